Background: an optimization exercise with open tools, aiming at small area and a short achievable clock period. Do not read the settings as production practice.
Where RTL was checked, it was by simulation tests only, not by an equivalence proof against the original.
Order is by start time. A run may have started before the one above it ended, and the first run may already hold edits.
Not every run is shown, and edits may drop behaviour that the tests do not exercise.
Function not checked in runs 5 to 7, 14 to 19 and 24 to 29: the RTL went through the layout flow alone.
Power and IR drop assume default switching activity.

$ cat flow/design.v
module fa(input x,y,z,output sum2,cy2);
assign sum2=x^y^z;
assign cy2=(x&y) | (y&z) | (z&x);
endmodule
module ha(input a,b,output sum1,cy1);
assign sum1=a^b;
assign cy1=a&b;
endmodule
module bk_adder(inp_a,inp_b,out,inp_carry);
parameter nLayer=5;
parameter N=2**(nLayer-1);
input [N-1:0] inp_a,inp_b;
input inp_carry;
output [N:0] out;
wire [N-1:0] P [N-1:0]; 
wire [N-1:0] G [N-1:0];
wire [N-1:0] carry_intermediate;
assign carry_intermediate[0] = inp_carry;
assign P[0] = inp_a ^ inp_b;
assign G[0] = inp_a & inp_b;
genvar i,j;
generate
	for(i=1;i<nLayer;i=i+1) begin : outer
		for(j=0;j<(N/(2**i));j=j+1) begin : inner
			assign P[i][j]=P[i-1][2*j] & P[i-1][(2*j)+1];
			assign G[i][j]=G[i-1][(2*j)+1] | (P[i-1][(2*j)+1] & G[i-1][2*j]);
		end
	end
endgenerate
assign out[N]= G[nLayer-1][0] | (P[nLayer-1][0] & inp_carry);	
genvar l;
generate
	for(l=1;l<N;l=l+2) begin : odd_carry
		assign carry_intermediate[l] = G[0][l-1] | (P[0][l-1] & carry_intermediate[l-1]);
	end
endgenerate
generate
	for(l=2;l<N;l=l+2) begin : even_carry
		assign carry_intermediate[l] = G[1][(l/2)-1] | (P[1][(l/2)-1] & carry_intermediate[l-2]);
	end
endgenerate
assign out[N-1:0] = P[0] ^ carry_intermediate;
endmodule
module dadda_16_16(mpd_in,mpr_in,op_out,clk);
input clk; 
input [15:0] mpd_in,mpr_in;
output reg [32:0] op_out;
reg [15:0] mpd,mpr;
wire [32:0] op;
wire [31:0] partial_prod [15:0];
wire [29:0]cout;
wire [31:0] l1 [12:0];
wire [31:0] l2 [8:0];
wire [31:0] l3 [5:0];
wire [31:0] l4 [3:0];
wire [31:0] l5 [2:0];
wire [31:0] l6 [1:0];
genvar i,j,k,l,m,n,p,p1,p2,p3,p4,p5,p6,a1,b1,a12,b12,a13,a14,a15,a16,a17,a18,c1,d1,e1,f1,g1;
always @(posedge clk) begin
mpd<=mpd_in;
mpr<=mpr_in;
op_out<=op;
end
generate
 for(i=0;i<=15;i=i+1)
	begin:Loop1
		for(j=0;j<=15;j=j+1)
		begin:loop1a
			assign partial_prod[i][j+i]=mpd[i] & mpr[j];
		end
	end
 endgenerate
 generate
	for(i=1;i<=15;i=i+1)
		begin: loop50
			for(j=0;j<i;j=j+1)
				begin:loop51
					assign partial_prod[i][j]=1'b0;
				end
			end
		endgenerate	
generate 
 for(k=0;k<=15;k=k+1)
 begin:loop52
	for(l=16+k;l<=30;l=l+1)
	 begin:loop2a
	  assign partial_prod[k][l]=1'b0;
	  end
 end 
  endgenerate
generate 
 for(k=0;k<=12;k=k+1)
 begin:loop2
	for(l=0;l<=12;l=l+1)
	 begin:loop2a
	  assign l1[k][l]=partial_prod[k][l];
	  end
 end 
  endgenerate
generate 
 for(m=2;m<=12;m=m+1)
  begin:loop3
    for(n=20;n<=30;n=n+1)
	  begin:loop3a
	   assign l1[m][n]=partial_prod[m+3][n];
		end
  end 
 endgenerate
 ha ha1(partial_prod[0][13],partial_prod[1][13],l1[0][13],l1[1][14]);
 fa fa1(partial_prod[0][14],partial_prod[1][14],partial_prod[2][14],l1[0][14],l1[1][15]);
 ha ha2(partial_prod[3][14],partial_prod[4][14],l1[2][14],l1[3][15]);
 fa fa2(partial_prod[0][15],partial_prod[1][15],partial_prod[2][15],l1[0][15],l1[1][16]);
 fa fa3(partial_prod[3][15],partial_prod[4][15],partial_prod[5][15],l1[2][15],l1[3][16]);
 ha ha3(partial_prod[6][15],partial_prod[7][15],l1[4][15],l1[5][16]);
 fa fa4(partial_prod[1][16],partial_prod[2][16],partial_prod[3][16],l1[0][16],l1[1][17]);
 fa fa5(partial_prod[4][16],partial_prod[5][16],partial_prod[6][16],l1[2][16],l1[3][17]);
 ha ha4(partial_prod[7][16],partial_prod[8][16],l1[4][16],l1[5][17]);
 fa fa6(partial_prod[2][17],partial_prod[3][17],partial_prod[4][17],l1[0][17],l1[1][18]);
 fa fa7(partial_prod[5][17],partial_prod[6][17],partial_prod[7][17],l1[2][17],l1[3][18]);
 fa fa8(partial_prod[3][18],partial_prod[4][18],partial_prod[5][18],l1[0][18],l1[1][19]);
 generate 
 for(p=1;p<=12;p=p+1)begin:loop4
	assign l1[p][13]=partial_prod[p+1][13];end
endgenerate
 generate 
 for(p1=3;p1<=12;p1=p1+1)begin:loop5
	assign l1[p1][14]=partial_prod[p1+2][14];end
endgenerate
 generate 
 for(p2=5;p2<=12;p2=p2+1)begin:loop6
	assign l1[p2][15]=partial_prod[p2+3][15];end
endgenerate 
 generate 
 for(p3=6;p3<=12;p3=p3+1)begin:loop7
	assign l1[p3][16]=partial_prod[p3+3][16];end
endgenerate
 generate 
 for(p4=6;p4<=12;p4=p4+1)begin:loop8
	assign l1[p4][17]=partial_prod[p4+3][17];end
endgenerate
 assign l1[4][17]=partial_prod[8][17];
  generate 
 for(p5=4;p5<=12;p5=p5+1)begin:loop9
	assign l1[p5][18]=partial_prod[p5+3][18];end
endgenerate
assign l1[2][18]=partial_prod[6][18];
 generate 
 for(p6=2;p6<=12;p6=p6+1)begin:loop10
	assign l1[p6][19]=partial_prod[p6+3][19];end
endgenerate
assign l1[0][19]=partial_prod[4][19];
generate 
 for(a1=0;a1<=8;a1=a1+1)
 begin:loop11
	for(b1=0;b1<=8;b1=b1+1)begin:loop11a
	  assign l2[a1][b1]=l1[a1][b1];end
 end 
endgenerate
generate 
 for(a12=2;a12<=8;a12=a12+1)
 begin:loop12
	for(b12=24;b12<=30;b12=b12+1)begin:loop12a
	  assign l2[a12][b12]=l1[a12+4][b12];end
 end 
endgenerate
ha ha5(l1[0][9],l1[1][9],l2[0][9],l2[1][10]);
fa fa9(l1[0][10],l1[1][10],l1[2][10],l2[0][10],l2[1][11]);
ha ha6(l1[3][10],l1[4][10],l2[2][10],l2[3][11]);
fa fa10(l1[0][11],l1[1][11],l1[2][11],l2[0][11],l2[1][12]);
fa fa11(l1[3][11],l1[4][11],l1[5][11],l2[2][11],l2[3][12]);
ha ha7(l1[6][11],l1[7][11],l2[4][11],l2[5][12]);
fa fa12(l1[0][12],l1[1][12],l1[2][12],l2[0][12],l2[1][13]);
fa fa13(l1[3][12],l1[4][12],l1[5][12],l2[2][12],l2[3][13]);
fa fa14(l1[6][12],l1[7][12],l1[8][12],l2[4][12],l2[5][13]);
ha ha8(l1[9][12],l1[10][12],l2[6][12],l2[7][13]);
fa fa15(l1[0][13],l1[1][13],l1[2][13],l2[0][13],l2[1][14]);
fa fa16(l1[3][13],l1[4][13],l1[5][13],l2[2][13],l2[3][14]);
fa fa17(l1[6][13],l1[7][13],l1[8][13],l2[4][13],l2[5][14]);
fa fa18(l1[9][13],l1[10][13],l1[11][13],l2[6][13],l2[7][14]);
fa fa19(l1[0][14],l1[1][14],l1[2][14],l2[0][14],l2[1][15]);
fa fa20(l1[3][14],l1[4][14],l1[5][14],l2[2][14],l2[3][15]);
fa fa21(l1[6][14],l1[7][14],l1[8][14],l2[4][14],l2[5][15]);
fa fa22(l1[9][14],l1[10][14],l1[11][14],l2[6][14],l2[7][15]);
fa fa23(l1[0][15],l1[1][15],l1[2][15],l2[0][15],l2[1][16]);
fa fa24(l1[3][15],l1[4][15],l1[5][15],l2[2][15],l2[3][16]);
fa fa25(l1[6][15],l1[7][15],l1[8][15],l2[4][15],l2[5][16]);
fa fa26(l1[9][15],l1[10][15],l1[11][15],l2[6][15],l2[7][16]);
fa fa27(l1[0][16],l1[1][16],l1[2][16],l2[0][16],l2[1][17]);
fa fa28(l1[3][16],l1[4][16],l1[5][16],l2[2][16],l2[3][17]);
fa fa29(l1[6][16],l1[7][16],l1[8][16],l2[4][16],l2[5][17]);
fa fa30(l1[9][16],l1[10][16],l1[11][16],l2[6][16],l2[7][17]);
fa fa31(l1[0][17],l1[1][17],l1[2][17],l2[0][17],l2[1][18]);
fa fa32(l1[3][17],l1[4][17],l1[5][17],l2[2][17],l2[3][18]);
fa fa33(l1[6][17],l1[7][17],l1[8][17],l2[4][17],l2[5][18]);
fa fa34(l1[9][17],l1[10][17],l1[11][17],l2[6][17],l2[7][18]);
fa fa35(l1[0][18],l1[1][18],l1[2][18],l2[0][18],l2[1][19]);
fa fa36(l1[3][18],l1[4][18],l1[5][18],l2[2][18],l2[3][19]);
fa fa37(l1[6][18],l1[7][18],l1[8][18],l2[4][18],l2[5][19]);
fa fa38(l1[9][18],l1[10][18],l1[11][18],l2[6][18],l2[7][19]);
fa fa39(l1[0][19],l1[1][19],l1[2][19],l2[0][19],l2[1][20]);
fa fa40(l1[3][19],l1[4][19],l1[5][19],l2[2][19],l2[3][20]);
fa fa41(l1[6][19],l1[7][19],l1[8][19],l2[4][19],l2[5][20]);
fa fa42(l1[9][19],l1[10][19],l1[11][19],l2[6][19],l2[7][20]);
fa fa43(l1[2][20],l1[3][20],l1[4][20],l2[0][20],l2[1][21]);
fa fa44(l1[5][20],l1[6][20],l1[7][20],l2[2][20],l2[3][21]);
fa fa45(l1[8][20],l1[9][20],l1[10][20],l2[4][20],l2[5][21]);
fa fa46(l1[3][21],l1[4][21],l1[5][21],l2[0][21],l2[1][22]);
fa fa47(l1[6][21],l1[7][21],l1[8][21],l2[2][21],l2[3][22]);
fa fa48(l1[4][22],l1[5][22],l1[6][22],l2[0][22],l2[1][23]);
generate 
 for(a13=1;a13<=8;a13=a13+1)begin:loop13
	  assign l2[a13][9]=l1[a13+1][9];end 
endgenerate
generate 
 for(a14=3;a14<=8;a14=a14+1)begin:loop14
	  assign l2[a14][10]=l1[a14+2][10];end 
endgenerate
generate 
 for(a15=5;a15<=8;a15=a15+1)begin:loop15
	  assign l2[a15][11]=l1[a15+3][11];end 
endgenerate
assign l2[7][12]=l1[11][12];
generate 
 for(a16=12;a16<=20;a16=a16+1)begin:loop16
	  assign l2[8][a16]=l1[12][a16]; end
endgenerate
assign l2[6][20]=l1[11][20];
generate 
 for(a17=2;a17<=8;a17=a17+1)begin:loop17
	  assign l2[a17][23]=l1[a17+4][23]; end
endgenerate
assign l2[0][23]=l1[5][23];
generate 
 for(a18=4;a18<=8;a18=a18+1)begin:loop18
	  assign l2[a18][22]=l1[a18+4][22];end 
endgenerate
assign l2[2][22]=l1[7][22];
assign l2[4][21]=l1[9][21];
assign l2[6][21]=l1[10][21];
assign l2[7][21]=l1[11][21];
assign l2[8][21]=l1[12][21];
generate 
 for(c1=0;c1<=5;c1=c1+1)
 begin:loop19
	for(d1=0;d1<=5;d1=d1+1)begin:loop19a
	  assign l3[c1][d1]=l2[c1][d1];end
 end 
endgenerate
assign l3[1][6]=l2[2][6];
assign l3[2][6]=l2[3][6];
assign l3[3][6]=l2[4][6];
assign l3[4][6]=l2[5][6];
assign l3[5][6]=l2[6][6];
assign l3[3][7]=l2[5][7];
assign l3[4][7]=l2[6][7];
assign l3[5][7]=l2[7][7];
assign l3[5][8]=l2[8][8];
ha ha9(l2[0][6],l2[1][6],l3[0][6],l3[1][7]);
fa fa49(l2[0][7],l2[1][7],l2[2][7],l3[0][7],l3[1][8]);
ha ha10(l2[3][7],l2[4][7],l3[2][7],l3[3][8]);
fa fa50(l2[0][8],l2[1][8],l2[2][8],l3[0][8],l3[1][9]); 
fa fa51(l2[3][8],l2[4][8],l2[5][8],l3[2][8],l3[3][9]);
ha ha11(l2[6][8],l2[7][8],l3[4][8],l3[5][9]);
fa fa52(l2[0][9],l2[1][9],l2[2][9],l3[0][9],l3[1][10]);
fa fa53(l2[3][9],l2[4][9],l2[5][9],l3[2][9],l3[3][10]);
fa fa54(l2[6][9],l2[7][9],l2[8][9],l3[4][9],l3[5][10]);
fa fa55(l2[0][10],l2[1][10],l2[2][10],l3[0][10],l3[1][11]);
fa fa56(l2[3][10],l2[4][10],l2[5][10],l3[2][10],l3[3][11]);
fa fa57(l2[6][10],l2[7][10],l2[8][10],l3[4][10],l3[5][11]);
fa fa58(l2[0][11],l2[1][11],l2[2][11],l3[0][11],l3[1][12]);
fa fa59(l2[3][11],l2[4][11],l2[5][11],l3[2][11],l3[3][12]);
fa fa60(l2[6][11],l2[7][11],l2[8][11],l3[4][11],l3[5][12]);
fa fa61(l2[0][12],l2[1][12],l2[2][12],l3[0][12],l3[1][13]);
fa fa62(l2[3][12],l2[4][12],l2[5][12],l3[2][12],l3[3][13]);
fa fa63(l2[6][12],l2[7][12],l2[8][12],l3[4][12],l3[5][13]);
fa fa64(l2[0][13],l2[1][13],l2[2][13],l3[0][13],l3[1][14]);
fa fa65(l2[3][13],l2[4][13],l2[5][13],l3[2][13],l3[3][14]);
fa fa66(l2[6][13],l2[7][13],l2[8][13],l3[4][13],l3[5][14]);
fa fa67(l2[0][14],l2[1][14],l2[2][14],l3[0][14],l3[1][15]);
fa fa68(l2[3][14],l2[4][14],l2[5][14],l3[2][14],l3[3][15]);
fa fa69(l2[6][14],l2[7][14],l2[8][14],l3[4][14],l3[5][15]); 
fa fa70(l2[0][15],l2[1][15],l2[2][15],l3[0][15],l3[1][16]);
fa fa71(l2[3][15],l2[4][15],l2[5][15],l3[2][15],l3[3][16]);
fa fa72(l2[6][15],l2[7][15],l2[8][15],l3[4][15],l3[5][16]); 
fa fa73(l2[0][16],l2[1][16],l2[2][16],l3[0][16],l3[1][17]);
fa fa74(l2[3][16],l2[4][16],l2[5][16],l3[2][16],l3[3][17]);
fa fa75(l2[6][16],l2[7][16],l2[8][16],l3[4][16],l3[5][17]);
fa fa76(l2[0][17],l2[1][17],l2[2][17],l3[0][17],l3[1][18]);
fa fa77(l2[3][17],l2[4][17],l2[5][17],l3[2][17],l3[3][18]);
fa fa78(l2[6][17],l2[7][17],l2[8][17],l3[4][17],l3[5][18]);
fa fa79(l2[0][18],l2[1][18],l2[2][18],l3[0][18],l3[1][19]);
fa fa80(l2[3][18],l2[4][18],l2[5][18],l3[2][18],l3[3][19]);
fa fa81(l2[6][18],l2[7][18],l2[8][18],l3[4][18],l3[5][19]);
fa fa82(l2[0][19],l2[1][19],l2[2][19],l3[0][19],l3[1][20]);
fa fa83(l2[3][19],l2[4][19],l2[5][19],l3[2][19],l3[3][20]);
fa fa84(l2[6][19],l2[7][19],l2[8][19],l3[4][19],l3[5][20]);
fa fa85(l2[0][20],l2[1][20],l2[2][20],l3[0][20],l3[1][21]);
fa fa86(l2[3][20],l2[4][20],l2[5][20],l3[2][20],l3[3][21]);
fa fa87(l2[6][20],l2[7][20],l2[8][20],l3[4][20],l3[5][21]);
fa fa88(l2[0][21],l2[1][21],l2[2][21],l3[0][21],l3[1][22]);
fa fa89(l2[3][21],l2[4][21],l2[5][21],l3[2][21],l3[3][22]);
fa fa90(l2[6][21],l2[7][21],l2[8][21],l3[4][21],l3[5][22]);
fa fa91(l2[0][22],l2[1][22],l2[2][22],l3[0][22],l3[1][23]);
fa fa92(l2[3][22],l2[4][22],l2[5][22],l3[2][22],l3[3][23]);
fa fa93(l2[6][22],l2[7][22],l2[8][22],l3[4][22],l3[5][23]);
fa fa94(l2[0][23],l2[1][23],l2[2][23],l3[0][23],l3[1][24]);
fa fa95(l2[3][23],l2[4][23],l2[5][23],l3[2][23],l3[3][24]);
fa fa96(l2[6][23],l2[7][23],l2[8][23],l3[4][23],l3[5][24]);
fa fa97(l2[3][24],l2[4][24],l2[5][24],l3[2][24],l3[3][25]);
fa fa98(l2[6][24],l2[7][24],l2[8][24],l3[4][24],l3[5][25]);
assign l3[0][24]=l2[2][24];
fa fa99(l2[3][25],l2[4][25],l2[5][25],l3[0][25],l3[1][26]); 
assign l3[1][25]=l2[6][25];
assign l3[2][25]=l2[7][25];
assign l3[4][25]=l2[8][25];
assign l3[0][26]=l2[4][26]; 
assign l3[2][26]=l2[5][26];
assign l3[3][26]=l2[6][26];
assign l3[4][26]=l2[7][26]; 
assign l3[5][26]=l2[8][26];
assign l3[2][27]=l2[5][27];
assign l3[3][27]=l2[6][27];
assign l3[4][27]=l2[7][27];
assign l3[5][27]=l2[8][27];
assign l3[3][28]=l2[6][28];
assign l3[4][28]=l2[7][28];
assign l3[5][28]=l2[8][28];
assign l3[4][29]=l2[7][29];
assign l3[5][29]=l2[8][29];
assign l3[5][30]=l2[8][30];
generate 
 for(e1=0;e1<=3;e1=e1+1)
 begin:loop20
	for(f1=0;f1<=3;f1=f1+1)begin:loop20a
	  assign l4[e1][f1]=l3[e1][f1];end
 end 
endgenerate
ha ha12(l3[0][4],l3[1][4],l4[0][4],l4[1][5]);
assign l4[1][4]=l3[2][4];
assign l4[2][4]=l3[3][4];
assign l4[3][4]=l3[4][4];
fa fa100(l3[0][5],l3[1][5],l3[2][5],l4[0][5],l4[1][6]);
ha ha13(l3[3][5],l3[4][5],l4[2][5],l4[3][6]);
assign l4[3][5]=l3[5][5];
fa fa102(l3[0][6],l3[1][6],l3[2][6],l4[0][6],l4[1][7]);
fa fa103(l3[3][6],l3[4][6],l3[5][6],l4[2][6],l4[3][7]);
fa fa104(l3[0][7],l3[1][7],l3[2][7],l4[0][7],l4[1][8]);
fa fa105(l3[3][7],l3[4][7],l3[5][7],l4[2][7],l4[3][8]);
fa fa106(l3[0][8],l3[1][8],l3[2][8],l4[0][8],l4[1][9]);
fa fa107(l3[3][8],l3[4][8],l3[5][8],l4[2][8],l4[3][9]);
fa fa108(l3[0][9],l3[1][9],l3[2][9],l4[0][9],l4[1][10]);
fa fa109(l3[3][9],l3[4][9],l3[5][9],l4[2][9],l4[3][10]);
fa fa110(l3[0][10],l3[1][10],l3[2][10],l4[0][10],l4[1][11]);
fa fa111(l3[3][10],l3[4][10],l3[5][10],l4[2][10],l4[3][11]);
fa fa112(l3[0][11],l3[1][11],l3[2][11],l4[0][11],l4[1][12]);
fa fa113(l3[3][11],l3[4][11],l3[5][11],l4[2][11],l4[3][12]);
fa fa114(l3[0][12],l3[1][12],l3[2][12],l4[0][12],l4[1][13]);
fa fa115(l3[3][12],l3[4][12],l3[5][12],l4[2][12],l4[3][13]);
fa fa116(l3[0][13],l3[1][13],l3[2][13],l4[0][13],l4[1][14]);
fa fa117(l3[3][13],l3[4][13],l3[5][13],l4[2][13],l4[3][14]);
fa fa118(l3[0][14],l3[1][14],l3[2][14],l4[0][14],l4[1][15]);
fa fa119(l3[3][14],l3[4][14],l3[5][14],l4[2][14],l4[3][15]);
fa fa120(l3[0][15],l3[1][15],l3[2][15],l4[0][15],l4[1][16]);
fa fa121(l3[3][15],l3[4][15],l3[5][15],l4[2][15],l4[3][16]);
fa fa122(l3[0][16],l3[1][16],l3[2][16],l4[0][16],l4[1][17]);
fa fa123(l3[3][16],l3[4][16],l3[5][16],l4[2][16],l4[3][17]);
fa fa124(l3[0][17],l3[1][17],l3[2][17],l4[0][17],l4[1][18]);
fa fa125(l3[3][17],l3[4][17],l3[5][17],l4[2][17],l4[3][18]);
fa fa126(l3[0][18],l3[1][18],l3[2][18],l4[0][18],l4[1][19]);
fa fa127(l3[3][18],l3[4][18],l3[5][18],l4[2][18],l4[3][19]);
fa fa128(l3[0][19],l3[1][19],l3[2][19],l4[0][19],l4[1][20]);
fa fa129(l3[3][19],l3[4][19],l3[5][19],l4[2][19],l4[3][20]);
fa fa130(l3[0][20],l3[1][20],l3[2][20],l4[0][20],l4[1][21]);
fa fa131(l3[3][20],l3[4][20],l3[5][20],l4[2][20],l4[3][21]);
fa fa132(l3[0][21],l3[1][21],l3[2][21],l4[0][21],l4[1][22]);
fa fa133(l3[3][21],l3[4][21],l3[5][21],l4[2][21],l4[3][22]);
fa fa134(l3[0][22],l3[1][22],l3[2][22],l4[0][22],l4[1][23]);
fa fa135(l3[3][22],l3[4][22],l3[5][22],l4[2][22],l4[3][23]);
fa fa136(l3[0][23],l3[1][23],l3[2][23],l4[0][23],l4[1][24]);
fa fa137(l3[3][23],l3[4][23],l3[5][23],l4[2][23],l4[3][24]);
fa fa138(l3[0][24],l3[1][24],l3[2][24],l4[0][24],l4[1][25]);
fa fa139(l3[3][24],l3[4][24],l3[5][24],l4[2][24],l4[3][25]);
fa fa140(l3[0][25],l3[1][25],l3[2][25],l4[0][25],l4[1][26]);
fa fa141(l3[3][25],l3[4][25],l3[5][25],l4[2][25],l4[3][26]);
fa fa142(l3[0][26],l3[1][26],l3[2][26],l4[0][26],l4[1][27]);
fa fa143(l3[3][26],l3[4][26],l3[5][26],l4[2][26],l4[3][27]);
fa fa144(l3[2][27],l3[3][27],l3[4][27],l4[0][27],l4[1][28]);
assign l4[2][27]=l3[5][27];
assign l4[0][28]=l3[3][28];
assign l4[2][28]=l3[4][28];
assign l4[3][28]=l3[5][28];
assign l4[2][29]=l3[4][29];
assign l4[3][29]=l3[5][29];
assign l4[3][30]=l3[5][30];
assign l5[0][0]=l4[0][0];
assign l5[0][1]=l4[0][1];
assign l5[1][1]=l4[1][1];
assign l5[0][2]=l4[0][2];
assign l5[1][2]=l4[1][2];
assign l5[2][2]=l4[2][2];
ha ha14(l4[0][3],l4[1][3],l5[0][3],l5[1][4]);
assign l5[1][3]=l4[2][3];
assign l5[2][3]=l4[3][3];
fa fa145(l4[0][4],l4[1][4],l4[2][4],l5[0][4],l5[1][5]);
fa fa146(l4[0][5],l4[1][5],l4[2][5],l5[0][5],l5[1][6]);
fa fa147(l4[0][6],l4[1][6],l4[2][6],l5[0][6],l5[1][7]);
fa fa148(l4[0][7],l4[1][7],l4[2][7],l5[0][7],l5[1][8]);
fa fa149(l4[0][8],l4[1][8],l4[2][8],l5[0][8],l5[1][9]);
fa fa150(l4[0][9],l4[1][9],l4[2][9],l5[0][9],l5[1][10]);
fa fa151(l4[0][10],l4[1][10],l4[2][10],l5[0][10],l5[1][11]);
fa fa152(l4[0][11],l4[1][11],l4[2][11],l5[0][11],l5[1][12]);
fa fa153(l4[0][12],l4[1][12],l4[2][12],l5[0][12],l5[1][13]);
fa fa154(l4[0][13],l4[1][13],l4[2][13],l5[0][13],l5[1][14]);
fa fa155(l4[0][14],l4[1][14],l4[2][14],l5[0][14],l5[1][15]);
fa fa156(l4[0][15],l4[1][15],l4[2][15],l5[0][15],l5[1][16]);
fa fa157(l4[0][16],l4[1][16],l4[2][16],l5[0][16],l5[1][17]);
fa fa158(l4[0][17],l4[1][17],l4[2][17],l5[0][17],l5[1][18]);
fa fa159(l4[0][18],l4[1][18],l4[2][18],l5[0][18],l5[1][19]);
fa fa160(l4[0][19],l4[1][19],l4[2][19],l5[0][19],l5[1][20]);
fa fa161(l4[0][20],l4[1][20],l4[2][20],l5[0][20],l5[1][21]);
fa fa162(l4[0][21],l4[1][21],l4[2][21],l5[0][21],l5[1][22]);
fa fa163(l4[0][22],l4[1][22],l4[2][22],l5[0][22],l5[1][23]);
fa fa164(l4[0][23],l4[1][23],l4[2][23],l5[0][23],l5[1][24]);
fa fa165(l4[0][24],l4[1][24],l4[2][24],l5[0][24],l5[1][25]);
fa fa166(l4[0][25],l4[1][25],l4[2][25],l5[0][25],l5[1][26]);
fa fa167(l4[0][26],l4[1][26],l4[2][26],l5[0][26],l5[1][27]);
fa fa168(l4[0][27],l4[1][27],l4[2][27],l5[0][27],l5[1][28]);
fa fa169(l4[0][28],l4[1][28],l4[2][28],l5[0][28],l5[1][29]);
assign l5[0][29]=l4[2][29];
generate
for(g1=4;g1<=30;g1=g1+1)begin:loop21
	assign l5[2][g1]=l4[3][g1];end
endgenerate
assign l6[1][0]=1'b0;
assign l6[0][0]=l5[0][0];
assign l6[0][1]=l5[0][1];
assign l6[1][1]=l5[1][1];
ha ha15(l5[0][2],l5[1][2],l6[0][2],l6[1][3]);
assign l6[1][2]=l5[2][2];
fa fa170(l5[0][3],l5[1][3],l5[2][3],l6[0][3],l6[1][4]);
fa fa171(l5[0][4],l5[1][4],l5[2][4],l6[0][4],l6[1][5]);
fa fa172(l5[0][5],l5[1][5],l5[2][5],l6[0][5],l6[1][6]);
fa fa173(l5[0][6],l5[1][6],l5[2][6],l6[0][6],l6[1][7]);
fa fa174(l5[0][7],l5[1][7],l5[2][7],l6[0][7],l6[1][8]);
fa fa175(l5[0][8],l5[1][8],l5[2][8],l6[0][8],l6[1][9]);
fa fa176(l5[0][9],l5[1][9],l5[2][9],l6[0][9],l6[1][10]);
fa fa177(l5[0][10],l5[1][10],l5[2][10],l6[0][10],l6[1][11]);
fa fa178(l5[0][11],l5[1][11],l5[2][11],l6[0][11],l6[1][12]);
fa fa179(l5[0][12],l5[1][12],l5[2][12],l6[0][12],l6[1][13]);
fa fa180(l5[0][13],l5[1][13],l5[2][13],l6[0][13],l6[1][14]);
fa fa181(l5[0][14],l5[1][14],l5[2][14],l6[0][14],l6[1][15]);
fa fa182(l5[0][15],l5[1][15],l5[2][15],l6[0][15],l6[1][16]);
fa fa183(l5[0][16],l5[1][16],l5[2][16],l6[0][16],l6[1][17]);
fa fa184(l5[0][17],l5[1][17],l5[2][17],l6[0][17],l6[1][18]);
fa fa185(l5[0][18],l5[1][18],l5[2][18],l6[0][18],l6[1][19]);
fa fa186(l5[0][19],l5[1][19],l5[2][19],l6[0][19],l6[1][20]);
fa fa187(l5[0][20],l5[1][20],l5[2][20],l6[0][20],l6[1][21]);
fa fa188(l5[0][21],l5[1][21],l5[2][21],l6[0][21],l6[1][22]);
fa fa189(l5[0][22],l5[1][22],l5[2][22],l6[0][22],l6[1][23]);
fa fa190(l5[0][23],l5[1][23],l5[2][23],l6[0][23],l6[1][24]);
fa fa191(l5[0][24],l5[1][24],l5[2][24],l6[0][24],l6[1][25]);
fa fa192(l5[0][25],l5[1][25],l5[2][25],l6[0][25],l6[1][26]);
fa fa193(l5[0][26],l5[1][26],l5[2][26],l6[0][26],l6[1][27]);
fa fa194(l5[0][27],l5[1][27],l5[2][27],l6[0][27],l6[1][28]);
fa fa195(l5[0][28],l5[1][28],l5[2][28],l6[0][28],l6[1][29]);
fa fa196(l5[0][29],l5[1][29],l5[2][29],l6[0][29],l6[1][30]);
assign l6[0][30]=l5[2][30];
assign l6[0][31]=1'b0;
assign l6[1][31]=1'b0;
bk_adder #(.nLayer(6)) bk(l6[0],l6[1],op,1'b0);
endmodule
$ cat flow/run.sh
#!/bin/bash
# synth_recipe.tcl (not shown) runs the flow's synth.tcl, then flattens the netlist and writes it again
# the make line also repeats each setting of config.mk as NAME=value (left out here)
make -C /OpenROAD-flow-scripts/flow DESIGN_CONFIG=/design/flow/config.mk WORK_HOME=/design/flow/orfs CLKGATE_MAP_FILE= SYNTH_SCRIPT=/design/flow/synth_recipe.tcl finish
$ cat flow/config.mk
export PLATFORM = sky130hd
export DESIGN_NAME = dadda_16_16
export DESIGN_NICKNAME = dadda_16_16
export VERILOG_FILES = /design/flow/design.v
export SDC_FILE = /design/flow/constraint.sdc
export NUM_CORES = 4
export LEC_CHECK = 0
export CAP_MARGIN = 20
export CORE_MARGIN = 2
export CORE_UTILIZATION = 40
export SLEW_MARGIN = 20
$ cat flow/constraint.sdc
create_clock -name core_clock -period 7.0 [get_ports {clk}]
set_input_delay 1.4000 -clock core_clock [delete_from_list [all_inputs] [get_ports {clk}]]
set_output_delay 1.4000 -clock core_clock [all_outputs]
set_load 0.01 [all_outputs]
==> flow_metrics.tcl, run 1 <==
set metrics [dict create \
    internal_power_mw 2.56 \
    die_w_microns 154 \
    post_cts_buffers 0 \
    fmax_mhz 151 \
    slew-limit-headroom_pct 53.6 \
    cpPeakStageDelay_ps 700 \
    synthTopCellsByArea "fa_1 (47%), dfxtp_1 (14%), and2_1 (13%), inv_1 (9.9%), ha_1 (6.1%)" \
    clockPowerShare_pct 10.5 \
    cts_buffer_depth 2 \
    maxSlewViolCount 0 \
    synth_top_area_share_pct 46.7 \
    antenna_found_initial 0 \
    cts.sinks 64 \
    skew_ps 11.1 \
    power_density_nw_per_um2 470 \
    crit_path_start_kind "register" \
    synth_compound_gate_area_share_pct 3.25 \
    synth_top_cell_by_area "fa_1" \
    worst_pin_slew_ps 695 \
    mostFrequentLayoutCells "inv_1 (237), fa_1 (210), and2_1 (183), nand2_1 (83), clkdlybuf4s50_1 (64)" \
    maxCapViolations 0 \
    grt_setup_unrepaired "false" \
    grt_pass1_wl_microns 33400 \
    crit_path_max_fanout 16 \
    synthDistinctLibCells 33 \
    die_area_sq_um 23700 \
    cts_tree "yes" \
    cts_buffers 9 \
    cp_cell_sequence "nand2_1, fa_1, fa_1, fa_1, fa_1, fa_1, inv_1, fa_1, ha_1, o21ai_0, o21ai_1, a221o_1, a311o_1, a2111oi_2, nor3_1, a21o_1, fa_1, xor2_1" \
    root_buffer "clkbuf_16" \
    initial_core_util_pct 41.0 \
    status "finished clean" \
    boundaryPins 66 \
    ys_ff_latch 64 \
    grt-ovfl-total 0 \
    total_leakage_power_nw 5.02 \
    clkLatencyLatePin_ps 350 \
    seq_power_share_pct 12.1 \
    sw_frac_of_total_pct 47.5 \
    vias 5911 \
    fp.dieH_microns 154 \
    num_antenna_cells 0 \
    portBuffers 64 \
    post-place-ws_ps 234 \
    layout_min_cycle_time_ps 6640 \
    wl_per_cell_microns 15.3 \
    final_nets 1275 \
    holdBufCountCts 0 \
    totalWireLength_microns 19500 \
    clk_pin_slew_worst_paths_ps 60 \
    startpoint "mpd[7]" \
    ant_nets 0 \
    cts_repair_resize_count 0 \
    syn_avg_cell_area_sq_um 9.72 \
    p_comb_share_pct 77.4 \
    std_cell_rows 54 \
    synthSimpleGateAreaFrac_pct 17.0 \
    synth_top_family_by_area "adder cells" \
    htree_levels 3 \
    netSwitchingPower_mw 2.31 \
    power_mw 4.87 \
    synth-xor-area-share_pct 1.36 \
    detail_route.drc_violations 0 \
    grt_pass1_vias 6566 \
    viasPerCell 4.64 \
    layout-drive-gt1-share_pct 4.23 \
    synth_mux_area_share_pct 0 \
    setup_tns_ps 0 \
    slowest_stage "dfxtp_1" \
    netlist_instances 926 \
    syn2layout_area_growth_pct 15.0 \
    min_from "mpd[0]" \
    hpwl_microns 16300 \
    hold_viol 0 \
    peakVddDrop_mv 0.417 \
    rr_startpoint "mpd[7]" \
    worstSetupEndpointType "register" \
    gp_congestion 0.837 \
    final_common_cell "inv_1" \
    cp.arrival_ps 6870 \
    track_usage_pct 18.1 \
    crit_required_ps 7230 \
    yosysWarningCount 2 \
    r2r_slack_ps 360 \
    setup_viol 0 \
    post-route-period-util_pct 94.8 \
    worstSetupPathType "register to register" \
    setup_slack_ps 363 \
    min_path_type "register to register" \
    drt-pass1-iter-count 4 \
    syn_area_sq_um 9000 \
    grt_max_degree 17 \
    crit_top_cell "fa_1" \
    drt_iter0_drc 197 \
    synthAdderAreaFrac_pct 52.8 \
    core_sq_um 22000 \
    synth-seq-area-share_pct 14.2 \
]
-- worst max-delay path: cells and delay by family, from the launching register on --
family	cells	cell delay (ps)
buf+inv	1	50
fa+ha+maj	8	3870
simple gates	2	280
compound gates	6	1450
xor+xnor	1	160
flops	1	700
-- power by group through the flow --
stage          clock (mW)  combinational, mW  sequential (mW)
2_1_floorplan           0               2.74            0.618
3_3_place_gp            0               3.84            0.598
3_5_place_dp            0               3.83            0.600
4_1_cts             0.528               3.88            0.593
5_1_grt             0.540               4.36            0.601
6_report            0.510               3.77            0.590
-- cells in the mapped netlist --
| library cell | n |
|---|---|
| o21a_1 | 5 |
| o21bai_1 | 1 |
| a211oi_1 | 2 |
| o211ai_1 | 3 |
| nand2_1 | 83 |
| xnor2_1 | 10 |
| inv_1 | 237 |
| buf_4 | 1 |
| o21ai_0 | 6 |
| o211a_1 | 1 |
| and3_1 | 1 |
| a211o_1 | 1 |
| nor2b_1 | 1 |
| a21oi_1 | 10 |
| o21ai_1 | 1 |
| ha_1 | 44 |
| a311o_1 | 1 |
| a221o_1 | 1 |
| dfxtp_1 | 64 |
| a31oi_1 | 1 |
| nand3_1 | 2 |
| nor2_1 | 5 |
| xor2_1 | 4 |
| a21o_1 | 6 |
| nand2b_1 | 2 |
| conb_1 | 1 |
| a2111oi_2 | 1 |
| a211oi_2 | 1 |
| nor3_1 | 4 |
| and2_1 | 183 |
| fa_1 | 210 |
| clkbuf_1 | 32 |
| a21boi_0 | 1 |
-- cell type report --
| cell class | instances | area, sq um |
|---|---|---|
| inverters | 237 | 890 |
| fillers | 2093 | 11600 |
| repair buffers | 84 | 791 |
| multi-input cells | 592 | 6700 |
| clock buffers | 9 | 225 |
| clock inverters | 7 | 104 |
| flip-flops and latches | 64 | 1290 |
| well taps | 280 | 350 |
-- final timing paths --
path,endpoint,cells after the start
max,op_out[29],18
min,op_out[0],2
max reg2reg,op_out[29],18
min reg2reg,op_out[0],2
-- per-layer routing --
| metal | up-vias | track usage, % | part of all wire, % |
|---|---|---|---|
| li1 | 2749 | - | - |
| met1 | 3048 | 22.5 | 42 |
| met2 | 91 | 32.6 | 53 |
| met3 | 23 | 3.13 | 3.3 |
| met4 | 0 | 4.67 | 2.2 |
| met5 | - | 0 | 0 |
-- sequential cells by signal (all words and copies together) (netlist names) --
name and count:
mpd 16, mpr 16, op_out 32
-- per-stage QoR --
step	cell area, sq um	hold slack (ps)	utilization, %	std cells
2_1_floorplan	9000	495	-	926
5_1_grt	10300	754	47.1	1273
6_report	10300	709	47.1	1273
4_1_cts	10300	721	47.1	1273
3_5_place_dp	10000	720	45.6	1257
3_3_place_gp	10000	724	45.6	1257
-- cells by family after synthesis --
logic type | count (synthesis)
buffers and inverters | 270
other | 1
and+or+nand+nor | 281
xor gates and xnor gates | 14
adders and majority gates | 254
AOI/OAI and AO/OA | 42
DFF | 64
==> inputs of run 2 (changes only) <==
==> flow/design.v (replaced) <==
module fa(input x, y, z, output s, c);
  assign s = x ^ y ^ z;
  assign c = (x & y) | (z & (x | y));
endmodule
module hac(input xn, yn, output sn, cn);
  assign sn = ~(xn ^ yn);
  assign cn = xn | yn;
endmodule
module dadda_16_16(mpd_in, mpr_in, op_out, clk);
  input clk;
  input [15:0] mpd_in, mpr_in;
  output [32:0] op_out;
  wire [17:0] ye = {2'b00, mpr_in};
  wire [7:0] e_one, e_two;
  genvar gi, gj;
  generate for (gi = 0; gi < 8; gi = gi + 1) begin : g_enc
    wire ym1 = (gi == 0) ? 1'b0 : ye[2*gi-1];
    assign e_one[gi] = ye[2*gi] ^ ym1;
    assign e_two[gi] = (ye[2*gi+1] & ~ye[2*gi] & ~ym1) | (~ye[2*gi+1] & ye[2*gi] & ym1);
  end endgenerate
  reg [15:0] x;
  reg [7:0] one, two, neg;
  reg [31:0] q0, q1;
  wire [31:0] r0n, r1n;
  always @(posedge clk) begin
    x <= mpd_in;
    one <= e_one;
    two <= e_two;
    neg <= {mpr_in[15], mpr_in[13], mpr_in[11], mpr_in[9], mpr_in[7], mpr_in[5], mpr_in[3], mpr_in[1]};
    q0 <= r0n;
    q1 <= r1n;
  end
  wire [7:0] negn = ~neg;
  wire [16:0] ppn [0:7];
  wire [17:0] xe = {1'b0, x, 1'b0};
  generate for (gi = 0; gi < 8; gi = gi + 1) begin : g_pp
    for (gj = 0; gj < 17; gj = gj + 1) begin : g_ppj
      assign ppn[gi][gj] = ~(((xe[gj+1] & one[gi]) | (xe[gj] & two[gi])) ^ neg[gi]);
    end
  end endgenerate
  wire [15:0] r8n = ~(x & {16{neg[7]}});
  wire ci1;
  wire ci2;
  wire ci3;
  wire ci4;
  wire ci5;
  wire ci6;
  wire w7;
  wire w8;
  wire w9;
  wire w10;
  wire w11;
  wire w12;
  wire w13;
  wire w14;
  wire w15;
  wire w16;
  wire w17;
  wire w18;
  wire w19;
  wire w20;
  wire w21;
  wire w22;
  wire w23;
  wire w24;
  wire w25;
  wire w26;
  wire w27;
  wire w28;
  wire w29;
  wire w30;
  wire w31;
  wire w32;
  wire w33;
  wire w34;
  wire w35;
  wire w36;
  wire w37;
  wire w38;
  wire w39;
  wire w40;
  wire w41;
  wire w42;
  wire w43;
  wire w44;
  wire w45;
  wire w46;
  wire w47;
  wire w48;
  wire w49;
  wire w50;
  wire w51;
  wire w52;
  wire w53;
  wire w54;
  wire w55;
  wire w56;
  wire w57;
  wire w58;
  wire w59;
  wire w60;
  wire w61;
  wire w62;
  wire w63;
  wire w64;
  wire w65;
  wire w66;
  wire w67;
  wire w68;
  wire w69;
  wire w70;
  wire w71;
  wire w72;
  wire w73;
  wire w74;
  wire w75;
  wire w76;
  wire w77;
  wire w78;
  wire w79;
  wire w80;
  wire w81;
  wire w82;
  wire w83;
  wire w84;
  wire w85;
  wire w86;
  wire w87;
  wire w88;
  wire w89;
  wire w90;
  wire w91;
  wire w92;
  wire w93;
  wire w94;
  wire w95;
  wire w96;
  wire w97;
  wire w98;
  wire w99;
  wire w100;
  wire w101;
  wire w102;
  wire w103;
  wire w104;
  wire w105;
  wire w106;
  wire w107;
  wire w108;
  wire w109;
  wire w110;
  wire w111;
  wire w112;
  wire w113;
  wire w114;
  wire w115;
  wire w116;
  wire w117;
  wire w118;
  wire w119;
  wire w120;
  wire w121;
  wire w122;
  wire w123;
  wire w124;
  wire w125;
  wire w126;
  wire w127;
  wire w128;
  wire w129;
  wire w130;
  wire w131;
  wire w132;
  wire w133;
  wire w134;
  wire w135;
  wire w136;
  wire w137;
  wire w138;
  wire w139;
  wire w140;
  wire w141;
  wire w142;
  wire w143;
  wire w144;
  wire w145;
  wire w146;
  wire w147;
  wire w148;
  wire w149;
  wire w150;
  wire w151;
  wire w152;
  wire w153;
  wire w154;
  wire w155;
  wire w156;
  wire w157;
  wire w158;
  wire w159;
  wire w160;
  wire w161;
  wire w162;
  wire w163;
  wire w164;
  wire w165;
  wire w166;
  wire w167;
  wire w168;
  wire w169;
  wire w170;
  wire w171;
  wire w172;
  wire w173;
  wire w174;
  wire w175;
  wire w176;
  wire w177;
  wire w178;
  wire w179;
  wire w180;
  wire w181;
  wire w182;
  wire w183;
  wire w184;
  wire w185;
  wire w186;
  wire w187;
  wire w188;
  wire w189;
  wire w190;
  wire w191;
  wire w192;
  wire w193;
  wire w194;
  wire w195;
  wire w196;
  wire w197;
  wire w198;
  wire w199;
  wire w200;
  wire w201;
  wire w202;
  wire w203;
  wire w204;
  wire w205;
  wire w206;
  wire w207;
  wire w208;
  wire w209;
  wire w210;
  wire w211;
  wire w212;
  wire w213;
  wire w214;
  wire w215;
  wire w216;
  wire w217;
  wire w218;
  wire w219;
  wire w220;
  wire w221;
  wire w222;
  wire w223;
  wire w224;
  wire w225;
  wire w226;
  wire w227;
  wire w228;
  wire w229;
  wire w230;
  wire w231;
  wire w232;
  wire w233;
  wire w234;
  wire w235;
  wire w236;
  wire w237;
  wire w238;
  wire w239;
  wire w240;
  wire w241;
  wire w242;
  wire w243;
  wire w244;
  wire w245;
  wire w246;
  wire w247;
  wire w248;
  wire w249;
  wire w250;
  wire w251;
  wire w252;
  wire w253;
  wire w254;
  wire w255;
  wire w256;
  wire w257;
  wire w258;
  assign ci1 = ~r8n[4];
  assign ci2 = ~r8n[6];
  assign ci3 = ~r8n[8];
  assign ci4 = ~r8n[10];
  assign ci5 = ~r8n[12];
  assign ci6 = ~r8n[14];
  hac u_w7 (.xn(negn[5]), .yn(ppn[0][10]), .sn(w7), .cn(w8));
  hac u_w9 (.xn(ppn[0][11]), .yn(ppn[1][9]), .sn(w9), .cn(w10));
  fa u_w11 (.x(negn[6]), .y(ppn[0][12]), .z(ppn[1][10]), .s(w11), .c(w12));
  hac u_w13 (.xn(ppn[2][8]), .yn(ppn[3][6]), .sn(w13), .cn(w14));
  fa u_w15 (.x(ppn[0][13]), .y(ppn[1][11]), .z(ppn[2][9]), .s(w15), .c(w16));
  hac u_w17 (.xn(ppn[3][7]), .yn(ppn[4][5]), .sn(w17), .cn(w18));
  fa u_w19 (.x(negn[7]), .y(ppn[0][14]), .z(ppn[1][12]), .s(w19), .c(w20));
  fa u_w21 (.x(ppn[2][10]), .y(ppn[3][8]), .z(ppn[4][6]), .s(w21), .c(w22));
  hac u_w23 (.xn(ppn[5][4]), .yn(ppn[6][2]), .sn(w23), .cn(w24));
  fa u_w25 (.x(ppn[0][15]), .y(ppn[1][13]), .z(ppn[2][11]), .s(w25), .c(w26));
  fa u_w27 (.x(ppn[3][9]), .y(ppn[4][7]), .z(ppn[5][5]), .s(w27), .c(w28));
  hac u_w29 (.xn(ppn[6][3]), .yn(ppn[7][1]), .sn(w29), .cn(w30));
  fa u_w31 (.x(r8n[0]), .y(ppn[0][16]), .z(ppn[1][14]), .s(w31), .c(w32));
  fa u_w33 (.x(ppn[2][12]), .y(ppn[3][10]), .z(ppn[4][8]), .s(w33), .c(w34));
  fa u_w35 (.x(ppn[5][6]), .y(ppn[6][4]), .z(ppn[7][2]), .s(w35), .c(w36));
  fa u_w37 (.x(r8n[1]), .y(negn[0]), .z(ppn[1][15]), .s(w37), .c(w38));
  fa u_w39 (.x(ppn[2][13]), .y(ppn[3][11]), .z(ppn[4][9]), .s(w39), .c(w40));
  fa u_w41 (.x(ppn[5][7]), .y(ppn[6][5]), .z(ppn[7][3]), .s(w41), .c(w42));
  fa u_w43 (.x(r8n[2]), .y(negn[0]), .z(ppn[1][16]), .s(w43), .c(w44));
  fa u_w45 (.x(ppn[2][14]), .y(ppn[3][12]), .z(ppn[4][10]), .s(w45), .c(w46));
  fa u_w47 (.x(ppn[5][8]), .y(ppn[6][6]), .z(ppn[7][4]), .s(w47), .c(w48));
  fa u_w49 (.x(r8n[3]), .y(neg[0]), .z(neg[1]), .s(w49), .c(w50));
  fa u_w51 (.x(ppn[2][15]), .y(ppn[3][13]), .z(ppn[4][11]), .s(w51), .c(w52));
  fa u_w53 (.x(ppn[5][9]), .y(ppn[6][7]), .z(ppn[7][5]), .s(w53), .c(w54));
  fa u_w55 (.x(ci1), .y(ppn[2][16]), .z(ppn[3][14]), .s(w55), .c(w56));
  fa u_w57 (.x(ppn[4][12]), .y(ppn[5][10]), .z(ppn[6][8]), .s(w57), .c(w58));
  fa u_w59 (.x(r8n[5]), .y(r8n[4]), .z(neg[2]), .s(w59), .c(w60));
  fa u_w61 (.x(ppn[3][15]), .y(ppn[4][13]), .z(ppn[5][11]), .s(w61), .c(w62));
  fa u_w63 (.x(ci2), .y(ppn[3][16]), .z(ppn[4][14]), .s(w63), .c(w64));
  fa u_w65 (.x(r8n[7]), .y(r8n[6]), .z(neg[3]), .s(w65), .c(w66));
  hac u_w67 (.xn(negn[3]), .yn(ppn[0][6]), .sn(w67), .cn(w68));
  hac u_w69 (.xn(ppn[0][7]), .yn(ppn[1][5]), .sn(w69), .cn(w70));
  fa u_w71 (.x(negn[4]), .y(ppn[0][8]), .z(ppn[1][6]), .s(w71), .c(w72));
  hac u_w73 (.xn(ppn[2][4]), .yn(ppn[3][2]), .sn(w73), .cn(w74));
  fa u_w75 (.x(ppn[0][9]), .y(ppn[1][7]), .z(ppn[2][5]), .s(w75), .c(w76));
  hac u_w77 (.xn(ppn[3][3]), .yn(ppn[4][1]), .sn(w77), .cn(w78));
  fa u_w79 (.x(ppn[1][8]), .y(ppn[2][6]), .z(ppn[3][4]), .s(w79), .c(w80));
  fa u_w81 (.x(ppn[4][2]), .y(ppn[5][0]), .z(w7), .s(w81), .c(w82));
  fa u_w83 (.x(ppn[2][7]), .y(ppn[3][5]), .z(ppn[4][3]), .s(w83), .c(w84));
  fa u_w85 (.x(ppn[5][1]), .y(w8), .z(w9), .s(w85), .c(w86));
  fa u_w87 (.x(ppn[4][4]), .y(ppn[5][2]), .z(ppn[6][0]), .s(w87), .c(w88));
  fa u_w89 (.x(w10), .y(w13), .z(w11), .s(w89), .c(w90));
  fa u_w91 (.x(ppn[5][3]), .y(ppn[6][1]), .z(w14), .s(w91), .c(w92));
  fa u_w93 (.x(w17), .y(w12), .z(w15), .s(w93), .c(w94));
  fa u_w95 (.x(ppn[7][0]), .y(w18), .z(w23), .s(w95), .c(w96));
  fa u_w97 (.x(w16), .y(w19), .z(w21), .s(w97), .c(w98));
  fa u_w99 (.x(w24), .y(w29), .z(w20), .s(w99), .c(w100));
  fa u_w101 (.x(w22), .y(w25), .z(w27), .s(w101), .c(w102));
  fa u_w103 (.x(w30), .y(w26), .z(w28), .s(w103), .c(w104));
  fa u_w105 (.x(w31), .y(w33), .z(w35), .s(w105), .c(w106));
  fa u_w107 (.x(w32), .y(w34), .z(w36), .s(w107), .c(w108));
  fa u_w109 (.x(w37), .y(w39), .z(w41), .s(w109), .c(w110));
  fa u_w111 (.x(w38), .y(w40), .z(w42), .s(w111), .c(w112));
  fa u_w113 (.x(w43), .y(w45), .z(w47), .s(w113), .c(w114));
  fa u_w115 (.x(w44), .y(w46), .z(w48), .s(w115), .c(w116));
  fa u_w117 (.x(w49), .y(w51), .z(w53), .s(w117), .c(w118));
  fa u_w119 (.x(ppn[7][6]), .y(w50), .z(w52), .s(w119), .c(w120));
  fa u_w121 (.x(w54), .y(w55), .z(w57), .s(w121), .c(w122));
  fa u_w123 (.x(ppn[6][9]), .y(ppn[7][7]), .z(w56), .s(w123), .c(w124));
  fa u_w125 (.x(w58), .y(w59), .z(w61), .s(w125), .c(w126));
  fa u_w127 (.x(ppn[5][12]), .y(ppn[6][10]), .z(ppn[7][8]), .s(w127), .c(w128));
  fa u_w129 (.x(w60), .y(w62), .z(w63), .s(w129), .c(w130));
  fa u_w131 (.x(ppn[4][15]), .y(ppn[5][13]), .z(ppn[6][11]), .s(w131), .c(w132));
  fa u_w133 (.x(ppn[7][9]), .y(w64), .z(w65), .s(w133), .c(w134));
  fa u_w135 (.x(ci3), .y(ppn[4][16]), .z(ppn[5][14]), .s(w135), .c(w136));
  fa u_w137 (.x(ppn[6][12]), .y(ppn[7][10]), .z(w66), .s(w137), .c(w138));
  fa u_w139 (.x(r8n[9]), .y(r8n[8]), .z(neg[4]), .s(w139), .c(w140));
  fa u_w141 (.x(ppn[5][15]), .y(ppn[6][13]), .z(ppn[7][11]), .s(w141), .c(w142));
  fa u_w143 (.x(ci4), .y(ppn[5][16]), .z(ppn[6][14]), .s(w143), .c(w144));
  fa u_w145 (.x(r8n[11]), .y(r8n[10]), .z(neg[5]), .s(w145), .c(w146));
  hac u_w147 (.xn(negn[2]), .yn(ppn[0][4]), .sn(w147), .cn(w148));
  hac u_w149 (.xn(ppn[0][5]), .yn(ppn[1][3]), .sn(w149), .cn(w150));
  fa u_w151 (.x(ppn[1][4]), .y(ppn[2][2]), .z(ppn[3][0]), .s(w151), .c(w152));
  fa u_w153 (.x(ppn[2][3]), .y(ppn[3][1]), .z(w68), .s(w153), .c(w154));
  fa u_w155 (.x(ppn[4][0]), .y(w70), .z(w73), .s(w155), .c(w156));
  fa u_w157 (.x(w74), .y(w77), .z(w72), .s(w157), .c(w158));
  fa u_w159 (.x(w78), .y(w76), .z(w79), .s(w159), .c(w160));
  fa u_w161 (.x(w80), .y(w83), .z(w82), .s(w161), .c(w162));
  fa u_w163 (.x(w84), .y(w87), .z(w86), .s(w163), .c(w164));
  fa u_w165 (.x(w88), .y(w91), .z(w90), .s(w165), .c(w166));
  fa u_w167 (.x(w92), .y(w95), .z(w94), .s(w167), .c(w168));
  fa u_w169 (.x(w96), .y(w98), .z(w99), .s(w169), .c(w170));
  fa u_w171 (.x(w100), .y(w102), .z(w103), .s(w171), .c(w172));
  fa u_w173 (.x(w104), .y(w106), .z(w107), .s(w173), .c(w174));
  fa u_w175 (.x(w108), .y(w110), .z(w111), .s(w175), .c(w176));
  fa u_w177 (.x(w112), .y(w114), .z(w115), .s(w177), .c(w178));
  fa u_w179 (.x(w116), .y(w118), .z(w119), .s(w179), .c(w180));
  fa u_w181 (.x(w120), .y(w122), .z(w123), .s(w181), .c(w182));
  fa u_w183 (.x(w127), .y(w124), .z(w126), .s(w183), .c(w184));
  fa u_w185 (.x(w128), .y(w131), .z(w130), .s(w185), .c(w186));
  fa u_w187 (.x(w132), .y(w135), .z(w137), .s(w187), .c(w188));
  fa u_w189 (.x(w136), .y(w139), .z(w141), .s(w189), .c(w190));
  fa u_w191 (.x(ppn[7][12]), .y(w140), .z(w142), .s(w191), .c(w192));
  fa u_w193 (.x(ppn[6][15]), .y(ppn[7][13]), .z(w144), .s(w193), .c(w194));
  fa u_w195 (.x(ci5), .y(ppn[6][16]), .z(ppn[7][14]), .s(w195), .c(w196));
  fa u_w197 (.x(r8n[13]), .y(r8n[12]), .z(neg[6]), .s(w197), .c(w198));
  hac u_w199 (.xn(negn[1]), .yn(ppn[0][2]), .sn(w199), .cn(w200));
  hac u_w201 (.xn(ppn[0][3]), .yn(ppn[1][1]), .sn(w201), .cn(w202));
  fa u_w203 (.x(ppn[1][2]), .y(ppn[2][0]), .z(w147), .s(w203), .c(w204));
  fa u_w205 (.x(ppn[2][1]), .y(w148), .z(w149), .s(w205), .c(w206));
  fa u_w207 (.x(w150), .y(w67), .z(w151), .s(w207), .c(w208));
  fa u_w209 (.x(w69), .y(w152), .z(w153), .s(w209), .c(w210));
  fa u_w211 (.x(w71), .y(w154), .z(w155), .s(w211), .c(w212));
  fa u_w213 (.x(w75), .y(w156), .z(w157), .s(w213), .c(w214));
  fa u_w215 (.x(w81), .y(w158), .z(w159), .s(w215), .c(w216));
  fa u_w217 (.x(w85), .y(w160), .z(w161), .s(w217), .c(w218));
  fa u_w219 (.x(w89), .y(w162), .z(w163), .s(w219), .c(w220));
  fa u_w221 (.x(w93), .y(w164), .z(w165), .s(w221), .c(w222));
  fa u_w223 (.x(w97), .y(w166), .z(w167), .s(w223), .c(w224));
  fa u_w225 (.x(w101), .y(w168), .z(w169), .s(w225), .c(w226));
  fa u_w227 (.x(w105), .y(w170), .z(w171), .s(w227), .c(w228));
  fa u_w229 (.x(w109), .y(w172), .z(w173), .s(w229), .c(w230));
  fa u_w231 (.x(w113), .y(w174), .z(w175), .s(w231), .c(w232));
  fa u_w233 (.x(w117), .y(w176), .z(w177), .s(w233), .c(w234));
  fa u_w235 (.x(w121), .y(w178), .z(w179), .s(w235), .c(w236));
  fa u_w237 (.x(w125), .y(w180), .z(w181), .s(w237), .c(w238));
  fa u_w239 (.x(w129), .y(w182), .z(w183), .s(w239), .c(w240));
  fa u_w241 (.x(w133), .y(w184), .z(w185), .s(w241), .c(w242));
  fa u_w243 (.x(w134), .y(w186), .z(w187), .s(w243), .c(w244));
  fa u_w245 (.x(w138), .y(w189), .z(w188), .s(w245), .c(w246));
  fa u_w247 (.x(w143), .y(w190), .z(w191), .s(w247), .c(w248));
  fa u_w249 (.x(w145), .y(w192), .z(w193), .s(w249), .c(w250));
  fa u_w251 (.x(w146), .y(w195), .z(w194), .s(w251), .c(w252));
  fa u_w253 (.x(ppn[7][15]), .y(w196), .z(w197), .s(w253), .c(w254));
  fa u_w255 (.x(ci6), .y(ppn[7][16]), .z(w198), .s(w255), .c(w256));
  fa u_w257 (.x(r8n[15]), .y(r8n[14]), .z(neg[7]), .s(w257), .c(w258));
  assign r0n[0] = negn[0];
  assign r1n[0] = ppn[0][0];
  assign r0n[1] = ppn[0][1];
  assign r1n[1] = 1'b1;
  assign r0n[2] = w199;
  assign r1n[2] = ppn[1][0];
  assign r0n[3] = w200;
  assign r1n[3] = w201;
  assign r0n[4] = w202;
  assign r1n[4] = w203;
  assign r0n[5] = w204;
  assign r1n[5] = w205;
  assign r0n[6] = w206;
  assign r1n[6] = w207;
  assign r0n[7] = w208;
  assign r1n[7] = w209;
  assign r0n[8] = w210;
  assign r1n[8] = w211;
  assign r0n[9] = w212;
  assign r1n[9] = w213;
  assign r0n[10] = w214;
  assign r1n[10] = w215;
  assign r0n[11] = w216;
  assign r1n[11] = w217;
  assign r0n[12] = w218;
  assign r1n[12] = w219;
  assign r0n[13] = w220;
  assign r1n[13] = w221;
  assign r0n[14] = w222;
  assign r1n[14] = w223;
  assign r0n[15] = w224;
  assign r1n[15] = w225;
  assign r0n[16] = w226;
  assign r1n[16] = w227;
  assign r0n[17] = w228;
  assign r1n[17] = w229;
  assign r0n[18] = w230;
  assign r1n[18] = w231;
  assign r0n[19] = w232;
  assign r1n[19] = w233;
  assign r0n[20] = w234;
  assign r1n[20] = w235;
  assign r0n[21] = w236;
  assign r1n[21] = w237;
  assign r0n[22] = w238;
  assign r1n[22] = w239;
  assign r0n[23] = w240;
  assign r1n[23] = w241;
  assign r0n[24] = w242;
  assign r1n[24] = w243;
  assign r0n[25] = w244;
  assign r1n[25] = w245;
  assign r0n[26] = w246;
  assign r1n[26] = w247;
  assign r0n[27] = w248;
  assign r1n[27] = w249;
  assign r0n[28] = w250;
  assign r1n[28] = w251;
  assign r0n[29] = w252;
  assign r1n[29] = w253;
  assign r0n[30] = w254;
  assign r1n[30] = w255;
  assign r0n[31] = w256;
  assign r1n[31] = w257;
  wire [31:0] hi = ~q0 + ~q1;
  assign op_out = {1'b0, hi};
endmodule
--- a/flow/config.mk
+++ b/flow/config.mk
@@ -11 +11,2 @@
 export SLEW_MARGIN = 20
+export SYNTH_HIERARCHICAL = 1
==> run 2 against run 1 <==
Net effect:
- clock skew shrank 1.7 ps
- critical path depth shrank 9
- utilization down 1.7 points
- total power up 0.79%
- clock power increased by 0.8%
- sequential cell count up 39
- combinational power fell by 7.7%
- final cell count is 1.7% higher
- worst hold slack better by 79 ps
- via count grew 14%
- non-clock buffer count shrank 20
- critical path type is now register to output port
- critical endpoint is now op_out[22]
==> flow_metrics.tcl, run 2 <==
set metrics [dict create \
    mostFrequentLayoutCells "xnor2_1 (154), inv_1 (127), a22oi_1 (122), fa_1 (112), dfxtp_1 (103)" \
    synth_top_cell_by_area "fa_1" \
    totalWireLength_microns 22300 \
    post_cts_buffers 0 \
    seq_power_share_pct 18.6 \
    clk_pin_slew_worst_paths_ps 70 \
    setup_tns_ps 0 \
    final_common_cell "xnor2_1" \
    drt_iter0_drc 622 \
    syn_avg_cell_area_sq_um 9.47 \
    yosysWarningCount 7 \
    hpwl_microns 16700 \
    grt_setup_unrepaired "false" \
    syn2layout_area_growth_pct 10.7 \
    core_sq_um 22800 \
    layout-drive-gt1-share_pct 3.87 \
    yosysMostFrequentCell "xnor2_1" \
    syn_area_sq_um 9340 \
    p_comb_share_pct 71.0 \
    gp_congestion 0.863 \
    hold_viol 0 \
    cp.arrival_ps 3250 \
    netlist_instances 986 \
    drt-pass1-iter-count 7 \
    cp_cell_sequence "inv_1, ha_1, nand4_1, a2111oi_1, a211oi_2, nand3_2, a31oi_1, xnor2_1, clkdlybuf4s50_1" \
    antenna_found_initial 0 \
    min_path_type "register to register" \
    synthDistinctLibCells 53 \
    dpl.cell_count 1279 \
    sw_frac_of_total_pct 43.3 \
    die_area_sq_um 24600 \
    grt_pass1_vias 6691 \
    viasPerCell 5.20 \
    maxSlewViolCount 0 \
    cts_tree "yes" \
    maxCapViolations 0 \
    ys_ff_latch 103 \
    clockPowerShare_pct 10.5 \
    synthTopCellsByArea "fa_1 (24%), dfxtp_1 (22%), xnor2_1 (14%), a22oi_1 (9.8%), ha_1 (6.0%)" \
    instances_no_fill 1295 \
    crit_path_start_kind "register" \
    skew_ps 9.44 \
    fillers 2212 \
    cts_buffer_depth 2 \
    total_leakage_power_nw 4.24 \
    crit_path_max_fanout 7 \
    synth-edff-count 0 \
    initial_core_util_pct 41.0 \
    peakVddDrop_mv 0.232 \
    cts_buffers 9 \
    grt-ovfl-total 0 \
    setup_viol 0 \
    fp.dieH_microns 157 \
    final_nets 1167 \
    largest_register_ffs 32 \
    regMostFlops "q0" \
    synth-seq-area-share_pct 22.1 \
    track_usage_pct 18.9 \
    vias 6737 \
    power_mw 4.91 \
    cts_repair_resize_count 0 \
    holdBufCountCts 0 \
    internal_power_mw 2.78 \
    top_regs "q0: 32 flops, q1: 31 flops, x: 16 flops" \
    cts.sinks 103 \
    htree_levels 3 \
    grt_max_degree 21 \
    layout_min_cycle_time_ps 4650 \
    netSwitchingPower_mw 2.12 \
    fmax_mhz 215 \
    die_w_microns 157 \
    holdWs_ps 788 \
    cpPeakStageDelay_ps 650 \
    crit_required_ps 5600 \
    worstSetupPathType "register to output port" \
    synth_flop_cell "dfxtp_1" \
    slowest_stage "a2111oi_1" \
    root_buffer "clkbuf_16" \
    worstSetupEndpointType "output port" \
    power_density_nw_per_um2 475 \
    slew-limit-headroom_pct 43.4 \
    std_cell_rows 55 \
    detail_route.drc_violations 0 \
    num_antenna_cells 0 \
    grt_pass1_wl_microns 36300 \
    portBuffers 64 \
    synth_top_area_share_pct 24.0 \
    status "finished clean" \
    ant_nets 0 \
    wl_per_cell_microns 17.2 \
    worst_pin_slew_ps 847 \
    async_flop_share_pct 0 \
    synth_common_cells "xnor2_1 (154), inv_1 (127), a22oi_1 (122)" \
    post-route-period-util_pct 66.5 \
    boundaryPins 66 \
    clkLatencyLatePin_ps 370 \
]
-- run 2: changes by cell type after synthesis, moves of 13 or more --
cell      delta
a22oi_1    +122
dfxtp_1     +39
nand2_1     -29
inv_1      -110
fa_1        -98
xor2_1      +13
xnor2_1    +144
a21oi_1     +21
and2_1     -182
clkbuf_1    +36
-- run 2: per-module statistics from Yosys (local to each module, per instance) --
module	flops+latches	area, sq um	copies in the design
hac	0	27.5	14
dadda_16_16	103	6710	1
fa	0	20.0	112
-- run 2: cell families after synthesis --
group                      synth area share (%)
DFF                                        22.1
buffers and inverters                      9.01
adders and majority gates                  30.0
and+or+nand+nor                            5.84
AOI/OAI and AO/OA                          16.9
other                                    0.0402
xor gates and xnor gates                   16.0
-- run 2: critical path, delay by kind of cell, from the launching register on --
family          cells  cell delay (ps)
simple gates        2              420
compound gates      3              940
flops               1              320
xor+xnor            1              170
fa+ha+maj           1              410
buf+inv             2              600
-- run 2: final cells by class --
| cell class | instances | area (sq um) | share of cell area [%] |
|---|---|---|---|
| clock buffers | 9 | 225 | 2.18 |
| clock inverters | 7 | 80.1 | 0.774 |
| inverters | 135 | 507 | 4.90 |
| multi-input cells | 664 | 6430 | 62.2 |
| flip-flops and latches | 103 | 2060 | 19.9 |
| well taps | 313 | 392 | 3.79 |
| repair buffers | 64 | 641 | 6.20 |
-- run 2: final timing paths --
kind                             start    endpoint  slack [ps]  cells past startpoint
worst min register to register  neg[5]      q1[27]         790                      2
worst max-delay path             q0[9]  op_out[22]        2350                      9
worst max register to register  neg[7]      q1[20]        3370                      6
worst min-delay path            neg[5]      q1[27]         790                      2
-- run 2: per-stage QoR --
| stage | area, sq um | setup slack, ps | util, % |
|---|---|---|---|
| final | 10300 | 2350 | 45.4 |
| after global routing | 10300 | 2150 | 45.4 |
| after CTS | 10300 | 2390 | 45.4 |
| after detailed placement | 10000 | 2800 | 44.1 |
| after global placement | 10000 | 2820 | 44.1 |
| after floorplan | 9340 | 3610 | - |
-- run 2: routing by layer --
layer	part of all wire [%]	wire [microns]	vias up	global-route usage [%]
met3	7.6	1710	35	3.16
met2	42	9340	252	27.7
met4	2.0	446	0	7.03
li1	-	-	3200	-
met1	49	10800	3250	27.9
met5	0	0	-	0
-- run 2: power groups by stage --
stage | sequential (mW) | clock, mW | combinational, mW
after floorplan | 0.839 | 0 | 2.31
after global placement | 0.920 | 0 | 3.46
after detailed placement | 0.923 | 0 | 3.49
after CTS | 0.909 | 0.524 | 3.50
after global routing | 0.933 | 0.548 | 3.87
final | 0.911 | 0.514 | 3.48
==> inputs of run 3 (changes only) <==
--- a/flow/config.mk
+++ b/flow/config.mk
@@ -10,2 +10,3 @@
 export CORE_UTILIZATION = 40
+export SETUP_SLACK_MARGIN = 4.2
 export SLEW_MARGIN = 20
==> run 3 against run 2 <==
Net effect:
- still clean on timing, DRC and antenna
- sequential share of layout area fell by 2.7 points
- clock-buffer cell count rose by 1
- worst hold slack got worse by 150 ps
- die area did not move
- first-iteration DRC count fell by 20%
- maximum frequency rose by 18%
- via count rose by 11%
- combinational power rose by 24%
- clock skew fell by 3.3 ps
- design area rose by 24%
- largest cell class unchanged
==> flow_metrics.tcl, run 3 <==
set metrics [dict create \
    status "finished clean" \
    root_buffer "clkbuf_16" \
    crit_required_ps 5600 \
    synthDistinctLibCells 53 \
    cts.sinks 103 \
    totalWireLength_microns 26500 \
    fmax_mhz 254 \
    maxSlewViolCount 0 \
    synthAdderAreaFrac_pct 30.0 \
    cts_buffers 9 \
    async_flop_share_pct 0 \
    wl_per_cell_microns 18.5 \
    min_from "neg[0]" \
    synth_common_cells "xnor2_1 (154), inv_1 (127), a22oi_1 (122)" \
    grt_max_degree 21 \
    largest_register_ffs 32 \
    grt-ovfl-total 0 \
    crit_path_max_fanout 7 \
    layout-drive-gt1-share_pct 42.8 \
    netlist_instances 986 \
    clkLatencyLatePin_ps 360 \
    vias 7445 \
    drt-pass1-iter-count 5 \
    gp_congestion 0.837 \
    cpPeakStageDelay_ps 410 \
    finalInstanceArea_sq_um 12800 \
    syn_avg_cell_area_sq_um 9.47 \
    cp.arrival_ps 2540 \
    total_leakage_power_nw 5.21 \
    core_sq_um 22800 \
    slowest_stage "a2111oi_4" \
    viasPerCell 5.20 \
    final_util_pct 56.3 \
    layout_min_cycle_time_ps 3940 \
    synth_mux_area_share_pct 0 \
    yosysWarningCount 7 \
    die_w_microns 157 \
    top_regs "q0: 32 flops, q1: 31 flops, x: 16 flops" \
    setup_slack_ps 3060 \
    cp_cell_sequence "inv_2, ha_4, ha_4, a21o_1, nand4_1, a2111oi_4, a211oi_2, buf_4, nand3_4, a21boi_2, xnor2_1, buf_2" \
    setup_viol 0 \
    peakVddDrop_mv 0.218 \
    power_density_nw_per_um2 445 \
    final_nets 1304 \
    worstSetupEndpointType "output port" \
    std_cell_rows 55 \
    cts_tree "yes" \
    num_antenna_cells 0 \
    rr_endpoint "q1[21]" \
    synth-edff-count 0 \
    holdPathStages 1 \
    skew_ps 6.17 \
    setup_tns_ps 0 \
    synth_flop_cell "dfxtp_1" \
    maxCapViolations 0 \
    holdBufCountCts 0 \
    rr_startpoint "one[4]" \
    hpwl_microns 16900 \
    hold-path-endpoint "q0[0]" \
    drt_iter0_drc 496 \
    hold_viol 0 \
    synth-seq-area-share_pct 22.1 \
    r2r_slack_ps 4080 \
    rr_worst_depth 7 \
    htree_levels 3 \
    synth_top_family_by_area "adder cells" \
    crit_top_cell "ha_4" \
    syn2layout_area_growth_pct 37.3 \
    track_usage_pct 21.9 \
    syn_area_sq_um 9340 \
    boundaryPins 66 \
    clk_pin_slew_worst_paths_ps 70 \
    yosysMostFrequentCell "xnor2_1" \
    ant_nets 0 \
    portBuffers 64 \
    synthTopCellsByArea "fa_1 (24%), dfxtp_1 (22%), xnor2_1 (14%), a22oi_1 (9.8%), ha_1 (6.0%)" \
    die_area_sq_um 24600 \
    grt_setup_unrepaired "true" \
    synth-xor-area-share_pct 16.0 \
    postPlaceCellArea_sq_um 10500 \
    worstSetupPathType "register to output port" \
    detail_route.drc_violations 0 \
    synthSimpleGateAreaFrac_pct 5.84 \
    synth_compound_gate_area_share_pct 16.9 \
    post-route-period-util_pct 56.3 \
    crit_path_start_kind "register" \
    synth_top_cell_by_area "fa_1" \
    cts_buffer_depth 2 \
    initial_core_util_pct 41.0 \
    grt_pass1_vias 7546 \
    ys_ff_latch 103 \
    regMostFlops "q0" \
    min_path_type "register to register" \
    mostFrequentLayoutCells "xnor2_1 (125), buf_4 (112), inv_1 (108), fa_1 (68)" \
    antenna_found_initial 0 \
    fp.dieH_microns 157 \
    post-place-ws_ps 2820 \
    grt_pass1_wl_microns 41700 \
    final_common_cell "xnor2_1" \
    synth_top_area_share_pct 24.0 \
]
-- run 3: cell counts after synthesis --
Identical to the previous run, type by type.
-- run 3: cell type report --
type | instances | area (sq um)
fill | 1943 | 9960
timing repair buffer | 201 | 1700
clock buffer | 10 | 239
multi-input combinational | 664 | 7670
clock inverter | 6 | 51.3
tap | 313 | 392
sequential | 103 | 2210
inverter | 135 | 552
-- run 3: metal layers --
layer  up-vias  wire length [microns]  GRT usage, %
li1       3475                      -             -
met1      3589                  12000          30.9
met2       321                  11700          33.8
met3        60                   1990          3.93
met4         0                    768          7.69
met5         -                      0             0
-- run 3: repair_timing --
action | CTS | global route
pin swaps | 115 | 81
endpoints found under the setup margin | 73 | 56
setup buffers | 108 | 29
resized for setup | 325 | 76
-- run 3: per-module statistics from Yosys, one instance, submodules excluded --
module / times used / area (sq um) / cells inside / flops+latches
dadda_16_16: 1 / 6710 / 804 / 103
fa: 112 / 20.0 / 1 / 0
hac: 14 / 27.5 / 5 / 0
-- run 3: stage by stage --
| step | instances | power, mW | hold WS (ps) |
|---|---|---|---|
| floorplan | 986 | 3.41 | 509 |
| global placement | 1279 | 4.62 | 773 |
| detailed placement | 1279 | 4.65 | 773 |
| CTS | 1403 | 5.37 | 611 |
| global route | 1432 | 6.17 | 636 |
| finish | 1432 | 5.70 | 635 |
-- run 3: kinds of logic (layout without fill, tap and decap cells) --
family,count (synthesis),in the layout
AO/OA/AOI/OAI,220,220
XOR/XNOR,171,171
flip-flops,103,103
AND/OR/NAND/NOR,115,115
other,1,1
adder cells (fa/ha/maj),157,157
buffers and inverters,219,352
-- run 3: how the worst max path moves through the flow --
stage	slack, ps	cells after the start	endpoint	start
floorplan	3670	10	op_out[31]	q0[14]
global placement	2880	10	op_out[30]	q0[4]
detailed placement	2820	10	op_out[30]	q0[4]
CTS	3090	12	op_out[22]	q1[0]
global route	2940	12	op_out[24]	q1[0]
finish	3060	12	op_out[24]	q1[0]
-- run 3: critical path: cells and delay by family, from the launching register on --
family | cells | cell delay (ps)
XOR/XNOR | 1 | 160
AND/OR/NAND/NOR | 2 | 350
adder cells (fa/ha/maj) | 2 | 270
flip-flops | 1 | 320
AO/OA/AOI/OAI | 4 | 700
buffers and inverters | 3 | 390
-- run 3: power by group --
part / internal (mW) / total (mW) / switching [mW] / leakage (nW)
Clock: 0.256 / 0.487 / 0.231 / 0.145
Sequential: 0.799 / 0.901 / 0.102 / 0.881
Combinational: 2.07 / 4.31 / 2.24 / 4.19
==> inputs of run 4 (changes only) <==
--- a/flow/config.mk
+++ b/flow/config.mk
@@ -10,3 +10,3 @@
 export CORE_UTILIZATION = 40
-export SETUP_SLACK_MARGIN = 4.2
+export SETUP_SLACK_MARGIN = 3.5
 export SLEW_MARGIN = 20
==> run 4 against run 3 <==
Net effect:
- utilization shrank 7.6 points
- total power shrank 3.8%
- non-clock buffer count shrank 99
- first-iteration DRC count grew 18%
- maximum frequency shrank 5.0%
- highest routed layer unchanged
- area after synthesis is the same
- worst setup slack lost 210 ps
- sequential share of layout area grew 1.6 points
- synthesized cell count is the same
- via count shrank 5.8%
==> flow_metrics.tcl, run 4 <==
set metrics [dict create \
    status "finished clean" \
    htree_levels 3 \
    track_usage_pct 19.7 \
    syn_area_sq_um 9340 \
    top_regs "q0: 32 flops, q1: 31 flops, x: 16 flops" \
    yosysMostFrequentCell "xnor2_1" \
    drt-pass1-iter-count 6 \
    wl_per_cell_microns 17.8 \
    r2r_slack_ps 3600 \
    fp.dieH_microns 157 \
    worst_pin_slew_ps 826 \
    peakVddDrop_mv 0.178 \
    synth-seq-area-share_pct 22.1 \
    slowest_stage "a211oi_2" \
    viasPerCell 5.26 \
    syn2layout_area_growth_pct 18.9 \
    root_buffer "clkbuf_16" \
    maxSlewViolCount 0 \
    crit_top_cell "ha_4" \
    maxCapViolations 0 \
    yosysWarningCount 7 \
    final_common_cell "xnor2_1" \
    timing.critical_path.buf_inv 3 \
    synth-edff-count 0 \
    slew-limit-headroom_pct 44.9 \
    total_leakage_power_nw 4.51 \
    largest_register_ffs 32 \
    drt_iter0_drc 585 \
    setup_slack_ps 2850 \
    synthDistinctLibCells 53 \
    netSwitchingPower_mw 2.47 \
    mostFrequentLayoutCells "xnor2_1 (152), a22oi_1 (120), inv_1 (116), fa_1 (112), dfxtp_1 (78)" \
    clkLatencyLatePin_ps 360 \
    power_density_nw_per_um2 494 \
    grt-ovfl-total 0 \
    std_cell_rows 55 \
    crit_required_ps 5600 \
    worstSetupEndpointType "output port" \
    seqCellArea_sq_um 2090 \
    seq_power_share_pct 16.8 \
    min_from "one[1]" \
    cpPeakStageDelay_ps 410 \
    synth_common_cells "xnor2_1 (154), inv_1 (127), a22oi_1 (122)" \
    hpwl_microns 16700 \
    setup_viol 0 \
    die_area_sq_um 24600 \
    internal_power_mw 3.01 \
    regMostFlops "q0" \
    post-place-ws_ps 2800 \
    gp_congestion 0.863 \
    crit_path_start_kind "register" \
    synth_flop_cell "dfxtp_1" \
    synth_top_area_share_pct 24.0 \
    rr_worst_depth 6 \
    antenna_found_initial 0 \
    setup_tns_ps 0 \
    cts_tree "yes" \
    crit_path_max_fanout 5 \
    cp_cell_sequence "inv_2, ha_4, ha_4, a21o_1, nand4_1, a2111oi_4, a211oi_2, nand3_4, buf_6, a31oi_4, xnor2_1, buf_2" \
    num_antenna_cells 0 \
    p_comb_share_pct 73.9 \
    portBuffers 64 \
    vias 7014 \
    cts_buffers 9 \
    holdPathStages 2 \
    grt_setup_unrepaired "true" \
    grt_pass1_vias 6981 \
    totalWireLength_microns 23700 \
    initial_core_util_pct 41.0 \
    core_sq_um 22800 \
    clockPowerShare_pct 9.3 \
    post-route-period-util_pct 59.2 \
    cp.arrival_ps 2750 \
    rr_startpoint "one[5]" \
    synthTopCellsByArea "fa_1 (24%), dfxtp_1 (22%), xnor2_1 (14%), a22oi_1 (9.8%), ha_1 (6.0%)" \
    worstSetupPathType "register to output port" \
    synth_top_cell_by_area "fa_1" \
    netlist_instances 986 \
    sw_frac_of_total_pct 45.1 \
    ys_ff_latch 103 \
    hold_viol 0 \
    holdWs_ps 698 \
    detail_route.drc_violations 0 \
    startpoint "q0[0]" \
    rr_endpoint "q1[16]" \
    min_path_type "register to register" \
    async_flop_share_pct 0 \
    boundaryPins 66 \
    final_nets 1205 \
    clk_pin_slew_worst_paths_ps 70 \
    syn_avg_cell_area_sq_um 9.47 \
    layout_min_cycle_time_ps 4150 \
    cts.sinks 103 \
    skew_ps 7.17 \
    cts_buffer_depth 2 \
    grt_pass1_wl_microns 37900 \
    grt_max_degree 21 \
    ant_nets 0 \
    layout-drive-gt1-share_pct 18.9 \
    die_w_microns 157 \
    multi_input_area_sq_um 6970 \
    hold-path-endpoint "q1[2]" \
    fillers 2135 \
    fmax_mhz 241 \
    cp_top_family "compound AO/OA/AOI/OAI gates" \
]
==> run 4: cell counts after synthesis <==
Identical to the previous run, type by type.
==> run 4: area by class of cell <==
class | count | share of cell area [%]
clock buffer | 9 | 2.03
multi-input combinational | 664 | 62.8
timing repair buffer | 102 | 7.52
clock inverter | 7 | 0.722
tap | 313 | 3.53
inverter | 135 | 4.57
sequential | 103 | 18.9
==> run 4: per-module statistics from Yosys (local to each module, per instance) <==
module	flops+latches	times used	cells
dadda_16_16	103	1	804
hac	0	14	5
fa	0	112	1
==> run 4: how the worst max path moves through the flow <==
stage | endpoint | slack, ps | cells after the start
6_report | op_out[22] | 2850 | 12
5_1_grt | op_out[28] | 2770 | 11
4_1_cts | op_out[30] | 2870 | 12
3_5_place_dp | op_out[22] | 2800 | 11
3_3_place_gp | op_out[22] | 2820 | 9
2_1_floorplan | op_out[31] | 3610 | 10
==> run 4: layer usage <==
metal	share of wire, %	track usage (%)	vias to the layer above
li1	-	-	3271
met1	47	28.6	3390
met2	43	29.1	314
met3	7.8	3.38	39
met4	2.2	7.86	0
met5	0	0	-
==> run 4: metrics by stage <==
stage	std cells	util, %	total power, mW	area, sq um
finish	1333	48.7	5.48	11100
global route	1333	48.7	5.95	11100
CTS	1318	47.5	5.16	10800
detailed placement	1279	44.1	4.41	10000
global placement	1279	44.1	4.38	10000
floorplan	986	-	3.15	9340
==> run 4: cell families after synthesis <==
| kind of cell | share of synthesized area (%) |
|---|---|
| AND/OR/NAND/NOR | 5.84 |
| buffers and inverters | 9.01 |
| other | 0.0402 |
| XOR/XNOR | 16.0 |
| adder cells (fa/ha/maj) | 30.0 |
| AO/OA/AOI/OAI | 16.9 |
| flip-flops | 22.1 |
==> run 4: power by group through the flow <==
stage	Combinational (mW)	Clock, mW	Sequential [mW]
after floorplan	2.31	0	0.839
after global placement	3.46	0	0.920
after detailed placement	3.49	0	0.923
after CTS	3.72	0.524	0.916
after global routing	4.46	0.548	0.941
final	4.05	0.511	0.920
==> run 4: worst min-delay path: cells and delay by family, from the launching register on <==
kind / cells / cell delay [ps]
simple gates: 1 / 130
flops: 1 / 440
xor+xnor: 1 / 70
==> run 4: what timing repair did <==
action / in CTS / in global routing
pin swaps: 58 / 29
endpoints found under the setup margin: 39 / 38
hold buffers: 0 / 0
buffers inserted: 23 / 15
resized for setup: 186 / 53
==> inputs of run 5 (changes only) <==
--- a/flow/design.v
+++ b/flow/design.v
@@ -4,5 +4,35 @@
 endmodule
+module bsel(input a, b, one, two, neg, output pn);
+  assign pn = ~(((a & one) | (b & two)) ^ neg);
+endmodule
 module hac(input xn, yn, output sn, cn);
-  assign sn = ~(xn ^ yn);
-  assign cn = xn | yn;
+  xnor_m u_s (.a(xn), .b(yn), .y(sn));
+  or_m u_c (.a(xn), .b(yn), .y(cn));
+endmodule
+module xnor_m(input a, b, output y);
+  assign y = ~(a ^ b);
+endmodule
+module or_m(input a, b, output y);
+  assign y = a | b;
+endmodule
+module g_inv(input a, output y);
+  assign y = ~a;
+endmodule
+module g_nand2(input a, b, output y);
+  assign y = ~(a & b);
+endmodule
+module g_nor2(input a, b, output y);
+  assign y = ~(a | b);
+endmodule
+module g_xor2(input a, b, output y);
+  assign y = a ^ b;
+endmodule
+module g_xnor2(input a, b, output y);
+  assign y = ~(a ^ b);
+endmodule
+module g_aoi21(input a, b, c, output y);
+  assign y = ~(c | (a & b));
+endmodule
+module g_oai21(input a, b, c, output y);
+  assign y = ~(c & (a | b));
 endmodule
@@ -22,4 +52,8 @@
   reg [7:0] one, two, neg;
-  reg [31:0] q0, q1;
-  wire [31:0] r0n, r1n;
+  reg [25:0] q0, q1;
+  reg [5:0] ql;
+  reg qc;
+  wire carry_n = w270;
+  wire [25:0] r0n, r1n;
+  wire [5:0] sln;
   always @(posedge clk) begin
@@ -31,2 +65,4 @@
     q1 <= r1n;
+    ql <= sln;
+    qc <= carry_n;
   end
@@ -37,6 +73,9 @@
     for (gj = 0; gj < 17; gj = gj + 1) begin : g_ppj
-      assign ppn[gi][gj] = ~(((xe[gj+1] & one[gi]) | (xe[gj] & two[gi])) ^ neg[gi]);
+      bsel u_sel (.a(xe[gj+1]), .b(xe[gj]), .one(one[gi]), .two(two[gi]), .neg(neg[gi]), .pn(ppn[gi][gj]));
     end
   end endgenerate
-  wire [15:0] r8n = ~(x & {16{neg[7]}});
+  wire [15:0] r8n;
+  generate for (gj = 0; gj < 16; gj = gj + 1) begin : g_r8
+    g_nand2 u_r8 (.a(x[gj]), .b(neg[7]), .y(r8n[gj]));
+  end endgenerate
   wire ci1;
@@ -299,2 +338,14 @@
   wire w258;
+  wire w259;
+  wire w260;
+  wire w261;
+  wire w262;
+  wire w263;
+  wire w264;
+  wire w265;
+  wire w266;
+  wire w267;
+  wire w268;
+  wire w269;
+  wire w270;
   assign ci1 = ~r8n[4];
@@ -431,68 +482,446 @@
   fa u_w257 (.x(r8n[15]), .y(r8n[14]), .z(neg[7]), .s(w257), .c(w258));
-  assign r0n[0] = negn[0];
-  assign r1n[0] = ppn[0][0];
-  assign r0n[1] = ppn[0][1];
-  assign r1n[1] = 1'b1;
-  assign r0n[2] = w199;
-  assign r1n[2] = ppn[1][0];
-  assign r0n[3] = w200;
-  assign r1n[3] = w201;
-  assign r0n[4] = w202;
-  assign r1n[4] = w203;
-  assign r0n[5] = w204;
-  assign r1n[5] = w205;
-  assign r0n[6] = w206;
-  assign r1n[6] = w207;
-  assign r0n[7] = w208;
-  assign r1n[7] = w209;
-  assign r0n[8] = w210;
-  assign r1n[8] = w211;
-  assign r0n[9] = w212;
-  assign r1n[9] = w213;
-  assign r0n[10] = w214;
-  assign r1n[10] = w215;
-  assign r0n[11] = w216;
-  assign r1n[11] = w217;
-  assign r0n[12] = w218;
-  assign r1n[12] = w219;
-  assign r0n[13] = w220;
-  assign r1n[13] = w221;
-  assign r0n[14] = w222;
-  assign r1n[14] = w223;
-  assign r0n[15] = w224;
-  assign r1n[15] = w225;
-  assign r0n[16] = w226;
-  assign r1n[16] = w227;
-  assign r0n[17] = w228;
-  assign r1n[17] = w229;
-  assign r0n[18] = w230;
-  assign r1n[18] = w231;
-  assign r0n[19] = w232;
-  assign r1n[19] = w233;
-  assign r0n[20] = w234;
-  assign r1n[20] = w235;
-  assign r0n[21] = w236;
-  assign r1n[21] = w237;
-  assign r0n[22] = w238;
-  assign r1n[22] = w239;
-  assign r0n[23] = w240;
-  assign r1n[23] = w241;
-  assign r0n[24] = w242;
-  assign r1n[24] = w243;
-  assign r0n[25] = w244;
-  assign r1n[25] = w245;
-  assign r0n[26] = w246;
-  assign r1n[26] = w247;
-  assign r0n[27] = w248;
-  assign r1n[27] = w249;
-  assign r0n[28] = w250;
-  assign r1n[28] = w251;
-  assign r0n[29] = w252;
-  assign r1n[29] = w253;
-  assign r0n[30] = w254;
-  assign r1n[30] = w255;
-  assign r0n[31] = w256;
-  assign r1n[31] = w257;
-  wire [31:0] hi = ~q0 + ~q1;
-  assign op_out = {1'b0, hi};
+  hac u_w259 (.xn(negn[0]), .yn(ppn[0][0]), .sn(w259), .cn(w260));
+  hac u_w261 (.xn(ppn[0][1]), .yn(w260), .sn(w261), .cn(w262));
+  fa u_w263 (.x(w199), .y(ppn[1][0]), .z(w262), .s(w263), .c(w264));
+  fa u_w265 (.x(w200), .y(w201), .z(w264), .s(w265), .c(w266));
+  fa u_w267 (.x(w202), .y(w203), .z(w266), .s(w267), .c(w268));
+  fa u_w269 (.x(w204), .y(w205), .z(w268), .s(w269), .c(w270));
+  assign r0n[0] = w206;
+  assign r1n[0] = w207;
+  assign r0n[1] = w208;
+  assign r1n[1] = w209;
+  assign r0n[2] = w210;
+  assign r1n[2] = w211;
+  assign r0n[3] = w212;
+  assign r1n[3] = w213;
+  assign r0n[4] = w214;
+  assign r1n[4] = w215;
+  assign r0n[5] = w216;
+  assign r1n[5] = w217;
+  assign r0n[6] = w218;
+  assign r1n[6] = w219;
+  assign r0n[7] = w220;
+  assign r1n[7] = w221;
+  assign r0n[8] = w222;
+  assign r1n[8] = w223;
+  assign r0n[9] = w224;
+  assign r1n[9] = w225;
+  assign r0n[10] = w226;
+  assign r1n[10] = w227;
+  assign r0n[11] = w228;
+  assign r1n[11] = w229;
+  assign r0n[12] = w230;
+  assign r1n[12] = w231;
+  assign r0n[13] = w232;
+  assign r1n[13] = w233;
+  assign r0n[14] = w234;
+  assign r1n[14] = w235;
+  assign r0n[15] = w236;
+  assign r1n[15] = w237;
+  assign r0n[16] = w238;
+  assign r1n[16] = w239;
+  assign r0n[17] = w240;
+  assign r1n[17] = w241;
+  assign r0n[18] = w242;
+  assign r1n[18] = w243;
+  assign r0n[19] = w244;
+  assign r1n[19] = w245;
+  assign r0n[20] = w246;
+  assign r1n[20] = w247;
+  assign r0n[21] = w248;
+  assign r1n[21] = w249;
+  assign r0n[22] = w250;
+  assign r1n[22] = w251;
+  assign r0n[23] = w252;
+  assign r1n[23] = w253;
+  assign r0n[24] = w254;
+  assign r1n[24] = w255;
+  assign r0n[25] = w256;
+  assign r1n[25] = w257;
+  assign sln[0] = w259;
+  assign sln[1] = w261;
+  assign sln[2] = w263;
+  assign sln[3] = w265;
+  assign sln[4] = w267;
+  assign sln[5] = w269;
+  wire a1;
+  wire a2;
+  wire a3;
+  wire a4;
+  wire a5;
+  wire a6;
+  wire a7;
+  wire a8;
+  wire a9;
+  wire a10;
+  wire a11;
+  wire a12;
+  wire a13;
+  wire a14;
+  wire a15;
+  wire a16;
+  wire a17;
+  wire a18;
+  wire a19;
+  wire a20;
+  wire a21;
+  wire a22;
+  wire a23;
+  wire a24;
+  wire a25;
+  wire a26;
+  wire a27;
+  wire a28;
+  wire a29;
+  wire a30;
+  wire a31;
+  wire a32;
+  wire a33;
+  wire a34;
+  wire a35;
+  wire a36;
+  wire a37;
+  wire a38;
+  wire a39;
+  wire a40;
+  wire a41;
+  wire a42;
+  wire a43;
+  wire a44;
+  wire a45;
+  wire a46;
+  wire a47;
+  wire a48;
+  wire a49;
+  wire a50;
+  wire a51;
+  wire a52;
+  wire a53;
+  wire a54;
+  wire a55;
+  wire a56;
+  wire a57;
+  wire a58;
+  wire a59;
+  wire a60;
+  wire a61;
+  wire a62;
+  wire a63;
+  wire a64;
+  wire a65;
+  wire a66;
+  wire a67;
+  wire a68;
+  wire a69;
+  wire a70;
+  wire a71;
+  wire a72;
+  wire a73;
+  wire a74;
+  wire a75;
+  wire a76;
+  wire a77;
+  wire a78;
+  wire a79;
+  wire a80;
+  wire a81;
+  wire a82;
+  wire a83;
+  wire a84;
+  wire a85;
+  wire a86;
+  wire a87;
+  wire a88;
+  wire a89;
+  wire a90;
+  wire a91;
+  wire a92;
+  wire a93;
+  wire a94;
+  wire a95;
+  wire a96;
+  wire a97;
+  wire a98;
+  wire a99;
+  wire a100;
+  wire a101;
+  wire a102;
+  wire a103;
+  wire a104;
+  wire a105;
+  wire a106;
+  wire a107;
+  wire a108;
+  wire a109;
+  wire a110;
+  wire a111;
+  wire a112;
+  wire a113;
+  wire a114;
+  wire a115;
+  wire a116;
+  wire a117;
+  wire a118;
+  wire a119;
+  wire a120;
+  wire a121;
+  wire a122;
+  wire a123;
+  wire a124;
+  wire a125;
+  wire a126;
+  wire a127;
+  wire a128;
+  wire a129;
+  wire a130;
+  wire a131;
+  wire a132;
+  wire a133;
+  wire a134;
+  wire a135;
+  wire a136;
+  wire a137;
+  wire a138;
+  wire a139;
+  wire a140;
+  wire a141;
+  wire a142;
+  wire a143;
+  wire a144;
+  wire a145;
+  wire a146;
+  wire a147;
+  wire a148;
+  wire a149;
+  wire a150;
+  wire a151;
+  wire a152;
+  wire a153;
+  wire a154;
+  wire a155;
+  wire a156;
+  wire a157;
+  wire a158;
+  wire a159;
+  wire a160;
+  wire a161;
+  wire a162;
+  wire a163;
+  wire a164;
+  wire a165;
+  wire a166;
+  wire a167;
+  wire a168;
+  wire a169;
+  wire a170;
+  wire a171;
+  wire a172;
+  wire a173;
+  wire a174;
+  wire a175;
+  wire a176;
+  g_nor2 u_a1 (.a(q0[0]), .b(q1[0]), .y(a1));
+  g_xor2 u_a2 (.a(q0[0]), .b(q1[0]), .y(a2));
+  g_nand2 u_a3 (.a(q0[0]), .b(q1[0]), .y(a3));
+  g_nor2 u_a4 (.a(q0[1]), .b(q1[1]), .y(a4));
+  g_xor2 u_a5 (.a(q0[1]), .b(q1[1]), .y(a5));
+  g_nand2 u_a6 (.a(q0[1]), .b(q1[1]), .y(a6));
+  g_nor2 u_a7 (.a(q0[2]), .b(q1[2]), .y(a7));
+  g_xor2 u_a8 (.a(q0[2]), .b(q1[2]), .y(a8));
+  g_nand2 u_a9 (.a(q0[2]), .b(q1[2]), .y(a9));
+  g_nor2 u_a10 (.a(q0[3]), .b(q1[3]), .y(a10));
+  g_xor2 u_a11 (.a(q0[3]), .b(q1[3]), .y(a11));
+  g_nand2 u_a12 (.a(q0[3]), .b(q1[3]), .y(a12));
+  g_nor2 u_a13 (.a(q0[4]), .b(q1[4]), .y(a13));
+  g_xor2 u_a14 (.a(q0[4]), .b(q1[4]), .y(a14));
+  g_nand2 u_a15 (.a(q0[4]), .b(q1[4]), .y(a15));
+  g_nor2 u_a16 (.a(q0[5]), .b(q1[5]), .y(a16));
+  g_xor2 u_a17 (.a(q0[5]), .b(q1[5]), .y(a17));
+  g_nand2 u_a18 (.a(q0[5]), .b(q1[5]), .y(a18));
+  g_nor2 u_a19 (.a(q0[6]), .b(q1[6]), .y(a19));
+  g_xor2 u_a20 (.a(q0[6]), .b(q1[6]), .y(a20));
+  g_nand2 u_a21 (.a(q0[6]), .b(q1[6]), .y(a21));
+  g_nor2 u_a22 (.a(q0[7]), .b(q1[7]), .y(a22));
+  g_xor2 u_a23 (.a(q0[7]), .b(q1[7]), .y(a23));
+  g_nand2 u_a24 (.a(q0[7]), .b(q1[7]), .y(a24));
+  g_nor2 u_a25 (.a(q0[8]), .b(q1[8]), .y(a25));
+  g_xor2 u_a26 (.a(q0[8]), .b(q1[8]), .y(a26));
+  g_nand2 u_a27 (.a(q0[8]), .b(q1[8]), .y(a27));
+  g_nor2 u_a28 (.a(q0[9]), .b(q1[9]), .y(a28));
+  g_xor2 u_a29 (.a(q0[9]), .b(q1[9]), .y(a29));
+  g_nand2 u_a30 (.a(q0[9]), .b(q1[9]), .y(a30));
+  g_nor2 u_a31 (.a(q0[10]), .b(q1[10]), .y(a31));
+  g_xor2 u_a32 (.a(q0[10]), .b(q1[10]), .y(a32));
+  g_nand2 u_a33 (.a(q0[10]), .b(q1[10]), .y(a33));
+  g_nor2 u_a34 (.a(q0[11]), .b(q1[11]), .y(a34));
+  g_xor2 u_a35 (.a(q0[11]), .b(q1[11]), .y(a35));
+  g_nand2 u_a36 (.a(q0[11]), .b(q1[11]), .y(a36));
+  g_nor2 u_a37 (.a(q0[12]), .b(q1[12]), .y(a37));
+  g_xor2 u_a38 (.a(q0[12]), .b(q1[12]), .y(a38));
+  g_nand2 u_a39 (.a(q0[12]), .b(q1[12]), .y(a39));
+  g_nor2 u_a40 (.a(q0[13]), .b(q1[13]), .y(a40));
+  g_xor2 u_a41 (.a(q0[13]), .b(q1[13]), .y(a41));
+  g_nand2 u_a42 (.a(q0[13]), .b(q1[13]), .y(a42));
+  g_nor2 u_a43 (.a(q0[14]), .b(q1[14]), .y(a43));
+  g_xor2 u_a44 (.a(q0[14]), .b(q1[14]), .y(a44));
+  g_nand2 u_a45 (.a(q0[14]), .b(q1[14]), .y(a45));
+  g_nor2 u_a46 (.a(q0[15]), .b(q1[15]), .y(a46));
+  g_xor2 u_a47 (.a(q0[15]), .b(q1[15]), .y(a47));
+  g_nand2 u_a48 (.a(q0[15]), .b(q1[15]), .y(a48));
+  g_nor2 u_a49 (.a(q0[16]), .b(q1[16]), .y(a49));
+  g_xor2 u_a50 (.a(q0[16]), .b(q1[16]), .y(a50));
+  g_nand2 u_a51 (.a(q0[16]), .b(q1[16]), .y(a51));
+  g_nor2 u_a52 (.a(q0[17]), .b(q1[17]), .y(a52));
+  g_xor2 u_a53 (.a(q0[17]), .b(q1[17]), .y(a53));
+  g_nand2 u_a54 (.a(q0[17]), .b(q1[17]), .y(a54));
+  g_nor2 u_a55 (.a(q0[18]), .b(q1[18]), .y(a55));
+  g_xor2 u_a56 (.a(q0[18]), .b(q1[18]), .y(a56));
+  g_nand2 u_a57 (.a(q0[18]), .b(q1[18]), .y(a57));
+  g_nor2 u_a58 (.a(q0[19]), .b(q1[19]), .y(a58));
+  g_xor2 u_a59 (.a(q0[19]), .b(q1[19]), .y(a59));
+  g_nand2 u_a60 (.a(q0[19]), .b(q1[19]), .y(a60));
+  g_nor2 u_a61 (.a(q0[20]), .b(q1[20]), .y(a61));
+  g_xor2 u_a62 (.a(q0[20]), .b(q1[20]), .y(a62));
+  g_nand2 u_a63 (.a(q0[20]), .b(q1[20]), .y(a63));
+  g_nor2 u_a64 (.a(q0[21]), .b(q1[21]), .y(a64));
+  g_xor2 u_a65 (.a(q0[21]), .b(q1[21]), .y(a65));
+  g_nand2 u_a66 (.a(q0[21]), .b(q1[21]), .y(a66));
+  g_nor2 u_a67 (.a(q0[22]), .b(q1[22]), .y(a67));
+  g_xor2 u_a68 (.a(q0[22]), .b(q1[22]), .y(a68));
+  g_nand2 u_a69 (.a(q0[22]), .b(q1[22]), .y(a69));
+  g_nor2 u_a70 (.a(q0[23]), .b(q1[23]), .y(a70));
+  g_xor2 u_a71 (.a(q0[23]), .b(q1[23]), .y(a71));
+  g_nand2 u_a72 (.a(q0[23]), .b(q1[23]), .y(a72));
+  g_nor2 u_a73 (.a(q0[24]), .b(q1[24]), .y(a73));
+  g_xor2 u_a74 (.a(q0[24]), .b(q1[24]), .y(a74));
+  g_nand2 u_a75 (.a(q0[24]), .b(q1[24]), .y(a75));
+  g_nor2 u_a76 (.a(q0[25]), .b(q1[25]), .y(a76));
+  g_xor2 u_a77 (.a(q0[25]), .b(q1[25]), .y(a77));
+  g_nand2 u_a78 (.a(q0[25]), .b(q1[25]), .y(a78));
+  g_inv u_a79 (.a(qc), .y(a79));
+  g_aoi21 u_a80 (.a(a3), .b(a79), .c(a1), .y(a80));
+  g_aoi21 u_a81 (.a(a9), .b(a4), .c(a7), .y(a81));
+  g_nand2 u_a82 (.a(a9), .b(a6), .y(a82));
+  g_aoi21 u_a83 (.a(a15), .b(a10), .c(a13), .y(a83));
+  g_nand2 u_a84 (.a(a15), .b(a12), .y(a84));
+  g_aoi21 u_a85 (.a(a21), .b(a16), .c(a19), .y(a85));
+  g_nand2 u_a86 (.a(a21), .b(a18), .y(a86));
+  g_aoi21 u_a87 (.a(a27), .b(a22), .c(a25), .y(a87));
+  g_nand2 u_a88 (.a(a27), .b(a24), .y(a88));
+  g_aoi21 u_a89 (.a(a33), .b(a28), .c(a31), .y(a89));
+  g_nand2 u_a90 (.a(a33), .b(a30), .y(a90));
+  g_aoi21 u_a91 (.a(a39), .b(a34), .c(a37), .y(a91));
+  g_nand2 u_a92 (.a(a39), .b(a36), .y(a92));
+  g_aoi21 u_a93 (.a(a45), .b(a40), .c(a43), .y(a93));
+  g_nand2 u_a94 (.a(a45), .b(a42), .y(a94));
+  g_aoi21 u_a95 (.a(a51), .b(a46), .c(a49), .y(a95));
+  g_nand2 u_a96 (.a(a51), .b(a48), .y(a96));
+  g_aoi21 u_a97 (.a(a57), .b(a52), .c(a55), .y(a97));
+  g_nand2 u_a98 (.a(a57), .b(a54), .y(a98));
+  g_aoi21 u_a99 (.a(a63), .b(a58), .c(a61), .y(a99));
+  g_nand2 u_a100 (.a(a63), .b(a60), .y(a100));
+  g_aoi21 u_a101 (.a(a69), .b(a64), .c(a67), .y(a101));
+  g_nand2 u_a102 (.a(a69), .b(a66), .y(a102));
+  g_aoi21 u_a103 (.a(a75), .b(a70), .c(a73), .y(a103));
+  g_nand2 u_a104 (.a(a75), .b(a72), .y(a104));
+  g_oai21 u_a105 (.a(a82), .b(a80), .c(a81), .y(a105));
+  g_oai21 u_a106 (.a(a86), .b(a83), .c(a85), .y(a106));
+  g_nor2 u_a107 (.a(a86), .b(a84), .y(a107));
+  g_oai21 u_a108 (.a(a90), .b(a87), .c(a89), .y(a108));
+  g_nor2 u_a109 (.a(a90), .b(a88), .y(a109));
+  g_oai21 u_a110 (.a(a94), .b(a91), .c(a93), .y(a110));
+  g_nor2 u_a111 (.a(a94), .b(a92), .y(a111));
+  g_oai21 u_a112 (.a(a98), .b(a95), .c(a97), .y(a112));
+  g_nor2 u_a113 (.a(a98), .b(a96), .y(a113));
+  g_oai21 u_a114 (.a(a102), .b(a99), .c(a101), .y(a114));
+  g_nor2 u_a115 (.a(a102), .b(a100), .y(a115));
+  g_aoi21 u_a116 (.a(a107), .b(a105), .c(a106), .y(a116));
+  g_aoi21 u_a117 (.a(a111), .b(a108), .c(a110), .y(a117));
+  g_nand2 u_a118 (.a(a111), .b(a109), .y(a118));
+  g_aoi21 u_a119 (.a(a115), .b(a112), .c(a114), .y(a119));
+  g_nand2 u_a120 (.a(a115), .b(a113), .y(a120));
+  g_oai21 u_a121 (.a(a118), .b(a116), .c(a117), .y(a121));
+  g_inv u_a122 (.a(a121), .y(a122));
+  g_oai21 u_a123 (.a(a120), .b(a122), .c(a119), .y(a123));
+  g_inv u_a124 (.a(a116), .y(a124));
+  g_aoi21 u_a125 (.a(a109), .b(a124), .c(a108), .y(a125));
+  g_aoi21 u_a126 (.a(a113), .b(a121), .c(a112), .y(a126));
+  g_inv u_a127 (.a(a105), .y(a127));
+  g_oai21 u_a128 (.a(a84), .b(a127), .c(a83), .y(a128));
+  g_oai21 u_a129 (.a(a88), .b(a116), .c(a87), .y(a129));
+  g_oai21 u_a130 (.a(a92), .b(a125), .c(a91), .y(a130));
+  g_oai21 u_a131 (.a(a96), .b(a122), .c(a95), .y(a131));
+  g_oai21 u_a132 (.a(a100), .b(a126), .c(a99), .y(a132));
+  g_inv u_a133 (.a(a123), .y(a133));
+  g_oai21 u_a134 (.a(a104), .b(a133), .c(a103), .y(a134));
+  g_inv u_a135 (.a(a80), .y(a135));
+  g_aoi21 u_a136 (.a(a6), .b(a135), .c(a4), .y(a136));
+  g_aoi21 u_a137 (.a(a12), .b(a105), .c(a10), .y(a137));
+  g_aoi21 u_a138 (.a(a18), .b(a128), .c(a16), .y(a138));
+  g_aoi21 u_a139 (.a(a24), .b(a124), .c(a22), .y(a139));
+  g_aoi21 u_a140 (.a(a30), .b(a129), .c(a28), .y(a140));
+  g_inv u_a141 (.a(a125), .y(a141));
+  g_aoi21 u_a142 (.a(a36), .b(a141), .c(a34), .y(a142));
+  g_aoi21 u_a143 (.a(a42), .b(a130), .c(a40), .y(a143));
+  g_aoi21 u_a144 (.a(a48), .b(a121), .c(a46), .y(a144));
+  g_aoi21 u_a145 (.a(a54), .b(a131), .c(a52), .y(a145));
+  g_inv u_a146 (.a(a126), .y(a146));
+  g_aoi21 u_a147 (.a(a60), .b(a146), .c(a58), .y(a147));
+  g_aoi21 u_a148 (.a(a66), .b(a132), .c(a64), .y(a148));
+  g_aoi21 u_a149 (.a(a72), .b(a123), .c(a70), .y(a149));
+  g_aoi21 u_a150 (.a(a78), .b(a134), .c(a76), .y(a150));
+  g_xnor2 u_a151 (.a(a2), .b(qc), .y(a151));
+  g_xnor2 u_a152 (.a(a5), .b(a80), .y(a152));
+  g_xnor2 u_a153 (.a(a8), .b(a136), .y(a153));
+  g_xor2 u_a154 (.a(a11), .b(a105), .y(a154));
+  g_xnor2 u_a155 (.a(a14), .b(a137), .y(a155));
+  g_xor2 u_a156 (.a(a17), .b(a128), .y(a156));
+  g_xnor2 u_a157 (.a(a20), .b(a138), .y(a157));
+  g_xnor2 u_a158 (.a(a23), .b(a116), .y(a158));
+  g_xnor2 u_a159 (.a(a26), .b(a139), .y(a159));
+  g_xor2 u_a160 (.a(a29), .b(a129), .y(a160));
+  g_xnor2 u_a161 (.a(a32), .b(a140), .y(a161));
+  g_xnor2 u_a162 (.a(a35), .b(a125), .y(a162));
+  g_xnor2 u_a163 (.a(a38), .b(a142), .y(a163));
+  g_xor2 u_a164 (.a(a41), .b(a130), .y(a164));
+  g_xnor2 u_a165 (.a(a44), .b(a143), .y(a165));
+  g_xor2 u_a166 (.a(a47), .b(a121), .y(a166));
+  g_xnor2 u_a167 (.a(a50), .b(a144), .y(a167));
+  g_xor2 u_a168 (.a(a53), .b(a131), .y(a168));
+  g_xnor2 u_a169 (.a(a56), .b(a145), .y(a169));
+  g_xnor2 u_a170 (.a(a59), .b(a126), .y(a170));
+  g_xnor2 u_a171 (.a(a62), .b(a147), .y(a171));
+  g_xor2 u_a172 (.a(a65), .b(a132), .y(a172));
+  g_xnor2 u_a173 (.a(a68), .b(a148), .y(a173));
+  g_xor2 u_a174 (.a(a71), .b(a123), .y(a174));
+  g_xnor2 u_a175 (.a(a74), .b(a149), .y(a175));
+  g_xor2 u_a176 (.a(a77), .b(a134), .y(a176));
+  wire [25:0] hi;
+  assign hi[0] = a151;
+  assign hi[1] = a152;
+  assign hi[2] = a153;
+  assign hi[3] = a154;
+  assign hi[4] = a155;
+  assign hi[5] = a156;
+  assign hi[6] = a157;
+  assign hi[7] = a158;
+  assign hi[8] = a159;
+  assign hi[9] = a160;
+  assign hi[10] = a161;
+  assign hi[11] = a162;
+  assign hi[12] = a163;
+  assign hi[13] = a164;
+  assign hi[14] = a165;
+  assign hi[15] = a166;
+  assign hi[16] = a167;
+  assign hi[17] = a168;
+  assign hi[18] = a169;
+  assign hi[19] = a170;
+  assign hi[20] = a171;
+  assign hi[21] = a172;
+  assign hi[22] = a173;
+  assign hi[23] = a174;
+  assign hi[24] = a175;
+  assign hi[25] = a176;
+  assign op_out = {1'b0, hi, ~ql};
 endmodule
==> flow/flow/run.sh (new file) <==
#!/bin/bash
# Standard layout, with a step after synthesis (flow/post_synth.tcl) that
# downsizes logic cells and removes synthesis buffers before placement.
set -euo pipefail
here=$(pwd)
bash standard.sh POST_SYNTH_TCL=$here/flow/post_synth.tcl finish > $here/standard_flow.log 2>&1
==> flow/flow/post_synth.tcl (new file) <==
# After synthesis: take every logic cell down to the smallest drive strength
# of its own kind and drop the buffers synthesis inserted; timing repair in the
# later steps sizes up what the critical paths need.
set n_resized 0
foreach inst [get_cells *] {
  set master [get_property $inst ref_name]
  if {![regexp {^(sky130_fd_sc_hd__[a-z0-9]+)_([0-9]+)$} $master -> base size]} { continue }
  if {[regexp {__(df|dl|sdf|edf|conb|tap|fill|decap|clk)} $base]} { continue }
  set best ""
  set best_area 1e9
  foreach s {0 1 2 4} {
    set lc [get_lib_cells -quiet */${base}_$s]
    if {$lc eq ""} { continue }
    if {[get_property $lc dont_use]} { continue }
    set a [get_property $lc area]
    if {$a < $best_area} { set best_area $a; set best [get_name $lc] }
  }
  if {$best ne "" && $best ne $master} {
    replace_cell $inst $best
    incr n_resized
  }
}
puts "post_synth: resized $n_resized cells"
remove_buffers
==> flow/standard.sh (new file) <==
#!/bin/bash
# synth_recipe.tcl (not shown) runs the flow's synth.tcl, then flattens the netlist and writes it again
# the make line also repeats each setting of config.mk as NAME=value (left out here)
make -C /OpenROAD-flow-scripts/flow DESIGN_CONFIG=/design/flow/config.mk WORK_HOME=/design/flow/orfs CLKGATE_MAP_FILE= SYNTH_SCRIPT=/design/flow/synth_recipe.tcl "${@:-finish}"
--- a/flow/config.mk
+++ b/flow/config.mk
@@ -10,3 +10,3 @@
 export CORE_UTILIZATION = 40
-export SETUP_SLACK_MARGIN = 3.5
+export SETUP_SLACK_MARGIN = 4.0
 export SLEW_MARGIN = 20
removed: flow/run.sh
==> run 5 against run 4 <==
Net effect:
- worst setup slack improved by 540 ps
- utilization rose by 4.3 points
- combinational power shrank 28%
- critical path depth unchanged
- clock skew rose by 4.0 ps
- total power down 19%
- first-iteration DRC count shrank 25%
- critical endpoint is now op_out[16]
- largest cell class unchanged
- largest power group unchanged
==> flow_metrics.tcl, run 5 <==
set metrics [dict create \
    core_sq_um 19600 \
    cp_top_family "compound AO/OA/AOI/OAI gates" \
    netSwitchingPower_mw 1.96 \
    multi_input_area_sq_um 6470 \
    root_buffer "clkbuf_16" \
    fmax_mhz 277 \
    maxSlewViolCount 0 \
    crit_top_cell "buf_6" \
    portBuffers 64 \
    layout-drive-gt1-share_pct 26.1 \
    boundaryPins 66 \
    hpwl_microns 13900 \
    initial_core_util_pct 41.1 \
    clkLatencyLatePin_ps 360 \
    cts.sinks 99 \
    num_antenna_cells 0 \
    cp.arrival_ps 2210 \
    total_leakage_power_nw 3.99 \
    crit_required_ps 5600 \
    std_cell_rows 51 \
    grt_max_degree 22 \
    seq_power_share_pct 22.9 \
    min_path_type "register to register" \
    crit_path_start_kind "register" \
    status "finished clean" \
    met1_usage_pct 26.7 \
    setup_tns_ps 0 \
    use_met3_pct 5.24 \
    track_usage_pct 20.1 \
    worstSetupPathType "register to output port" \
    sw_frac_of_total_pct 44.3 \
    htree_levels 3 \
    syn2layout_area_growth_pct 28.9 \
    slowest_stage "dfxtp_4" \
    syn_area_sq_um 8060 \
    maxCapViolations 0 \
    postPlaceCellArea_sq_um 9160 \
    crit_path_max_fanout 3 \
    drt-pass1-iter-count 5 \
    peakVddDrop_mv 0.312 \
    seqCellArea_sq_um 2150 \
    power_density_nw_per_um2 427 \
    grt_use_met2_pct 31.9 \
    vias 6214 \
    post-route-period-util_pct 51.5 \
    cts_tree "yes" \
    instances_no_fill 1173 \
    grt-busiest-layer "met2" \
    wl_per_cell_microns 18.1 \
    finalInstanceArea_sq_um 10400 \
    clk_pin_slew_worst_paths_ps 80 \
    fillers 1756 \
    antenna_found_initial 0 \
    netlist_instances 758 \
    final_common_cell "xor2_1" \
    yosysWarningCount 7 \
    detail_route.drc_violations 0 \
    drt_iter0_drc 438 \
    grt_pass1_vias 6338 \
    totalWireLength_microns 21300 \
    clockPowerShare_pct 11.4 \
    fp.dieH_microns 146 \
    grt-ovfl-total 0 \
    cts_buffers 9 \
    die_area_sq_um 21300 \
    worstSetupEndpointType "output port" \
    holdWs_ps 708 \
    die_w_microns 146 \
    ant_nets 0 \
    cts_buffer_depth 2 \
    dpl.cell_count 1104 \
    skew_ps 11.2 \
    final_nets 1052 \
    hold_viol 0 \
    gp_congestion 0.812 \
    syn_avg_cell_area_sq_um 10.6 \
    internal_power_mw 2.47 \
    cpPeakStageDelay_ps 370 \
    p_comb_share_pct 65.7 \
    viasPerCell 5.30 \
    timing.critical_path.buf_inv 5 \
    layout_min_cycle_time_ps 3610 \
    cp_cell_sequence "nand2_2, a21oi_4, o21ai_4, a21oi_4, buf_4, buf_6, buf_6, buf_6, o21ai_2, a21oi_1, xnor2_1, buf_2" \
    setup_viol 0 \
    grt_pass1_wl_microns 33700 \
    grt_setup_unrepaired "true" \
    top_regs "q0: 26 flops, q1: 26 flops, x: 16 flops" \
    mostFrequentLayoutCells "xor2_1 (172), a22oi_1 (115), fa_1 (98), nand2_1 (50), dfxtp_1 (49)" \
    holdBufCountCts 0 \
]
## run 5: worst paths after layout
kind                end  slack [ps]    from  cells past startpoint
max          op_out[16]        3390   q1[0]                     12
min               ql[0]         710  neg[0]                      2
max reg2reg      q1[12]        4000    x[8]                      7
min reg2reg       ql[0]         710  neg[0]                      2
## run 5: timing repair
item | in CTS | in global routing
gates cloned | 0 | 1
setup buffers | 18 | 34
pin swaps | 23 | 44
resized for setup | 190 | 96
endpoints found under the hold margin | 0 | 0
endpoints found under the setup margin | 56 | 44
## run 5: power by group through the flow
stage	combinational, mW	clock, mW	sequential [mW]
floorplan	1.70	0	0.960
global placement	2.72	0	1.02
detailed placement	2.74	0	1.02
CTS	2.73	0.520	1.00
global route	3.29	0.546	1.04
finish	2.92	0.505	1.02
## run 5: layer usage
layer / vias up / part of all wire [%]
met4: 0 / 1.7
met1: 3122 / 43
met2: 207 / 49
li1: 2857 / -
met3: 28 / 6.3
met5: - / 0
## run 5: worst min-delay path, delay by kind of cell, from the launching register on
kind | cells | cell delay [ps]
flops | 1 | 370
xor+xnor | 1 | 160
buf+inv | 1 | 150
## run 5: per-stage QoR
stage / util (%) / power [mW] / worst slack [ps]
finish: 53.0 / 4.44 / 3390
global route: 53.0 / 4.88 / 3230
CTS: 49.9 / 4.25 / 3320
detailed placement: 46.7 / 3.77 / 3040
global placement: 46.7 / 3.74 / 3040
floorplan: - / 2.66 / 3930
## run 5: final cells by class
type	instances	share of cell area [%]
clock buffers	9	2.17
clock inverters	7	0.880
inverters	28	1.01
multi-input cells	647	62.3
flip-flops and latches	99	20.7
well taps	265	3.19
repair buffers	118	9.76
==> inputs of run 6 (changes only) <==
--- a/flow/config.mk
+++ b/flow/config.mk
@@ -10,3 +10,3 @@
 export CORE_UTILIZATION = 40
-export SETUP_SLACK_MARGIN = 4.0
+export SETUP_SLACK_MARGIN = 3.5
 export SLEW_MARGIN = 20
==> run 6 against run 5 <==
Net effect:
- utilization is 2.9 points lower
- sequential cell count stayed put
- still clean on timing, DRC and antenna
- non-clock buffer count decreased by 27
- area after synthesis did not move
- clock skew decreased by 3.5 ps
- worst hold slack better by 170 ps
- register-to-register slack got worse by 420 ps
- maximum frequency is 1.9% lower
- routed wire length decreased by 7.2%
- via count fell by 4.0%
- global-route usage is 0.78 points lower
==> flow_metrics.tcl, run 6 <==
set metrics [dict create \
    status "finished clean" \
    setup_viol 0 \
    holdPathStages 2 \
    min_path_type "register to register" \
    layout_min_cycle_time_ps 3680 \
    r2r_slack_ps 3580 \
    p_comb_share_pct 64.3 \
    skew_ps 7.65 \
    maxCapViolations 0 \
    grt-ovfl-total 0 \
    clockPowerShare_pct 12.7 \
    root_buffer "clkbuf_16" \
    setup_slack_ps 3320 \
    num_antenna_cells 0 \
    slew-limit-headroom_pct 44.5 \
    holdBufCountCts 0 \
    antenna_found_initial 0 \
    detail_route.drc_violations 0 \
    seq_power_share_pct 23.0 \
    crit_path_max_fanout 3 \
    worstSetupEndpointType "output port" \
    setup_tns_ps 0 \
    gp_congestion 0.816 \
    wl_per_cell_microns 17.2 \
    grt_pass1_wl_microns 32700 \
    syn_avg_cell_area_sq_um 10.6 \
    total_leakage_power_nw 3.83 \
    cp.arrival_ps 2280 \
    mostFrequentLayoutCells "xor2_1 (178), a22oi_1 (136), fa_1 (116), dfxtp_1 (70), nand2_1 (52)" \
    totalWireLength_microns 19700 \
    peakVddDrop_mv 0.309 \
    yosysWarningCount 7 \
    crit_path_start_kind "register" \
    power_density_nw_per_um2 448 \
    internal_power_mw 2.51 \
    sw_frac_of_total_pct 42.8 \
    track_usage_pct 19.3 \
    netSwitchingPower_mw 1.88 \
    post-place-ws_ps 2330 \
    drt_iter0_drc 406 \
    post-route-period-util_pct 52.6 \
    cts_buffers 9 \
    die_w_microns 146 \
    maxSlewViolCount 0 \
    top_regs "q0: 26 flops, q1: 26 flops, x: 16 flops" \
    hold-path-endpoint "q1[25]" \
    drt-pass1-iter-count 5 \
    final_nets 1025 \
    grt_pass1_vias 6254 \
    cts_tree "yes" \
    final_common_cell "xor2_1" \
    grt_max_degree 36 \
    ant_nets 0 \
    cts.sinks 99 \
    clk_pin_slew_worst_paths_ps 70 \
    std_cell_rows 51 \
    layout-drive-gt1-share_pct 14.1 \
    min_from "x[15]" \
    cts_buffer_depth 2 \
    portBuffers 64 \
    viasPerCell 5.21 \
    clkLatencyLatePin_ps 360 \
    grt_setup_unrepaired "true" \
    fmax_mhz 272 \
    hpwl_microns 13600 \
    vias 5966 \
    syn2layout_area_growth_pct 21.7 \
    fp.dieH_microns 146 \
    crit_required_ps 5600 \
    die_area_sq_um 21300 \
    worst_pin_slew_ps 832 \
    core_sq_um 19600 \
    netlist_instances 758 \
    worstSetupPathType "register to output port" \
    boundaryPins 66 \
    initial_core_util_pct 41.1 \
    syn_area_sq_um 8060 \
    rr_worst_depth 6 \
    rr_startpoint "x[8]" \
    hold_viol 0 \
    rr_endpoint "q1[9]" \
    htree_levels 3 \
]
## run 6: timing repair
action	CTS	global route
gates resized for setup	111	42
pin swaps	23	10
endpoints found under the setup margin	24	27
buffers inserted	13	5
## run 6: layout make-up
| class | instances | area, sq um |
|---|---|---|
| clock buffer | 9 | 225 |
| clock inverter | 7 | 116 |
| fill | 1836 | 9780 |
| inverter | 28 | 105 |
| multi-input combinational | 647 | 6230 |
| sequential | 99 | 2020 |
| tap | 265 | 332 |
| timing repair buffer | 91 | 783 |
## run 6: layer usage
layer	track usage, %	wire (microns)	up-vias
li1	-	-	2808
met1	26.4	8870	2943
met2	31.2	9390	195
met3	3.89	1190	20
met4	5.39	308	0
met5	0	0	-
## run 6: power groups by stage
stage / logic, mW / clock network, mW / registers (mW)
2_1_floorplan: 1.65 / 0 / 0.959
3_3_place_gp: 2.69 / 0 / 0.990
3_5_place_dp: 2.71 / 0 / 0.996
4_1_cts: 2.80 / 0.571 / 0.989
5_1_grt: 3.18 / 0.594 / 1.04
6_report: 2.82 / 0.557 / 1.01
## run 6: worst max path at each step
stage / from / endpoint / slack [ps] / cells after the start
2_1_floorplan: neg[0] / ql[5] / 3550 / 7
3_3_place_gp: q1[0] / op_out[31] / 2330 / 11
3_5_place_dp: q1[0] / op_out[31] / 2330 / 11
4_1_cts: q0[12] / op_out[31] / 3360 / 11
5_1_grt: q0[3] / op_out[28] / 3220 / 11
6_report: q0[3] / op_out[28] / 3320 / 11
## run 6: critical path, stage by stage, from the launching register on
cell,delay [ps]
dfxtp_1,410
nor2_4,60
a21oi_2,170
o21ai_2,100
a21oi_4,210
o21ai_4,130
buf_4,160
a21oi_4,160
o21ai_2,90
a21oi_2,160
xnor2_1,120
buf_2,140
## run 6: stage by stage
step	area [sq um]	std cells	power (mW)	hold slack, ps	util [%]
after floorplan	8120	774	2.61	708	-
after global placement	9160	1112	3.68	871	46.8
after CTS	9720	1141	4.36	903	49.6
after detailed placement	9160	1112	3.71	872	46.8
after global routing	9810	1146	4.81	935	50.1
final	9810	1146	4.39	883	50.1
==> inputs of run 7 (changes only) <==
--- a/flow/design.v
+++ b/flow/design.v
@@ -7,2 +7,5 @@
 endmodule
+module bsel1(input a, s, neg, output pn);
+  assign pn = ~((a & s) ^ neg);
+endmodule
 module hac(input xn, yn, output sn, cn);
@@ -70,6 +73,11 @@
   wire [16:0] ppn [0:7];
-  wire [17:0] xe = {1'b0, x, 1'b0};
   generate for (gi = 0; gi < 8; gi = gi + 1) begin : g_pp
     for (gj = 0; gj < 17; gj = gj + 1) begin : g_ppj
-      bsel u_sel (.a(xe[gj+1]), .b(xe[gj]), .one(one[gi]), .two(two[gi]), .neg(neg[gi]), .pn(ppn[gi][gj]));
+      if (gj == 0) begin : g_lo
+        bsel1 u_sel (.a(x[0]), .s(one[gi]), .neg(neg[gi]), .pn(ppn[gi][gj]));
+      end else if (gj == 16) begin : g_hi
+        bsel1 u_sel (.a(x[15]), .s(two[gi]), .neg(neg[gi]), .pn(ppn[gi][gj]));
+      end else begin : g_mid
+        bsel u_sel (.a(x[gj]), .b(x[gj-1]), .one(one[gi]), .two(two[gi]), .neg(neg[gi]), .pn(ppn[gi][gj]));
+      end
     end
@@ -722,2 +730,120 @@
   wire a176;
+  wire a177;
+  wire a178;
+  wire a179;
+  wire a180;
+  wire a181;
+  wire a182;
+  wire a183;
+  wire a184;
+  wire a185;
+  wire a186;
+  wire a187;
+  wire a188;
+  wire a189;
+  wire a190;
+  wire a191;
+  wire a192;
+  wire a193;
+  wire a194;
+  wire a195;
+  wire a196;
+  wire a197;
+  wire a198;
+  wire a199;
+  wire a200;
+  wire a201;
+  wire a202;
+  wire a203;
+  wire a204;
+  wire a205;
+  wire a206;
+  wire a207;
+  wire a208;
+  wire a209;
+  wire a210;
+  wire a211;
+  wire a212;
+  wire a213;
+  wire a214;
+  wire a215;
+  wire a216;
+  wire a217;
+  wire a218;
+  wire a219;
+  wire a220;
+  wire a221;
+  wire a222;
+  wire a223;
+  wire a224;
+  wire a225;
+  wire a226;
+  wire a227;
+  wire a228;
+  wire a229;
+  wire a230;
+  wire a231;
+  wire a232;
+  wire a233;
+  wire a234;
+  wire a235;
+  wire a236;
+  wire a237;
+  wire a238;
+  wire a239;
+  wire a240;
+  wire a241;
+  wire a242;
+  wire a243;
+  wire a244;
+  wire a245;
+  wire a246;
+  wire a247;
+  wire a248;
+  wire a249;
+  wire a250;
+  wire a251;
+  wire a252;
+  wire a253;
+  wire a254;
+  wire a255;
+  wire a256;
+  wire a257;
+  wire a258;
+  wire a259;
+  wire a260;
+  wire a261;
+  wire a262;
+  wire a263;
+  wire a264;
+  wire a265;
+  wire a266;
+  wire a267;
+  wire a268;
+  wire a269;
+  wire a270;
+  wire a271;
+  wire a272;
+  wire a273;
+  wire a274;
+  wire a275;
+  wire a276;
+  wire a277;
+  wire a278;
+  wire a279;
+  wire a280;
+  wire a281;
+  wire a282;
+  wire a283;
+  wire a284;
+  wire a285;
+  wire a286;
+  wire a287;
+  wire a288;
+  wire a289;
+  wire a290;
+  wire a291;
+  wire a292;
+  wire a293;
+  wire a294;
   g_nor2 u_a1 (.a(q0[0]), .b(q1[0]), .y(a1));
@@ -802,125 +928,243 @@
   g_aoi21 u_a80 (.a(a3), .b(a79), .c(a1), .y(a80));
-  g_aoi21 u_a81 (.a(a9), .b(a4), .c(a7), .y(a81));
-  g_nand2 u_a82 (.a(a9), .b(a6), .y(a82));
-  g_aoi21 u_a83 (.a(a15), .b(a10), .c(a13), .y(a83));
-  g_nand2 u_a84 (.a(a15), .b(a12), .y(a84));
-  g_aoi21 u_a85 (.a(a21), .b(a16), .c(a19), .y(a85));
-  g_nand2 u_a86 (.a(a21), .b(a18), .y(a86));
-  g_aoi21 u_a87 (.a(a27), .b(a22), .c(a25), .y(a87));
-  g_nand2 u_a88 (.a(a27), .b(a24), .y(a88));
-  g_aoi21 u_a89 (.a(a33), .b(a28), .c(a31), .y(a89));
-  g_nand2 u_a90 (.a(a33), .b(a30), .y(a90));
-  g_aoi21 u_a91 (.a(a39), .b(a34), .c(a37), .y(a91));
-  g_nand2 u_a92 (.a(a39), .b(a36), .y(a92));
-  g_aoi21 u_a93 (.a(a45), .b(a40), .c(a43), .y(a93));
-  g_nand2 u_a94 (.a(a45), .b(a42), .y(a94));
-  g_aoi21 u_a95 (.a(a51), .b(a46), .c(a49), .y(a95));
-  g_nand2 u_a96 (.a(a51), .b(a48), .y(a96));
-  g_aoi21 u_a97 (.a(a57), .b(a52), .c(a55), .y(a97));
-  g_nand2 u_a98 (.a(a57), .b(a54), .y(a98));
-  g_aoi21 u_a99 (.a(a63), .b(a58), .c(a61), .y(a99));
-  g_nand2 u_a100 (.a(a63), .b(a60), .y(a100));
-  g_aoi21 u_a101 (.a(a69), .b(a64), .c(a67), .y(a101));
-  g_nand2 u_a102 (.a(a69), .b(a66), .y(a102));
-  g_aoi21 u_a103 (.a(a75), .b(a70), .c(a73), .y(a103));
-  g_nand2 u_a104 (.a(a75), .b(a72), .y(a104));
-  g_oai21 u_a105 (.a(a82), .b(a80), .c(a81), .y(a105));
-  g_oai21 u_a106 (.a(a86), .b(a83), .c(a85), .y(a106));
-  g_nor2 u_a107 (.a(a86), .b(a84), .y(a107));
-  g_oai21 u_a108 (.a(a90), .b(a87), .c(a89), .y(a108));
-  g_nor2 u_a109 (.a(a90), .b(a88), .y(a109));
-  g_oai21 u_a110 (.a(a94), .b(a91), .c(a93), .y(a110));
-  g_nor2 u_a111 (.a(a94), .b(a92), .y(a111));
-  g_oai21 u_a112 (.a(a98), .b(a95), .c(a97), .y(a112));
-  g_nor2 u_a113 (.a(a98), .b(a96), .y(a113));
-  g_oai21 u_a114 (.a(a102), .b(a99), .c(a101), .y(a114));
-  g_nor2 u_a115 (.a(a102), .b(a100), .y(a115));
-  g_aoi21 u_a116 (.a(a107), .b(a105), .c(a106), .y(a116));
-  g_aoi21 u_a117 (.a(a111), .b(a108), .c(a110), .y(a117));
-  g_nand2 u_a118 (.a(a111), .b(a109), .y(a118));
-  g_aoi21 u_a119 (.a(a115), .b(a112), .c(a114), .y(a119));
-  g_nand2 u_a120 (.a(a115), .b(a113), .y(a120));
-  g_oai21 u_a121 (.a(a118), .b(a116), .c(a117), .y(a121));
-  g_inv u_a122 (.a(a121), .y(a122));
-  g_oai21 u_a123 (.a(a120), .b(a122), .c(a119), .y(a123));
-  g_inv u_a124 (.a(a116), .y(a124));
-  g_aoi21 u_a125 (.a(a109), .b(a124), .c(a108), .y(a125));
-  g_aoi21 u_a126 (.a(a113), .b(a121), .c(a112), .y(a126));
-  g_inv u_a127 (.a(a105), .y(a127));
-  g_oai21 u_a128 (.a(a84), .b(a127), .c(a83), .y(a128));
-  g_oai21 u_a129 (.a(a88), .b(a116), .c(a87), .y(a129));
-  g_oai21 u_a130 (.a(a92), .b(a125), .c(a91), .y(a130));
-  g_oai21 u_a131 (.a(a96), .b(a122), .c(a95), .y(a131));
-  g_oai21 u_a132 (.a(a100), .b(a126), .c(a99), .y(a132));
-  g_inv u_a133 (.a(a123), .y(a133));
-  g_oai21 u_a134 (.a(a104), .b(a133), .c(a103), .y(a134));
-  g_inv u_a135 (.a(a80), .y(a135));
-  g_aoi21 u_a136 (.a(a6), .b(a135), .c(a4), .y(a136));
-  g_aoi21 u_a137 (.a(a12), .b(a105), .c(a10), .y(a137));
-  g_aoi21 u_a138 (.a(a18), .b(a128), .c(a16), .y(a138));
-  g_aoi21 u_a139 (.a(a24), .b(a124), .c(a22), .y(a139));
-  g_aoi21 u_a140 (.a(a30), .b(a129), .c(a28), .y(a140));
-  g_inv u_a141 (.a(a125), .y(a141));
-  g_aoi21 u_a142 (.a(a36), .b(a141), .c(a34), .y(a142));
-  g_aoi21 u_a143 (.a(a42), .b(a130), .c(a40), .y(a143));
-  g_aoi21 u_a144 (.a(a48), .b(a121), .c(a46), .y(a144));
-  g_aoi21 u_a145 (.a(a54), .b(a131), .c(a52), .y(a145));
-  g_inv u_a146 (.a(a126), .y(a146));
-  g_aoi21 u_a147 (.a(a60), .b(a146), .c(a58), .y(a147));
-  g_aoi21 u_a148 (.a(a66), .b(a132), .c(a64), .y(a148));
-  g_aoi21 u_a149 (.a(a72), .b(a123), .c(a70), .y(a149));
-  g_aoi21 u_a150 (.a(a78), .b(a134), .c(a76), .y(a150));
-  g_xnor2 u_a151 (.a(a2), .b(qc), .y(a151));
-  g_xnor2 u_a152 (.a(a5), .b(a80), .y(a152));
-  g_xnor2 u_a153 (.a(a8), .b(a136), .y(a153));
-  g_xor2 u_a154 (.a(a11), .b(a105), .y(a154));
-  g_xnor2 u_a155 (.a(a14), .b(a137), .y(a155));
-  g_xor2 u_a156 (.a(a17), .b(a128), .y(a156));
-  g_xnor2 u_a157 (.a(a20), .b(a138), .y(a157));
-  g_xnor2 u_a158 (.a(a23), .b(a116), .y(a158));
-  g_xnor2 u_a159 (.a(a26), .b(a139), .y(a159));
-  g_xor2 u_a160 (.a(a29), .b(a129), .y(a160));
-  g_xnor2 u_a161 (.a(a32), .b(a140), .y(a161));
-  g_xnor2 u_a162 (.a(a35), .b(a125), .y(a162));
-  g_xnor2 u_a163 (.a(a38), .b(a142), .y(a163));
-  g_xor2 u_a164 (.a(a41), .b(a130), .y(a164));
-  g_xnor2 u_a165 (.a(a44), .b(a143), .y(a165));
-  g_xor2 u_a166 (.a(a47), .b(a121), .y(a166));
-  g_xnor2 u_a167 (.a(a50), .b(a144), .y(a167));
-  g_xor2 u_a168 (.a(a53), .b(a131), .y(a168));
-  g_xnor2 u_a169 (.a(a56), .b(a145), .y(a169));
-  g_xnor2 u_a170 (.a(a59), .b(a126), .y(a170));
-  g_xnor2 u_a171 (.a(a62), .b(a147), .y(a171));
-  g_xor2 u_a172 (.a(a65), .b(a132), .y(a172));
-  g_xnor2 u_a173 (.a(a68), .b(a148), .y(a173));
-  g_xor2 u_a174 (.a(a71), .b(a123), .y(a174));
-  g_xnor2 u_a175 (.a(a74), .b(a149), .y(a175));
-  g_xor2 u_a176 (.a(a77), .b(a134), .y(a176));
+  g_aoi21 u_a81 (.a(a6), .b(a1), .c(a4), .y(a81));
+  g_nand2 u_a82 (.a(a6), .b(a3), .y(a82));
+  g_aoi21 u_a83 (.a(a9), .b(a4), .c(a7), .y(a83));
+  g_nand2 u_a84 (.a(a9), .b(a6), .y(a84));
+  g_aoi21 u_a85 (.a(a12), .b(a7), .c(a10), .y(a85));
+  g_nand2 u_a86 (.a(a12), .b(a9), .y(a86));
+  g_aoi21 u_a87 (.a(a15), .b(a10), .c(a13), .y(a87));
+  g_nand2 u_a88 (.a(a15), .b(a12), .y(a88));
+  g_aoi21 u_a89 (.a(a18), .b(a13), .c(a16), .y(a89));
+  g_nand2 u_a90 (.a(a18), .b(a15), .y(a90));
+  g_aoi21 u_a91 (.a(a21), .b(a16), .c(a19), .y(a91));
+  g_nand2 u_a92 (.a(a21), .b(a18), .y(a92));
+  g_aoi21 u_a93 (.a(a24), .b(a19), .c(a22), .y(a93));
+  g_nand2 u_a94 (.a(a24), .b(a21), .y(a94));
+  g_aoi21 u_a95 (.a(a27), .b(a22), .c(a25), .y(a95));
+  g_nand2 u_a96 (.a(a27), .b(a24), .y(a96));
+  g_aoi21 u_a97 (.a(a30), .b(a25), .c(a28), .y(a97));
+  g_nand2 u_a98 (.a(a30), .b(a27), .y(a98));
+  g_aoi21 u_a99 (.a(a33), .b(a28), .c(a31), .y(a99));
+  g_nand2 u_a100 (.a(a33), .b(a30), .y(a100));
+  g_aoi21 u_a101 (.a(a36), .b(a31), .c(a34), .y(a101));
+  g_nand2 u_a102 (.a(a36), .b(a33), .y(a102));
+  g_aoi21 u_a103 (.a(a39), .b(a34), .c(a37), .y(a103));
+  g_nand2 u_a104 (.a(a39), .b(a36), .y(a104));
+  g_aoi21 u_a105 (.a(a42), .b(a37), .c(a40), .y(a105));
+  g_nand2 u_a106 (.a(a42), .b(a39), .y(a106));
+  g_aoi21 u_a107 (.a(a45), .b(a40), .c(a43), .y(a107));
+  g_nand2 u_a108 (.a(a45), .b(a42), .y(a108));
+  g_aoi21 u_a109 (.a(a48), .b(a43), .c(a46), .y(a109));
+  g_nand2 u_a110 (.a(a48), .b(a45), .y(a110));
+  g_aoi21 u_a111 (.a(a51), .b(a46), .c(a49), .y(a111));
+  g_nand2 u_a112 (.a(a51), .b(a48), .y(a112));
+  g_aoi21 u_a113 (.a(a54), .b(a49), .c(a52), .y(a113));
+  g_nand2 u_a114 (.a(a54), .b(a51), .y(a114));
+  g_aoi21 u_a115 (.a(a57), .b(a52), .c(a55), .y(a115));
+  g_nand2 u_a116 (.a(a57), .b(a54), .y(a116));
+  g_aoi21 u_a117 (.a(a60), .b(a55), .c(a58), .y(a117));
+  g_nand2 u_a118 (.a(a60), .b(a57), .y(a118));
+  g_aoi21 u_a119 (.a(a63), .b(a58), .c(a61), .y(a119));
+  g_nand2 u_a120 (.a(a63), .b(a60), .y(a120));
+  g_aoi21 u_a121 (.a(a66), .b(a61), .c(a64), .y(a121));
+  g_nand2 u_a122 (.a(a66), .b(a63), .y(a122));
+  g_aoi21 u_a123 (.a(a69), .b(a64), .c(a67), .y(a123));
+  g_nand2 u_a124 (.a(a69), .b(a66), .y(a124));
+  g_aoi21 u_a125 (.a(a72), .b(a67), .c(a70), .y(a125));
+  g_nand2 u_a126 (.a(a72), .b(a69), .y(a126));
+  g_aoi21 u_a127 (.a(a75), .b(a70), .c(a73), .y(a127));
+  g_nand2 u_a128 (.a(a75), .b(a72), .y(a128));
+  g_aoi21 u_a129 (.a(a78), .b(a73), .c(a76), .y(a129));
+  g_nand2 u_a130 (.a(a78), .b(a75), .y(a130));
+  g_oai21 u_a131 (.a(a82), .b(qc), .c(a81), .y(a131));
+  g_oai21 u_a132 (.a(a84), .b(a80), .c(a83), .y(a132));
+  g_oai21 u_a133 (.a(a86), .b(a81), .c(a85), .y(a133));
+  g_nor2 u_a134 (.a(a86), .b(a82), .y(a134));
+  g_oai21 u_a135 (.a(a88), .b(a83), .c(a87), .y(a135));
+  g_nor2 u_a136 (.a(a88), .b(a84), .y(a136));
+  g_oai21 u_a137 (.a(a90), .b(a85), .c(a89), .y(a137));
+  g_nor2 u_a138 (.a(a90), .b(a86), .y(a138));
+  g_oai21 u_a139 (.a(a92), .b(a87), .c(a91), .y(a139));
+  g_nor2 u_a140 (.a(a92), .b(a88), .y(a140));
+  g_oai21 u_a141 (.a(a94), .b(a89), .c(a93), .y(a141));
+  g_nor2 u_a142 (.a(a94), .b(a90), .y(a142));
+  g_oai21 u_a143 (.a(a96), .b(a91), .c(a95), .y(a143));
+  g_nor2 u_a144 (.a(a96), .b(a92), .y(a144));
+  g_oai21 u_a145 (.a(a98), .b(a93), .c(a97), .y(a145));
+  g_nor2 u_a146 (.a(a98), .b(a94), .y(a146));
+  g_oai21 u_a147 (.a(a100), .b(a95), .c(a99), .y(a147));
+  g_nor2 u_a148 (.a(a100), .b(a96), .y(a148));
+  g_oai21 u_a149 (.a(a102), .b(a97), .c(a101), .y(a149));
+  g_nor2 u_a150 (.a(a102), .b(a98), .y(a150));
+  g_oai21 u_a151 (.a(a104), .b(a99), .c(a103), .y(a151));
+  g_nor2 u_a152 (.a(a104), .b(a100), .y(a152));
+  g_oai21 u_a153 (.a(a106), .b(a101), .c(a105), .y(a153));
+  g_nor2 u_a154 (.a(a106), .b(a102), .y(a154));
+  g_oai21 u_a155 (.a(a108), .b(a103), .c(a107), .y(a155));
+  g_nor2 u_a156 (.a(a108), .b(a104), .y(a156));
+  g_oai21 u_a157 (.a(a110), .b(a105), .c(a109), .y(a157));
+  g_nor2 u_a158 (.a(a110), .b(a106), .y(a158));
+  g_oai21 u_a159 (.a(a112), .b(a107), .c(a111), .y(a159));
+  g_nor2 u_a160 (.a(a112), .b(a108), .y(a160));
+  g_oai21 u_a161 (.a(a114), .b(a109), .c(a113), .y(a161));
+  g_nor2 u_a162 (.a(a114), .b(a110), .y(a162));
+  g_oai21 u_a163 (.a(a116), .b(a111), .c(a115), .y(a163));
+  g_nor2 u_a164 (.a(a116), .b(a112), .y(a164));
+  g_oai21 u_a165 (.a(a118), .b(a113), .c(a117), .y(a165));
+  g_nor2 u_a166 (.a(a118), .b(a114), .y(a166));
+  g_oai21 u_a167 (.a(a120), .b(a115), .c(a119), .y(a167));
+  g_nor2 u_a168 (.a(a120), .b(a116), .y(a168));
+  g_oai21 u_a169 (.a(a122), .b(a117), .c(a121), .y(a169));
+  g_nor2 u_a170 (.a(a122), .b(a118), .y(a170));
+  g_oai21 u_a171 (.a(a124), .b(a119), .c(a123), .y(a171));
+  g_nor2 u_a172 (.a(a124), .b(a120), .y(a172));
+  g_oai21 u_a173 (.a(a126), .b(a121), .c(a125), .y(a173));
+  g_nor2 u_a174 (.a(a126), .b(a122), .y(a174));
+  g_oai21 u_a175 (.a(a128), .b(a123), .c(a127), .y(a175));
+  g_nor2 u_a176 (.a(a128), .b(a124), .y(a176));
+  g_oai21 u_a177 (.a(a130), .b(a125), .c(a129), .y(a177));
+  g_nor2 u_a178 (.a(a130), .b(a126), .y(a178));
+  g_aoi21 u_a179 (.a(a134), .b(a79), .c(a133), .y(a179));
+  g_inv u_a180 (.a(a80), .y(a180));
+  g_aoi21 u_a181 (.a(a136), .b(a180), .c(a135), .y(a181));
+  g_aoi21 u_a182 (.a(a138), .b(a131), .c(a137), .y(a182));
+  g_aoi21 u_a183 (.a(a140), .b(a132), .c(a139), .y(a183));
+  g_aoi21 u_a184 (.a(a142), .b(a133), .c(a141), .y(a184));
+  g_nand2 u_a185 (.a(a142), .b(a134), .y(a185));
+  g_aoi21 u_a186 (.a(a144), .b(a135), .c(a143), .y(a186));
+  g_nand2 u_a187 (.a(a144), .b(a136), .y(a187));
+  g_aoi21 u_a188 (.a(a146), .b(a137), .c(a145), .y(a188));
+  g_nand2 u_a189 (.a(a146), .b(a138), .y(a189));
+  g_aoi21 u_a190 (.a(a148), .b(a139), .c(a147), .y(a190));
+  g_nand2 u_a191 (.a(a148), .b(a140), .y(a191));
+  g_aoi21 u_a192 (.a(a150), .b(a141), .c(a149), .y(a192));
+  g_nand2 u_a193 (.a(a150), .b(a142), .y(a193));
+  g_aoi21 u_a194 (.a(a152), .b(a143), .c(a151), .y(a194));
+  g_nand2 u_a195 (.a(a152), .b(a144), .y(a195));
+  g_aoi21 u_a196 (.a(a154), .b(a145), .c(a153), .y(a196));
+  g_nand2 u_a197 (.a(a154), .b(a146), .y(a197));
+  g_aoi21 u_a198 (.a(a156), .b(a147), .c(a155), .y(a198));
+  g_nand2 u_a199 (.a(a156), .b(a148), .y(a199));
+  g_aoi21 u_a200 (.a(a158), .b(a149), .c(a157), .y(a200));
+  g_nand2 u_a201 (.a(a158), .b(a150), .y(a201));
+  g_aoi21 u_a202 (.a(a160), .b(a151), .c(a159), .y(a202));
+  g_nand2 u_a203 (.a(a160), .b(a152), .y(a203));
+  g_aoi21 u_a204 (.a(a162), .b(a153), .c(a161), .y(a204));
+  g_nand2 u_a205 (.a(a162), .b(a154), .y(a205));
+  g_aoi21 u_a206 (.a(a164), .b(a155), .c(a163), .y(a206));
+  g_nand2 u_a207 (.a(a164), .b(a156), .y(a207));
+  g_aoi21 u_a208 (.a(a166), .b(a157), .c(a165), .y(a208));
+  g_nand2 u_a209 (.a(a166), .b(a158), .y(a209));
+  g_aoi21 u_a210 (.a(a168), .b(a159), .c(a167), .y(a210));
+  g_nand2 u_a211 (.a(a168), .b(a160), .y(a211));
+  g_aoi21 u_a212 (.a(a170), .b(a161), .c(a169), .y(a212));
+  g_nand2 u_a213 (.a(a170), .b(a162), .y(a213));
+  g_aoi21 u_a214 (.a(a172), .b(a163), .c(a171), .y(a214));
+  g_nand2 u_a215 (.a(a172), .b(a164), .y(a215));
+  g_aoi21 u_a216 (.a(a174), .b(a165), .c(a173), .y(a216));
+  g_nand2 u_a217 (.a(a174), .b(a166), .y(a217));
+  g_aoi21 u_a218 (.a(a176), .b(a167), .c(a175), .y(a218));
+  g_nand2 u_a219 (.a(a176), .b(a168), .y(a219));
+  g_aoi21 u_a220 (.a(a178), .b(a169), .c(a177), .y(a220));
+  g_nand2 u_a221 (.a(a178), .b(a170), .y(a221));
+  g_oai21 u_a222 (.a(a185), .b(qc), .c(a184), .y(a222));
+  g_oai21 u_a223 (.a(a187), .b(a80), .c(a186), .y(a223));
+  g_inv u_a224 (.a(a131), .y(a224));
+  g_oai21 u_a225 (.a(a189), .b(a224), .c(a188), .y(a225));
+  g_inv u_a226 (.a(a132), .y(a226));
+  g_oai21 u_a227 (.a(a191), .b(a226), .c(a190), .y(a227));
+  g_oai21 u_a228 (.a(a193), .b(a179), .c(a192), .y(a228));
+  g_oai21 u_a229 (.a(a195), .b(a181), .c(a194), .y(a229));
+  g_oai21 u_a230 (.a(a197), .b(a182), .c(a196), .y(a230));
+  g_oai21 u_a231 (.a(a199), .b(a183), .c(a198), .y(a231));
+  g_oai21 u_a232 (.a(a201), .b(a184), .c(a200), .y(a232));
+  g_nor2 u_a233 (.a(a201), .b(a185), .y(a233));
+  g_oai21 u_a234 (.a(a203), .b(a186), .c(a202), .y(a234));
+  g_nor2 u_a235 (.a(a203), .b(a187), .y(a235));
+  g_oai21 u_a236 (.a(a205), .b(a188), .c(a204), .y(a236));
+  g_nor2 u_a237 (.a(a205), .b(a189), .y(a237));
+  g_oai21 u_a238 (.a(a207), .b(a190), .c(a206), .y(a238));
+  g_nor2 u_a239 (.a(a207), .b(a191), .y(a239));
+  g_oai21 u_a240 (.a(a209), .b(a192), .c(a208), .y(a240));
+  g_nor2 u_a241 (.a(a209), .b(a193), .y(a241));
+  g_oai21 u_a242 (.a(a211), .b(a194), .c(a210), .y(a242));
+  g_nor2 u_a243 (.a(a211), .b(a195), .y(a243));
+  g_oai21 u_a244 (.a(a213), .b(a196), .c(a212), .y(a244));
+  g_nor2 u_a245 (.a(a213), .b(a197), .y(a245));
+  g_oai21 u_a246 (.a(a215), .b(a198), .c(a214), .y(a246));
+  g_nor2 u_a247 (.a(a215), .b(a199), .y(a247));
+  g_oai21 u_a248 (.a(a217), .b(a200), .c(a216), .y(a248));
+  g_nor2 u_a249 (.a(a217), .b(a201), .y(a249));
+  g_oai21 u_a250 (.a(a219), .b(a202), .c(a218), .y(a250));
+  g_nor2 u_a251 (.a(a219), .b(a203), .y(a251));
+  g_oai21 u_a252 (.a(a221), .b(a204), .c(a220), .y(a252));
+  g_nor2 u_a253 (.a(a221), .b(a205), .y(a253));
+  g_aoi21 u_a254 (.a(a233), .b(a79), .c(a232), .y(a254));
+  g_aoi21 u_a255 (.a(a235), .b(a180), .c(a234), .y(a255));
+  g_aoi21 u_a256 (.a(a237), .b(a131), .c(a236), .y(a256));
+  g_aoi21 u_a257 (.a(a239), .b(a132), .c(a238), .y(a257));
+  g_inv u_a258 (.a(a179), .y(a258));
+  g_aoi21 u_a259 (.a(a241), .b(a258), .c(a240), .y(a259));
+  g_inv u_a260 (.a(a181), .y(a260));
+  g_aoi21 u_a261 (.a(a243), .b(a260), .c(a242), .y(a261));
+  g_inv u_a262 (.a(a182), .y(a262));
+  g_aoi21 u_a263 (.a(a245), .b(a262), .c(a244), .y(a263));
+  g_inv u_a264 (.a(a183), .y(a264));
+  g_aoi21 u_a265 (.a(a247), .b(a264), .c(a246), .y(a265));
+  g_aoi21 u_a266 (.a(a249), .b(a222), .c(a248), .y(a266));
+  g_aoi21 u_a267 (.a(a251), .b(a223), .c(a250), .y(a267));
+  g_aoi21 u_a268 (.a(a253), .b(a225), .c(a252), .y(a268));
+  g_xnor2 u_a269 (.a(a2), .b(qc), .y(a269));
+  g_xnor2 u_a270 (.a(a5), .b(a80), .y(a270));
+  g_xor2 u_a271 (.a(a8), .b(a131), .y(a271));
+  g_xor2 u_a272 (.a(a11), .b(a132), .y(a272));
+  g_xnor2 u_a273 (.a(a14), .b(a179), .y(a273));
+  g_xnor2 u_a274 (.a(a17), .b(a181), .y(a274));
+  g_xnor2 u_a275 (.a(a20), .b(a182), .y(a275));
+  g_xnor2 u_a276 (.a(a23), .b(a183), .y(a276));
+  g_xor2 u_a277 (.a(a26), .b(a222), .y(a277));
+  g_xor2 u_a278 (.a(a29), .b(a223), .y(a278));
+  g_xor2 u_a279 (.a(a32), .b(a225), .y(a279));
+  g_xor2 u_a280 (.a(a35), .b(a227), .y(a280));
+  g_xor2 u_a281 (.a(a38), .b(a228), .y(a281));
+  g_xor2 u_a282 (.a(a41), .b(a229), .y(a282));
+  g_xor2 u_a283 (.a(a44), .b(a230), .y(a283));
+  g_xor2 u_a284 (.a(a47), .b(a231), .y(a284));
+  g_xnor2 u_a285 (.a(a50), .b(a254), .y(a285));
+  g_xnor2 u_a286 (.a(a53), .b(a255), .y(a286));
+  g_xnor2 u_a287 (.a(a56), .b(a256), .y(a287));
+  g_xnor2 u_a288 (.a(a59), .b(a257), .y(a288));
+  g_xnor2 u_a289 (.a(a62), .b(a259), .y(a289));
+  g_xnor2 u_a290 (.a(a65), .b(a261), .y(a290));
+  g_xnor2 u_a291 (.a(a68), .b(a263), .y(a291));
+  g_xnor2 u_a292 (.a(a71), .b(a265), .y(a292));
+  g_xnor2 u_a293 (.a(a74), .b(a266), .y(a293));
+  g_xnor2 u_a294 (.a(a77), .b(a267), .y(a294));
   wire [25:0] hi;
-  assign hi[0] = a151;
-  assign hi[1] = a152;
-  assign hi[2] = a153;
-  assign hi[3] = a154;
-  assign hi[4] = a155;
-  assign hi[5] = a156;
-  assign hi[6] = a157;
-  assign hi[7] = a158;
-  assign hi[8] = a159;
-  assign hi[9] = a160;
-  assign hi[10] = a161;
-  assign hi[11] = a162;
-  assign hi[12] = a163;
-  assign hi[13] = a164;
-  assign hi[14] = a165;
-  assign hi[15] = a166;
-  assign hi[16] = a167;
-  assign hi[17] = a168;
-  assign hi[18] = a169;
-  assign hi[19] = a170;
-  assign hi[20] = a171;
-  assign hi[21] = a172;
-  assign hi[22] = a173;
-  assign hi[23] = a174;
-  assign hi[24] = a175;
-  assign hi[25] = a176;
+  assign hi[0] = a269;
+  assign hi[1] = a270;
+  assign hi[2] = a271;
+  assign hi[3] = a272;
+  assign hi[4] = a273;
+  assign hi[5] = a274;
+  assign hi[6] = a275;
+  assign hi[7] = a276;
+  assign hi[8] = a277;
+  assign hi[9] = a278;
+  assign hi[10] = a279;
+  assign hi[11] = a280;
+  assign hi[12] = a281;
+  assign hi[13] = a282;
+  assign hi[14] = a283;
+  assign hi[15] = a284;
+  assign hi[16] = a285;
+  assign hi[17] = a286;
+  assign hi[18] = a287;
+  assign hi[19] = a288;
+  assign hi[20] = a289;
+  assign hi[21] = a290;
+  assign hi[22] = a291;
+  assign hi[23] = a292;
+  assign hi[24] = a293;
+  assign hi[25] = a294;
   assign op_out = {1'b0, hi, ~ql};
==> flow/flow/run.sh (replaced) <==
#!/bin/bash
# Standard layout (standard.sh) with two changes:
#  - after synthesis, flow/post_synth.tcl takes logic cells down to their
#    smallest drive strength (timing repair later sizes up what it needs);
#  - the port buffers are buf_1 cells (sized up by repair where needed).
set -euo pipefail
here=$(pwd)
bash standard.sh POST_SYNTH_TCL=$here/flow/post_synth.tcl \
  "BUFFER_PORTS_ARGS=-buffer_cell sky130_fd_sc_hd__buf_1" finish > $here/standard_flow.log 2>&1
--- a/flow/config.mk
+++ b/flow/config.mk
@@ -9,4 +9,5 @@
 export CORE_MARGIN = 2
-export CORE_UTILIZATION = 40
-export SETUP_SLACK_MARGIN = 3.5
+export CORE_UTILIZATION = 55
+export CTS_BUF_LIST = sky130_fd_sc_hd__clkbuf_4 sky130_fd_sc_hd__clkbuf_8
+export SETUP_SLACK_MARGIN = 3.8
 export SLEW_MARGIN = 20
==> run 7 against run 6 <==
Net effect:
- clock power is 34% lower
- critical path depth down 3
- routed wire length increased by 31%
- sequential cell count stayed put
- utilization increased by 19 points
- global-route usage increased by 12 points
- design area grew 6.4%
- die area fell by 23%
- via count up 21%
==> flow_metrics.tcl, run 7 <==
set metrics [dict create \
    status "finished clean" \
    cts_buffer_depth 2 \
    syn2layout_area_growth_pct 23.0 \
    setup_tns_ps 0 \
    clockPowerShare_pct 6.8 \
    route.met3.wl_microns 2040 \
    detail_route.drc_violations 0 \
    worstSetupEndpointType "output port" \
    worst_pin_slew_ps 530 \
    crit_path_max_fanout 3 \
    worstSetupPathType "register to output port" \
    post-route-period-util_pct 48.7 \
    final_common_cell "xor2_1" \
    total_leakage_power_nw 3.92 \
    min_path_type "register to register" \
    drt-pass1-iter-count 6 \
    final_util_pct 68.9 \
    path_depth 8 \
    cp_cell_sequence "nand2_2, nand2_2, nor2_4, nand2_1, o21ai_4, a21oi_2, xnor2_1, buf_2" \
    r2r_slack_ps 3840 \
    mostFrequentLayoutCells "xor2_1 (179), a22oi_1 (119), fa_1 (116), nand2_1 (70), buf_1 (43)" \
    cp.arrival_ps 2010 \
    grt_max_degree 36 \
    seq_power_share_pct 20.7 \
    viasPerCell 6.15 \
    drt_iter0_drc 578 \
    grt-ovfl-total 0 \
    initial_core_util_pct 56.0 \
    wl_met2_microns 12100 \
    netlist_instances 868 \
    internal_power_mw 2.62 \
    wl_per_cell_microns 21.9 \
    power_density_nw_per_um2 517 \
    track_usage_pct 31.7 \
    grt_setup_unrepaired "true" \
    cp_top_family "simple AND/OR/NAND/NOR gates" \
    crit_required_ps 5600 \
    ant_nets 0 \
    portBuffers 64 \
    netSwitchingPower_mw 2.78 \
    root_buffer "clkbuf_8" \
    core_sq_um 15100 \
    vias 7237 \
    holdPathStages 2 \
    timing.critical_path.buf_inv 1 \
    hpwl_microns 17000 \
    die_w_microns 128 \
    syn_area_sq_um 8480 \
    syn_avg_cell_area_sq_um 9.77 \
    fp.dieH_microns 128 \
    setup_viol 0 \
    top_regs "q0: 26 flops, q1: 26 flops, x: 16 flops" \
    cts_tree "yes" \
    final_nets 1133 \
    layout-drive-gt1-share_pct 28.3 \
    hold_viol 0 \
    sw_frac_of_total_pct 51.5 \
    slew-limit-headroom_pct 64.6 \
    layout_min_cycle_time_ps 3410 \
    antenna_found_initial 0 \
    crit_top_cell "nand2_2" \
    totalWireLength_microns 25800 \
    clkLatencyLatePin_ps 410 \
    cpPeakStageDelay_ps 370 \
    gp_congestion 0.896 \
    top_layer "met4" \
    clk_pin_slew_worst_paths_ps 110 \
    peakVddDrop_mv 0.351 \
    slowest_stage "dfxtp_4" \
    htree_levels 3 \
    skew_ps 18.7 \
    grt_pass1_vias 7334 \
    cts_buffers 9 \
    maxSlewViolCount 0 \
    std_cell_rows 45 \
    power_mw 5.40 \
    rr_worst_depth 6 \
    maxCapViolations 0 \
    die_area_sq_um 16400 \
    boundaryPins 66 \
    grt_pass1_wl_microns 39400 \
    p_comb_share_pct 72.5 \
    cts.sinks 99 \
    yosysWarningCount 7 \
    num_antenna_cells 0 \
    fmax_mhz 293 \
    crit_path_start_kind "register" \
    wl_met1_microns 10900 \
    holdBufCountCts 0 \
]
==> run 7: cell types whose count changed in the layout (fill, tap and decap cells not counted), moves of 18 or more <==
cell | before | now
dfxtp_1 | 70 | 25
dfxtp_4 | 1 | 40
buf_1 | 0 | 43
nand2_2 | 3 | 23
nand2_1 | 52 | 70
clkdlybuf4s50_1 | 42 | 0
==> run 7: cell type report <==
type                       instances  area (sq um)
fill                            1143          4710
clock buffer                      10           138
sequential                        99          2170
clock inverter                     6          56.3
timing repair buffer             105           594
multi-input combinational        741          7120
inverter                          28           109
tap                              188           235
==> run 7: power groups by stage <==
stage / sequential, mW / clock [mW] / combinational [mW]
2_1_floorplan: 0.954 / 0 / 1.96
3_3_place_gp: 1.01 / 0 / 2.80
3_5_place_dp: 1.02 / 0 / 2.85
4_1_cts: 1.09 / 0.370 / 3.51
5_1_grt: 1.14 / 0.400 / 4.22
6_report: 1.12 / 0.366 / 3.91
==> run 7: path summary, 6_finish.rpt <==
| path | from | endpoint |
|---|---|---|
| min | neg[0] | ql[0] |
| max | q0[6] | op_out[31] |
| min reg2reg | neg[0] | ql[0] |
| max reg2reg | x[12] | q1[11] |
==> run 7: repair_timing <==
| action | CTS | global route |
|---|---|---|
| endpoints found under the setup margin | 50 | 39 |
| setup buffers | 27 | 9 |
| resized for setup | 270 | 82 |
| pin swaps | 38 | 21 |
==> run 7: per-layer routing <==
metal	global-route usage, %	vias up
li1	-	3186
met1	43.7	3580
met2	50.8	409
met3	6.09	62
met4	10.5	0
met5	0	-
==> run 7: through the flow <==
stage | hold WS [ps] | worst slack [ps] | instance area (sq um) | instances
2_1_floorplan | 711 | 3840 | 8480 | 868
3_3_place_gp | 908 | 3370 | 9000 | 1125
3_5_place_dp | 928 | 3330 | 9000 | 1125
4_1_cts | 652 | 3650 | 10100 | 1168
5_1_grt | 679 | 3430 | 10400 | 1177
6_report | 653 | 3590 | 10400 | 1177
==> run 7: worst register-to-register path: cells and delay by family, from the launching register on <==
family	cells	cell delay, ps
AO/OA/AOI/OAI	1	190
XOR/XNOR	1	210
flip-flops	1	610
adder cells (fa/ha/maj)	4	2010
==> inputs of run 8 (changes only) <==
--- a/flow/design.v
+++ b/flow/design.v
@@ -779,71 +779,2 @@
   wire a225;
-  wire a226;
-  wire a227;
-  wire a228;
-  wire a229;
-  wire a230;
-  wire a231;
-  wire a232;
-  wire a233;
-  wire a234;
-  wire a235;
-  wire a236;
-  wire a237;
-  wire a238;
-  wire a239;
-  wire a240;
-  wire a241;
-  wire a242;
-  wire a243;
-  wire a244;
-  wire a245;
-  wire a246;
-  wire a247;
-  wire a248;
-  wire a249;
-  wire a250;
-  wire a251;
-  wire a252;
-  wire a253;
-  wire a254;
-  wire a255;
-  wire a256;
-  wire a257;
-  wire a258;
-  wire a259;
-  wire a260;
-  wire a261;
-  wire a262;
-  wire a263;
-  wire a264;
-  wire a265;
-  wire a266;
-  wire a267;
-  wire a268;
-  wire a269;
-  wire a270;
-  wire a271;
-  wire a272;
-  wire a273;
-  wire a274;
-  wire a275;
-  wire a276;
-  wire a277;
-  wire a278;
-  wire a279;
-  wire a280;
-  wire a281;
-  wire a282;
-  wire a283;
-  wire a284;
-  wire a285;
-  wire a286;
-  wire a287;
-  wire a288;
-  wire a289;
-  wire a290;
-  wire a291;
-  wire a292;
-  wire a293;
-  wire a294;
   g_nor2 u_a1 (.a(q0[0]), .b(q1[0]), .y(a1));
@@ -928,243 +859,174 @@
   g_aoi21 u_a80 (.a(a3), .b(a79), .c(a1), .y(a80));
-  g_aoi21 u_a81 (.a(a6), .b(a1), .c(a4), .y(a81));
-  g_nand2 u_a82 (.a(a6), .b(a3), .y(a82));
-  g_aoi21 u_a83 (.a(a9), .b(a4), .c(a7), .y(a83));
-  g_nand2 u_a84 (.a(a9), .b(a6), .y(a84));
-  g_aoi21 u_a85 (.a(a12), .b(a7), .c(a10), .y(a85));
-  g_nand2 u_a86 (.a(a12), .b(a9), .y(a86));
-  g_aoi21 u_a87 (.a(a15), .b(a10), .c(a13), .y(a87));
-  g_nand2 u_a88 (.a(a15), .b(a12), .y(a88));
-  g_aoi21 u_a89 (.a(a18), .b(a13), .c(a16), .y(a89));
-  g_nand2 u_a90 (.a(a18), .b(a15), .y(a90));
-  g_aoi21 u_a91 (.a(a21), .b(a16), .c(a19), .y(a91));
-  g_nand2 u_a92 (.a(a21), .b(a18), .y(a92));
-  g_aoi21 u_a93 (.a(a24), .b(a19), .c(a22), .y(a93));
-  g_nand2 u_a94 (.a(a24), .b(a21), .y(a94));
-  g_aoi21 u_a95 (.a(a27), .b(a22), .c(a25), .y(a95));
-  g_nand2 u_a96 (.a(a27), .b(a24), .y(a96));
-  g_aoi21 u_a97 (.a(a30), .b(a25), .c(a28), .y(a97));
-  g_nand2 u_a98 (.a(a30), .b(a27), .y(a98));
-  g_aoi21 u_a99 (.a(a33), .b(a28), .c(a31), .y(a99));
-  g_nand2 u_a100 (.a(a33), .b(a30), .y(a100));
-  g_aoi21 u_a101 (.a(a36), .b(a31), .c(a34), .y(a101));
-  g_nand2 u_a102 (.a(a36), .b(a33), .y(a102));
-  g_aoi21 u_a103 (.a(a39), .b(a34), .c(a37), .y(a103));
-  g_nand2 u_a104 (.a(a39), .b(a36), .y(a104));
-  g_aoi21 u_a105 (.a(a42), .b(a37), .c(a40), .y(a105));
-  g_nand2 u_a106 (.a(a42), .b(a39), .y(a106));
-  g_aoi21 u_a107 (.a(a45), .b(a40), .c(a43), .y(a107));
-  g_nand2 u_a108 (.a(a45), .b(a42), .y(a108));
-  g_aoi21 u_a109 (.a(a48), .b(a43), .c(a46), .y(a109));
-  g_nand2 u_a110 (.a(a48), .b(a45), .y(a110));
-  g_aoi21 u_a111 (.a(a51), .b(a46), .c(a49), .y(a111));
-  g_nand2 u_a112 (.a(a51), .b(a48), .y(a112));
-  g_aoi21 u_a113 (.a(a54), .b(a49), .c(a52), .y(a113));
-  g_nand2 u_a114 (.a(a54), .b(a51), .y(a114));
-  g_aoi21 u_a115 (.a(a57), .b(a52), .c(a55), .y(a115));
-  g_nand2 u_a116 (.a(a57), .b(a54), .y(a116));
-  g_aoi21 u_a117 (.a(a60), .b(a55), .c(a58), .y(a117));
-  g_nand2 u_a118 (.a(a60), .b(a57), .y(a118));
-  g_aoi21 u_a119 (.a(a63), .b(a58), .c(a61), .y(a119));
-  g_nand2 u_a120 (.a(a63), .b(a60), .y(a120));
-  g_aoi21 u_a121 (.a(a66), .b(a61), .c(a64), .y(a121));
-  g_nand2 u_a122 (.a(a66), .b(a63), .y(a122));
-  g_aoi21 u_a123 (.a(a69), .b(a64), .c(a67), .y(a123));
-  g_nand2 u_a124 (.a(a69), .b(a66), .y(a124));
-  g_aoi21 u_a125 (.a(a72), .b(a67), .c(a70), .y(a125));
-  g_nand2 u_a126 (.a(a72), .b(a69), .y(a126));
-  g_aoi21 u_a127 (.a(a75), .b(a70), .c(a73), .y(a127));
-  g_nand2 u_a128 (.a(a75), .b(a72), .y(a128));
-  g_aoi21 u_a129 (.a(a78), .b(a73), .c(a76), .y(a129));
-  g_nand2 u_a130 (.a(a78), .b(a75), .y(a130));
-  g_oai21 u_a131 (.a(a82), .b(qc), .c(a81), .y(a131));
-  g_oai21 u_a132 (.a(a84), .b(a80), .c(a83), .y(a132));
-  g_oai21 u_a133 (.a(a86), .b(a81), .c(a85), .y(a133));
-  g_nor2 u_a134 (.a(a86), .b(a82), .y(a134));
-  g_oai21 u_a135 (.a(a88), .b(a83), .c(a87), .y(a135));
-  g_nor2 u_a136 (.a(a88), .b(a84), .y(a136));
-  g_oai21 u_a137 (.a(a90), .b(a85), .c(a89), .y(a137));
-  g_nor2 u_a138 (.a(a90), .b(a86), .y(a138));
-  g_oai21 u_a139 (.a(a92), .b(a87), .c(a91), .y(a139));
-  g_nor2 u_a140 (.a(a92), .b(a88), .y(a140));
-  g_oai21 u_a141 (.a(a94), .b(a89), .c(a93), .y(a141));
-  g_nor2 u_a142 (.a(a94), .b(a90), .y(a142));
-  g_oai21 u_a143 (.a(a96), .b(a91), .c(a95), .y(a143));
-  g_nor2 u_a144 (.a(a96), .b(a92), .y(a144));
-  g_oai21 u_a145 (.a(a98), .b(a93), .c(a97), .y(a145));
-  g_nor2 u_a146 (.a(a98), .b(a94), .y(a146));
-  g_oai21 u_a147 (.a(a100), .b(a95), .c(a99), .y(a147));
-  g_nor2 u_a148 (.a(a100), .b(a96), .y(a148));
-  g_oai21 u_a149 (.a(a102), .b(a97), .c(a101), .y(a149));
-  g_nor2 u_a150 (.a(a102), .b(a98), .y(a150));
-  g_oai21 u_a151 (.a(a104), .b(a99), .c(a103), .y(a151));
-  g_nor2 u_a152 (.a(a104), .b(a100), .y(a152));
-  g_oai21 u_a153 (.a(a106), .b(a101), .c(a105), .y(a153));
-  g_nor2 u_a154 (.a(a106), .b(a102), .y(a154));
-  g_oai21 u_a155 (.a(a108), .b(a103), .c(a107), .y(a155));
-  g_nor2 u_a156 (.a(a108), .b(a104), .y(a156));
-  g_oai21 u_a157 (.a(a110), .b(a105), .c(a109), .y(a157));
-  g_nor2 u_a158 (.a(a110), .b(a106), .y(a158));
-  g_oai21 u_a159 (.a(a112), .b(a107), .c(a111), .y(a159));
-  g_nor2 u_a160 (.a(a112), .b(a108), .y(a160));
-  g_oai21 u_a161 (.a(a114), .b(a109), .c(a113), .y(a161));
-  g_nor2 u_a162 (.a(a114), .b(a110), .y(a162));
-  g_oai21 u_a163 (.a(a116), .b(a111), .c(a115), .y(a163));
-  g_nor2 u_a164 (.a(a116), .b(a112), .y(a164));
-  g_oai21 u_a165 (.a(a118), .b(a113), .c(a117), .y(a165));
-  g_nor2 u_a166 (.a(a118), .b(a114), .y(a166));
-  g_oai21 u_a167 (.a(a120), .b(a115), .c(a119), .y(a167));
-  g_nor2 u_a168 (.a(a120), .b(a116), .y(a168));
-  g_oai21 u_a169 (.a(a122), .b(a117), .c(a121), .y(a169));
-  g_nor2 u_a170 (.a(a122), .b(a118), .y(a170));
-  g_oai21 u_a171 (.a(a124), .b(a119), .c(a123), .y(a171));
-  g_nor2 u_a172 (.a(a124), .b(a120), .y(a172));
-  g_oai21 u_a173 (.a(a126), .b(a121), .c(a125), .y(a173));
-  g_nor2 u_a174 (.a(a126), .b(a122), .y(a174));
-  g_oai21 u_a175 (.a(a128), .b(a123), .c(a127), .y(a175));
-  g_nor2 u_a176 (.a(a128), .b(a124), .y(a176));
-  g_oai21 u_a177 (.a(a130), .b(a125), .c(a129), .y(a177));
-  g_nor2 u_a178 (.a(a130), .b(a126), .y(a178));
-  g_aoi21 u_a179 (.a(a134), .b(a79), .c(a133), .y(a179));
-  g_inv u_a180 (.a(a80), .y(a180));
-  g_aoi21 u_a181 (.a(a136), .b(a180), .c(a135), .y(a181));
-  g_aoi21 u_a182 (.a(a138), .b(a131), .c(a137), .y(a182));
-  g_aoi21 u_a183 (.a(a140), .b(a132), .c(a139), .y(a183));
-  g_aoi21 u_a184 (.a(a142), .b(a133), .c(a141), .y(a184));
-  g_nand2 u_a185 (.a(a142), .b(a134), .y(a185));
-  g_aoi21 u_a186 (.a(a144), .b(a135), .c(a143), .y(a186));
-  g_nand2 u_a187 (.a(a144), .b(a136), .y(a187));
-  g_aoi21 u_a188 (.a(a146), .b(a137), .c(a145), .y(a188));
-  g_nand2 u_a189 (.a(a146), .b(a138), .y(a189));
-  g_aoi21 u_a190 (.a(a148), .b(a139), .c(a147), .y(a190));
-  g_nand2 u_a191 (.a(a148), .b(a140), .y(a191));
-  g_aoi21 u_a192 (.a(a150), .b(a141), .c(a149), .y(a192));
-  g_nand2 u_a193 (.a(a150), .b(a142), .y(a193));
-  g_aoi21 u_a194 (.a(a152), .b(a143), .c(a151), .y(a194));
-  g_nand2 u_a195 (.a(a152), .b(a144), .y(a195));
-  g_aoi21 u_a196 (.a(a154), .b(a145), .c(a153), .y(a196));
-  g_nand2 u_a197 (.a(a154), .b(a146), .y(a197));
-  g_aoi21 u_a198 (.a(a156), .b(a147), .c(a155), .y(a198));
-  g_nand2 u_a199 (.a(a156), .b(a148), .y(a199));
-  g_aoi21 u_a200 (.a(a158), .b(a149), .c(a157), .y(a200));
-  g_nand2 u_a201 (.a(a158), .b(a150), .y(a201));
-  g_aoi21 u_a202 (.a(a160), .b(a151), .c(a159), .y(a202));
-  g_nand2 u_a203 (.a(a160), .b(a152), .y(a203));
-  g_aoi21 u_a204 (.a(a162), .b(a153), .c(a161), .y(a204));
-  g_nand2 u_a205 (.a(a162), .b(a154), .y(a205));
-  g_aoi21 u_a206 (.a(a164), .b(a155), .c(a163), .y(a206));
-  g_nand2 u_a207 (.a(a164), .b(a156), .y(a207));
-  g_aoi21 u_a208 (.a(a166), .b(a157), .c(a165), .y(a208));
-  g_nand2 u_a209 (.a(a166), .b(a158), .y(a209));
-  g_aoi21 u_a210 (.a(a168), .b(a159), .c(a167), .y(a210));
-  g_nand2 u_a211 (.a(a168), .b(a160), .y(a211));
-  g_aoi21 u_a212 (.a(a170), .b(a161), .c(a169), .y(a212));
-  g_nand2 u_a213 (.a(a170), .b(a162), .y(a213));
-  g_aoi21 u_a214 (.a(a172), .b(a163), .c(a171), .y(a214));
-  g_nand2 u_a215 (.a(a172), .b(a164), .y(a215));
-  g_aoi21 u_a216 (.a(a174), .b(a165), .c(a173), .y(a216));
-  g_nand2 u_a217 (.a(a174), .b(a166), .y(a217));
-  g_aoi21 u_a218 (.a(a176), .b(a167), .c(a175), .y(a218));
-  g_nand2 u_a219 (.a(a176), .b(a168), .y(a219));
-  g_aoi21 u_a220 (.a(a178), .b(a169), .c(a177), .y(a220));
-  g_nand2 u_a221 (.a(a178), .b(a170), .y(a221));
-  g_oai21 u_a222 (.a(a185), .b(qc), .c(a184), .y(a222));
-  g_oai21 u_a223 (.a(a187), .b(a80), .c(a186), .y(a223));
-  g_inv u_a224 (.a(a131), .y(a224));
-  g_oai21 u_a225 (.a(a189), .b(a224), .c(a188), .y(a225));
-  g_inv u_a226 (.a(a132), .y(a226));
-  g_oai21 u_a227 (.a(a191), .b(a226), .c(a190), .y(a227));
-  g_oai21 u_a228 (.a(a193), .b(a179), .c(a192), .y(a228));
-  g_oai21 u_a229 (.a(a195), .b(a181), .c(a194), .y(a229));
-  g_oai21 u_a230 (.a(a197), .b(a182), .c(a196), .y(a230));
-  g_oai21 u_a231 (.a(a199), .b(a183), .c(a198), .y(a231));
-  g_oai21 u_a232 (.a(a201), .b(a184), .c(a200), .y(a232));
-  g_nor2 u_a233 (.a(a201), .b(a185), .y(a233));
-  g_oai21 u_a234 (.a(a203), .b(a186), .c(a202), .y(a234));
-  g_nor2 u_a235 (.a(a203), .b(a187), .y(a235));
-  g_oai21 u_a236 (.a(a205), .b(a188), .c(a204), .y(a236));
-  g_nor2 u_a237 (.a(a205), .b(a189), .y(a237));
-  g_oai21 u_a238 (.a(a207), .b(a190), .c(a206), .y(a238));
-  g_nor2 u_a239 (.a(a207), .b(a191), .y(a239));
-  g_oai21 u_a240 (.a(a209), .b(a192), .c(a208), .y(a240));
-  g_nor2 u_a241 (.a(a209), .b(a193), .y(a241));
-  g_oai21 u_a242 (.a(a211), .b(a194), .c(a210), .y(a242));
-  g_nor2 u_a243 (.a(a211), .b(a195), .y(a243));
-  g_oai21 u_a244 (.a(a213), .b(a196), .c(a212), .y(a244));
-  g_nor2 u_a245 (.a(a213), .b(a197), .y(a245));
-  g_oai21 u_a246 (.a(a215), .b(a198), .c(a214), .y(a246));
-  g_nor2 u_a247 (.a(a215), .b(a199), .y(a247));
-  g_oai21 u_a248 (.a(a217), .b(a200), .c(a216), .y(a248));
-  g_nor2 u_a249 (.a(a217), .b(a201), .y(a249));
-  g_oai21 u_a250 (.a(a219), .b(a202), .c(a218), .y(a250));
-  g_nor2 u_a251 (.a(a219), .b(a203), .y(a251));
-  g_oai21 u_a252 (.a(a221), .b(a204), .c(a220), .y(a252));
-  g_nor2 u_a253 (.a(a221), .b(a205), .y(a253));
-  g_aoi21 u_a254 (.a(a233), .b(a79), .c(a232), .y(a254));
-  g_aoi21 u_a255 (.a(a235), .b(a180), .c(a234), .y(a255));
-  g_aoi21 u_a256 (.a(a237), .b(a131), .c(a236), .y(a256));
-  g_aoi21 u_a257 (.a(a239), .b(a132), .c(a238), .y(a257));
-  g_inv u_a258 (.a(a179), .y(a258));
-  g_aoi21 u_a259 (.a(a241), .b(a258), .c(a240), .y(a259));
-  g_inv u_a260 (.a(a181), .y(a260));
-  g_aoi21 u_a261 (.a(a243), .b(a260), .c(a242), .y(a261));
-  g_inv u_a262 (.a(a182), .y(a262));
-  g_aoi21 u_a263 (.a(a245), .b(a262), .c(a244), .y(a263));
-  g_inv u_a264 (.a(a183), .y(a264));
-  g_aoi21 u_a265 (.a(a247), .b(a264), .c(a246), .y(a265));
-  g_aoi21 u_a266 (.a(a249), .b(a222), .c(a248), .y(a266));
-  g_aoi21 u_a267 (.a(a251), .b(a223), .c(a250), .y(a267));
-  g_aoi21 u_a268 (.a(a253), .b(a225), .c(a252), .y(a268));
-  g_xnor2 u_a269 (.a(a2), .b(qc), .y(a269));
-  g_xnor2 u_a270 (.a(a5), .b(a80), .y(a270));
-  g_xor2 u_a271 (.a(a8), .b(a131), .y(a271));
-  g_xor2 u_a272 (.a(a11), .b(a132), .y(a272));
-  g_xnor2 u_a273 (.a(a14), .b(a179), .y(a273));
-  g_xnor2 u_a274 (.a(a17), .b(a181), .y(a274));
-  g_xnor2 u_a275 (.a(a20), .b(a182), .y(a275));
-  g_xnor2 u_a276 (.a(a23), .b(a183), .y(a276));
-  g_xor2 u_a277 (.a(a26), .b(a222), .y(a277));
-  g_xor2 u_a278 (.a(a29), .b(a223), .y(a278));
-  g_xor2 u_a279 (.a(a32), .b(a225), .y(a279));
-  g_xor2 u_a280 (.a(a35), .b(a227), .y(a280));
-  g_xor2 u_a281 (.a(a38), .b(a228), .y(a281));
-  g_xor2 u_a282 (.a(a41), .b(a229), .y(a282));
-  g_xor2 u_a283 (.a(a44), .b(a230), .y(a283));
-  g_xor2 u_a284 (.a(a47), .b(a231), .y(a284));
-  g_xnor2 u_a285 (.a(a50), .b(a254), .y(a285));
-  g_xnor2 u_a286 (.a(a53), .b(a255), .y(a286));
-  g_xnor2 u_a287 (.a(a56), .b(a256), .y(a287));
-  g_xnor2 u_a288 (.a(a59), .b(a257), .y(a288));
-  g_xnor2 u_a289 (.a(a62), .b(a259), .y(a289));
-  g_xnor2 u_a290 (.a(a65), .b(a261), .y(a290));
-  g_xnor2 u_a291 (.a(a68), .b(a263), .y(a291));
-  g_xnor2 u_a292 (.a(a71), .b(a265), .y(a292));
-  g_xnor2 u_a293 (.a(a74), .b(a266), .y(a293));
-  g_xnor2 u_a294 (.a(a77), .b(a267), .y(a294));
+  g_aoi21 u_a81 (.a(a9), .b(a4), .c(a7), .y(a81));
+  g_nand2 u_a82 (.a(a9), .b(a6), .y(a82));
+  g_aoi21 u_a83 (.a(a15), .b(a10), .c(a13), .y(a83));
+  g_nand2 u_a84 (.a(a15), .b(a12), .y(a84));
+  g_aoi21 u_a85 (.a(a21), .b(a16), .c(a19), .y(a85));
+  g_nand2 u_a86 (.a(a21), .b(a18), .y(a86));
+  g_aoi21 u_a87 (.a(a27), .b(a22), .c(a25), .y(a87));
+  g_nand2 u_a88 (.a(a27), .b(a24), .y(a88));
+  g_aoi21 u_a89 (.a(a33), .b(a28), .c(a31), .y(a89));
+  g_nand2 u_a90 (.a(a33), .b(a30), .y(a90));
+  g_aoi21 u_a91 (.a(a39), .b(a34), .c(a37), .y(a91));
+  g_nand2 u_a92 (.a(a39), .b(a36), .y(a92));
+  g_aoi21 u_a93 (.a(a45), .b(a40), .c(a43), .y(a93));
+  g_nand2 u_a94 (.a(a45), .b(a42), .y(a94));
+  g_aoi21 u_a95 (.a(a51), .b(a46), .c(a49), .y(a95));
+  g_nand2 u_a96 (.a(a51), .b(a48), .y(a96));
+  g_aoi21 u_a97 (.a(a57), .b(a52), .c(a55), .y(a97));
+  g_nand2 u_a98 (.a(a57), .b(a54), .y(a98));
+  g_aoi21 u_a99 (.a(a63), .b(a58), .c(a61), .y(a99));
+  g_nand2 u_a100 (.a(a63), .b(a60), .y(a100));
+  g_aoi21 u_a101 (.a(a69), .b(a64), .c(a67), .y(a101));
+  g_nand2 u_a102 (.a(a69), .b(a66), .y(a102));
+  g_aoi21 u_a103 (.a(a75), .b(a70), .c(a73), .y(a103));
+  g_nand2 u_a104 (.a(a75), .b(a72), .y(a104));
+  g_inv u_a105 (.a(a80), .y(a105));
+  g_aoi21 u_a106 (.a(a6), .b(a105), .c(a4), .y(a106));
+  g_oai21 u_a107 (.a(a82), .b(a80), .c(a81), .y(a107));
+  g_inv u_a108 (.a(a83), .y(a108));
+  g_aoi21 u_a109 (.a(a18), .b(a108), .c(a16), .y(a109));
+  g_inv u_a110 (.a(a84), .y(a110));
+  g_nand2 u_a111 (.a(a18), .b(a110), .y(a111));
+  g_oai21 u_a112 (.a(a86), .b(a83), .c(a85), .y(a112));
+  g_nor2 u_a113 (.a(a86), .b(a84), .y(a113));
+  g_inv u_a114 (.a(a87), .y(a114));
+  g_aoi21 u_a115 (.a(a30), .b(a114), .c(a28), .y(a115));
+  g_inv u_a116 (.a(a88), .y(a116));
+  g_nand2 u_a117 (.a(a30), .b(a116), .y(a117));
+  g_oai21 u_a118 (.a(a90), .b(a87), .c(a89), .y(a118));
+  g_nor2 u_a119 (.a(a90), .b(a88), .y(a119));
+  g_inv u_a120 (.a(a91), .y(a120));
+  g_aoi21 u_a121 (.a(a42), .b(a120), .c(a40), .y(a121));
+  g_inv u_a122 (.a(a92), .y(a122));
+  g_nand2 u_a123 (.a(a42), .b(a122), .y(a123));
+  g_oai21 u_a124 (.a(a94), .b(a91), .c(a93), .y(a124));
+  g_nor2 u_a125 (.a(a94), .b(a92), .y(a125));
+  g_inv u_a126 (.a(a95), .y(a126));
+  g_aoi21 u_a127 (.a(a54), .b(a126), .c(a52), .y(a127));
+  g_inv u_a128 (.a(a96), .y(a128));
+  g_nand2 u_a129 (.a(a54), .b(a128), .y(a129));
+  g_oai21 u_a130 (.a(a98), .b(a95), .c(a97), .y(a130));
+  g_nor2 u_a131 (.a(a98), .b(a96), .y(a131));
+  g_inv u_a132 (.a(a99), .y(a132));
+  g_aoi21 u_a133 (.a(a66), .b(a132), .c(a64), .y(a133));
+  g_inv u_a134 (.a(a100), .y(a134));
+  g_nand2 u_a135 (.a(a66), .b(a134), .y(a135));
+  g_oai21 u_a136 (.a(a102), .b(a99), .c(a101), .y(a136));
+  g_nor2 u_a137 (.a(a102), .b(a100), .y(a137));
+  g_inv u_a138 (.a(a103), .y(a138));
+  g_aoi21 u_a139 (.a(a78), .b(a138), .c(a76), .y(a139));
+  g_inv u_a140 (.a(a104), .y(a140));
+  g_nand2 u_a141 (.a(a78), .b(a140), .y(a141));
+  g_aoi21 u_a142 (.a(a12), .b(a107), .c(a10), .y(a142));
+  g_inv u_a143 (.a(a107), .y(a143));
+  g_oai21 u_a144 (.a(a84), .b(a143), .c(a83), .y(a144));
+  g_oai21 u_a145 (.a(a111), .b(a143), .c(a109), .y(a145));
+  g_aoi21 u_a146 (.a(a113), .b(a107), .c(a112), .y(a146));
+  g_aoi21 u_a147 (.a(a36), .b(a118), .c(a34), .y(a147));
+  g_nand2 u_a148 (.a(a36), .b(a119), .y(a148));
+  g_inv u_a149 (.a(a118), .y(a149));
+  g_oai21 u_a150 (.a(a92), .b(a149), .c(a91), .y(a150));
+  g_nand2 u_a151 (.a(a122), .b(a119), .y(a151));
+  g_oai21 u_a152 (.a(a123), .b(a149), .c(a121), .y(a152));
+  g_inv u_a153 (.a(a123), .y(a153));
+  g_nand2 u_a154 (.a(a153), .b(a119), .y(a154));
+  g_aoi21 u_a155 (.a(a125), .b(a118), .c(a124), .y(a155));
+  g_nand2 u_a156 (.a(a125), .b(a119), .y(a156));
+  g_aoi21 u_a157 (.a(a60), .b(a130), .c(a58), .y(a157));
+  g_nand2 u_a158 (.a(a60), .b(a131), .y(a158));
+  g_inv u_a159 (.a(a130), .y(a159));
+  g_oai21 u_a160 (.a(a100), .b(a159), .c(a99), .y(a160));
+  g_nand2 u_a161 (.a(a134), .b(a131), .y(a161));
+  g_oai21 u_a162 (.a(a135), .b(a159), .c(a133), .y(a162));
+  g_inv u_a163 (.a(a135), .y(a163));
+  g_nand2 u_a164 (.a(a163), .b(a131), .y(a164));
+  g_aoi21 u_a165 (.a(a137), .b(a130), .c(a136), .y(a165));
+  g_nand2 u_a166 (.a(a137), .b(a131), .y(a166));
+  g_inv u_a167 (.a(a146), .y(a167));
+  g_aoi21 u_a168 (.a(a24), .b(a167), .c(a22), .y(a168));
+  g_oai21 u_a169 (.a(a88), .b(a146), .c(a87), .y(a169));
+  g_oai21 u_a170 (.a(a117), .b(a146), .c(a115), .y(a170));
+  g_aoi21 u_a171 (.a(a119), .b(a167), .c(a118), .y(a171));
+  g_oai21 u_a172 (.a(a148), .b(a146), .c(a147), .y(a172));
+  g_inv u_a173 (.a(a150), .y(a173));
+  g_oai21 u_a174 (.a(a151), .b(a146), .c(a173), .y(a174));
+  g_inv u_a175 (.a(a152), .y(a175));
+  g_oai21 u_a176 (.a(a154), .b(a146), .c(a175), .y(a176));
+  g_oai21 u_a177 (.a(a156), .b(a146), .c(a155), .y(a177));
+  g_inv u_a178 (.a(a165), .y(a178));
+  g_aoi21 u_a179 (.a(a72), .b(a178), .c(a70), .y(a179));
+  g_inv u_a180 (.a(a166), .y(a180));
+  g_nand2 u_a181 (.a(a72), .b(a180), .y(a181));
+  g_oai21 u_a182 (.a(a104), .b(a165), .c(a103), .y(a182));
+  g_nor2 u_a183 (.a(a104), .b(a166), .y(a183));
+  g_oai21 u_a184 (.a(a141), .b(a165), .c(a139), .y(a184));
+  g_nor2 u_a185 (.a(a141), .b(a166), .y(a185));
+  g_aoi21 u_a186 (.a(a48), .b(a177), .c(a46), .y(a186));
+  g_inv u_a187 (.a(a177), .y(a187));
+  g_oai21 u_a188 (.a(a96), .b(a187), .c(a95), .y(a188));
+  g_oai21 u_a189 (.a(a129), .b(a187), .c(a127), .y(a189));
+  g_aoi21 u_a190 (.a(a131), .b(a177), .c(a130), .y(a190));
+  g_oai21 u_a191 (.a(a158), .b(a187), .c(a157), .y(a191));
+  g_inv u_a192 (.a(a161), .y(a192));
+  g_aoi21 u_a193 (.a(a192), .b(a177), .c(a160), .y(a193));
+  g_inv u_a194 (.a(a164), .y(a194));
+  g_aoi21 u_a195 (.a(a194), .b(a177), .c(a162), .y(a195));
+  g_oai21 u_a196 (.a(a166), .b(a187), .c(a165), .y(a196));
+  g_oai21 u_a197 (.a(a181), .b(a187), .c(a179), .y(a197));
+  g_aoi21 u_a198 (.a(a183), .b(a177), .c(a182), .y(a198));
+  g_aoi21 u_a199 (.a(a185), .b(a177), .c(a184), .y(a199));
+  g_xnor2 u_a200 (.a(a2), .b(qc), .y(a200));
+  g_xnor2 u_a201 (.a(a5), .b(a80), .y(a201));
+  g_xnor2 u_a202 (.a(a8), .b(a106), .y(a202));
+  g_xor2 u_a203 (.a(a11), .b(a107), .y(a203));
+  g_xnor2 u_a204 (.a(a14), .b(a142), .y(a204));
+  g_xor2 u_a205 (.a(a17), .b(a144), .y(a205));
+  g_xor2 u_a206 (.a(a20), .b(a145), .y(a206));
+  g_xnor2 u_a207 (.a(a23), .b(a146), .y(a207));
+  g_xnor2 u_a208 (.a(a26), .b(a168), .y(a208));
+  g_xor2 u_a209 (.a(a29), .b(a169), .y(a209));
+  g_xor2 u_a210 (.a(a32), .b(a170), .y(a210));
+  g_xnor2 u_a211 (.a(a35), .b(a171), .y(a211));
+  g_xor2 u_a212 (.a(a38), .b(a172), .y(a212));
+  g_xor2 u_a213 (.a(a41), .b(a174), .y(a213));
+  g_xor2 u_a214 (.a(a44), .b(a176), .y(a214));
+  g_xor2 u_a215 (.a(a47), .b(a177), .y(a215));
+  g_xnor2 u_a216 (.a(a50), .b(a186), .y(a216));
+  g_xor2 u_a217 (.a(a53), .b(a188), .y(a217));
+  g_xor2 u_a218 (.a(a56), .b(a189), .y(a218));
+  g_xnor2 u_a219 (.a(a59), .b(a190), .y(a219));
+  g_xor2 u_a220 (.a(a62), .b(a191), .y(a220));
+  g_xnor2 u_a221 (.a(a65), .b(a193), .y(a221));
+  g_xnor2 u_a222 (.a(a68), .b(a195), .y(a222));
+  g_xor2 u_a223 (.a(a71), .b(a196), .y(a223));
+  g_xor2 u_a224 (.a(a74), .b(a197), .y(a224));
+  g_xnor2 u_a225 (.a(a77), .b(a198), .y(a225));
   wire [25:0] hi;
-  assign hi[0] = a269;
-  assign hi[1] = a270;
-  assign hi[2] = a271;
-  assign hi[3] = a272;
-  assign hi[4] = a273;
-  assign hi[5] = a274;
-  assign hi[6] = a275;
-  assign hi[7] = a276;
-  assign hi[8] = a277;
-  assign hi[9] = a278;
-  assign hi[10] = a279;
-  assign hi[11] = a280;
-  assign hi[12] = a281;
-  assign hi[13] = a282;
-  assign hi[14] = a283;
-  assign hi[15] = a284;
-  assign hi[16] = a285;
-  assign hi[17] = a286;
-  assign hi[18] = a287;
-  assign hi[19] = a288;
-  assign hi[20] = a289;
-  assign hi[21] = a290;
-  assign hi[22] = a291;
-  assign hi[23] = a292;
-  assign hi[24] = a293;
-  assign hi[25] = a294;
+  assign hi[0] = a200;
+  assign hi[1] = a201;
+  assign hi[2] = a202;
+  assign hi[3] = a203;
+  assign hi[4] = a204;
+  assign hi[5] = a205;
+  assign hi[6] = a206;
+  assign hi[7] = a207;
+  assign hi[8] = a208;
+  assign hi[9] = a209;
+  assign hi[10] = a210;
+  assign hi[11] = a211;
+  assign hi[12] = a212;
+  assign hi[13] = a213;
+  assign hi[14] = a214;
+  assign hi[15] = a215;
+  assign hi[16] = a216;
+  assign hi[17] = a217;
+  assign hi[18] = a218;
+  assign hi[19] = a219;
+  assign hi[20] = a220;
+  assign hi[21] = a221;
+  assign hi[22] = a222;
+  assign hi[23] = a223;
+  assign hi[24] = a224;
+  assign hi[25] = a225;
   assign op_out = {1'b0, hi, ~ql};
==> run 8 against run 7 <==
Net effect:
- still clean
- area after synthesis is 3.6% lower
- clock power hardly changed
- critical path depth is 1 higher
- clock skew is 5.4 ps lower
- maximum frequency is 3.5% lower
- synthesized cell count is 7.7% lower
- utilization is 3.3 points lower
- non-clock buffer count is 5 lower
- routed wire length is 20% lower
- sequential power is 9% lower
- largest power group unchanged
- highest routed layer unchanged
==> flow_metrics.tcl, run 8 <==
set metrics [dict create \
    post-route-period-util_pct 50.5 \
    rr_worst_depth 6 \
    setup_tns_ps 0 \
    rr_endpoint "q1[11]" \
    drt-pass1-iter-count 6 \
    totalWireLength_microns 20600 \
    cts_buffer_depth 2 \
    setup_viol 0 \
    seq_power_share_pct 23.9 \
    syn_area_sq_um 8180 \
    yosysWarningCount 7 \
    hpwl_microns 14100 \
    portBuffers 64 \
    netlist_instances 801 \
    num_antenna_cells 0 \
    final_nets 1061 \
    core_sq_um 14500 \
    crit_path_max_fanout 5 \
    grt_pass1_wl_microns 33800 \
    skew_ps 13.2 \
    min_path_type "register to register" \
    fmax_mhz 283 \
    root_buffer "clkbuf_8" \
    internal_power_mw 2.27 \
    grt-ovfl-total 0 \
    maxCapViolations 0 \
    drt_iter0_drc 398 \
    clockPowerShare_pct 8.6 \
    fp.dieH_microns 126 \
    p_comb_share_pct 67.5 \
    peakVddDrop_mv 0.256 \
    boundaryPins 66 \
    die_w_microns 126 \
    maxSlewViolCount 0 \
    crit_required_ps 5600 \
    vias 6303 \
    wl_per_cell_microns 18.7 \
    crit_path_start_kind "register" \
    sw_frac_of_total_pct 46.9 \
    mostFrequentLayoutCells "xor2_1 (183), a22oi_1 (120), fa_1 (115), nand2_1 (77), dfxtp_1 (53)" \
    grt_setup_unrepaired "true" \
    htree_levels 3 \
    die_area_sq_um 15900 \
    r2r_slack_ps 3910 \
    gp_congestion 0.863 \
    rr_startpoint "one[6]" \
    cts.sinks 99 \
    top_regs "q0: 26 flops, q1: 26 flops, x: 16 flops" \
    layout-drive-gt1-share_pct 18.8 \
    ant_nets 0 \
    cp.arrival_ps 2130 \
    worstSetupEndpointType "output port" \
    clkLatencyLatePin_ps 390 \
    final_common_cell "xor2_1" \
    hold_viol 0 \
    cts_buffers 9 \
    worstSetupPathType "register to output port" \
    cts_tree "yes" \
    grt_pass1_vias 6651 \
    holdWs_ps 727 \
    viasPerCell 5.72 \
    netSwitchingPower_mw 2.00 \
    cp-endpoint "op_out[23]" \
    startpoint "q1[0]" \
    syn_avg_cell_area_sq_um 10.2 \
    track_usage_pct 27.0 \
    total_leakage_power_nw 3.81 \
    layout_min_cycle_time_ps 3530 \
    power_density_nw_per_um2 448 \
    antenna_found_initial 0 \
    detail_route.drc_violations 0 \
    grt_max_degree 36 \
    status "finished clean" \
    clk_pin_slew_worst_paths_ps 110 \
    initial_core_util_pct 56.3 \
    std_cell_rows 44 \
    syn2layout_area_growth_pct 16.6 \
]
## run 8: worst min path at each step
stage / from / to / slack, ps / cells past startpoint
floorplan: x[15] / q1[25] / 710 / 2
global placement: one[0] / ql[0] / 860 / 3
detailed placement: x[0] / ql[0] / 870 / 4
CTS: x[15] / q1[25] / 780 / 2
global route: one[0] / ql[0] / 760 / 3
finish: one[0] / ql[0] / 730 / 3
## run 8: layer usage
layer | track usage (%) | vias up | routed length [microns]
li1 | - | 2908 | -
met1 | 35.4 | 3156 | 8590
met2 | 45.5 | 218 | 10300
met3 | 4.33 | 21 | 1320
met4 | 9.57 | 0 | 337
met5 | 0 | - | 0
## run 8: power by group through the flow
stage | Clock, mW | Sequential [mW] | Combinational (mW)
4_1_cts | 0.381 | 1.00 | 2.74
3_5_place_dp | 0 | 0.999 | 2.37
6_report | 0.369 | 1.02 | 2.88
2_1_floorplan | 0 | 0.954 | 1.72
3_3_place_gp | 0 | 0.986 | 2.32
5_1_grt | 0.401 | 1.05 | 3.23
## run 8: through the flow
stage,worst slack [ps],instances,instance area (sq um),utilization (%),power [mW]
2_1_floorplan,3840,801,8190,-,2.68
3_3_place_gp,3390,1058,8720,60.0,3.30
3_5_place_dp,3240,1058,8720,60.0,3.37
4_1_cts,3510,1083,9260,63.7,4.12
5_1_grt,3380,1101,9530,65.6,4.68
6_report,3470,1101,9530,65.6,4.27
## run 8: layout make-up
type / instances / area, sq um
Multi-Input combinational cell: 657 / 6270
Fill cell: 1178 / 5000
Sequential cell: 99 / 2070
Timing Repair Buffer: 100 / 587
Tap cell: 184 / 230
Inverter: 45 / 174
Clock buffer: 10 / 138
Clock inverter: 6 / 65.1
## run 8: what timing repair did
item	4_1_cts	5_1_grt
gates resized for setup	125	42
buffers inserted	9	18
pin swaps	24	12
hold buffers	0	0
cloned	0	0
endpoints found under the setup margin	46	37
## run 8: critical path: stages, from the launching register on
cell	delay (ps)
dfxtp_4	370
nor2_4	130
a21oi_4	50
o21ai_4	200
a21oi_4	110
o21ai_4	330
inv_4	100
o21ai_2	140
xor2_1	160
buf_2	150
==> run 9: too many edits to list; what changed since run 8 <==
flow/design.v: 1033 -> 877 lines; modules unchanged: 13
  dadda_16_16: edited, 992 -> 836 lines, shown in part
==> module dadda_16_16, changes in run 9, first 61 of 613 lines <==
@@ -455,54 +455,54 @@
   fa u_w269 (.x(w204), .y(w205), .z(w268), .s(w269), .c(w270));
-  assign r0n[0] = w206;
-  assign r1n[0] = w207;
-  assign r0n[1] = w208;
-  assign r1n[1] = w209;
-  assign r0n[2] = w210;
-  assign r1n[2] = w211;
-  assign r0n[3] = w212;
-  assign r1n[3] = w213;
-  assign r0n[4] = w214;
-  assign r1n[4] = w215;
-  assign r0n[5] = w216;
-  assign r1n[5] = w217;
-  assign r0n[6] = w218;
-  assign r1n[6] = w219;
-  assign r0n[7] = w220;
-  assign r1n[7] = w221;
-  assign r0n[8] = w222;
-  assign r1n[8] = w223;
-  assign r0n[9] = w224;
-  assign r1n[9] = w225;
-  assign r0n[10] = w226;
-  assign r1n[10] = w227;
-  assign r0n[11] = w228;
-  assign r1n[11] = w229;
-  assign r0n[12] = w230;
-  assign r1n[12] = w231;
-  assign r0n[13] = w232;
-  assign r1n[13] = w233;
-  assign r0n[14] = w234;
-  assign r1n[14] = w235;
-  assign r0n[15] = w236;
-  assign r1n[15] = w237;
-  assign r0n[16] = w238;
-  assign r1n[16] = w239;
-  assign r0n[17] = w240;
-  assign r1n[17] = w241;
-  assign r0n[18] = w242;
-  assign r1n[18] = w243;
-  assign r0n[19] = w244;
-  assign r1n[19] = w245;
-  assign r0n[20] = w246;
-  assign r1n[20] = w247;
-  assign r0n[21] = w248;
-  assign r1n[21] = w249;
-  assign r0n[22] = w250;
-  assign r1n[22] = w251;
-  assign r0n[23] = w252;
-  assign r1n[23] = w253;
-  assign r0n[24] = w254;
-  assign r1n[24] = w255;
-  assign r0n[25] = w256;
-  assign r1n[25] = w257;
+  g_nor2 u_g0 (.a(w206), .b(w207), .y(r0n[0]));
+  g_xor2 u_p0 (.a(w206), .b(w207), .y(r1n[0]));
+  g_nor2 u_g1 (.a(w208), .b(w209), .y(r0n[1]));
+  g_xor2 u_p1 (.a(w208), .b(w209), .y(r1n[1]));
+  g_nor2 u_g2 (.a(w210), .b(w211), .y(r0n[2]));
+  g_xor2 u_p2 (.a(w210), .b(w211), .y(r1n[2]));
+  g_nor2 u_g3 (.a(w212), .b(w213), .y(r0n[3]));
==> run 9 against run 8 <==
Net effect:
- still clean on timing, DRC and antenna
- die area is 1.4% lower
- clock power is 3% higher
- routed wire length is 2.8% higher
- largest power group unchanged
- highest routed layer unchanged
==> flow_metrics.tcl, run 9 <==
set metrics [dict create \
    die_w_microns 125 \
    die_area_sq_um 15600 \
    slowest_stage "dfxtp_2" \
    fmax_mhz 295 \
    final_common_cell "xor2_1" \
    netSwitchingPower_mw 1.83 \
    timing.critical_path.buf_inv 2 \
    boundaryPins 66 \
    htree_levels 3 \
    min_path_type "register to register" \
    setup_viol 0 \
    core_sq_um 14400 \
    antenna_found_initial 0 \
    cp_cell_sequence "a21oi_2, o21ai_4, a21oi_2, o21ai_4, buf_8, a21oi_4, xnor2_1, buf_2" \
    mostFrequentLayoutCells "xor2_1 (178), fa_1 (99), a22oi_1 (97), nand2_1 (54)" \
    cts_buffer_depth 2 \
    std_cell_rows 44 \
    worstSetupPathType "register to output port" \
    grt-busiest-layer "met2" \
    hpwl_microns 13800 \
    gp_congestion 0.820 \
    drt_iter0_drc 393 \
    clockPowerShare_pct 9.3 \
    grt_max_degree 20 \
    layout_min_cycle_time_ps 3390 \
    cpPeakStageDelay_ps 350 \
    layout-drive-gt1-share_pct 25.9 \
    vias 6361 \
    cts_buffers 9 \
    crit_path_start_kind "register" \
    postPlaceCellArea_sq_um 8570 \
    sw_frac_of_total_pct 44.6 \
    finalInstanceArea_sq_um 9860 \
    maxSlewViolCount 0 \
    startpoint "q1[8]" \
    root_buffer "clkbuf_8" \
    total_leakage_power_nw 3.83 \
    top_regs "q1: 26 flops, q0: 25 flops, x: 16 flops" \
    crit_required_ps 5600 \
    yosysWarningCount 7 \
    initial_core_util_pct 55.9 \
    num_antenna_cells 0 \
    detail_route.drc_violations 0 \
    clkLatencyLatePin_ps 380 \
    status "finished clean" \
    wl_per_cell_microns 19.3 \
    hold_viol 0 \
    setup_slack_ps 3610 \
    final_util_pct 68.4 \
    skew_ps 15.4 \
    maxCapViolations 0 \
    cts.sinks 98 \
    final_nets 1055 \
    largest_register_ffs 26 \
    power_density_nw_per_um2 415 \
    viasPerCell 5.81 \
    grt_setup_unrepaired "true" \
    cp.arrival_ps 1990 \
    portBuffers 64 \
    setup_tns_ps 0 \
    grt_pass1_wl_microns 34300 \
    post-place-ws_ps 3100 \
    cts_tree "yes" \
    worstSetupEndpointType "output port" \
    syn2layout_area_growth_pct 22.3 \
    grt-ovfl-total 0 \
    peakVddDrop_mv 0.225 \
    syn_area_sq_um 8060 \
    netlist_instances 775 \
    internal_power_mw 2.27 \
    clk_pin_slew_worst_paths_ps 100 \
    post-route-period-util_pct 48.4 \
    r2r_slack_ps 3860 \
    cp_top_family "compound AO/OA/AOI/OAI gates" \
    power_mw 4.10 \
    rr_startpoint "x[9]" \
    fp.dieH_microns 125 \
    totalWireLength_microns 21200 \
    regMostFlops "q1" \
    use_met3_pct 3.68 \
    min_from "x[0]" \
    drt-pass1-iter-count 5 \
    ant_nets 0 \
    met1_usage_pct 35.8 \
    track_usage_pct 27.3 \
    crit_path_max_fanout 6 \
    grt_use_met2_pct 46.3 \
    holdBufCountCts 0 \
    seq_power_share_pct 24.7 \
    syn_avg_cell_area_sq_um 10.4 \
    grt_pass1_vias 6696 \
    p_comb_share_pct 66.1 \
    fillers 1141 \
]
==> run 9: cell count changes in the layout (fill, tap and decap cells not counted), sizes merged <==
| cell | previous run | this run |
|---|---|---|
| clkinv | 3 | 1 |
| nand2 | 83 | 58 |
| buf | 98 | 117 |
| inv | 48 | 49 |
| dfxtp | 99 | 98 |
| bufinv | 0 | 1 |
==> run 9: per-layer routing <==
| layer | routed length (microns) | up-vias |
|---|---|---|
| met2 | 10600 | 225 |
| met5 | 0 | - |
| met1 | 8790 | 3211 |
| li1 | - | 2870 |
| met4 | 677 | 0 |
| met3 | 1110 | 55 |
==> run 9: path summary, 6_finish.rpt <==
| kind | end | cells past startpoint |
|---|---|---|
| worst max-delay path | op_out[28] | 8 |
| worst min register to register | ql[0] | 3 |
| worst max register to register | q1[10] | 9 |
| worst min-delay path | ql[0] | 3 |
==> run 9: final cells by class <==
class | count | area (sq um) | area share (%)
multi-input cells | 632 | 6380 | 64.7
flip-flops and latches | 98 | 2130 | 21.6
repair buffers | 120 | 756 | 7.66
well taps | 184 | 230 | 2.33
inverters | 45 | 174 | 1.76
clock buffers | 9 | 124 | 1.26
clock inverters | 6 | 72.6 | 0.736
==> run 9: through the flow <==
stage | hold WS [ps] | std cells
floorplan | 753 | 775
global placement | 858 | 1026
detailed placement | 882 | 1026
CTS | 696 | 1056
global route | 722 | 1094
finish | 682 | 1094
==> run 9: power groups by stage <==
| stage | Clock (mW) | Sequential, mW | Combinational (mW) |
|---|---|---|---|
| 2_1_floorplan | 0 | 0.928 | 1.83 |
| 3_3_place_gp | 0 | 0.984 | 2.28 |
| 3_5_place_dp | 0 | 0.990 | 2.35 |
| 4_1_cts | 0.391 | 0.988 | 2.56 |
| 5_1_grt | 0.414 | 1.04 | 3.07 |
| 6_report | 0.379 | 1.01 | 2.71 |
==> run 9: worst reg2reg max path, cell delays in order, from the launching register on <==
cell	delay [ps]
dfxtp_4	380
buf_6	140
buf_4	130
a22oi_2	150
xor2_1	220
fa_1	490
fa_2	410
fa_1	420
fa_1	520
xor2_1	170
==> run 9: timing repair <==
item,CTS,global route
buffers inserted,15,38
resized for setup,144,98
endpoints found under the setup margin,52,43
pin swaps,20,56
==> inputs of run 10 (changes only) <==
--- a/flow/config.mk
+++ b/flow/config.mk
@@ -11,3 +11,3 @@
 export CTS_BUF_LIST = sky130_fd_sc_hd__clkbuf_4 sky130_fd_sc_hd__clkbuf_8
-export SETUP_SLACK_MARGIN = 3.8
+export SETUP_SLACK_MARGIN = 3.6
 export SLEW_MARGIN = 20
==> run 10 against run 9 <==
Net effect:
- design area shrank 6.4%
- global-route usage down 0.17 points
- sequential cell count unchanged
- register-to-register slack got worse by 170 ps
- largest power group unchanged
- sequential share of layout area up 0.66 points
- die area unchanged
- combinational power decreased by 4%
- critical endpoint is now op_out[25]
- critical path depth increased by 2
- largest cell class unchanged
- clock power is 17% higher
- routed wire length fell by 4.5%
==> flow_metrics.tcl, run 10 <==
set metrics [dict create \
    status "finished clean" \
    num_antenna_cells 0 \
    vias 6189 \
    grt_pass1_wl_microns 33800 \
    hpwl_microns 14000 \
    cts_tree "yes" \
    boundaryPins 66 \
    power_density_nw_per_um2 436 \
    worstSetupEndpointType "output port" \
    fmax_mhz 285 \
    layout-drive-gt1-share_pct 14.1 \
    skew_ps 21.4 \
    worst_pin_slew_ps 504 \
    viasPerCell 5.85 \
    core_sq_um 14400 \
    hold-path-endpoint "ql[0]" \
    holdPathStages 3 \
    top_regs "q1: 26 flops, q0: 25 flops, x: 16 flops" \
    layout_min_cycle_time_ps 3510 \
    drt-pass1-iter-count 5 \
    cts_buffers 9 \
    min_path_type "register to register" \
    yosysWarningCount 7 \
    root_buffer "clkbuf_8" \
    setup_slack_ps 3490 \
    clk_pin_slew_worst_paths_ps 110 \
    multi_input_area_sq_um 6110 \
    antenna_found_initial 0 \
    hold_viol 0 \
    regMostFlops "q1" \
    std_cell_rows 44 \
    wl_per_cell_microns 19.1 \
    final_nets 1018 \
    mostFrequentLayoutCells "xor2_1 (183), a22oi_1 (120), fa_1 (116), nand2_1 (55), dfxtp_1 (55)" \
    rr_startpoint "x[13]" \
    cpPeakStageDelay_ps 340 \
    r2r_slack_ps 3690 \
    die_area_sq_um 15600 \
    syn_avg_cell_area_sq_um 10.4 \
    holdBufCountCts 0 \
    crit_path_max_fanout 7 \
    gp_congestion 0.832 \
    htree_levels 3 \
    drt_iter0_drc 442 \
    crit_path_start_kind "register" \
    grt_pass1_vias 6694 \
    rr_worst_depth 7 \
    largest_register_ffs 26 \
    fillers 1217 \
    seqCellArea_sq_um 2050 \
    crit_required_ps 5600 \
    totalWireLength_microns 20200 \
    setup_tns_ps 0 \
    maxSlewViolCount 0 \
    worstSetupPathType "register to output port" \
    initial_core_util_pct 55.9 \
    die_w_microns 125 \
    clkLatencyLatePin_ps 400 \
    total_leakage_power_nw 3.62 \
    netlist_instances 775 \
    grt-ovfl-total 0 \
    min_from "x[0]" \
    setup_viol 0 \
    post-place-ws_ps 2830 \
    slowest_stage "dfxtp_2" \
    peakVddDrop_mv 0.171 \
    maxCapViolations 0 \
    syn_area_sq_um 8060 \
    grt_setup_unrepaired "true" \
    slew-limit-headroom_pct 66.4 \
    cp_cell_sequence "inv_2, a21oi_4, o21ai_4, a21oi_4, buf_12, o21ai_4, buf_8, a21oi_2, xnor2_1, buf_2" \
    cp.arrival_ps 2110 \
    post-route-period-util_pct 50.1 \
    rr_endpoint "q1[14]" \
    cts.sinks 98 \
    detail_route.drc_violations 0 \
    final_common_cell "xor2_1" \
    fp.dieH_microns 125 \
    syn2layout_area_growth_pct 14.5 \
    ant_nets 0 \
    track_usage_pct 27.1 \
    cts_buffer_depth 2 \
    portBuffers 64 \
    grt_max_degree 36 \
]
-- run 10: final cells by class --
type	count	area share, %
Tap cell	184	2.49
Timing Repair Buffer	83	4.54
Clock inverter	6	1.14
Clock buffer	10	1.49
Multi-Input combinational cell	632	66.2
Inverter	45	1.86
Sequential cell	98	22.2
-- run 10: worst max-delay path by stage --
| stage | start | end | depth (start not counted) |
|---|---|---|---|
| CTS | qc | op_out[25] | 10 |
| floorplan | qc | op_out[24] | 8 |
| global placement | qc | op_out[24] | 9 |
| finish | qc | op_out[25] | 10 |
| global route | qc | op_out[25] | 10 |
| detailed placement | qc | op_out[24] | 9 |
-- run 10: metrics by stage --
step                utilization, %  cells  total power [mW]  instance area [sq um]  hold WS, ps
floorplan                        -    775              2.76                   8070          753
global placement              59.6   1032              3.27                   8600          856
detailed placement            59.6   1032              3.36                   8600          870
CTS                           63.0   1053              3.98                   9090          778
global route                  64.0   1058              4.42                   9230          821
finish                        64.0   1058              4.03                   9230          764
-- run 10: per-layer routing --
layer,part of all wire (%),GRT usage (%),wire [microns],up-vias
li1,-,-,-,2789
met1,41,34.1,8370,3144
met2,51,46.5,10400,213
met3,4.9,4.92,999,43
met4,2.4,10.7,482,0
met5,0,0,0,-
-- run 10: critical path: cells and delay by family (launching register included) --
kind | cells | cell delay [ps]
compound gates | 5 | 690
xor+xnor | 1 | 140
buf+inv | 4 | 540
flops | 1 | 340
-- run 10: report_power, final --
part | internal [mW] | switching [mW]
Sequential | 0.792 | 0.198
Clock | 0.219 | 0.226
Combinational | 1.22 | 1.37
-- run 10: repair_timing --
| action | in CTS | in global routing |
|---|---|---|
| setup buffers | 5 | 5 |
| resized for setup | 90 | 34 |
| pin swaps | 14 | 10 |
| setup endpoints to repair | 45 | 27 |
| endpoints found under the hold margin | 0 | 0 |
==> inputs of run 11 (changes only) <==
--- a/flow/config.mk
+++ b/flow/config.mk
@@ -11,3 +11,3 @@
 export CTS_BUF_LIST = sky130_fd_sc_hd__clkbuf_4 sky130_fd_sc_hd__clkbuf_8
-export SETUP_SLACK_MARGIN = 3.6
+export SETUP_SLACK_MARGIN = 3.2
 export SLEW_MARGIN = 20
==> run 11 against run 10 <==
Net effect:
- still clean
- combinational power is 8.1% lower
- synthesized cell count unchanged
- sequential cell count did not move
- final cell count fell by 0.57%
- largest cell class unchanged
- highest routed layer unchanged
==> flow_metrics.tcl, run 11 <==
set metrics [dict create \
    netSwitchingPower_mw 1.68 \
    wl_per_cell_microns 18.5 \
    fp.dieH_microns 125 \
    cts_tree "yes" \
    setup_tns_ps 0 \
    std_cell_rows 44 \
    maxCapViolations 0 \
    clkLatencyLatePin_ps 390 \
    syn_area_sq_um 8060 \
    status "finished clean" \
    worstSetupEndpointType "output port" \
    cts_buffer_depth 2 \
    min_path_type "register to register" \
    cp_top_family "compound AO/OA/AOI/OAI gates" \
    slew-limit-headroom_pct 43.7 \
    gp_congestion 0.853 \
    largest_register_ffs 26 \
    hpwl_microns 14000 \
    fmax_mhz 275 \
    peakVddDrop_mv 0.192 \
    rr_worst_depth 7 \
    final_common_cell "xor2_1" \
    crit_required_ps 5600 \
    grt_setup_unrepaired "true" \
    layout_min_cycle_time_ps 3640 \
    holdPathStages 3 \
    rr_endpoint "q1[13]" \
    setup_viol 0 \
    min_from "one[0]" \
    htree_levels 3 \
    drt-pass1-iter-count 5 \
    rr_startpoint "one[6]" \
    regMostFlops "q1" \
    final_nets 1012 \
    boundaryPins 66 \
    yosysWarningCount 7 \
    crit_path_start_kind "register" \
    syn_avg_cell_area_sq_um 10.4 \
    totalWireLength_microns 19500 \
    root_buffer "clkbuf_8" \
    clockPowerShare_pct 10.7 \
    track_usage_pct 26.5 \
    grt_max_degree 36 \
    slowest_stage "dfxtp_1" \
    detail_route.drc_violations 0 \
    worstSetupPathType "register to output port" \
    portBuffers 64 \
    timing.critical_path.buf_inv 3 \
    die_w_microns 125 \
    worst_pin_slew_ps 843 \
    antenna_found_initial 0 \
    vias 6069 \
    syn2layout_area_growth_pct 10.2 \
    hold-path-endpoint "ql[0]" \
    cpPeakStageDelay_ps 400 \
    r2r_slack_ps 3380 \
    maxSlewViolCount 0 \
    grt-ovfl-total 0 \
    netlist_instances 775 \
    total_leakage_power_nw 3.50 \
    clk_pin_slew_worst_paths_ps 110 \
    ant_nets 0 \
    grt_pass1_wl_microns 33100 \
    p_comb_share_pct 63.8 \
    drt_iter0_drc 417 \
    hold_viol 0 \
    mostFrequentLayoutCells "xor2_1 (183), a22oi_1 (120), fa_1 (116), dfxtp_1 (98), buf_1 (64)" \
    post-route-period-util_pct 51.9 \
    cts_buffers 9 \
    seq_power_share_pct 25.6 \
    holdWs_ps 874 \
    layout-drive-gt1-share_pct 3.80 \
    top_regs "q1: 26 flops, q0: 25 flops, x: 16 flops" \
    grt_pass1_vias 6726 \
    core_sq_um 14400 \
    internal_power_mw 2.06 \
    power_density_nw_per_um2 421 \
    crit_path_max_fanout 7 \
    cts.sinks 98 \
    holdBufCountCts 0 \
    cp.arrival_ps 2240 \
    cp_cell_sequence "a21oi_4, o21ai_4, a21oi_4, o21ai_0, buf_4, inv_1, o21ai_0, xor2_1, buf_1" \
    viasPerCell 5.77 \
    initial_core_util_pct 55.9 \
    skew_ps 15.8 \
    num_antenna_cells 0 \
    sw_frac_of_total_pct 44.8 \
    die_area_sq_um 15600 \
]
-- run 11: cell count changes in the layout (fill, tap and decap cells not counted), sizes merged --
cell / previous run / this run
clkinvlp: 0 / 1
bufinv: 2 / 1
buf: 81 / 77
clkbuf: 12 / 10
-- run 11: worst max-delay path by stage --
| stage | startpoint | endpoint | slack (ps) | cells after the start |
|---|---|---|---|---|
| floorplan | neg[7] | q1[15] | 3400 | 7 |
| global placement | qc | op_out[29] | 3140 | 10 |
| detailed placement | qc | op_out[23] | 3050 | 10 |
| CTS | qc | op_out[23] | 3240 | 10 |
| global route | q1[0] | op_out[29] | 3150 | 9 |
| finish | q1[0] | op_out[30] | 3360 | 9 |
-- run 11: area by class of cell --
| class | instances | area, sq um |
|---|---|---|
| tap | 184 | 230 |
| clock inverter | 6 | 80.1 |
| timing repair buffer | 77 | 338 |
| clock buffer | 10 | 138 |
| sequential | 98 | 1960 |
| multi-input combinational | 632 | 5970 |
| fill | 1283 | 5540 |
| inverter | 45 | 169 |
-- run 11: worst min-delay path, delay by kind of cell (launching register included) --
| family | cells | cell delay [ps] |
|---|---|---|
| DFF | 1 | 500 |
| and+or+nand+nor | 1 | 150 |
| xor gates and xnor gates | 2 | 210 |
-- run 11: through the flow --
stage	total power [mW]	std cells	area, sq um	utilization, %	worst slack [ps]
after floorplan	2.76	775	8060	-	3400
after global placement	3.27	1035	8620	59.8	3140
after detailed placement	3.35	1035	8620	59.8	3050
final	3.74	1052	8880	61.6	3360
after CTS	3.77	1052	8860	61.4	3240
after global routing	4.14	1052	8880	61.6	3150
-- run 11: timing repair --
item	CTS	global route
setup buffers	1	0
gates resized for setup	4	7
endpoints found under the setup margin	18	6
pin swaps	1	0
cloned	0	0
-- run 11: power groups by stage --
stage / combinational (mW) / sequential [mW] / clock [mW]
6_report: 2.38 / 0.956 / 0.398
2_1_floorplan: 1.83 / 0.927 / 0
5_1_grt: 2.73 / 0.983 / 0.433
3_5_place_dp: 2.38 / 0.966 / 0
4_1_cts: 2.41 / 0.953 / 0.412
3_3_place_gp: 2.31 / 0.958 / 0
-- run 11: routing by layer --
layer,GRT usage (%),part of all wire (%)
met1,32.8,41
met2,46.4,52
met3,5.26,5.7
met4,8.89,1.7
met5,0,0
==> inputs of run 12 (changes only) <==
--- a/flow/config.mk
+++ b/flow/config.mk
@@ -11,3 +11,3 @@
 export CTS_BUF_LIST = sky130_fd_sc_hd__clkbuf_4 sky130_fd_sc_hd__clkbuf_8
-export SETUP_SLACK_MARGIN = 3.2
+export SETUP_SLACK_MARGIN = 3.3
 export SLEW_MARGIN = 20
==> run 12 against run 11 <==
Net effect:
- still clean on timing, DRC and antenna
- synthesized cell count unchanged
- register-to-register slack better by 50 ps
- clock skew about the same
- die area unchanged
- sequential share of layout area up 0.13 points
- design area up 0.55%
- critical path type is now register to register
- critical endpoint is now q1[15]
- largest cell class unchanged
- largest power group unchanged
==> flow_metrics.tcl, run 12 <==
set metrics [dict create \
    status "finished clean" \
    clkLatencyLatePin_ps 390 \
    totalWireLength_microns 19500 \
    timing.critical_path.buf_inv 0 \
    cpPeakStageDelay_ps 810 \
    initial_core_util_pct 55.9 \
    met1_usage_pct 32.9 \
    fp.dieH_microns 125 \
    post-route-period-util_pct 51.0 \
    gp_congestion 0.853 \
    maxCapViolations 0 \
    netSwitchingPower_mw 1.68 \
    cp.arrival_ps 3840 \
    setup_tns_ps 0 \
    core_sq_um 14400 \
    ant_nets 0 \
    peakVddDrop_mv 0.192 \
    cts_tree "yes" \
    clockPowerShare_pct 10.6 \
    htree_levels 3 \
    fmax_mhz 280 \
    final_nets 1014 \
    track_usage_pct 26.5 \
    die_area_sq_um 15600 \
    detail_route.drc_violations 0 \
    postPlaceCellArea_sq_um 8620 \
    worst_pin_slew_ps 797 \
    hpwl_microns 14000 \
    hold_viol 0 \
    layout_min_cycle_time_ps 3570 \
    final_common_cell "xor2_1" \
    worstSetupPathType "register to register" \
    largest_register_ffs 26 \
    internal_power_mw 2.08 \
    dpl.cell_count 1035 \
    clk_pin_slew_worst_paths_ps 110 \
    syn_area_sq_um 8060 \
    total_leakage_power_nw 3.51 \
    cts_buffers 9 \
    crit_top_cell "fa_1" \
    drt_iter0_drc 433 \
    instances_no_fill 1054 \
    portBuffers 64 \
    power_density_nw_per_um2 421 \
    skew_ps 16.0 \
    setup_viol 0 \
    mostFrequentLayoutCells "xor2_1 (183), a22oi_1 (120), fa_1 (116), dfxtp_1 (80), buf_1 (64)" \
    cts_buffer_depth 2 \
    seq_power_share_pct 25.5 \
    grt-ovfl-total 0 \
    grt_max_degree 36 \
    sw_frac_of_total_pct 44.7 \
    cp_top_family "adder cells" \
    vias 6072 \
    maxSlewViolCount 0 \
    root_buffer "clkbuf_8" \
    worstSetupEndpointType "register" \
    viasPerCell 5.76 \
    holdWs_ps 801 \
    grt_pass1_wl_microns 33200 \
    antenna_found_initial 0 \
    grt_use_met2_pct 46.2 \
    boundaryPins 66 \
    grt-busiest-layer "met2" \
    slowest_stage "dfxtp_1" \
    layout-drive-gt1-share_pct 6.55 \
    regMostFlops "q1" \
    syn2layout_area_growth_pct 10.8 \
    min_path_type "register to register" \
    std_cell_rows 44 \
    grt_pass1_vias 6741 \
    wl_per_cell_microns 18.5 \
    yosysWarningCount 7 \
    netlist_instances 775 \
    use_met3_pct 5.31 \
    crit_path_max_fanout 16 \
    grt_setup_unrepaired "false" \
    top_regs "q1: 26 flops, q0: 25 flops, x: 16 flops" \
    cts.sinks 98 \
    holdBufCountCts 0 \
    p_comb_share_pct 64.0 \
    die_w_microns 125 \
    crit_required_ps 7270 \
    finalInstanceArea_sq_um 8930 \
    slew-limit-headroom_pct 46.8 \
    num_antenna_cells 0 \
    cp_cell_sequence "a22oi_1, xor2_1, fa_1, fa_1, fa_1, fa_1, xor2_1" \
    crit_path_start_kind "register" \
    syn_avg_cell_area_sq_um 10.4 \
    drt-pass1-iter-count 5 \
]
==> run 12: changes by cell type in the layout (fill, tap and decap cells not counted), sizes merged <==
cell / before / now
buf: 77 / 79
==> run 12: metal layers <==
| metal | wire (microns) | part of all wire (%) | up-vias |
|---|---|---|---|
| li1 | - | - | 2784 |
| met1 | 8100 | 42 | 3068 |
| met2 | 10100 | 52 | 198 |
| met3 | 971 | 5.0 | 22 |
| met4 | 360 | 1.8 | 0 |
| met5 | 0 | 0 | - |
==> run 12: power by group through the flow <==
stage / Clock [mW] / Combinational (mW) / Sequential (mW)
final: 0.397 / 2.41 / 0.960
after global routing: 0.433 / 2.75 / 0.988
after CTS: 0.412 / 2.42 / 0.955
after detailed placement: 0 / 2.38 / 0.966
after global placement: 0 / 2.31 / 0.958
after floorplan: 0 / 1.83 / 0.927
==> run 12: path summary, 6_finish.rpt <==
kind                              from  depth (start not counted)  slack [ps]  endpoint
worst min register to register    x[0]                          3         800     ql[0]
worst max register to register  one[5]                          7        3430    q1[15]
worst max-delay path            one[5]                          7        3430    q1[15]
worst min-delay path              x[0]                          3         800     ql[0]
==> run 12: metrics by stage <==
stage               setup WS, ps  util (%)  power (mW)
global placement            3140      59.8        3.27
detailed placement          3050      59.8        3.35
floorplan                   3400         -        2.76
CTS                         3340      61.6        3.79
global route                3290      61.9        4.18
finish                      3430      61.9        3.76
==> run 12: final cells by class <==
class	count	area (sq um)
Multi-Input combinational cell	632	5980
Tap cell	184	230
Inverter	45	169
Clock inverter	6	80.1
Sequential cell	98	1980
Fill cell	1273	5490
Clock buffer	10	138
Timing Repair Buffer	79	353
==> run 12: tightest hold or removal path: stages, from the launching register on <==
cell and delay, ps:
dfxtp_2 450, nand2_1 130, xor2_1 80, xnor2_1 120
==> run 12: repair_timing <==
| item | 4_1_cts | 5_1_grt |
|---|---|---|
| pin swaps | 1 | 1 |
| gates resized for setup | 9 | 30 |
| buffers inserted | 1 | 2 |
| endpoints found under the setup margin | 19 | 17 |
==> inputs of run 13 (changes only) <==
--- a/flow/config.mk
+++ b/flow/config.mk
@@ -11,3 +11,3 @@
 export CTS_BUF_LIST = sky130_fd_sc_hd__clkbuf_4 sky130_fd_sc_hd__clkbuf_8
-export SETUP_SLACK_MARGIN = 3.3
+export SETUP_SLACK_MARGIN = 3.4
 export SLEW_MARGIN = 20
==> run 13 against run 12 <==
Net effect:
- highest routed layer unchanged
- combinational power about the same
- die area unchanged
- non-clock buffer count increased by 1
- register-to-register slack improved by 180 ps
- still clean
- design area increased by 0.55%
- area after synthesis unchanged
- clock power about the same
- synthesized cell count unchanged
- first-iteration DRC count decreased by 5.5%
- via count increased by 0.13%
- maximum frequency increased by 3.0%
- critical endpoint is now op_out[23]
- worst hold slack improved by 2.3 ps
==> flow_metrics.tcl, run 13 <==
set metrics [dict create \
    crit_path_start_kind "register" \
    fp.dieH_microns 125 \
    totalWireLength_microns 19600 \
    wl_met2_microns 10100 \
    gp_congestion 0.853 \
    core_sq_um 14400 \
    worstSetupEndpointType "output port" \
    cp_top_family "compound AO/OA/AOI/OAI gates" \
    cts_buffers 9 \
    hold_viol 0 \
    netlist_instances 775 \
    setup_tns_ps 0 \
    top_regs "q1: 26 flops, q0: 25 flops, x: 16 flops" \
    cts_tree "yes" \
    die_area_sq_um 15600 \
    wl_per_cell_microns 18.6 \
    worst_pin_slew_ps 549 \
    fmax_mhz 289 \
    final_common_cell "xor2_1" \
    cp.arrival_ps 2070 \
    worstSetupPathType "register to output port" \
    portBuffers 64 \
    track_usage_pct 26.5 \
    root_buffer "clkbuf_8" \
    dpl.cell_count 1035 \
    slew-limit-headroom_pct 63.3 \
    hpwl_microns 14000 \
    viasPerCell 5.76 \
    layout_min_cycle_time_ps 3470 \
    vias 6080 \
    initial_core_util_pct 55.9 \
    yosysWarningCount 7 \
    mostFrequentLayoutCells "xor2_1 (183), a22oi_1 (120), fa_1 (116), buf_1 (63), dfxtp_1 (63)" \
    syn_avg_cell_area_sq_um 10.4 \
    maxCapViolations 0 \
    netSwitchingPower_mw 1.70 \
    sw_frac_of_total_pct 44.7 \
    cts.sinks 98 \
    setup_viol 0 \
    route.met3.wl_microns 1120 \
    layout-drive-gt1-share_pct 9.18 \
    syn2layout_area_growth_pct 11.4 \
    grt_pass1_wl_microns 33200 \
    wl_met1_microns 8070 \
    peakVddDrop_mv 0.191 \
    instances_no_fill 1055 \
    seqCellArea_sq_um 2010 \
    grt_max_degree 36 \
    fillers 1262 \
    clkLatencyLatePin_ps 390 \
    grt_setup_unrepaired "true" \
    die_w_microns 125 \
    detail_route.drc_violations 0 \
    power_density_nw_per_um2 422 \
    clockPowerShare_pct 10.5 \
    post-route-period-util_pct 49.5 \
    slowest_stage "dfxtp_2" \
    regMostFlops "q1" \
    boundaryPins 66 \
    crit_path_max_fanout 7 \
    status "finished clean" \
    maxSlewViolCount 0 \
    top_layer "met4" \
    drt_iter0_drc 409 \
    clk_pin_slew_worst_paths_ps 110 \
    timing.critical_path.buf_inv 4 \
    drt-pass1-iter-count 5 \
    cp_cell_sequence "inv_1, a21oi_4, o21ai_4, a21oi_4, o21ai_1, buf_4, inv_2, o21ai_1, xor2_1, buf_1" \
    syn_area_sq_um 8060 \
    total_leakage_power_nw 3.52 \
    antenna_found_initial 0 \
    skew_ps 15.5 \
    min_path_type "register to register" \
    num_antenna_cells 0 \
    grt-ovfl-total 0 \
    htree_levels 3 \
    cts_buffer_depth 2 \
    std_cell_rows 44 \
    crit_required_ps 5600 \
    internal_power_mw 2.10 \
    largest_register_ffs 26 \
    p_comb_share_pct 63.9 \
    seq_power_share_pct 25.6 \
    holdBufCountCts 0 \
    cpPeakStageDelay_ps 340 \
    final_nets 1015 \
    grt_pass1_vias 6749 \
    multi_input_area_sq_um 6000 \
    ant_nets 0 \
]
==> run 13: path summary, 6_finish.rpt <==
path	startpoint	endpoint	slack [ps]	cells past startpoint
worst min register to register	x[0]	ql[0]	800	3
worst max-delay path	qc	op_out[23]	3530	10
worst min-delay path	x[0]	ql[0]	800	3
worst max register to register	one[0]	q1[9]	3610	7
==> run 13: cell type report <==
type / count / share of cell area (%)
Clock buffer: 10 / 1.53
Clock inverter: 6 / 0.891
Inverter: 45 / 1.88
Multi-Input combinational cell: 632 / 66.8
Sequential cell: 98 / 22.3
Tap cell: 184 / 2.56
Timing Repair Buffer: 80 / 4.03
==> run 13: power groups by stage <==
stage	Clock (mW)	Combinational (mW)	Sequential [mW]
2_1_floorplan	0	1.83	0.927
3_3_place_gp	0	2.31	0.958
3_5_place_dp	0	2.38	0.966
4_1_cts	0.412	2.43	0.957
5_1_grt	0.433	2.77	0.997
6_report	0.397	2.42	0.971
==> run 13: repair_timing <==
action	CTS	global route
setup buffers	1	3
gates resized for setup	17	45
setup endpoints to repair	19	32
pin swaps	1	4
==> run 13: per-layer routing <==
layer | global-route usage, % | up-vias
met1 | 32.9 | 3077
met5 | 0 | -
met3 | 5.31 | 20
li1 | - | 2787
met4 | 9.41 | 0
met2 | 46.3 | 196
==> run 13: worst reg2reg max path: stages (launching register included) <==
cell	delay [ps]
dfxtp_1	680
a22oi_1	200
xor2_1	270
fa_1	460
fa_1	470
fa_1	570
fa_1	450
xor2_1	170
==> run 13: per-stage QoR <==
step                      worst slack, ps  area (sq um)  utilization, %  hold slack [ps]  total power [mW]
final                                3530          8980            62.3              803              3.79
after global routing                 3370          8980            62.3              884              4.20
after CTS                            3420          8890            61.6              864              3.80
after detailed placement             3050          8620            59.8              858              3.35
after global placement               3140          8620            59.8              854              3.27
after floorplan                      3400          8060               -              753              2.76
==> inputs of run 14 (changes only) <==
--- a/flow/design.v
+++ b/flow/design.v
@@ -69,3 +69,3 @@
     ql <= sln;
-    qc <= carry_n;
+    qc <= ~carry_n;
   end
@@ -700,177 +700,175 @@
   wire a146;
-  wire a147;
-  g_inv u_a1 (.a(qc), .y(a1));
-  g_aoi21 u_a2 (.a(q1[0]), .b(a1), .c(q0[0]), .y(a2));
-  g_aoi21 u_a3 (.a(q1[2]), .b(q0[1]), .c(q0[2]), .y(a3));
-  g_nand2 u_a4 (.a(q1[2]), .b(q1[1]), .y(a4));
-  g_aoi21 u_a5 (.a(q1[4]), .b(q0[3]), .c(q0[4]), .y(a5));
-  g_nand2 u_a6 (.a(q1[4]), .b(q1[3]), .y(a6));
-  g_aoi21 u_a7 (.a(q1[6]), .b(q0[5]), .c(q0[6]), .y(a7));
-  g_nand2 u_a8 (.a(q1[6]), .b(q1[5]), .y(a8));
-  g_aoi21 u_a9 (.a(q1[8]), .b(q0[7]), .c(q0[8]), .y(a9));
-  g_nand2 u_a10 (.a(q1[8]), .b(q1[7]), .y(a10));
-  g_aoi21 u_a11 (.a(q1[10]), .b(q0[9]), .c(q0[10]), .y(a11));
-  g_nand2 u_a12 (.a(q1[10]), .b(q1[9]), .y(a12));
-  g_aoi21 u_a13 (.a(q1[12]), .b(q0[11]), .c(q0[12]), .y(a13));
-  g_nand2 u_a14 (.a(q1[12]), .b(q1[11]), .y(a14));
-  g_aoi21 u_a15 (.a(q1[14]), .b(q0[13]), .c(q0[14]), .y(a15));
-  g_nand2 u_a16 (.a(q1[14]), .b(q1[13]), .y(a16));
-  g_aoi21 u_a17 (.a(q1[16]), .b(q0[15]), .c(q0[16]), .y(a17));
-  g_nand2 u_a18 (.a(q1[16]), .b(q1[15]), .y(a18));
-  g_aoi21 u_a19 (.a(q1[18]), .b(q0[17]), .c(q0[18]), .y(a19));
-  g_nand2 u_a20 (.a(q1[18]), .b(q1[17]), .y(a20));
-  g_aoi21 u_a21 (.a(q1[20]), .b(q0[19]), .c(q0[20]), .y(a21));
-  g_nand2 u_a22 (.a(q1[20]), .b(q1[19]), .y(a22));
-  g_aoi21 u_a23 (.a(q1[22]), .b(q0[21]), .c(q0[22]), .y(a23));
-  g_nand2 u_a24 (.a(q1[22]), .b(q1[21]), .y(a24));
-  g_aoi21 u_a25 (.a(q1[24]), .b(q0[23]), .c(q0[24]), .y(a25));
-  g_nand2 u_a26 (.a(q1[24]), .b(q1[23]), .y(a26));
-  g_inv u_a27 (.a(a2), .y(a27));
-  g_aoi21 u_a28 (.a(q1[1]), .b(a27), .c(q0[1]), .y(a28));
-  g_oai21 u_a29 (.a(a4), .b(a2), .c(a3), .y(a29));
-  g_inv u_a30 (.a(a5), .y(a30));
-  g_aoi21 u_a31 (.a(q1[5]), .b(a30), .c(q0[5]), .y(a31));
-  g_inv u_a32 (.a(a6), .y(a32));
-  g_nand2 u_a33 (.a(q1[5]), .b(a32), .y(a33));
-  g_oai21 u_a34 (.a(a8), .b(a5), .c(a7), .y(a34));
-  g_nor2 u_a35 (.a(a8), .b(a6), .y(a35));
-  g_inv u_a36 (.a(a9), .y(a36));
-  g_aoi21 u_a37 (.a(q1[9]), .b(a36), .c(q0[9]), .y(a37));
-  g_inv u_a38 (.a(a10), .y(a38));
-  g_nand2 u_a39 (.a(q1[9]), .b(a38), .y(a39));
-  g_oai21 u_a40 (.a(a12), .b(a9), .c(a11), .y(a40));
-  g_nor2 u_a41 (.a(a12), .b(a10), .y(a41));
-  g_inv u_a42 (.a(a13), .y(a42));
-  g_aoi21 u_a43 (.a(q1[13]), .b(a42), .c(q0[13]), .y(a43));
-  g_inv u_a44 (.a(a14), .y(a44));
-  g_nand2 u_a45 (.a(q1[13]), .b(a44), .y(a45));
-  g_oai21 u_a46 (.a(a16), .b(a13), .c(a15), .y(a46));
-  g_nor2 u_a47 (.a(a16), .b(a14), .y(a47));
-  g_inv u_a48 (.a(a17), .y(a48));
-  g_aoi21 u_a49 (.a(q1[17]), .b(a48), .c(q0[17]), .y(a49));
-  g_inv u_a50 (.a(a18), .y(a50));
-  g_nand2 u_a51 (.a(q1[17]), .b(a50), .y(a51));
-  g_oai21 u_a52 (.a(a20), .b(a17), .c(a19), .y(a52));
-  g_nor2 u_a53 (.a(a20), .b(a18), .y(a53));
-  g_inv u_a54 (.a(a21), .y(a54));
-  g_aoi21 u_a55 (.a(q1[21]), .b(a54), .c(q0[21]), .y(a55));
-  g_inv u_a56 (.a(a22), .y(a56));
-  g_nand2 u_a57 (.a(q1[21]), .b(a56), .y(a57));
-  g_oai21 u_a58 (.a(a24), .b(a21), .c(a23), .y(a58));
-  g_nor2 u_a59 (.a(a24), .b(a22), .y(a59));
-  g_inv u_a60 (.a(a25), .y(a60));
-  g_aoi21 u_a61 (.a(q1[25]), .b(a60), .c(q0[25]), .y(a61));
-  g_inv u_a62 (.a(a26), .y(a62));
-  g_nand2 u_a63 (.a(q1[25]), .b(a62), .y(a63));
-  g_aoi21 u_a64 (.a(q1[3]), .b(a29), .c(q0[3]), .y(a64));
-  g_inv u_a65 (.a(a29), .y(a65));
-  g_oai21 u_a66 (.a(a6), .b(a65), .c(a5), .y(a66));
-  g_oai21 u_a67 (.a(a33), .b(a65), .c(a31), .y(a67));
-  g_aoi21 u_a68 (.a(a35), .b(a29), .c(a34), .y(a68));
-  g_aoi21 u_a69 (.a(q1[11]), .b(a40), .c(q0[11]), .y(a69));
-  g_nand2 u_a70 (.a(q1[11]), .b(a41), .y(a70));
-  g_inv u_a71 (.a(a40), .y(a71));
-  g_oai21 u_a72 (.a(a14), .b(a71), .c(a13), .y(a72));
-  g_nand2 u_a73 (.a(a44), .b(a41), .y(a73));
-  g_oai21 u_a74 (.a(a45), .b(a71), .c(a43), .y(a74));
-  g_inv u_a75 (.a(a45), .y(a75));
-  g_nand2 u_a76 (.a(a75), .b(a41), .y(a76));
-  g_aoi21 u_a77 (.a(a47), .b(a40), .c(a46), .y(a77));
-  g_nand2 u_a78 (.a(a47), .b(a41), .y(a78));
-  g_aoi21 u_a79 (.a(q1[19]), .b(a52), .c(q0[19]), .y(a79));
-  g_nand2 u_a80 (.a(q1[19]), .b(a53), .y(a80));
-  g_inv u_a81 (.a(a52), .y(a81));
-  g_oai21 u_a82 (.a(a22), .b(a81), .c(a21), .y(a82));
-  g_nand2 u_a83 (.a(a56), .b(a53), .y(a83));
-  g_oai21 u_a84 (.a(a57), .b(a81), .c(a55), .y(a84));
-  g_inv u_a85 (.a(a57), .y(a85));
-  g_nand2 u_a86 (.a(a85), .b(a53), .y(a86));
-  g_aoi21 u_a87 (.a(a59), .b(a52), .c(a58), .y(a87));
-  g_nand2 u_a88 (.a(a59), .b(a53), .y(a88));
-  g_inv u_a89 (.a(a68), .y(a89));
-  g_aoi21 u_a90 (.a(q1[7]), .b(a89), .c(q0[7]), .y(a90));
-  g_oai21 u_a91 (.a(a10), .b(a68), .c(a9), .y(a91));
-  g_oai21 u_a92 (.a(a39), .b(a68), .c(a37), .y(a92));
-  g_aoi21 u_a93 (.a(a41), .b(a89), .c(a40), .y(a93));
-  g_oai21 u_a94 (.a(a70), .b(a68), .c(a69), .y(a94));
-  g_inv u_a95 (.a(a72), .y(a95));
-  g_oai21 u_a96 (.a(a73), .b(a68), .c(a95), .y(a96));
-  g_inv u_a97 (.a(a74), .y(a97));
-  g_oai21 u_a98 (.a(a76), .b(a68), .c(a97), .y(a98));
-  g_oai21 u_a99 (.a(a78), .b(a68), .c(a77), .y(a99));
-  g_inv u_a100 (.a(a87), .y(a100));
-  g_aoi21 u_a101 (.a(q1[23]), .b(a100), .c(q0[23]), .y(a101));
-  g_inv u_a102 (.a(a88), .y(a102));
-  g_nand2 u_a103 (.a(q1[23]), .b(a102), .y(a103));
-  g_oai21 u_a104 (.a(a26), .b(a87), .c(a25), .y(a104));
-  g_nor2 u_a105 (.a(a26), .b(a88), .y(a105));
-  g_oai21 u_a106 (.a(a63), .b(a87), .c(a61), .y(a106));
-  g_nor2 u_a107 (.a(a63), .b(a88), .y(a107));
-  g_aoi21 u_a108 (.a(q1[15]), .b(a99), .c(q0[15]), .y(a108));
-  g_inv u_a109 (.a(a99), .y(a109));
-  g_oai21 u_a110 (.a(a18), .b(a109), .c(a17), .y(a110));
-  g_oai21 u_a111 (.a(a51), .b(a109), .c(a49), .y(a111));
-  g_aoi21 u_a112 (.a(a53), .b(a99), .c(a52), .y(a112));
-  g_oai21 u_a113 (.a(a80), .b(a109), .c(a79), .y(a113));
-  g_inv u_a114 (.a(a83), .y(a114));
-  g_aoi21 u_a115 (.a(a114), .b(a99), .c(a82), .y(a115));
-  g_inv u_a116 (.a(a86), .y(a116));
-  g_aoi21 u_a117 (.a(a116), .b(a99), .c(a84), .y(a117));
-  g_oai21 u_a118 (.a(a88), .b(a109), .c(a87), .y(a118));
-  g_oai21 u_a119 (.a(a103), .b(a109), .c(a101), .y(a119));
-  g_aoi21 u_a120 (.a(a105), .b(a99), .c(a104), .y(a120));
-  g_aoi21 u_a121 (.a(a107), .b(a99), .c(a106), .y(a121));
-  g_xnor2 u_a122 (.a(q1[0]), .b(qc), .y(a122));
-  g_xnor2 u_a123 (.a(q1[1]), .b(a2), .y(a123));
-  g_xnor2 u_a124 (.a(q1[2]), .b(a28), .y(a124));
-  g_xor2 u_a125 (.a(q1[3]), .b(a29), .y(a125));
-  g_xnor2 u_a126 (.a(q1[4]), .b(a64), .y(a126));
-  g_xor2 u_a127 (.a(q1[5]), .b(a66), .y(a127));
-  g_xor2 u_a128 (.a(q1[6]), .b(a67), .y(a128));
-  g_xnor2 u_a129 (.a(q1[7]), .b(a68), .y(a129));
-  g_xnor2 u_a130 (.a(q1[8]), .b(a90), .y(a130));
-  g_xor2 u_a131 (.a(q1[9]), .b(a91), .y(a131));
-  g_xor2 u_a132 (.a(q1[10]), .b(a92), .y(a132));
-  g_xnor2 u_a133 (.a(q1[11]), .b(a93), .y(a133));
-  g_xor2 u_a134 (.a(q1[12]), .b(a94), .y(a134));
-  g_xor2 u_a135 (.a(q1[13]), .b(a96), .y(a135));
-  g_xor2 u_a136 (.a(q1[14]), .b(a98), .y(a136));
-  g_xor2 u_a137 (.a(q1[15]), .b(a99), .y(a137));
-  g_xnor2 u_a138 (.a(q1[16]), .b(a108), .y(a138));
-  g_xor2 u_a139 (.a(q1[17]), .b(a110), .y(a139));
-  g_xor2 u_a140 (.a(q1[18]), .b(a111), .y(a140));
-  g_xnor2 u_a141 (.a(q1[19]), .b(a112), .y(a141));
-  g_xor2 u_a142 (.a(q1[20]), .b(a113), .y(a142));
-  g_xnor2 u_a143 (.a(q1[21]), .b(a115), .y(a143));
-  g_xnor2 u_a144 (.a(q1[22]), .b(a117), .y(a144));
-  g_xor2 u_a145 (.a(q1[23]), .b(a118), .y(a145));
-  g_xor2 u_a146 (.a(q1[24]), .b(a119), .y(a146));
-  g_xnor2 u_a147 (.a(q1[25]), .b(a120), .y(a147));
+  g_aoi21 u_a1 (.a(q1[0]), .b(qc), .c(q0[0]), .y(a1));
+  g_aoi21 u_a2 (.a(q1[2]), .b(q0[1]), .c(q0[2]), .y(a2));
+  g_nand2 u_a3 (.a(q1[2]), .b(q1[1]), .y(a3));
+  g_aoi21 u_a4 (.a(q1[4]), .b(q0[3]), .c(q0[4]), .y(a4));
+  g_nand2 u_a5 (.a(q1[4]), .b(q1[3]), .y(a5));
+  g_aoi21 u_a6 (.a(q1[6]), .b(q0[5]), .c(q0[6]), .y(a6));
+  g_nand2 u_a7 (.a(q1[6]), .b(q1[5]), .y(a7));
+  g_aoi21 u_a8 (.a(q1[8]), .b(q0[7]), .c(q0[8]), .y(a8));
+  g_nand2 u_a9 (.a(q1[8]), .b(q1[7]), .y(a9));
+  g_aoi21 u_a10 (.a(q1[10]), .b(q0[9]), .c(q0[10]), .y(a10));
+  g_nand2 u_a11 (.a(q1[10]), .b(q1[9]), .y(a11));
+  g_aoi21 u_a12 (.a(q1[12]), .b(q0[11]), .c(q0[12]), .y(a12));
+  g_nand2 u_a13 (.a(q1[12]), .b(q1[11]), .y(a13));
+  g_aoi21 u_a14 (.a(q1[14]), .b(q0[13]), .c(q0[14]), .y(a14));
+  g_nand2 u_a15 (.a(q1[14]), .b(q1[13]), .y(a15));
+  g_aoi21 u_a16 (.a(q1[16]), .b(q0[15]), .c(q0[16]), .y(a16));
+  g_nand2 u_a17 (.a(q1[16]), .b(q1[15]), .y(a17));
+  g_aoi21 u_a18 (.a(q1[18]), .b(q0[17]), .c(q0[18]), .y(a18));
+  g_nand2 u_a19 (.a(q1[18]), .b(q1[17]), .y(a19));
+  g_aoi21 u_a20 (.a(q1[20]), .b(q0[19]), .c(q0[20]), .y(a20));
+  g_nand2 u_a21 (.a(q1[20]), .b(q1[19]), .y(a21));
+  g_aoi21 u_a22 (.a(q1[22]), .b(q0[21]), .c(q0[22]), .y(a22));
+  g_nand2 u_a23 (.a(q1[22]), .b(q1[21]), .y(a23));
+  g_aoi21 u_a24 (.a(q1[24]), .b(q0[23]), .c(q0[24]), .y(a24));
+  g_nand2 u_a25 (.a(q1[24]), .b(q1[23]), .y(a25));
+  g_inv u_a26 (.a(a1), .y(a26));
+  g_aoi21 u_a27 (.a(q1[1]), .b(a26), .c(q0[1]), .y(a27));
+  g_oai21 u_a28 (.a(a3), .b(a1), .c(a2), .y(a28));
+  g_inv u_a29 (.a(a4), .y(a29));
+  g_aoi21 u_a30 (.a(q1[5]), .b(a29), .c(q0[5]), .y(a30));
+  g_inv u_a31 (.a(a5), .y(a31));
+  g_nand2 u_a32 (.a(q1[5]), .b(a31), .y(a32));
+  g_oai21 u_a33 (.a(a7), .b(a4), .c(a6), .y(a33));
+  g_nor2 u_a34 (.a(a7), .b(a5), .y(a34));
+  g_inv u_a35 (.a(a8), .y(a35));
+  g_aoi21 u_a36 (.a(q1[9]), .b(a35), .c(q0[9]), .y(a36));
+  g_inv u_a37 (.a(a9), .y(a37));
+  g_nand2 u_a38 (.a(q1[9]), .b(a37), .y(a38));
+  g_oai21 u_a39 (.a(a11), .b(a8), .c(a10), .y(a39));
+  g_nor2 u_a40 (.a(a11), .b(a9), .y(a40));
+  g_inv u_a41 (.a(a12), .y(a41));
+  g_aoi21 u_a42 (.a(q1[13]), .b(a41), .c(q0[13]), .y(a42));
+  g_inv u_a43 (.a(a13), .y(a43));
+  g_nand2 u_a44 (.a(q1[13]), .b(a43), .y(a44));
+  g_oai21 u_a45 (.a(a15), .b(a12), .c(a14), .y(a45));
+  g_nor2 u_a46 (.a(a15), .b(a13), .y(a46));
+  g_inv u_a47 (.a(a16), .y(a47));
+  g_aoi21 u_a48 (.a(q1[17]), .b(a47), .c(q0[17]), .y(a48));
+  g_inv u_a49 (.a(a17), .y(a49));
+  g_nand2 u_a50 (.a(q1[17]), .b(a49), .y(a50));
+  g_oai21 u_a51 (.a(a19), .b(a16), .c(a18), .y(a51));
+  g_nor2 u_a52 (.a(a19), .b(a17), .y(a52));
+  g_inv u_a53 (.a(a20), .y(a53));
+  g_aoi21 u_a54 (.a(q1[21]), .b(a53), .c(q0[21]), .y(a54));
+  g_inv u_a55 (.a(a21), .y(a55));
+  g_nand2 u_a56 (.a(q1[21]), .b(a55), .y(a56));
+  g_oai21 u_a57 (.a(a23), .b(a20), .c(a22), .y(a57));
+  g_nor2 u_a58 (.a(a23), .b(a21), .y(a58));
+  g_inv u_a59 (.a(a24), .y(a59));
+  g_aoi21 u_a60 (.a(q1[25]), .b(a59), .c(q0[25]), .y(a60));
+  g_inv u_a61 (.a(a25), .y(a61));
+  g_nand2 u_a62 (.a(q1[25]), .b(a61), .y(a62));
+  g_aoi21 u_a63 (.a(q1[3]), .b(a28), .c(q0[3]), .y(a63));
+  g_inv u_a64 (.a(a28), .y(a64));
+  g_oai21 u_a65 (.a(a5), .b(a64), .c(a4), .y(a65));
+  g_oai21 u_a66 (.a(a32), .b(a64), .c(a30), .y(a66));
+  g_aoi21 u_a67 (.a(a34), .b(a28), .c(a33), .y(a67));
+  g_aoi21 u_a68 (.a(q1[11]), .b(a39), .c(q0[11]), .y(a68));
+  g_nand2 u_a69 (.a(q1[11]), .b(a40), .y(a69));
+  g_inv u_a70 (.a(a39), .y(a70));
+  g_oai21 u_a71 (.a(a13), .b(a70), .c(a12), .y(a71));
+  g_nand2 u_a72 (.a(a43), .b(a40), .y(a72));
+  g_oai21 u_a73 (.a(a44), .b(a70), .c(a42), .y(a73));
+  g_inv u_a74 (.a(a44), .y(a74));
+  g_nand2 u_a75 (.a(a74), .b(a40), .y(a75));
+  g_aoi21 u_a76 (.a(a46), .b(a39), .c(a45), .y(a76));
+  g_nand2 u_a77 (.a(a46), .b(a40), .y(a77));
+  g_aoi21 u_a78 (.a(q1[19]), .b(a51), .c(q0[19]), .y(a78));
+  g_nand2 u_a79 (.a(q1[19]), .b(a52), .y(a79));
+  g_inv u_a80 (.a(a51), .y(a80));
+  g_oai21 u_a81 (.a(a21), .b(a80), .c(a20), .y(a81));
+  g_nand2 u_a82 (.a(a55), .b(a52), .y(a82));
+  g_oai21 u_a83 (.a(a56), .b(a80), .c(a54), .y(a83));
+  g_inv u_a84 (.a(a56), .y(a84));
+  g_nand2 u_a85 (.a(a84), .b(a52), .y(a85));
+  g_aoi21 u_a86 (.a(a58), .b(a51), .c(a57), .y(a86));
+  g_nand2 u_a87 (.a(a58), .b(a52), .y(a87));
+  g_inv u_a88 (.a(a67), .y(a88));
+  g_aoi21 u_a89 (.a(q1[7]), .b(a88), .c(q0[7]), .y(a89));
+  g_oai21 u_a90 (.a(a9), .b(a67), .c(a8), .y(a90));
+  g_oai21 u_a91 (.a(a38), .b(a67), .c(a36), .y(a91));
+  g_aoi21 u_a92 (.a(a40), .b(a88), .c(a39), .y(a92));
+  g_oai21 u_a93 (.a(a69), .b(a67), .c(a68), .y(a93));
+  g_inv u_a94 (.a(a71), .y(a94));
+  g_oai21 u_a95 (.a(a72), .b(a67), .c(a94), .y(a95));
+  g_inv u_a96 (.a(a73), .y(a96));
+  g_oai21 u_a97 (.a(a75), .b(a67), .c(a96), .y(a97));
+  g_oai21 u_a98 (.a(a77), .b(a67), .c(a76), .y(a98));
+  g_inv u_a99 (.a(a86), .y(a99));
+  g_aoi21 u_a100 (.a(q1[23]), .b(a99), .c(q0[23]), .y(a100));
+  g_inv u_a101 (.a(a87), .y(a101));
+  g_nand2 u_a102 (.a(q1[23]), .b(a101), .y(a102));
+  g_oai21 u_a103 (.a(a25), .b(a86), .c(a24), .y(a103));
+  g_nor2 u_a104 (.a(a25), .b(a87), .y(a104));
+  g_oai21 u_a105 (.a(a62), .b(a86), .c(a60), .y(a105));
+  g_nor2 u_a106 (.a(a62), .b(a87), .y(a106));
+  g_aoi21 u_a107 (.a(q1[15]), .b(a98), .c(q0[15]), .y(a107));
+  g_inv u_a108 (.a(a98), .y(a108));
+  g_oai21 u_a109 (.a(a17), .b(a108), .c(a16), .y(a109));
+  g_oai21 u_a110 (.a(a50), .b(a108), .c(a48), .y(a110));
+  g_aoi21 u_a111 (.a(a52), .b(a98), .c(a51), .y(a111));
+  g_oai21 u_a112 (.a(a79), .b(a108), .c(a78), .y(a112));
+  g_inv u_a113 (.a(a82), .y(a113));
+  g_aoi21 u_a114 (.a(a113), .b(a98), .c(a81), .y(a114));
+  g_inv u_a115 (.a(a85), .y(a115));
+  g_aoi21 u_a116 (.a(a115), .b(a98), .c(a83), .y(a116));
+  g_oai21 u_a117 (.a(a87), .b(a108), .c(a86), .y(a117));
+  g_oai21 u_a118 (.a(a102), .b(a108), .c(a100), .y(a118));
+  g_aoi21 u_a119 (.a(a104), .b(a98), .c(a103), .y(a119));
+  g_aoi21 u_a120 (.a(a106), .b(a98), .c(a105), .y(a120));
+  g_xor2 u_a121 (.a(q1[0]), .b(qc), .y(a121));
+  g_xnor2 u_a122 (.a(q1[1]), .b(a1), .y(a122));
+  g_xnor2 u_a123 (.a(q1[2]), .b(a27), .y(a123));
+  g_xor2 u_a124 (.a(q1[3]), .b(a28), .y(a124));
+  g_xnor2 u_a125 (.a(q1[4]), .b(a63), .y(a125));
+  g_xor2 u_a126 (.a(q1[5]), .b(a65), .y(a126));
+  g_xor2 u_a127 (.a(q1[6]), .b(a66), .y(a127));
+  g_xnor2 u_a128 (.a(q1[7]), .b(a67), .y(a128));
+  g_xnor2 u_a129 (.a(q1[8]), .b(a89), .y(a129));
+  g_xor2 u_a130 (.a(q1[9]), .b(a90), .y(a130));
+  g_xor2 u_a131 (.a(q1[10]), .b(a91), .y(a131));
+  g_xnor2 u_a132 (.a(q1[11]), .b(a92), .y(a132));
+  g_xor2 u_a133 (.a(q1[12]), .b(a93), .y(a133));
+  g_xor2 u_a134 (.a(q1[13]), .b(a95), .y(a134));
+  g_xor2 u_a135 (.a(q1[14]), .b(a97), .y(a135));
+  g_xor2 u_a136 (.a(q1[15]), .b(a98), .y(a136));
+  g_xnor2 u_a137 (.a(q1[16]), .b(a107), .y(a137));
+  g_xor2 u_a138 (.a(q1[17]), .b(a109), .y(a138));
+  g_xor2 u_a139 (.a(q1[18]), .b(a110), .y(a139));
+  g_xnor2 u_a140 (.a(q1[19]), .b(a111), .y(a140));
+  g_xor2 u_a141 (.a(q1[20]), .b(a112), .y(a141));
+  g_xnor2 u_a142 (.a(q1[21]), .b(a114), .y(a142));
+  g_xnor2 u_a143 (.a(q1[22]), .b(a116), .y(a143));
+  g_xor2 u_a144 (.a(q1[23]), .b(a117), .y(a144));
+  g_xor2 u_a145 (.a(q1[24]), .b(a118), .y(a145));
+  g_xnor2 u_a146 (.a(q1[25]), .b(a119), .y(a146));
   wire [25:0] hi;
-  assign hi[0] = a122;
-  assign hi[1] = a123;
-  assign hi[2] = a124;
-  assign hi[3] = a125;
-  assign hi[4] = a126;
-  assign hi[5] = a127;
-  assign hi[6] = a128;
-  assign hi[7] = a129;
-  assign hi[8] = a130;
-  assign hi[9] = a131;
-  assign hi[10] = a132;
-  assign hi[11] = a133;
-  assign hi[12] = a134;
-  assign hi[13] = a135;
-  assign hi[14] = a136;
-  assign hi[15] = a137;
-  assign hi[16] = a138;
-  assign hi[17] = a139;
-  assign hi[18] = a140;
-  assign hi[19] = a141;
-  assign hi[20] = a142;
-  assign hi[21] = a143;
-  assign hi[22] = a144;
-  assign hi[23] = a145;
-  assign hi[24] = a146;
-  assign hi[25] = a147;
+  assign hi[0] = a121;
+  assign hi[1] = a122;
+  assign hi[2] = a123;
+  assign hi[3] = a124;
+  assign hi[4] = a125;
+  assign hi[5] = a126;
+  assign hi[6] = a127;
+  assign hi[7] = a128;
+  assign hi[8] = a129;
+  assign hi[9] = a130;
+  assign hi[10] = a131;
+  assign hi[11] = a132;
+  assign hi[12] = a133;
+  assign hi[13] = a134;
+  assign hi[14] = a135;
+  assign hi[15] = a136;
+  assign hi[16] = a137;
+  assign hi[17] = a138;
+  assign hi[18] = a139;
+  assign hi[19] = a140;
+  assign hi[20] = a141;
+  assign hi[21] = a142;
+  assign hi[22] = a143;
+  assign hi[23] = a144;
+  assign hi[24] = a145;
+  assign hi[25] = a146;
   assign op_out = {1'b0, hi, ~ql};
==> run 14 against run 13 <==
Net effect:
- total power rose by 0.86%
- utilization rose by 0.21 points
- routed wire length rose by 1.1%
- worst hold slack improved by 8.0 ps
- final cell count barely moved
- sequential share of layout area rose by 0.065 points
- die area did not move
- design area rose by 0.33%
- maximum frequency fell by 3.6%
- critical path type unchanged
- clock skew rose by 4.5 ps
- clock-buffer cell count fell by 1
- largest power group unchanged
==> flow_metrics.tcl, run 14 <==
set metrics [dict create \
    top_regs "q1: 26 flops, q0: 25 flops, x: 16 flops" \
    syn2layout_area_growth_pct 11.8 \
    peakVddDrop_mv 0.193 \
    total_leakage_power_nw 3.54 \
    vias 6190 \
    clk_pin_slew_worst_paths_ps 110 \
    grt-ovfl-total 0 \
    syn_avg_cell_area_sq_um 10.4 \
    drt_iter0_drc 341 \
    seqCellArea_sq_um 2020 \
    seq_power_share_pct 25.8 \
    initial_core_util_pct 55.9 \
    rr_endpoint "q1[9]" \
    post-place-ws_ps 3110 \
    clockPowerShare_pct 9.1 \
    cts_tree "yes" \
    worstSetupPathType "register to output port" \
    track_usage_pct 26.9 \
    multi_input_area_sq_um 6030 \
    detail_route.drc_violations 0 \
    power_density_nw_per_um2 424 \
    syn_area_sq_um 8060 \
    boundaryPins 66 \
    hold_viol 0 \
    gp_congestion 0.836 \
    netlist_instances 775 \
    grt_pass1_wl_microns 33600 \
    crit_path_max_fanout 7 \
    viasPerCell 5.86 \
    crit_required_ps 5600 \
    hpwl_microns 14000 \
    cts.sinks 98 \
    holdPathStages 3 \
    rr_startpoint "one[0]" \
    cts_buffer_depth 2 \
    netSwitchingPower_mw 1.74 \
    mostFrequentLayoutCells "xor2_1 (184), a22oi_1 (120), fa_1 (116), buf_1 (59), dfxtp_1 (59)" \
    setup_viol 0 \
    hold-path-endpoint "ql[0]" \
    layout-drive-gt1-share_pct 11.4 \
    wl_per_cell_microns 18.8 \
    status "finished clean" \
    std_cell_rows 44 \
    final_nets 1017 \
    layout_min_cycle_time_ps 3600 \
    totalWireLength_microns 19800 \
    rr_worst_depth 7 \
    fp.dieH_microns 125 \
    antenna_found_initial 0 \
    min_from "x[0]" \
    worstSetupEndpointType "output port" \
    die_area_sq_um 15600 \
    clkLatencyLatePin_ps 400 \
    r2r_slack_ps 3560 \
    slew-limit-headroom_pct 53.9 \
    p_comb_share_pct 65.2 \
    cp.arrival_ps 2200 \
    setup_slack_ps 3400 \
    fillers 1243 \
    post-route-period-util_pct 51.4 \
    root_buffer "clkbuf_8" \
    largest_register_ffs 26 \
    regMostFlops "q1" \
    grt_setup_unrepaired "true" \
    portBuffers 64 \
    maxSlewViolCount 0 \
    yosysWarningCount 7 \
    setup_tns_ps 0 \
    die_w_microns 125 \
    min_path_type "register to register" \
    cts_buffers 9 \
    core_sq_um 14400 \
    htree_levels 3 \
    drt-pass1-iter-count 5 \
    maxCapViolations 0 \
    final_common_cell "xor2_1" \
    grt_max_degree 36 \
    crit_path_start_kind "register" \
    holdBufCountCts 0 \
    ant_nets 0 \
    sw_frac_of_total_pct 45.5 \
    grt_pass1_vias 6791 \
    worst_pin_slew_ps 691 \
    fmax_mhz 278 \
    internal_power_mw 2.09 \
    skew_ps 20.0 \
    num_antenna_cells 0 \
]
-- run 14: power groups by stage --
stage	clock [mW]	combinational [mW]	sequential (mW)
global route	0.379	2.82	1.01
finish	0.347	2.49	0.986
global placement	0	2.31	0.960
floorplan	0	1.83	0.927
detailed placement	0	2.38	0.969
CTS	0.360	2.44	0.958
-- run 14: timing repair --
item | 4_1_cts | 5_1_grt
endpoints found under the setup margin | 21 | 31
cloned | 0 | 0
gates resized for setup | 19 | 65
pin swaps | 2 | 5
buffers inserted | 3 | 4
-- run 14: worst max path at each step --
stage	cells past startpoint	to	startpoint	slack, ps
3_5_place_dp	9	op_out[23]	q1[0]	3110
3_3_place_gp	9	op_out[23]	q1[0]	3170
6_report	9	op_out[23]	q1[12]	3400
2_1_floorplan	7	q1[15]	neg[7]	3400
4_1_cts	9	op_out[23]	q1[8]	3400
5_1_grt	9	op_out[23]	q1[12]	3230
-- run 14: layout make-up --
cell class / count / share of cell area [%]
Tap cell: 184 / 2.55
Sequential cell: 98 / 22.4
Inverter: 45 / 1.92
Timing Repair Buffer: 82 / 4.28
Clock buffer: 9 / 1.37
Clock inverter: 6 / 0.528
Multi-Input combinational cell: 632 / 67.0
-- run 14: layer usage --
metal | up-vias | global-route usage, % | wire, microns
met3 | 47 | 5.09 | 1140
met4 | 0 | 12.2 | 589
met2 | 249 | 46.6 | 10100
li1 | 2792 | - | -
met1 | 3102 | 32.7 | 7960
met5 | - | 0 | 0
-- run 14: critical path: stages (launching register included) --
cell and delay [ps]:
dfxtp_1 410, nand2_1 130, nor2_2 200, nand2_1 90, o21ai_2 130, buf_6 160
clkinvlp_4 160, o21ai_1 200, xor2_1 160, buf_1 170
-- run 14: stage by stage --
stage | util, % | area (sq um) | instances | power (mW) | hold slack, ps
after floorplan | - | 8060 | 775 | 2.75 | 753
after global placement | 59.7 | 8620 | 1034 | 3.27 | 846
after detailed placement | 59.7 | 8620 | 1034 | 3.35 | 864
after CTS | 61.3 | 8840 | 1052 | 3.75 | 866
after global routing | 62.5 | 9010 | 1056 | 4.21 | 871
final | 62.5 | 9010 | 1056 | 3.83 | 811
==> inputs of run 15 (changes only) <==
--- a/flow/config.mk
+++ b/flow/config.mk
@@ -10,3 +10,5 @@
 export CORE_UTILIZATION = 55
-export CTS_BUF_LIST = sky130_fd_sc_hd__clkbuf_4 sky130_fd_sc_hd__clkbuf_8
+export CTS_BUF_LIST = sky130_fd_sc_hd__clkbuf_8 sky130_fd_sc_hd__clkbuf_16
+export CTS_CLUSTER_DIAMETER = 60
+export CTS_CLUSTER_SIZE = 30
 export SETUP_SLACK_MARGIN = 3.4
==> run 15 against run 14 <==
Net effect:
- area after synthesis is the same
- critical path depth is the same
- clock-buffer cell count is the same
- final cell count shrank 0.19%
- largest cell class unchanged
- clock skew shrank 6.8 ps
- register-to-register slack lost 20 ps
- critical path type unchanged
- sequential cell count is the same
- die area is the same
==> flow_metrics.tcl, run 15 <==
set metrics [dict create \
    status "finished clean" \
    mostFrequentLayoutCells "xor2_1 (184), a22oi_1 (120), fa_1 (116), dfxtp_1 (71), buf_1 (62)" \
    power_density_nw_per_um2 429 \
    min_path_type "register to register" \
    grt_setup_unrepaired "true" \
    grt-ovfl-total 0 \
    drt_iter0_drc 346 \
    worst_pin_slew_ps 722 \
    largest_register_ffs 26 \
    worstSetupPathType "register to output port" \
    grt_pass1_vias 6827 \
    clk_pin_slew_worst_paths_ps 80 \
    syn2layout_area_growth_pct 12.0 \
    crit_required_ps 5600 \
    slew-limit-headroom_pct 51.8 \
    portBuffers 64 \
    layout-drive-gt1-share_pct 8.16 \
    track_usage_pct 26.8 \
    std_cell_rows 44 \
    fmax_mhz 288 \
    gp_congestion 0.836 \
    grt_pass1_wl_microns 33500 \
    ant_nets 0 \
    layout_min_cycle_time_ps 3480 \
    top_regs "q1: 26 flops, q0: 25 flops, x: 16 flops" \
    total_leakage_power_nw 3.56 \
    instances_no_fill 1054 \
    die_w_microns 125 \
    cts_tree "yes" \
    grt_max_degree 36 \
    wl_per_cell_microns 18.5 \
    maxSlewViolCount 0 \
    initial_core_util_pct 55.9 \
    setup_tns_ps 0 \
    boundaryPins 66 \
    post-route-period-util_pct 49.7 \
    skew_ps 13.2 \
    die_area_sq_um 15600 \
    cts_buffers 9 \
    crit_path_max_fanout 7 \
    cp.arrival_ps 2080 \
    root_buffer "clkbuf_16" \
    totalWireLength_microns 19500 \
    final_common_cell "xor2_1" \
    worstSetupEndpointType "output port" \
    antenna_found_initial 0 \
    clkLatencyLatePin_ps 350 \
    cts_buffer_depth 2 \
    cts.sinks 98 \
    vias 6116 \
    htree_levels 3 \
    netlist_instances 775 \
    power_mw 3.87 \
    yosysWarningCount 7 \
    fillers 1239 \
    final_nets 1015 \
    hold_viol 0 \
    core_sq_um 14400 \
    detail_route.drc_violations 0 \
    regMostFlops "q1" \
    crit_path_start_kind "register" \
    syn_avg_cell_area_sq_um 10.4 \
    dpl.cell_count 1034 \
    peakVddDrop_mv 0.186 \
    viasPerCell 5.80 \
    setup_viol 0 \
    syn_area_sq_um 8060 \
    num_antenna_cells 0 \
    fp.dieH_microns 125 \
    drt-pass1-iter-count 5 \
    maxCapViolations 0 \
    hpwl_microns 14000 \
]
-- run 15: critical path, stage by stage, from the launching register on --
cell,delay [ps]
dfxtp_1,380
nand2_1,100
nor2_1,200
a21oi_4,100
o21ai_1,150
buf_4,190
inv_1,100
o21ai_1,170
xor2_1,160
buf_1,170
-- run 15: timing repair --
action | in CTS | in global routing
hold buffers | 0 | 0
pin swaps | 2 | 2
gates resized for setup | 11 | 43
endpoints found under the setup margin | 20 | 30
setup buffers | 3 | 2
-- run 15: routing by layer --
metal / wire length [microns] / part of all wire, % / up-vias / track usage [%]
li1: - / - / 2784 / -
met1: 7780 / 40 / 3047 / 32.3
met2: 9990 / 51 / 242 / 46.5
met3: 1190 / 6.1 / 43 / 5.91
met4: 540 / 2.8 / 0 / 11.1
met5: 0 / 0 / - / 0
-- run 15: metrics by stage --
step                setup WS, ps  hold WS (ps)  util, %  cell area (sq um)
floorplan                   3400           753        -               8060
detailed placement          3110           864     59.7               8620
global route                3320           865     62.6               9030
finish                      3520           813     62.6               9030
CTS                         3400           866     61.9               8930
global placement            3170           846     59.7               8620
-- run 15: path summary, 6_finish.rpt --
path          start         end  slack, ps  cells after the start
min reg2reg    x[0]       ql[0]        810                      3
max reg2reg  two[7]      q1[13]       3540                      7
max           q1[4]  op_out[23]       3520                      9
min            x[0]       ql[0]        810                      3
-- run 15: area by class of cell --
class                      instances  area (sq um)  area share (%)
multi-input combinational        632          6000            66.4
sequential                        98          2000            22.1
timing repair buffer              80           363            4.02
tap                              184           230            2.55
clock buffer                       9           225            2.49
inverter                          45           169            1.87
clock inverter                     6          47.5           0.527
-- run 15: where the power goes --
group	switching [mW]	internal [mW]	leakage (nW)	total, mW
combinational	1.30	1.13	2.60	2.43
sequential	0.186	0.785	0.825	0.970
clock	0.225	0.244	0.138	0.470
==> inputs of run 16 (changes only) <==
--- a/flow/config.mk
+++ b/flow/config.mk
@@ -9,6 +9,4 @@
 export CORE_MARGIN = 2
-export CORE_UTILIZATION = 55
-export CTS_BUF_LIST = sky130_fd_sc_hd__clkbuf_8 sky130_fd_sc_hd__clkbuf_16
-export CTS_CLUSTER_DIAMETER = 60
-export CTS_CLUSTER_SIZE = 30
+export CORE_UTILIZATION = 70
+export CTS_BUF_LIST = sky130_fd_sc_hd__clkbuf_4 sky130_fd_sc_hd__clkbuf_8
 export SETUP_SLACK_MARGIN = 3.4
==> run 16 against run 15 <==
Net effect:
- maximum frequency decreased by 1.3%
- clock skew increased by 1.3 ps
- sequential power increased by 0.7%
- final cell count decreased by 4.0%
- first-iteration DRC count increased by 61%
- worst hold slack improved by 10 ps
- non-clock buffer count decreased by 1
- worst setup slack got worse by 47 ps
- utilization increased by 16 points
- via count increased by 2.4%
==> flow_metrics.tcl, run 16 <==
set metrics [dict create \
    mostFrequentLayoutCells "xor2_1 (184), a22oi_1 (120), fa_1 (116), buf_1 (60)" \
    syn_area_sq_um 8060 \
    regMostFlops "q1" \
    setup_tns_ps 0 \
    crit_required_ps 5600 \
    ant_nets 0 \
    die_area_sq_um 12400 \
    fillers 775 \
    r2r_slack_ps 3520 \
    setup_viol 0 \
    syn_avg_cell_area_sq_um 10.4 \
    totalWireLength_microns 19300 \
    detail_route.drc_violations 0 \
    netlist_instances 775 \
    total_leakage_power_nw 3.53 \
    post-route-period-util_pct 50.3 \
    cts_buffer_depth 2 \
    cts_tree "yes" \
    layout_min_cycle_time_ps 3520 \
    cts.sinks 98 \
    boundaryPins 66 \
    sw_frac_of_total_pct 45.3 \
    internal_power_mw 2.11 \
    grt_setup_unrepaired "true" \
    status "finished clean" \
    hpwl_microns 13300 \
    hold_viol 0 \
    vias 6263 \
    clockPowerShare_pct 10.0 \
    grt-ovfl-total 0 \
    min_path_type "register to register" \
    initial_core_util_pct 71.2 \
    netSwitchingPower_mw 1.75 \
    slew-limit-headroom_pct 55.2 \
    std_cell_rows 39 \
    grt_pass1_vias 6454 \
    layout-drive-gt1-share_pct 10.8 \
    antenna_found_initial 0 \
    fp.dieH_microns 111 \
    seq_power_share_pct 25.4 \
    fmax_mhz 284 \
    track_usage_pct 32.2 \
    postPlaceCellArea_sq_um 8560 \
    worst_pin_slew_ps 671 \
    final_util_pct 79.0 \
    finalInstanceArea_sq_um 8940 \
    holdWs_ps 823 \
    holdBufCountCts 0 \
    final_nets 1014 \
    cts_buffers 9 \
    clkLatencyLatePin_ps 390 \
    num_antenna_cells 0 \
    clk_pin_slew_worst_paths_ps 100 \
    p_comb_share_pct 64.6 \
    grt_max_degree 36 \
    root_buffer "clkbuf_8" \
    skew_ps 14.5 \
    crit_path_max_fanout 7 \
    gp_congestion 0.883 \
    largest_register_ffs 26 \
    final_common_cell "xor2_1" \
    power_density_nw_per_um2 431 \
    viasPerCell 6.19 \
    drt_iter0_drc 558 \
    dpl.cell_count 993 \
    core_sq_um 11300 \
    maxSlewViolCount 0 \
    drt-pass1-iter-count 6 \
    worstSetupEndpointType "output port" \
    die_w_microns 111 \
    portBuffers 64 \
    instances_no_fill 1012 \
    htree_levels 3 \
    yosysWarningCount 7 \
    maxCapViolations 0 \
    peakVddDrop_mv 0.379 \
    grt_pass1_wl_microns 31500 \
    top_regs "q1: 26 flops, q0: 25 flops, x: 16 flops" \
    crit_path_start_kind "register" \
    syn2layout_area_growth_pct 10.9 \
    worstSetupPathType "register to output port" \
    cp.arrival_ps 2120 \
    wl_per_cell_microns 19.0 \
]
==> run 16: final timing paths <==
path                from          to  cells past startpoint
setup / recovery   q1[9]  op_out[29]                      9
hold / removal      x[0]       ql[0]                      3
setup reg to reg  one[7]      q1[14]                      7
hold reg to reg     x[0]       ql[0]                      3
==> run 16: final cells by class <==
type	count	area [sq um]	area share [%]
inverter	45	173	1.93
clock buffer	9	124	1.38
tap	143	179	2.00
sequential	98	2010	22.5
timing repair buffer	79	362	4.04
multi-input combinational	632	6020	67.3
clock inverter	6	72.6	0.811
==> run 16: per-stage QoR <==
| step | setup slack, ps | power [mW] |
|---|---|---|
| global placement | 3240 | 3.23 |
| CTS | 3400 | 3.78 |
| floorplan | 3400 | 2.75 |
| global route | 3370 | 4.21 |
| finish | 3480 | 3.85 |
| detailed placement | 3160 | 3.34 |
==> run 16: power by group through the flow <==
stage | combinational, mW | clock (mW) | sequential, mW
after global placement | 2.27 | 0 | 0.954
final | 2.49 | 0.386 | 0.977
after global routing | 2.80 | 0.410 | 0.996
after floorplan | 1.83 | 0 | 0.927
after CTS | 2.43 | 0.393 | 0.957
after detailed placement | 2.37 | 0 | 0.963
==> run 16: critical path, cell delays in order (launching register included) <==
cell and delay (ps):
dfxtp_2 360, nand2_1 120, o21ai_2 250, a21oi_1 120, o21ai_2 80, buf_6 160
clkinvlp_4 160, o21ai_2 170, xor2_1 180, clkbuf_2 160
==> run 16: metal layers <==
metal	global-route usage (%)	part of all wire (%)
met1	40.9	38
met2	54.2	49
met3	6.45	8.9
met4	14.0	4.1
met5	0	0
==> run 16: what timing repair did <==
item                                    4_1_cts  5_1_grt
pin swaps                                     3        9
gates resized for setup                      16       64
endpoints found under the setup margin       19       24
buffers inserted                              2        2
==> inputs of run 17 (changes only) <==
--- a/flow/design.v
+++ b/flow/design.v
@@ -689,13 +689,2 @@
   wire a135;
-  wire a136;
-  wire a137;
-  wire a138;
-  wire a139;
-  wire a140;
-  wire a141;
-  wire a142;
-  wire a143;
-  wire a144;
-  wire a145;
-  wire a146;
   g_aoi21 u_a1 (.a(q1[0]), .b(qc), .c(q0[0]), .y(a1));
@@ -725,150 +714,139 @@
   g_nand2 u_a25 (.a(q1[24]), .b(q1[23]), .y(a25));
-  g_inv u_a26 (.a(a1), .y(a26));
-  g_aoi21 u_a27 (.a(q1[1]), .b(a26), .c(q0[1]), .y(a27));
-  g_oai21 u_a28 (.a(a3), .b(a1), .c(a2), .y(a28));
-  g_inv u_a29 (.a(a4), .y(a29));
-  g_aoi21 u_a30 (.a(q1[5]), .b(a29), .c(q0[5]), .y(a30));
-  g_inv u_a31 (.a(a5), .y(a31));
-  g_nand2 u_a32 (.a(q1[5]), .b(a31), .y(a32));
-  g_oai21 u_a33 (.a(a7), .b(a4), .c(a6), .y(a33));
-  g_nor2 u_a34 (.a(a7), .b(a5), .y(a34));
-  g_inv u_a35 (.a(a8), .y(a35));
-  g_aoi21 u_a36 (.a(q1[9]), .b(a35), .c(q0[9]), .y(a36));
-  g_inv u_a37 (.a(a9), .y(a37));
-  g_nand2 u_a38 (.a(q1[9]), .b(a37), .y(a38));
-  g_oai21 u_a39 (.a(a11), .b(a8), .c(a10), .y(a39));
-  g_nor2 u_a40 (.a(a11), .b(a9), .y(a40));
-  g_inv u_a41 (.a(a12), .y(a41));
-  g_aoi21 u_a42 (.a(q1[13]), .b(a41), .c(q0[13]), .y(a42));
-  g_inv u_a43 (.a(a13), .y(a43));
-  g_nand2 u_a44 (.a(q1[13]), .b(a43), .y(a44));
-  g_oai21 u_a45 (.a(a15), .b(a12), .c(a14), .y(a45));
-  g_nor2 u_a46 (.a(a15), .b(a13), .y(a46));
-  g_inv u_a47 (.a(a16), .y(a47));
-  g_aoi21 u_a48 (.a(q1[17]), .b(a47), .c(q0[17]), .y(a48));
-  g_inv u_a49 (.a(a17), .y(a49));
-  g_nand2 u_a50 (.a(q1[17]), .b(a49), .y(a50));
-  g_oai21 u_a51 (.a(a19), .b(a16), .c(a18), .y(a51));
-  g_nor2 u_a52 (.a(a19), .b(a17), .y(a52));
-  g_inv u_a53 (.a(a20), .y(a53));
-  g_aoi21 u_a54 (.a(q1[21]), .b(a53), .c(q0[21]), .y(a54));
-  g_inv u_a55 (.a(a21), .y(a55));
-  g_nand2 u_a56 (.a(q1[21]), .b(a55), .y(a56));
-  g_oai21 u_a57 (.a(a23), .b(a20), .c(a22), .y(a57));
-  g_nor2 u_a58 (.a(a23), .b(a21), .y(a58));
-  g_inv u_a59 (.a(a24), .y(a59));
-  g_aoi21 u_a60 (.a(q1[25]), .b(a59), .c(q0[25]), .y(a60));
-  g_inv u_a61 (.a(a25), .y(a61));
-  g_nand2 u_a62 (.a(q1[25]), .b(a61), .y(a62));
-  g_aoi21 u_a63 (.a(q1[3]), .b(a28), .c(q0[3]), .y(a63));
-  g_inv u_a64 (.a(a28), .y(a64));
-  g_oai21 u_a65 (.a(a5), .b(a64), .c(a4), .y(a65));
-  g_oai21 u_a66 (.a(a32), .b(a64), .c(a30), .y(a66));
-  g_aoi21 u_a67 (.a(a34), .b(a28), .c(a33), .y(a67));
-  g_aoi21 u_a68 (.a(q1[11]), .b(a39), .c(q0[11]), .y(a68));
-  g_nand2 u_a69 (.a(q1[11]), .b(a40), .y(a69));
-  g_inv u_a70 (.a(a39), .y(a70));
-  g_oai21 u_a71 (.a(a13), .b(a70), .c(a12), .y(a71));
-  g_nand2 u_a72 (.a(a43), .b(a40), .y(a72));
-  g_oai21 u_a73 (.a(a44), .b(a70), .c(a42), .y(a73));
-  g_inv u_a74 (.a(a44), .y(a74));
-  g_nand2 u_a75 (.a(a74), .b(a40), .y(a75));
-  g_aoi21 u_a76 (.a(a46), .b(a39), .c(a45), .y(a76));
-  g_nand2 u_a77 (.a(a46), .b(a40), .y(a77));
-  g_aoi21 u_a78 (.a(q1[19]), .b(a51), .c(q0[19]), .y(a78));
-  g_nand2 u_a79 (.a(q1[19]), .b(a52), .y(a79));
-  g_inv u_a80 (.a(a51), .y(a80));
-  g_oai21 u_a81 (.a(a21), .b(a80), .c(a20), .y(a81));
-  g_nand2 u_a82 (.a(a55), .b(a52), .y(a82));
-  g_oai21 u_a83 (.a(a56), .b(a80), .c(a54), .y(a83));
-  g_inv u_a84 (.a(a56), .y(a84));
-  g_nand2 u_a85 (.a(a84), .b(a52), .y(a85));
-  g_aoi21 u_a86 (.a(a58), .b(a51), .c(a57), .y(a86));
-  g_nand2 u_a87 (.a(a58), .b(a52), .y(a87));
-  g_inv u_a88 (.a(a67), .y(a88));
-  g_aoi21 u_a89 (.a(q1[7]), .b(a88), .c(q0[7]), .y(a89));
-  g_oai21 u_a90 (.a(a9), .b(a67), .c(a8), .y(a90));
-  g_oai21 u_a91 (.a(a38), .b(a67), .c(a36), .y(a91));
-  g_aoi21 u_a92 (.a(a40), .b(a88), .c(a39), .y(a92));
-  g_oai21 u_a93 (.a(a69), .b(a67), .c(a68), .y(a93));
-  g_inv u_a94 (.a(a71), .y(a94));
-  g_oai21 u_a95 (.a(a72), .b(a67), .c(a94), .y(a95));
-  g_inv u_a96 (.a(a73), .y(a96));
-  g_oai21 u_a97 (.a(a75), .b(a67), .c(a96), .y(a97));
-  g_oai21 u_a98 (.a(a77), .b(a67), .c(a76), .y(a98));
-  g_inv u_a99 (.a(a86), .y(a99));
-  g_aoi21 u_a100 (.a(q1[23]), .b(a99), .c(q0[23]), .y(a100));
-  g_inv u_a101 (.a(a87), .y(a101));
-  g_nand2 u_a102 (.a(q1[23]), .b(a101), .y(a102));
-  g_oai21 u_a103 (.a(a25), .b(a86), .c(a24), .y(a103));
-  g_nor2 u_a104 (.a(a25), .b(a87), .y(a104));
-  g_oai21 u_a105 (.a(a62), .b(a86), .c(a60), .y(a105));
-  g_nor2 u_a106 (.a(a62), .b(a87), .y(a106));
-  g_aoi21 u_a107 (.a(q1[15]), .b(a98), .c(q0[15]), .y(a107));
-  g_inv u_a108 (.a(a98), .y(a108));
-  g_oai21 u_a109 (.a(a17), .b(a108), .c(a16), .y(a109));
-  g_oai21 u_a110 (.a(a50), .b(a108), .c(a48), .y(a110));
-  g_aoi21 u_a111 (.a(a52), .b(a98), .c(a51), .y(a111));
-  g_oai21 u_a112 (.a(a79), .b(a108), .c(a78), .y(a112));
-  g_inv u_a113 (.a(a82), .y(a113));
-  g_aoi21 u_a114 (.a(a113), .b(a98), .c(a81), .y(a114));
-  g_inv u_a115 (.a(a85), .y(a115));
-  g_aoi21 u_a116 (.a(a115), .b(a98), .c(a83), .y(a116));
-  g_oai21 u_a117 (.a(a87), .b(a108), .c(a86), .y(a117));
-  g_oai21 u_a118 (.a(a102), .b(a108), .c(a100), .y(a118));
-  g_aoi21 u_a119 (.a(a104), .b(a98), .c(a103), .y(a119));
-  g_aoi21 u_a120 (.a(a106), .b(a98), .c(a105), .y(a120));
-  g_xor2 u_a121 (.a(q1[0]), .b(qc), .y(a121));
-  g_xnor2 u_a122 (.a(q1[1]), .b(a1), .y(a122));
-  g_xnor2 u_a123 (.a(q1[2]), .b(a27), .y(a123));
-  g_xor2 u_a124 (.a(q1[3]), .b(a28), .y(a124));
-  g_xnor2 u_a125 (.a(q1[4]), .b(a63), .y(a125));
-  g_xor2 u_a126 (.a(q1[5]), .b(a65), .y(a126));
-  g_xor2 u_a127 (.a(q1[6]), .b(a66), .y(a127));
-  g_xnor2 u_a128 (.a(q1[7]), .b(a67), .y(a128));
-  g_xnor2 u_a129 (.a(q1[8]), .b(a89), .y(a129));
-  g_xor2 u_a130 (.a(q1[9]), .b(a90), .y(a130));
-  g_xor2 u_a131 (.a(q1[10]), .b(a91), .y(a131));
-  g_xnor2 u_a132 (.a(q1[11]), .b(a92), .y(a132));
-  g_xor2 u_a133 (.a(q1[12]), .b(a93), .y(a133));
-  g_xor2 u_a134 (.a(q1[13]), .b(a95), .y(a134));
-  g_xor2 u_a135 (.a(q1[14]), .b(a97), .y(a135));
-  g_xor2 u_a136 (.a(q1[15]), .b(a98), .y(a136));
-  g_xnor2 u_a137 (.a(q1[16]), .b(a107), .y(a137));
-  g_xor2 u_a138 (.a(q1[17]), .b(a109), .y(a138));
-  g_xor2 u_a139 (.a(q1[18]), .b(a110), .y(a139));
-  g_xnor2 u_a140 (.a(q1[19]), .b(a111), .y(a140));
-  g_xor2 u_a141 (.a(q1[20]), .b(a112), .y(a141));
-  g_xnor2 u_a142 (.a(q1[21]), .b(a114), .y(a142));
-  g_xnor2 u_a143 (.a(q1[22]), .b(a116), .y(a143));
-  g_xor2 u_a144 (.a(q1[23]), .b(a117), .y(a144));
-  g_xor2 u_a145 (.a(q1[24]), .b(a118), .y(a145));
-  g_xnor2 u_a146 (.a(q1[25]), .b(a119), .y(a146));
+  g_oai21 u_a26 (.a(a3), .b(a1), .c(a2), .y(a26));
+  g_oai21 u_a27 (.a(a5), .b(a2), .c(a4), .y(a27));
+  g_nor2 u_a28 (.a(a5), .b(a3), .y(a28));
+  g_oai21 u_a29 (.a(a7), .b(a4), .c(a6), .y(a29));
+  g_nor2 u_a30 (.a(a7), .b(a5), .y(a30));
+  g_oai21 u_a31 (.a(a9), .b(a6), .c(a8), .y(a31));
+  g_nor2 u_a32 (.a(a9), .b(a7), .y(a32));
+  g_oai21 u_a33 (.a(a11), .b(a8), .c(a10), .y(a33));
+  g_nor2 u_a34 (.a(a11), .b(a9), .y(a34));
+  g_oai21 u_a35 (.a(a13), .b(a10), .c(a12), .y(a35));
+  g_nor2 u_a36 (.a(a13), .b(a11), .y(a36));
+  g_oai21 u_a37 (.a(a15), .b(a12), .c(a14), .y(a37));
+  g_nor2 u_a38 (.a(a15), .b(a13), .y(a38));
+  g_oai21 u_a39 (.a(a17), .b(a14), .c(a16), .y(a39));
+  g_nor2 u_a40 (.a(a17), .b(a15), .y(a40));
+  g_oai21 u_a41 (.a(a19), .b(a16), .c(a18), .y(a41));
+  g_nor2 u_a42 (.a(a19), .b(a17), .y(a42));
+  g_oai21 u_a43 (.a(a21), .b(a18), .c(a20), .y(a43));
+  g_nor2 u_a44 (.a(a21), .b(a19), .y(a44));
+  g_oai21 u_a45 (.a(a23), .b(a20), .c(a22), .y(a45));
+  g_nor2 u_a46 (.a(a23), .b(a21), .y(a46));
+  g_oai21 u_a47 (.a(a25), .b(a22), .c(a24), .y(a47));
+  g_nor2 u_a48 (.a(a25), .b(a23), .y(a48));
+  g_inv u_a49 (.a(a1), .y(a49));
+  g_aoi21 u_a50 (.a(a28), .b(a49), .c(a27), .y(a50));
+  g_aoi21 u_a51 (.a(a30), .b(a26), .c(a29), .y(a51));
+  g_aoi21 u_a52 (.a(a32), .b(a27), .c(a31), .y(a52));
+  g_nand2 u_a53 (.a(a32), .b(a28), .y(a53));
+  g_aoi21 u_a54 (.a(a34), .b(a29), .c(a33), .y(a54));
+  g_nand2 u_a55 (.a(a34), .b(a30), .y(a55));
+  g_aoi21 u_a56 (.a(a36), .b(a31), .c(a35), .y(a56));
+  g_nand2 u_a57 (.a(a36), .b(a32), .y(a57));
+  g_aoi21 u_a58 (.a(a38), .b(a33), .c(a37), .y(a58));
+  g_nand2 u_a59 (.a(a38), .b(a34), .y(a59));
+  g_aoi21 u_a60 (.a(a40), .b(a35), .c(a39), .y(a60));
+  g_nand2 u_a61 (.a(a40), .b(a36), .y(a61));
+  g_aoi21 u_a62 (.a(a42), .b(a37), .c(a41), .y(a62));
+  g_nand2 u_a63 (.a(a42), .b(a38), .y(a63));
+  g_aoi21 u_a64 (.a(a44), .b(a39), .c(a43), .y(a64));
+  g_nand2 u_a65 (.a(a44), .b(a40), .y(a65));
+  g_aoi21 u_a66 (.a(a46), .b(a41), .c(a45), .y(a66));
+  g_nand2 u_a67 (.a(a46), .b(a42), .y(a67));
+  g_aoi21 u_a68 (.a(a48), .b(a43), .c(a47), .y(a68));
+  g_nand2 u_a69 (.a(a48), .b(a44), .y(a69));
+  g_oai21 u_a70 (.a(a53), .b(a1), .c(a52), .y(a70));
+  g_inv u_a71 (.a(a26), .y(a71));
+  g_oai21 u_a72 (.a(a55), .b(a71), .c(a54), .y(a72));
+  g_oai21 u_a73 (.a(a57), .b(a50), .c(a56), .y(a73));
+  g_oai21 u_a74 (.a(a59), .b(a51), .c(a58), .y(a74));
+  g_oai21 u_a75 (.a(a61), .b(a52), .c(a60), .y(a75));
+  g_nor2 u_a76 (.a(a61), .b(a53), .y(a76));
+  g_oai21 u_a77 (.a(a63), .b(a54), .c(a62), .y(a77));
+  g_nor2 u_a78 (.a(a63), .b(a55), .y(a78));
+  g_oai21 u_a79 (.a(a65), .b(a56), .c(a64), .y(a79));
+  g_nor2 u_a80 (.a(a65), .b(a57), .y(a80));
+  g_oai21 u_a81 (.a(a67), .b(a58), .c(a66), .y(a81));
+  g_nor2 u_a82 (.a(a67), .b(a59), .y(a82));
+  g_oai21 u_a83 (.a(a69), .b(a60), .c(a68), .y(a83));
+  g_nor2 u_a84 (.a(a69), .b(a61), .y(a84));
+  g_aoi21 u_a85 (.a(a76), .b(a49), .c(a75), .y(a85));
+  g_aoi21 u_a86 (.a(a78), .b(a26), .c(a77), .y(a86));
+  g_inv u_a87 (.a(a50), .y(a87));
+  g_aoi21 u_a88 (.a(a80), .b(a87), .c(a79), .y(a88));
+  g_inv u_a89 (.a(a51), .y(a89));
+  g_aoi21 u_a90 (.a(a82), .b(a89), .c(a81), .y(a90));
+  g_aoi21 u_a91 (.a(a84), .b(a70), .c(a83), .y(a91));
+  g_aoi21 u_a92 (.a(q1[1]), .b(a49), .c(q0[1]), .y(a92));
+  g_aoi21 u_a93 (.a(q1[3]), .b(a26), .c(q0[3]), .y(a93));
+  g_aoi21 u_a94 (.a(q1[5]), .b(a87), .c(q0[5]), .y(a94));
+  g_aoi21 u_a95 (.a(q1[7]), .b(a89), .c(q0[7]), .y(a95));
+  g_aoi21 u_a96 (.a(q1[9]), .b(a70), .c(q0[9]), .y(a96));
+  g_aoi21 u_a97 (.a(q1[11]), .b(a72), .c(q0[11]), .y(a97));
+  g_aoi21 u_a98 (.a(q1[13]), .b(a73), .c(q0[13]), .y(a98));
+  g_aoi21 u_a99 (.a(q1[15]), .b(a74), .c(q0[15]), .y(a99));
+  g_inv u_a100 (.a(a85), .y(a100));
+  g_aoi21 u_a101 (.a(q1[17]), .b(a100), .c(q0[17]), .y(a101));
+  g_inv u_a102 (.a(a86), .y(a102));
+  g_aoi21 u_a103 (.a(q1[19]), .b(a102), .c(q0[19]), .y(a103));
+  g_inv u_a104 (.a(a88), .y(a104));
+  g_aoi21 u_a105 (.a(q1[21]), .b(a104), .c(q0[21]), .y(a105));
+  g_inv u_a106 (.a(a90), .y(a106));
+  g_aoi21 u_a107 (.a(q1[23]), .b(a106), .c(q0[23]), .y(a107));
+  g_inv u_a108 (.a(a91), .y(a108));
+  g_aoi21 u_a109 (.a(q1[25]), .b(a108), .c(q0[25]), .y(a109));
+  g_xor2 u_a110 (.a(q1[0]), .b(qc), .y(a110));
+  g_xnor2 u_a111 (.a(q1[1]), .b(a1), .y(a111));
+  g_xnor2 u_a112 (.a(q1[2]), .b(a92), .y(a112));
+  g_xor2 u_a113 (.a(q1[3]), .b(a26), .y(a113));
+  g_xnor2 u_a114 (.a(q1[4]), .b(a93), .y(a114));
+  g_xnor2 u_a115 (.a(q1[5]), .b(a50), .y(a115));
+  g_xnor2 u_a116 (.a(q1[6]), .b(a94), .y(a116));
+  g_xnor2 u_a117 (.a(q1[7]), .b(a51), .y(a117));
+  g_xnor2 u_a118 (.a(q1[8]), .b(a95), .y(a118));
+  g_xor2 u_a119 (.a(q1[9]), .b(a70), .y(a119));
+  g_xnor2 u_a120 (.a(q1[10]), .b(a96), .y(a120));
+  g_xor2 u_a121 (.a(q1[11]), .b(a72), .y(a121));
+  g_xnor2 u_a122 (.a(q1[12]), .b(a97), .y(a122));
+  g_xor2 u_a123 (.a(q1[13]), .b(a73), .y(a123));
+  g_xnor2 u_a124 (.a(q1[14]), .b(a98), .y(a124));
+  g_xor2 u_a125 (.a(q1[15]), .b(a74), .y(a125));
+  g_xnor2 u_a126 (.a(q1[16]), .b(a99), .y(a126));
+  g_xnor2 u_a127 (.a(q1[17]), .b(a85), .y(a127));
+  g_xnor2 u_a128 (.a(q1[18]), .b(a101), .y(a128));
+  g_xnor2 u_a129 (.a(q1[19]), .b(a86), .y(a129));
+  g_xnor2 u_a130 (.a(q1[20]), .b(a103), .y(a130));
+  g_xnor2 u_a131 (.a(q1[21]), .b(a88), .y(a131));
+  g_xnor2 u_a132 (.a(q1[22]), .b(a105), .y(a132));
+  g_xnor2 u_a133 (.a(q1[23]), .b(a90), .y(a133));
+  g_xnor2 u_a134 (.a(q1[24]), .b(a107), .y(a134));
+  g_xnor2 u_a135 (.a(q1[25]), .b(a91), .y(a135));
   wire [25:0] hi;
-  assign hi[0] = a121;
-  assign hi[1] = a122;
-  assign hi[2] = a123;
-  assign hi[3] = a124;
-  assign hi[4] = a125;
-  assign hi[5] = a126;
-  assign hi[6] = a127;
-  assign hi[7] = a128;
-  assign hi[8] = a129;
-  assign hi[9] = a130;
-  assign hi[10] = a131;
-  assign hi[11] = a132;
-  assign hi[12] = a133;
-  assign hi[13] = a134;
-  assign hi[14] = a135;
-  assign hi[15] = a136;
-  assign hi[16] = a137;
-  assign hi[17] = a138;
-  assign hi[18] = a139;
-  assign hi[19] = a140;
-  assign hi[20] = a141;
-  assign hi[21] = a142;
-  assign hi[22] = a143;
-  assign hi[23] = a144;
-  assign hi[24] = a145;
-  assign hi[25] = a146;
+  assign hi[0] = a110;
+  assign hi[1] = a111;
+  assign hi[2] = a112;
+  assign hi[3] = a113;
+  assign hi[4] = a114;
+  assign hi[5] = a115;
+  assign hi[6] = a116;
+  assign hi[7] = a117;
+  assign hi[8] = a118;
+  assign hi[9] = a119;
+  assign hi[10] = a120;
+  assign hi[11] = a121;
+  assign hi[12] = a122;
+  assign hi[13] = a123;
+  assign hi[14] = a124;
+  assign hi[15] = a125;
+  assign hi[16] = a126;
+  assign hi[17] = a127;
+  assign hi[18] = a128;
+  assign hi[19] = a129;
+  assign hi[20] = a130;
+  assign hi[21] = a131;
+  assign hi[22] = a132;
+  assign hi[23] = a133;
+  assign hi[24] = a134;
+  assign hi[25] = a135;
   assign op_out = {1'b0, hi, ~ql};
--- a/flow/config.mk
+++ b/flow/config.mk
@@ -9,3 +9,3 @@
 export CORE_MARGIN = 2
-export CORE_UTILIZATION = 70
+export CORE_UTILIZATION = 55
 export CTS_BUF_LIST = sky130_fd_sc_hd__clkbuf_4 sky130_fd_sc_hd__clkbuf_8
==> run 17 against run 16 <==
Net effect:
- still clean
- non-clock buffer count is 5 lower
- maximum frequency shrank 1.1%
- sequential share of layout area fell by 0.096 points
- die area rose by 26%
- area after synthesis down 0.20%
- register-to-register slack improved by 20 ps
- total power grew 2.4%
- critical path depth is 1 higher
- clock skew increased by 5.5 ps
- final cell count grew 3.1%
- worst hold slack improved by 52 ps
- design area barely moved
- highest routed layer unchanged
==> flow_metrics.tcl, run 17 <==
set metrics [dict create \
    postPlaceCellArea_sq_um 8560 \
    drt_iter0_drc 478 \
    hold_viol 0 \
    rr_startpoint "two[7]" \
    antenna_found_initial 0 \
    timing.critical_path.buf_inv 5 \
    std_cell_rows 44 \
    top_regs "q1: 26 flops, q0: 25 flops, x: 16 flops" \
    core_sq_um 14400 \
    holdWs_ps 875 \
    mostFrequentLayoutCells "xor2_1 (175), a22oi_1 (120), fa_1 (116), dfxtp_1 (65), buf_1 (61)" \
    cts_buffers 9 \
    largest_register_ffs 26 \
    layout-drive-gt1-share_pct 9.78 \
    maxSlewViolCount 0 \
    cp.arrival_ps 2160 \
    drt-pass1-iter-count 5 \
    cts.sinks 98 \
    final_common_cell "xor2_1" \
    min_path_type "register to register" \
    worst_pin_slew_ps 682 \
    layout_min_cycle_time_ps 3560 \
    grt_setup_unrepaired "true" \
    vias 6122 \
    seqCellArea_sq_um 2010 \
    fillers 1208 \
    wl_per_cell_microns 20.5 \
    internal_power_mw 2.10 \
    holdPathStages 3 \
    final_util_pct 62.0 \
    grt_pass1_vias 6495 \
    sw_frac_of_total_pct 46.8 \
    die_area_sq_um 15600 \
    status "finished clean" \
    dpl.cell_count 1022 \
    regMostFlops "q1" \
    totalWireLength_microns 21400 \
    crit_required_ps 5600 \
    cp_top_family "compound AO/OA/AOI/OAI gates" \
    htree_levels 3 \
    slew-limit-headroom_pct 54.5 \
    die_w_microns 125 \
    clockPowerShare_pct 9.2 \
    yosysWarningCount 7 \
    portBuffers 64 \
    cts_buffer_depth 2 \
    slowest_stage "dfxtp_4" \
    syn_avg_cell_area_sq_um 10.5 \
    netlist_instances 769 \
    fmax_mhz 281 \
    fp.dieH_microns 125 \
    initial_core_util_pct 55.8 \
    peakVddDrop_mv 0.151 \
    detail_route.drc_violations 0 \
    worstSetupEndpointType "output port" \
    setup_tns_ps 0 \
    netSwitchingPower_mw 1.85 \
    post-route-period-util_pct 50.9 \
    multi_input_area_sq_um 6090 \
    cts_tree "yes" \
    p_comb_share_pct 65.6 \
    finalInstanceArea_sq_um 8950 \
    ant_nets 0 \
    hold-path-endpoint "ql[0]" \
    clkLatencyLatePin_ps 400 \
    boundaryPins 66 \
    syn2layout_area_growth_pct 11.2 \
    cp_cell_sequence "a21oi_4, buf_4, inv_4, a21oi_4, inv_2, a21oi_4, inv_1, a21oi_1, xnor2_1, clkbuf_2" \
    final_nets 1003 \
    crit_path_start_kind "register" \
    gp_congestion 0.930 \
    syn_area_sq_um 8050 \
    min_from "x[0]" \
    viasPerCell 5.87 \
    root_buffer "clkbuf_8" \
    power_density_nw_per_um2 441 \
    grt-ovfl-total 0 \
    hpwl_microns 15000 \
    grt_max_degree 36 \
    rr_worst_depth 7 \
    skew_ps 20.1 \
    total_leakage_power_nw 3.36 \
    num_antenna_cells 0 \
    setup_viol 0 \
    clk_pin_slew_worst_paths_ps 110 \
    rr_endpoint "q1[14]" \
    crit_path_max_fanout 4 \
    seq_power_share_pct 25.2 \
    worstSetupPathType "register to output port" \
    grt_pass1_wl_microns 34900 \
    track_usage_pct 28.6 \
    cpPeakStageDelay_ps 390 \
    crit_top_cell "a21oi_4" \
    instances_no_fill 1043 \
    maxCapViolations 0 \
    r2r_slack_ps 3540 \
]
==> run 17: changes by cell type in the layout (fill, tap and decap cells not counted), sizes merged <==
cell,change
a21oi,+8
buf,-4
bufinv,-1
clkinv,+2
clkinvlp,-1
inv,-16
nand2,-5
nor2,+10
o21ai,-3
xnor2,+9
xor2,-9
==> run 17: cell type report <==
type,count,share of cell area [%]
flip-flops and latches,98,22.4
well taps,184,2.57
clock buffers,10,1.54
repair buffers,74,3.56
multi-input cells,642,68.1
clock inverters,6,0.615
inverters,29,1.24
==> run 17: per-stage QoR <==
stage               setup slack (ps)  power, mW
floorplan                       3400       2.77
global placement                3210       3.37
detailed placement              3170       3.45
CTS                             3310       3.83
global route                    3260       4.32
finish                          3440       3.94
==> run 17: worst max-delay path by stage <==
stage,depth (start not counted),to,startpoint,slack [ps]
finish,10,op_out[28],qc,3440
global route,9,op_out[24],q1[2],3260
CTS,9,op_out[24],q1[2],3310
detailed placement,9,op_out[30],qc,3170
global placement,9,op_out[30],qc,3210
floorplan,7,q1[15],neg[7],3400
==> run 17: timing repair <==
item	in CTS	in global routing
resized for setup	25	52
setup endpoints to repair	29	34
pin swaps	1	9
buffers inserted	0	5
hold buffers	0	0
==> run 17: routing by layer <==
layer  part of all wire [%]  up-vias  GRT usage (%)
met3                    7.1       34           5.52
met4                    2.3        0           10.7
met1                     44     3034           40.5
li1                       -     2773              -
met2                     47      281           44.1
met5                      0        -              0
==> run 17: worst min-delay path: stages, from the launching register on <==
cell and delay, ps:
dfxtp_2 460, nand2_1 130, xor2_1 100, xnor2_1 130
==> run 17: power by group through the flow <==
stage                     logic, mW  registers (mW)  clock network [mW]
after CTS                      2.49           0.974               0.370
after floorplan                1.85           0.923                   0
after global routing           2.91            1.02               0.393
after detailed placement       2.46           0.981                   0
after global placement         2.40           0.976                   0
final                          2.59           0.993               0.362
==> inputs of run 18 (changes only) <==
==> flow/design.v: back to that of run 14 <==
--- a/flow/config.mk
+++ b/flow/config.mk
@@ -9,5 +9,5 @@
 export CORE_MARGIN = 2
-export CORE_UTILIZATION = 55
-export CTS_BUF_LIST = sky130_fd_sc_hd__clkbuf_4 sky130_fd_sc_hd__clkbuf_8
-export SETUP_SLACK_MARGIN = 3.4
+export CORE_UTILIZATION = 70
+export CTS_BUF_LIST = sky130_fd_sc_hd__clkbuf_8 sky130_fd_sc_hd__clkbuf_16
+export SETUP_SLACK_MARGIN = 3.5
 export SLEW_MARGIN = 20
==> run 18 against run 17 <==
Net effect:
- non-clock buffer count increased by 6
- routed wire length decreased by 8.7%
- total power increased by 0.41%
- critical endpoint is now op_out[31]
==> flow_metrics.tcl, run 18 <==
set metrics [dict create \
    cts_tree "yes" \
    fp.dieH_microns 111 \
    track_usage_pct 33.7 \
    fmax_mhz 287 \
    fillers 789 \
    skew_ps 12.8 \
    setup_tns_ps 0 \
    wl_per_cell_microns 19.2 \
    power_density_nw_per_um2 438 \
    layout_min_cycle_time_ps 3480 \
    holdBufCountCts 0 \
    maxSlewViolCount 0 \
    antenna_found_initial 0 \
    rr_worst_depth 7 \
    crit_top_cell "a21oi_1" \
    die_area_sq_um 12400 \
    root_buffer "clkbuf_16" \
    final_common_cell "xor2_1" \
    cts_buffers 9 \
    portBuffers 64 \
    core_sq_um 11300 \
    holdPathStages 3 \
    cp.arrival_ps 2080 \
    total_leakage_power_nw 3.57 \
    status "finished clean" \
    maxCapViolations 0 \
    post-route-period-util_pct 49.7 \
    detail_route.drc_violations 0 \
    drt-pass1-iter-count 5 \
    layout-drive-gt1-share_pct 9.43 \
    grt_max_degree 36 \
    mostFrequentLayoutCells "xor2_1 (184), a22oi_1 (120), fa_1 (116), dfxtp_1 (63), buf_1 (62)" \
    std_cell_rows 39 \
    cts.sinks 98 \
    finalInstanceArea_sq_um 9030 \
    gp_congestion 0.887 \
    setup_slack_ps 3520 \
    path_depth 8 \
    drt_iter0_drc 437 \
    cpPeakStageDelay_ps 340 \
    boundaryPins 66 \
    slew-limit-headroom_pct 66.2 \
    die_w_microns 111 \
    syn_avg_cell_area_sq_um 10.4 \
    netlist_instances 775 \
    cp_cell_sequence "a21oi_2, o21ai_2, a21oi_1, o21ai_4, buf_4, a21oi_1, xnor2_1, buf_1" \
    initial_core_util_pct 71.2 \
    yosysWarningCount 7 \
    top_regs "q1: 26 flops, q0: 25 flops, x: 16 flops" \
    regMostFlops "q1" \
    syn2layout_area_growth_pct 12.0 \
    ant_nets 0 \
    power_mw 3.96 \
    post-place-ws_ps 2890 \
    clkLatencyLatePin_ps 360 \
    grt_pass1_vias 6759 \
    min_path_type "register to register" \
    peakVddDrop_mv 0.404 \
    vias 6323 \
    grt-ovfl-total 0 \
    cts_buffer_depth 2 \
    clk_pin_slew_worst_paths_ps 80 \
    worst_pin_slew_ps 507 \
    timing.critical_path.buf_inv 2 \
    crit_required_ps 5600 \
    htree_levels 3 \
    crit_path_max_fanout 4 \
    num_antenna_cells 0 \
    grt_pass1_wl_microns 33100 \
    hpwl_microns 13300 \
    setup_viol 0 \
    syn_area_sq_um 8060 \
    cp_top_family "compound AO/OA/AOI/OAI gates" \
    viasPerCell 6.24 \
    grt_setup_unrepaired "true" \
    slowest_stage "dfxtp_1" \
    postPlaceCellArea_sq_um 8540 \
    crit_path_start_kind "register" \
    totalWireLength_microns 19500 \
    hold_viol 0 \
    r2r_slack_ps 3680 \
    final_nets 1015 \
    worstSetupPathType "register to output port" \
    largest_register_ffs 26 \
    worstSetupEndpointType "output port" \
]
run 18: cell types whose count changed in the layout (fill, tap and decap cells not counted), sizes merged:
| cell | delta |
|---|---|
| inv | +17 |
| nor2 | -10 |
| xnor2 | -9 |
| xor2 | +9 |
| a21oi | -8 |
| buf | +6 |
| nand2 | +5 |
| o21ai | +3 |
| clkinv | -2 |
| bufinv | +1 |
| clkbuf | -1 |
run 18: repair_timing:
action / 4_1_cts / 5_1_grt
setup endpoints to repair: 28 / 42
setup buffers: 5 / 3
gates resized for setup: 33 / 32
cloned: 0 / 0
pin swaps: 3 / 5
run 18: worst min-delay path, cell delays in order (launching register included):
cell and delay [ps]:
dfxtp_2 400, nand2_1 110, xor2_1 90, xnor2_1 120
run 18: final timing paths:
kind	from	to
worst max register to register	one[3]	q1[15]
worst min-delay path	one[0]	ql[0]
worst max-delay path	q1[8]	op_out[31]
worst min register to register	one[0]	ql[0]
run 18: area by class of cell:
class	count	area [sq um]	share of cell area, %
inverters	45	169	1.87
clock buffers	9	225	2.49
multi-input cells	632	6010	66.6
well taps	143	179	1.98
repair buffers	80	363	4.02
clock inverters	6	72.6	0.804
flip-flops and latches	98	2010	22.2
run 18: report_power, final:
part	switching (mW)	internal, mW	total (mW)
clock network	0.227	0.281	0.508
logic	1.33	1.14	2.47
registers	0.192	0.787	0.979
run 18: per-layer routing:
metal / global-route usage (%) / part of all wire [%] / vias to the layer above
met2: 58.7 / 51 / 306
met3: 5.90 / 7.9 / 64
li1: - / - / 2791
met4: 16.5 / 3.6 / 0
met5: 0 / 0 / -
met1: 40.8 / 38 / 3162
run 18: per-stage QoR:
stage | utilization [%] | cells | hold WS, ps
floorplan | - | 775 | 753
global placement | 75.5 | 990 | 828
detailed placement | 75.5 | 990 | 862
CTS | 79.2 | 1010 | 823
global route | 79.8 | 1013 | 821
finish | 79.8 | 1013 | 752
==> inputs of run 19 (changes only) <==
--- a/flow/config.mk
+++ b/flow/config.mk
@@ -11,3 +11,3 @@
 export CTS_BUF_LIST = sky130_fd_sc_hd__clkbuf_8 sky130_fd_sc_hd__clkbuf_16
-export SETUP_SLACK_MARGIN = 3.5
+export SETUP_SLACK_MARGIN = 3.4
 export SLEW_MARGIN = 20
==> run 19 against run 18 <==
Net effect:
- first-iteration DRC count is 5.5% higher
- worst hold slack better by 65 ps
- combinational power hardly changed
- largest cell class unchanged
==> flow_metrics.tcl, run 19 <==
set metrics [dict create \
    totalWireLength_microns 19300 \
    gp_congestion 0.883 \
    largest_register_ffs 26 \
    netlist_instances 775 \
    top_regs "q1: 26 flops, q0: 25 flops, x: 16 flops" \
    grt_pass1_vias 6536 \
    grt_max_degree 36 \
    setup_tns_ps 0 \
    post-route-period-util_pct 50.6 \
    worst_pin_slew_ps 763 \
    power_density_nw_per_um2 439 \
    num_antenna_cells 0 \
    maxSlewViolCount 0 \
    initial_core_util_pct 71.2 \
    final_common_cell "xor2_1" \
    slowest_stage "dfxtp_1" \
    root_buffer "clkbuf_16" \
    regMostFlops "q1" \
    slew-limit-headroom_pct 49.0 \
    drt-pass1-iter-count 6 \
    detail_route.drc_violations 0 \
    min_path_type "register to register" \
    cts_tree "yes" \
    htree_levels 3 \
    fp.dieH_microns 111 \
    wl_per_cell_microns 19.1 \
    syn2layout_area_growth_pct 11.7 \
    status "finished clean" \
    vias 6267 \
    cp_cell_sequence "nand2_1, o21ai_2, a21oi_1, o21ai_1, buf_4, clkinvlp_4, o21ai_1, xor2_1, clkbuf_2" \
    clkLatencyLatePin_ps 360 \
    syn_avg_cell_area_sq_um 10.4 \
    cpPeakStageDelay_ps 380 \
    layout_min_cycle_time_ps 3540 \
    dpl.cell_count 993 \
    antenna_found_initial 0 \
    grt_setup_unrepaired "true" \
    crit_path_max_fanout 7 \
    holdBufCountCts 0 \
    total_leakage_power_nw 3.57 \
    drt_iter0_drc 461 \
    maxCapViolations 0 \
    yosysWarningCount 7 \
    mostFrequentLayoutCells "xor2_1 (184), a22oi_1 (120), fa_1 (116), dfxtp_1 (67), buf_1 (59)" \
    grt-ovfl-total 0 \
    cp.arrival_ps 2140 \
    grt_pass1_wl_microns 31900 \
    final_nets 1014 \
    worstSetupPathType "register to output port" \
    fmax_mhz 283 \
    clk_pin_slew_worst_paths_ps 80 \
    hold_viol 0 \
    die_area_sq_um 12400 \
    setup_viol 0 \
    cts.sinks 98 \
    worstSetupEndpointType "output port" \
    viasPerCell 6.19 \
    cts_buffers 9 \
    cts_buffer_depth 2 \
    ant_nets 0 \
    peakVddDrop_mv 0.364 \
    crit_required_ps 5600 \
    fillers 770 \
    hpwl_microns 13300 \
    die_w_microns 111 \
    track_usage_pct 32.6 \
    crit_path_start_kind "register" \
    std_cell_rows 39 \
    instances_no_fill 1012 \
    boundaryPins 66 \
    layout-drive-gt1-share_pct 9.32 \
    syn_area_sq_um 8060 \
    crit_top_cell "o21ai_1" \
    portBuffers 64 \
    skew_ps 14.1 \
    core_sq_um 11300 \
]
==> run 19: area by class of cell <==
class / count / area, sq um / area share, %
clock buffer: 9 / 225 / 2.50
timing repair buffer: 79 / 359 / 3.99
inverter: 45 / 173 / 1.92
clock inverter: 6 / 72.6 / 0.805
tap: 143 / 179 / 1.99
multi-input combinational: 632 / 6000 / 66.6
sequential: 98 / 2000 / 22.2
==> run 19: final timing paths <==
path	start	end	slack (ps)	depth (start not counted)
setup / recovery	q1[9]	op_out[30]	3460	9
hold / removal	x[0]	ql[0]	820	3
setup reg to reg	two[6]	q1[14]	3490	7
hold reg to reg	x[0]	ql[0]	820	3
==> run 19: per-stage QoR <==
step | worst slack, ps | total power, mW | utilization (%) | hold slack, ps | cell area, sq um
final | 3460 | 3.95 | 79.6 | 817 | 9010
after global routing | 3320 | 4.31 | 79.6 | 863 | 9010
after CTS | 3430 | 3.90 | 78.7 | 861 | 8910
after detailed placement | 3160 | 3.34 | 75.7 | 856 | 8560
after global placement | 3240 | 3.23 | 75.7 | 836 | 8560
after floorplan | 3400 | 2.75 | - | 753 | 8060
==> run 19: routing by layer <==
layer / share of wire (%) / up-vias / global-route usage (%) / routed length (microns)
li1: - / 2789 / - / -
met1: 37 / 3101 / 41.4 / 7220
met2: 50 / 324 / 55.4 / 9730
met3: 8.7 / 53 / 5.96 / 1690
met4: 3.5 / 0 / 13.9 / 673
met5: 0 / - / 0 / 0
==> run 19: worst max-delay path, delay by kind of cell (launching register included) <==
family | cells | cell delay (ps)
compound gates | 4 | 590
buf+inv | 3 | 520
flops | 1 | 380
xor+xnor | 1 | 170
simple gates | 1 | 130
==> run 19: what timing repair did <==
action,4_1_cts,5_1_grt
pin swaps,2,3
cloned,0,0
endpoints found under the hold margin,0,0
setup endpoints to repair,18,22
setup buffers,2,2
resized for setup,9,55
==> run 19: report_power, final <==
group / total [mW] / leakage [nW] / switching, mW / internal (mW)
sequential: 0.968 / 0.825 / 0.179 / 0.789
combinational: 2.47 / 2.60 / 1.34 / 1.14
clock: 0.512 / 0.149 / 0.231 / 0.281
total: 3.95 / 3.57 / 1.75 / 2.21
==> inputs of run 20 (changes only) <==
==> flow/design.v: back to that of run 9 <==
--- a/flow/config.mk
+++ b/flow/config.mk
@@ -9,4 +9,6 @@
 export CORE_MARGIN = 2
-export CORE_UTILIZATION = 70
+export CORE_UTILIZATION = 55
 export CTS_BUF_LIST = sky130_fd_sc_hd__clkbuf_8 sky130_fd_sc_hd__clkbuf_16
+export CTS_CLUSTER_DIAMETER = 60
+export CTS_CLUSTER_SIZE = 30
 export SETUP_SLACK_MARGIN = 3.4
==> run 20 against run 19 <==
Net effect:
- still clean on timing, DRC and antenna
- die area increased by 26%
- critical path depth unchanged
- utilization decreased by 17 points
- sequential power decreased by 0.7%
- via count decreased by 3.3%
- first-iteration DRC count decreased by 21%
- sequential share of layout area decreased by 0.16 points
- global-route usage decreased by 6.0 points
- sequential cell count unchanged
- worst setup slack improved by 39 ps
- final cell count increased by 4.2%
==> flow_metrics.tcl, run 20 <==
set metrics [dict create \
    drt_iter0_drc 365 \
    die_area_sq_um 15600 \
    gp_congestion 0.853 \
    core_sq_um 14400 \
    rr_startpoint "two[1]" \
    htree_levels 3 \
    r2r_slack_ps 3520 \
    slew-limit-headroom_pct 55.4 \
    vias 6059 \
    num_antenna_cells 0 \
    grt_pass1_wl_microns 33300 \
    fillers 1253 \
    hold_viol 0 \
    syn_area_sq_um 8060 \
    antenna_found_initial 0 \
    yosysWarningCount 7 \
    cp.arrival_ps 2100 \
    maxCapViolations 0 \
    largest_register_ffs 26 \
    crit_path_max_fanout 6 \
    layout-drive-gt1-share_pct 7.59 \
    final_util_pct 62.7 \
    power_mw 3.90 \
    maxSlewViolCount 0 \
    initial_core_util_pct 55.9 \
    peakVddDrop_mv 0.173 \
    layout_min_cycle_time_ps 3500 \
    cts_tree "yes" \
    seqCellArea_sq_um 1990 \
    detail_route.drc_violations 0 \
    grt-ovfl-total 0 \
    skew_ps 9.93 \
    setup_viol 0 \
    worstSetupPathType "register to output port" \
    die_w_microns 125 \
    std_cell_rows 44 \
    multi_input_area_sq_um 5980 \
    netlist_instances 775 \
    setup_tns_ps 0 \
    track_usage_pct 26.7 \
    status "finished clean" \
    rr_endpoint "q1[10]" \
    boundaryPins 66 \
    wl_per_cell_microns 18.6 \
    grt_pass1_vias 6710 \
    rr_worst_depth 7 \
    worstSetupEndpointType "output port" \
    holdBufCountCts 0 \
    min_path_type "register to register" \
    hold-path-endpoint "ql[0]" \
    top_regs "q1: 26 flops, q0: 25 flops, x: 16 flops" \
    totalWireLength_microns 19600 \
    grt_max_degree 36 \
    cts_buffer_depth 2 \
    fmax_mhz 286 \
    final_nets 1014 \
    holdPathStages 3 \
    final_common_cell "xor2_1" \
    hpwl_microns 14000 \
    total_leakage_power_nw 3.56 \
    worst_pin_slew_ps 669 \
    viasPerCell 5.75 \
    regMostFlops "q1" \
    cts.sinks 98 \
    crit_path_start_kind "register" \
    power_density_nw_per_um2 431 \
    clk_pin_slew_worst_paths_ps 70 \
    fp.dieH_microns 125 \
    cts_buffers 9 \
    syn_avg_cell_area_sq_um 10.4 \
    ant_nets 0 \
    clkLatencyLatePin_ps 350 \
    portBuffers 64 \
    crit_required_ps 5600 \
    drt-pass1-iter-count 5 \
    root_buffer "clkbuf_16" \
    syn2layout_area_growth_pct 12.2 \
    post-route-period-util_pct 50.0 \
    min_from "x[0]" \
    grt_setup_unrepaired "false" \
    mostFrequentLayoutCells "xor2_1 (183), a22oi_1 (120), fa_1 (116), dfxtp_1 (72), buf_1 (63)" \
]
run 20: per-stage QoR:
stage / worst slack, ps / hold WS [ps] / std cells / area [sq um]
global route: 3390 / 878 / 1054 / 9050
floorplan: 3400 / 753 / 775 / 8060
CTS: 3390 / 865 / 1052 / 8980
detailed placement: 3050 / 858 / 1035 / 8620
finish: 3500 / 799 / 1054 / 9050
global placement: 3140 / 854 / 1035 / 8620
run 20: per-layer routing:
metal | up-vias | routed length, microns | GRT usage, %
met5 | - | 0 | 0
met1 | 3048 | 8090 | 33.6
met3 | 30 | 1090 | 4.88
met2 | 198 | 10000 | 46.1
li1 | 2783 | - | -
met4 | 0 | 436 | 9.61
run 20: where the power goes:
part	internal, mW	leakage, nW	switching [mW]
clock network	0.294	0.153	0.229
logic	1.12	2.58	1.30
registers	0.784	0.825	0.178
total	2.20	3.56	1.70
run 20: what timing repair did:
item | in CTS | in global routing
gates resized for setup | 11 | 37
buffers inserted | 1 | 2
setup endpoints to repair | 19 | 30
pin swaps | 1 | 2
run 20: critical path, cell delays in order (launching register included):
cell and delay [ps]:
dfxtp_1 340, a21oi_1 220, o21ai_1 150, a21oi_4 200
o21ai_1 100, buf_4 170, buf_4 140, a21oi_1 140
xnor2_1 130, clkbuf_2 150
run 20: area by class of cell:
| type | count | share of cell area [%] |
|---|---|---|
| sequential | 98 | 22.0 |
| clock buffer | 10 | 2.64 |
| clock inverter | 6 | 0.885 |
| tap | 184 | 2.54 |
| multi-input combinational | 632 | 66.1 |
| timing repair buffer | 79 | 3.91 |
| inverter | 45 | 1.87 |
run 20: worst max path at each step:
stage / from / end / slack [ps]
after CTS: q1[0] / op_out[30] / 3390
after floorplan: neg[7] / q1[15] / 3400
after global placement: qc / op_out[29] / 3140
after global routing: qc / op_out[22] / 3390
after detailed placement: qc / op_out[23] / 3050
final: q1[4] / op_out[22] / 3500
==> inputs of run 21 (changes only) <==
--- a/flow/config.mk
+++ b/flow/config.mk
@@ -13,3 +13,3 @@
 export CTS_CLUSTER_SIZE = 30
-export SETUP_SLACK_MARGIN = 3.4
+export SETUP_SLACK_MARGIN = 3.45
 export SLEW_MARGIN = 20
==> run 21 against run 20 <==
Net effect:
- synthesized cell count stayed put
- combinational power is 2% higher
- final cell count is 0.19% lower
- first-iteration DRC count is 4.9% lower
- critical endpoint is now op_out[28]
- non-clock buffer count is 2 lower
- design area is 0.80% higher
==> flow_metrics.tcl, run 21 <==
set metrics [dict create \
    post-route-period-util_pct 49.4 \
    std_cell_rows 44 \
    grt_setup_unrepaired "true" \
    drt-pass1-iter-count 5 \
    syn_avg_cell_area_sq_um 10.4 \
    skew_ps 9.76 \
    crit_path_max_fanout 8 \
    sw_frac_of_total_pct 43.8 \
    hold_viol 0 \
    clockPowerShare_pct 13.2 \
    grt_max_degree 36 \
    boundaryPins 66 \
    setup_viol 0 \
    cts_buffers 9 \
    largest_register_ffs 26 \
    cp.arrival_ps 2060 \
    regMostFlops "q1" \
    postPlaceCellArea_sq_um 8600 \
    cts_buffer_depth 2 \
    cts.sinks 98 \
    min_path_type "register to register" \
    final_nets 1012 \
    slew-limit-headroom_pct 66.7 \
    maxCapViolations 0 \
    layout-drive-gt1-share_pct 10.1 \
    core_sq_um 14400 \
    fillers 1236 \
    slowest_stage "dfxtp_1" \
    totalWireLength_microns 19700 \
    grt-ovfl-total 0 \
    crit_required_ps 5600 \
    worstSetupPathType "register to output port" \
    fmax_mhz 289 \
    netSwitchingPower_mw 1.74 \
    wl_per_cell_microns 18.7 \
    cpPeakStageDelay_ps 330 \
    status "finished clean" \
    post-place-ws_ps 2870 \
    power_density_nw_per_um2 436 \
    gp_congestion 0.829 \
    syn2layout_area_growth_pct 13.1 \
    viasPerCell 5.76 \
    power_mw 3.97 \
    initial_core_util_pct 55.9 \
    grt_pass1_wl_microns 33800 \
    top_regs "q1: 26 flops, q0: 25 flops, x: 16 flops" \
    clkLatencyLatePin_ps 360 \
    seq_power_share_pct 24.5 \
    num_antenna_cells 0 \
    layout_min_cycle_time_ps 3460 \
    clk_pin_slew_worst_paths_ps 70 \
    peakVddDrop_mv 0.181 \
    p_comb_share_pct 62.3 \
    cp_top_family "compound AO/OA/AOI/OAI gates" \
    cp_cell_sequence "a21oi_1, o21ai_4, a21oi_4, buf_12, o21ai_4, buf_6, a21oi_1, xnor2_1, clkbuf_2" \
    mostFrequentLayoutCells "xor2_1 (183), a22oi_1 (120), fa_1 (116), dfxtp_1 (64), buf_1 (59)" \
    htree_levels 3 \
    internal_power_mw 2.23 \
    die_w_microns 125 \
    portBuffers 64 \
    final_common_cell "xor2_1" \
    worstSetupEndpointType "output port" \
    setup_slack_ps 3540 \
    worst_pin_slew_ps 499 \
    root_buffer "clkbuf_16" \
    cts_tree "yes" \
    antenna_found_initial 0 \
    finalInstanceArea_sq_um 9120 \
    netlist_instances 775 \
    detail_route.drc_violations 0 \
    yosysWarningCount 7 \
    timing.critical_path.buf_inv 3 \
    fp.dieH_microns 125 \
    grt_pass1_vias 6785 \
    syn_area_sq_um 8060 \
    vias 6058 \
    crit_path_start_kind "register" \
    total_leakage_power_nw 3.58 \
    setup_tns_ps 0 \
    die_area_sq_um 15600 \
    maxSlewViolCount 0 \
    hpwl_microns 13900 \
    track_usage_pct 27.1 \
    drt_iter0_drc 347 \
    holdBufCountCts 0 \
    ant_nets 0 \
]
==> run 21: layout make-up <==
type                            count  area (sq um)  share of cell area (%)
Multi-Input combinational cell    632          6040                    66.2
Inverter                           45           169                    1.85
Clock inverter                      6          77.6                   0.851
Sequential cell                    98          2010                    22.0
Clock buffer                       10           239                    2.62
Tap cell                          184           230                    2.52
Timing Repair Buffer               77           360                    3.95
==> run 21: metal layers <==
| metal | track usage, % | part of all wire (%) |
|---|---|---|
| met1 | 34.7 | 41 |
| met2 | 47.4 | 52 |
| met3 | 3.29 | 5.7 |
| met4 | 9.61 | 1.5 |
| met5 | 0 | 0 |
==> run 21: power by group through the flow <==
| stage | registers (mW) | clock network, mW | logic (mW) |
|---|---|---|---|
| 4_1_cts | 0.959 | 0.533 | 2.45 |
| 5_1_grt | 0.998 | 0.556 | 2.85 |
| 3_5_place_dp | 0.970 | 0 | 2.37 |
| 3_3_place_gp | 0.964 | 0 | 2.30 |
| 2_1_floorplan | 0.927 | 0 | 1.83 |
| 6_report | 0.972 | 0.526 | 2.48 |
==> run 21: path summary, 6_finish.rpt <==
check                            start         end  slack (ps)  depth (start not counted)
worst max-delay path             q1[2]  op_out[28]        3540                          9
worst min-delay path            one[0]       ql[0]         750                          3
worst max register to register  one[5]      q1[15]        3660                          7
worst min register to register  one[0]       ql[0]         750                          3
==> run 21: repair_timing <==
| item | in CTS | in global routing |
|---|---|---|
| pin swaps | 3 | 2 |
| endpoints found under the setup margin | 25 | 38 |
| endpoints found under the hold margin | 0 | 0 |
| setup buffers | 3 | 1 |
| gates resized for setup | 21 | 54 |
==> run 21: metrics by stage <==
step | utilization [%] | hold slack, ps | cells
floorplan | - | 753 | 775
CTS | 62.4 | 856 | 1051
global route | 63.2 | 817 | 1052
detailed placement | 59.6 | 839 | 1032
global placement | 59.6 | 836 | 1032
finish | 63.2 | 748 | 1052
==> run 21: tightest hold or removal path, cell delays in order (launching register included) <==
cell     delay [ps]
dfxtp_2         400
nand2_1         100
xor2_1           80
xnor2_1         120
==> inputs of run 22 (changes only) <==
--- a/flow/flow/post_synth.tcl
+++ b/flow/flow/post_synth.tcl
@@ -24 +24,11 @@
 remove_buffers
+# The first-stage registers each drive a row or column of Booth selectors
+# (16-17 loads): give them the strongest flip-flop of their kind.
+set n_up 0
+foreach inst [get_cells *] {
+  if {[regexp {^(x|one|two|neg)\[} [get_name $inst]] && [get_property $inst ref_name] eq "sky130_fd_sc_hd__dfxtp_1"} {
+    replace_cell $inst sky130_fd_sc_hd__dfxtp_4
+    incr n_up
+  }
+}
+puts "post_synth: upsized $n_up first-stage flip-flops"
--- a/flow/config.mk
+++ b/flow/config.mk
@@ -13,3 +13,3 @@
 export CTS_CLUSTER_SIZE = 30
-export SETUP_SLACK_MARGIN = 3.45
+export SETUP_SLACK_MARGIN = 3.6
 export SLEW_MARGIN = 20
==> run 22 against run 21 <==
Net effect:
- total power rose by 3.4%
- maximum frequency rose by 2.1%
- global-route usage fell by 0.21 points
- sequential power rose by 5%
- clock-buffer cell count fell by 1
- critical path type unchanged
- largest cell class unchanged
==> flow_metrics.tcl, run 22 <==
set metrics [dict create \
    top_regs "q1: 26 flops, q0: 25 flops, x: 16 flops" \
    crit_required_ps 5600 \
    largest_register_ffs 26 \
    antenna_found_initial 0 \
    drt-pass1-iter-count 5 \
    cp_top_family "compound AO/OA/AOI/OAI gates" \
    use_met3_pct 5.35 \
    postPlaceCellArea_sq_um 8680 \
    clkLatencyLatePin_ps 360 \
    initial_core_util_pct 56.3 \
    status "finished clean" \
    htree_levels 3 \
    die_area_sq_um 15900 \
    portBuffers 64 \
    total_leakage_power_nw 3.61 \
    grt_setup_unrepaired "true" \
    gp_congestion 0.839 \
    cts_buffers 9 \
    fp.dieH_microns 126 \
    viasPerCell 5.81 \
    ant_nets 0 \
    grt_pass1_wl_microns 33700 \
    netlist_instances 775 \
    crit_path_max_fanout 6 \
    syn_avg_cell_area_sq_um 10.6 \
    grt-busiest-layer "met2" \
    regMostFlops "q1" \
    die_w_microns 126 \
    grt_use_met2_pct 45.7 \
    timing.critical_path.buf_inv 3 \
    seqCellArea_sq_um 2140 \
    totalWireLength_microns 20400 \
    cpPeakStageDelay_ps 360 \
    cp.arrival_ps 1980 \
    maxCapViolations 0 \
    slowest_stage "dfxtp_4" \
    multi_input_area_sq_um 6130 \
    grt_max_degree 36 \
    cts_tree "yes" \
    layout_min_cycle_time_ps 3380 \
    track_usage_pct 26.8 \
    yosysWarningCount 7 \
    vias 6097 \
    grt_pass1_vias 6525 \
    final_nets 1009 \
    maxSlewViolCount 0 \
    layout-drive-gt1-share_pct 14.8 \
    std_cell_rows 44 \
    worstSetupPathType "register to output port" \
    setup_tns_ps 0 \
    skew_ps 15.0 \
    cp_cell_sequence "a21oi_4, o21ai_4, a21oi_4, o21ai_4, buf_8, buf_6, xor2_1, buf_2" \
    fillers 1239 \
    boundaryPins 66 \
    mostFrequentLayoutCells "xor2_1 (183), a22oi_1 (120), fa_1 (116), nand2_1 (55), buf_1 (50)" \
    post-route-period-util_pct 48.3 \
    final_common_cell "xor2_1" \
    power_density_nw_per_um2 441 \
    detail_route.drc_violations 0 \
    setup_viol 0 \
    grt-ovfl-total 0 \
    hold_viol 0 \
    core_sq_um 14600 \
    num_antenna_cells 0 \
    clk_pin_slew_worst_paths_ps 80 \
    drt_iter0_drc 436 \
    syn_area_sq_um 8210 \
    finalInstanceArea_sq_um 9330 \
    cts.sinks 98 \
    wl_per_cell_microns 19.5 \
    holdBufCountCts 0 \
    worstSetupEndpointType "output port" \
    met1_usage_pct 33.8 \
    fmax_mhz 296 \
    peakVddDrop_mv 0.223 \
    hpwl_microns 14100 \
    syn2layout_area_growth_pct 13.5 \
    crit_path_start_kind "register" \
    min_path_type "register to register" \
    cts_buffer_depth 2 \
    root_buffer "clkbuf_16" \
]
-- run 22: repair_timing --
action / 4_1_cts / 5_1_grt
pin swaps: 6 / 14
setup endpoints to repair: 21 / 18
buffers inserted: 6 / 4
gates resized for setup: 44 / 54
-- run 22: metal layers --
metal  share of wire (%)  routed length [microns]
met1                  41                     8310
met2                  51                    10300
met3                 6.2                     1260
met4                 2.5                      510
met5                   0                        0
-- run 22: path summary, 6_finish.rpt --
path	from	endpoint	slack (ps)	depth (start not counted)
setup / recovery	q1[0]	op_out[21]	3620	8
hold / removal	one[0]	ql[0]	730	3
setup reg to reg	neg[0]	ql[5]	3760	7
hold reg to reg	one[0]	ql[0]	730	3
-- run 22: final cells by class --
type                       count  area share, %
tap                          184           2.47
inverter                      45           1.84
clock buffer                   9           2.42
multi-input combinational    632           65.7
clock inverter                 7          0.899
sequential                    98           22.9
timing repair buffer          74           3.73
-- run 22: stage by stage --
stage | hold WS, ps | total power [mW] | instances | worst slack [ps] | utilization, %
after global placement | 720 | 3.27 | 1023 | 2950 | 59.5
after CTS | 739 | 4.02 | 1045 | 3600 | 62.7
after detailed placement | 730 | 3.35 | 1023 | 2790 | 59.5
final | 731 | 4.11 | 1049 | 3620 | 63.9
after floorplan | 672 | 2.75 | 775 | 3620 | -
after global routing | 791 | 4.51 | 1049 | 3530 | 63.9
-- run 22: where the power goes --
| part | switching [mW] | total (mW) | internal (mW) |
|---|---|---|---|
| sequential | 0.230 | 1.02 | 0.792 |
| combinational | 1.36 | 2.57 | 1.21 |
| clock | 0.235 | 0.518 | 0.283 |
| total | 1.82 | 4.11 | 2.29 |
-- run 22: worst reg2reg max path, delay by kind of cell, from the launching register on --
family	cells	cell delay [ps]
flip-flops	1	560
adder cells (fa/ha/maj)	4	1760
buffers and inverters	1	250
AND/OR/NAND/NOR	2	550
==> inputs of run 23 (changes only) <==
--- a/flow/config.mk
+++ b/flow/config.mk
@@ -13,3 +13,3 @@
 export CTS_CLUSTER_SIZE = 30
-export SETUP_SLACK_MARGIN = 3.6
+export SETUP_SLACK_MARGIN = 3.4
 export SLEW_MARGIN = 20
==> run 23 against run 22 <==
Net effect:
- worst hold slack improved by 5.0 ps
- critical endpoint is now op_out[17]
- die area unchanged
- critical path type unchanged
- synthesized cell count unchanged
- still clean
==> flow_metrics.tcl, run 23 <==
set metrics [dict create \
    status "finished clean" \
    cp_cell_sequence "a21oi_1, o21ai_4, a21oi_4, buf_4, buf_4, inv_1, a21oi_1, xnor2_1, buf_1" \
    top_regs "q1: 26 flops, q0: 25 flops, x: 16 flops" \
    std_cell_rows 44 \
    skew_ps 10.9 \
    final_nets 1004 \
    clk_pin_slew_worst_paths_ps 80 \
    grt-busiest-layer "met2" \
    boundaryPins 66 \
    initial_core_util_pct 56.3 \
    dpl.cell_count 1024 \
    grt_max_degree 36 \
    root_buffer "clkbuf_16" \
    p_comb_share_pct 60.7 \
    regMostFlops "q1" \
    peakVddDrop_mv 0.175 \
    final_common_cell "xor2_1" \
    maxSlewViolCount 0 \
    netSwitchingPower_mw 1.71 \
    fillers 1229 \
    wl_per_cell_microns 19.1 \
    setup_viol 0 \
    ant_nets 0 \
    layout_min_cycle_time_ps 3440 \
    cpPeakStageDelay_ps 340 \
    syn2layout_area_growth_pct 11.1 \
    viasPerCell 5.83 \
    cp_top_family "compound AO/OA/AOI/OAI gates" \
    cts_buffers 9 \
    fmax_mhz 290 \
    drt_iter0_drc 428 \
    seqCellArea_sq_um 2110 \
    power_density_nw_per_um2 433 \
    use_met3_pct 5.27 \
    largest_register_ffs 26 \
    crit_required_ps 5600 \
    crit_path_max_fanout 7 \
    drt-pass1-iter-count 5 \
    post-route-period-util_pct 49.2 \
    holdBufCountCts 0 \
    hold_viol 0 \
    cts_buffer_depth 2 \
    power_mw 3.95 \
    grt_pass1_vias 6661 \
    vias 6087 \
    num_antenna_cells 0 \
    mostFrequentLayoutCells "xor2_1 (183), a22oi_1 (120), fa_1 (116), buf_1 (60), nand2_1 (58)" \
    worstSetupEndpointType "output port" \
    gp_congestion 0.845 \
    grt-ovfl-total 0 \
    total_leakage_power_nw 3.55 \
    cts_tree "yes" \
    core_sq_um 14600 \
    met1_usage_pct 34.1 \
    worstSetupPathType "register to output port" \
    fp.dieH_microns 126 \
    seq_power_share_pct 25.0 \
    r2r_slack_ps 3730 \
    die_w_microns 126 \
    clkLatencyLatePin_ps 360 \
    syn_area_sq_um 8210 \
    maxCapViolations 0 \
    crit_path_start_kind "register" \
    grt_pass1_wl_microns 33700 \
    slowest_stage "dfxtp_1" \
    totalWireLength_microns 19900 \
    internal_power_mw 2.24 \
    portBuffers 64 \
    track_usage_pct 26.8 \
    clockPowerShare_pct 14.3 \
    die_area_sq_um 15900 \
    layout-drive-gt1-share_pct 8.72 \
    cts.sinks 98 \
    yosysWarningCount 7 \
    min_path_type "register to register" \
    netlist_instances 775 \
    hpwl_microns 14000 \
    timing.critical_path.buf_inv 4 \
    grt_use_met2_pct 44.6 \
    detail_route.drc_violations 0 \
    instances_no_fill 1044 \
    multi_input_area_sq_um 5980 \
    sw_frac_of_total_pct 43.4 \
    antenna_found_initial 0 \
    syn_avg_cell_area_sq_um 10.6 \
    grt_setup_unrepaired "false" \
    setup_tns_ps 0 \
    cp.arrival_ps 2040 \
    htree_levels 3 \
]
run 23: final timing paths:
kind | from | endpoint | depth (start not counted)
worst max-delay path | q1[2] | op_out[17] | 9
worst min-delay path | one[0] | ql[0] | 3
worst max register to register | neg[0] | ql[5] | 7
worst min register to register | one[0] | ql[0] | 3
run 23: what timing repair did:
action / in CTS / in global routing
setup endpoints to repair: 19 / 15
gates resized for setup: 11 / 15
setup buffers: 3 / 1
pin swaps: 3 / 4
run 23: layout make-up:
type,count,area share [%]
multi-input combinational,632,65.6
sequential,98,23.2
timing repair buffer,69,3.10
clock buffer,10,2.62
tap,184,2.52
inverter,45,1.85
clock inverter,6,1.15
run 23: per-layer routing:
layer	vias up	part of all wire [%]
met1	3053	41
met2	222	50
li1	2770	-
met3	42	6.0
met4	0	3.0
met5	-	0
run 23: power groups by stage:
stage               registers [mW]  logic, mW  clock network (mW)
floorplan                    0.924       1.83                   0
global placement             0.986       2.28                   0
detailed placement           0.994       2.36                   0
CTS                          0.982       2.41               0.578
global route                  1.01       2.74               0.600
finish                       0.987       2.40               0.567
run 23: worst register-to-register path, cell delays in order, from the launching register on:
cell     delay (ps)
dfxtp_4         570
inv_1           250
or2_0           290
or2_0           270
fa_1            430
fa_1            450
fa_1            430
fa_1            460
run 23: metrics by stage:
step / utilization (%) / cell area (sq um) / hold WS (ps) / worst slack [ps]
global placement: 59.6 / 8690 / 718 / 3140
CTS: 62.2 / 9080 / 736 / 3410
detailed placement: 59.6 / 8690 / 727 / 3050
global route: 62.5 / 9120 / 796 / 3400
finish: 62.5 / 9120 / 736 / 3560
floorplan: - / 8210 / 672 / 3440
==> inputs of run 24 (changes only) <==
--- a/flow/design.v
+++ b/flow/design.v
@@ -701,2 +701,9 @@
   wire a147;
+  wire a148;
+  wire a149;
+  wire a150;
+  wire a151;
+  wire a152;
+  wire a153;
+  wire a154;
   g_inv u_a1 (.a(qc), .y(a1));
@@ -768,109 +775,116 @@
   g_oai21 u_a67 (.a(a33), .b(a65), .c(a31), .y(a67));
-  g_aoi21 u_a68 (.a(a35), .b(a29), .c(a34), .y(a68));
-  g_aoi21 u_a69 (.a(q1[11]), .b(a40), .c(q0[11]), .y(a69));
-  g_nand2 u_a70 (.a(q1[11]), .b(a41), .y(a70));
-  g_inv u_a71 (.a(a40), .y(a71));
-  g_oai21 u_a72 (.a(a14), .b(a71), .c(a13), .y(a72));
-  g_nand2 u_a73 (.a(a44), .b(a41), .y(a73));
-  g_oai21 u_a74 (.a(a45), .b(a71), .c(a43), .y(a74));
-  g_inv u_a75 (.a(a45), .y(a75));
-  g_nand2 u_a76 (.a(a75), .b(a41), .y(a76));
-  g_aoi21 u_a77 (.a(a47), .b(a40), .c(a46), .y(a77));
-  g_nand2 u_a78 (.a(a47), .b(a41), .y(a78));
-  g_aoi21 u_a79 (.a(q1[19]), .b(a52), .c(q0[19]), .y(a79));
-  g_nand2 u_a80 (.a(q1[19]), .b(a53), .y(a80));
-  g_inv u_a81 (.a(a52), .y(a81));
-  g_oai21 u_a82 (.a(a22), .b(a81), .c(a21), .y(a82));
-  g_nand2 u_a83 (.a(a56), .b(a53), .y(a83));
-  g_oai21 u_a84 (.a(a57), .b(a81), .c(a55), .y(a84));
-  g_inv u_a85 (.a(a57), .y(a85));
-  g_nand2 u_a86 (.a(a85), .b(a53), .y(a86));
-  g_aoi21 u_a87 (.a(a59), .b(a52), .c(a58), .y(a87));
-  g_nand2 u_a88 (.a(a59), .b(a53), .y(a88));
-  g_inv u_a89 (.a(a68), .y(a89));
-  g_aoi21 u_a90 (.a(q1[7]), .b(a89), .c(q0[7]), .y(a90));
-  g_oai21 u_a91 (.a(a10), .b(a68), .c(a9), .y(a91));
-  g_oai21 u_a92 (.a(a39), .b(a68), .c(a37), .y(a92));
-  g_aoi21 u_a93 (.a(a41), .b(a89), .c(a40), .y(a93));
-  g_oai21 u_a94 (.a(a70), .b(a68), .c(a69), .y(a94));
-  g_inv u_a95 (.a(a72), .y(a95));
-  g_oai21 u_a96 (.a(a73), .b(a68), .c(a95), .y(a96));
-  g_inv u_a97 (.a(a74), .y(a97));
-  g_oai21 u_a98 (.a(a76), .b(a68), .c(a97), .y(a98));
-  g_oai21 u_a99 (.a(a78), .b(a68), .c(a77), .y(a99));
-  g_inv u_a100 (.a(a87), .y(a100));
-  g_aoi21 u_a101 (.a(q1[23]), .b(a100), .c(q0[23]), .y(a101));
-  g_inv u_a102 (.a(a88), .y(a102));
-  g_nand2 u_a103 (.a(q1[23]), .b(a102), .y(a103));
-  g_oai21 u_a104 (.a(a26), .b(a87), .c(a25), .y(a104));
-  g_nor2 u_a105 (.a(a26), .b(a88), .y(a105));
-  g_oai21 u_a106 (.a(a63), .b(a87), .c(a61), .y(a106));
-  g_nor2 u_a107 (.a(a63), .b(a88), .y(a107));
-  g_aoi21 u_a108 (.a(q1[15]), .b(a99), .c(q0[15]), .y(a108));
-  g_inv u_a109 (.a(a99), .y(a109));
-  g_oai21 u_a110 (.a(a18), .b(a109), .c(a17), .y(a110));
-  g_oai21 u_a111 (.a(a51), .b(a109), .c(a49), .y(a111));
-  g_aoi21 u_a112 (.a(a53), .b(a99), .c(a52), .y(a112));
-  g_oai21 u_a113 (.a(a80), .b(a109), .c(a79), .y(a113));
-  g_inv u_a114 (.a(a83), .y(a114));
-  g_aoi21 u_a115 (.a(a114), .b(a99), .c(a82), .y(a115));
-  g_inv u_a116 (.a(a86), .y(a116));
-  g_aoi21 u_a117 (.a(a116), .b(a99), .c(a84), .y(a117));
-  g_oai21 u_a118 (.a(a88), .b(a109), .c(a87), .y(a118));
-  g_oai21 u_a119 (.a(a103), .b(a109), .c(a101), .y(a119));
-  g_aoi21 u_a120 (.a(a105), .b(a99), .c(a104), .y(a120));
-  g_aoi21 u_a121 (.a(a107), .b(a99), .c(a106), .y(a121));
-  g_xnor2 u_a122 (.a(q1[0]), .b(qc), .y(a122));
-  g_xnor2 u_a123 (.a(q1[1]), .b(a2), .y(a123));
-  g_xnor2 u_a124 (.a(q1[2]), .b(a28), .y(a124));
-  g_xor2 u_a125 (.a(q1[3]), .b(a29), .y(a125));
-  g_xnor2 u_a126 (.a(q1[4]), .b(a64), .y(a126));
-  g_xor2 u_a127 (.a(q1[5]), .b(a66), .y(a127));
-  g_xor2 u_a128 (.a(q1[6]), .b(a67), .y(a128));
-  g_xnor2 u_a129 (.a(q1[7]), .b(a68), .y(a129));
-  g_xnor2 u_a130 (.a(q1[8]), .b(a90), .y(a130));
-  g_xor2 u_a131 (.a(q1[9]), .b(a91), .y(a131));
-  g_xor2 u_a132 (.a(q1[10]), .b(a92), .y(a132));
-  g_xnor2 u_a133 (.a(q1[11]), .b(a93), .y(a133));
-  g_xor2 u_a134 (.a(q1[12]), .b(a94), .y(a134));
-  g_xor2 u_a135 (.a(q1[13]), .b(a96), .y(a135));
-  g_xor2 u_a136 (.a(q1[14]), .b(a98), .y(a136));
-  g_xor2 u_a137 (.a(q1[15]), .b(a99), .y(a137));
-  g_xnor2 u_a138 (.a(q1[16]), .b(a108), .y(a138));
-  g_xor2 u_a139 (.a(q1[17]), .b(a110), .y(a139));
-  g_xor2 u_a140 (.a(q1[18]), .b(a111), .y(a140));
-  g_xnor2 u_a141 (.a(q1[19]), .b(a112), .y(a141));
-  g_xor2 u_a142 (.a(q1[20]), .b(a113), .y(a142));
-  g_xnor2 u_a143 (.a(q1[21]), .b(a115), .y(a143));
-  g_xnor2 u_a144 (.a(q1[22]), .b(a117), .y(a144));
-  g_xor2 u_a145 (.a(q1[23]), .b(a118), .y(a145));
-  g_xor2 u_a146 (.a(q1[24]), .b(a119), .y(a146));
-  g_xnor2 u_a147 (.a(q1[25]), .b(a120), .y(a147));
+  g_oai21 u_a68 (.a(a4), .b(a2), .c(a3), .y(a68));
+  g_aoi21 u_a69 (.a(a35), .b(a68), .c(a34), .y(a69));
+  g_aoi21 u_a70 (.a(q1[11]), .b(a40), .c(q0[11]), .y(a70));
+  g_nand2 u_a71 (.a(q1[11]), .b(a41), .y(a71));
+  g_inv u_a72 (.a(a40), .y(a72));
+  g_oai21 u_a73 (.a(a14), .b(a72), .c(a13), .y(a73));
+  g_nand2 u_a74 (.a(a44), .b(a41), .y(a74));
+  g_oai21 u_a75 (.a(a45), .b(a72), .c(a43), .y(a75));
+  g_inv u_a76 (.a(a45), .y(a76));
+  g_nand2 u_a77 (.a(a76), .b(a41), .y(a77));
+  g_oai21 u_a78 (.a(a12), .b(a9), .c(a11), .y(a78));
+  g_aoi21 u_a79 (.a(a47), .b(a78), .c(a46), .y(a79));
+  g_nand2 u_a80 (.a(a47), .b(a41), .y(a80));
+  g_aoi21 u_a81 (.a(q1[19]), .b(a52), .c(q0[19]), .y(a81));
+  g_nand2 u_a82 (.a(q1[19]), .b(a53), .y(a82));
+  g_inv u_a83 (.a(a52), .y(a83));
+  g_oai21 u_a84 (.a(a22), .b(a83), .c(a21), .y(a84));
+  g_nand2 u_a85 (.a(a56), .b(a53), .y(a85));
+  g_oai21 u_a86 (.a(a57), .b(a83), .c(a55), .y(a86));
+  g_inv u_a87 (.a(a57), .y(a87));
+  g_nand2 u_a88 (.a(a87), .b(a53), .y(a88));
+  g_oai21 u_a89 (.a(a20), .b(a17), .c(a19), .y(a89));
+  g_aoi21 u_a90 (.a(a59), .b(a89), .c(a58), .y(a90));
+  g_nand2 u_a91 (.a(a59), .b(a53), .y(a91));
+  g_inv u_a92 (.a(a69), .y(a92));
+  g_aoi21 u_a93 (.a(q1[7]), .b(a92), .c(q0[7]), .y(a93));
+  g_oai21 u_a94 (.a(a10), .b(a69), .c(a9), .y(a94));
+  g_oai21 u_a95 (.a(a39), .b(a69), .c(a37), .y(a95));
+  g_aoi21 u_a96 (.a(a35), .b(a68), .c(a34), .y(a96));
+  g_inv u_a97 (.a(a96), .y(a97));
+  g_aoi21 u_a98 (.a(a41), .b(a97), .c(a40), .y(a98));
+  g_oai21 u_a99 (.a(a71), .b(a96), .c(a70), .y(a99));
+  g_inv u_a100 (.a(a73), .y(a100));
+  g_oai21 u_a101 (.a(a74), .b(a96), .c(a100), .y(a101));
+  g_inv u_a102 (.a(a75), .y(a102));
+  g_oai21 u_a103 (.a(a77), .b(a96), .c(a102), .y(a103));
+  g_oai21 u_a104 (.a(a80), .b(a96), .c(a79), .y(a104));
+  g_inv u_a105 (.a(a90), .y(a105));
+  g_aoi21 u_a106 (.a(q1[23]), .b(a105), .c(q0[23]), .y(a106));
+  g_inv u_a107 (.a(a91), .y(a107));
+  g_nand2 u_a108 (.a(q1[23]), .b(a107), .y(a108));
+  g_oai21 u_a109 (.a(a26), .b(a90), .c(a25), .y(a109));
+  g_nor2 u_a110 (.a(a26), .b(a91), .y(a110));
+  g_oai21 u_a111 (.a(a63), .b(a90), .c(a61), .y(a111));
+  g_nor2 u_a112 (.a(a63), .b(a91), .y(a112));
+  g_aoi21 u_a113 (.a(q1[15]), .b(a104), .c(q0[15]), .y(a113));
+  g_inv u_a114 (.a(a104), .y(a114));
+  g_oai21 u_a115 (.a(a18), .b(a114), .c(a17), .y(a115));
+  g_oai21 u_a116 (.a(a51), .b(a114), .c(a49), .y(a116));
+  g_oai21 u_a117 (.a(a80), .b(a96), .c(a79), .y(a117));
+  g_aoi21 u_a118 (.a(a53), .b(a117), .c(a52), .y(a118));
+  g_inv u_a119 (.a(a117), .y(a119));
+  g_oai21 u_a120 (.a(a82), .b(a119), .c(a81), .y(a120));
+  g_inv u_a121 (.a(a85), .y(a121));
+  g_aoi21 u_a122 (.a(a121), .b(a117), .c(a84), .y(a122));
+  g_inv u_a123 (.a(a88), .y(a123));
+  g_aoi21 u_a124 (.a(a123), .b(a117), .c(a86), .y(a124));
+  g_oai21 u_a125 (.a(a91), .b(a119), .c(a90), .y(a125));
+  g_oai21 u_a126 (.a(a108), .b(a119), .c(a106), .y(a126));
+  g_aoi21 u_a127 (.a(a110), .b(a117), .c(a109), .y(a127));
+  g_aoi21 u_a128 (.a(a112), .b(a117), .c(a111), .y(a128));
+  g_xnor2 u_a129 (.a(q1[0]), .b(qc), .y(a129));
+  g_xnor2 u_a130 (.a(q1[1]), .b(a2), .y(a130));
+  g_xnor2 u_a131 (.a(q1[2]), .b(a28), .y(a131));
+  g_xor2 u_a132 (.a(q1[3]), .b(a29), .y(a132));
+  g_xnor2 u_a133 (.a(q1[4]), .b(a64), .y(a133));
+  g_xor2 u_a134 (.a(q1[5]), .b(a66), .y(a134));
+  g_xor2 u_a135 (.a(q1[6]), .b(a67), .y(a135));
+  g_xnor2 u_a136 (.a(q1[7]), .b(a69), .y(a136));
+  g_xnor2 u_a137 (.a(q1[8]), .b(a93), .y(a137));
+  g_xor2 u_a138 (.a(q1[9]), .b(a94), .y(a138));
+  g_xor2 u_a139 (.a(q1[10]), .b(a95), .y(a139));
+  g_xnor2 u_a140 (.a(q1[11]), .b(a98), .y(a140));
+  g_xor2 u_a141 (.a(q1[12]), .b(a99), .y(a141));
+  g_xor2 u_a142 (.a(q1[13]), .b(a101), .y(a142));
+  g_xor2 u_a143 (.a(q1[14]), .b(a103), .y(a143));
+  g_xor2 u_a144 (.a(q1[15]), .b(a104), .y(a144));
+  g_xnor2 u_a145 (.a(q1[16]), .b(a113), .y(a145));
+  g_xor2 u_a146 (.a(q1[17]), .b(a115), .y(a146));
+  g_xor2 u_a147 (.a(q1[18]), .b(a116), .y(a147));
+  g_xnor2 u_a148 (.a(q1[19]), .b(a118), .y(a148));
+  g_xor2 u_a149 (.a(q1[20]), .b(a120), .y(a149));
+  g_xnor2 u_a150 (.a(q1[21]), .b(a122), .y(a150));
+  g_xnor2 u_a151 (.a(q1[22]), .b(a124), .y(a151));
+  g_xor2 u_a152 (.a(q1[23]), .b(a125), .y(a152));
+  g_xor2 u_a153 (.a(q1[24]), .b(a126), .y(a153));
+  g_xnor2 u_a154 (.a(q1[25]), .b(a127), .y(a154));
   wire [25:0] hi;
-  assign hi[0] = a122;
-  assign hi[1] = a123;
-  assign hi[2] = a124;
-  assign hi[3] = a125;
-  assign hi[4] = a126;
-  assign hi[5] = a127;
-  assign hi[6] = a128;
-  assign hi[7] = a129;
-  assign hi[8] = a130;
-  assign hi[9] = a131;
-  assign hi[10] = a132;
-  assign hi[11] = a133;
-  assign hi[12] = a134;
-  assign hi[13] = a135;
-  assign hi[14] = a136;
-  assign hi[15] = a137;
-  assign hi[16] = a138;
-  assign hi[17] = a139;
-  assign hi[18] = a140;
-  assign hi[19] = a141;
-  assign hi[20] = a142;
-  assign hi[21] = a143;
-  assign hi[22] = a144;
-  assign hi[23] = a145;
-  assign hi[24] = a146;
-  assign hi[25] = a147;
+  assign hi[0] = a129;
+  assign hi[1] = a130;
+  assign hi[2] = a131;
+  assign hi[3] = a132;
+  assign hi[4] = a133;
+  assign hi[5] = a134;
+  assign hi[6] = a135;
+  assign hi[7] = a136;
+  assign hi[8] = a137;
+  assign hi[9] = a138;
+  assign hi[10] = a139;
+  assign hi[11] = a140;
+  assign hi[12] = a141;
+  assign hi[13] = a142;
+  assign hi[14] = a143;
+  assign hi[15] = a144;
+  assign hi[16] = a145;
+  assign hi[17] = a146;
+  assign hi[18] = a147;
+  assign hi[19] = a148;
+  assign hi[20] = a149;
+  assign hi[21] = a150;
+  assign hi[22] = a151;
+  assign hi[23] = a152;
+  assign hi[24] = a153;
+  assign hi[25] = a154;
   assign op_out = {1'b0, hi, ~ql};
--- a/flow/config.mk
+++ b/flow/config.mk
@@ -13,3 +13,3 @@
 export CTS_CLUSTER_SIZE = 30
-export SETUP_SLACK_MARGIN = 3.4
+export SETUP_SLACK_MARGIN = 3.5
 export SLEW_MARGIN = 20
==> run 24 against run 23 <==
Net effect:
- worst setup slack improved by 43 ps
- non-clock buffer count fell by 2
- utilization rose by 0.20 points
- critical endpoint is now op_out[31]
==> flow_metrics.tcl, run 24 <==
set metrics [dict create \
    syn_area_sq_um 8250 \
    fp.dieH_microns 126 \
    cp-endpoint "op_out[31]" \
    rr_startpoint "neg[0]" \
    syn2layout_area_growth_pct 11.0 \
    worstSetupPathType "register to output port" \
    antenna_found_initial 0 \
    std_cell_rows 44 \
    clk_pin_slew_worst_paths_ps 80 \
    multi_input_area_sq_um 6050 \
    setup_viol 0 \
    total_leakage_power_nw 3.54 \
    fmax_mhz 294 \
    seqCellArea_sq_um 2120 \
    grt_pass1_wl_microns 32700 \
    crit_path_max_fanout 5 \
    r2r_slack_ps 3740 \
    detail_route.drc_violations 0 \
    regMostFlops "q1" \
    maxCapViolations 0 \
    met1_usage_pct 34.1 \
    fillers 1205 \
    grt_pass1_vias 6395 \
    hold_viol 0 \
    largest_register_ffs 26 \
    peakVddDrop_mv 0.215 \
    final_nets 1009 \
    cts_tree "yes" \
    grt_setup_unrepaired "true" \
    rr_worst_depth 7 \
    setup_tns_ps 0 \
    crit_required_ps 5600 \
    cts.sinks 98 \
    yosysWarningCount 7 \
    power_mw 3.95 \
    worstSetupEndpointType "output port" \
    cp.arrival_ps 2000 \
    viasPerCell 5.78 \
    holdPathStages 3 \
    rr_endpoint "qc" \
    boundaryPins 66 \
    cts_buffers 9 \
    layout-drive-gt1-share_pct 10.5 \
    cts_buffer_depth 2 \
    grt-busiest-layer "met2" \
    mostFrequentLayoutCells "xor2_1 (183), a22oi_1 (120), fa_1 (116), buf_1 (59), nand2_1 (56)" \
    startpoint "q1[8]" \
    drt_iter0_drc 446 \
    netlist_instances 782 \
    vias 6057 \
    power_density_nw_per_um2 432 \
    ant_nets 0 \
    die_area_sq_um 16000 \
    portBuffers 64 \
    grt_max_degree 36 \
    dpl.cell_count 1030 \
    drt-pass1-iter-count 7 \
    layout_min_cycle_time_ps 3400 \
    htree_levels 3 \
    root_buffer "clkbuf_16" \
    syn_avg_cell_area_sq_um 10.5 \
    skew_ps 11.9 \
    clkLatencyLatePin_ps 350 \
    gp_congestion 0.837 \
    wl_per_cell_microns 19.0 \
    core_sq_um 14600 \
    hpwl_microns 14100 \
    totalWireLength_microns 20000 \
    final_common_cell "xor2_1" \
    crit_path_start_kind "register" \
    top_regs "q1: 26 flops, q0: 25 flops, x: 16 flops" \
    min_path_type "register to register" \
    num_antenna_cells 0 \
    grt_use_met2_pct 44.4 \
    initial_core_util_pct 56.5 \
    track_usage_pct 26.2 \
    grt-ovfl-total 0 \
    instances_no_fill 1048 \
    die_w_microns 126 \
    use_met3_pct 4.81 \
    maxSlewViolCount 0 \
    post-route-period-util_pct 48.6 \
    status "finished clean" \
]
## run 24: cell types whose count changed in the layout (fill, tap and decap cells not counted), moves of 3 or more
| cell | before | now |
|---|---|---|
| a21oi_1 | 30 | 26 |
| dfxtp_2 | 1 | 6 |
| buf_4 | 5 | 2 |
| o21ai_2 | 2 | 5 |
| dfxtp_1 | 57 | 52 |
| a21oi_2 | 1 | 7 |
## run 24: worst min-delay path by stage
stage	end	from	slack [ps]
floorplan	ql[0]	one[0]	670
global placement	ql[0]	one[0]	710
detailed placement	ql[0]	one[0]	730
CTS	ql[0]	one[0]	730
global route	ql[0]	one[0]	800
finish	ql[0]	one[0]	730
## run 24: metal layers
metal,wire [microns],vias up,part of all wire (%)
met2,10100,221,51
li1,-,2793,-
met5,0,-,0
met4,327,0,1.6
met1,8260,3018,41
met3,1230,25,6.2
## run 24: critical path, stage by stage, from the launching register on
cell and delay [ps]:
dfxtp_1 340, a21oi_2 230, o21ai_1 150, a21oi_2 290, o21ai_4 160, a21oi_1 200, xnor2_1 130, buf_1 160
## run 24: final cells by class
type | instances | share of cell area [%]
Tap cell | 184 | 2.52
Inverter | 47 | 1.93
Clock buffer | 9 | 2.46
Timing Repair Buffer | 67 | 2.98
Sequential cell | 98 | 23.2
Multi-Input combinational cell | 637 | 66.2
Clock inverter | 6 | 0.793
## run 24: power breakdown
| group | switching (mW) | internal, mW |
|---|---|---|
| clock network | 0.227 | 0.281 |
| logic | 1.32 | 1.13 |
| registers | 0.211 | 0.783 |
| total | 1.76 | 2.19 |
## run 24: timing repair
| item | 4_1_cts | 5_1_grt |
|---|---|---|
| pin swaps | 3 | 10 |
| resized for setup | 23 | 26 |
| setup buffers | 2 | 1 |
| setup endpoints to repair | 18 | 17 |
| hold buffers | 0 | 0 |
## run 24: through the flow
stage	setup slack (ps)	cell area, sq um	utilization (%)	hold WS, ps
floorplan	3890	8250	-	672
global placement	3190	8720	59.7	712
detailed placement	3070	8720	59.7	726
CTS	3510	9080	62.2	727
global route	3460	9150	62.7	797
finish	3600	9150	62.7	729
==> inputs of run 25 (changes only) <==
--- a/flow/design.v
+++ b/flow/design.v
@@ -704,6 +704,2 @@
   wire a150;
-  wire a151;
-  wire a152;
-  wire a153;
-  wire a154;
   g_inv u_a1 (.a(qc), .y(a1));
@@ -775,116 +771,112 @@
   g_oai21 u_a67 (.a(a33), .b(a65), .c(a31), .y(a67));
-  g_oai21 u_a68 (.a(a4), .b(a2), .c(a3), .y(a68));
-  g_aoi21 u_a69 (.a(a35), .b(a68), .c(a34), .y(a69));
-  g_aoi21 u_a70 (.a(q1[11]), .b(a40), .c(q0[11]), .y(a70));
-  g_nand2 u_a71 (.a(q1[11]), .b(a41), .y(a71));
-  g_inv u_a72 (.a(a40), .y(a72));
-  g_oai21 u_a73 (.a(a14), .b(a72), .c(a13), .y(a73));
-  g_nand2 u_a74 (.a(a44), .b(a41), .y(a74));
-  g_oai21 u_a75 (.a(a45), .b(a72), .c(a43), .y(a75));
-  g_inv u_a76 (.a(a45), .y(a76));
-  g_nand2 u_a77 (.a(a76), .b(a41), .y(a77));
-  g_oai21 u_a78 (.a(a12), .b(a9), .c(a11), .y(a78));
-  g_aoi21 u_a79 (.a(a47), .b(a78), .c(a46), .y(a79));
-  g_nand2 u_a80 (.a(a47), .b(a41), .y(a80));
-  g_aoi21 u_a81 (.a(q1[19]), .b(a52), .c(q0[19]), .y(a81));
-  g_nand2 u_a82 (.a(q1[19]), .b(a53), .y(a82));
-  g_inv u_a83 (.a(a52), .y(a83));
-  g_oai21 u_a84 (.a(a22), .b(a83), .c(a21), .y(a84));
-  g_nand2 u_a85 (.a(a56), .b(a53), .y(a85));
-  g_oai21 u_a86 (.a(a57), .b(a83), .c(a55), .y(a86));
-  g_inv u_a87 (.a(a57), .y(a87));
-  g_nand2 u_a88 (.a(a87), .b(a53), .y(a88));
-  g_oai21 u_a89 (.a(a20), .b(a17), .c(a19), .y(a89));
-  g_aoi21 u_a90 (.a(a59), .b(a89), .c(a58), .y(a90));
-  g_nand2 u_a91 (.a(a59), .b(a53), .y(a91));
-  g_inv u_a92 (.a(a69), .y(a92));
-  g_aoi21 u_a93 (.a(q1[7]), .b(a92), .c(q0[7]), .y(a93));
-  g_oai21 u_a94 (.a(a10), .b(a69), .c(a9), .y(a94));
-  g_oai21 u_a95 (.a(a39), .b(a69), .c(a37), .y(a95));
-  g_aoi21 u_a96 (.a(a35), .b(a68), .c(a34), .y(a96));
-  g_inv u_a97 (.a(a96), .y(a97));
-  g_aoi21 u_a98 (.a(a41), .b(a97), .c(a40), .y(a98));
-  g_oai21 u_a99 (.a(a71), .b(a96), .c(a70), .y(a99));
-  g_inv u_a100 (.a(a73), .y(a100));
-  g_oai21 u_a101 (.a(a74), .b(a96), .c(a100), .y(a101));
-  g_inv u_a102 (.a(a75), .y(a102));
-  g_oai21 u_a103 (.a(a77), .b(a96), .c(a102), .y(a103));
-  g_oai21 u_a104 (.a(a80), .b(a96), .c(a79), .y(a104));
-  g_inv u_a105 (.a(a90), .y(a105));
-  g_aoi21 u_a106 (.a(q1[23]), .b(a105), .c(q0[23]), .y(a106));
-  g_inv u_a107 (.a(a91), .y(a107));
-  g_nand2 u_a108 (.a(q1[23]), .b(a107), .y(a108));
-  g_oai21 u_a109 (.a(a26), .b(a90), .c(a25), .y(a109));
-  g_nor2 u_a110 (.a(a26), .b(a91), .y(a110));
-  g_oai21 u_a111 (.a(a63), .b(a90), .c(a61), .y(a111));
-  g_nor2 u_a112 (.a(a63), .b(a91), .y(a112));
-  g_aoi21 u_a113 (.a(q1[15]), .b(a104), .c(q0[15]), .y(a113));
-  g_inv u_a114 (.a(a104), .y(a114));
-  g_oai21 u_a115 (.a(a18), .b(a114), .c(a17), .y(a115));
-  g_oai21 u_a116 (.a(a51), .b(a114), .c(a49), .y(a116));
-  g_oai21 u_a117 (.a(a80), .b(a96), .c(a79), .y(a117));
-  g_aoi21 u_a118 (.a(a53), .b(a117), .c(a52), .y(a118));
-  g_inv u_a119 (.a(a117), .y(a119));
-  g_oai21 u_a120 (.a(a82), .b(a119), .c(a81), .y(a120));
-  g_inv u_a121 (.a(a85), .y(a121));
-  g_aoi21 u_a122 (.a(a121), .b(a117), .c(a84), .y(a122));
-  g_inv u_a123 (.a(a88), .y(a123));
-  g_aoi21 u_a124 (.a(a123), .b(a117), .c(a86), .y(a124));
-  g_oai21 u_a125 (.a(a91), .b(a119), .c(a90), .y(a125));
-  g_oai21 u_a126 (.a(a108), .b(a119), .c(a106), .y(a126));
-  g_aoi21 u_a127 (.a(a110), .b(a117), .c(a109), .y(a127));
-  g_aoi21 u_a128 (.a(a112), .b(a117), .c(a111), .y(a128));
-  g_xnor2 u_a129 (.a(q1[0]), .b(qc), .y(a129));
-  g_xnor2 u_a130 (.a(q1[1]), .b(a2), .y(a130));
-  g_xnor2 u_a131 (.a(q1[2]), .b(a28), .y(a131));
-  g_xor2 u_a132 (.a(q1[3]), .b(a29), .y(a132));
-  g_xnor2 u_a133 (.a(q1[4]), .b(a64), .y(a133));
-  g_xor2 u_a134 (.a(q1[5]), .b(a66), .y(a134));
-  g_xor2 u_a135 (.a(q1[6]), .b(a67), .y(a135));
-  g_xnor2 u_a136 (.a(q1[7]), .b(a69), .y(a136));
-  g_xnor2 u_a137 (.a(q1[8]), .b(a93), .y(a137));
-  g_xor2 u_a138 (.a(q1[9]), .b(a94), .y(a138));
-  g_xor2 u_a139 (.a(q1[10]), .b(a95), .y(a139));
-  g_xnor2 u_a140 (.a(q1[11]), .b(a98), .y(a140));
-  g_xor2 u_a141 (.a(q1[12]), .b(a99), .y(a141));
-  g_xor2 u_a142 (.a(q1[13]), .b(a101), .y(a142));
-  g_xor2 u_a143 (.a(q1[14]), .b(a103), .y(a143));
-  g_xor2 u_a144 (.a(q1[15]), .b(a104), .y(a144));
-  g_xnor2 u_a145 (.a(q1[16]), .b(a113), .y(a145));
-  g_xor2 u_a146 (.a(q1[17]), .b(a115), .y(a146));
-  g_xor2 u_a147 (.a(q1[18]), .b(a116), .y(a147));
-  g_xnor2 u_a148 (.a(q1[19]), .b(a118), .y(a148));
-  g_xor2 u_a149 (.a(q1[20]), .b(a120), .y(a149));
-  g_xnor2 u_a150 (.a(q1[21]), .b(a122), .y(a150));
-  g_xnor2 u_a151 (.a(q1[22]), .b(a124), .y(a151));
-  g_xor2 u_a152 (.a(q1[23]), .b(a125), .y(a152));
-  g_xor2 u_a153 (.a(q1[24]), .b(a126), .y(a153));
-  g_xnor2 u_a154 (.a(q1[25]), .b(a127), .y(a154));
+  g_aoi21 u_a68 (.a(a35), .b(a29), .c(a34), .y(a68));
+  g_aoi21 u_a69 (.a(q1[11]), .b(a40), .c(q0[11]), .y(a69));
+  g_nand2 u_a70 (.a(q1[11]), .b(a41), .y(a70));
+  g_inv u_a71 (.a(a40), .y(a71));
+  g_oai21 u_a72 (.a(a14), .b(a71), .c(a13), .y(a72));
+  g_nand2 u_a73 (.a(a44), .b(a41), .y(a73));
+  g_oai21 u_a74 (.a(a45), .b(a71), .c(a43), .y(a74));
+  g_inv u_a75 (.a(a45), .y(a75));
+  g_nand2 u_a76 (.a(a75), .b(a41), .y(a76));
+  g_aoi21 u_a77 (.a(a47), .b(a40), .c(a46), .y(a77));
+  g_nand2 u_a78 (.a(a47), .b(a41), .y(a78));
+  g_aoi21 u_a79 (.a(q1[19]), .b(a52), .c(q0[19]), .y(a79));
+  g_nand2 u_a80 (.a(q1[19]), .b(a53), .y(a80));
+  g_inv u_a81 (.a(a52), .y(a81));
+  g_oai21 u_a82 (.a(a22), .b(a81), .c(a21), .y(a82));
+  g_nand2 u_a83 (.a(a56), .b(a53), .y(a83));
+  g_oai21 u_a84 (.a(a57), .b(a81), .c(a55), .y(a84));
+  g_inv u_a85 (.a(a57), .y(a85));
+  g_nand2 u_a86 (.a(a85), .b(a53), .y(a86));
+  g_aoi21 u_a87 (.a(a59), .b(a52), .c(a58), .y(a87));
+  g_nand2 u_a88 (.a(a59), .b(a53), .y(a88));
+  g_inv u_a89 (.a(a68), .y(a89));
+  g_aoi21 u_a90 (.a(q1[7]), .b(a89), .c(q0[7]), .y(a90));
+  g_oai21 u_a91 (.a(a10), .b(a68), .c(a9), .y(a91));
+  g_oai21 u_a92 (.a(a39), .b(a68), .c(a37), .y(a92));
+  g_aoi21 u_a93 (.a(a41), .b(a89), .c(a40), .y(a93));
+  g_aoi21 u_a94 (.a(a35), .b(a29), .c(a34), .y(a94));
+  g_oai21 u_a95 (.a(a70), .b(a94), .c(a69), .y(a95));
+  g_inv u_a96 (.a(a72), .y(a96));
+  g_oai21 u_a97 (.a(a73), .b(a94), .c(a96), .y(a97));
+  g_inv u_a98 (.a(a74), .y(a98));
+  g_oai21 u_a99 (.a(a76), .b(a94), .c(a98), .y(a99));
+  g_oai21 u_a100 (.a(a78), .b(a94), .c(a77), .y(a100));
+  g_inv u_a101 (.a(a87), .y(a101));
+  g_aoi21 u_a102 (.a(q1[23]), .b(a101), .c(q0[23]), .y(a102));
+  g_inv u_a103 (.a(a88), .y(a103));
+  g_nand2 u_a104 (.a(q1[23]), .b(a103), .y(a104));
+  g_oai21 u_a105 (.a(a26), .b(a87), .c(a25), .y(a105));
+  g_nor2 u_a106 (.a(a26), .b(a88), .y(a106));
+  g_oai21 u_a107 (.a(a63), .b(a87), .c(a61), .y(a107));
+  g_nor2 u_a108 (.a(a63), .b(a88), .y(a108));
+  g_aoi21 u_a109 (.a(q1[15]), .b(a100), .c(q0[15]), .y(a109));
+  g_inv u_a110 (.a(a100), .y(a110));
+  g_oai21 u_a111 (.a(a18), .b(a110), .c(a17), .y(a111));
+  g_oai21 u_a112 (.a(a51), .b(a110), .c(a49), .y(a112));
+  g_aoi21 u_a113 (.a(a53), .b(a100), .c(a52), .y(a113));
+  g_oai21 u_a114 (.a(a78), .b(a94), .c(a77), .y(a114));
+  g_inv u_a115 (.a(a114), .y(a115));
+  g_oai21 u_a116 (.a(a80), .b(a115), .c(a79), .y(a116));
+  g_inv u_a117 (.a(a83), .y(a117));
+  g_aoi21 u_a118 (.a(a117), .b(a114), .c(a82), .y(a118));
+  g_inv u_a119 (.a(a86), .y(a119));
+  g_aoi21 u_a120 (.a(a119), .b(a114), .c(a84), .y(a120));
+  g_oai21 u_a121 (.a(a88), .b(a115), .c(a87), .y(a121));
+  g_oai21 u_a122 (.a(a104), .b(a115), .c(a102), .y(a122));
+  g_aoi21 u_a123 (.a(a106), .b(a114), .c(a105), .y(a123));
+  g_aoi21 u_a124 (.a(a108), .b(a114), .c(a107), .y(a124));
+  g_xnor2 u_a125 (.a(q1[0]), .b(qc), .y(a125));
+  g_xnor2 u_a126 (.a(q1[1]), .b(a2), .y(a126));
+  g_xnor2 u_a127 (.a(q1[2]), .b(a28), .y(a127));
+  g_xor2 u_a128 (.a(q1[3]), .b(a29), .y(a128));
+  g_xnor2 u_a129 (.a(q1[4]), .b(a64), .y(a129));
+  g_xor2 u_a130 (.a(q1[5]), .b(a66), .y(a130));
+  g_xor2 u_a131 (.a(q1[6]), .b(a67), .y(a131));
+  g_xnor2 u_a132 (.a(q1[7]), .b(a68), .y(a132));
+  g_xnor2 u_a133 (.a(q1[8]), .b(a90), .y(a133));
+  g_xor2 u_a134 (.a(q1[9]), .b(a91), .y(a134));
+  g_xor2 u_a135 (.a(q1[10]), .b(a92), .y(a135));
+  g_xnor2 u_a136 (.a(q1[11]), .b(a93), .y(a136));
+  g_xor2 u_a137 (.a(q1[12]), .b(a95), .y(a137));
+  g_xor2 u_a138 (.a(q1[13]), .b(a97), .y(a138));
+  g_xor2 u_a139 (.a(q1[14]), .b(a99), .y(a139));
+  g_xor2 u_a140 (.a(q1[15]), .b(a100), .y(a140));
+  g_xnor2 u_a141 (.a(q1[16]), .b(a109), .y(a141));
+  g_xor2 u_a142 (.a(q1[17]), .b(a111), .y(a142));
+  g_xor2 u_a143 (.a(q1[18]), .b(a112), .y(a143));
+  g_xnor2 u_a144 (.a(q1[19]), .b(a113), .y(a144));
+  g_xor2 u_a145 (.a(q1[20]), .b(a116), .y(a145));
+  g_xnor2 u_a146 (.a(q1[21]), .b(a118), .y(a146));
+  g_xnor2 u_a147 (.a(q1[22]), .b(a120), .y(a147));
+  g_xor2 u_a148 (.a(q1[23]), .b(a121), .y(a148));
+  g_xor2 u_a149 (.a(q1[24]), .b(a122), .y(a149));
+  g_xnor2 u_a150 (.a(q1[25]), .b(a123), .y(a150));
   wire [25:0] hi;
-  assign hi[0] = a129;
-  assign hi[1] = a130;
-  assign hi[2] = a131;
-  assign hi[3] = a132;
-  assign hi[4] = a133;
-  assign hi[5] = a134;
-  assign hi[6] = a135;
-  assign hi[7] = a136;
-  assign hi[8] = a137;
-  assign hi[9] = a138;
-  assign hi[10] = a139;
-  assign hi[11] = a140;
-  assign hi[12] = a141;
-  assign hi[13] = a142;
-  assign hi[14] = a143;
-  assign hi[15] = a144;
-  assign hi[16] = a145;
-  assign hi[17] = a146;
-  assign hi[18] = a147;
-  assign hi[19] = a148;
-  assign hi[20] = a149;
-  assign hi[21] = a150;
-  assign hi[22] = a151;
-  assign hi[23] = a152;
-  assign hi[24] = a153;
-  assign hi[25] = a154;
+  assign hi[0] = a125;
+  assign hi[1] = a126;
+  assign hi[2] = a127;
+  assign hi[3] = a128;
+  assign hi[4] = a129;
+  assign hi[5] = a130;
+  assign hi[6] = a131;
+  assign hi[7] = a132;
+  assign hi[8] = a133;
+  assign hi[9] = a134;
+  assign hi[10] = a135;
+  assign hi[11] = a136;
+  assign hi[12] = a137;
+  assign hi[13] = a138;
+  assign hi[14] = a139;
+  assign hi[15] = a140;
+  assign hi[16] = a141;
+  assign hi[17] = a142;
+  assign hi[18] = a143;
+  assign hi[19] = a144;
+  assign hi[20] = a145;
+  assign hi[21] = a146;
+  assign hi[22] = a147;
+  assign hi[23] = a148;
+  assign hi[24] = a149;
+  assign hi[25] = a150;
   assign op_out = {1'b0, hi, ~ql};
==> run 25 against run 24 <==
Net effect:
- highest routed layer unchanged
- first-iteration DRC count decreased by 4.3%
- still clean on timing, DRC and antenna
- clock-buffer cell count rose by 1
- area after synthesis is 0.23% lower
- register-to-register slack worse by 30 ps
- design area rose by 0.68%
- largest cell class unchanged
==> flow_metrics.tcl, run 25 <==
set metrics [dict create \
    gp_congestion 0.872 \
    syn2layout_area_growth_pct 12.0 \
    final_common_cell "xor2_1" \
    wl_per_cell_microns 19.1 \
    grt_pass1_vias 6666 \
    rr_worst_depth 7 \
    netSwitchingPower_mw 1.76 \
    initial_core_util_pct 56.4 \
    std_cell_rows 44 \
    boundaryPins 66 \
    drt-pass1-iter-count 5 \
    mostFrequentLayoutCells "xor2_1 (183), a22oi_1 (120), fa_1 (116), buf_1 (59), nand2_1 (55)" \
    seqCellArea_sq_um 2120 \
    final_util_pct 63.1 \
    regMostFlops "q1" \
    clkLatencyLatePin_ps 360 \
    grt-ovfl-total 0 \
    hold_viol 0 \
    grt_pass1_wl_microns 33500 \
    multi_input_area_sq_um 6080 \
    post-route-period-util_pct 48.4 \
    cts_buffers 9 \
    die_area_sq_um 16000 \
    syn_avg_cell_area_sq_um 10.6 \
    status "finished clean" \
    crit_required_ps 5600 \
    maxCapViolations 0 \
    cts_tree "yes" \
    min_path_type "register to register" \
    final_nets 1007 \
    grt_setup_unrepaired "true" \
    root_buffer "clkbuf_16" \
    rr_startpoint "neg[0]" \
    cp.arrival_ps 1990 \
    drt_iter0_drc 427 \
    total_leakage_power_nw 3.56 \
    maxSlewViolCount 0 \
    post-place-ws_ps 2940 \
    core_sq_um 14600 \
    syn_area_sq_um 8230 \
    layout-drive-gt1-share_pct 11.2 \
    power_density_nw_per_um2 434 \
    htree_levels 3 \
    vias 6088 \
    hpwl_microns 14100 \
    crit_path_max_fanout 4 \
    crit_path_start_kind "register" \
    ant_nets 0 \
    internal_power_mw 2.24 \
    worstSetupEndpointType "output port" \
    layout_min_cycle_time_ps 3390 \
    die_w_microns 126 \
    cts.sinks 98 \
    yosysWarningCount 7 \
    p_comb_share_pct 62.0 \
    min_from "one[0]" \
    grt_max_degree 36 \
    skew_ps 10.4 \
    top_regs "q1: 26 flops, q0: 25 flops, x: 16 flops" \
    worstSetupPathType "register to output port" \
    setup_viol 0 \
    clockPowerShare_pct 13.1 \
    totalWireLength_microns 20000 \
    antenna_found_initial 0 \
    viasPerCell 5.81 \
    detail_route.drc_violations 0 \
    r2r_slack_ps 3710 \
    fillers 1251 \
    portBuffers 64 \
    fp.dieH_microns 126 \
    setup_slack_ps 3610 \
    num_antenna_cells 0 \
    seq_power_share_pct 24.9 \
    holdPathStages 3 \
    fmax_mhz 295 \
    largest_register_ffs 26 \
    rr_endpoint "qc" \
    clk_pin_slew_worst_paths_ps 70 \
    sw_frac_of_total_pct 44.1 \
    netlist_instances 778 \
    peakVddDrop_mv 0.206 \
    hold-path-endpoint "ql[0]" \
    track_usage_pct 26.6 \
    setup_tns_ps 0 \
    cts_buffer_depth 2 \
]
-- run 25: final cells by class --
type	instances	area share, %
flip-flops and latches	98	23.0
clock buffers	10	2.59
repair buffers	69	3.22
multi-input cells	634	66.0
well taps	184	2.50
inverters	46	1.87
clock inverters	6	0.842
-- run 25: what timing repair did --
action	4_1_cts	5_1_grt
pin swaps	3	7
setup endpoints to repair	18	14
setup buffers	3	2
hold endpoints to repair	0	0
resized for setup	23	35
hold buffers	0	0
-- run 25: per-layer routing --
metal  routed length, microns  GRT usage (%)
met4                      414           8.53
met2                    10100           45.3
met5                        0              0
met1                     8230           34.7
met3                     1270           4.93
-- run 25: per-stage QoR --
step | hold WS [ps] | cells | cell area, sq um | total power [mW]
final | 756 | 1047 | 9210 | 4.00
after global routing | 798 | 1047 | 9210 | 4.42
after CTS | 761 | 1045 | 9120 | 3.96
after detailed placement | 755 | 1026 | 8700 | 3.35
after global placement | 738 | 1026 | 8700 | 3.27
after floorplan | 672 | 778 | 8230 | 2.76
-- run 25: power groups by stage --
stage / clock [mW] / sequential [mW] / combinational [mW]
3_3_place_gp: 0 / 0.984 / 2.29
3_5_place_dp: 0 / 0.992 / 2.36
4_1_cts: 0.537 / 0.980 / 2.45
6_report: 0.525 / 0.996 / 2.48
2_1_floorplan: 0 / 0.924 / 1.84
5_1_grt: 0.561 / 1.02 / 2.84
-- run 25: how the worst max path moves through the flow --
stage / from / endpoint / cells after the start
2_1_floorplan: qc / op_out[24] / 8
3_3_place_gp: qc / op_out[26] / 9
3_5_place_dp: qc / op_out[30] / 9
4_1_cts: q1[2] / op_out[26] / 9
5_1_grt: q1[16] / op_out[31] / 7
6_report: qc / op_out[23] / 10
-- run 25: worst max-delay path: stages, from the launching register on --
cell	delay, ps
dfxtp_2	330
inv_2	60
a21oi_4	70
o21ai_4	230
a21oi_4	90
buf_12	140
o21ai_4	190
inv_2	70
o21ai_2	150
xor2_1	150
clkbuf_2	140
==> inputs of run 26 (changes only) <==
==> flow/design.v: back to that of run 24 <==
--- a/flow/config.mk
+++ b/flow/config.mk
@@ -13,3 +13,3 @@
 export CTS_CLUSTER_SIZE = 30
-export SETUP_SLACK_MARGIN = 3.5
+export SETUP_SLACK_MARGIN = 3.75
 export SLEW_MARGIN = 20
==> run 26 against run 25 <==
Net effect:
- clock power decreased by 3%
- final cell count increased by 2.4%
- utilization increased by 3.0 points
- sequential share of layout area decreased by 0.91 points
- sequential power about the same
- register-to-register slack improved by 110 ps
==> flow_metrics.tcl, run 26 <==
set metrics [dict create \
    status "finished clean" \
    min_path_type "register to register" \
    portBuffers 64 \
    drt-pass1-iter-count 5 \
    cp.arrival_ps 1990 \
    grt_max_degree 36 \
    peakVddDrop_mv 0.217 \
    clk_pin_slew_worst_paths_ps 70 \
    worstSetupEndpointType "output port" \
    track_usage_pct 26.5 \
    gp_congestion 0.837 \
    layout_min_cycle_time_ps 3390 \
    largest_register_ffs 26 \
    cts.sinks 98 \
    vias 6231 \
    hold-path-endpoint "ql[0]" \
    root_buffer "clkbuf_16" \
    yosysWarningCount 7 \
    grt_setup_unrepaired "true" \
    crit_path_max_fanout 4 \
    setup_slack_ps 3610 \
    final_nets 1033 \
    num_antenna_cells 0 \
    grt_pass1_wl_microns 33200 \
    cts_tree "yes" \
    die_area_sq_um 16000 \
    post-place-ws_ps 3070 \
    maxCapViolations 0 \
    post-route-period-util_pct 48.5 \
    final_util_pct 66.1 \
    std_cell_rows 44 \
    clkLatencyLatePin_ps 360 \
    holdPathStages 3 \
    power_density_nw_per_um2 429 \
    die_w_microns 126 \
    skew_ps 12.2 \
    setup_tns_ps 0 \
    fmax_mhz 295 \
    top_regs "q1: 26 flops, q0: 25 flops, x: 16 flops" \
    regMostFlops "q1" \
    boundaryPins 66 \
    setup_viol 0 \
    power_mw 4.13 \
    ant_nets 0 \
    cts_buffer_depth 2 \
    crit_required_ps 5600 \
    mostFrequentLayoutCells "xor2_1 (177), fa_1 (113), a22oi_1 (95), nand2_1 (53), buf_1 (50)" \
    netlist_instances 782 \
    cts_buffers 9 \
    rr_worst_depth 7 \
    maxSlewViolCount 0 \
    layout-drive-gt1-share_pct 19.9 \
    syn2layout_area_growth_pct 17.0 \
    grt-ovfl-total 0 \
    worstSetupPathType "register to output port" \
    viasPerCell 5.81 \
    grt_pass1_vias 6459 \
    total_leakage_power_nw 3.73 \
    crit_path_start_kind "register" \
    antenna_found_initial 0 \
    drt_iter0_drc 425 \
    initial_core_util_pct 56.5 \
    hpwl_microns 14100 \
    detail_route.drc_violations 0 \
    syn_avg_cell_area_sq_um 10.5 \
    wl_per_cell_microns 19.3 \
    totalWireLength_microns 20700 \
    core_sq_um 14600 \
    fp.dieH_microns 126 \
    final_common_cell "xor2_1" \
    syn_area_sq_um 8250 \
    r2r_slack_ps 3820 \
    min_from "x[0]" \
    holdBufCountCts 0 \
    rr_startpoint "one[3]" \
    rr_endpoint "q1[12]" \
    hold_viol 0 \
    htree_levels 3 \
]
run 26: worst max-delay path, cell delays in order, from the launching register on:
cell and delay (ps):
dfxtp_4 390, nand2_4 60, o21ai_4 170, a21oi_2 80, buf_6 130, o21ai_4 250
buf_6 160, a21oi_4 50, xnor2_1 180, buf_2 160
run 26: final cells by class:
type / instances / area, sq um
clock buffer: 9 / 225
clock inverter: 6 / 72.6
fill: 1163 / 4940
inverter: 47 / 176
multi-input combinational: 637 / 6320
sequential: 98 / 2130
tap: 184 / 230
timing repair buffer: 91 / 489
run 26: power breakdown:
| group | internal, mW | total (mW) | switching, mW | leakage [nW] |
|---|---|---|---|---|
| clock | 0.281 | 0.508 | 0.228 | 0.145 |
| sequential | 0.788 | 1.01 | 0.225 | 0.839 |
| combinational | 1.23 | 2.61 | 1.38 | 2.74 |
run 26: how the worst max path moves through the flow:
stage,endpoint,startpoint,cells after the start
4_1_cts,op_out[29],q1[2],9
5_1_grt,op_out[26],q1[2],9
6_report,op_out[27],q1[2],9
3_5_place_dp,op_out[26],qc,9
3_3_place_gp,op_out[26],qc,9
2_1_floorplan,op_out[30],qc,8
run 26: repair_timing:
item	CTS	global route
buffers inserted	9	18
gates resized for setup	67	60
pin swaps	17	19
setup endpoints to repair	20	37
run 26: routing by layer:
metal  up-vias  track usage, %  share of wire [%]
li1       2831               -                  -
met1      3144            34.5                 41
met2       219            45.1                 51
met3        37            4.81                5.8
met4         0            8.40                2.1
met5         -               0                  0
run 26: through the flow:
step	instance area [sq um]	cells	hold slack [ps]
detailed placement	8720	1030	726
finish	9640	1072	678
global placement	8720	1030	712
CTS	9240	1054	727
floorplan	8250	782	672
global route	9640	1072	742
==> inputs of run 27 (changes only) <==
--- a/flow/config.mk
+++ b/flow/config.mk
@@ -13,3 +13,3 @@
 export CTS_CLUSTER_SIZE = 30
-export SETUP_SLACK_MARGIN = 3.75
+export SETUP_SLACK_MARGIN = 3.65
 export SLEW_MARGIN = 20
==> run 27 against run 26 <==
Net effect:
- still clean on timing, DRC and antenna
- sequential cell count unchanged
- critical path depth did not move
- routed wire length fell by 0.74%
- sequential power about the same
- clock-buffer cell count is the same
- design area shrank 2.7%
- clock power is essentially flat
- area after synthesis is the same
- non-clock buffer count fell by 6
- critical endpoint is now op_out[31]
- largest cell class unchanged
- highest routed layer unchanged
==> flow_metrics.tcl, run 27 <==
set metrics [dict create \
    status "finished clean" \
    cp.arrival_ps 2000 \
    grt-ovfl-total 0 \
    top_regs "q1: 26 flops, q0: 25 flops, x: 16 flops" \
    setup_viol 0 \
    hpwl_microns 14100 \
    crit_required_ps 5600 \
    clkLatencyLatePin_ps 360 \
    fp.dieH_microns 126 \
    grt_max_degree 36 \
    holdBufCountCts 0 \
    clk_pin_slew_worst_paths_ps 70 \
    num_antenna_cells 0 \
    track_usage_pct 26.3 \
    crit_path_start_kind "register" \
    holdWs_ps 732 \
    syn_avg_cell_area_sq_um 10.5 \
    cts_tree "yes" \
    largest_register_ffs 26 \
    setup_slack_ps 3600 \
    layout_min_cycle_time_ps 3400 \
    worstSetupEndpointType "output port" \
    fmax_mhz 295 \
    post-place-ws_ps 3070 \
    cts.sinks 98 \
    worstSetupPathType "register to output port" \
    peakVddDrop_mv 0.220 \
    total_leakage_power_nw 3.67 \
    crit_path_max_fanout 5 \
    gp_congestion 0.837 \
    postPlaceCellArea_sq_um 8720 \
    die_area_sq_um 16000 \
    setup_tns_ps 0 \
    mostFrequentLayoutCells "xor2_1 (183), a22oi_1 (119), fa_1 (116), nand2_1 (53), buf_1 (53)" \
    boundaryPins 66 \
    grt_pass1_wl_microns 32900 \
    drt-pass1-iter-count 5 \
    regMostFlops "q1" \
    maxCapViolations 0 \
    final_common_cell "xor2_1" \
    initial_core_util_pct 56.5 \
    std_cell_rows 44 \
    netlist_instances 782 \
    yosysWarningCount 7 \
    antenna_found_initial 0 \
    grt_setup_unrepaired "true" \
    finalInstanceArea_sq_um 9390 \
    portBuffers 64 \
    wl_per_cell_microns 19.2 \
    final_nets 1027 \
    grt_pass1_vias 6443 \
    ant_nets 0 \
    drt_iter0_drc 458 \
    hold_viol 0 \
    die_w_microns 126 \
    viasPerCell 5.81 \
    syn2layout_area_growth_pct 13.8 \
    layout-drive-gt1-share_pct 15.2 \
    post-route-period-util_pct 48.5 \
    power_density_nw_per_um2 434 \
    min_path_type "register to register" \
    root_buffer "clkbuf_16" \
    cts_buffers 9 \
    syn_area_sq_um 8250 \
    vias 6190 \
    totalWireLength_microns 20500 \
    skew_ps 11.9 \
    detail_route.drc_violations 0 \
    cts_buffer_depth 2 \
    core_sq_um 14600 \
    maxSlewViolCount 0 \
    htree_levels 3 \
]
==> run 27: power breakdown <==
group          internal (mW)  switching, mW
Combinational           1.20           1.36
Sequential             0.787          0.216
Clock                  0.281          0.227
==> run 27: repair_timing <==
item,4_1_cts,5_1_grt
buffers inserted,8,13
endpoints found under the setup margin,19,23
resized for setup,48,36
pin swaps,13,9
==> run 27: through the flow <==
step,util [%],power [mW],cells
after detailed placement,59.7,3.36,1030
after CTS,63.0,4.01,1053
after global placement,59.7,3.29,1030
after global routing,64.3,4.47,1066
final,64.3,4.08,1066
after floorplan,-,2.77,782
==> run 27: final cells by class <==
| class | instances | area [sq um] |
|---|---|---|
| Clock buffer | 9 | 225 |
| Tap cell | 184 | 230 |
| Clock inverter | 6 | 72.6 |
| Timing Repair Buffer | 85 | 445 |
| Sequential cell | 98 | 2130 |
| Inverter | 47 | 176 |
| Multi-Input combinational cell | 637 | 6110 |
| Fill cell | 1184 | 5200 |
==> run 27: per-layer routing <==
layer	vias to the layer above	part of all wire, %	track usage [%]
li1	2820	-	-
met1	3092	41	34.2
met3	38	6.5	4.85
met2	240	50	44.7
met4	0	2.2	8.60
met5	-	0	0
==> run 27: worst max-delay path, cell delays in order, from the launching register on <==
cell and delay (ps):
dfxtp_2 340, a21oi_4 200, o21ai_2 100, a21oi_2 160, buf_6 150, o21ai_4 70
buf_12 140, a21oi_1 170, xnor2_1 130, buf_1 160
==> run 27: path summary, 6_finish.rpt <==
kind         slack [ps]          to  startpoint  cells past startpoint
min                 730       ql[0]      one[0]                      3
max                3600  op_out[31]       q1[0]                      9
min reg2reg         730       ql[0]      one[0]                      3
max reg2reg        3810      q1[14]      one[3]                      7
==> run 28: too many edits to list; what changed since run 27 <==
flow/design.v: 891 -> 910 lines; modules unchanged: 13
  dadda_16_16: edited, 850 -> 869 lines, shown in part
==> module dadda_16_16, changes in run 28, first 47 of 470 lines <==
@@ -14,8 +14,8 @@
   reg [7:0] one, two, neg;
-  reg [25:0] q0, q1;
-  reg [5:0] ql;
+  reg [26:0] q0, q1;
+  reg [4:0] ql;
   reg qc;
-  wire carry_n = w270;
-  wire [25:0] r0n, r1n;
-  wire [5:0] sln;
+  wire carry_n = w268;
+  wire [26:0] r0n, r1n;
+  wire [4:0] sln;
   always @(posedge clk) begin
@@ -315,4 +315,2 @@
   wire w268;
-  wire w269;
-  wire w270;
   assign ci1 = ~r8n[4];
@@ -454,55 +452,56 @@
   fa u_w267 (.x(w202), .y(w203), .z(w266), .s(w267), .c(w268));
-  fa u_w269 (.x(w204), .y(w205), .z(w268), .s(w269), .c(w270));
-  g_nor2 u_g0 (.a(w206), .b(w207), .y(r0n[0]));
-  g_xor2 u_p0 (.a(w206), .b(w207), .y(r1n[0]));
-  g_nor2 u_g1 (.a(w208), .b(w209), .y(r0n[1]));
-  g_xor2 u_p1 (.a(w208), .b(w209), .y(r1n[1]));
-  g_nor2 u_g2 (.a(w210), .b(w211), .y(r0n[2]));
-  g_xor2 u_p2 (.a(w210), .b(w211), .y(r1n[2]));
-  g_nor2 u_g3 (.a(w212), .b(w213), .y(r0n[3]));
-  g_xor2 u_p3 (.a(w212), .b(w213), .y(r1n[3]));
-  g_nor2 u_g4 (.a(w214), .b(w215), .y(r0n[4]));
-  g_xor2 u_p4 (.a(w214), .b(w215), .y(r1n[4]));
-  g_nor2 u_g5 (.a(w216), .b(w217), .y(r0n[5]));
-  g_xor2 u_p5 (.a(w216), .b(w217), .y(r1n[5]));
-  g_nor2 u_g6 (.a(w218), .b(w219), .y(r0n[6]));
-  g_xor2 u_p6 (.a(w218), .b(w219), .y(r1n[6]));
-  g_nor2 u_g7 (.a(w220), .b(w221), .y(r0n[7]));
-  g_xor2 u_p7 (.a(w220), .b(w221), .y(r1n[7]));
-  g_nor2 u_g8 (.a(w222), .b(w223), .y(r0n[8]));
-  g_xor2 u_p8 (.a(w222), .b(w223), .y(r1n[8]));
-  g_nor2 u_g9 (.a(w224), .b(w225), .y(r0n[9]));
-  g_xor2 u_p9 (.a(w224), .b(w225), .y(r1n[9]));
-  g_nor2 u_g10 (.a(w226), .b(w227), .y(r0n[10]));
-  g_xor2 u_p10 (.a(w226), .b(w227), .y(r1n[10]));
-  g_nor2 u_g11 (.a(w228), .b(w229), .y(r0n[11]));
-  g_xor2 u_p11 (.a(w228), .b(w229), .y(r1n[11]));
-  g_nor2 u_g12 (.a(w230), .b(w231), .y(r0n[12]));
--- a/flow/config.mk
+++ b/flow/config.mk
@@ -13,3 +13,3 @@
 export CTS_CLUSTER_SIZE = 30
-export SETUP_SLACK_MARGIN = 3.65
+export SETUP_SLACK_MARGIN = 3.5
 export SLEW_MARGIN = 20
==> run 28 against run 27 <==
Net effect:
- still clean
- clock power about the same
- register-to-register slack got worse by 30 ps
- total power fell by 0.69%
- global-route usage is 0.23 points lower
- design area fell by 0.97%
- sequential cell count is 1 higher
- synthesized cell count rose by 1.2%
- area after synthesis is 0.58% higher
- worst setup slack got worse by 93 ps
- critical path type unchanged
- largest cell class unchanged
- largest power group unchanged
==> flow_metrics.tcl, run 28 <==
set metrics [dict create \
    cp.arrival_ps 2090 \
    fmax_mhz 287 \
    clk_pin_slew_worst_paths_ps 80 \
    grt_max_degree 36 \
    totalWireLength_microns 20000 \
    hold-path-endpoint "ql[0]" \
    status "finished clean" \
    syn_avg_cell_area_sq_um 10.5 \
    sw_frac_of_total_pct 44.9 \
    std_cell_rows 44 \
    setup_viol 0 \
    netSwitchingPower_mw 1.82 \
    wl_per_cell_microns 18.8 \
    holdPathStages 3 \
    final_common_cell "xor2_1" \
    cts_buffer_depth 2 \
    clockPowerShare_pct 12.6 \
    finalInstanceArea_sq_um 9300 \
    power_density_nw_per_um2 435 \
    total_leakage_power_nw 3.62 \
    worstSetupPathType "register to output port" \
    num_antenna_cells 0 \
    ant_nets 0 \
    internal_power_mw 2.23 \
    gp_congestion 0.817 \
    regMostFlops "q1" \
    rr_startpoint "x[12]" \
    antenna_found_initial 0 \
    die_area_sq_um 16100 \
    drt_iter0_drc 354 \
    rr_endpoint "q1[14]" \
    yosysWarningCount 7 \
    htree_levels 3 \
    crit_required_ps 5600 \
    worstSetupEndpointType "output port" \
    netlist_instances 791 \
    hpwl_microns 14200 \
    detail_route.drc_violations 0 \
    holdBufCountCts 0 \
    mostFrequentLayoutCells "xor2_1 (184), a22oi_1 (120), fa_1 (115), nand2_1 (56), buf_1 (55)" \
    setup_tns_ps 0 \
    grt_pass1_wl_microns 33000 \
    postPlaceCellArea_sq_um 8760 \
    grt_setup_unrepaired "true" \
    cts_buffers 9 \
    maxSlewViolCount 0 \
    boundaryPins 66 \
    hold_viol 0 \
    min_from "one[0]" \
    post-place-ws_ps 2980 \
    root_buffer "clkbuf_16" \
    syn2layout_area_growth_pct 12.1 \
    cts.sinks 99 \
    portBuffers 64 \
    r2r_slack_ps 3780 \
    cts_tree "yes" \
    syn_area_sq_um 8290 \
    grt_pass1_vias 6636 \
    post-route-period-util_pct 49.8 \
    rr_worst_depth 7 \
    crit_path_max_fanout 6 \
    crit_path_start_kind "register" \
    layout_min_cycle_time_ps 3490 \
    die_w_microns 127 \
    maxCapViolations 0 \
    core_sq_um 14600 \
    drt-pass1-iter-count 8 \
    setup_slack_ps 3510 \
    grt-ovfl-total 0 \
    seq_power_share_pct 24.9 \
    skew_ps 16.5 \
    clkLatencyLatePin_ps 370 \
    vias 6167 \
    p_comb_share_pct 62.5 \
    top_regs "q1: 27 flops, q0: 26 flops, x: 16 flops" \
    final_nets 1021 \
    fp.dieH_microns 127 \
    viasPerCell 5.81 \
    min_path_type "register to register" \
    fillers 1207 \
    initial_core_util_pct 56.6 \
    largest_register_ffs 27 \
    track_usage_pct 26.1 \
    peakVddDrop_mv 0.222 \
    layout-drive-gt1-share_pct 12.3 \
]
[run 28: area by class of cell]
type | instances | area, sq um | area share (%)
multi-input cells | 644 | 6110 | 65.8
flip-flops and latches | 99 | 2140 | 23.0
repair buffers | 71 | 312 | 3.35
well taps | 184 | 230 | 2.48
clock buffers | 9 | 225 | 2.42
inverters | 48 | 180 | 1.94
clock inverters | 7 | 93.8 | 1.01
[run 28: layer usage]
metal	track usage, %	up-vias	wire, microns
met5	0	-	0
met4	11.3	0	541
met3	3.42	35	1030
met2	47.9	213	10600
met1	30.7	3084	7770
li1	-	2835	-
[run 28: how the worst max path moves through the flow]
stage | start | endpoint | slack, ps | cells after the start
2_1_floorplan | qc | op_out[29] | 3830 | 8
3_3_place_gp | qc | op_out[29] | 3130 | 9
3_5_place_dp | qc | op_out[25] | 2980 | 9
4_1_cts | qc | op_out[25] | 3500 | 10
5_1_grt | qc | op_out[25] | 3410 | 10
6_report | qc | op_out[28] | 3510 | 10
[run 28: worst max-delay path, stage by stage (launching register included)]
cell and delay (ps):
dfxtp_2 340, inv_2 60, a21oi_4 60, o21ai_4 180, a21oi_2 80, buf_6 140
o21ai_4 320, inv_2 110, o21ai_2 140, xor2_1 140, buf_2 140
[run 28: repair_timing]
action / in CTS / in global routing
hold endpoints to repair: 0 / 0
resized for setup: 25 / 40
endpoints found under the setup margin: 19 / 18
setup buffers: 2 / 5
pin swaps: 3 / 14
[run 28: power groups by stage]
| stage | Clock [mW] | Sequential (mW) | Combinational, mW |
|---|---|---|---|
| floorplan | 0 | 0.933 | 1.86 |
| global placement | 0 | 0.993 | 2.34 |
| detailed placement | 0 | 1.00 | 2.40 |
| CTS | 0.519 | 0.991 | 2.46 |
| global route | 0.543 | 1.03 | 2.87 |
| finish | 0.510 | 1.01 | 2.53 |
[run 28: metrics by stage]
stage          instances  hold WS [ps]  power, mW  util (%)
5_1_grt             1062           785       4.45      63.5
6_report            1062           738       4.05      63.5
3_5_place_dp        1039           720       3.41      59.8
3_3_place_gp        1039           707       3.33      59.8
4_1_cts             1057           739       3.97      62.5
2_1_floorplan        791           672       2.79         -
==> run 29: too many edits to list; what changed since run 28 <==
flow/design.v: 910 -> 889 lines; modules unchanged: 13
  dadda_16_16: edited, 869 -> 848 lines, shown in part
==> module dadda_16_16, changes in run 29, first 51 of 524 lines <==
@@ -14,8 +14,8 @@
   reg [7:0] one, two, neg;
-  reg [26:0] q0, q1;
-  reg [4:0] ql;
+  reg [25:0] q0, q1;
+  reg [5:0] ql;
   reg qc;
-  wire carry_n = w268;
-  wire [26:0] r0n, r1n;
-  wire [4:0] sln;
+  wire carry_n = w270;
+  wire [25:0] r0n, r1n;
+  wire [5:0] sln;
   always @(posedge clk) begin
@@ -28,3 +28,3 @@
     ql <= sln;
-    qc <= carry_n;
+    qc <= ~carry_n;
   end
@@ -315,2 +315,4 @@
   wire w268;
+  wire w269;
+  wire w270;
   assign ci1 = ~r8n[4];
@@ -452,56 +454,55 @@
   fa u_w267 (.x(w202), .y(w203), .z(w266), .s(w267), .c(w268));
-  g_nor2 u_g0 (.a(w204), .b(w205), .y(r0n[0]));
-  g_xor2 u_p0 (.a(w204), .b(w205), .y(r1n[0]));
-  g_nor2 u_g1 (.a(w206), .b(w207), .y(r0n[1]));
-  g_xor2 u_p1 (.a(w206), .b(w207), .y(r1n[1]));
-  g_nor2 u_g2 (.a(w208), .b(w209), .y(r0n[2]));
-  g_xor2 u_p2 (.a(w208), .b(w209), .y(r1n[2]));
-  g_nor2 u_g3 (.a(w210), .b(w211), .y(r0n[3]));
-  g_xor2 u_p3 (.a(w210), .b(w211), .y(r1n[3]));
-  g_nor2 u_g4 (.a(w212), .b(w213), .y(r0n[4]));
-  g_xor2 u_p4 (.a(w212), .b(w213), .y(r1n[4]));
-  g_nor2 u_g5 (.a(w214), .b(w215), .y(r0n[5]));
-  g_xor2 u_p5 (.a(w214), .b(w215), .y(r1n[5]));
-  g_nor2 u_g6 (.a(w216), .b(w217), .y(r0n[6]));
-  g_xor2 u_p6 (.a(w216), .b(w217), .y(r1n[6]));
-  g_nor2 u_g7 (.a(w218), .b(w219), .y(r0n[7]));
-  g_xor2 u_p7 (.a(w218), .b(w219), .y(r1n[7]));
-  g_nor2 u_g8 (.a(w220), .b(w221), .y(r0n[8]));
-  g_xor2 u_p8 (.a(w220), .b(w221), .y(r1n[8]));
-  g_nor2 u_g9 (.a(w222), .b(w223), .y(r0n[9]));
-  g_xor2 u_p9 (.a(w222), .b(w223), .y(r1n[9]));
-  g_nor2 u_g10 (.a(w224), .b(w225), .y(r0n[10]));
-  g_xor2 u_p10 (.a(w224), .b(w225), .y(r1n[10]));
-  g_nor2 u_g11 (.a(w226), .b(w227), .y(r0n[11]));
-  g_xor2 u_p11 (.a(w226), .b(w227), .y(r1n[11]));
-  g_nor2 u_g12 (.a(w228), .b(w229), .y(r0n[12]));
==> run 29 against run 28 <==
Net effect:
- highest routed layer unchanged
- clock power increased by 4%
- register-to-register slack got worse by 40 ps
- sequential power about the same
- largest power group unchanged
- largest cell class unchanged
- maximum frequency increased by 2.0%
- total power decreased by 0.62%
==> flow_metrics.tcl, run 29 <==
set metrics [dict create \
    antenna_found_initial 0 \
    core_sq_um 14600 \
    hold_viol 0 \
    syn_avg_cell_area_sq_um 10.5 \
    cts.sinks 98 \
    root_buffer "clkbuf_16" \
    initial_core_util_pct 56.5 \
    top_regs "q1: 26 flops, q0: 25 flops, x: 16 flops" \
    netlist_instances 782 \
    track_usage_pct 26.7 \
    min_path_type "register to register" \
    std_cell_rows 44 \
    status "finished clean" \
    htree_levels 3 \
    final_util_pct 63.4 \
    holdBufCountCts 0 \
    regMostFlops "q1" \
    final_common_cell "xor2_1" \
    maxCapViolations 0 \
    wl_per_cell_microns 19.3 \
    layout_min_cycle_time_ps 3420 \
    vias 6026 \
    yosysWarningCount 7 \
    syn2layout_area_growth_pct 12.1 \
    layout-drive-gt1-share_pct 11.8 \
    portBuffers 64 \
    total_leakage_power_nw 3.58 \
    fp.dieH_microns 126 \
    clk_pin_slew_worst_paths_ps 80 \
    crit_path_max_fanout 5 \
    die_w_microns 126 \
    worstSetupPathType "register to output port" \
    grt-ovfl-total 0 \
    ant_nets 0 \
    finalInstanceArea_sq_um 9250 \
    peakVddDrop_mv 0.213 \
    viasPerCell 5.73 \
    postPlaceCellArea_sq_um 8720 \
    setup_tns_ps 0 \
    startpoint "q1[0]" \
    skew_ps 12.5 \
    cp.arrival_ps 2020 \
    num_antenna_cells 0 \
    fillers 1230 \
    cts_buffers 9 \
    drt_iter0_drc 410 \
    grt_pass1_wl_microns 33700 \
    syn_area_sq_um 8250 \
    post-route-period-util_pct 48.9 \
    crit_required_ps 5600 \
    min_from "one[0]" \
    grt_max_degree 36 \
    final_nets 1012 \
    die_area_sq_um 16000 \
    power_mw 4.02 \
    rr_startpoint "neg[0]" \
    drt-pass1-iter-count 5 \
    holdWs_ps 759 \
    maxSlewViolCount 0 \
    cts_tree "yes" \
    mostFrequentLayoutCells "xor2_1 (184), a22oi_1 (120), fa_1 (116), buf_1 (60), nand2_1 (54)" \
    detail_route.drc_violations 0 \
    grt_pass1_vias 6518 \
    boundaryPins 66 \
    grt_setup_unrepaired "true" \
    clkLatencyLatePin_ps 360 \
    power_density_nw_per_um2 435 \
    hpwl_microns 14300 \
    setup_viol 0 \
    crit_path_start_kind "register" \
    totalWireLength_microns 20300 \
    worstSetupEndpointType "output port" \
    fmax_mhz 292 \
    gp_congestion 0.841 \
    cts_buffer_depth 2 \
    largest_register_ffs 26 \
]
==> run 29: cell types whose count changed in the layout (fill, tap and decap cells not counted), sizes merged <==
cell | previous run | this run
a21oi | 36 | 34
bufinv | 0 | 1
clkbuf | 13 | 12
clkinv | 5 | 2
clkinvlp | 0 | 1
dfxtp | 99 | 98
fa | 115 | 116
nand2 | 59 | 58
nor2 | 33 | 31
o21ai | 36 | 35
xnor2 | 29 | 27
==> run 29: critical path, cell delays in order (launching register included) <==
cell and delay (ps):
dfxtp_4 370, a21oi_4 80, o21ai_4 200, a21oi_4 130
o21ai_4 310, inv_2 100, o21ai_1 180, xor2_1 150
clkbuf_2 140
==> run 29: cell type report <==
| type | count | area, sq um | share of cell area (%) |
|---|---|---|---|
| clock buffers | 9 | 225 | 2.44 |
| clock inverters | 7 | 96.3 | 1.04 |
| inverters | 47 | 176 | 1.91 |
| multi-input cells | 637 | 6100 | 66.0 |
| flip-flops and latches | 98 | 2130 | 23.0 |
| well taps | 184 | 230 | 2.49 |
| repair buffers | 70 | 290 | 3.14 |
==> run 29: repair_timing <==
action	CTS	global route
pin swaps	3	8
gates resized for setup	19	42
buffers inserted	1	5
endpoints found under the setup margin	18	14
==> run 29: through the flow <==
stage               setup slack (ps)  cells
CTS                             3480   1047
finish                          3580   1052
global placement                3200   1030
floorplan                       3900    782
global route                    3470   1052
detailed placement              3070   1030
==> run 29: report_power, final <==
| group | total [mW] | leakage (nW) | internal [mW] | switching (mW) |
|---|---|---|---|---|
| Combinational | 2.49 | 2.58 | 1.15 | 1.34 |
| Sequential | 1.01 | 0.839 | 0.786 | 0.219 |
| Clock | 0.528 | 0.154 | 0.288 | 0.240 |
==> run 29: worst paths after layout <==
| check | to | slack [ps] | cells after the start |
|---|---|---|---|
| hold / removal | ql[0] | 760 | 3 |
| setup reg to reg | qc | 3740 | 8 |
| hold reg to reg | ql[0] | 760 | 3 |
| setup / recovery | op_out[30] | 3580 | 8 |
==> run 29: per-layer routing <==
layer  track usage (%)  vias up  share of wire [%]
li1                  -     2789                  -
met4              7.95        0                1.6
met3              5.19       26                6.6
met5                 0        -                  0
met2              44.8      217                 50
met1              35.5     2994                 42
==> inputs of run 30 (changes only) <==
==> flow/design.v: back to that of run 9 <==
--- a/flow/flow/post_synth.tcl
+++ b/flow/flow/post_synth.tcl
@@ -24,11 +24 @@
 remove_buffers
-# The first-stage registers each drive a row or column of Booth selectors
-# (16-17 loads): give them the strongest flip-flop of their kind.
-set n_up 0
-foreach inst [get_cells *] {
-  if {[regexp {^(x|one|two|neg)\[} [get_name $inst]] && [get_property $inst ref_name] eq "sky130_fd_sc_hd__dfxtp_1"} {
-    replace_cell $inst sky130_fd_sc_hd__dfxtp_4
-    incr n_up
-  }
-}
-puts "post_synth: upsized $n_up first-stage flip-flops"
--- a/flow/config.mk
+++ b/flow/config.mk
@@ -9,7 +9,5 @@
 export CORE_MARGIN = 2
-export CORE_UTILIZATION = 55
-export CTS_BUF_LIST = sky130_fd_sc_hd__clkbuf_8 sky130_fd_sc_hd__clkbuf_16
-export CTS_CLUSTER_DIAMETER = 60
-export CTS_CLUSTER_SIZE = 30
-export SETUP_SLACK_MARGIN = 3.5
+export CORE_UTILIZATION = 65
+export CTS_BUF_LIST = sky130_fd_sc_hd__clkbuf_4 sky130_fd_sc_hd__clkbuf_8
+export SETUP_SLACK_MARGIN = 3.4
 export SLEW_MARGIN = 20
==> run 30 against run 29 <==
Net effect:
- via count is 2.7% higher
- highest routed layer unchanged
- routed wire length is 6.9% lower
- still clean
- non-clock buffer count is 10 higher
- worst hold slack worse by 8.5 ps
- final cell count is 1.3% lower
- worst setup slack worse by 62 ps
- global-route usage is 4.1 points higher
==> flow_metrics.tcl, run 30 <==
set metrics [dict create \
    grt_pass1_vias 6490 \
    syn2layout_area_growth_pct 10.8 \
    crit_path_max_fanout 7 \
    die_area_sq_um 13300 \
    crit_path_start_kind "register" \
    ant_nets 0 \
    skew_ps 18.8 \
    layout_min_cycle_time_ps 3480 \
    power_mw 3.79 \
    internal_power_mw 2.10 \
    clkLatencyLatePin_ps 390 \
    syn_area_sq_um 8060 \
    holdWs_ps 750 \
    setup_viol 0 \
    peakVddDrop_mv 0.213 \
    seqCellArea_sq_um 2000 \
    antenna_found_initial 0 \
    crit_required_ps 5600 \
    std_cell_rows 40 \
    wl_per_cell_microns 18.2 \
    setup_tns_ps 0 \
    grt_max_degree 36 \
    viasPerCell 5.96 \
    status "finished clean" \
    postPlaceCellArea_sq_um 8590 \
    wl_met1_microns 7270 \
    largest_register_ffs 26 \
    final_util_pct 74.1 \
    multi_input_area_sq_um 5990 \
    cts_buffer_depth 2 \
    power_density_nw_per_um2 424 \
    maxCapViolations 0 \
    root_buffer "clkbuf_8" \
    yosysWarningCount 7 \
    top_regs "q1: 26 flops, q0: 25 flops, x: 16 flops" \
    detail_route.drc_violations 0 \
    cts_buffers 9 \
    mostFrequentLayoutCells "xor2_1 (183), a22oi_1 (120), fa_1 (116), dfxtp_1 (64), buf_1 (59)" \
    fillers 916 \
    cts_tree "yes" \
    num_antenna_cells 0 \
    fp.dieH_microns 115 \
    hpwl_microns 13400 \
    layout-drive-gt1-share_pct 9.20 \
    post-place-ws_ps 3090 \
    cp.arrival_ps 2080 \
    instances_no_fill 1038 \
    slew-limit-headroom_pct 64.2 \
    top_layer "met4" \
    worstSetupEndpointType "output port" \
    maxSlewViolCount 0 \
    hold_viol 0 \
    htree_levels 3 \
    drt_iter0_drc 442 \
    netSwitchingPower_mw 1.69 \
    total_leakage_power_nw 3.53 \
    grt_pass1_wl_microns 31600 \
    route.met3.wl_microns 1430 \
    setup_slack_ps 3520 \
    fmax_mhz 287 \
    gp_congestion 0.885 \
    grt-ovfl-total 0 \
    final_common_cell "xor2_1" \
    initial_core_util_pct 66.8 \
    drt-pass1-iter-count 6 \
    syn_avg_cell_area_sq_um 10.4 \
    cts.sinks 98 \
    clockPowerShare_pct 10.1 \
    clk_pin_slew_worst_paths_ps 110 \
    holdPathStages 3 \
    holdBufCountCts 0 \
    core_sq_um 12100 \
    regMostFlops "q1" \
    finalInstanceArea_sq_um 8940 \
    track_usage_pct 30.9 \
    worst_pin_slew_ps 536 \
    sw_frac_of_total_pct 44.6 \
    post-route-period-util_pct 49.8 \
    vias 6188 \
    totalWireLength_microns 18900 \
    die_w_microns 115 \
    wl_met2_microns 9650 \
    min_path_type "register to register" \
    dpl.cell_count 1017 \
    grt_setup_unrepaired "true" \
    final_nets 1015 \
    worstSetupPathType "register to output port" \
    portBuffers 64 \
    seq_power_share_pct 25.6 \
    netlist_instances 775 \
    boundaryPins 66 \
    p_comb_share_pct 64.3 \
    rr_worst_depth 7 \
]
-- run 30: changes by cell type in the layout (fill, tap and decap cells not counted), moves of 3 or more --
cell and change:
a21oi_2 -9, inv_6 +3, a21oi_1 +8, buf_4 +10
buf_2 +3, clkbuf_16 -9, nand2_2 -4, nand2_1 +4
dfxtp_4 -41, dfxtp_2 +26, clkbuf_8 +9, dfxtp_1 +15
o21ai_4 -3
-- run 30: critical path, stage by stage, from the launching register on --
cell and delay, ps:
dfxtp_1 360, inv_1 80, a21oi_4 200, o21ai_4 80, a21oi_4 180, buf_4 130, buf_4 140, inv_1 60
a21oi_1 170, xnor2_1 140, buf_1 160
-- run 30: area by class of cell --
type                    count  area share, %
inverters                  45           1.89
clock buffers               9           1.39
repair buffers             80           4.10
well taps                 168           2.35
clock inverters             6          0.812
flip-flops and latches     98           22.4
multi-input cells         632           67.0
-- run 30: path summary, 6_finish.rpt --
| kind | start | end | slack (ps) |
|---|---|---|---|
| min | one[0] | ql[0] | 750 |
| max reg2reg | two[0] | q1[9] | 3580 |
| min reg2reg | one[0] | ql[0] | 750 |
| max | qc | op_out[17] | 3520 |
-- run 30: repair_timing --
item,4_1_cts,5_1_grt
pin swaps,3,3
setup endpoints to repair,19,30
resized for setup,16,46
setup buffers,2,4
-- run 30: layer usage --
metal  vias to the layer above  track usage, %
met1                      3061            38.1
met2                       290            53.4
met5                         -               0
met4                         0            13.2
li1                       2786               -
met3                        51            5.32
-- run 30: power by group through the flow --
| stage | logic [mW] | clock network (mW) | registers (mW) |
|---|---|---|---|
| 6_report | 2.44 | 0.382 | 0.969 |
| 5_1_grt | 2.77 | 0.414 | 0.990 |
| 4_1_cts | 2.42 | 0.392 | 0.956 |
| 3_5_place_dp | 2.36 | 0 | 0.967 |
| 3_3_place_gp | 2.28 | 0 | 0.958 |
| 2_1_floorplan | 1.83 | 0 | 0.927 |
==> inputs of run 31 (changes only) <==
--- a/flow/config.mk
+++ b/flow/config.mk
@@ -9,3 +9,3 @@
 export CORE_MARGIN = 2
-export CORE_UTILIZATION = 65
+export CORE_UTILIZATION = 45
 export CTS_BUF_LIST = sky130_fd_sc_hd__clkbuf_4 sky130_fd_sc_hd__clkbuf_8
==> run 31 against run 30 <==
Net effect:
- still clean
- total power rose by 1.9%
- maximum frequency fell by 0.57%
- sequential power rose by 1%
- worst setup slack got worse by 20 ps
- combinational power barely moved
- non-clock buffer count fell by 3
- first-iteration DRC count fell by 12%
- highest routed layer unchanged
==> flow_metrics.tcl, run 31 <==
set metrics [dict create \
    cts_buffers 9 \
    wl_per_cell_microns 18.2 \
    sw_frac_of_total_pct 44.5 \
    startpoint "q1[4]" \
    fillers 1636 \
    cts_buffer_depth 2 \
    portBuffers 64 \
    root_buffer "clkbuf_8" \
    core_sq_um 17400 \
    mostFrequentLayoutCells "xor2_1 (183), a22oi_1 (120), fa_1 (116), dfxtp_1 (61), buf_1 (59)" \
    netSwitchingPower_mw 1.72 \
    crit_path_start_kind "register" \
    top_regs "q1: 26 flops, q0: 25 flops, x: 16 flops" \
    grt_pass1_vias 6557 \
    skew_ps 19.5 \
    worst_pin_slew_ps 634 \
    grt_setup_unrepaired "true" \
    worstSetupEndpointType "output port" \
    initial_core_util_pct 46.3 \
    netlist_instances 775 \
    slowest_stage "dfxtp_2" \
    crit_path_max_fanout 7 \
    cp_cell_sequence "a21oi_2, o21ai_2, a21oi_4, o21ai_2, buf_4, inv_2, o21ai_0, xor2_1, buf_2" \
    num_antenna_cells 0 \
    clk_pin_slew_worst_paths_ps 110 \
    worstSetupPathType "register to output port" \
    antenna_found_initial 0 \
    cts_tree "yes" \
    final_nets 1012 \
    status "finished clean" \
    layout-drive-gt1-share_pct 9.79 \
    min_from "one[0]" \
    cpPeakStageDelay_ps 350 \
    seq_power_share_pct 25.4 \
    htree_levels 3 \
    std_cell_rows 48 \
    ant_nets 0 \
    grt-ovfl-total 0 \
    post-route-period-util_pct 50.0 \
    clkLatencyLatePin_ps 400 \
    viasPerCell 5.55 \
    yosysWarningCount 7 \
    hpwl_microns 14100 \
    rr_startpoint "two[1]" \
    largest_register_ffs 26 \
    grt_max_degree 36 \
    die_w_microns 138 \
    dpl.cell_count 1072 \
    grt_pass1_wl_microns 33200 \
    seqCellArea_sq_um 2010 \
    total_leakage_power_nw 3.53 \
    syn2layout_area_growth_pct 12.4 \
    maxSlewViolCount 0 \
    fp.dieH_microns 138 \
    rr_worst_depth 7 \
    min_path_type "register to register" \
    syn_area_sq_um 8060 \
    boundaryPins 66 \
    final_common_cell "xor2_1" \
    vias 6067 \
    clockPowerShare_pct 11.5 \
    slew-limit-headroom_pct 57.7 \
    totalWireLength_microns 19900 \
    layout_min_cycle_time_ps 3500 \
    track_usage_pct 22.7 \
    p_comb_share_pct 63.1 \
    instances_no_fill 1093 \
    gp_congestion 0.876 \
    peakVddDrop_mv 0.224 \
    power_density_nw_per_um2 426 \
    syn_avg_cell_area_sq_um 10.4 \
    hold_viol 0 \
    cts.sinks 98 \
    die_area_sq_um 19000 \
    holdPathStages 3 \
    multi_input_area_sq_um 6020 \
    maxCapViolations 0 \
    setup_tns_ps 0 \
    drt_iter0_drc 388 \
    fmax_mhz 286 \
    crit_top_cell "o21ai_2" \
    internal_power_mw 2.14 \
    cp.arrival_ps 2100 \
    setup_viol 0 \
    detail_route.drc_violations 0 \
    drt-pass1-iter-count 5 \
    crit_required_ps 5600 \
    regMostFlops "q1" \
]
run 31: metrics by stage:
step	power, mW	area, sq um	utilization (%)	hold slack (ps)	worst slack [ps]
detailed placement	3.36	8640	49.6	882	3020
CTS	3.87	8960	51.5	898	3390
floorplan	2.76	8060	-	753	3400
finish	3.86	9060	52.0	777	3500
global route	4.27	9060	52.0	840	3370
global placement	3.28	8640	49.6	871	3120
run 31: worst paths after layout:
check	endpoint	slack, ps
max	op_out[24]	3500
min	ql[0]	780
max reg2reg	q1[10]	3530
min reg2reg	ql[0]	780
run 31: area by class of cell:
cell class / count / share of cell area [%]
Timing Repair Buffer: 77 / 3.80
Multi-Input combinational cell: 632 / 66.4
Tap cell: 225 / 3.11
Clock buffer: 10 / 1.52
Inverter: 45 / 1.86
Clock inverter: 6 / 1.10
Sequential cell: 98 / 22.2
run 31: worst max-delay path, delay by kind of cell (launching register included):
| family | cells | cell delay (ps) |
|---|---|---|
| xor+xnor | 1 | 160 |
| compound gates | 5 | 770 |
| buf+inv | 3 | 400 |
| flops | 1 | 350 |
run 31: power by group through the flow:
stage	Clock (mW)	Sequential (mW)	Combinational (mW)
after floorplan	0	0.927	1.83
after detailed placement	0	0.972	2.39
final	0.444	0.979	2.44
after global routing	0.481	1.00	2.79
after global placement	0	0.966	2.32
after CTS	0.459	0.966	2.45
run 31: repair_timing:
action / 4_1_cts / 5_1_grt
endpoints found under the setup margin: 31 / 33
setup buffers: 2 / 3
resized for setup: 27 / 44
hold buffers: 0 / 0
pin swaps: 4 / 3
run 31: routing by layer:
metal	up-vias	global-route usage (%)	part of all wire, %
li1	2776	-	-
met4	0	7.82	2.1
met2	228	38.6	50
met1	3033	29.3	41
met3	30	4.02	6.4
met5	-	0	0

==> port drivers added, routing unchanged <==
In the flow no input, the clock included, has a driving cell. The finished layouts below were timed again as built, in two steps.
Step 1: set_driving_cell puts a clkbuf_16 on clk and a buf_2 on each other input, an assumption about the parent block.
Step 2 times the ports against the registers' clock, not the clock port: input delays grow and output delays shrink by t, the midpoint of the rising clock arrivals with the driver on.
Three values: ideal ports, drivers, drivers and shift; two values: the first two.
| run | t, ns | setup WS [ns] | clock arrival spread, ns |
|---|---|---|---|
| run 1 | 0.386 | 0.363 / 0.363 / 0.363 | 0.012 / 0.011 |
| run 2 | 0.406 | 2.347 / 2.303 / 2.709 | 0.010 / 0.010 |
| run 3 | 0.399 | 3.060 / 3.014 / 3.413 | 0.007 / 0.006 |
| run 4 | 0.406 | 2.853 / 2.808 / 3.214 | 0.008 / 0.007 |
| run 5 | 0.401 | 3.392 / 3.349 / 3.749 | 0.011 / 0.011 |
| run 6 | 0.398 | 3.321 / 3.280 / 3.577 | 0.008 / 0.008 |
| run 7 | 0.439 | 3.591 / 3.551 / 3.836 | 0.019 / 0.019 |
| run 8 | 0.422 | 3.467 / 3.428 / 3.851 | 0.013 / 0.013 |
| run 9 | 0.415 | 3.613 / 3.575 / 3.858 | 0.016 / 0.016 |
| run 10 | 0.429 | 3.494 / 3.456 / 3.695 | 0.024 / 0.023 |
| run 11 | 0.419 | 3.365 / 3.327 / 3.377 | 0.018 / 0.018 |
| run 12 | 0.418 | 3.429 / 3.395 / 3.429 | 0.016 / 0.016 |
| run 13 | 0.415 | 3.535 / 3.497 / 3.612 | 0.015 / 0.015 |
| run 14 | 0.428 | 3.404 / 3.366 / 3.562 | 0.020 / 0.020 |
| run 15 | 0.389 | 3.523 / 3.481 / 3.537 | 0.013 / 0.013 |
| run 16 | 0.419 | 3.477 / 3.442 / 3.520 | 0.017 / 0.017 |
| run 17 | 0.430 | 3.439 / 3.398 / 3.540 | 0.020 / 0.020 |
| run 18 | 0.396 | 3.521 / 3.481 / 3.683 | 0.013 / 0.013 |
| run 19 | 0.394 | 3.461 / 3.419 / 3.487 | 0.014 / 0.015 |
| run 20 | 0.390 | 3.499 / 3.457 / 3.516 | 0.012 / 0.012 |
| run 21 | 0.394 | 3.544 / 3.504 / 3.661 | 0.010 / 0.010 |
| run 22 | 0.397 | 3.616 / 3.576 / 3.757 | 0.015 / 0.016 |
| run 23 | 0.396 | 3.558 / 3.514 / 3.732 | 0.012 / 0.012 |
| run 24 | 0.391 | 3.600 / 3.558 / 3.742 | 0.013 / 0.012 |
| run 25 | 0.394 | 3.615 / 3.572 / 3.714 | 0.011 / 0.010 |
| run 26 | 0.393 | 3.607 / 3.564 / 3.824 | 0.012 / 0.012 |
| run 27 | 0.392 | 3.605 / 3.562 / 3.808 | 0.011 / 0.012 |
| run 28 | 0.402 | 3.511 / 3.469 / 3.784 | 0.018 / 0.018 |
| run 29 | 0.393 | 3.580 / 3.536 / 3.738 | 0.012 / 0.013 |
| run 30 | 0.421 | 3.517 / 3.480 / 3.584 | 0.019 / 0.019 |
| run 31 | 0.430 | 3.498 / 3.459 / 3.528 | 0.019 / 0.020 |
After both steps every run listed still meets setup and hold.
